Background: an optimization exercise with open tools, aiming at small area, a short achievable clock period and few clock cycles per item. Do not read the settings as production practice. At most, simulation tests tie the RTL to the original design; equivalence was not proved. Runs are listed by start time; runs that overlapped did not see each other's results, and the first one shown may already differ from the original design. Some runs may be left out. An edit can pass the tests and still lose a function that they never use. Function not checked in runs 2 to 4, 6 to 14, 16, 17, 21 to 24, 28, 29 and 35: the RTL went through the layout flow alone. Power and IR drop assume default switching activity.

**config.mk**
```make
export PLATFORM = sky130hd
export DESIGN_NAME = pipelined
export DESIGN_NICKNAME = pipelined
export VERILOG_FILES = /design/flow/design.v
export SDC_FILE = /design/flow/constraint.sdc
export NUM_CORES = 4
export LEC_CHECK = 0
export CAP_MARGIN = 20
export CORE_MARGIN = 2
export CORE_UTILIZATION = 40
export SLEW_MARGIN = 20
```
**constraint.sdc**
```tcl
create_clock -name core_clock -period 8.0 [get_ports {clk}]
set_input_delay 1.6000 -clock core_clock [delete_from_list [all_inputs] [get_ports {clk}]]
set_output_delay 1.6000 -clock core_clock [all_outputs]
set_load 0.01 [all_outputs]
```
**design.v**
```verilog
`timescale 1ns / 1ps
module pipelined(
    input  wire              clk,
    input  wire              rst,
    input  wire              in_valid,
    output wire              in_ready,
    input  wire signed [15:0] a,
    input  wire signed [15:0] b,
    input  wire signed [15:0] c,
    input  wire signed [15:0] d,
    input  wire signed [15:0] e,
    output reg               out_valid,
    input  wire              out_ready,
    output reg signed [31:0]  y
);
    wire s3_ready_in;
    wire s2_ready_in;
    wire s1_ready_in;
    assign s3_ready_in = (~out_valid) || (out_valid && out_ready);
    assign s2_ready_in = (~s2_valid)  || (s2_valid  && s3_ready_in);
    assign s1_ready_in = (~s1_valid)  || (s1_valid  && s2_ready_in);
    assign in_ready = s1_ready_in;
    wire in_send = in_valid && in_ready;
    reg signed [31:0] s1_p1;
    reg signed [31:0] s1_p2;
    reg signed [15:0] s1_e;
    reg               s1_valid;
    always @(posedge clk) begin
        if (rst) begin
            s1_valid <= 1'b0;
            s1_p1    <= 32'sd0;
            s1_p2    <= 32'sd0;
            s1_e     <= 16'sd0;
        end else if (s1_ready_in) begin
            s1_valid <= in_send;
            if (in_send) begin
                s1_p1 <= $signed(a) * $signed(b);
                s1_p2 <= $signed(c) * $signed(d);
                s1_e  <= e;
            end
        end
    end
    reg signed [31:0] s2_s;
    reg signed [15:0] s2_e;
    reg               s2_valid;
    always @(posedge clk) begin
        if (rst) begin
            s2_valid <= 1'b0;
            s2_s     <= 32'sd0;
            s2_e     <= 16'sd0;
        end else if (s2_ready_in) begin
            s2_valid <= s1_valid;
            if (s1_valid) begin
                s2_s <= s1_p1 + s1_p2;
                s2_e <= s1_e;
            end
        end
    end
    always @(posedge clk) begin
        if (rst) begin
            out_valid <= 1'b0;
            y         <= 32'sd0;
        end else if (s3_ready_in) begin
            out_valid <= s2_valid;
            if (s2_valid) begin
                y <= s2_s + $signed(s2_e);
            end
        end
    end
endmodule
```
**run.sh**
```bash
#!/bin/bash
# synth_recipe.tcl (not shown) runs the flow's synth.tcl, then flattens the netlist and writes it again
# the make line also repeats each setting of config.mk as NAME=value (left out here)
make -C /OpenROAD-flow-scripts/flow DESIGN_CONFIG=/design/flow/config.mk WORK_HOME=/design/flow/orfs CLKGATE_MAP_FILE= SYNTH_SCRIPT=/design/flow/synth_recipe.tcl finish
```
==> results of run 1 <==
[per-stage QoR]
| stage | TNS, ns | utilization | cell area (µm²) |
|---|---|---|---|
| global placement | -0.152 | 0.448 | 31300 |
| CTS | 0 | 0.457 | 31900 |
| finish | 0 | 0.458 | 32000 |
| floorplan | 0 | - | 28200 |
| global route | 0 | 0.458 | 32000 |
| detailed placement | -0.393 | 0.448 | 31300 |
[placed cells by master, fill, tap and decap left out, types with 66 or more instances in the layout]
cell,count
nor2_1,94
clkdlybuf4s50_1,114
buf_4,158
fa_1,526
inv_1,596
dfxtp_1,163
ha_1,226
nand2_1,474
o21ai_0,77
xnor2_1,66
and2_1,254
a21oi_1,198
[flip-flops by register name (all words and copies together), names as in the netlist]
signal	flops
s2_valid	1
s2_e	16
s1_e	16
s1_valid	1
y	32
out_valid	1
s1_p1	32
s2_s	32
s1_p2	32
[how the worst min path moves through the flow]
| stage | slack [ns] | startpoint | end |
|---|---|---|---|
| floorplan | 0.43 | s1_p2[25]$_SDFFE_PP0P_ | s1_p2[25]$_SDFFE_PP0P_ |
| global placement | 0.44 | y[11]$_SDFFE_PP0P_ | y[11]$_SDFFE_PP0P_ |
| detailed placement | 0.44 | y[27]$_SDFFE_PP0P_ | y[27]$_SDFFE_PP0P_ |
| CTS | 0.45 | y[11]$_SDFFE_PP0P_ | y[11]$_SDFFE_PP0P_ |
| global route | 0.47 | s1_e[11]$_SDFFE_PP0P_ | s2_e[11]$_SDFFE_PP0P_ |
| finish | 0.45 | y[3]$_SDFFE_PP0P_ | y[3]$_SDFFE_PP0P_ |
[area by class of cell]
type                    count  area, µm²
fillers                  7022      37900
multi-input cells        2363      22200
flip-flops and latches    163       3260
repair buffers            277       2420
inverters                 597       2240
well taps                 940       1180
clock buffers              18        429
clock inverters            13        220
[per-layer routing]
metal  GRT usage  vias up
met2       0.337      310
met4      0.0358        0
met1       0.259    10800
met5           0        -
met3      0.0125       55
li1            -    10500
[cells by family after synthesis]
| logic type | share of synthesized area |
|---|---|
| AO/OA/AOI/OAI | 0.102 |
| XOR/XNOR | 0.0277 |
| adder cells (fa/ha/maj) | 0.474 |
| buffers and inverters | 0.0958 |
| flip-flops | 0.116 |
| multiplexers | 0.00249 |
| AND/OR/NAND/NOR | 0.182 |
[timing repair]
action,in CTS,in global routing
endpoints found under the setup margin,0,4
resized for setup,0,4
hold buffers,0,0
[critical path, delay by kind of cell]
kind / cells / cell delay, ns
mux: 1 / 0.16
fa+ha+maj: 7 / 3.24
simple gates: 4 / 0.83
compound gates: 5 / 1.01
buf+inv: 7 / 1.17
==> out/qor.csv, run 1 <==
metric;value;unit
TritonRoute pass-1 iters;7;
Remaining DRCs;0;
Final nets;4255;
routed vias/inst;4.97;
CP startpoint kind;input port;
CTS Buffer Depth;2;
Slew headroom;0.350;
Inst Count DP;4339;
maximum capacitance violations;0;
reg2reg start;s1_p1[0]$_SDFFE_PP0P_;
pin count of the biggest net entering global routing;94;
Mean Syn Cell Area;8.68;µm²
post-route setup slack;0.307;ns
Register-to-Register Setup Slack;4.27;ns
mapped cell area;0.0282;mm²
I/O Buffers;117;
clock insertion delay at the later pin of the skew report;0.44;ns
Yosys cell types;66;
vias in the first global route;22800;
Hold Path Depth;2;
critical-path cell with the highest stage delay;clkdlybuf4s50_1;
Data arrival, critical path;8.01;ns
Placer Congestion;0.849;
Crit path top cell by count;fa_1;
vias;21700;
Post-synth EDFFs;0;
Slew @ Worst Pin;0.974;ns
Synth Net Count;4081;
synthesized instance count;3245;
r2r endpoint;s2_s[18]$_SDFFE_PP0P_;
largest cells by area after synthesis;fa_1, dfxtp_1, ha_1;
Tot GR Track Use;0.191;
total die area;0.0726;mm²
H-tree depth;4;
Tmin final;7.69;ns
drt total wl;66300;µm
DR top layer;met4;
# Post-CTS Setup Buffers;0;
Setup crit end kind;flop;
status;no timing/DRC/antenna violations;
met1 wire length;30300;µm
Initial Util;0.403;
Place WS;-0.133;ns
register area share after synthesis;0.116;
CP Cell Sequence;clkdlybuf4s50_1, buf_4, and2_1, fa_1, inv_1, fa_1, fa_1, inv_1, fa_1, fa_1, inv_1, fa_1, inv_1, ha_1, o21ai_0, nand2b_1, or4b_1, a21oi_2, nor3_2, o31ai_1, o31a_1, buf_4, mux2i_1, o21ai_0;
Antenna Cells;0;
post-detailed-route wirelength per cell;15.2;µm
cts bufs inserted;17;
count leader, synth;inv_1;
top cell type by total area after synthesis;fa_1;
clock root cell;clkbuf_16;
Area Growth Syn to Fin;13.5;%
initial antenna violation count;0;
CP Max Fanout;11;
fraction of registers with async set/reset;0;
Synthesis Warnings;1;
prevailing post-synth register cell;dfxtp_1;
cell row count;97;
clock-pin transition on the worst setup and hold timing paths;0.07;ns
wire length on met3;1590;µm
DR WL met2;33400;µm
chip width;269;µm
worst reg2reg path depth;12;
share of the synthesized area in the top cell type;0.374;
non-filler cells, final;4371;
Worst Setup SP;a[11];
Slew Viols, Final;0;
Clock Skew;0.00984;ns
Antenna Nets Post-Route;0;
Post-synth top cells;inv_1, fa_1, nand2_1;
critical path's largest stage delay;0.57;ns
first-pass GRT wire length;114000;µm
core box area;0.0699;mm²
RSZ-0062 raised after global routing;no;
Synth Register Bits;163;
starting DRC count in detailed routing;863;
share of cells above drive strength 1;0.0609;
worst hold-check slack;0.450;ns
grt ovf;0;
# IOs;118;
final setup fails;0;
CTS tree;done;
max frequency;130;MHz
die height;269;µm
WS Path Type;in2reg;
detailed placer's ending HPWL;56100;µm
final hold violations;0;
CTS sink count;163;
crit share post-route;0.962;
Worst Path Required;8.32;ns
Hold Crit Class;reg2reg;
Setup crit end;s1_p1[31]$_SDFFE_PP0P_;
Testbench counts, summed over its fixed seeds: cycles 32,024, items 32,000.
Power of run 1 is not shown: default switching activity piles up to over one toggle a cycle in this logic, so the estimate is an artifact.
==> run 2: changes to the inputs <==
==> design.v (replaced) <==
module pipelined(
    input  wire              clk,
    input  wire              rst,
    input  wire              in_valid,
    output wire              in_ready,
    input  wire signed [15:0] a,
    input  wire signed [15:0] b,
    input  wire signed [15:0] c,
    input  wire signed [15:0] d,
    input  wire signed [15:0] e,
    output reg               out_valid,
    input  wire              out_ready,
    output wire signed [31:0] y
);
  wire stall = out_valid & ~out_ready;
  assign in_ready = ~stall;
  reg [15:0] A, B, C, D, E;
  reg va;
  always @(posedge clk) if (~stall) begin A <= a; B <= b; C <= c; D <= d; E <= e; end
  always @(posedge clk) if (rst) va <= 1'b0; else if (~stall) va <= in_valid;
  wire ppx1 = A[0] & B[0];
  wire ppx2 = A[1] & B[0];
  wire ppx3 = A[2] & B[0];
  wire ppx4 = A[3] & B[0];
  wire ppx5 = A[4] & B[0];
  wire ppx6 = A[5] & B[0];
  wire ppx7 = A[6] & B[0];
  wire ppx8 = A[7] & B[0];
  wire ppx9 = A[8] & B[0];
  wire ppx10 = A[9] & B[0];
  wire ppx11 = A[10] & B[0];
  wire ppx12 = A[11] & B[0];
  wire ppx13 = A[12] & B[0];
  wire ppx14 = A[13] & B[0];
  wire ppx15 = A[14] & B[0];
  wire ppx16 = A[15] & B[0];
  wire ns17 = ~ppx16;
  wire ppx18 = A[0] & B[1];
  wire ppx19 = A[1] & B[1];
  wire ppx20 = A[2] & B[1];
  wire ppx21 = A[3] & B[1];
  wire ppx22 = A[4] & B[1];
  wire ppx23 = A[5] & B[1];
  wire ppx24 = A[6] & B[1];
  wire ppx25 = A[7] & B[1];
  wire ppx26 = A[8] & B[1];
  wire ppx27 = A[9] & B[1];
  wire ppx28 = A[10] & B[1];
  wire ppx29 = A[11] & B[1];
  wire ppx30 = A[12] & B[1];
  wire ppx31 = A[13] & B[1];
  wire ppx32 = A[14] & B[1];
  wire ppx33 = A[15] & B[1];
  wire ns34 = ~ppx33;
  wire ppx35 = A[0] & B[2];
  wire ppx36 = A[1] & B[2];
  wire ppx37 = A[2] & B[2];
  wire ppx38 = A[3] & B[2];
  wire ppx39 = A[4] & B[2];
  wire ppx40 = A[5] & B[2];
  wire ppx41 = A[6] & B[2];
  wire ppx42 = A[7] & B[2];
  wire ppx43 = A[8] & B[2];
  wire ppx44 = A[9] & B[2];
  wire ppx45 = A[10] & B[2];
  wire ppx46 = A[11] & B[2];
  wire ppx47 = A[12] & B[2];
  wire ppx48 = A[13] & B[2];
  wire ppx49 = A[14] & B[2];
  wire ppx50 = A[15] & B[2];
  wire ns51 = ~ppx50;
  wire ppx52 = A[0] & B[3];
  wire ppx53 = A[1] & B[3];
  wire ppx54 = A[2] & B[3];
  wire ppx55 = A[3] & B[3];
  wire ppx56 = A[4] & B[3];
  wire ppx57 = A[5] & B[3];
  wire ppx58 = A[6] & B[3];
  wire ppx59 = A[7] & B[3];
  wire ppx60 = A[8] & B[3];
  wire ppx61 = A[9] & B[3];
  wire ppx62 = A[10] & B[3];
  wire ppx63 = A[11] & B[3];
  wire ppx64 = A[12] & B[3];
  wire ppx65 = A[13] & B[3];
  wire ppx66 = A[14] & B[3];
  wire ppx67 = A[15] & B[3];
  wire ns68 = ~ppx67;
  wire ppx69 = A[0] & B[4];
  wire ppx70 = A[1] & B[4];
  wire ppx71 = A[2] & B[4];
  wire ppx72 = A[3] & B[4];
  wire ppx73 = A[4] & B[4];
  wire ppx74 = A[5] & B[4];
  wire ppx75 = A[6] & B[4];
  wire ppx76 = A[7] & B[4];
  wire ppx77 = A[8] & B[4];
  wire ppx78 = A[9] & B[4];
  wire ppx79 = A[10] & B[4];
  wire ppx80 = A[11] & B[4];
  wire ppx81 = A[12] & B[4];
  wire ppx82 = A[13] & B[4];
  wire ppx83 = A[14] & B[4];
  wire ppx84 = A[15] & B[4];
  wire ns85 = ~ppx84;
  wire ppx86 = A[0] & B[5];
  wire ppx87 = A[1] & B[5];
  wire ppx88 = A[2] & B[5];
  wire ppx89 = A[3] & B[5];
  wire ppx90 = A[4] & B[5];
  wire ppx91 = A[5] & B[5];
  wire ppx92 = A[6] & B[5];
  wire ppx93 = A[7] & B[5];
  wire ppx94 = A[8] & B[5];
  wire ppx95 = A[9] & B[5];
  wire ppx96 = A[10] & B[5];
  wire ppx97 = A[11] & B[5];
  wire ppx98 = A[12] & B[5];
  wire ppx99 = A[13] & B[5];
  wire ppx100 = A[14] & B[5];
  wire ppx101 = A[15] & B[5];
  wire ns102 = ~ppx101;
  wire ppx103 = A[0] & B[6];
  wire ppx104 = A[1] & B[6];
  wire ppx105 = A[2] & B[6];
  wire ppx106 = A[3] & B[6];
  wire ppx107 = A[4] & B[6];
  wire ppx108 = A[5] & B[6];
  wire ppx109 = A[6] & B[6];
  wire ppx110 = A[7] & B[6];
  wire ppx111 = A[8] & B[6];
  wire ppx112 = A[9] & B[6];
  wire ppx113 = A[10] & B[6];
  wire ppx114 = A[11] & B[6];
  wire ppx115 = A[12] & B[6];
  wire ppx116 = A[13] & B[6];
  wire ppx117 = A[14] & B[6];
  wire ppx118 = A[15] & B[6];
  wire ns119 = ~ppx118;
  wire ppx120 = A[0] & B[7];
  wire ppx121 = A[1] & B[7];
  wire ppx122 = A[2] & B[7];
  wire ppx123 = A[3] & B[7];
  wire ppx124 = A[4] & B[7];
  wire ppx125 = A[5] & B[7];
  wire ppx126 = A[6] & B[7];
  wire ppx127 = A[7] & B[7];
  wire ppx128 = A[8] & B[7];
  wire ppx129 = A[9] & B[7];
  wire ppx130 = A[10] & B[7];
  wire ppx131 = A[11] & B[7];
  wire ppx132 = A[12] & B[7];
  wire ppx133 = A[13] & B[7];
  wire ppx134 = A[14] & B[7];
  wire ppx135 = A[15] & B[7];
  wire ns136 = ~ppx135;
  wire ppx137 = A[0] & B[8];
  wire ppx138 = A[1] & B[8];
  wire ppx139 = A[2] & B[8];
  wire ppx140 = A[3] & B[8];
  wire ppx141 = A[4] & B[8];
  wire ppx142 = A[5] & B[8];
  wire ppx143 = A[6] & B[8];
  wire ppx144 = A[7] & B[8];
  wire ppx145 = A[8] & B[8];
  wire ppx146 = A[9] & B[8];
  wire ppx147 = A[10] & B[8];
  wire ppx148 = A[11] & B[8];
  wire ppx149 = A[12] & B[8];
  wire ppx150 = A[13] & B[8];
  wire ppx151 = A[14] & B[8];
  wire ppx152 = A[15] & B[8];
  wire ns153 = ~ppx152;
  wire ppx154 = A[0] & B[9];
  wire ppx155 = A[1] & B[9];
  wire ppx156 = A[2] & B[9];
  wire ppx157 = A[3] & B[9];
  wire ppx158 = A[4] & B[9];
  wire ppx159 = A[5] & B[9];
  wire ppx160 = A[6] & B[9];
  wire ppx161 = A[7] & B[9];
  wire ppx162 = A[8] & B[9];
  wire ppx163 = A[9] & B[9];
  wire ppx164 = A[10] & B[9];
  wire ppx165 = A[11] & B[9];
  wire ppx166 = A[12] & B[9];
  wire ppx167 = A[13] & B[9];
  wire ppx168 = A[14] & B[9];
  wire ppx169 = A[15] & B[9];
  wire ns170 = ~ppx169;
  wire ppx171 = A[0] & B[10];
  wire ppx172 = A[1] & B[10];
  wire ppx173 = A[2] & B[10];
  wire ppx174 = A[3] & B[10];
  wire ppx175 = A[4] & B[10];
  wire ppx176 = A[5] & B[10];
  wire ppx177 = A[6] & B[10];
  wire ppx178 = A[7] & B[10];
  wire ppx179 = A[8] & B[10];
  wire ppx180 = A[9] & B[10];
  wire ppx181 = A[10] & B[10];
  wire ppx182 = A[11] & B[10];
  wire ppx183 = A[12] & B[10];
  wire ppx184 = A[13] & B[10];
  wire ppx185 = A[14] & B[10];
  wire ppx186 = A[15] & B[10];
  wire ns187 = ~ppx186;
  wire ppx188 = A[0] & B[11];
  wire ppx189 = A[1] & B[11];
  wire ppx190 = A[2] & B[11];
  wire ppx191 = A[3] & B[11];
  wire ppx192 = A[4] & B[11];
  wire ppx193 = A[5] & B[11];
  wire ppx194 = A[6] & B[11];
  wire ppx195 = A[7] & B[11];
  wire ppx196 = A[8] & B[11];
  wire ppx197 = A[9] & B[11];
  wire ppx198 = A[10] & B[11];
  wire ppx199 = A[11] & B[11];
  wire ppx200 = A[12] & B[11];
  wire ppx201 = A[13] & B[11];
  wire ppx202 = A[14] & B[11];
  wire ppx203 = A[15] & B[11];
  wire ns204 = ~ppx203;
  wire ppx205 = A[0] & B[12];
  wire ppx206 = A[1] & B[12];
  wire ppx207 = A[2] & B[12];
  wire ppx208 = A[3] & B[12];
  wire ppx209 = A[4] & B[12];
  wire ppx210 = A[5] & B[12];
  wire ppx211 = A[6] & B[12];
  wire ppx212 = A[7] & B[12];
  wire ppx213 = A[8] & B[12];
  wire ppx214 = A[9] & B[12];
  wire ppx215 = A[10] & B[12];
  wire ppx216 = A[11] & B[12];
  wire ppx217 = A[12] & B[12];
  wire ppx218 = A[13] & B[12];
  wire ppx219 = A[14] & B[12];
  wire ppx220 = A[15] & B[12];
  wire ns221 = ~ppx220;
  wire ppx222 = A[0] & B[13];
  wire ppx223 = A[1] & B[13];
  wire ppx224 = A[2] & B[13];
  wire ppx225 = A[3] & B[13];
  wire ppx226 = A[4] & B[13];
  wire ppx227 = A[5] & B[13];
  wire ppx228 = A[6] & B[13];
  wire ppx229 = A[7] & B[13];
  wire ppx230 = A[8] & B[13];
  wire ppx231 = A[9] & B[13];
  wire ppx232 = A[10] & B[13];
  wire ppx233 = A[11] & B[13];
  wire ppx234 = A[12] & B[13];
  wire ppx235 = A[13] & B[13];
  wire ppx236 = A[14] & B[13];
  wire ppx237 = A[15] & B[13];
  wire ns238 = ~ppx237;
  wire ppx239 = A[0] & B[14];
  wire ppx240 = A[1] & B[14];
  wire ppx241 = A[2] & B[14];
  wire ppx242 = A[3] & B[14];
  wire ppx243 = A[4] & B[14];
  wire ppx244 = A[5] & B[14];
  wire ppx245 = A[6] & B[14];
  wire ppx246 = A[7] & B[14];
  wire ppx247 = A[8] & B[14];
  wire ppx248 = A[9] & B[14];
  wire ppx249 = A[10] & B[14];
  wire ppx250 = A[11] & B[14];
  wire ppx251 = A[12] & B[14];
  wire ppx252 = A[13] & B[14];
  wire ppx253 = A[14] & B[14];
  wire ppx254 = A[15] & B[14];
  wire ns255 = ~ppx254;
  wire ppx256 = A[0] & B[15];
  wire ns257 = ~ppx256;
  wire ppx258 = A[1] & B[15];
  wire ns259 = ~ppx258;
  wire ppx260 = A[2] & B[15];
  wire ns261 = ~ppx260;
  wire ppx262 = A[3] & B[15];
  wire ns263 = ~ppx262;
  wire ppx264 = A[4] & B[15];
  wire ns265 = ~ppx264;
  wire ppx266 = A[5] & B[15];
  wire ns267 = ~ppx266;
  wire ppx268 = A[6] & B[15];
  wire ns269 = ~ppx268;
  wire ppx270 = A[7] & B[15];
  wire ns271 = ~ppx270;
  wire ppx272 = A[8] & B[15];
  wire ns273 = ~ppx272;
  wire ppx274 = A[9] & B[15];
  wire ns275 = ~ppx274;
  wire ppx276 = A[10] & B[15];
  wire ns277 = ~ppx276;
  wire ppx278 = A[11] & B[15];
  wire ns279 = ~ppx278;
  wire ppx280 = A[12] & B[15];
  wire ns281 = ~ppx280;
  wire ppx282 = A[13] & B[15];
  wire ns283 = ~ppx282;
  wire ppx284 = A[14] & B[15];
  wire ns285 = ~ppx284;
  wire ppx286 = A[15] & B[15];
  wire ppy287 = C[0] & D[0];
  wire ppy288 = C[1] & D[0];
  wire ppy289 = C[2] & D[0];
  wire ppy290 = C[3] & D[0];
  wire ppy291 = C[4] & D[0];
  wire ppy292 = C[5] & D[0];
  wire ppy293 = C[6] & D[0];
  wire ppy294 = C[7] & D[0];
  wire ppy295 = C[8] & D[0];
  wire ppy296 = C[9] & D[0];
  wire ppy297 = C[10] & D[0];
  wire ppy298 = C[11] & D[0];
  wire ppy299 = C[12] & D[0];
  wire ppy300 = C[13] & D[0];
  wire ppy301 = C[14] & D[0];
  wire ppy302 = C[15] & D[0];
  wire ns303 = ~ppy302;
  wire ppy304 = C[0] & D[1];
  wire ppy305 = C[1] & D[1];
  wire ppy306 = C[2] & D[1];
  wire ppy307 = C[3] & D[1];
  wire ppy308 = C[4] & D[1];
  wire ppy309 = C[5] & D[1];
  wire ppy310 = C[6] & D[1];
  wire ppy311 = C[7] & D[1];
  wire ppy312 = C[8] & D[1];
  wire ppy313 = C[9] & D[1];
  wire ppy314 = C[10] & D[1];
  wire ppy315 = C[11] & D[1];
  wire ppy316 = C[12] & D[1];
  wire ppy317 = C[13] & D[1];
  wire ppy318 = C[14] & D[1];
  wire ppy319 = C[15] & D[1];
  wire ns320 = ~ppy319;
  wire ppy321 = C[0] & D[2];
  wire ppy322 = C[1] & D[2];
  wire ppy323 = C[2] & D[2];
  wire ppy324 = C[3] & D[2];
  wire ppy325 = C[4] & D[2];
  wire ppy326 = C[5] & D[2];
  wire ppy327 = C[6] & D[2];
  wire ppy328 = C[7] & D[2];
  wire ppy329 = C[8] & D[2];
  wire ppy330 = C[9] & D[2];
  wire ppy331 = C[10] & D[2];
  wire ppy332 = C[11] & D[2];
  wire ppy333 = C[12] & D[2];
  wire ppy334 = C[13] & D[2];
  wire ppy335 = C[14] & D[2];
  wire ppy336 = C[15] & D[2];
  wire ns337 = ~ppy336;
  wire ppy338 = C[0] & D[3];
  wire ppy339 = C[1] & D[3];
  wire ppy340 = C[2] & D[3];
  wire ppy341 = C[3] & D[3];
  wire ppy342 = C[4] & D[3];
  wire ppy343 = C[5] & D[3];
  wire ppy344 = C[6] & D[3];
  wire ppy345 = C[7] & D[3];
  wire ppy346 = C[8] & D[3];
  wire ppy347 = C[9] & D[3];
  wire ppy348 = C[10] & D[3];
  wire ppy349 = C[11] & D[3];
  wire ppy350 = C[12] & D[3];
  wire ppy351 = C[13] & D[3];
  wire ppy352 = C[14] & D[3];
  wire ppy353 = C[15] & D[3];
  wire ns354 = ~ppy353;
  wire ppy355 = C[0] & D[4];
  wire ppy356 = C[1] & D[4];
  wire ppy357 = C[2] & D[4];
  wire ppy358 = C[3] & D[4];
  wire ppy359 = C[4] & D[4];
  wire ppy360 = C[5] & D[4];
  wire ppy361 = C[6] & D[4];
  wire ppy362 = C[7] & D[4];
  wire ppy363 = C[8] & D[4];
  wire ppy364 = C[9] & D[4];
  wire ppy365 = C[10] & D[4];
  wire ppy366 = C[11] & D[4];
  wire ppy367 = C[12] & D[4];
  wire ppy368 = C[13] & D[4];
  wire ppy369 = C[14] & D[4];
  wire ppy370 = C[15] & D[4];
  wire ns371 = ~ppy370;
  wire ppy372 = C[0] & D[5];
  wire ppy373 = C[1] & D[5];
  wire ppy374 = C[2] & D[5];
  wire ppy375 = C[3] & D[5];
  wire ppy376 = C[4] & D[5];
  wire ppy377 = C[5] & D[5];
  wire ppy378 = C[6] & D[5];
  wire ppy379 = C[7] & D[5];
  wire ppy380 = C[8] & D[5];
  wire ppy381 = C[9] & D[5];
  wire ppy382 = C[10] & D[5];
  wire ppy383 = C[11] & D[5];
  wire ppy384 = C[12] & D[5];
  wire ppy385 = C[13] & D[5];
  wire ppy386 = C[14] & D[5];
  wire ppy387 = C[15] & D[5];
  wire ns388 = ~ppy387;
  wire ppy389 = C[0] & D[6];
  wire ppy390 = C[1] & D[6];
  wire ppy391 = C[2] & D[6];
  wire ppy392 = C[3] & D[6];
  wire ppy393 = C[4] & D[6];
  wire ppy394 = C[5] & D[6];
  wire ppy395 = C[6] & D[6];
  wire ppy396 = C[7] & D[6];
  wire ppy397 = C[8] & D[6];
  wire ppy398 = C[9] & D[6];
  wire ppy399 = C[10] & D[6];
  wire ppy400 = C[11] & D[6];
  wire ppy401 = C[12] & D[6];
  wire ppy402 = C[13] & D[6];
  wire ppy403 = C[14] & D[6];
  wire ppy404 = C[15] & D[6];
  wire ns405 = ~ppy404;
  wire ppy406 = C[0] & D[7];
  wire ppy407 = C[1] & D[7];
  wire ppy408 = C[2] & D[7];
  wire ppy409 = C[3] & D[7];
  wire ppy410 = C[4] & D[7];
  wire ppy411 = C[5] & D[7];
  wire ppy412 = C[6] & D[7];
  wire ppy413 = C[7] & D[7];
  wire ppy414 = C[8] & D[7];
  wire ppy415 = C[9] & D[7];
  wire ppy416 = C[10] & D[7];
  wire ppy417 = C[11] & D[7];
  wire ppy418 = C[12] & D[7];
  wire ppy419 = C[13] & D[7];
  wire ppy420 = C[14] & D[7];
  wire ppy421 = C[15] & D[7];
  wire ns422 = ~ppy421;
  wire ppy423 = C[0] & D[8];
  wire ppy424 = C[1] & D[8];
  wire ppy425 = C[2] & D[8];
  wire ppy426 = C[3] & D[8];
  wire ppy427 = C[4] & D[8];
  wire ppy428 = C[5] & D[8];
  wire ppy429 = C[6] & D[8];
  wire ppy430 = C[7] & D[8];
  wire ppy431 = C[8] & D[8];
  wire ppy432 = C[9] & D[8];
  wire ppy433 = C[10] & D[8];
  wire ppy434 = C[11] & D[8];
  wire ppy435 = C[12] & D[8];
  wire ppy436 = C[13] & D[8];
  wire ppy437 = C[14] & D[8];
  wire ppy438 = C[15] & D[8];
  wire ns439 = ~ppy438;
  wire ppy440 = C[0] & D[9];
  wire ppy441 = C[1] & D[9];
  wire ppy442 = C[2] & D[9];
  wire ppy443 = C[3] & D[9];
  wire ppy444 = C[4] & D[9];
  wire ppy445 = C[5] & D[9];
  wire ppy446 = C[6] & D[9];
  wire ppy447 = C[7] & D[9];
  wire ppy448 = C[8] & D[9];
  wire ppy449 = C[9] & D[9];
  wire ppy450 = C[10] & D[9];
  wire ppy451 = C[11] & D[9];
  wire ppy452 = C[12] & D[9];
  wire ppy453 = C[13] & D[9];
  wire ppy454 = C[14] & D[9];
  wire ppy455 = C[15] & D[9];
  wire ns456 = ~ppy455;
  wire ppy457 = C[0] & D[10];
  wire ppy458 = C[1] & D[10];
  wire ppy459 = C[2] & D[10];
  wire ppy460 = C[3] & D[10];
  wire ppy461 = C[4] & D[10];
  wire ppy462 = C[5] & D[10];
  wire ppy463 = C[6] & D[10];
  wire ppy464 = C[7] & D[10];
  wire ppy465 = C[8] & D[10];
  wire ppy466 = C[9] & D[10];
  wire ppy467 = C[10] & D[10];
  wire ppy468 = C[11] & D[10];
  wire ppy469 = C[12] & D[10];
  wire ppy470 = C[13] & D[10];
  wire ppy471 = C[14] & D[10];
  wire ppy472 = C[15] & D[10];
  wire ns473 = ~ppy472;
  wire ppy474 = C[0] & D[11];
  wire ppy475 = C[1] & D[11];
  wire ppy476 = C[2] & D[11];
  wire ppy477 = C[3] & D[11];
  wire ppy478 = C[4] & D[11];
  wire ppy479 = C[5] & D[11];
  wire ppy480 = C[6] & D[11];
  wire ppy481 = C[7] & D[11];
  wire ppy482 = C[8] & D[11];
  wire ppy483 = C[9] & D[11];
  wire ppy484 = C[10] & D[11];
  wire ppy485 = C[11] & D[11];
  wire ppy486 = C[12] & D[11];
  wire ppy487 = C[13] & D[11];
  wire ppy488 = C[14] & D[11];
  wire ppy489 = C[15] & D[11];
  wire ns490 = ~ppy489;
  wire ppy491 = C[0] & D[12];
  wire ppy492 = C[1] & D[12];
  wire ppy493 = C[2] & D[12];
  wire ppy494 = C[3] & D[12];
  wire ppy495 = C[4] & D[12];
  wire ppy496 = C[5] & D[12];
  wire ppy497 = C[6] & D[12];
  wire ppy498 = C[7] & D[12];
  wire ppy499 = C[8] & D[12];
  wire ppy500 = C[9] & D[12];
  wire ppy501 = C[10] & D[12];
  wire ppy502 = C[11] & D[12];
  wire ppy503 = C[12] & D[12];
  wire ppy504 = C[13] & D[12];
  wire ppy505 = C[14] & D[12];
  wire ppy506 = C[15] & D[12];
  wire ns507 = ~ppy506;
  wire ppy508 = C[0] & D[13];
  wire ppy509 = C[1] & D[13];
  wire ppy510 = C[2] & D[13];
  wire ppy511 = C[3] & D[13];
  wire ppy512 = C[4] & D[13];
  wire ppy513 = C[5] & D[13];
  wire ppy514 = C[6] & D[13];
  wire ppy515 = C[7] & D[13];
  wire ppy516 = C[8] & D[13];
  wire ppy517 = C[9] & D[13];
  wire ppy518 = C[10] & D[13];
  wire ppy519 = C[11] & D[13];
  wire ppy520 = C[12] & D[13];
  wire ppy521 = C[13] & D[13];
  wire ppy522 = C[14] & D[13];
  wire ppy523 = C[15] & D[13];
  wire ns524 = ~ppy523;
  wire ppy525 = C[0] & D[14];
  wire ppy526 = C[1] & D[14];
  wire ppy527 = C[2] & D[14];
  wire ppy528 = C[3] & D[14];
  wire ppy529 = C[4] & D[14];
  wire ppy530 = C[5] & D[14];
  wire ppy531 = C[6] & D[14];
  wire ppy532 = C[7] & D[14];
  wire ppy533 = C[8] & D[14];
  wire ppy534 = C[9] & D[14];
  wire ppy535 = C[10] & D[14];
  wire ppy536 = C[11] & D[14];
  wire ppy537 = C[12] & D[14];
  wire ppy538 = C[13] & D[14];
  wire ppy539 = C[14] & D[14];
  wire ppy540 = C[15] & D[14];
  wire ns541 = ~ppy540;
  wire ppy542 = C[0] & D[15];
  wire ns543 = ~ppy542;
  wire ppy544 = C[1] & D[15];
  wire ns545 = ~ppy544;
  wire ppy546 = C[2] & D[15];
  wire ns547 = ~ppy546;
  wire ppy548 = C[3] & D[15];
  wire ns549 = ~ppy548;
  wire ppy550 = C[4] & D[15];
  wire ns551 = ~ppy550;
  wire ppy552 = C[5] & D[15];
  wire ns553 = ~ppy552;
  wire ppy554 = C[6] & D[15];
  wire ns555 = ~ppy554;
  wire ppy556 = C[7] & D[15];
  wire ns557 = ~ppy556;
  wire ppy558 = C[8] & D[15];
  wire ns559 = ~ppy558;
  wire ppy560 = C[9] & D[15];
  wire ns561 = ~ppy560;
  wire ppy562 = C[10] & D[15];
  wire ns563 = ~ppy562;
  wire ppy564 = C[11] & D[15];
  wire ns565 = ~ppy564;
  wire ppy566 = C[12] & D[15];
  wire ns567 = ~ppy566;
  wire ppy568 = C[13] & D[15];
  wire ns569 = ~ppy568;
  wire ppy570 = C[14] & D[15];
  wire ns571 = ~ppy570;
  wire ppy572 = C[15] & D[15];
  wire ns573 = ~E[15];
  wire s574 = ppx14 ^ ppx30;
  wire c575 = ppx14 & ppx30;
  wire s576 = ppx15 ^ ppx31 ^ ppx47;
  wire c577 = (ppx15 & ppx31) | (ppx15 & ppx47) | (ppx31 & ppx47);
  wire s578 = ppx63 ^ ppx79 ^ ppx95;
  wire c579 = (ppx63 & ppx79) | (ppx63 & ppx95) | (ppx79 & ppx95);
  wire s580 = ns17 ^ ppx32 ^ ppx48;
  wire c581 = (ns17 & ppx32) | (ns17 & ppx48) | (ppx32 & ppx48);
  wire s582 = ppx64 ^ ppx80 ^ ppx96;
  wire c583 = (ppx64 & ppx80) | (ppx64 & ppx96) | (ppx80 & ppx96);
  wire s584 = ppx112 ^ ppx128 ^ ppx144;
  wire c585 = (ppx112 & ppx128) | (ppx112 & ppx144) | (ppx128 & ppx144);
  wire s586 = ppx160 ^ ppx176 ^ ppx192;
  wire c587 = (ppx160 & ppx176) | (ppx160 & ppx192) | (ppx176 & ppx192);
  wire s588 = ns34 ^ ppx49 ^ ppx65;
  wire c589 = (ns34 & ppx49) | (ns34 & ppx65) | (ppx49 & ppx65);
  wire s590 = ppx81 ^ ppx97 ^ ppx113;
  wire c591 = (ppx81 & ppx97) | (ppx81 & ppx113) | (ppx97 & ppx113);
  wire s592 = ppx129 ^ ppx145 ^ ppx161;
  wire c593 = (ppx129 & ppx145) | (ppx129 & ppx161) | (ppx145 & ppx161);
  wire s594 = ppx177 ^ ppx193;
  wire c595 = ppx177 & ppx193;
  wire s596 = ns51 ^ ppx66 ^ ppx82;
  wire c597 = (ns51 & ppx66) | (ns51 & ppx82) | (ppx66 & ppx82);
  wire s598 = ppx98 ^ ppx114 ^ ppx130;
  wire c599 = (ppx98 & ppx114) | (ppx98 & ppx130) | (ppx114 & ppx130);
  wire s600 = ppx10 ^ ppx26 ^ ppx42;
  wire c601 = (ppx10 & ppx26) | (ppx10 & ppx42) | (ppx26 & ppx42);
  wire s602 = ppx11 ^ ppx27 ^ ppx43;
  wire c603 = (ppx11 & ppx27) | (ppx11 & ppx43) | (ppx27 & ppx43);
  wire s604 = ppx59 ^ ppx75 ^ ppx91;
  wire c605 = (ppx59 & ppx75) | (ppx59 & ppx91) | (ppx75 & ppx91);
  wire s606 = ppx107 ^ ppx123;
  wire c607 = ppx107 & ppx123;
  wire s608 = ppx12 ^ ppx28 ^ ppx44;
  wire c609 = (ppx12 & ppx28) | (ppx12 & ppx44) | (ppx28 & ppx44);
  wire s610 = ppx60 ^ ppx76 ^ ppx92;
  wire c611 = (ppx60 & ppx76) | (ppx60 & ppx92) | (ppx76 & ppx92);
  wire s612 = ppx108 ^ ppx124 ^ ppx140;
  wire c613 = (ppx108 & ppx124) | (ppx108 & ppx140) | (ppx124 & ppx140);
  wire s614 = ppx156 ^ ppx172 ^ ppx188;
  wire c615 = (ppx156 & ppx172) | (ppx156 & ppx188) | (ppx172 & ppx188);
  wire s616 = ppy298 ^ ppy314;
  wire c617 = ppy298 & ppy314;
  wire s618 = ppx13 ^ ppx29 ^ ppx45;
  wire c619 = (ppx13 & ppx29) | (ppx13 & ppx45) | (ppx29 & ppx45);
  wire s620 = ppx61 ^ ppx77 ^ ppx93;
  wire c621 = (ppx61 & ppx77) | (ppx61 & ppx93) | (ppx77 & ppx93);
  wire s622 = ppx109 ^ ppx125 ^ ppx141;
  wire c623 = (ppx109 & ppx125) | (ppx109 & ppx141) | (ppx125 & ppx141);
  wire s624 = ppx157 ^ ppx173 ^ ppx189;
  wire c625 = (ppx157 & ppx173) | (ppx157 & ppx189) | (ppx173 & ppx189);
  wire s626 = ppx205 ^ ppy299 ^ ppy315;
  wire c627 = (ppx205 & ppy299) | (ppx205 & ppy315) | (ppy299 & ppy315);
  wire s628 = ppy331 ^ ppy347 ^ ppy363;
  wire c629 = (ppy331 & ppy347) | (ppy331 & ppy363) | (ppy347 & ppy363);
  wire s630 = ppy379 ^ ppy395;
  wire c631 = ppy379 & ppy395;
  wire s632 = ppx46 ^ ppx62 ^ ppx78;
  wire c633 = (ppx46 & ppx62) | (ppx46 & ppx78) | (ppx62 & ppx78);
  wire s634 = ppx94 ^ ppx110 ^ ppx126;
  wire c635 = (ppx94 & ppx110) | (ppx94 & ppx126) | (ppx110 & ppx126);
  wire s636 = ppx142 ^ ppx158 ^ ppx174;
  wire c637 = (ppx142 & ppx158) | (ppx142 & ppx174) | (ppx158 & ppx174);
  wire s638 = ppx190 ^ ppx206 ^ ppx222;
  wire c639 = (ppx190 & ppx206) | (ppx190 & ppx222) | (ppx206 & ppx222);
  wire s640 = ppy300 ^ ppy316 ^ ppy332;
  wire c641 = (ppy300 & ppy316) | (ppy300 & ppy332) | (ppy316 & ppy332);
  wire s642 = ppy348 ^ ppy364 ^ ppy380;
  wire c643 = (ppy348 & ppy364) | (ppy348 & ppy380) | (ppy364 & ppy380);
  wire s644 = ppy396 ^ ppy412 ^ ppy428;
  wire c645 = (ppy396 & ppy412) | (ppy396 & ppy428) | (ppy412 & ppy428);
  wire s646 = ppy444 ^ ppy460 ^ ppy476;
  wire c647 = (ppy444 & ppy460) | (ppy444 & ppy476) | (ppy460 & ppy476);
  wire s648 = ppx111 ^ ppx127 ^ ppx143;
  wire c649 = (ppx111 & ppx127) | (ppx111 & ppx143) | (ppx127 & ppx143);
  wire s650 = ppx159 ^ ppx175 ^ ppx191;
  wire c651 = (ppx159 & ppx175) | (ppx159 & ppx191) | (ppx175 & ppx191);
  wire s652 = ppx207 ^ ppx223 ^ ppx239;
  wire c653 = (ppx207 & ppx223) | (ppx207 & ppx239) | (ppx223 & ppx239);
  wire s654 = ppy301 ^ ppy317 ^ ppy333;
  wire c655 = (ppy301 & ppy317) | (ppy301 & ppy333) | (ppy317 & ppy333);
  wire s656 = ppy349 ^ ppy365 ^ ppy381;
  wire c657 = (ppy349 & ppy365) | (ppy349 & ppy381) | (ppy365 & ppy381);
  wire s658 = ppy397 ^ ppy413 ^ ppy429;
  wire c659 = (ppy397 & ppy413) | (ppy397 & ppy429) | (ppy413 & ppy429);
  wire s660 = ppy445 ^ ppy461 ^ ppy477;
  wire c661 = (ppy445 & ppy461) | (ppy445 & ppy477) | (ppy461 & ppy477);
  wire s662 = ppy493 ^ ppy509 ^ ppy525;
  wire c663 = (ppy493 & ppy509) | (ppy493 & ppy525) | (ppy509 & ppy525);
  wire s664 = E[14] ^ s576;
  wire c665 = E[14] & s576;
  wire s666 = ppx208 ^ ppx224 ^ ppx240;
  wire c667 = (ppx208 & ppx224) | (ppx208 & ppx240) | (ppx224 & ppx240);
  wire s668 = ns257 ^ ns303 ^ ppy318;
  wire c669 = (ns257 & ns303) | (ns257 & ppy318) | (ns303 & ppy318);
  wire s670 = ppy334 ^ ppy350 ^ ppy366;
  wire c671 = (ppy334 & ppy350) | (ppy334 & ppy366) | (ppy350 & ppy366);
  wire s672 = ppy382 ^ ppy398 ^ ppy414;
  wire c673 = (ppy382 & ppy398) | (ppy382 & ppy414) | (ppy398 & ppy414);
  wire s674 = ppy430 ^ ppy446 ^ ppy462;
  wire c675 = (ppy430 & ppy446) | (ppy430 & ppy462) | (ppy446 & ppy462);
  wire s676 = ppy478 ^ ppy494 ^ ppy510;
  wire c677 = (ppy478 & ppy494) | (ppy478 & ppy510) | (ppy494 & ppy510);
  wire s678 = ppy526 ^ ns543 ^ ns573;
  wire c679 = (ppy526 & ns543) | (ppy526 & ns573) | (ns543 & ns573);
  wire s680 = 1'b1 ^ s580 ^ s582;
  wire c681 = (1'b1 & s580) | (1'b1 & s582) | (s580 & s582);
  wire s682 = s584 ^ s586 ^ c577;
  wire c683 = (s584 & s586) | (s584 & c577) | (s586 & c577);
  wire s684 = ppx209 ^ ppx225 ^ ppx241;
  wire c685 = (ppx209 & ppx225) | (ppx209 & ppx241) | (ppx225 & ppx241);
  wire s686 = ns259 ^ ns320 ^ ppy335;
  wire c687 = (ns259 & ns320) | (ns259 & ppy335) | (ns320 & ppy335);
  wire s688 = ppy351 ^ ppy367 ^ ppy383;
  wire c689 = (ppy351 & ppy367) | (ppy351 & ppy383) | (ppy367 & ppy383);
  wire s690 = ppy399 ^ ppy415 ^ ppy431;
  wire c691 = (ppy399 & ppy415) | (ppy399 & ppy431) | (ppy415 & ppy431);
  wire s692 = ppy447 ^ ppy463 ^ ppy479;
  wire c693 = (ppy447 & ppy463) | (ppy447 & ppy479) | (ppy463 & ppy479);
  wire s694 = ppy495 ^ ppy511 ^ ppy527;
  wire c695 = (ppy495 & ppy511) | (ppy495 & ppy527) | (ppy511 & ppy527);
  wire s696 = ns545 ^ 1'b1 ^ s588;
  wire c697 = (ns545 & 1'b1) | (ns545 & s588) | (1'b1 & s588);
  wire s698 = s590 ^ s592 ^ s594;
  wire c699 = (s590 & s592) | (s590 & s594) | (s592 & s594);
  wire s700 = c581 ^ c583 ^ c585;
  wire c701 = (c581 & c583) | (c581 & c585) | (c583 & c585);
  wire s702 = ppx146 ^ ppx162 ^ ppx178;
  wire c703 = (ppx146 & ppx162) | (ppx146 & ppx178) | (ppx162 & ppx178);
  wire s704 = ppx194 ^ ppx210 ^ ppx226;
  wire c705 = (ppx194 & ppx210) | (ppx194 & ppx226) | (ppx210 & ppx226);
  wire s706 = ppx242 ^ ns261 ^ ns337;
  wire c707 = (ppx242 & ns261) | (ppx242 & ns337) | (ns261 & ns337);
  wire s708 = ppy352 ^ ppy368 ^ ppy384;
  wire c709 = (ppy352 & ppy368) | (ppy352 & ppy384) | (ppy368 & ppy384);
  wire s710 = ppy400 ^ ppy416 ^ ppy432;
  wire c711 = (ppy400 & ppy416) | (ppy400 & ppy432) | (ppy416 & ppy432);
  wire s712 = ppy448 ^ ppy464 ^ ppy480;
  wire c713 = (ppy448 & ppy464) | (ppy448 & ppy480) | (ppy464 & ppy480);
  wire s714 = ppy496 ^ ppy512 ^ ppy528;
  wire c715 = (ppy496 & ppy512) | (ppy496 & ppy528) | (ppy512 & ppy528);
  wire s716 = ns547 ^ s596 ^ s598;
  wire c717 = (ns547 & s596) | (ns547 & s598) | (s596 & s598);
  wire s718 = c589 ^ c591 ^ c593;
  wire c719 = (c589 & c591) | (c589 & c593) | (c591 & c593);
  wire s720 = ns68 ^ ppx83 ^ ppx99;
  wire c721 = (ns68 & ppx83) | (ns68 & ppx99) | (ppx83 & ppx99);
  wire s722 = ppx115 ^ ppx131 ^ ppx147;
  wire c723 = (ppx115 & ppx131) | (ppx115 & ppx147) | (ppx131 & ppx147);
  wire s724 = ppx163 ^ ppx179 ^ ppx195;
  wire c725 = (ppx163 & ppx179) | (ppx163 & ppx195) | (ppx179 & ppx195);
  wire s726 = ppx211 ^ ppx227 ^ ppx243;
  wire c727 = (ppx211 & ppx227) | (ppx211 & ppx243) | (ppx227 & ppx243);
  wire s728 = ns263 ^ ns354 ^ ppy369;
  wire c729 = (ns263 & ns354) | (ns263 & ppy369) | (ns354 & ppy369);
  wire s730 = ppy385 ^ ppy401 ^ ppy417;
  wire c731 = (ppy385 & ppy401) | (ppy385 & ppy417) | (ppy401 & ppy417);
  wire s732 = ppy433 ^ ppy449 ^ ppy465;
  wire c733 = (ppy433 & ppy449) | (ppy433 & ppy465) | (ppy449 & ppy465);
  wire s734 = ppy481 ^ ppy497 ^ ppy513;
  wire c735 = (ppy481 & ppy497) | (ppy481 & ppy513) | (ppy497 & ppy513);
  wire s736 = ppy529 ^ ns549 ^ c597;
  wire c737 = (ppy529 & ns549) | (ppy529 & c597) | (ns549 & c597);
  wire s738 = ns85 ^ ppx100 ^ ppx116;
  wire c739 = (ns85 & ppx100) | (ns85 & ppx116) | (ppx100 & ppx116);
  wire s740 = ppx132 ^ ppx148 ^ ppx164;
  wire c741 = (ppx132 & ppx148) | (ppx132 & ppx164) | (ppx148 & ppx164);
  wire s742 = ppx180 ^ ppx196 ^ ppx212;
  wire c743 = (ppx180 & ppx196) | (ppx180 & ppx212) | (ppx196 & ppx212);
  wire s744 = ppx228 ^ ppx244 ^ ns265;
  wire c745 = (ppx228 & ppx244) | (ppx228 & ns265) | (ppx244 & ns265);
  wire s746 = ns371 ^ ppy386 ^ ppy402;
  wire c747 = (ns371 & ppy386) | (ns371 & ppy402) | (ppy386 & ppy402);
  wire s748 = ppy418 ^ ppy434 ^ ppy450;
  wire c749 = (ppy418 & ppy434) | (ppy418 & ppy450) | (ppy434 & ppy450);
  wire s750 = ppy466 ^ ppy482 ^ ppy498;
  wire c751 = (ppy466 & ppy482) | (ppy466 & ppy498) | (ppy482 & ppy498);
  wire s752 = ns102 ^ ppx117 ^ ppx133;
  wire c753 = (ns102 & ppx117) | (ns102 & ppx133) | (ppx117 & ppx133);
  wire s754 = ppx149 ^ ppx165 ^ ppx181;
  wire c755 = (ppx149 & ppx165) | (ppx149 & ppx181) | (ppx165 & ppx181);
  wire s756 = ppx197 ^ ppx213 ^ ppx229;
  wire c757 = (ppx197 & ppx213) | (ppx197 & ppx229) | (ppx213 & ppx229);
  wire s758 = ppx245 ^ ns267 ^ ns388;
  wire c759 = (ppx245 & ns267) | (ppx245 & ns388) | (ns267 & ns388);
  wire s760 = ppy403 ^ ppy419 ^ ppy435;
  wire c761 = (ppy403 & ppy419) | (ppy403 & ppy435) | (ppy419 & ppy435);
  wire s762 = ns119 ^ ppx134 ^ ppx150;
  wire c763 = (ns119 & ppx134) | (ns119 & ppx150) | (ppx134 & ppx150);
  wire s764 = ppx166 ^ ppx182 ^ ppx198;
  wire c765 = (ppx166 & ppx182) | (ppx166 & ppx198) | (ppx182 & ppx198);
  wire s766 = ppx214 ^ ppx230 ^ ppx246;
  wire c767 = (ppx214 & ppx230) | (ppx214 & ppx246) | (ppx230 & ppx246);
  wire s768 = ns136 ^ ppx151 ^ ppx167;
  wire c769 = (ns136 & ppx151) | (ns136 & ppx167) | (ppx151 & ppx167);
  wire s770 = ppx7 ^ ppx23 ^ ppx39;
  wire c771 = (ppx7 & ppx23) | (ppx7 & ppx39) | (ppx23 & ppx39);
  wire s772 = ppx8 ^ ppx24 ^ ppx40;
  wire c773 = (ppx8 & ppx24) | (ppx8 & ppx40) | (ppx24 & ppx40);
  wire s774 = ppx56 ^ ppx72 ^ ppx88;
  wire c775 = (ppx56 & ppx72) | (ppx56 & ppx88) | (ppx72 & ppx88);
  wire s776 = ppx104 ^ ppx120;
  wire c777 = ppx104 & ppx120;
  wire s778 = ppx9 ^ ppx25 ^ ppx41;
  wire c779 = (ppx9 & ppx25) | (ppx9 & ppx41) | (ppx25 & ppx41);
  wire s780 = ppx57 ^ ppx73 ^ ppx89;
  wire c781 = (ppx57 & ppx73) | (ppx57 & ppx89) | (ppx73 & ppx89);
  wire s782 = ppx105 ^ ppx121 ^ ppx137;
  wire c783 = (ppx105 & ppx121) | (ppx105 & ppx137) | (ppx121 & ppx137);
  wire s784 = ppy295 ^ ppy311 ^ ppy327;
  wire c785 = (ppy295 & ppy311) | (ppy295 & ppy327) | (ppy311 & ppy327);
  wire s786 = ppy343 ^ ppy359;
  wire c787 = ppy343 & ppy359;
  wire s788 = ppx58 ^ ppx74 ^ ppx90;
  wire c789 = (ppx58 & ppx74) | (ppx58 & ppx90) | (ppx74 & ppx90);
  wire s790 = ppx106 ^ ppx122 ^ ppx138;
  wire c791 = (ppx106 & ppx122) | (ppx106 & ppx138) | (ppx122 & ppx138);
  wire s792 = ppx154 ^ ppy296 ^ ppy312;
  wire c793 = (ppx154 & ppy296) | (ppx154 & ppy312) | (ppy296 & ppy312);
  wire s794 = ppy328 ^ ppy344 ^ ppy360;
  wire c795 = (ppy328 & ppy344) | (ppy328 & ppy360) | (ppy344 & ppy360);
  wire s796 = ppy376 ^ ppy392 ^ ppy408;
  wire c797 = (ppy376 & ppy392) | (ppy376 & ppy408) | (ppy392 & ppy408);
  wire s798 = ppy424 ^ ppy440;
  wire c799 = ppy424 & ppy440;
  wire s800 = ppx139 ^ ppx155 ^ ppx171;
  wire c801 = (ppx139 & ppx155) | (ppx139 & ppx171) | (ppx155 & ppx171);
  wire s802 = ppy297 ^ ppy313 ^ ppy329;
  wire c803 = (ppy297 & ppy313) | (ppy297 & ppy329) | (ppy313 & ppy329);
  wire s804 = ppy345 ^ ppy361 ^ ppy377;
  wire c805 = (ppy345 & ppy361) | (ppy345 & ppy377) | (ppy361 & ppy377);
  wire s806 = ppy393 ^ ppy409 ^ ppy425;
  wire c807 = (ppy393 & ppy409) | (ppy393 & ppy425) | (ppy409 & ppy425);
  wire s808 = ppy441 ^ ppy457 ^ E[10];
  wire c809 = (ppy441 & ppy457) | (ppy441 & E[10]) | (ppy457 & E[10]);
  wire s810 = s602 ^ s604 ^ s606;
  wire c811 = (s602 & s604) | (s602 & s606) | (s604 & s606);
  wire s812 = ppy330 ^ ppy346 ^ ppy362;
  wire c813 = (ppy330 & ppy346) | (ppy330 & ppy362) | (ppy346 & ppy362);
  wire s814 = ppy378 ^ ppy394 ^ ppy410;
  wire c815 = (ppy378 & ppy394) | (ppy378 & ppy410) | (ppy394 & ppy410);
  wire s816 = ppy426 ^ ppy442 ^ ppy458;
  wire c817 = (ppy426 & ppy442) | (ppy426 & ppy458) | (ppy442 & ppy458);
  wire s818 = ppy474 ^ E[11] ^ s608;
  wire c819 = (ppy474 & E[11]) | (ppy474 & s608) | (E[11] & s608);
  wire s820 = s610 ^ s612 ^ s614;
  wire c821 = (s610 & s612) | (s610 & s614) | (s612 & s614);
  wire s822 = s616 ^ c603 ^ c605;
  wire c823 = (s616 & c603) | (s616 & c605) | (c603 & c605);
  wire s824 = ppy411 ^ ppy427 ^ ppy443;
  wire c825 = (ppy411 & ppy427) | (ppy411 & ppy443) | (ppy427 & ppy443);
  wire s826 = ppy459 ^ ppy475 ^ ppy491;
  wire c827 = (ppy459 & ppy475) | (ppy459 & ppy491) | (ppy475 & ppy491);
  wire s828 = E[12] ^ s618 ^ s620;
  wire c829 = (E[12] & s618) | (E[12] & s620) | (s618 & s620);
  wire s830 = s622 ^ s624 ^ s626;
  wire c831 = (s622 & s624) | (s622 & s626) | (s624 & s626);
  wire s832 = s628 ^ s630 ^ c609;
  wire c833 = (s628 & s630) | (s628 & c609) | (s630 & c609);
  wire s834 = c611 ^ c613 ^ c615;
  wire c835 = (c611 & c613) | (c611 & c615) | (c613 & c615);
  wire s836 = ppy492 ^ ppy508 ^ E[13];
  wire c837 = (ppy492 & ppy508) | (ppy492 & E[13]) | (ppy508 & E[13]);
  wire s838 = s574 ^ s632 ^ s634;
  wire c839 = (s574 & s632) | (s574 & s634) | (s632 & s634);
  wire s840 = s636 ^ s638 ^ s640;
  wire c841 = (s636 & s638) | (s636 & s640) | (s638 & s640);
  wire s842 = s642 ^ s644 ^ s646;
  wire c843 = (s642 & s644) | (s642 & s646) | (s644 & s646);
  wire s844 = c619 ^ c621 ^ c623;
  wire c845 = (c619 & c621) | (c619 & c623) | (c621 & c623);
  wire s846 = c625 ^ c627 ^ c629;
  wire c847 = (c625 & c627) | (c625 & c629) | (c627 & c629);
  wire s848 = s578 ^ c575 ^ s648;
  wire c849 = (s578 & c575) | (s578 & s648) | (c575 & s648);
  wire s850 = s650 ^ s652 ^ s654;
  wire c851 = (s650 & s652) | (s650 & s654) | (s652 & s654);
  wire s852 = s656 ^ s658 ^ s660;
  wire c853 = (s656 & s658) | (s656 & s660) | (s658 & s660);
  wire s854 = s662 ^ s664 ^ c633;
  wire c855 = (s662 & s664) | (s662 & c633) | (s664 & c633);
  wire s856 = c635 ^ c637 ^ c639;
  wire c857 = (c635 & c637) | (c635 & c639) | (c637 & c639);
  wire s858 = c641 ^ c643 ^ c645;
  wire c859 = (c641 & c643) | (c641 & c645) | (c643 & c645);
  wire s860 = c579 ^ s666 ^ s668;
  wire c861 = (c579 & s666) | (c579 & s668) | (s666 & s668);
  wire s862 = s670 ^ s672 ^ s674;
  wire c863 = (s670 & s672) | (s670 & s674) | (s672 & s674);
  wire s864 = s676 ^ s678 ^ s680;
  wire c865 = (s676 & s678) | (s676 & s680) | (s678 & s680);
  wire s866 = s682 ^ c649 ^ c651;
  wire c867 = (s682 & c649) | (s682 & c651) | (c649 & c651);
  wire s868 = c653 ^ c655 ^ c657;
  wire c869 = (c653 & c655) | (c653 & c657) | (c655 & c657);
  wire s870 = c659 ^ c661 ^ c663;
  wire c871 = (c659 & c661) | (c659 & c663) | (c661 & c663);
  wire s872 = c587 ^ s684 ^ s686;
  wire c873 = (c587 & s684) | (c587 & s686) | (s684 & s686);
  wire s874 = s688 ^ s690 ^ s692;
  wire c875 = (s688 & s690) | (s688 & s692) | (s690 & s692);
  wire s876 = s694 ^ s696 ^ s698;
  wire c877 = (s694 & s696) | (s694 & s698) | (s696 & s698);
  wire s878 = s700 ^ c667 ^ c669;
  wire c879 = (s700 & c667) | (s700 & c669) | (c667 & c669);
  wire s880 = c671 ^ c673 ^ c675;
  wire c881 = (c671 & c673) | (c671 & c675) | (c673 & c675);
  wire s882 = c677 ^ c679 ^ c681;
  wire c883 = (c677 & c679) | (c677 & c681) | (c679 & c681);
  wire s884 = c595 ^ s702 ^ s704;
  wire c885 = (c595 & s702) | (c595 & s704) | (s702 & s704);
  wire s886 = s706 ^ s708 ^ s710;
  wire c887 = (s706 & s708) | (s706 & s710) | (s708 & s710);
  wire s888 = s712 ^ s714 ^ s716;
  wire c889 = (s712 & s714) | (s712 & s716) | (s714 & s716);
  wire s890 = s718 ^ c685 ^ c687;
  wire c891 = (s718 & c685) | (s718 & c687) | (c685 & c687);
  wire s892 = c689 ^ c691 ^ c693;
  wire c893 = (c689 & c691) | (c689 & c693) | (c691 & c693);
  wire s894 = c695 ^ c697 ^ c699;
  wire c895 = (c695 & c697) | (c695 & c699) | (c697 & c699);
  wire s896 = c599 ^ s720 ^ s722;
  wire c897 = (c599 & s720) | (c599 & s722) | (s720 & s722);
  wire s898 = s724 ^ s726 ^ s728;
  wire c899 = (s724 & s726) | (s724 & s728) | (s726 & s728);
  wire s900 = s730 ^ s732 ^ s734;
  wire c901 = (s730 & s732) | (s730 & s734) | (s732 & s734);
  wire s902 = s736 ^ c703 ^ c705;
  wire c903 = (s736 & c703) | (s736 & c705) | (c703 & c705);
  wire s904 = c707 ^ c709 ^ c711;
  wire c905 = (c707 & c709) | (c707 & c711) | (c709 & c711);
  wire s906 = c713 ^ c715 ^ c717;
  wire c907 = (c713 & c715) | (c713 & c717) | (c715 & c717);
  wire s908 = ppy514 ^ ppy530 ^ ns551;
  wire c909 = (ppy514 & ppy530) | (ppy514 & ns551) | (ppy530 & ns551);
  wire s910 = s738 ^ s740 ^ s742;
  wire c911 = (s738 & s740) | (s738 & s742) | (s740 & s742);
  wire s912 = s744 ^ s746 ^ s748;
  wire c913 = (s744 & s746) | (s744 & s748) | (s746 & s748);
  wire s914 = s750 ^ c721 ^ c723;
  wire c915 = (s750 & c721) | (s750 & c723) | (c721 & c723);
  wire s916 = c725 ^ c727 ^ c729;
  wire c917 = (c725 & c727) | (c725 & c729) | (c727 & c729);
  wire s918 = c731 ^ c733 ^ c735;
  wire c919 = (c731 & c733) | (c731 & c735) | (c733 & c735);
  wire s920 = ppy451 ^ ppy467 ^ ppy483;
  wire c921 = (ppy451 & ppy467) | (ppy451 & ppy483) | (ppy467 & ppy483);
  wire s922 = ppy499 ^ ppy515 ^ ppy531;
  wire c923 = (ppy499 & ppy515) | (ppy499 & ppy531) | (ppy515 & ppy531);
  wire s924 = ns553 ^ s752 ^ s754;
  wire c925 = (ns553 & s752) | (ns553 & s754) | (s752 & s754);
  wire s926 = s756 ^ s758 ^ s760;
  wire c927 = (s756 & s758) | (s756 & s760) | (s758 & s760);
  wire s928 = c739 ^ c741 ^ c743;
  wire c929 = (c739 & c741) | (c739 & c743) | (c741 & c743);
  wire s930 = c745 ^ c747 ^ c749;
  wire c931 = (c745 & c747) | (c745 & c749) | (c747 & c749);
  wire s932 = ns269 ^ ns405 ^ ppy420;
  wire c933 = (ns269 & ns405) | (ns269 & ppy420) | (ns405 & ppy420);
  wire s934 = ppy436 ^ ppy452 ^ ppy468;
  wire c935 = (ppy436 & ppy452) | (ppy436 & ppy468) | (ppy452 & ppy468);
  wire s936 = ppy484 ^ ppy500 ^ ppy516;
  wire c937 = (ppy484 & ppy500) | (ppy484 & ppy516) | (ppy500 & ppy516);
  wire s938 = ppy532 ^ ns555 ^ s762;
  wire c939 = (ppy532 & ns555) | (ppy532 & s762) | (ns555 & s762);
  wire s940 = s764 ^ s766 ^ c753;
  wire c941 = (s764 & s766) | (s764 & c753) | (s766 & c753);
  wire s942 = c755 ^ c757 ^ c759;
  wire c943 = (c755 & c757) | (c755 & c759) | (c757 & c759);
  wire s944 = ppx183 ^ ppx199 ^ ppx215;
  wire c945 = (ppx183 & ppx199) | (ppx183 & ppx215) | (ppx199 & ppx215);
  wire s946 = ppx231 ^ ppx247 ^ ns271;
  wire c947 = (ppx231 & ppx247) | (ppx231 & ns271) | (ppx247 & ns271);
  wire s948 = ns422 ^ ppy437 ^ ppy453;
  wire c949 = (ns422 & ppy437) | (ns422 & ppy453) | (ppy437 & ppy453);
  wire s950 = ppy469 ^ ppy485 ^ ppy501;
  wire c951 = (ppy469 & ppy485) | (ppy469 & ppy501) | (ppy485 & ppy501);
  wire s952 = ppy517 ^ ppy533 ^ ns557;
  wire c953 = (ppy517 & ppy533) | (ppy517 & ns557) | (ppy533 & ns557);
  wire s954 = s768 ^ c763 ^ c765;
  wire c955 = (s768 & c763) | (s768 & c765) | (c763 & c765);
  wire s956 = ns153 ^ ppx168 ^ ppx184;
  wire c957 = (ns153 & ppx168) | (ns153 & ppx184) | (ppx168 & ppx184);
  wire s958 = ppx200 ^ ppx216 ^ ppx232;
  wire c959 = (ppx200 & ppx216) | (ppx200 & ppx232) | (ppx216 & ppx232);
  wire s960 = ppx248 ^ ns273 ^ ns439;
  wire c961 = (ppx248 & ns273) | (ppx248 & ns439) | (ns273 & ns439);
  wire s962 = ppy454 ^ ppy470 ^ ppy486;
  wire c963 = (ppy454 & ppy470) | (ppy454 & ppy486) | (ppy470 & ppy486);
  wire s964 = ppy502 ^ ppy518 ^ ppy534;
  wire c965 = (ppy502 & ppy518) | (ppy502 & ppy534) | (ppy518 & ppy534);
  wire s966 = ns170 ^ ppx185 ^ ppx201;
  wire c967 = (ns170 & ppx185) | (ns170 & ppx201) | (ppx185 & ppx201);
  wire s968 = ppx217 ^ ppx233 ^ ppx249;
  wire c969 = (ppx217 & ppx233) | (ppx217 & ppx249) | (ppx233 & ppx249);
  wire s970 = ns275 ^ ns456 ^ ppy471;
  wire c971 = (ns275 & ns456) | (ns275 & ppy471) | (ns456 & ppy471);
  wire s972 = ns187 ^ ppx202 ^ ppx218;
  wire c973 = (ns187 & ppx202) | (ns187 & ppx218) | (ppx202 & ppx218);
  wire s974 = ppx5 ^ ppx21 ^ ppx37;
  wire c975 = (ppx5 & ppx21) | (ppx5 & ppx37) | (ppx21 & ppx37);
  wire s976 = ppx6 ^ ppx22 ^ ppx38;
  wire c977 = (ppx6 & ppx22) | (ppx6 & ppx38) | (ppx22 & ppx38);
  wire s978 = ppx54 ^ ppx70 ^ ppx86;
  wire c979 = (ppx54 & ppx70) | (ppx54 & ppx86) | (ppx70 & ppx86);
  wire s980 = ppy292 ^ ppy308;
  wire c981 = ppy292 & ppy308;
  wire s982 = ppx55 ^ ppx71 ^ ppx87;
  wire c983 = (ppx55 & ppx71) | (ppx55 & ppx87) | (ppx71 & ppx87);
  wire s984 = ppx103 ^ ppy293 ^ ppy309;
  wire c985 = (ppx103 & ppy293) | (ppx103 & ppy309) | (ppy293 & ppy309);
  wire s986 = ppy325 ^ ppy341 ^ ppy357;
  wire c987 = (ppy325 & ppy341) | (ppy325 & ppy357) | (ppy341 & ppy357);
  wire s988 = ppy373 ^ ppy389;
  wire c989 = ppy373 & ppy389;
  wire s990 = ppy294 ^ ppy310 ^ ppy326;
  wire c991 = (ppy294 & ppy310) | (ppy294 & ppy326) | (ppy310 & ppy326);
  wire s992 = ppy342 ^ ppy358 ^ ppy374;
  wire c993 = (ppy342 & ppy358) | (ppy342 & ppy374) | (ppy358 & ppy374);
  wire s994 = ppy390 ^ ppy406 ^ E[7];
  wire c995 = (ppy390 & ppy406) | (ppy390 & E[7]) | (ppy406 & E[7]);
  wire s996 = s772 ^ s774 ^ s776;
  wire c997 = (s772 & s774) | (s772 & s776) | (s774 & s776);
  wire s998 = ppy375 ^ ppy391 ^ ppy407;
  wire c999 = (ppy375 & ppy391) | (ppy375 & ppy407) | (ppy391 & ppy407);
  wire s1000 = ppy423 ^ E[8] ^ s778;
  wire c1001 = (ppy423 & E[8]) | (ppy423 & s778) | (E[8] & s778);
  wire s1002 = s780 ^ s782 ^ s784;
  wire c1003 = (s780 & s782) | (s780 & s784) | (s782 & s784);
  wire s1004 = s786 ^ c773 ^ c775;
  wire c1005 = (s786 & c773) | (s786 & c775) | (c773 & c775);
  wire s1006 = E[9] ^ s600 ^ s788;
  wire c1007 = (E[9] & s600) | (E[9] & s788) | (s600 & s788);
  wire s1008 = s790 ^ s792 ^ s794;
  wire c1009 = (s790 & s792) | (s790 & s794) | (s792 & s794);
  wire s1010 = s796 ^ s798 ^ c779;
  wire c1011 = (s796 & s798) | (s796 & c779) | (s798 & c779);
  wire s1012 = c781 ^ c783 ^ c785;
  wire c1013 = (c781 & c783) | (c781 & c785) | (c783 & c785);
  wire s1014 = c601 ^ s800 ^ s802;
  wire c1015 = (c601 & s800) | (c601 & s802) | (s800 & s802);
  wire s1016 = s804 ^ s806 ^ s808;
  wire c1017 = (s804 & s806) | (s804 & s808) | (s806 & s808);
  wire s1018 = s810 ^ c789 ^ c791;
  wire c1019 = (s810 & c789) | (s810 & c791) | (c789 & c791);
  wire s1020 = c793 ^ c795 ^ c797;
  wire c1021 = (c793 & c795) | (c793 & c797) | (c795 & c797);
  wire s1022 = c607 ^ s812 ^ s814;
  wire c1023 = (c607 & s812) | (c607 & s814) | (s812 & s814);
  wire s1024 = s816 ^ s818 ^ s820;
  wire c1025 = (s816 & s818) | (s816 & s820) | (s818 & s820);
  wire s1026 = s822 ^ c801 ^ c803;
  wire c1027 = (s822 & c801) | (s822 & c803) | (c801 & c803);
  wire s1028 = c805 ^ c807 ^ c809;
  wire c1029 = (c805 & c807) | (c805 & c809) | (c807 & c809);
  wire s1030 = c617 ^ s824 ^ s826;
  wire c1031 = (c617 & s824) | (c617 & s826) | (s824 & s826);
  wire s1032 = s828 ^ s830 ^ s832;
  wire c1033 = (s828 & s830) | (s828 & s832) | (s830 & s832);
  wire s1034 = s834 ^ c813 ^ c815;
  wire c1035 = (s834 & c813) | (s834 & c815) | (c813 & c815);
  wire s1036 = c817 ^ c819 ^ c821;
  wire c1037 = (c817 & c819) | (c817 & c821) | (c819 & c821);
  wire s1038 = c631 ^ s836 ^ s838;
  wire c1039 = (c631 & s836) | (c631 & s838) | (s836 & s838);
  wire s1040 = s840 ^ s842 ^ s844;
  wire c1041 = (s840 & s842) | (s840 & s844) | (s842 & s844);
  wire s1042 = s846 ^ c825 ^ c827;
  wire c1043 = (s846 & c825) | (s846 & c827) | (c825 & c827);
  wire s1044 = c829 ^ c831 ^ c833;
  wire c1045 = (c829 & c831) | (c829 & c833) | (c831 & c833);
  wire s1046 = c647 ^ s848 ^ s850;
  wire c1047 = (c647 & s848) | (c647 & s850) | (s848 & s850);
  wire s1048 = s852 ^ s854 ^ s856;
  wire c1049 = (s852 & s854) | (s852 & s856) | (s854 & s856);
  wire s1050 = s858 ^ c837 ^ c839;
  wire c1051 = (s858 & c837) | (s858 & c839) | (c837 & c839);
  wire s1052 = c841 ^ c843 ^ c845;
  wire c1053 = (c841 & c843) | (c841 & c845) | (c843 & c845);
  wire s1054 = c665 ^ s860 ^ s862;
  wire c1055 = (c665 & s860) | (c665 & s862) | (s860 & s862);
  wire s1056 = s864 ^ s866 ^ s868;
  wire c1057 = (s864 & s866) | (s864 & s868) | (s866 & s868);
  wire s1058 = s870 ^ c849 ^ c851;
  wire c1059 = (s870 & c849) | (s870 & c851) | (c849 & c851);
  wire s1060 = c853 ^ c855 ^ c857;
  wire c1061 = (c853 & c855) | (c853 & c857) | (c855 & c857);
  wire s1062 = c683 ^ s872 ^ s874;
  wire c1063 = (c683 & s872) | (c683 & s874) | (s872 & s874);
  wire s1064 = s876 ^ s878 ^ s880;
  wire c1065 = (s876 & s878) | (s876 & s880) | (s878 & s880);
  wire s1066 = s882 ^ c861 ^ c863;
  wire c1067 = (s882 & c861) | (s882 & c863) | (c861 & c863);
  wire s1068 = c865 ^ c867 ^ c869;
  wire c1069 = (c865 & c867) | (c865 & c869) | (c867 & c869);
  wire s1070 = c701 ^ s884 ^ s886;
  wire c1071 = (c701 & s884) | (c701 & s886) | (s884 & s886);
  wire s1072 = s888 ^ s890 ^ s892;
  wire c1073 = (s888 & s890) | (s888 & s892) | (s890 & s892);
  wire s1074 = s894 ^ c873 ^ c875;
  wire c1075 = (s894 & c873) | (s894 & c875) | (c873 & c875);
  wire s1076 = c877 ^ c879 ^ c881;
  wire c1077 = (c877 & c879) | (c877 & c881) | (c879 & c881);
  wire s1078 = c719 ^ s896 ^ s898;
  wire c1079 = (c719 & s896) | (c719 & s898) | (s896 & s898);
  wire s1080 = s900 ^ s902 ^ s904;
  wire c1081 = (s900 & s902) | (s900 & s904) | (s902 & s904);
  wire s1082 = s906 ^ c885 ^ c887;
  wire c1083 = (s906 & c885) | (s906 & c887) | (c885 & c887);
  wire s1084 = c889 ^ c891 ^ c893;
  wire c1085 = (c889 & c891) | (c889 & c893) | (c891 & c893);
  wire s1086 = c737 ^ s908 ^ s910;
  wire c1087 = (c737 & s908) | (c737 & s910) | (s908 & s910);
  wire s1088 = s912 ^ s914 ^ s916;
  wire c1089 = (s912 & s914) | (s912 & s916) | (s914 & s916);
  wire s1090 = s918 ^ c897 ^ c899;
  wire c1091 = (s918 & c897) | (s918 & c899) | (c897 & c899);
  wire s1092 = c901 ^ c903 ^ c905;
  wire c1093 = (c901 & c903) | (c901 & c905) | (c903 & c905);
  wire s1094 = c751 ^ s920 ^ s922;
  wire c1095 = (c751 & s920) | (c751 & s922) | (s920 & s922);
  wire s1096 = s924 ^ s926 ^ s928;
  wire c1097 = (s924 & s926) | (s924 & s928) | (s926 & s928);
  wire s1098 = s930 ^ c909 ^ c911;
  wire c1099 = (s930 & c909) | (s930 & c911) | (c909 & c911);
  wire s1100 = c913 ^ c915 ^ c917;
  wire c1101 = (c913 & c915) | (c913 & c917) | (c915 & c917);
  wire s1102 = c761 ^ s932 ^ s934;
  wire c1103 = (c761 & s932) | (c761 & s934) | (s932 & s934);
  wire s1104 = s936 ^ s938 ^ s940;
  wire c1105 = (s936 & s938) | (s936 & s940) | (s938 & s940);
  wire s1106 = s942 ^ c921 ^ c923;
  wire c1107 = (s942 & c921) | (s942 & c923) | (c921 & c923);
  wire s1108 = c925 ^ c927 ^ c929;
  wire c1109 = (c925 & c927) | (c925 & c929) | (c927 & c929);
  wire s1110 = c767 ^ s944 ^ s946;
  wire c1111 = (c767 & s944) | (c767 & s946) | (s944 & s946);
  wire s1112 = s948 ^ s950 ^ s952;
  wire c1113 = (s948 & s950) | (s948 & s952) | (s950 & s952);
  wire s1114 = s954 ^ c933 ^ c935;
  wire c1115 = (s954 & c933) | (s954 & c935) | (c933 & c935);
  wire s1116 = c937 ^ c939 ^ c941;
  wire c1117 = (c937 & c939) | (c937 & c941) | (c939 & c941);
  wire s1118 = ns559 ^ c769 ^ s956;
  wire c1119 = (ns559 & c769) | (ns559 & s956) | (c769 & s956);
  wire s1120 = s958 ^ s960 ^ s962;
  wire c1121 = (s958 & s960) | (s958 & s962) | (s960 & s962);
  wire s1122 = s964 ^ c945 ^ c947;
  wire c1123 = (s964 & c945) | (s964 & c947) | (c945 & c947);
  wire s1124 = c949 ^ c951 ^ c953;
  wire c1125 = (c949 & c951) | (c949 & c953) | (c951 & c953);
  wire s1126 = ppy487 ^ ppy503 ^ ppy519;
  wire c1127 = (ppy487 & ppy503) | (ppy487 & ppy519) | (ppy503 & ppy519);
  wire s1128 = ppy535 ^ ns561 ^ s966;
  wire c1129 = (ppy535 & ns561) | (ppy535 & s966) | (ns561 & s966);
  wire s1130 = s968 ^ s970 ^ c957;
  wire c1131 = (s968 & s970) | (s968 & c957) | (s970 & c957);
  wire s1132 = c959 ^ c961 ^ c963;
  wire c1133 = (c959 & c961) | (c959 & c963) | (c961 & c963);
  wire s1134 = ppx234 ^ ppx250 ^ ns277;
  wire c1135 = (ppx234 & ppx250) | (ppx234 & ns277) | (ppx250 & ns277);
  wire s1136 = ns473 ^ ppy488 ^ ppy504;
  wire c1137 = (ns473 & ppy488) | (ns473 & ppy504) | (ppy488 & ppy504);
  wire s1138 = ppy520 ^ ppy536 ^ ns563;
  wire c1139 = (ppy520 & ppy536) | (ppy520 & ns563) | (ppy536 & ns563);
  wire s1140 = s972 ^ c967 ^ c969;
  wire c1141 = (s972 & c967) | (s972 & c969) | (c967 & c969);
  wire s1142 = ns204 ^ ppx219 ^ ppx235;
  wire c1143 = (ns204 & ppx219) | (ns204 & ppx235) | (ppx219 & ppx235);
  wire s1144 = ppx251 ^ ns279 ^ ns490;
  wire c1145 = (ppx251 & ns279) | (ppx251 & ns490) | (ns279 & ns490);
  wire s1146 = ppy505 ^ ppy521 ^ ppy537;
  wire c1147 = (ppy505 & ppy521) | (ppy505 & ppy537) | (ppy521 & ppy537);
  wire s1148 = ns221 ^ ppx236 ^ ppx252;
  wire c1149 = (ns221 & ppx236) | (ns221 & ppx252) | (ppx236 & ppx252);
  wire s1150 = ppx3 ^ ppx19;
  wire c1151 = ppx3 & ppx19;
  wire s1152 = ppx4 ^ ppx20 ^ ppx36;
  wire c1153 = (ppx4 & ppx20) | (ppx4 & ppx36) | (ppx20 & ppx36);
  wire s1154 = ppx52 ^ ppy290 ^ ppy306;
  wire c1155 = (ppx52 & ppy290) | (ppx52 & ppy306) | (ppy290 & ppy306);
  wire s1156 = ppx53 ^ ppx69 ^ ppy291;
  wire c1157 = (ppx53 & ppx69) | (ppx53 & ppy291) | (ppx69 & ppy291);
  wire s1158 = ppy307 ^ ppy323 ^ ppy339;
  wire c1159 = (ppy307 & ppy323) | (ppy307 & ppy339) | (ppy323 & ppy339);
  wire s1160 = ppy355 ^ E[4];
  wire c1161 = ppy355 & E[4];
  wire s1162 = ppy324 ^ ppy340 ^ ppy356;
  wire c1163 = (ppy324 & ppy340) | (ppy324 & ppy356) | (ppy340 & ppy356);
  wire s1164 = ppy372 ^ E[5] ^ s976;
  wire c1165 = (ppy372 & E[5]) | (ppy372 & s976) | (E[5] & s976);
  wire s1166 = s978 ^ s980 ^ c975;
  wire c1167 = (s978 & s980) | (s978 & c975) | (s980 & c975);
  wire s1168 = E[6] ^ s770 ^ s982;
  wire c1169 = (E[6] & s770) | (E[6] & s982) | (s770 & s982);
  wire s1170 = s984 ^ s986 ^ s988;
  wire c1171 = (s984 & s986) | (s984 & s988) | (s986 & s988);
  wire s1172 = c977 ^ c979 ^ c981;
  wire c1173 = (c977 & c979) | (c977 & c981) | (c979 & c981);
  wire s1174 = c771 ^ s990 ^ s992;
  wire c1175 = (c771 & s990) | (c771 & s992) | (s990 & s992);
  wire s1176 = s994 ^ s996 ^ c983;
  wire c1177 = (s994 & s996) | (s994 & c983) | (s996 & c983);
  wire s1178 = c985 ^ c987 ^ c989;
  wire c1179 = (c985 & c987) | (c985 & c989) | (c987 & c989);
  wire s1180 = c777 ^ s998 ^ s1000;
  wire c1181 = (c777 & s998) | (c777 & s1000) | (s998 & s1000);
  wire s1182 = s1002 ^ s1004 ^ c991;
  wire c1183 = (s1002 & s1004) | (s1002 & c991) | (s1004 & c991);
  wire s1184 = c993 ^ c995 ^ c997;
  wire c1185 = (c993 & c995) | (c993 & c997) | (c995 & c997);
  wire s1186 = c787 ^ s1006 ^ s1008;
  wire c1187 = (c787 & s1006) | (c787 & s1008) | (s1006 & s1008);
  wire s1188 = s1010 ^ s1012 ^ c999;
  wire c1189 = (s1010 & s1012) | (s1010 & c999) | (s1012 & c999);
  wire s1190 = c1001 ^ c1003 ^ c1005;
  wire c1191 = (c1001 & c1003) | (c1001 & c1005) | (c1003 & c1005);
  wire s1192 = c799 ^ s1014 ^ s1016;
  wire c1193 = (c799 & s1014) | (c799 & s1016) | (s1014 & s1016);
  wire s1194 = s1018 ^ s1020 ^ c1007;
  wire c1195 = (s1018 & s1020) | (s1018 & c1007) | (s1020 & c1007);
  wire s1196 = c1009 ^ c1011 ^ c1013;
  wire c1197 = (c1009 & c1011) | (c1009 & c1013) | (c1011 & c1013);
  wire s1198 = c811 ^ s1022 ^ s1024;
  wire c1199 = (c811 & s1022) | (c811 & s1024) | (s1022 & s1024);
  wire s1200 = s1026 ^ s1028 ^ c1015;
  wire c1201 = (s1026 & s1028) | (s1026 & c1015) | (s1028 & c1015);
  wire s1202 = c1017 ^ c1019 ^ c1021;
  wire c1203 = (c1017 & c1019) | (c1017 & c1021) | (c1019 & c1021);
  wire s1204 = c823 ^ s1030 ^ s1032;
  wire c1205 = (c823 & s1030) | (c823 & s1032) | (s1030 & s1032);
  wire s1206 = s1034 ^ s1036 ^ c1023;
  wire c1207 = (s1034 & s1036) | (s1034 & c1023) | (s1036 & c1023);
  wire s1208 = c1025 ^ c1027 ^ c1029;
  wire c1209 = (c1025 & c1027) | (c1025 & c1029) | (c1027 & c1029);
  wire s1210 = c835 ^ s1038 ^ s1040;
  wire c1211 = (c835 & s1038) | (c835 & s1040) | (s1038 & s1040);
  wire s1212 = s1042 ^ s1044 ^ c1031;
  wire c1213 = (s1042 & s1044) | (s1042 & c1031) | (s1044 & c1031);
  wire s1214 = c1033 ^ c1035 ^ c1037;
  wire c1215 = (c1033 & c1035) | (c1033 & c1037) | (c1035 & c1037);
  wire s1216 = c847 ^ s1046 ^ s1048;
  wire c1217 = (c847 & s1046) | (c847 & s1048) | (s1046 & s1048);
  wire s1218 = s1050 ^ s1052 ^ c1039;
  wire c1219 = (s1050 & s1052) | (s1050 & c1039) | (s1052 & c1039);
  wire s1220 = c1041 ^ c1043 ^ c1045;
  wire c1221 = (c1041 & c1043) | (c1041 & c1045) | (c1043 & c1045);
  wire s1222 = c859 ^ s1054 ^ s1056;
  wire c1223 = (c859 & s1054) | (c859 & s1056) | (s1054 & s1056);
  wire s1224 = s1058 ^ s1060 ^ c1047;
  wire c1225 = (s1058 & s1060) | (s1058 & c1047) | (s1060 & c1047);
  wire s1226 = c1049 ^ c1051 ^ c1053;
  wire c1227 = (c1049 & c1051) | (c1049 & c1053) | (c1051 & c1053);
  wire s1228 = c871 ^ s1062 ^ s1064;
  wire c1229 = (c871 & s1062) | (c871 & s1064) | (s1062 & s1064);
  wire s1230 = s1066 ^ s1068 ^ c1055;
  wire c1231 = (s1066 & s1068) | (s1066 & c1055) | (s1068 & c1055);
  wire s1232 = c1057 ^ c1059 ^ c1061;
  wire c1233 = (c1057 & c1059) | (c1057 & c1061) | (c1059 & c1061);
  wire s1234 = c883 ^ s1070 ^ s1072;
  wire c1235 = (c883 & s1070) | (c883 & s1072) | (s1070 & s1072);
  wire s1236 = s1074 ^ s1076 ^ c1063;
  wire c1237 = (s1074 & s1076) | (s1074 & c1063) | (s1076 & c1063);
  wire s1238 = c1065 ^ c1067 ^ c1069;
  wire c1239 = (c1065 & c1067) | (c1065 & c1069) | (c1067 & c1069);
  wire s1240 = c895 ^ s1078 ^ s1080;
  wire c1241 = (c895 & s1078) | (c895 & s1080) | (s1078 & s1080);
  wire s1242 = s1082 ^ s1084 ^ c1071;
  wire c1243 = (s1082 & s1084) | (s1082 & c1071) | (s1084 & c1071);
  wire s1244 = c1073 ^ c1075 ^ c1077;
  wire c1245 = (c1073 & c1075) | (c1073 & c1077) | (c1075 & c1077);
  wire s1246 = c907 ^ s1086 ^ s1088;
  wire c1247 = (c907 & s1086) | (c907 & s1088) | (s1086 & s1088);
  wire s1248 = s1090 ^ s1092 ^ c1079;
  wire c1249 = (s1090 & s1092) | (s1090 & c1079) | (s1092 & c1079);
  wire s1250 = c1081 ^ c1083 ^ c1085;
  wire c1251 = (c1081 & c1083) | (c1081 & c1085) | (c1083 & c1085);
  wire s1252 = c919 ^ s1094 ^ s1096;
  wire c1253 = (c919 & s1094) | (c919 & s1096) | (s1094 & s1096);
  wire s1254 = s1098 ^ s1100 ^ c1087;
  wire c1255 = (s1098 & s1100) | (s1098 & c1087) | (s1100 & c1087);
  wire s1256 = c1089 ^ c1091 ^ c1093;
  wire c1257 = (c1089 & c1091) | (c1089 & c1093) | (c1091 & c1093);
  wire s1258 = c931 ^ s1102 ^ s1104;
  wire c1259 = (c931 & s1102) | (c931 & s1104) | (s1102 & s1104);
  wire s1260 = s1106 ^ s1108 ^ c1095;
  wire c1261 = (s1106 & s1108) | (s1106 & c1095) | (s1108 & c1095);
  wire s1262 = c1097 ^ c1099 ^ c1101;
  wire c1263 = (c1097 & c1099) | (c1097 & c1101) | (c1099 & c1101);
  wire s1264 = c943 ^ s1110 ^ s1112;
  wire c1265 = (c943 & s1110) | (c943 & s1112) | (s1110 & s1112);
  wire s1266 = s1114 ^ s1116 ^ c1103;
  wire c1267 = (s1114 & s1116) | (s1114 & c1103) | (s1116 & c1103);
  wire s1268 = c1105 ^ c1107 ^ c1109;
  wire c1269 = (c1105 & c1107) | (c1105 & c1109) | (c1107 & c1109);
  wire s1270 = c955 ^ s1118 ^ s1120;
  wire c1271 = (c955 & s1118) | (c955 & s1120) | (s1118 & s1120);
  wire s1272 = s1122 ^ s1124 ^ c1111;
  wire c1273 = (s1122 & s1124) | (s1122 & c1111) | (s1124 & c1111);
  wire s1274 = c1113 ^ c1115 ^ c1117;
  wire c1275 = (c1113 & c1115) | (c1113 & c1117) | (c1115 & c1117);
  wire s1276 = c965 ^ s1126 ^ s1128;
  wire c1277 = (c965 & s1126) | (c965 & s1128) | (s1126 & s1128);
  wire s1278 = s1130 ^ s1132 ^ c1119;
  wire c1279 = (s1130 & s1132) | (s1130 & c1119) | (s1132 & c1119);
  wire s1280 = c1121 ^ c1123 ^ c1125;
  wire c1281 = (c1121 & c1123) | (c1121 & c1125) | (c1123 & c1125);
  wire s1282 = c971 ^ s1134 ^ s1136;
  wire c1283 = (c971 & s1134) | (c971 & s1136) | (s1134 & s1136);
  wire s1284 = s1138 ^ s1140 ^ c1127;
  wire c1285 = (s1138 & s1140) | (s1138 & c1127) | (s1140 & c1127);
  wire s1286 = c1129 ^ c1131 ^ c1133;
  wire c1287 = (c1129 & c1131) | (c1129 & c1133) | (c1131 & c1133);
  wire s1288 = ns565 ^ c973 ^ s1142;
  wire c1289 = (ns565 & c973) | (ns565 & s1142) | (c973 & s1142);
  wire s1290 = s1144 ^ s1146 ^ c1135;
  wire c1291 = (s1144 & s1146) | (s1144 & c1135) | (s1146 & c1135);
  wire s1292 = c1137 ^ c1139 ^ c1141;
  wire c1293 = (c1137 & c1139) | (c1137 & c1141) | (c1139 & c1141);
  wire s1294 = ns281 ^ ns507 ^ ppy522;
  wire c1295 = (ns281 & ns507) | (ns281 & ppy522) | (ns507 & ppy522);
  wire s1296 = ppy538 ^ ns567 ^ s1148;
  wire c1297 = (ppy538 & ns567) | (ppy538 & s1148) | (ns567 & s1148);
  wire s1298 = c1143 ^ c1145 ^ c1147;
  wire c1299 = (c1143 & c1145) | (c1143 & c1147) | (c1145 & c1147);
  wire s1300 = ns238 ^ ppx253 ^ ns283;
  wire c1301 = (ns238 & ppx253) | (ns238 & ns283) | (ppx253 & ns283);
  wire s1302 = ns524 ^ ppy539 ^ ns569;
  wire c1303 = (ns524 & ppy539) | (ns524 & ns569) | (ppy539 & ns569);
  wire s1304 = ppx2 ^ ppx18;
  wire c1305 = ppx2 & ppx18;
  wire s1306 = ppx35 ^ ppy289 ^ ppy305;
  wire c1307 = (ppx35 & ppy289) | (ppx35 & ppy305) | (ppy289 & ppy305);
  wire s1308 = ppy321 ^ E[2];
  wire c1309 = ppy321 & E[2];
  wire s1310 = ppy322 ^ ppy338 ^ E[3];
  wire c1311 = (ppy322 & ppy338) | (ppy322 & E[3]) | (ppy338 & E[3]);
  wire s1312 = s1152 ^ s1154 ^ c1151;
  wire c1313 = (s1152 & s1154) | (s1152 & c1151) | (s1154 & c1151);
  wire s1314 = s974 ^ s1156 ^ s1158;
  wire c1315 = (s974 & s1156) | (s974 & s1158) | (s1156 & s1158);
  wire s1316 = s1160 ^ c1153 ^ c1155;
  wire c1317 = (s1160 & c1153) | (s1160 & c1155) | (c1153 & c1155);
  wire s1318 = s1162 ^ s1164 ^ s1166;
  wire c1319 = (s1162 & s1164) | (s1162 & s1166) | (s1164 & s1166);
  wire s1320 = c1157 ^ c1159 ^ c1161;
  wire c1321 = (c1157 & c1159) | (c1157 & c1161) | (c1159 & c1161);
  wire s1322 = s1168 ^ s1170 ^ s1172;
  wire c1323 = (s1168 & s1170) | (s1168 & s1172) | (s1170 & s1172);
  wire s1324 = c1163 ^ c1165 ^ c1167;
  wire c1325 = (c1163 & c1165) | (c1163 & c1167) | (c1165 & c1167);
  wire s1326 = s1174 ^ s1176 ^ s1178;
  wire c1327 = (s1174 & s1176) | (s1174 & s1178) | (s1176 & s1178);
  wire s1328 = c1169 ^ c1171 ^ c1173;
  wire c1329 = (c1169 & c1171) | (c1169 & c1173) | (c1171 & c1173);
  wire s1330 = s1180 ^ s1182 ^ s1184;
  wire c1331 = (s1180 & s1182) | (s1180 & s1184) | (s1182 & s1184);
  wire s1332 = c1175 ^ c1177 ^ c1179;
  wire c1333 = (c1175 & c1177) | (c1175 & c1179) | (c1177 & c1179);
  wire s1334 = s1186 ^ s1188 ^ s1190;
  wire c1335 = (s1186 & s1188) | (s1186 & s1190) | (s1188 & s1190);
  wire s1336 = c1181 ^ c1183 ^ c1185;
  wire c1337 = (c1181 & c1183) | (c1181 & c1185) | (c1183 & c1185);
  wire s1338 = s1192 ^ s1194 ^ s1196;
  wire c1339 = (s1192 & s1194) | (s1192 & s1196) | (s1194 & s1196);
  wire s1340 = c1187 ^ c1189 ^ c1191;
  wire c1341 = (c1187 & c1189) | (c1187 & c1191) | (c1189 & c1191);
  wire s1342 = s1198 ^ s1200 ^ s1202;
  wire c1343 = (s1198 & s1200) | (s1198 & s1202) | (s1200 & s1202);
  wire s1344 = c1193 ^ c1195 ^ c1197;
  wire c1345 = (c1193 & c1195) | (c1193 & c1197) | (c1195 & c1197);
  wire s1346 = s1204 ^ s1206 ^ s1208;
  wire c1347 = (s1204 & s1206) | (s1204 & s1208) | (s1206 & s1208);
  wire s1348 = c1199 ^ c1201 ^ c1203;
  wire c1349 = (c1199 & c1201) | (c1199 & c1203) | (c1201 & c1203);
  wire s1350 = s1210 ^ s1212 ^ s1214;
  wire c1351 = (s1210 & s1212) | (s1210 & s1214) | (s1212 & s1214);
  wire s1352 = c1205 ^ c1207 ^ c1209;
  wire c1353 = (c1205 & c1207) | (c1205 & c1209) | (c1207 & c1209);
  wire s1354 = s1216 ^ s1218 ^ s1220;
  wire c1355 = (s1216 & s1218) | (s1216 & s1220) | (s1218 & s1220);
  wire s1356 = c1211 ^ c1213 ^ c1215;
  wire c1357 = (c1211 & c1213) | (c1211 & c1215) | (c1213 & c1215);
  wire s1358 = s1222 ^ s1224 ^ s1226;
  wire c1359 = (s1222 & s1224) | (s1222 & s1226) | (s1224 & s1226);
  wire s1360 = c1217 ^ c1219 ^ c1221;
  wire c1361 = (c1217 & c1219) | (c1217 & c1221) | (c1219 & c1221);
  wire s1362 = s1228 ^ s1230 ^ s1232;
  wire c1363 = (s1228 & s1230) | (s1228 & s1232) | (s1230 & s1232);
  wire s1364 = c1223 ^ c1225 ^ c1227;
  wire c1365 = (c1223 & c1225) | (c1223 & c1227) | (c1225 & c1227);
  wire s1366 = s1234 ^ s1236 ^ s1238;
  wire c1367 = (s1234 & s1236) | (s1234 & s1238) | (s1236 & s1238);
  wire s1368 = c1229 ^ c1231 ^ c1233;
  wire c1369 = (c1229 & c1231) | (c1229 & c1233) | (c1231 & c1233);
  wire s1370 = s1240 ^ s1242 ^ s1244;
  wire c1371 = (s1240 & s1242) | (s1240 & s1244) | (s1242 & s1244);
  wire s1372 = c1235 ^ c1237 ^ c1239;
  wire c1373 = (c1235 & c1237) | (c1235 & c1239) | (c1237 & c1239);
  wire s1374 = s1246 ^ s1248 ^ s1250;
  wire c1375 = (s1246 & s1248) | (s1246 & s1250) | (s1248 & s1250);
  wire s1376 = c1241 ^ c1243 ^ c1245;
  wire c1377 = (c1241 & c1243) | (c1241 & c1245) | (c1243 & c1245);
  wire s1378 = s1252 ^ s1254 ^ s1256;
  wire c1379 = (s1252 & s1254) | (s1252 & s1256) | (s1254 & s1256);
  wire s1380 = c1247 ^ c1249 ^ c1251;
  wire c1381 = (c1247 & c1249) | (c1247 & c1251) | (c1249 & c1251);
  wire s1382 = s1258 ^ s1260 ^ s1262;
  wire c1383 = (s1258 & s1260) | (s1258 & s1262) | (s1260 & s1262);
  wire s1384 = c1253 ^ c1255 ^ c1257;
  wire c1385 = (c1253 & c1255) | (c1253 & c1257) | (c1255 & c1257);
  wire s1386 = s1264 ^ s1266 ^ s1268;
  wire c1387 = (s1264 & s1266) | (s1264 & s1268) | (s1266 & s1268);
  wire s1388 = c1259 ^ c1261 ^ c1263;
  wire c1389 = (c1259 & c1261) | (c1259 & c1263) | (c1261 & c1263);
  wire s1390 = s1270 ^ s1272 ^ s1274;
  wire c1391 = (s1270 & s1272) | (s1270 & s1274) | (s1272 & s1274);
  wire s1392 = c1265 ^ c1267 ^ c1269;
  wire c1393 = (c1265 & c1267) | (c1265 & c1269) | (c1267 & c1269);
  wire s1394 = s1276 ^ s1278 ^ s1280;
  wire c1395 = (s1276 & s1278) | (s1276 & s1280) | (s1278 & s1280);
  wire s1396 = c1271 ^ c1273 ^ c1275;
  wire c1397 = (c1271 & c1273) | (c1271 & c1275) | (c1273 & c1275);
  wire s1398 = s1282 ^ s1284 ^ s1286;
  wire c1399 = (s1282 & s1284) | (s1282 & s1286) | (s1284 & s1286);
  wire s1400 = c1277 ^ c1279 ^ c1281;
  wire c1401 = (c1277 & c1279) | (c1277 & c1281) | (c1279 & c1281);
  wire s1402 = s1288 ^ s1290 ^ s1292;
  wire c1403 = (s1288 & s1290) | (s1288 & s1292) | (s1290 & s1292);
  wire s1404 = c1283 ^ c1285 ^ c1287;
  wire c1405 = (c1283 & c1285) | (c1283 & c1287) | (c1285 & c1287);
  wire s1406 = s1294 ^ s1296 ^ s1298;
  wire c1407 = (s1294 & s1296) | (s1294 & s1298) | (s1296 & s1298);
  wire s1408 = c1289 ^ c1291 ^ c1293;
  wire c1409 = (c1289 & c1291) | (c1289 & c1293) | (c1291 & c1293);
  wire s1410 = c1149 ^ s1300 ^ s1302;
  wire c1411 = (c1149 & s1300) | (c1149 & s1302) | (s1300 & s1302);
  wire s1412 = c1295 ^ c1297 ^ c1299;
  wire c1413 = (c1295 & c1297) | (c1295 & c1299) | (c1297 & c1299);
  wire s1414 = ns255 ^ ns285 ^ ns541;
  wire c1415 = (ns255 & ns285) | (ns255 & ns541) | (ns285 & ns541);
  wire s1416 = ns571 ^ c1301 ^ c1303;
  wire c1417 = (ns571 & c1301) | (ns571 & c1303) | (c1301 & c1303);
  wire s1418 = ppy288 ^ ppy304;
  wire c1419 = ppy288 & ppy304;
  wire s1420 = s1150 ^ s1306 ^ s1308;
  wire c1421 = (s1150 & s1306) | (s1150 & s1308) | (s1306 & s1308);
  wire s1422 = s1310 ^ s1312 ^ c1307;
  wire c1423 = (s1310 & s1312) | (s1310 & c1307) | (s1312 & c1307);
  wire s1424 = s1314 ^ s1316 ^ c1311;
  wire c1425 = (s1314 & s1316) | (s1314 & c1311) | (s1316 & c1311);
  wire s1426 = s1318 ^ s1320 ^ c1315;
  wire c1427 = (s1318 & s1320) | (s1318 & c1315) | (s1320 & c1315);
  wire s1428 = s1322 ^ s1324 ^ c1319;
  wire c1429 = (s1322 & s1324) | (s1322 & c1319) | (s1324 & c1319);
  wire s1430 = s1326 ^ s1328 ^ c1323;
  wire c1431 = (s1326 & s1328) | (s1326 & c1323) | (s1328 & c1323);
  wire s1432 = s1330 ^ s1332 ^ c1327;
  wire c1433 = (s1330 & s1332) | (s1330 & c1327) | (s1332 & c1327);
  wire s1434 = s1334 ^ s1336 ^ c1331;
  wire c1435 = (s1334 & s1336) | (s1334 & c1331) | (s1336 & c1331);
  wire s1436 = s1338 ^ s1340 ^ c1335;
  wire c1437 = (s1338 & s1340) | (s1338 & c1335) | (s1340 & c1335);
  wire s1438 = s1342 ^ s1344 ^ c1339;
  wire c1439 = (s1342 & s1344) | (s1342 & c1339) | (s1344 & c1339);
  wire s1440 = s1346 ^ s1348 ^ c1343;
  wire c1441 = (s1346 & s1348) | (s1346 & c1343) | (s1348 & c1343);
  wire s1442 = s1350 ^ s1352 ^ c1347;
  wire c1443 = (s1350 & s1352) | (s1350 & c1347) | (s1352 & c1347);
  wire s1444 = s1354 ^ s1356 ^ c1351;
  wire c1445 = (s1354 & s1356) | (s1354 & c1351) | (s1356 & c1351);
  wire s1446 = s1358 ^ s1360 ^ c1355;
  wire c1447 = (s1358 & s1360) | (s1358 & c1355) | (s1360 & c1355);
  wire s1448 = s1362 ^ s1364 ^ c1359;
  wire c1449 = (s1362 & s1364) | (s1362 & c1359) | (s1364 & c1359);
  wire s1450 = s1366 ^ s1368 ^ c1363;
  wire c1451 = (s1366 & s1368) | (s1366 & c1363) | (s1368 & c1363);
  wire s1452 = s1370 ^ s1372 ^ c1367;
  wire c1453 = (s1370 & s1372) | (s1370 & c1367) | (s1372 & c1367);
  wire s1454 = s1374 ^ s1376 ^ c1371;
  wire c1455 = (s1374 & s1376) | (s1374 & c1371) | (s1376 & c1371);
  wire s1456 = s1378 ^ s1380 ^ c1375;
  wire c1457 = (s1378 & s1380) | (s1378 & c1375) | (s1380 & c1375);
  wire s1458 = s1382 ^ s1384 ^ c1379;
  wire c1459 = (s1382 & s1384) | (s1382 & c1379) | (s1384 & c1379);
  wire s1460 = s1386 ^ s1388 ^ c1383;
  wire c1461 = (s1386 & s1388) | (s1386 & c1383) | (s1388 & c1383);
  wire s1462 = s1390 ^ s1392 ^ c1387;
  wire c1463 = (s1390 & s1392) | (s1390 & c1387) | (s1392 & c1387);
  wire s1464 = s1394 ^ s1396 ^ c1391;
  wire c1465 = (s1394 & s1396) | (s1394 & c1391) | (s1396 & c1391);
  wire s1466 = s1398 ^ s1400 ^ c1395;
  wire c1467 = (s1398 & s1400) | (s1398 & c1395) | (s1400 & c1395);
  wire s1468 = s1402 ^ s1404 ^ c1399;
  wire c1469 = (s1402 & s1404) | (s1402 & c1399) | (s1404 & c1399);
  wire s1470 = s1406 ^ s1408 ^ c1403;
  wire c1471 = (s1406 & s1408) | (s1406 & c1403) | (s1408 & c1403);
  wire s1472 = s1410 ^ s1412 ^ c1407;
  wire c1473 = (s1410 & s1412) | (s1410 & c1407) | (s1412 & c1407);
  wire s1474 = s1414 ^ s1416 ^ c1411;
  wire c1475 = (s1414 & s1416) | (s1414 & c1411) | (s1416 & c1411);
  wire s1476 = ppx286 ^ ppy572 ^ c1415;
  wire c1477 = (ppx286 & ppy572) | (ppx286 & c1415) | (ppy572 & c1415);
  wire s1478 = ppx1 ^ ppy287;
  wire c1479 = ppx1 & ppy287;
  wire s1480 = E[1] ^ s1304 ^ s1418;
  wire c1481 = (E[1] & s1304) | (E[1] & s1418) | (s1304 & s1418);
  wire s1482 = c1305 ^ s1420 ^ c1419;
  wire c1483 = (c1305 & s1420) | (c1305 & c1419) | (s1420 & c1419);
  wire s1484 = c1309 ^ s1422 ^ c1421;
  wire c1485 = (c1309 & s1422) | (c1309 & c1421) | (s1422 & c1421);
  wire s1486 = c1313 ^ s1424 ^ c1423;
  wire c1487 = (c1313 & s1424) | (c1313 & c1423) | (s1424 & c1423);
  wire s1488 = c1317 ^ s1426 ^ c1425;
  wire c1489 = (c1317 & s1426) | (c1317 & c1425) | (s1426 & c1425);
  wire s1490 = c1321 ^ s1428 ^ c1427;
  wire c1491 = (c1321 & s1428) | (c1321 & c1427) | (s1428 & c1427);
  wire s1492 = c1325 ^ s1430 ^ c1429;
  wire c1493 = (c1325 & s1430) | (c1325 & c1429) | (s1430 & c1429);
  wire s1494 = c1329 ^ s1432 ^ c1431;
  wire c1495 = (c1329 & s1432) | (c1329 & c1431) | (s1432 & c1431);
  wire s1496 = c1333 ^ s1434 ^ c1433;
  wire c1497 = (c1333 & s1434) | (c1333 & c1433) | (s1434 & c1433);
  wire s1498 = c1337 ^ s1436 ^ c1435;
  wire c1499 = (c1337 & s1436) | (c1337 & c1435) | (s1436 & c1435);
  wire s1500 = c1341 ^ s1438 ^ c1437;
  wire c1501 = (c1341 & s1438) | (c1341 & c1437) | (s1438 & c1437);
  wire s1502 = c1345 ^ s1440 ^ c1439;
  wire c1503 = (c1345 & s1440) | (c1345 & c1439) | (s1440 & c1439);
  wire s1504 = c1349 ^ s1442 ^ c1441;
  wire c1505 = (c1349 & s1442) | (c1349 & c1441) | (s1442 & c1441);
  wire s1506 = c1353 ^ s1444 ^ c1443;
  wire c1507 = (c1353 & s1444) | (c1353 & c1443) | (s1444 & c1443);
  wire s1508 = c1357 ^ s1446 ^ c1445;
  wire c1509 = (c1357 & s1446) | (c1357 & c1445) | (s1446 & c1445);
  wire s1510 = c1361 ^ s1448 ^ c1447;
  wire c1511 = (c1361 & s1448) | (c1361 & c1447) | (s1448 & c1447);
  wire s1512 = c1365 ^ s1450 ^ c1449;
  wire c1513 = (c1365 & s1450) | (c1365 & c1449) | (s1450 & c1449);
  wire s1514 = c1369 ^ s1452 ^ c1451;
  wire c1515 = (c1369 & s1452) | (c1369 & c1451) | (s1452 & c1451);
  wire s1516 = c1373 ^ s1454 ^ c1453;
  wire c1517 = (c1373 & s1454) | (c1373 & c1453) | (s1454 & c1453);
  wire s1518 = c1377 ^ s1456 ^ c1455;
  wire c1519 = (c1377 & s1456) | (c1377 & c1455) | (s1456 & c1455);
  wire s1520 = c1381 ^ s1458 ^ c1457;
  wire c1521 = (c1381 & s1458) | (c1381 & c1457) | (s1458 & c1457);
  wire s1522 = c1385 ^ s1460 ^ c1459;
  wire c1523 = (c1385 & s1460) | (c1385 & c1459) | (s1460 & c1459);
  wire s1524 = c1389 ^ s1462 ^ c1461;
  wire c1525 = (c1389 & s1462) | (c1389 & c1461) | (s1462 & c1461);
  wire s1526 = c1393 ^ s1464 ^ c1463;
  wire c1527 = (c1393 & s1464) | (c1393 & c1463) | (s1464 & c1463);
  wire s1528 = c1397 ^ s1466 ^ c1465;
  wire c1529 = (c1397 & s1466) | (c1397 & c1465) | (s1466 & c1465);
  wire s1530 = c1401 ^ s1468 ^ c1467;
  wire c1531 = (c1401 & s1468) | (c1401 & c1467) | (s1468 & c1467);
  wire s1532 = c1405 ^ s1470 ^ c1469;
  wire c1533 = (c1405 & s1470) | (c1405 & c1469) | (s1470 & c1469);
  wire s1534 = c1409 ^ s1472 ^ c1471;
  wire c1535 = (c1409 & s1472) | (c1409 & c1471) | (s1472 & c1471);
  wire s1536 = c1413 ^ s1474 ^ c1473;
  wire c1537 = (c1413 & s1474) | (c1413 & c1473) | (s1474 & c1473);
  wire s1538 = c1417 ^ s1476 ^ c1475;
  wire c1539 = (c1417 & s1476) | (c1417 & c1475) | (s1476 & c1475);
  reg q0_0;
  always @(posedge clk) if (~stall) q0_0 <= E[0];
  reg q1_0;
  always @(posedge clk) if (~stall) q1_0 <= s1478;
  reg q0_1;
  always @(posedge clk) if (~stall) q0_1 <= s1480;
  reg q1_1;
  always @(posedge clk) if (~stall) q1_1 <= c1479;
  reg q0_2;
  always @(posedge clk) if (~stall) q0_2 <= s1482;
  reg q1_2;
  always @(posedge clk) if (~stall) q1_2 <= c1481;
  reg q0_3;
  always @(posedge clk) if (~stall) q0_3 <= s1484;
  reg q1_3;
  always @(posedge clk) if (~stall) q1_3 <= c1483;
  reg q0_4;
  always @(posedge clk) if (~stall) q0_4 <= s1486;
  reg q1_4;
  always @(posedge clk) if (~stall) q1_4 <= c1485;
  reg q0_5;
  always @(posedge clk) if (~stall) q0_5 <= s1488;
  reg q1_5;
  always @(posedge clk) if (~stall) q1_5 <= c1487;
  reg q0_6;
  always @(posedge clk) if (~stall) q0_6 <= s1490;
  reg q1_6;
  always @(posedge clk) if (~stall) q1_6 <= c1489;
  reg q0_7;
  always @(posedge clk) if (~stall) q0_7 <= s1492;
  reg q1_7;
  always @(posedge clk) if (~stall) q1_7 <= c1491;
  reg q0_8;
  always @(posedge clk) if (~stall) q0_8 <= s1494;
  reg q1_8;
  always @(posedge clk) if (~stall) q1_8 <= c1493;
  reg q0_9;
  always @(posedge clk) if (~stall) q0_9 <= s1496;
  reg q1_9;
  always @(posedge clk) if (~stall) q1_9 <= c1495;
  reg q0_10;
  always @(posedge clk) if (~stall) q0_10 <= s1498;
  reg q1_10;
  always @(posedge clk) if (~stall) q1_10 <= c1497;
  reg q0_11;
  always @(posedge clk) if (~stall) q0_11 <= s1500;
  reg q1_11;
  always @(posedge clk) if (~stall) q1_11 <= c1499;
  reg q0_12;
  always @(posedge clk) if (~stall) q0_12 <= s1502;
  reg q1_12;
  always @(posedge clk) if (~stall) q1_12 <= c1501;
  reg q0_13;
  always @(posedge clk) if (~stall) q0_13 <= s1504;
  reg q1_13;
  always @(posedge clk) if (~stall) q1_13 <= c1503;
  reg q0_14;
  always @(posedge clk) if (~stall) q0_14 <= s1506;
  reg q1_14;
  always @(posedge clk) if (~stall) q1_14 <= c1505;
  reg q0_15;
  always @(posedge clk) if (~stall) q0_15 <= s1508;
  reg q1_15;
  always @(posedge clk) if (~stall) q1_15 <= c1507;
  reg q0_16;
  always @(posedge clk) if (~stall) q0_16 <= s1510;
  reg q1_16;
  always @(posedge clk) if (~stall) q1_16 <= c1509;
  reg q0_17;
  always @(posedge clk) if (~stall) q0_17 <= s1512;
  reg q1_17;
  always @(posedge clk) if (~stall) q1_17 <= c1511;
  reg q0_18;
  always @(posedge clk) if (~stall) q0_18 <= s1514;
  reg q1_18;
  always @(posedge clk) if (~stall) q1_18 <= c1513;
  reg q0_19;
  always @(posedge clk) if (~stall) q0_19 <= s1516;
  reg q1_19;
  always @(posedge clk) if (~stall) q1_19 <= c1515;
  reg q0_20;
  always @(posedge clk) if (~stall) q0_20 <= s1518;
  reg q1_20;
  always @(posedge clk) if (~stall) q1_20 <= c1517;
  reg q0_21;
  always @(posedge clk) if (~stall) q0_21 <= s1520;
  reg q1_21;
  always @(posedge clk) if (~stall) q1_21 <= c1519;
  reg q0_22;
  always @(posedge clk) if (~stall) q0_22 <= s1522;
  reg q1_22;
  always @(posedge clk) if (~stall) q1_22 <= c1521;
  reg q0_23;
  always @(posedge clk) if (~stall) q0_23 <= s1524;
  reg q1_23;
  always @(posedge clk) if (~stall) q1_23 <= c1523;
  reg q0_24;
  always @(posedge clk) if (~stall) q0_24 <= s1526;
  reg q1_24;
  always @(posedge clk) if (~stall) q1_24 <= c1525;
  reg q0_25;
  always @(posedge clk) if (~stall) q0_25 <= s1528;
  reg q1_25;
  always @(posedge clk) if (~stall) q1_25 <= c1527;
  reg q0_26;
  always @(posedge clk) if (~stall) q0_26 <= s1530;
  reg q1_26;
  always @(posedge clk) if (~stall) q1_26 <= c1529;
  reg q0_27;
  always @(posedge clk) if (~stall) q0_27 <= s1532;
  reg q1_27;
  always @(posedge clk) if (~stall) q1_27 <= c1531;
  reg q0_28;
  always @(posedge clk) if (~stall) q0_28 <= s1534;
  reg q1_28;
  always @(posedge clk) if (~stall) q1_28 <= c1533;
  reg q0_29;
  always @(posedge clk) if (~stall) q0_29 <= s1536;
  reg q1_29;
  always @(posedge clk) if (~stall) q1_29 <= c1535;
  reg q0_30;
  always @(posedge clk) if (~stall) q0_30 <= s1538;
  reg q1_30;
  always @(posedge clk) if (~stall) q1_30 <= c1537;
  reg q0_31;
  always @(posedge clk) if (~stall) q0_31 <= c1477;
  reg q1_31;
  always @(posedge clk) if (~stall) q1_31 <= c1539;
  always @(posedge clk) if (rst) out_valid <= 1'b0; else if (~stall) out_valid <= va;
  wire [31:0] row0 = {q0_31, q0_30, q0_29, q0_28, q0_27, q0_26, q0_25, q0_24, q0_23, q0_22, q0_21, q0_20, q0_19, q0_18, q0_17, q0_16, q0_15, q0_14, q0_13, q0_12, q0_11, q0_10, q0_9, q0_8, q0_7, q0_6, q0_5, q0_4, q0_3, q0_2, q0_1, q0_0};
  wire [31:0] row1 = {q1_31, q1_30, q1_29, q1_28, q1_27, q1_26, q1_25, q1_24, q1_23, q1_22, q1_21, q1_20, q1_19, q1_18, q1_17, q1_16, q1_15, q1_14, q1_13, q1_12, q1_11, q1_10, q1_9, q1_8, q1_7, q1_6, q1_5, q1_4, q1_3, q1_2, q1_1, q1_0};
  assign y = row0 + row1;
endmodule
==> run 2 against run 1 <==
Effect of this change: die area shrank 29%; still clean; critical endpoint is now y[28]; highest routed layer unchanged; sequential cell count is 17 lower; utilization is 0.094 points lower; worst hold slack worse by 0.027 ns; critical path type is now reg2out.
==> out/qor.csv, run 2 <==
metric;value;unit;change
Mean Syn Cell Area;11.0;µm²;was 8.68 µm²
Worst Hold Launch;E[0]$_DFFE_PN_;;was y[3]$_SDFFE_PP0P_
TritonRoute pass-1 iters;7;;unchanged
Antenna Cells;0;;unchanged
Slew headroom;0.295;;was 0.350
maximum capacitance violations;0;;unchanged
Area Growth Syn to Fin;12.6;%;was 13.5%
pin count of the biggest net entering global routing;65;;was 94
prevailing post-synth register cell;edfxtp_1;;was dfxtp_1
Data arrival, critical path;4.20;ns;was 8.01 ns
starting DRC count in detailed routing;769;;was 863
CTS Buffer Depth;2;;unchanged
core box area;0.0490;mm²;was 0.0699 mm²
max frequency;172;MHz;was 130 MHz
drt total wl;55800;µm;was 66300 µm
share of the synthesized area in the top cell type;0.469;;was 0.374
final hold violations;0;;unchanged
Slew @ Worst Pin;1.06;ns;was 0.974 ns
count leader, synth;fa_1;;was inv_1
vias in the first global route;14600;;was 22800
grt ovf;0;;unchanged
clock root cell;clkbuf_16;;unchanged
setup_tns;0;ns;unchanged
r2r endpoint;q0_16$_DFFE_PN_;;was s2_s[18]$_SDFFE_PP0P_
worst reg2reg path depth;11;;was 12
Final nets;2488;;was 4255
Synth Register Bits;146;;was 163
Initial Util;0.405;;was 0.403
routed vias/inst;4.96;;was 4.97
WS Path Type;reg2out;;was in2reg
Synthesis Warnings;1;;unchanged
clock-pin transition on the worst setup and hold timing paths;0.07;ns;about the same
Hold Crit Class;reg2reg;;unchanged
Slew Viols, Final;0;;unchanged
reg2reg start;A[8]$_DFFE_PN_;;was s1_p1[0]$_SDFFE_PP0P_
top cell type by total area after synthesis;fa_1;;unchanged
I/O Buffers;117;;unchanged
storage element area;0.00436;mm²;was 0.00326 mm²
Antenna Nets Post-Route;0;;unchanged
detailed placer's ending HPWL;43300;µm;was 56100 µm
CTS sink count;146;;was 163
multi-input logic area;0.0138;mm²;was 0.0222 mm²
fraction of registers with async set/reset;0;;unchanged
Synth Net Count;2402;;was 4081
Worst Path Required;6.40;ns;was 8.32 ns
share of cells above drive strength 1;0.0352;;was 0.0609
total die area;0.0514;mm²;was 0.0726 mm²
synthesized instance count;1803;;was 3245
post-detailed-route wirelength per cell;21.8;µm;was 15.2 µm
Tmin final;5.80;ns;was 7.69 ns
H-tree depth;4;;unchanged
Hold Path Depth;0;;was 2
Clock Skew;0.0161;ns;was 0.00984 ns
clock insertion delay at the later pin of the skew report;0.50;ns;was 0.44 ns
Post-synth top cells;fa_1, inv_1, and2_1;;was inv_1, fa_1, nand2_1
Worst Setup SP;q0_0$_DFFE_PN_;;was a[11]
Register-to-Register Setup Slack;2.62;ns;was 4.27 ns
mapped cell area;0.0198;mm²;was 0.0282 mm²
register area share after synthesis;0.220;;was 0.116
WHS Endpoint;q0_0$_DFFE_PN_;;was y[3]$_SDFFE_PP0P_
Remaining DRCs;0;;unchanged
Post-synth EDFFs;144;;was 0
CP startpoint kind;flop;;was input port
# Post-CTS Setup Buffers;0;;unchanged
Post-CTS Hold Fix Bufs;0;;unchanged
crit share post-route;0.725;;was 0.962
cts bufs inserted;17;;unchanged
CTS resizes;0;;unchanged
# IOs;118;;unchanged
vias;12700;;was 21700
commonest non-fill, non-tap cells in the layout;fa_1, inv_1, and2_1;;was inv_1, fa_1, nand2_1
final setup fails;0;;unchanged
CP Max Fanout;4;;was 11
CTS tree;done;;unchanged
initial antenna violation count;0;;unchanged
status;no timing/DRC/antenna violations;;unchanged
chip width;227;µm;was 269 µm
commonest non-fill, non-tap cell in the layout;fa_1;;was inv_1
die height;227;µm;was 269 µm
Fillers;4511;;was 7022
RSZ-0062 raised after global routing;no;;unchanged
Yosys cell types;54;;was 66
Setup crit end kind;primary output;;was flop
cell row count;81;;was 97
Tot GR Track Use;0.236;;was 0.191
first-pass GRT wire length;86700;µm;was 114000 µm
largest cells by area after synthesis;fa_1, edfxtp_1, and2_1;;was fa_1, dfxtp_1, ha_1
Placer Congestion;0.887;;was 0.849
## run 2: kinds of logic (layout without fill, tap and decap cells)
group / Yosys count / after routing / synth area share
multiplexers: 1 / 1 / 0.000504
AND/OR/NAND/NOR: 570 / 570 / 0.148
XOR/XNOR: 30 / 30 / 0.0132
buffers and inverters: 459 / 558 / 0.0874
AO/OA/AOI/OAI: 82 / 82 / 0.0301
adder cells (fa/ha/maj): 515 / 515 / 0.501
flip-flops: 146 / 146 / 0.220
## run 2: cell type report
cell class | count | share of cell area
Multi-Input combinational cell | 1198 | 0.615
Sequential cell | 146 | 0.195
Inverter | 392 | 0.0658
Timing Repair Buffer | 134 | 0.0581
Tap cell | 664 | 0.0372
Clock buffer | 17 | 0.0190
Clock inverter | 15 | 0.00935
## run 2: how the worst max path moves through the flow
stage                                  to  slack (ns)  cells past startpoint
final                               y[28]        2.20                     12
after global routing                y[28]        1.96                     12
after detailed placement  q0_16$_DFFE_PN_        2.62                     11
after floorplan                  in_ready        1.21                      1
after global placement    q0_16$_DFFE_PN_        2.68                     11
after CTS                           y[28]        2.12                     12
## run 2: stage by stage
| stage | instances | utilization | worst slack [ns] | cell area, µm² | hold WS [ns] |
|---|---|---|---|---|---|
| after floorplan | 1803 | - | 1.21 | 19800 | 0.400 |
| after global placement | 2534 | 0.444 | 2.68 | 21700 | 0.402 |
| after detailed placement | 2534 | 0.444 | 2.62 | 21700 | 0.416 |
| after CTS | 2566 | 0.457 | 2.12 | 22400 | 0.427 |
| after global routing | 2566 | 0.457 | 1.96 | 22400 | 0.444 |
| final | 2566 | 0.457 | 2.20 | 22400 | 0.424 |
## run 2: worst max-delay path, cell delays in order (launching register included)
cell	delay (ns)
edfxtp_1	0.41
ha_1	0.25
inv_1	0.07
fa_1	0.21
and2b_1	0.20
o2111ai_1	0.31
a211oi_2	0.15
o211ai_2	0.54
nor3_1	0.21
o211a_1	0.34
a221oi_2	0.30
xnor2_1	0.16
clkdlybuf4s50_1	0.56
## run 2: layer usage
metal | part of all wire | GRT usage | routed length [µm] | up-vias
met2 | 0.49 | 0.391 | 27400 | 420
met4 | 0.041 | 0.105 | 2290 | 0
li1 | - | - | - | 5489
met3 | 0.068 | 0.0616 | 3810 | 106
met5 | 0 | 0 | 0 | -
met1 | 0.40 | 0.291 | 22400 | 6709
Power of run 2 is not shown: the default activity estimate is doubtful for this run.
## Run 3: large edit since run 2, in outline
design.v: 1692 -> 1140 lines; modules unchanged: 0
  pipelined: edited, 1692 -> 1140 lines, shown in part
==> module pipelined as of run 3, first 38 of 1140 lines <==
module pipelined(
    input  wire              clk,
    input  wire              rst,
    input  wire              in_valid,
    output wire              in_ready,
    input  wire signed [15:0] a,
    input  wire signed [15:0] b,
    input  wire signed [15:0] c,
    input  wire signed [15:0] d,
    input  wire signed [15:0] e,
    output reg               out_valid,
    input  wire              out_ready,
    output wire signed [31:0] y
);
  wire stall = out_valid & ~out_ready;
  assign in_ready = ~stall;
  reg [15:0] A, B, C, D, E;
  reg va;
  always @(posedge clk) if (~stall) begin A <= a; B <= b; C <= c; D <= d; E <= e; end
  always @(posedge clk) if (rst) va <= 1'b0; else if (~stall) va <= in_valid;
  wire onex0_1 = B[0] ^ 1'b0;
  wire twox0_2 = (B[1] & ~B[0] & ~1'b0) | (~B[1] & B[0] & 1'b0);
  wire ppx0_3 = (onex0_1 & A[0]) ^ B[1];
  wire ppx0_4 = ((onex0_1 & A[1]) | (twox0_2 & A[0])) ^ B[1];
  wire ppx0_5 = ((onex0_1 & A[2]) | (twox0_2 & A[1])) ^ B[1];
  wire ppx0_6 = ((onex0_1 & A[3]) | (twox0_2 & A[2])) ^ B[1];
  wire ppx0_7 = ((onex0_1 & A[4]) | (twox0_2 & A[3])) ^ B[1];
  wire ppx0_8 = ((onex0_1 & A[5]) | (twox0_2 & A[4])) ^ B[1];
  wire ppx0_9 = ((onex0_1 & A[6]) | (twox0_2 & A[5])) ^ B[1];
  wire ppx0_10 = ((onex0_1 & A[7]) | (twox0_2 & A[6])) ^ B[1];
  wire ppx0_11 = ((onex0_1 & A[8]) | (twox0_2 & A[7])) ^ B[1];
  wire ppx0_12 = ((onex0_1 & A[9]) | (twox0_2 & A[8])) ^ B[1];
  wire ppx0_13 = ((onex0_1 & A[10]) | (twox0_2 & A[9])) ^ B[1];
  wire ppx0_14 = ((onex0_1 & A[11]) | (twox0_2 & A[10])) ^ B[1];
  wire ppx0_15 = ((onex0_1 & A[12]) | (twox0_2 & A[11])) ^ B[1];
  wire ppx0_16 = ((onex0_1 & A[13]) | (twox0_2 & A[12])) ^ B[1];
  wire ppx0_17 = ((onex0_1 & A[14]) | (twox0_2 & A[13])) ^ B[1];
  wire ppx0_18 = ((onex0_1 & A[15]) | (twox0_2 & A[14])) ^ B[1];
==> run 3 against run 2 <==
Effect of this change: count of clock-buffer cells in the layout grew 17; clock skew grew 0.0059 ns; wire length grew 35%; setup slack gained 0.46 ns; first-iteration DRC count grew to 3.2 times the previous value; worst hold slack lost 0.0019 ns; cell count grew 42%; via count grew 65%; die area grew 27%; critical path depth shrank 1; global-route usage shrank 0.65 points; sequential share of layout area grew 6.1 points; critical path type is now reg2reg.
==> out/qor.csv, run 3 <==
metric;value;unit;change
status;no timing/DRC/antenna violations;;unchanged
Final nets;3172;;was 2488
Compound-Gate Fraction of Synth Area;0.220;;was 0.0301
commonest non-fill, non-tap cell in the layout;inv_1;;was fa_1
Hold Crit Class;reg2reg;;unchanged
Synthesis Warnings;1;;unchanged
final setup fails;0;;unchanged
commonest non-fill, non-tap cells in the layout;inv_1, nand2_1, a21oi_1;;was fa_1, inv_1, and2_1
initial antenna violation count;0;;unchanged
CP startpoint kind;flop;;unchanged
grt ovf;0;;unchanged
clock-pin transition on the worst setup and hold timing paths;0.06;ns;was 0.07 ns
drt total wl;75500;µm;was 55800 µm
Post-synth top cells;inv_1, nand2_1, a21oi_1;;was fa_1, inv_1, and2_1
first-pass GRT wire length;115000;µm;was 86700 µm
maximum capacitance violations;0;;unchanged
Data arrival, critical path;5.67;ns;was 4.20 ns
Hold Path Depth;0;;unchanged
Worst Setup SP;D[2]$_DFFE_PN_;;was q0_0$_DFFE_PN_
max FFs per register;32;;
Setup crit end kind;flop;;was primary output
Slew @ Worst Pin;1.03;ns;was 1.06 ns
starting DRC count in detailed routing;2425;;was 769
Remaining DRCs;0;;unchanged
pin count of the biggest net entering global routing;96;;was 65
Tot GR Track Use;0.230;;was 0.236
Fillers;6033;;was 4511
mapped cell area;0.0253;mm²;was 0.0198 mm²
Design Area, Final;0.0277;mm²;was 0.0224 mm²
worst reg2reg path depth;11;;unchanged
r2r endpoint;m0_17$_DFFE_PN_;;was q0_16$_DFFE_PN_
setup_tns;0;ns;unchanged
Antenna Cells;0;;unchanged
largest cells by area after synthesis;edfxtp_1, fa_1, a21oi_1;;was fa_1, edfxtp_1, and2_1
detailed placer's ending HPWL;55300;µm;was 43300 µm
routed vias/inst;5.74;;was 4.96
proportion of synthesized area in mux cells;0.00342;;was 0.000504
Yosys cell types;70;;was 54
Placer Congestion;0.889;;was 0.887
core box area;0.0627;mm²;was 0.0490 mm²
Synth Net Count;3262;;was 2402
Worst Hold Launch;E[2]$_DFFE_PN_;;was E[0]$_DFFE_PN_
post-synthesis simple-gate area fraction;0.116;;was 0.148
post-detailed-route wirelength per cell;20.6;µm;was 21.8 µm
Area Growth Syn to Fin;9.54;%;was 12.6%
Place WS;2.75;ns;was 2.62 ns
XOR/XNOR Fraction of Synth Area;0.0305;;was 0.0132
TritonRoute pass-1 iters;5;;was 7
Largest Register;yq;;
Slew headroom;0.311;;was 0.295
share of the synthesized area in the top cell type;0.278;;was 0.469
prevailing post-synth register cell;edfxtp_1;;unchanged
Register-to-Register Setup Slack;2.66;ns;was 2.62 ns
final hold violations;0;;unchanged
clock root cell;clkbuf_16;;unchanged
Mean Syn Cell Area;8.77;µm²;was 11.0 µm²
register area share after synthesis;0.281;;was 0.220
placed cell areas;0.0267;mm²;was 0.0217 mm²
largest family of logic cells by synthesized area;adder cells;;unchanged
total die area;0.0652;mm²;was 0.0514 mm²
Initial Util;0.402;;was 0.405
fraction of registers with async set/reset;0;;unchanged
Tmin final;5.34;ns;was 5.80 ns
synthesized instance count;2879;;was 1803
RSZ-0062 raised after global routing;no;;unchanged
count leader, synth;inv_1;;was fa_1
vias;21000;;was 12700
cell row count;92;;was 81
reg2reg start;D[2]$_DFFE_PN_;;was A[8]$_DFFE_PN_
Synth Register Bits;237;;was 146
CTS sink count;237;;was 146
Clock Skew;0.0221;ns;was 0.0161 ns
Worst Path Required;8.33;ns;was 6.40 ns
top cell type by total area after synthesis;edfxtp_1;;was fa_1
Post-CTS Hold Fix Bufs;0;;unchanged
WS Path Type;reg2reg;;was reg2out
CTS resizes;0;;unchanged
max frequency;187;MHz;was 172 MHz
Post-synth EDFFs;234;;was 144
Synth Area in Adders;0.255;;was 0.501
post-route setup slack;2.66;ns;was 2.20 ns
Setup crit end;m0_17$_DFFE_PN_;;was y[28]
share of cells above drive strength 1;0.0473;;was 0.0352
CTS Buffer Depth;3;;was 2
I/O Buffers;117;;unchanged
CTS tree;done;;unchanged
CP Max Fanout;29;;was 4
worst hold-check slack;0.422;ns;was 0.424 ns
# Post-CTS Setup Buffers;0;;unchanged
Antenna Nets Post-Route;0;;unchanged
Slew Viols, Final;0;;unchanged
H-tree depth;1;;was 4
cts bufs inserted;30;;was 17
clock insertion delay at the later pin of the skew report;0.60;ns;was 0.50 ns
vias in the first global route;19000;;was 14600
die height;255;µm;was 227 µm
crit share post-route;0.668;;was 0.725
chip width;255;µm;was 227 µm
# IOs;118;;unchanged
==> run 3: stage by stage <==
step | instances | utilization
6_report | 3656 | 0.441
5_1_grt | 3656 | 0.441
4_1_cts | 3655 | 0.441
3_5_place_dp | 3602 | 0.426
3_3_place_gp | 3602 | 0.426
2_1_floorplan | 2879 | -
==> run 3: worst max-delay path, cell delays in order, from the launching register on <==
cell      delay, ns
edfxtp_1       1.00
clkinv_1       0.73
nor2_1         0.80
a21oi_1        0.16
o22ai_1        0.15
a21oi_1        0.10
fa_1           0.55
inv_1          0.05
fa_1           0.49
fa_1           0.55
inv_1          0.05
fa_1           0.42
==> run 3: kinds of logic (layout without fill, tap and decap cells) <==
logic type,Yosys count,after routing
AO/OA/AOI/OAI,868,868
AND/OR/NAND/NOR,667,667
buffers and inverters,621,552
adder cells (fa/ha/maj),390,390
flip-flops,237,237
XOR/XNOR,88,88
multiplexers,8,8
==> run 3: per-layer routing <==
metal	vias to the layer above	part of all wire	GRT usage
met5	-	0	0
met4	0	0.025	0.0505
met3	105	0.079	0.0333
met2	917	0.45	0.359
met1	10200	0.45	0.337
li1	9790	-	-
==> run 3: how the worst min path moves through the flow <==
stage,endpoint,slack [ns]
3_5_place_dp,m2_1$_DFFE_PN_,0.41
6_report,m1_2$_DFFE_PN_,0.42
2_1_floorplan,m1_2$_DFFE_PN_,0.40
3_3_place_gp,m2_1$_DFFE_PN_,0.41
4_1_cts,m1_2$_DFFE_PN_,0.42
5_1_grt,m2_1$_DFFE_PN_,0.44
==> run 3: cell type report <==
class,instances,area (µm²),share of cell area
clock buffers,34,766,0.0277
clock inverters,19,133,0.00479
inverters,324,1220,0.0442
multi-input cells,2021,15800,0.570
flip-flops and latches,237,7090,0.256
well taps,846,1060,0.0383
repair buffers,175,1610,0.0584
Power of run 3 is not shown: the default activity estimate is doubtful for this run.
==> run 4: changes to the inputs <==
--- a/config.mk
+++ b/config.mk
@@ -8,4 +8,5 @@
 export CAP_MARGIN = 20
 export CORE_MARGIN = 2
 export CORE_UTILIZATION = 40
+export SETUP_SLACK_MARGIN = 4.0
 export SLEW_MARGIN = 20
==> run 4 against run 3 <==
Effect of this change: still clean; clock skew increased by 0.0072 ns; first-iteration DRC count increased by 0.91%; count of clock-buffer cells in the layout decreased by 4; utilization increased by 1.4 points; fmax increased by 35%; synthesized area unchanged; sequential share of layout area decreased by 0.80 points; largest cell class unchanged.
==> out/qor.csv, run 4 <==
metric;value;unit;change
Antenna Cells;0;;unchanged
Synth Net Count;3262;;unchanged
register area share after synthesis;0.281;;unchanged
Area Growth Syn to Fin;13.1;%;was 9.54%
Slew headroom;0.336;;was 0.311
maximum capacitance violations;0;;unchanged
synthesized instance count;2879;;unchanged
I/O Buffers;117;;unchanged
CTS Buffer Depth;3;;unchanged
CP startpoint kind;flop;;unchanged
Mean Syn Cell Area;8.77;µm²;unchanged
top cell type by total area after synthesis;edfxtp_1;;unchanged
clock-pin transition on the worst setup and hold timing paths;0.06;ns;about the same
max FFs per register;32;;unchanged
Slew @ Worst Pin;0.996;ns;was 1.03 ns
RSZ-0062 raised after global routing;yes;;was no
reg2reg start;D[3]$_DFFE_PN_;;was D[2]$_DFFE_PN_
share of cells above drive strength 1;0.0866;;was 0.0473
WS Path Type;reg2reg;;unchanged
Worst Setup SP;D[3]$_DFFE_PN_;;was D[2]$_DFFE_PN_
Setup crit end kind;flop;;unchanged
CTS sink count;237;;unchanged
vias in the first global route;19300;;was 19000
Worst Path Required;8.33;ns;about the same
Yosys cell types;70;;unchanged
crit share post-route;0.494;;was 0.668
chip width;255;µm;unchanged
final hold violations;0;;unchanged
starting DRC count in detailed routing;2447;;was 2425
TritonRoute pass-1 iters;8;;was 5
Synth Register Bits;237;;unchanged
Fillers;5941;;was 6033
mapped cell area;0.0253;mm²;unchanged
grt ovf;0;;unchanged
fraction of registers with async set/reset;0;;unchanged
Placer Congestion;0.899;;was 0.889
Hold Crit Class;reg2reg;;unchanged
Synthesis Warnings;1;;unchanged
routed vias/inst;5.75;;was 5.74
Final nets;3236;;was 3172
count leader, synth;inv_1;;unchanged
cts bufs inserted;28;;was 30
max frequency;253;MHz;was 187 MHz
setup_tns;0;ns;unchanged
Remaining DRCs;0;;unchanged
# IOs;118;;unchanged
Clock Skew;0.0293;ns;was 0.0221 ns
largest cells by area after synthesis;edfxtp_1, fa_1, a21oi_1;;unchanged
CTS tree;done;;unchanged
Design Area, Final;0.0286;mm²;was 0.0277 mm²
vias;21400;;was 21000
post-detailed-route wirelength per cell;21.1;µm;was 20.6 µm
detailed placer's ending HPWL;55700;µm;was 55300 µm
initial antenna violation count;0;;unchanged
Antenna Nets Post-Route;0;;unchanged
Largest Register;yq;;unchanged
total die area;0.0652;mm²;unchanged
Tmin final;3.95;ns;was 5.34 ns
drt total wl;78600;µm;was 75500 µm
CP Max Fanout;77;;was 29
first-pass GRT wire length;118000;µm;was 115000 µm
cell row count;92;;unchanged
Post-CTS Hold Fix Bufs;0;;unchanged
final setup fails;0;;unchanged
Tot GR Track Use;0.236;;was 0.230
Worst Hold Launch;E[2]$_DFFE_PN_;;unchanged
core box area;0.0627;mm²;unchanged
clock root cell;clkbuf_16;;unchanged
clock insertion delay at the later pin of the skew report;0.59;ns;was 0.60 ns
pin count of the biggest net entering global routing;96;;unchanged
Initial Util;0.402;;unchanged
Post-synth top cells;inv_1, nand2_1, a21oi_1;;unchanged
Post-synth EDFFs;234;;unchanged
share of the synthesized area in the top cell type;0.278;;unchanged
placed cell areas;0.0268;mm²;was 0.0267 mm²
H-tree depth;1;;unchanged
status;no timing/DRC/antenna violations;;unchanged
prevailing post-synth register cell;edfxtp_1;;unchanged
Data arrival, critical path;4.29;ns;was 5.67 ns
Slew Viols, Final;0;;unchanged
commonest non-fill, non-tap cell in the layout;nand2_1;;was inv_1
die height;255;µm;unchanged
commonest non-fill, non-tap cells in the layout;nand2_1, inv_1, a21oi_1;;was inv_1, nand2_1, a21oi_1
worst hold-check slack;0.399;ns;was 0.422 ns
[run 4: cell counts after synthesis]
No cell type changed its count.
[run 4: kinds of logic after synthesis]
group,count (synthesis),share of synthesized area
compound gates,868,0.220
simple gates,667,0.116
buf+inv,621,0.0944
fa+ha+maj,390,0.255
flops,237,0.281
xor+xnor,88,0.0305
mux,8,0.00342
[run 4: per-layer routing]
layer	wire length, µm	part of all wire	vias up	GRT usage
li1	-	-	9942	-
met1	34800	0.44	10400	0.350
met2	35000	0.45	969	0.366
met3	6380	0.081	118	0.0307
met4	2350	0.030	0	0.0546
met5	0	0	-	0
[run 4: cell type report]
class,instances,area [µm²],area share
clock buffers,30,708,0.0248
clock inverters,21,200,0.00701
inverters,324,1260,0.0441
multi-input cells,2021,15900,0.558
flip-flops and latches,237,7090,0.248
well taps,846,1060,0.0371
repair buffers,240,2300,0.0804
repair inverters,1,5.00,0.000175
[run 4: final timing paths]
path / end / slack (ns) / cells past startpoint
hold reg to reg: m1_2$_DFFE_PN_ / 0.40 / 0
hold / removal: m1_2$_DFFE_PN_ / 0.40 / 0
setup reg to reg: m0_17$_DFFE_PN_ / 4.05 / 12
setup / recovery: m0_17$_DFFE_PN_ / 4.05 / 12
[run 4: worst max-delay path, cell delays in order (launching register included)]
cell       delay [ns]
edfxtp_1         0.36
clkbuf_16        0.30
inv_1            0.21
nor2_1           0.28
nand2_1          0.14
o21ai_0          0.14
a21oi_1          0.13
fa_1             0.53
inv_1            0.06
fa_1             0.48
fa_1             0.54
inv_1            0.05
fa_1             0.45
[run 4: timing repair]
item,4_1_cts,5_1_grt
buffers inserted,26,32
pin swaps,0,3
resized for setup,61,50
cloned,1,4
setup endpoints to repair,207,28
endpoints found under the hold margin,0,0
[run 4: stage by stage]
step	cells	util	setup slack (ns)
after floorplan	2879	-	2.01
after global placement	3606	0.427	2.86
after detailed placement	3606	0.427	2.68
after CTS	3684	0.448	3.91
after global routing	3720	0.455	3.94
final	3720	0.455	4.05
Power of run 4 is not shown: the default activity estimate is doubtful for this run.
==> run 5: changes to the inputs <==
--- a/design.v
+++ b/design.v
@@ -761,377 +761,319 @@
   wire c741 = (ns140 & ppx7_157) | (ns140 & ns300) | (ppx7_157 & ns300);
   wire s742 = ppy7_317 ^ 1'b1;
   wire c743 = ppy7_317 & 1'b1;
+  wire s744 = ppy0_163 ^ D[1];
+  wire c745 = ppy0_163 & D[1];
+  wire s746 = ppx0_4 ^ ppy0_164 ^ E[1];
+  wire c747 = (ppx0_4 & ppy0_164) | (ppx0_4 & E[1]) | (ppy0_164 & E[1]);
+  wire s748 = D[3] ^ E[2] ^ s504;
+  wire c749 = (D[3] & E[2]) | (D[3] & s504) | (E[2] & s504);
+  wire s750 = c505 ^ s640 ^ s642;
+  wire c751 = (c505 & s640) | (c505 & s642) | (s640 & s642);
+  wire s752 = s644 ^ s646 ^ c641;
+  wire c753 = (s644 & s646) | (s644 & c641) | (s646 & c641);
+  wire s754 = s648 ^ s650 ^ c645;
+  wire c755 = (s648 & s650) | (s648 & c645) | (s650 & c645);
+  wire s756 = s652 ^ s654 ^ c649;
+  wire c757 = (s652 & s654) | (s652 & c649) | (s654 & c649);
+  wire s758 = s656 ^ s658 ^ c653;
+  wire c759 = (s656 & s658) | (s656 & c653) | (s658 & c653);
+  wire s760 = s660 ^ s662 ^ c657;
+  wire c761 = (s660 & s662) | (s660 & c657) | (s662 & c657);
+  wire s762 = s664 ^ s666 ^ c661;
+  wire c763 = (s664 & s666) | (s664 & c661) | (s666 & c661);
+  wire s764 = s668 ^ s670 ^ c665;
+  wire c765 = (s668 & s670) | (s668 & c665) | (s670 & c665);
+  wire s766 = s672 ^ s674 ^ c669;
+  wire c767 = (s672 & s674) | (s672 & c669) | (s674 & c669);
+  wire s768 = s676 ^ s678 ^ c673;
+  wire c769 = (s676 & s678) | (s676 & c673) | (s678 & c673);
+  wire s770 = s680 ^ s682 ^ c677;
+  wire c771 = (s680 & s682) | (s680 & c677) | (s682 & c677);
+  wire s772 = s684 ^ s686 ^ c681;
+  wire c773 = (s684 & s686) | (s684 & c681) | (s686 & c681);
+  wire s774 = s688 ^ s690 ^ c685;
+  wire c775 = (s688 & s690) | (s688 & c685) | (s690 & c685);
+  wire s776 = s692 ^ s694 ^ c689;
+  wire c777 = (s692 & s694) | (s692 & c689) | (s694 & c689);
+  wire s778 = s696 ^ s698 ^ c693;
+  wire c779 = (s696 & s698) | (s696 & c693) | (s698 & c693);
+  wire s780 = s700 ^ s702 ^ c697;
+  wire c781 = (s700 & s702) | (s700 & c697) | (s702 & c697);
+  wire s782 = s704 ^ s706 ^ c701;
+  wire c783 = (s704 & s706) | (s704 & c701) | (s706 & c701);
+  wire s784 = s708 ^ s710 ^ c705;
+  wire c785 = (s708 & s710) | (s708 & c705) | (s710 & c705);
+  wire s786 = s712 ^ s714 ^ c709;
+  wire c787 = (s712 & s714) | (s712 & c709) | (s714 & c709);
+  wire s788 = s716 ^ s718 ^ c713;
+  wire c789 = (s716 & s718) | (s716 & c713) | (s718 & c713);
+  wire s790 = s720 ^ s722 ^ c717;
+  wire c791 = (s720 & s722) | (s720 & c717) | (s722 & c717);
+  wire s792 = s724 ^ s726 ^ c721;
+  wire c793 = (s724 & s726) | (s724 & c721) | (s726 & c721);
+  wire s794 = s728 ^ s730 ^ c725;
+  wire c795 = (s728 & s730) | (s728 & c725) | (s730 & c725);
+  wire s796 = s732 ^ s734 ^ c729;
+  wire c797 = (s732 & s734) | (s732 & c729) | (s734 & c729);
+  wire s798 = s736 ^ s738 ^ c733;
+  wire c799 = (s736 & s738) | (s736 & c733) | (s738 & c733);
+  wire s800 = s740 ^ s742 ^ c737;
+  wire c801 = (s740 & s742) | (s740 & c737) | (s742 & c737);
+  wire s802 = ppx7_158 ^ ppy7_318 ^ c741;
+  wire c803 = (ppx7_158 & ppy7_318) | (ppx7_158 & c741) | (ppy7_318 & c741);
+  wire s804 = ns160 ^ ns320;
+  wire c805 = ns160 & ns320;
   reg m0_0;
-  always @(posedge clk) if (~stall) m0_0 <= ppy0_163;
+  always @(posedge clk) if (~stall) m0_0 <= E[0];
   reg m1_0;
-  always @(posedge clk) if (~stall) m1_0 <= D[1];
+  always @(posedge clk) if (~stall) m1_0 <= s636;
   reg m2_0;
-  always @(posedge clk) if (~stall) m2_0 <= E[0];
-  reg m3_0;
-  always @(posedge clk) if (~stall) m3_0 <= s636;
+  always @(posedge clk) if (~stall) m2_0 <= s744;
   reg m0_1;
-  always @(posedge clk) if (~stall) m0_1 <= ppx0_4;
+  always @(posedge clk) if (~stall) m0_1 <= c637;
   reg m1_1;
-  always @(posedge clk) if (~stall) m1_1 <= ppy0_164;
+  always @(posedge clk) if (~stall) m1_1 <= s746;
   reg m2_1;
-  always @(posedge clk) if (~stall) m2_1 <= E[1];
-  reg m3_1;
-  always @(posedge clk) if (~stall) m3_1 <= c637;
+  always @(posedge clk) if (~stall) m2_1 <= c745;
   reg m0_2;
-  always @(posedge clk) if (~stall) m0_2 <= D[3];
+  always @(posedge clk) if (~stall) m0_2 <= s638;
   reg m1_2;
-  always @(posedge clk) if (~stall) m1_2 <= E[2];
+  always @(posedge clk) if (~stall) m1_2 <= s748;
   reg m2_2;
-  always @(posedge clk) if (~stall) m2_2 <= s504;
-  reg m3_2;
-  always @(posedge clk) if (~stall) m3_2 <= s638;
+  always @(posedge clk) if (~stall) m2_2 <= c747;
   reg m0_3;
-  always @(posedge clk) if (~stall) m0_3 <= c505;
+  always @(posedge clk) if (~stall) m0_3 <= c639;
   reg m1_3;
-  always @(posedge clk) if (~stall) m1_3 <= s640;
+  always @(posedge clk) if (~stall) m1_3 <= s750;
   reg m2_3;
-  always @(posedge clk) if (~stall) m2_3 <= s642;
-  reg m3_3;
-  always @(posedge clk) if (~stall) m3_3 <= c639;
+  always @(posedge clk) if (~stall) m2_3 <= c749;
   reg m0_4;
-  always @(posedge clk) if (~stall) m0_4 <= s644;
+  always @(posedge clk) if (~stall) m0_4 <= c643;
   reg m1_4;
-  always @(posedge clk) if (~stall) m1_4 <= s646;
+  always @(posedge clk) if (~stall) m1_4 <= s752;
   reg m2_4;
-  always @(posedge clk) if (~stall) m2_4 <= c641;
-  reg m3_4;
-  always @(posedge clk) if (~stall) m3_4 <= c643;
+  always @(posedge clk) if (~stall) m2_4 <= c751;
   reg m0_5;
-  always @(posedge clk) if (~stall) m0_5 <= s648;
+  always @(posedge clk) if (~stall) m0_5 <= c647;
   reg m1_5;
-  always @(posedge clk) if (~stall) m1_5 <= s650;
+  always @(posedge clk) if (~stall) m1_5 <= s754;
   reg m2_5;
-  always @(posedge clk) if (~stall) m2_5 <= c645;
-  reg m3_5;
-  always @(posedge clk) if (~stall) m3_5 <= c647;
+  always @(posedge clk) if (~stall) m2_5 <= c753;
   reg m0_6;
-  always @(posedge clk) if (~stall) m0_6 <= s652;
+  always @(posedge clk) if (~stall) m0_6 <= c651;
   reg m1_6;
-  always @(posedge clk) if (~stall) m1_6 <= s654;
+  always @(posedge clk) if (~stall) m1_6 <= s756;
   reg m2_6;
-  always @(posedge clk) if (~stall) m2_6 <= c649;
-  reg m3_6;
-  always @(posedge clk) if (~stall) m3_6 <= c651;
+  always @(posedge clk) if (~stall) m2_6 <= c755;
   reg m0_7;
-  always @(posedge clk) if (~stall) m0_7 <= s656;
+  always @(posedge clk) if (~stall) m0_7 <= c655;
   reg m1_7;
-  always @(posedge clk) if (~stall) m1_7 <= s658;
+  always @(posedge clk) if (~stall) m1_7 <= s758;
   reg m2_7;
-  always @(posedge clk) if (~stall) m2_7 <= c653;
-  reg m3_7;
-  always @(posedge clk) if (~stall) m3_7 <= c655;
+  always @(posedge clk) if (~stall) m2_7 <= c757;
   reg m0_8;
-  always @(posedge clk) if (~stall) m0_8 <= s660;
+  always @(posedge clk) if (~stall) m0_8 <= c659;
   reg m1_8;
-  always @(posedge clk) if (~stall) m1_8 <= s662;
+  always @(posedge clk) if (~stall) m1_8 <= s760;
   reg m2_8;
-  always @(posedge clk) if (~stall) m2_8 <= c657;
-  reg m3_8;
-  always @(posedge clk) if (~stall) m3_8 <= c659;
+  always @(posedge clk) if (~stall) m2_8 <= c759;
   reg m0_9;
-  always @(posedge clk) if (~stall) m0_9 <= s664;
+  always @(posedge clk) if (~stall) m0_9 <= c663;
   reg m1_9;
-  always @(posedge clk) if (~stall) m1_9 <= s666;
+  always @(posedge clk) if (~stall) m1_9 <= s762;
   reg m2_9;
-  always @(posedge clk) if (~stall) m2_9 <= c661;
-  reg m3_9;
-  always @(posedge clk) if (~stall) m3_9 <= c663;
+  always @(posedge clk) if (~stall) m2_9 <= c761;
   reg m0_10;
-  always @(posedge clk) if (~stall) m0_10 <= s668;
+  always @(posedge clk) if (~stall) m0_10 <= c667;
   reg m1_10;
-  always @(posedge clk) if (~stall) m1_10 <= s670;
+  always @(posedge clk) if (~stall) m1_10 <= s764;
   reg m2_10;
-  always @(posedge clk) if (~stall) m2_10 <= c665;
-  reg m3_10;
-  always @(posedge clk) if (~stall) m3_10 <= c667;
+  always @(posedge clk) if (~stall) m2_10 <= c763;
   reg m0_11;
-  always @(posedge clk) if (~stall) m0_11 <= s672;
+  always @(posedge clk) if (~stall) m0_11 <= c671;
   reg m1_11;
-  always @(posedge clk) if (~stall) m1_11 <= s674;
+  always @(posedge clk) if (~stall) m1_11 <= s766;
   reg m2_11;
-  always @(posedge clk) if (~stall) m2_11 <= c669;
-  reg m3_11;
-  always @(posedge clk) if (~stall) m3_11 <= c671;
+  always @(posedge clk) if (~stall) m2_11 <= c765;
   reg m0_12;
-  always @(posedge clk) if (~stall) m0_12 <= s676;
+  always @(posedge clk) if (~stall) m0_12 <= c675;
   reg m1_12;
-  always @(posedge clk) if (~stall) m1_12 <= s678;
+  always @(posedge clk) if (~stall) m1_12 <= s768;
   reg m2_12;
-  always @(posedge clk) if (~stall) m2_12 <= c673;
-  reg m3_12;
-  always @(posedge clk) if (~stall) m3_12 <= c675;
+  always @(posedge clk) if (~stall) m2_12 <= c767;
   reg m0_13;
-  always @(posedge clk) if (~stall) m0_13 <= s680;
+  always @(posedge clk) if (~stall) m0_13 <= c679;
   reg m1_13;
-  always @(posedge clk) if (~stall) m1_13 <= s682;
+  always @(posedge clk) if (~stall) m1_13 <= s770;
   reg m2_13;
-  always @(posedge clk) if (~stall) m2_13 <= c677;
-  reg m3_13;
-  always @(posedge clk) if (~stall) m3_13 <= c679;
+  always @(posedge clk) if (~stall) m2_13 <= c769;
   reg m0_14;
-  always @(posedge clk) if (~stall) m0_14 <= s684;
+  always @(posedge clk) if (~stall) m0_14 <= c683;
   reg m1_14;
-  always @(posedge clk) if (~stall) m1_14 <= s686;
+  always @(posedge clk) if (~stall) m1_14 <= s772;
   reg m2_14;
-  always @(posedge clk) if (~stall) m2_14 <= c681;
-  reg m3_14;
-  always @(posedge clk) if (~stall) m3_14 <= c683;
+  always @(posedge clk) if (~stall) m2_14 <= c771;
   reg m0_15;
-  always @(posedge clk) if (~stall) m0_15 <= s688;
+  always @(posedge clk) if (~stall) m0_15 <= c687;
   reg m1_15;
-  always @(posedge clk) if (~stall) m1_15 <= s690;
+  always @(posedge clk) if (~stall) m1_15 <= s774;
   reg m2_15;
-  always @(posedge clk) if (~stall) m2_15 <= c685;
-  reg m3_15;
-  always @(posedge clk) if (~stall) m3_15 <= c687;
+  always @(posedge clk) if (~stall) m2_15 <= c773;
   reg m0_16;
-  always @(posedge clk) if (~stall) m0_16 <= s692;
+  always @(posedge clk) if (~stall) m0_16 <= c691;
   reg m1_16;
-  always @(posedge clk) if (~stall) m1_16 <= s694;
+  always @(posedge clk) if (~stall) m1_16 <= s776;
   reg m2_16;
-  always @(posedge clk) if (~stall) m2_16 <= c689;
-  reg m3_16;
-  always @(posedge clk) if (~stall) m3_16 <= c691;
+  always @(posedge clk) if (~stall) m2_16 <= c775;
   reg m0_17;
-  always @(posedge clk) if (~stall) m0_17 <= s696;
+  always @(posedge clk) if (~stall) m0_17 <= c695;
   reg m1_17;
-  always @(posedge clk) if (~stall) m1_17 <= s698;
+  always @(posedge clk) if (~stall) m1_17 <= s778;
   reg m2_17;
-  always @(posedge clk) if (~stall) m2_17 <= c693;
-  reg m3_17;
-  always @(posedge clk) if (~stall) m3_17 <= c695;
+  always @(posedge clk) if (~stall) m2_17 <= c777;
   reg m0_18;
-  always @(posedge clk) if (~stall) m0_18 <= s700;
+  always @(posedge clk) if (~stall) m0_18 <= c699;
   reg m1_18;
-  always @(posedge clk) if (~stall) m1_18 <= s702;
+  always @(posedge clk) if (~stall) m1_18 <= s780;
   reg m2_18;
-  always @(posedge clk) if (~stall) m2_18 <= c697;
-  reg m3_18;
-  always @(posedge clk) if (~stall) m3_18 <= c699;
+  always @(posedge clk) if (~stall) m2_18 <= c779;
   reg m0_19;
-  always @(posedge clk) if (~stall) m0_19 <= s704;
+  always @(posedge clk) if (~stall) m0_19 <= c703;
   reg m1_19;
-  always @(posedge clk) if (~stall) m1_19 <= s706;
+  always @(posedge clk) if (~stall) m1_19 <= s782;
   reg m2_19;
-  always @(posedge clk) if (~stall) m2_19 <= c701;
-  reg m3_19;
-  always @(posedge clk) if (~stall) m3_19 <= c703;
+  always @(posedge clk) if (~stall) m2_19 <= c781;
   reg m0_20;
-  always @(posedge clk) if (~stall) m0_20 <= s708;
+  always @(posedge clk) if (~stall) m0_20 <= c707;
   reg m1_20;
-  always @(posedge clk) if (~stall) m1_20 <= s710;
+  always @(posedge clk) if (~stall) m1_20 <= s784;
   reg m2_20;
-  always @(posedge clk) if (~stall) m2_20 <= c705;
-  reg m3_20;
-  always @(posedge clk) if (~stall) m3_20 <= c707;
+  always @(posedge clk) if (~stall) m2_20 <= c783;
   reg m0_21;
-  always @(posedge clk) if (~stall) m0_21 <= s712;
+  always @(posedge clk) if (~stall) m0_21 <= c711;
   reg m1_21;
-  always @(posedge clk) if (~stall) m1_21 <= s714;
+  always @(posedge clk) if (~stall) m1_21 <= s786;
   reg m2_21;
-  always @(posedge clk) if (~stall) m2_21 <= c709;
-  reg m3_21;
-  always @(posedge clk) if (~stall) m3_21 <= c711;
+  always @(posedge clk) if (~stall) m2_21 <= c785;
   reg m0_22;
-  always @(posedge clk) if (~stall) m0_22 <= s716;
+  always @(posedge clk) if (~stall) m0_22 <= c715;
   reg m1_22;
-  always @(posedge clk) if (~stall) m1_22 <= s718;
+  always @(posedge clk) if (~stall) m1_22 <= s788;
   reg m2_22;
-  always @(posedge clk) if (~stall) m2_22 <= c713;
-  reg m3_22;
-  always @(posedge clk) if (~stall) m3_22 <= c715;
+  always @(posedge clk) if (~stall) m2_22 <= c787;
   reg m0_23;
-  always @(posedge clk) if (~stall) m0_23 <= s720;
+  always @(posedge clk) if (~stall) m0_23 <= c719;
   reg m1_23;
-  always @(posedge clk) if (~stall) m1_23 <= s722;
+  always @(posedge clk) if (~stall) m1_23 <= s790;
   reg m2_23;
-  always @(posedge clk) if (~stall) m2_23 <= c717;
-  reg m3_23;
-  always @(posedge clk) if (~stall) m3_23 <= c719;
+  always @(posedge clk) if (~stall) m2_23 <= c789;
   reg m0_24;
-  always @(posedge clk) if (~stall) m0_24 <= s724;
+  always @(posedge clk) if (~stall) m0_24 <= c723;
   reg m1_24;
-  always @(posedge clk) if (~stall) m1_24 <= s726;
+  always @(posedge clk) if (~stall) m1_24 <= s792;
   reg m2_24;
-  always @(posedge clk) if (~stall) m2_24 <= c721;
-  reg m3_24;
-  always @(posedge clk) if (~stall) m3_24 <= c723;
+  always @(posedge clk) if (~stall) m2_24 <= c791;
   reg m0_25;
-  always @(posedge clk) if (~stall) m0_25 <= s728;
+  always @(posedge clk) if (~stall) m0_25 <= c727;
   reg m1_25;
-  always @(posedge clk) if (~stall) m1_25 <= s730;
+  always @(posedge clk) if (~stall) m1_25 <= s794;
   reg m2_25;
-  always @(posedge clk) if (~stall) m2_25 <= c725;
-  reg m3_25;
-  always @(posedge clk) if (~stall) m3_25 <= c727;
+  always @(posedge clk) if (~stall) m2_25 <= c793;
   reg m0_26;
-  always @(posedge clk) if (~stall) m0_26 <= s732;
+  always @(posedge clk) if (~stall) m0_26 <= c731;
   reg m1_26;
-  always @(posedge clk) if (~stall) m1_26 <= s734;
+  always @(posedge clk) if (~stall) m1_26 <= s796;
   reg m2_26;
-  always @(posedge clk) if (~stall) m2_26 <= c729;
-  reg m3_26;
-  always @(posedge clk) if (~stall) m3_26 <= c731;
+  always @(posedge clk) if (~stall) m2_26 <= c795;
   reg m0_27;
-  always @(posedge clk) if (~stall) m0_27 <= s736;
+  always @(posedge clk) if (~stall) m0_27 <= c735;
   reg m1_27;
-  always @(posedge clk) if (~stall) m1_27 <= s738;
+  always @(posedge clk) if (~stall) m1_27 <= s798;
   reg m2_27;
-  always @(posedge clk) if (~stall) m2_27 <= c733;
-  reg m3_27;
-  always @(posedge clk) if (~stall) m3_27 <= c735;
+  always @(posedge clk) if (~stall) m2_27 <= c797;
   reg m0_28;
-  always @(posedge clk) if (~stall) m0_28 <= s740;
+  always @(posedge clk) if (~stall) m0_28 <= c739;
   reg m1_28;
-  always @(posedge clk) if (~stall) m1_28 <= s742;
+  always @(posedge clk) if (~stall) m1_28 <= s800;
   reg m2_28;
-  always @(posedge clk) if (~stall) m2_28 <= c737;
-  reg m3_28;
-  always @(posedge clk) if (~stall) m3_28 <= c739;
+  always @(posedge clk) if (~stall) m2_28 <= c799;
   reg m0_29;
-  always @(posedge clk) if (~stall) m0_29 <= ppx7_158;
+  always @(posedge clk) if (~stall) m0_29 <= c743;
   reg m1_29;
-  always @(posedge clk) if (~stall) m1_29 <= ppy7_318;
+  always @(posedge clk) if (~stall) m1_29 <= s802;
   reg m2_29;
-  always @(posedge clk) if (~stall) m2_29 <= c741;
-  reg m3_29;
-  always @(posedge clk) if (~stall) m3_29 <= c743;
-  reg m0_30;
-  always @(posedge clk) if (~stall) m0_30 <= ns160;
+  always @(posedge clk) if (~stall) m2_29 <= c801;
   reg m1_30;
-  always @(posedge clk) if (~stall) m1_30 <= ns320;
+  always @(posedge clk) if (~stall) m1_30 <= s804;
+  reg m2_30;
+  always @(posedge clk) if (~stall) m2_30 <= c803;
+  reg m0_31;
+  always @(posedge clk) if (~stall) m0_31 <= c805;
   reg vm;
   always @(posedge clk) if (rst) vm <= 1'b0; else if (~stall) vm <= va;
-  wire s744 = m0_0 ^ m1_0;
-  wire c745 = m0_0 & m1_0;
-  wire s746 = m0_1 ^ m1_1 ^ m2_1;
-  wire c747 = (m0_1 & m1_1) | (m0_1 & m2_1) | (m1_1 & m2_1);
-  wire s748 = m0_2 ^ m1_2 ^ m2_2;
-  wire c749 = (m0_2 & m1_2) | (m0_2 & m2_2) | (m1_2 & m2_2);
-  wire s750 = m0_3 ^ m1_3 ^ m2_3;
-  wire c751 = (m0_3 & m1_3) | (m0_3 & m2_3) | (m1_3 & m2_3);
-  wire s752 = m0_4 ^ m1_4 ^ m2_4;
-  wire c753 = (m0_4 & m1_4) | (m0_4 & m2_4) | (m1_4 & m2_4);
-  wire s754 = m0_5 ^ m1_5 ^ m2_5;
-  wire c755 = (m0_5 & m1_5) | (m0_5 & m2_5) | (m1_5 & m2_5);
-  wire s756 = m0_6 ^ m1_6 ^ m2_6;
-  wire c757 = (m0_6 & m1_6) | (m0_6 & m2_6) | (m1_6 & m2_6);
-  wire s758 = m0_7 ^ m1_7 ^ m2_7;
-  wire c759 = (m0_7 & m1_7) | (m0_7 & m2_7) | (m1_7 & m2_7);
-  wire s760 = m0_8 ^ m1_8 ^ m2_8;
-  wire c761 = (m0_8 & m1_8) | (m0_8 & m2_8) | (m1_8 & m2_8);
-  wire s762 = m0_9 ^ m1_9 ^ m2_9;
-  wire c763 = (m0_9 & m1_9) | (m0_9 & m2_9) | (m1_9 & m2_9);
-  wire s764 = m0_10 ^ m1_10 ^ m2_10;
-  wire c765 = (m0_10 & m1_10) | (m0_10 & m2_10) | (m1_10 & m2_10);
-  wire s766 = m0_11 ^ m1_11 ^ m2_11;
-  wire c767 = (m0_11 & m1_11) | (m0_11 & m2_11) | (m1_11 & m2_11);
-  wire s768 = m0_12 ^ m1_12 ^ m2_12;
-  wire c769 = (m0_12 & m1_12) | (m0_12 & m2_12) | (m1_12 & m2_12);
-  wire s770 = m0_13 ^ m1_13 ^ m2_13;
-  wire c771 = (m0_13 & m1_13) | (m0_13 & m2_13) | (m1_13 & m2_13);
-  wire s772 = m0_14 ^ m1_14 ^ m2_14;
-  wire c773 = (m0_14 & m1_14) | (m0_14 & m2_14) | (m1_14 & m2_14);
-  wire s774 = m0_15 ^ m1_15 ^ m2_15;
-  wire c775 = (m0_15 & m1_15) | (m0_15 & m2_15) | (m1_15 & m2_15);
-  wire s776 = m0_16 ^ m1_16 ^ m2_16;
-  wire c777 = (m0_16 & m1_16) | (m0_16 & m2_16) | (m1_16 & m2_16);
-  wire s778 = m0_17 ^ m1_17 ^ m2_17;
-  wire c779 = (m0_17 & m1_17) | (m0_17 & m2_17) | (m1_17 & m2_17);
-  wire s780 = m0_18 ^ m1_18 ^ m2_18;
-  wire c781 = (m0_18 & m1_18) | (m0_18 & m2_18) | (m1_18 & m2_18);
-  wire s782 = m0_19 ^ m1_19 ^ m2_19;
-  wire c783 = (m0_19 & m1_19) | (m0_19 & m2_19) | (m1_19 & m2_19);
-  wire s784 = m0_20 ^ m1_20 ^ m2_20;
-  wire c785 = (m0_20 & m1_20) | (m0_20 & m2_20) | (m1_20 & m2_20);
-  wire s786 = m0_21 ^ m1_21 ^ m2_21;
-  wire c787 = (m0_21 & m1_21) | (m0_21 & m2_21) | (m1_21 & m2_21);
-  wire s788 = m0_22 ^ m1_22 ^ m2_22;
-  wire c789 = (m0_22 & m1_22) | (m0_22 & m2_22) | (m1_22 & m2_22);
-  wire s790 = m0_23 ^ m1_23 ^ m2_23;
-  wire c791 = (m0_23 & m1_23) | (m0_23 & m2_23) | (m1_23 & m2_23);
-  wire s792 = m0_24 ^ m1_24 ^ m2_24;
-  wire c793 = (m0_24 & m1_24) | (m0_24 & m2_24) | (m1_24 & m2_24);
-  wire s794 = m0_25 ^ m1_25 ^ m2_25;
-  wire c795 = (m0_25 & m1_25) | (m0_25 & m2_25) | (m1_25 & m2_25);
-  wire s796 = m0_26 ^ m1_26 ^ m2_26;
-  wire c797 = (m0_26 & m1_26) | (m0_26 & m2_26) | (m1_26 & m2_26);
-  wire s798 = m0_27 ^ m1_27 ^ m2_27;
-  wire c799 = (m0_27 & m1_27) | (m0_27 & m2_27) | (m1_27 & m2_27);
-  wire s800 = m0_28 ^ m1_28 ^ m2_28;
-  wire c801 = (m0_28 & m1_28) | (m0_28 & m2_28) | (m1_28 & m2_28);
-  wire s802 = m0_29 ^ m1_29 ^ m2_29;
-  wire c803 = (m0_29 & m1_29) | (m0_29 & m2_29) | (m1_29 & m2_29);
-  wire s804 = m0_30 ^ m1_30;
-  wire c805 = m0_30 & m1_30;
-  wire s806 = m2_0 ^ m3_0;
-  wire c807 = m2_0 & m3_0;
-  wire s808 = m3_1 ^ s746 ^ c745;
-  wire c809 = (m3_1 & s746) | (m3_1 & c745) | (s746 & c745);
-  wire s810 = m3_2 ^ s748 ^ c747;
-  wire c811 = (m3_2 & s748) | (m3_2 & c747) | (s748 & c747);
-  wire s812 = m3_3 ^ s750 ^ c749;
-  wire c813 = (m3_3 & s750) | (m3_3 & c749) | (s750 & c749);
-  wire s814 = m3_4 ^ s752 ^ c751;
-  wire c815 = (m3_4 & s752) | (m3_4 & c751) | (s752 & c751);
-  wire s816 = m3_5 ^ s754 ^ c753;
-  wire c817 = (m3_5 & s754) | (m3_5 & c753) | (s754 & c753);
-  wire s818 = m3_6 ^ s756 ^ c755;
-  wire c819 = (m3_6 & s756) | (m3_6 & c755) | (s756 & c755);
-  wire s820 = m3_7 ^ s758 ^ c757;
-  wire c821 = (m3_7 & s758) | (m3_7 & c757) | (s758 & c757);
-  wire s822 = m3_8 ^ s760 ^ c759;
-  wire c823 = (m3_8 & s760) | (m3_8 & c759) | (s760 & c759);
-  wire s824 = m3_9 ^ s762 ^ c761;
-  wire c825 = (m3_9 & s762) | (m3_9 & c761) | (s762 & c761);
-  wire s826 = m3_10 ^ s764 ^ c763;
-  wire c827 = (m3_10 & s764) | (m3_10 & c763) | (s764 & c763);
-  wire s828 = m3_11 ^ s766 ^ c765;
-  wire c829 = (m3_11 & s766) | (m3_11 & c765) | (s766 & c765);
-  wire s830 = m3_12 ^ s768 ^ c767;
-  wire c831 = (m3_12 & s768) | (m3_12 & c767) | (s768 & c767);
-  wire s832 = m3_13 ^ s770 ^ c769;
-  wire c833 = (m3_13 & s770) | (m3_13 & c769) | (s770 & c769);
-  wire s834 = m3_14 ^ s772 ^ c771;
-  wire c835 = (m3_14 & s772) | (m3_14 & c771) | (s772 & c771);
-  wire s836 = m3_15 ^ s774 ^ c773;
-  wire c837 = (m3_15 & s774) | (m3_15 & c773) | (s774 & c773);
-  wire s838 = m3_16 ^ s776 ^ c775;
-  wire c839 = (m3_16 & s776) | (m3_16 & c775) | (s776 & c775);
-  wire s840 = m3_17 ^ s778 ^ c777;
-  wire c841 = (m3_17 & s778) | (m3_17 & c777) | (s778 & c777);
-  wire s842 = m3_18 ^ s780 ^ c779;
-  wire c843 = (m3_18 & s780) | (m3_18 & c779) | (s780 & c779);
-  wire s844 = m3_19 ^ s782 ^ c781;
-  wire c845 = (m3_19 & s782) | (m3_19 & c781) | (s782 & c781);
-  wire s846 = m3_20 ^ s784 ^ c783;
-  wire c847 = (m3_20 & s784) | (m3_20 & c783) | (s784 & c783);
-  wire s848 = m3_21 ^ s786 ^ c785;
-  wire c849 = (m3_21 & s786) | (m3_21 & c785) | (s786 & c785);
-  wire s850 = m3_22 ^ s788 ^ c787;
-  wire c851 = (m3_22 & s788) | (m3_22 & c787) | (s788 & c787);
-  wire s852 = m3_23 ^ s790 ^ c789;
-  wire c853 = (m3_23 & s790) | (m3_23 & c789) | (s790 & c789);
-  wire s854 = m3_24 ^ s792 ^ c791;
-  wire c855 = (m3_24 & s792) | (m3_24 & c791) | (s792 & c791);
-  wire s856 = m3_25 ^ s794 ^ c793;
-  wire c857 = (m3_25 & s794) | (m3_25 & c793) | (s794 & c793);
-  wire s858 = m3_26 ^ s796 ^ c795;
-  wire c859 = (m3_26 & s796) | (m3_26 & c795) | (s796 & c795);
-  wire s860 = m3_27 ^ s798 ^ c797;
-  wire c861 = (m3_27 & s798) | (m3_27 & c797) | (s798 & c797);
-  wire s862 = m3_28 ^ s800 ^ c799;
-  wire c863 = (m3_28 & s800) | (m3_28 & c799) | (s800 & c799);
-  wire s864 = m3_29 ^ s802 ^ c801;
-  wire c865 = (m3_29 & s802) | (m3_29 & c801) | (s802 & c801);
-  wire s866 = 1'b1 ^ s804 ^ c803;
-  wire c867 = (1'b1 & s804) | (1'b1 & c803) | (s804 & c803);
-  wire [31:0] row0 = {c805, s866, s864, s862, s860, s858, s856, s854, s852, s850, s848, s846, s844, s842, s840, s838, s836, s834, s832, s830, s828, s826, s824, s822, s820, s818, s816, s814, s812, s810, s808, s744};
+  wire s806 = m0_0 ^ m1_0;
+  wire c807 = m0_0 & m1_0;
+  wire s808 = m0_1 ^ m1_1 ^ m2_1;
+  wire c809 = (m0_1 & m1_1) | (m0_1 & m2_1) | (m1_1 & m2_1);
+  wire s810 = m0_2 ^ m1_2 ^ m2_2;
+  wire c811 = (m0_2 & m1_2) | (m0_2 & m2_2) | (m1_2 & m2_2);
+  wire s812 = m0_3 ^ m1_3 ^ m2_3;
+  wire c813 = (m0_3 & m1_3) | (m0_3 & m2_3) | (m1_3 & m2_3);
+  wire s814 = m0_4 ^ m1_4 ^ m2_4;
+  wire c815 = (m0_4 & m1_4) | (m0_4 & m2_4) | (m1_4 & m2_4);
+  wire s816 = m0_5 ^ m1_5 ^ m2_5;
+  wire c817 = (m0_5 & m1_5) | (m0_5 & m2_5) | (m1_5 & m2_5);
+  wire s818 = m0_6 ^ m1_6 ^ m2_6;
+  wire c819 = (m0_6 & m1_6) | (m0_6 & m2_6) | (m1_6 & m2_6);
+  wire s820 = m0_7 ^ m1_7 ^ m2_7;
+  wire c821 = (m0_7 & m1_7) | (m0_7 & m2_7) | (m1_7 & m2_7);
+  wire s822 = m0_8 ^ m1_8 ^ m2_8;
+  wire c823 = (m0_8 & m1_8) | (m0_8 & m2_8) | (m1_8 & m2_8);
+  wire s824 = m0_9 ^ m1_9 ^ m2_9;
+  wire c825 = (m0_9 & m1_9) | (m0_9 & m2_9) | (m1_9 & m2_9);
+  wire s826 = m0_10 ^ m1_10 ^ m2_10;
+  wire c827 = (m0_10 & m1_10) | (m0_10 & m2_10) | (m1_10 & m2_10);
+  wire s828 = m0_11 ^ m1_11 ^ m2_11;
+  wire c829 = (m0_11 & m1_11) | (m0_11 & m2_11) | (m1_11 & m2_11);
+  wire s830 = m0_12 ^ m1_12 ^ m2_12;
+  wire c831 = (m0_12 & m1_12) | (m0_12 & m2_12) | (m1_12 & m2_12);
+  wire s832 = m0_13 ^ m1_13 ^ m2_13;
+  wire c833 = (m0_13 & m1_13) | (m0_13 & m2_13) | (m1_13 & m2_13);
+  wire s834 = m0_14 ^ m1_14 ^ m2_14;
+  wire c835 = (m0_14 & m1_14) | (m0_14 & m2_14) | (m1_14 & m2_14);
+  wire s836 = m0_15 ^ m1_15 ^ m2_15;
+  wire c837 = (m0_15 & m1_15) | (m0_15 & m2_15) | (m1_15 & m2_15);
+  wire s838 = m0_16 ^ m1_16 ^ m2_16;
+  wire c839 = (m0_16 & m1_16) | (m0_16 & m2_16) | (m1_16 & m2_16);
+  wire s840 = m0_17 ^ m1_17 ^ m2_17;
+  wire c841 = (m0_17 & m1_17) | (m0_17 & m2_17) | (m1_17 & m2_17);
+  wire s842 = m0_18 ^ m1_18 ^ m2_18;
+  wire c843 = (m0_18 & m1_18) | (m0_18 & m2_18) | (m1_18 & m2_18);
+  wire s844 = m0_19 ^ m1_19 ^ m2_19;
+  wire c845 = (m0_19 & m1_19) | (m0_19 & m2_19) | (m1_19 & m2_19);
+  wire s846 = m0_20 ^ m1_20 ^ m2_20;
+  wire c847 = (m0_20 & m1_20) | (m0_20 & m2_20) | (m1_20 & m2_20);
+  wire s848 = m0_21 ^ m1_21 ^ m2_21;
+  wire c849 = (m0_21 & m1_21) | (m0_21 & m2_21) | (m1_21 & m2_21);
+  wire s850 = m0_22 ^ m1_22 ^ m2_22;
+  wire c851 = (m0_22 & m1_22) | (m0_22 & m2_22) | (m1_22 & m2_22);
+  wire s852 = m0_23 ^ m1_23 ^ m2_23;
+  wire c853 = (m0_23 & m1_23) | (m0_23 & m2_23) | (m1_23 & m2_23);
+  wire s854 = m0_24 ^ m1_24 ^ m2_24;
+  wire c855 = (m0_24 & m1_24) | (m0_24 & m2_24) | (m1_24 & m2_24);
+  wire s856 = m0_25 ^ m1_25 ^ m2_25;
+  wire c857 = (m0_25 & m1_25) | (m0_25 & m2_25) | (m1_25 & m2_25);
+  wire s858 = m0_26 ^ m1_26 ^ m2_26;
+  wire c859 = (m0_26 & m1_26) | (m0_26 & m2_26) | (m1_26 & m2_26);
+  wire s860 = m0_27 ^ m1_27 ^ m2_27;
+  wire c861 = (m0_27 & m1_27) | (m0_27 & m2_27) | (m1_27 & m2_27);
+  wire s862 = m0_28 ^ m1_28 ^ m2_28;
+  wire c863 = (m0_28 & m1_28) | (m0_28 & m2_28) | (m1_28 & m2_28);
+  wire s864 = m0_29 ^ m1_29 ^ m2_29;
+  wire c865 = (m0_29 & m1_29) | (m0_29 & m2_29) | (m1_29 & m2_29);
+  wire s866 = 1'b1 ^ m1_30 ^ m2_30;
+  wire c867 = (1'b1 & m1_30) | (1'b1 & m2_30) | (m1_30 & m2_30);
+  wire [31:0] row0 = {m0_31, s866, s864, s862, s860, s858, s856, s854, s852, s850, s848, s846, s844, s842, s840, s838, s836, s834, s832, s830, s828, s826, s824, s822, s820, s818, s816, s814, s812, s810, s808, m2_0};
   wire [31:0] row1 = {c867, c865, c863, c861, c859, c857, c855, c853, c851, c849, c847, c845, c843, c841, c839, c837, c835, c833, c831, c829, c827, c825, c823, c821, c819, c817, c815, c813, c811, c809, c807, s806};
   reg [31:0] yq;
   always @(posedge clk) if (~stall) yq <= row0 + row1;
==> flow/run.sh (new file) <==
#!/bin/bash
# Standard ORFS layout, except that Yosys's "synth" runs with -noabc, so the quick
# ABC pass before full-adder extraction does not scramble the adder tree's polarity.
set -euo pipefail
sed 's/yosys synth -nofsm -noshare {\*}\$args/yosys synth -nofsm -noshare -noabc {*}$args/' synth_recipe.tcl > flow/noabc_synth.tcl
grep -q -- '-noabc' flow/noabc_synth.tcl
sed "s#SYNTH_SCRIPT=[^ ]*#SYNTH_SCRIPT=$PWD/flow/noabc_synth.tcl#" standard.sh > flow/standard_noabc.sh
grep -q noabc_synth flow/standard_noabc.sh
bash flow/standard_noabc.sh > standard.log 2>&1
==> standard.sh (new file) <==
#!/bin/bash
# synth_recipe.tcl (not shown) runs the flow's synth.tcl, then flattens the netlist and writes it again
# the make line also repeats each setting of config.mk as NAME=value (left out here)
make -C /OpenROAD-flow-scripts/flow DESIGN_CONFIG=/design/flow/config.mk WORK_HOME=/design/flow/orfs CLKGATE_MAP_FILE= SYNTH_SCRIPT=/design/flow/synth_recipe.tcl "${@:-finish}"
--- a/config.mk
+++ b/config.mk
@@ -5,6 +5,7 @@
 export SDC_FILE = /design/flow/constraint.sdc
 export NUM_CORES = 4
 export LEC_CHECK = 0
+export ABC_AREA = 1
 export CAP_MARGIN = 20
 export CORE_MARGIN = 2
 export CORE_UTILIZATION = 40
removed: run.sh
==> run 5 against run 4 <==
Effect of this change: worst hold slack better by 0.018 ns; first-iteration DRC count down 55%; count of clock-buffer cells in the layout unchanged; register-to-register slack worse by 0.35 ns; utilization up 5.4 points; critical path depth unchanged; synthesized area down 21%; non-clock buffer count up 30; largest cell class unchanged; die area down 21%; sequential cell count down 29; highest routed layer unchanged.
==> out/qor.csv, run 5 <==
metric;value;unit;change
Post-synth top cells;nand2_1, xor2_1, fa_1;;was inv_1, nand2_1, a21oi_1
vias in the first global route;14700;;was 19300
reg2reg start;B[7]$_DFFE_PN_;;was D[3]$_DFFE_PN_
placed cell areas;0.0217;mm²;was 0.0268 mm²
critical-path cell with the highest stage delay;fa_2;;was fa_1
post-detailed-route wirelength per cell;22.2;µm;was 21.1 µm
critical path's top delay family;adder cells;;unchanged
Largest Register;yq;;unchanged
H-tree depth;1;;unchanged
top cell type by total area after synthesis;edfxtp_1;;unchanged
Hold Crit Class;reg2reg;;unchanged
Buffers & Inverters on Critical Path;2;;was 4
clock-pin transition on the worst setup and hold timing paths;0.06;ns;about the same
initial antenna violation count;0;;unchanged
share of the synthesized area in the top cell type;0.308;;was 0.278
Yosys cell types;40;;was 70
I/O Buffers;117;;unchanged
Slew @ Worst Pin;0.987;ns;was 0.996 ns
Crit path top cell by count;fa_1;;unchanged
clock insertion delay at the later pin of the skew report;0.56;ns;was 0.59 ns
TritonRoute pass-1 iters;8;;unchanged
Slew Viols, Final;0;;unchanged
Placer Congestion;0.919;;was 0.899
CTS sink count;208;;was 237
Slew headroom;0.342;;was 0.336
Setup crit end kind;flop;;unchanged
total die area;0.0518;mm²;was 0.0652 mm²
Worst Path Required;8.29;ns;was 8.33 ns
count leader, synth;nand2_1;;was inv_1
Area Growth Syn to Fin;25.2;%;was 13.1%
synthesized instance count;1822;;was 2879
Synth Net Count;2220;;was 3262
Clock Skew;0.0162;ns;was 0.0293 ns
Worst Hold Launch;E[0]$_DFFE_PN_;;was E[2]$_DFFE_PN_
RSZ-0062 raised after global routing;yes;;unchanged
setup_tns;0;ns;unchanged
Remaining DRCs;0;;unchanged
Synth Register Bits;208;;was 237
fin util;0.509;;was 0.455
cts bufs inserted;26;;was 28
non-filler cells, final;2706;;was 3720
max FFs per register;32;;unchanged
maximum capacitance violations;0;;unchanged
cell row count;81;;was 92
Tot GR Track Use;0.235;;was 0.236
commonest non-fill, non-tap cells in the layout;nand2_1, xor2_1, fa_1;;was nand2_1, inv_1, a21oi_1
CP startpoint kind;flop;;unchanged
largest cells by area after synthesis;edfxtp_1, fa_1, xor2_1;;was edfxtp_1, fa_1, a21oi_1
# IOs;118;;unchanged
status;no timing/DRC/antenna violations;;unchanged
final setup fails;0;;unchanged
prevailing post-synth register cell;edfxtp_1;;unchanged
pin count of the biggest net entering global routing;81;;was 96
Fillers;4321;;was 5941
Data arrival, critical path;4.60;ns;was 4.29 ns
Antenna Cells;0;;unchanged
critical path's largest stage delay;0.61;ns;was 0.54 ns
Design Area, Final;0.0250;mm²;was 0.0286 mm²
CP Cell Sequence;buf_12, or2_4, nand2_8, nand2_8, buf_6, o22ai_2, xor2_2, fa_1, fa_2, fa_1, fa_2, fa_1;;was clkbuf_16, inv_1, nor2_1, nand2_1, o21ai_0, a21oi_1, fa_1, inv_1, fa_1, fa_1, inv_1, fa_1
detailed placer's ending HPWL;42700;µm;was 55700 µm
drt total wl;60000;µm;was 78600 µm
commonest non-fill, non-tap cell in the layout;nand2_1;;unchanged
grt ovf;0;;unchanged
CTS tree;done;;unchanged
Initial Util;0.407;;was 0.402
share of cells above drive strength 1;0.243;;was 0.0866
mapped cell area;0.0200;mm²;was 0.0253 mm²
vias;14400;;was 21400
first-pass GRT wire length;90100;µm;was 118000 µm
routed vias/inst;5.31;;was 5.75
clock root cell;clkbuf_16;;unchanged
crit share post-route;0.538;;was 0.494
Mean Syn Cell Area;11.0;µm²;was 8.77 µm²
CTS Buffer Depth;3;;unchanged
Post-CTS Hold Fix Bufs;0;;unchanged
Worst Setup SP;B[7]$_DFFE_PN_;;was D[3]$_DFFE_PN_
die height;228;µm;was 255 µm
Post-synth EDFFs;205;;was 234
CP Max Fanout;6;;was 77
Tmin final;4.30;ns;was 3.95 ns
core box area;0.0492;mm²;was 0.0627 mm²
WS Path Type;reg2reg;;unchanged
fraction of registers with async set/reset;0;;unchanged
final hold violations;0;;unchanged
register area share after synthesis;0.311;;was 0.281
Antenna Nets Post-Route;0;;unchanged
max frequency;232;MHz;was 253 MHz
Synthesis Warnings;1;;unchanged
chip width;228;µm;was 255 µm
Inst Count DP;2530;;was 3606
Final nets;2423;;was 3236
starting DRC count in detailed routing;1104;;was 2447
run 5: path summary, 6_finish.rpt:
path	to	cells past startpoint	slack (ns)
worst max register to register	m1_12$_DFFE_PN_	12	3.70
worst min-delay path	m0_0$_DFFE_PN_	0	0.42
worst max-delay path	m1_12$_DFFE_PN_	12	3.70
worst min register to register	m0_0$_DFFE_PN_	0	0.42
run 5: layout make-up:
class / instances / area, µm² / share of cell area
multi-input combinational: 1301 / 13400 / 0.535
sequential: 208 / 6220 / 0.248
timing repair buffer: 270 / 2900 / 0.116
inverter: 218 / 917 / 0.0367
tap: 664 / 831 / 0.0332
clock buffer: 30 / 666 / 0.0266
clock inverter: 15 / 106 / 0.00425
run 5: routing by layer:
layer | wire length [µm] | up-vias | part of all wire | global-route usage
met5 | 0 | - | 0 | 0
met4 | 1650 | 0 | 0.027 | 0.0635
li1 | - | 6468 | - | -
met2 | 28700 | 580 | 0.48 | 0.391
met3 | 4130 | 79 | 0.069 | 0.0356
met1 | 25600 | 7248 | 0.43 | 0.320
run 5: timing repair:
action | 4_1_cts | 5_1_grt
endpoints found under the setup margin | 46 | 114
pin swaps | 88 | 81
cloned | 12 | 0
buffers inserted | 91 | 28
resized for setup | 201 | 77
run 5: cell families (layout without fill, tap and decap cells):
kind of cell,after synthesis,count (layout),synth area share
compound gates,292,292,0.124
simple gates,427,430,0.0891
flops,208,208,0.311
fa+ha+maj,314,314,0.287
xor+xnor,265,265,0.118
buf+inv,316,533,0.0700
run 5: through the flow:
| step | hold slack (ns) | worst slack (ns) |
|---|---|---|
| after detailed placement | 0.406 | 3.07 |
| after global placement | 0.402 | 3.07 |
| after global routing | 0.429 | 3.63 |
| after CTS | 0.420 | 3.75 |
| final | 0.417 | 3.70 |
| after floorplan | 0.400 | 2.36 |
Testbench counts for the RTL of run 5, summed over its fixed seeds: cycles 32,024, items 32,000.
Power of run 5 is not shown: the default activity estimate is doubtful for this run.
==> run 6: too many edits to list; what changed since run 5 <==
design.v: 1082 -> 1127 lines; modules unchanged: 0
  pipelined: edited, 1082 -> 1127 lines, shown in part
==> module pipelined as of run 6, first 30 of 1127 lines <==
module pipelined(
    input  wire              clk,
    input  wire              rst,
    input  wire              in_valid,
    output wire              in_ready,
    input  wire signed [15:0] a,
    input  wire signed [15:0] b,
    input  wire signed [15:0] c,
    input  wire signed [15:0] d,
    input  wire signed [15:0] e,
    output reg               out_valid,
    input  wire              out_ready,
    output wire signed [31:0] y
);
  wire stall = out_valid & ~out_ready;
  assign in_ready = ~stall;
  reg vA, vM;
  always @(posedge clk) begin
    if (rst) begin
      vA <= 1'b0; vM <= 1'b0; out_valid <= 1'b0;
    end else if (~stall) begin
      vA <= in_valid; vM <= vA; out_valid <= vM;
    end
  end
  reg [15:0] A, C, E;
  always @(posedge clk) if (~stall) begin A <= a; C <= c; E <= e; end
  reg [7:0] xneg, xone, xtwo;
  always @(posedge clk) if (~stall) begin xneg[0] <= b[1]; xone[0] <= b[0] ^ 1'b0; xtwo[0] <= (b[1] & ~b[0] & ~1'b0) | (~b[1] & b[0] & 1'b0); end
  always @(posedge clk) if (~stall) begin xneg[1] <= b[3]; xone[1] <= b[2] ^ b[1]; xtwo[1] <= (b[3] & ~b[2] & ~b[1]) | (~b[3] & b[2] & b[1]); end
  always @(posedge clk) if (~stall) begin xneg[2] <= b[5]; xone[2] <= b[4] ^ b[3]; xtwo[2] <= (b[5] & ~b[4] & ~b[3]) | (~b[5] & b[4] & b[3]); end
==> flow/noabc_synth.tcl (new file) <==
proc synth {args} { yosys synth -nofsm -noshare -noabc {*}$args }
source $::env(SCRIPTS_DIR)/synth.tcl
# left out here: clear keep_hierarchy, flatten, clean up, hide names made inside functions, write 1_2_yosys.v
==> flow/standard_noabc.sh (new file) <==
#!/bin/bash
# The standard flow's own layout of this design, on the ORFS make targets given (by default finish). After
# finish it leaves the final layout's DEF at /design/flow/out/final.def.
set -euo pipefail
make -C /OpenROAD-flow-scripts/flow DESIGN_CONFIG=/design/flow/config.mk WORK_HOME=/design/flow/orfs CLKGATE_MAP_FILE= SYNTH_SCRIPT=/design/flow/flow/noabc_synth.tcl ABC_AREA=1 CAP_MARGIN=20 CORE_MARGIN=2 CORE_UTILIZATION=40 SETUP_SLACK_MARGIN=4.5 SLEW_MARGIN=20 "${@:-finish}"
if [[ -f /design/flow/orfs/results/sky130hd/pipelined/base/6_final.odb ]]; then
  : # left out here: write the final layout as DEF
fi
--- a/config.mk
+++ b/config.mk
@@ -9,5 +9,5 @@
 export CAP_MARGIN = 20
 export CORE_MARGIN = 2
 export CORE_UTILIZATION = 40
-export SETUP_SLACK_MARGIN = 4.0
+export SETUP_SLACK_MARGIN = 4.5
 export SLEW_MARGIN = 20
==> run 6 against run 5 <==
Effect of this change: die area is 2.9% higher; still clean; register-to-register slack better by 0.75 ns; synthesized area is 2.9% higher; highest routed layer is now met5; largest cell class unchanged; utilization is 1.4 points lower; critical path depth is 7 lower; via count is 4.0% higher; final area is 1.2% higher; synthesized cell count is 1.6% higher; sequential share of layout area is 5.1 points higher.
==> out/qor.csv, run 6 <==
metric;value;unit;change
post-detailed-route wirelength per cell;22.3;µm;was 22.2 µm
initial antenna violation count;1;;was 0
Clock Skew;0.0194;ns;was 0.0162 ns
routed vias/inst;5.31;;about the same
Post-synth top cells;xor2_1, edfxtp_1, fa_1;;was nand2_1, xor2_1, fa_1
Buffers & Inverters on Critical Path;4;;was 2
largest family of logic cells by synthesized area;adder cells;;unchanged
Slew Viols, Final;0;;unchanged
count leader, synth;xor2_1;;was nand2_1
starting DRC count in detailed routing;1654;;was 1104
Initial Util;0.403;;was 0.407
status;no timing/DRC/antenna violations;;unchanged
CTS tree;done;;unchanged
reg2reg start;xone[2]$_DFFE_PN_;;was B[7]$_DFFE_PN_
synthesized instance count;1851;;was 1822
WHS Endpoint;m1_0$_DFFE_PN_;;was m0_0$_DFFE_PN_
Tot GR Track Use;0.229;;was 0.235
WS Path Type;in2out;;was reg2reg
Placer Congestion;0.951;;was 0.919
storage element area;0.00757;mm²;was 0.00622 mm²
CP startpoint kind;input port;;was flop
Post-synth EDFFs;250;;was 205
commonest non-fill, non-tap cell in the layout;xor2_1;;was nand2_1
XOR/XNOR Fraction of Synth Area;0.123;;was 0.118
largest cells by area after synthesis;edfxtp_1, fa_1, xor2_1;;unchanged
critical path's top delay family;buffers and inverters;;was adder cells
Data arrival, critical path;2.18;ns;was 4.60 ns
Synth Register Bits;253;;was 208
cts bufs inserted;29;;was 26
Compound-Gate Fraction of Synth Area;0.0837;;was 0.124
Setup crit end kind;primary output;;was flop
final setup fails;0;;unchanged
Register-to-Register Setup Slack;4.45;ns;was 3.70 ns
Slew @ Worst Pin;1.06;ns;was 0.987 ns
pin count of the biggest net entering global routing;182;;was 81
Remaining DRCs;0;;unchanged
CP Cell Sequence;buf_6, nor2_4, clkinvlp_4, buf_12, buf_6;;was buf_12, or2_4, nand2_8, nand2_8, buf_6, o22ai_2, xor2_2, fa_1, fa_2, fa_1, fa_2, fa_1
proportion of synthesized area in mux cells;0.00766;;was 0
setup_tns;0;ns;unchanged
share of cells above drive strength 1;0.190;;was 0.243
WP depth;5;;was 12
grt ovf;0;;unchanged
Hold Path Depth;0;;unchanged
core box area;0.0511;mm²;was 0.0492 mm²
Fillers;4634;;was 4321
register area share after synthesis;0.368;;was 0.311
Area Growth Syn to Fin;23.0;%;was 25.2%
# IOs;118;;unchanged
critical path's largest stage delay;0.15;ns;was 0.61 ns
clock root cell;clkbuf_16;;unchanged
detailed placer's ending HPWL;45100;µm;was 42700 µm
clock-pin transition on the worst setup and hold timing paths;0.06;ns;about the same
chip width;231;µm;was 228 µm
prevailing post-synth register cell;edfxtp_1;;unchanged
Final nets;2503;;was 2423
commonest non-fill, non-tap cells in the layout;xor2_1, edfxtp_1, fa_1;;was nand2_1, xor2_1, fa_1
non-filler cells, final;2815;;was 2706
Post-CTS Hold Fix Bufs;0;;unchanged
share of the synthesized area in the top cell type;0.365;;was 0.308
Antenna Nets Post-Route;0;;unchanged
max FFs per register;32;;unchanged
maximum capacitance violations;0;;unchanged
drt total wl;62800;µm;was 60000 µm
I/O Buffers;117;;unchanged
cell row count;83;;was 81
Tmin final;3.78;ns;was 4.30 ns
H-tree depth;1;;unchanged
Design Area, Final;0.0253;mm²;was 0.0250 mm²
Inst Count DP;2566;;was 2530
Worst Path Required;6.40;ns;was 8.29 ns
r2r endpoint;m12_3$_DFFE_PN_;;was m1_12$_DFFE_PN_
CTS Buffer Depth;3;;unchanged
worst hold-check slack;0.422;ns;was 0.417 ns
Synth Area in Adders;0.273;;was 0.287
first-pass GRT wire length;91500;µm;was 90100 µm
Synthesis Warnings;1;;unchanged
vias;14900;;was 14400
post-synthesis simple-gate area fraction;0.0786;;was 0.0891
Hold Crit Class;reg2reg;;unchanged
TritonRoute pass-1 iters;5;;was 8
RSZ-0062 raised after global routing;yes;;unchanged
crit share post-route;0.473;;was 0.538
fraction of registers with async set/reset;0;;unchanged
clock insertion delay at the later pin of the skew report;0.58;ns;was 0.56 ns
Synth Net Count;2240;;was 2220
Worst Hold Launch;E[1]$_DFFE_PN_;;was E[0]$_DFFE_PN_
worst reg2reg path depth;8;;was 12
Crit path top cell by count;buf_6;;was fa_1
die height;231;µm;was 228 µm
vias in the first global route;14700;;about the same
Largest Register;Y;;was yq
multi-input logic area;0.0117;mm²;was 0.0134 mm²
Slew headroom;0.295;;was 0.342
mapped cell area;0.0206;mm²;was 0.0200 mm²
Mean Syn Cell Area;11.1;µm²;was 11.0 µm²
critical-path cell with the highest stage delay;buf_12;;was fa_2
total die area;0.0533;mm²;was 0.0518 mm²
Antenna Cells;0;;unchanged
placed cell areas;0.0223;mm²;was 0.0217 mm²
CTS sink count;253;;was 208
Yosys cell types;30;;was 40
CP Max Fanout;2;;was 6
top cell type by total area after synthesis;edfxtp_1;;unchanged
max frequency;264;MHz;was 232 MHz
final hold violations;0;;unchanged
==> run 6: what timing repair did <==
action | 4_1_cts | 5_1_grt
resized for setup | 51 | 34
cloned | 0 | 8
pin swaps | 1 | 4
endpoints found under the hold margin | 0 | 0
setup buffers | 79 | 110
endpoints found under the setup margin | 25 | 23
==> run 6: how the worst max path moves through the flow <==
| stage | startpoint | to | slack [ns] |
|---|---|---|---|
| final | out_ready | in_ready | 4.22 |
| after global routing | out_ready | in_ready | 4.17 |
| after CTS | out_ready | in_ready | 4.18 |
| after detailed placement | out_ready | in_ready | 3.23 |
| after global placement | out_ready | in_ready | 3.23 |
| after floorplan | out_ready | in_ready | 1.88 |
==> run 6: layout make-up <==
cell class | count | area share
Inverter | 244 | 0.0451
Timing Repair inverter | 8 | 0.00178
Clock inverter | 17 | 0.00618
Timing Repair Buffer | 318 | 0.122
Clock buffer | 35 | 0.0300
Multi-Input combinational cell | 1260 | 0.463
Tap cell | 680 | 0.0336
Sequential cell | 253 | 0.299
==> run 6: logic make-up after synthesis <==
kind of cell               Yosys count
DFF                                253
and+or+nand+nor                    372
AOI/OAI and AO/OA                  281
adders and majority gates          305
buffers and inverters              338
muxes                               14
xor gates and xnor gates           288
==> run 6: worst reg2reg max path, stage by stage, from the launching register on <==
cell and delay [ns]:
edfxtp_1 0.49, clkinvlp_2 0.46, buf_4 0.29, o22ai_1 0.15, xor2_1 0.12, fa_1 0.43
fa_1 0.53, fa_1 0.48, ha_1 0.33
==> run 6: metrics by stage <==
step	utilization	setup WS, ns
finish	0.495	4.22
global route	0.495	4.17
CTS	0.471	4.18
floorplan	-	1.88
global placement	0.436	3.23
detailed placement	0.436	3.23
==> run 6: metal layers <==
layer	GRT usage	wire [µm]	vias to the layer above
met4	0.0815	2710	2
li1	-	-	6713
met5	0	14	-
met1	0.308	25700	7290
met3	0.0447	5450	174
met2	0.369	28900	764
Power of run 6 is not shown: the default activity estimate is doubtful for this run.
## Run 7: large edit since run 6, in outline
design.v: 1127 -> 1126 lines; modules unchanged: 0
  pipelined: edited, 1127 -> 1126 lines, shown in part
==> module pipelined, changes in run 7, first 43 of 1513 lines <==
@@ -12,14 +12,23 @@
     input  wire              out_ready,
     output wire signed [31:0] y
 );
-  wire stall = out_valid & ~out_ready;
-  assign in_ready = ~stall;
-  reg vA, vM;
+  reg vA, vM, y2v, rdy;
+  wire stall = y2v;             
+  wire pop = out_valid & out_ready;
+  assign in_ready = rdy;
   always @(posedge clk) begin
     if (rst) begin
-      vA <= 1'b0; vM <= 1'b0; out_valid <= 1'b0;
-    end else if (~stall) begin
-      vA <= in_valid; vM <= vA; out_valid <= vM;
+      vA <= 1'b0; vM <= 1'b0; out_valid <= 1'b0; y2v <= 1'b0; rdy <= 1'b1;
+    end else begin
+      if (~y2v) begin
+        vA <= in_valid; vM <= vA;
+      end
+      if (~out_valid | out_ready) out_valid <= y2v | vM;
+      if (y2v) begin
+        y2v <= ~pop; rdy <= pop;
+      end else begin
+        y2v <= out_valid & ~out_ready & vM; rdy <= ~(out_valid & ~out_ready & vM);
+      end
     end
   end
   reg [15:0] A, C, E;
@@ -331,797 +340,787 @@
   wire ppy7_287 = ((yone[7] & C[15]) | (ytwo[7] & C[15])) ^ yneg[7];
   wire ns288 = ~ppy7_287;
   wire ns289 = ~E[15];
-  wire s290 = E[0] ^ xneg[0];
-  wire c291 = E[0] & xneg[0];
-  wire s292 = E[2] ^ xneg[1] ^ yneg[1];
-  wire c293 = (E[2] & xneg[1]) | (E[2] & yneg[1]) | (xneg[1] & yneg[1]);
-  wire s294 = ppx0_3 ^ ppx1_19;
-  wire c295 = ppx0_3 & ppx1_19;
-  wire s296 = E[3] ^ c293 ^ ppx0_4;
-  wire c297 = (E[3] & c293) | (E[3] & ppx0_4) | (c293 & ppx0_4);
-  wire s298 = ppx1_20 ^ ppy0_148;
==> flow/standard_noabc.sh (replaced) <==
#!/bin/bash
# The standard flow's own layout of this design, on the ORFS make targets given (by default finish). After
# finish it leaves the final layout's DEF at /design/flow/out/final.def.
set -euo pipefail
make -C /OpenROAD-flow-scripts/flow DESIGN_CONFIG=/design/flow/config.mk WORK_HOME=/design/flow/orfs CLKGATE_MAP_FILE= SYNTH_SCRIPT=/design/flow/flow/noabc_synth.tcl ABC_AREA=1 CAP_MARGIN=20 CORE_MARGIN=2 CORE_UTILIZATION=40 SETUP_SLACK_MARGIN=5.0 SLEW_MARGIN=20 "${@:-finish}"
if [[ -f /design/flow/orfs/results/sky130hd/pipelined/base/6_final.odb ]]; then
  : # left out here: write the final layout as DEF
fi
--- a/config.mk
+++ b/config.mk
@@ -9,5 +9,5 @@
 export CAP_MARGIN = 20
 export CORE_MARGIN = 2
 export CORE_UTILIZATION = 40
-export SETUP_SLACK_MARGIN = 4.5
+export SETUP_SLACK_MARGIN = 5.0
 export SLEW_MARGIN = 20
==> run 7 against run 6 <==
Effect of this change: cell count increased by 2.7%; sequential share of layout area decreased by 0.55 points; die area rose by 2.5%; via count increased by 3.3%; clock skew up 0.0089 ns; highest routed layer is now met4.
==> out/qor.csv, run 7 <==
metric;value;unit;change
status;no timing/DRC/antenna violations;;unchanged
final hold violations;0;;unchanged
total die area;0.0546;mm²;was 0.0533 mm²
Register-to-Register Setup Slack;4.46;ns;was 4.45 ns
Final nets;2570;;was 2503
Fillers;4563;;was 4634
Slew @ Worst Pin;0.933;ns;was 1.06 ns
vias;15400;;was 14900
CTS Buffer Depth;3;;unchanged
prevailing post-synth register cell;edfxtp_1;;unchanged
Worst Hold Launch;Y2[31]$_DFF_P_;;was E[1]$_DFFE_PN_
RSZ-0062 raised after global routing;yes;;unchanged
top cell type by total area after synthesis;edfxtp_1;;unchanged
Post-CTS Hold Fix Bufs;0;;unchanged
Post-synth EDFFs;240;;was 250
share of the synthesized area in the top cell type;0.342;;was 0.365
crit share post-route;0.442;;was 0.473
clock-pin transition on the worst setup and hold timing paths;0.06;ns;about the same
fraction of registers with async set/reset;0;;unchanged
post-detailed-route wirelength per cell;21.8;µm;was 22.3 µm
mapped cell area;0.0211;mm²;was 0.0206 mm²
register area share after synthesis;0.377;;was 0.368
CP Max Fanout;4;;was 2
chip width;234;µm;was 231 µm
Synth Register Bits;277;;was 253
commonest non-fill, non-tap cells in the layout;xor2_1, edfxtp_1, nand2_1;;was xor2_1, edfxtp_1, fa_1
Slew Viols, Final;0;;unchanged
count leader, synth;nand2_1;;was xor2_1
TritonRoute pass-1 iters;5;;unchanged
Hold Path Depth;2;;was 0
Data arrival, critical path;3.87;ns;was 2.18 ns
commonest non-fill, non-tap cell in the layout;xor2_1;;unchanged
pin count of the biggest net entering global routing;112;;was 182
Initial Util;0.403;;about the same
Setup crit end kind;flop;;was primary output
core box area;0.0523;mm²;was 0.0511 mm²
detailed placer's ending HPWL;45500;µm;was 45100 µm
cell row count;84;;was 83
r2r endpoint;Y[28]$_DFFE_PP_;;was m12_3$_DFFE_PN_
final setup fails;0;;unchanged
Antenna Nets Post-Route;0;;unchanged
max frequency;283;MHz;was 264 MHz
Mean Syn Cell Area;11.0;µm²;was 11.1 µm²
setup_tns;0;ns;unchanged
CP startpoint kind;flop;;was input port
routed vias/inst;5.34;;was 5.31
# IOs;118;;unchanged
largest cells by area after synthesis;edfxtp_1, fa_1, xor2_1;;unchanged
Post-synth top cells;nand2_1, xor2_1, fa_1;;was xor2_1, edfxtp_1, fa_1
Tot GR Track Use;0.228;;was 0.229
clock insertion delay at the later pin of the skew report;0.61;ns;was 0.58 ns
Top Registers;Y2: 32 flops, Y: 32 flops;;
Remaining DRCs;0;;unchanged
Slew headroom;0.378;;was 0.295
Synth Net Count;2314;;was 2240
worst hold-check slack;0.442;ns;was 0.422 ns
Clock Skew;0.0283;ns;was 0.0194 ns
drt total wl;63000;µm;was 62800 µm
CTS sink count;277;;was 253
worst reg2reg path depth;15;;was 8
die height;234;µm;was 231 µm
grt ovf;0;;unchanged
reg2reg start;m17_5$_DFFE_PN_;;was xone[2]$_DFFE_PN_
clock root cell;clkbuf_16;;unchanged
share of cells above drive strength 1;0.241;;was 0.190
cts bufs inserted;31;;was 29
Hold Crit Class;reg2reg;;unchanged
Area Growth Syn to Fin;28.4;%;was 23.0%
CTS tree;done;;unchanged
WS Path Type;reg2reg;;was in2out
initial antenna violation count;0;;was 1
I/O Buffers;117;;unchanged
Worst Path Required;8.34;ns;was 6.40 ns
maximum capacitance violations;0;;unchanged
vias in the first global route;15500;;was 14700
Synthesis Warnings;1;;unchanged
Tmin final;3.54;ns;was 3.78 ns
starting DRC count in detailed routing;1370;;was 1654
Yosys cell types;35;;was 30
synthesized instance count;1924;;was 1851
Placer Congestion;0.943;;was 0.951
first-pass GRT wire length;93400;µm;was 91500 µm
H-tree depth;1;;unchanged
Antenna Cells;0;;unchanged
WHS Endpoint;Y2[31]$_DFF_P_;;was m1_0$_DFFE_PN_
[run 7: cell types whose count changed after synthesis, moves of 15 or more]
cell      previous run  this run
dfxtp_1              3        37
clkbuf_1             5        57
nand2_2             28        11
nand3_1             21        40
nand2_1            237       288
xor2_1             274       259
buf_2               77        31
[run 7: worst max-delay path by stage]
| stage | slack [ns] | depth (start not counted) | endpoint | startpoint |
|---|---|---|---|---|
| CTS | 4.43 | 15 | Y[30]$_DFFE_PP_ | m15_1$_DFFE_PN_ |
| global placement | 4.38 | 14 | Y[31]$_DFFE_PP_ | m15_5$_DFFE_PN_ |
| floorplan | 4.68 | 15 | Y[28]$_DFFE_PP_ | m17_5$_DFFE_PN_ |
| detailed placement | 4.35 | 14 | Y[27]$_DFFE_PP_ | m15_5$_DFFE_PN_ |
| finish | 4.46 | 15 | Y[28]$_DFFE_PP_ | m17_5$_DFFE_PN_ |
| global route | 4.30 | 14 | Y[27]$_DFFE_PP_ | m13_5$_DFFE_PN_ |
[run 7: per-stage QoR]
step / instances / util / worst slack, ns / instance area, µm²
after floorplan: 1924 / - / 4.68 / 21300
after global placement: 2640 / 0.439 / 4.38 / 23000
after detailed placement: 2640 / 0.439 / 4.35 / 23000
after CTS: 2813 / 0.495 / 4.43 / 25900
after global routing: 2892 / 0.518 / 4.30 / 27100
final: 2892 / 0.518 / 4.46 / 27100
[run 7: cell type report]
class                      count  area (µm²)  area share
timing repair inverter         8        55.1     0.00203
sequential                   277        7950       0.293
timing repair buffer         316        3330       0.123
tap                          688         861      0.0318
clock inverter                22         201     0.00744
multi-input combinational   1318       12800       0.473
inverter                     228        1100      0.0405
clock buffer                  35         791      0.0292
[run 7: kinds of logic (layout without fill, tap and decap cells)]
family,Yosys count,in the layout,synth area share
AO/OA/AOI/OAI,288,288,0.0831
XOR/XNOR,280,280,0.116
adder cells (fa/ha/maj),306,306,0.268
AND/OR/NAND/NOR,430,430,0.0879
multiplexers,14,14,0.00748
buffers and inverters,329,609,0.0604
flip-flops,277,277,0.377
[run 7: per-layer routing]
layer | up-vias | wire, µm | track usage
met5 | - | 0 | 0
met4 | 0 | 2990 | 0.0843
met3 | 172 | 4680 | 0.0364
met2 | 685 | 29200 | 0.371
met1 | 7652 | 26100 | 0.307
li1 | 6934 | - | -
[run 7: worst max-delay path, cell delays in order, from the launching register on]
cell and delay [ns]:
edfxtp_1 0.40, fa_1 0.52, fa_2 0.38, fa_2 0.35, fa_2 0.56, ha_4 0.23
nand2_4 0.10, inv_1 0.04, nand2_1 0.05, nand2_1 0.06, inv_1 0.06, nand2_2 0.08
a21oi_4 0.18, nand3_1 0.09, nand3_1 0.09, nand2_1 0.08
[run 7: repair_timing]
action / in CTS / in global routing
buffers inserted: 116 / 71
resized for setup: 189 / 102
pin swaps: 50 / 63
gates cloned: 0 / 8
setup endpoints to repair: 156 / 92
Power of run 7 is not shown: default switching activity piles up to over one toggle a cycle in this logic, so the estimate is an artifact.
--- run 8: outline of the changes from run 7 ---
design.v: 1126 -> 1082 lines; modules unchanged: 0
  pipelined: edited, 1126 -> 1082 lines, shown in part
==> module pipelined, changes in run 8, first 31 of 1356 lines <==
@@ -362,8 +362,8 @@
   wire c309 = (ppx1_20 & ppy0_148) | (ppx1_20 & ppy1_164) | (ppy0_148 & ppy1_164);
   wire s310 = c301 ^ s306 ^ s308;
   wire c311 = (c301 & s306) | (c301 & s308) | (s306 & s308);
-  wire s312 = c303 ^ s310;
-  wire c313 = c303 & s310;
+  wire s312 = c303 ^ s310 ^ c305;
+  wire c313 = (c303 & s310) | (c303 & c305) | (s310 & c305);
   wire s314 = E[4] ^ xneg[2] ^ yneg[2];
   wire c315 = (E[4] & xneg[2]) | (E[4] & yneg[2]) | (xneg[2] & yneg[2]);
   wire s316 = ppx0_5 ^ ppx1_21 ^ ppx2_37;
@@ -374,8 +374,8 @@
   wire c321 = (s314 & c307) | (s314 & c309) | (c307 & c309);
   wire s322 = s316 ^ s318 ^ c311;
   wire c323 = (s316 & s318) | (s316 & c311) | (s318 & c311);
-  wire s324 = s320 ^ c313;
-  wire c325 = s320 & c313;
+  wire s324 = s320 ^ s322;
+  wire c325 = s320 & s322;
   wire s326 = E[5] ^ c315 ^ ppx0_6;
   wire c327 = (E[5] & c315) | (E[5] & ppx0_6) | (c315 & ppx0_6);
   wire s328 = ppx1_22 ^ ppx2_38 ^ ppy0_150;
@@ -386,374 +386,422 @@
   wire c333 = (c319 & s326) | (c319 & s328) | (s326 & s328);
   wire s334 = c321 ^ s330 ^ s332;
   wire c335 = (c321 & s330) | (c321 & s332) | (s330 & s332);
-  wire s336 = E[6] ^ xneg[3] ^ yneg[3];
-  wire c337 = (E[6] & xneg[3]) | (E[6] & yneg[3]) | (xneg[3] & yneg[3]);
-  wire s338 = ppx0_7 ^ ppx1_23 ^ ppx2_39;
-  wire c339 = (ppx0_7 & ppx1_23) | (ppx0_7 & ppx2_39) | (ppx1_23 & ppx2_39);
-  wire s340 = ppx3_55 ^ ppy0_151 ^ ppy1_167;
==> flow/standard_noabc.sh (replaced) <==
#!/bin/bash
# The standard flow's own layout of this design, on the ORFS make targets given (by default finish). After
# finish it leaves the final layout's DEF at /design/flow/out/final.def.
set -euo pipefail
make -C /OpenROAD-flow-scripts/flow DESIGN_CONFIG=/design/flow/config.mk WORK_HOME=/design/flow/orfs CLKGATE_MAP_FILE= SYNTH_SCRIPT=/design/flow/flow/noabc_synth.tcl ABC_AREA=1 CAP_MARGIN=20 CORE_MARGIN=2 CORE_UTILIZATION=40 SETUP_SLACK_MARGIN=4.9 SLEW_MARGIN=20 "${@:-finish}"
if [[ -f /design/flow/orfs/results/sky130hd/pipelined/base/6_final.odb ]]; then
  : # left out here: write the final layout as DEF
fi
--- a/config.mk
+++ b/config.mk
@@ -9,5 +9,5 @@
 export CAP_MARGIN = 20
 export CORE_MARGIN = 2
 export CORE_UTILIZATION = 40
-export SETUP_SLACK_MARGIN = 5.0
+export SETUP_SLACK_MARGIN = 4.9
 export SLEW_MARGIN = 20
==> run 8 against run 7 <==
Effect of this change: still clean; synthesized area fell by 3.7%; utilization rose by 4.0 points; clock skew fell by 0.015 ns; register-to-register slack improved by 0.23 ns; non-clock buffer count rose by 66.
==> out/qor.csv, run 8 <==
metric;value;unit;change
Initial Util;0.405;;was 0.403
Antenna Cells;0;;unchanged
CP Max Fanout;5;;was 4
Tot GR Track Use;0.248;;was 0.228
prevailing post-synth register cell;edfxtp_1;;unchanged
CP startpoint kind;flop;;unchanged
maximum capacitance violations;0;;unchanged
WS Path Type;reg2reg;;unchanged
CTS Buffer Depth;3;;unchanged
die height;229;µm;was 234 µm
initial antenna violation count;0;;unchanged
Setup crit end kind;flop;;unchanged
pin count of the biggest net entering global routing;77;;was 112
share of the synthesized area in the top cell type;0.321;;was 0.342
# IOs;118;;unchanged
setup_tns;0;ns;unchanged
max frequency;302;MHz;was 283 MHz
met2 GRT Util;0.398;;was 0.371
Final nets;2595;;was 2570
CTS sink count;254;;was 277
critical-path cell with the highest stage delay;fa_2;;unchanged
vias in the first global route;16000;;was 15500
Placer Congestion;0.945;;was 0.943
Clock Skew;0.0131;ns;was 0.0283 ns
CTS tree;done;;unchanged
starting DRC count in detailed routing;1564;;was 1370
count leader, synth;nand2_1;;unchanged
Slew headroom;0.355;;was 0.378
vias;15500;;was 15400
Area Growth Syn to Fin;37.7;%;was 28.4%
Post-synth EDFFs;217;;was 240
cts bufs inserted;30;;was 31
synthesized instance count;1887;;was 1924
met3 Usage GRT;0.0433;;was 0.0364
Buffers & Inverters on Critical Path;3;;was 2
mapped cell area;0.0203;mm²;was 0.0211 mm²
status;no timing/DRC/antenna violations;;unchanged
total die area;0.0526;mm²;was 0.0546 mm²
Top Registers;Y2: 32 flops, Y: 32 flops;;unchanged
H-tree depth;1;;unchanged
Crit path top cell by count;fa_2;;
multi-input logic area;0.0137;mm²;was 0.0128 mm²
routed vias/inst;5.35;;was 5.34
Worst Path Required;8.33;ns;was 8.34 ns
commonest non-fill, non-tap cell in the layout;nand2_1;;was xor2_1
Yosys cell types;38;;was 35
TritonRoute pass-1 iters;6;;was 5
storage element area;0.00726;mm²;was 0.00795 mm²
Remaining DRCs;0;;unchanged
commonest non-fill, non-tap cells in the layout;nand2_1, xor2_1, edfxtp_1;;was xor2_1, edfxtp_1, nand2_1
post-detailed-route wirelength per cell;22.6;µm;was 21.8 µm
fin util;0.557;;was 0.518
most used routing layer;met2;;unchanged
cell row count;82;;was 84
clock root cell;clkbuf_16;;unchanged
Tmin final;3.31;ns;was 3.54 ns
CP Cell Sequence;buf_4, clkinvlp_4, buf_4, o22ai_2, xor2_1, fa_2, fa_2, fa_2, fa_1;;was fa_1, fa_2, fa_2, fa_2, ha_4, nand2_4, inv_1, nand2_1, nand2_1, inv_1, nand2_2, a21oi_4, nand3_1, nand3_1, nand2_1
fraction of registers with async set/reset;0;;unchanged
grt ovf;0;;unchanged
clock-pin transition on the worst setup and hold timing paths;0.06;ns;about the same
crit share post-route;0.414;;was 0.442
Slew Viols, Final;0;;unchanged
I/O Buffers;117;;unchanged
critical path's largest stage delay;0.53;ns;was 0.56 ns
Synth Register Bits;254;;was 277
register area share after synthesis;0.357;;was 0.377
Hold Crit Class;reg2reg;;unchanged
share of cells above drive strength 1;0.353;;was 0.241
drt total wl;65700;µm;was 63000 µm
met1 Usage GRT;0.333;;was 0.307
top cell type by total area after synthesis;edfxtp_1;;unchanged
Synthesis Warnings;1;;unchanged
largest cells by area after synthesis;edfxtp_1, fa_1, xor2_1;;unchanged
chip width;229;µm;was 234 µm
Synth Net Count;2277;;was 2314
Fillers;4140;;was 4563
first-pass GRT wire length;98600;µm;was 93400 µm
Data arrival, critical path;3.64;ns;was 3.87 ns
Mean Syn Cell Area;10.8;µm²;was 11.0 µm²
final setup fails;0;;unchanged
RSZ-0062 raised after global routing;yes;;unchanged
critical path's top delay family;adder cells;;unchanged
Slew @ Worst Pin;0.967;ns;was 0.933 ns
clock insertion delay at the later pin of the skew report;0.59;ns;was 0.61 ns
detailed placer's ending HPWL;45700;µm;was 45500 µm
core box area;0.0502;mm²;was 0.0523 mm²
Antenna Nets Post-Route;0;;unchanged
Post-synth top cells;nand2_1, xor2_1, fa_1;;unchanged
final hold violations;0;;unchanged
[run 8: cell type report]
type	instances	share of cell area
multi-input cells	1307	0.489
flip-flops and latches	254	0.260
clock inverters	10	0.00336
clock buffers	45	0.0319
repair inverters	6	0.00161
inverters	224	0.0385
repair buffers	382	0.146
well taps	672	0.0301
[run 8: cell families after synthesis]
group | count (synthesis) | share of synthesized area
AOI/OAI and AO/OA | 290 | 0.0870
and+or+nand+nor | 419 | 0.0866
xor gates and xnor gates | 278 | 0.120
buffers and inverters | 326 | 0.0624
DFF | 254 | 0.357
adders and majority gates | 306 | 0.279
muxes | 14 | 0.00777
[run 8: through the flow]
| step | instance area (µm²) | std cells | hold WS [ns] | setup WS, ns |
|---|---|---|---|---|
| floorplan | 20400 | 1887 | 0.418 | 4.83 |
| finish | 28000 | 2900 | 0.448 | 4.69 |
| detailed placement | 22000 | 2586 | 0.436 | 4.10 |
| global placement | 22000 | 2582 | 0.431 | 4.18 |
| CTS | 26800 | 2870 | 0.452 | 4.74 |
| global route | 28000 | 2900 | 0.470 | 4.64 |
[run 8: worst min-delay path: stages (launching register included)]
cell     delay (ns)
dfxtp_1        0.30
nand2_1        0.05
nand2_1        0.07
[run 8: repair_timing]
| action | 4_1_cts | 5_1_grt |
|---|---|---|
| endpoints found under the setup margin | 118 | 90 |
| pin swaps | 149 | 157 |
| gates resized for setup | 333 | 207 |
| gates cloned | 7 | 0 |
| hold buffers | 0 | 0 |
| buffers inserted | 222 | 30 |
[run 8: worst paths after layout]
check	start	depth (start not counted)	slack, ns	to
worst max-delay path	yone[5]$_DFFE_PN_	9	4.69	m18_3$_DFFE_PN_
worst min-delay path	Y2[28]$_DFF_P_	2	0.45	Y2[28]$_DFF_P_
worst max register to register	yone[5]$_DFFE_PN_	9	4.69	m18_3$_DFFE_PN_
worst min register to register	Y2[28]$_DFF_P_	2	0.45	Y2[28]$_DFF_P_
[run 8: per-layer routing]
metal | wire (µm) | vias up | part of all wire
li1 | - | 6919 | -
met1 | 27500 | 7714 | 0.42
met2 | 30300 | 711 | 0.46
met3 | 4620 | 183 | 0.070
met4 | 3300 | 0 | 0.050
met5 | 0 | - | 0
Power of run 8 is not shown: the default activity estimate is doubtful for this run.
==> run 9: changes to the inputs <==
--- a/flow/run.sh
+++ b/flow/run.sh
@@ -6,4 +6,4 @@
 grep -q -- '-noabc' flow/noabc_synth.tcl
 sed "s#SYNTH_SCRIPT=[^ ]*#SYNTH_SCRIPT=$PWD/flow/noabc_synth.tcl#" standard.sh > flow/standard_noabc.sh
 grep -q noabc_synth flow/standard_noabc.sh
-bash flow/standard_noabc.sh > standard.log 2>&1
+bash flow/standard_noabc.sh "BUFFER_PORTS_ARGS=-buffer_cell sky130_fd_sc_hd__buf_1" finish > standard.log 2>&1
==> flow/standard_noabc.sh (replaced) <==
#!/bin/bash
# The standard flow's own layout of this design, on the ORFS make targets given (by default finish). After
# finish it leaves the final layout's DEF at /design/flow/out/final.def.
set -euo pipefail
make -C /OpenROAD-flow-scripts/flow DESIGN_CONFIG=/design/flow/config.mk WORK_HOME=/design/flow/orfs CLKGATE_MAP_FILE= SYNTH_SCRIPT=/design/flow/flow/noabc_synth.tcl ABC_AREA=1 CAP_MARGIN=20 CORE_MARGIN=2 CORE_UTILIZATION=40 SETUP_SLACK_MARGIN=4.5 SLEW_MARGIN=20 "${@:-finish}"
if [[ -f /design/flow/orfs/results/sky130hd/pipelined/base/6_final.odb ]]; then
  : # left out here: write the final layout as DEF
fi
--- a/config.mk
+++ b/config.mk
@@ -9,5 +9,5 @@
 export CAP_MARGIN = 20
 export CORE_MARGIN = 2
 export CORE_UTILIZATION = 40
-export SETUP_SLACK_MARGIN = 4.9
+export SETUP_SLACK_MARGIN = 4.5
 export SLEW_MARGIN = 20
==> run 9 against run 8 <==
Effect of this change: global-route usage is 0.45 points lower; highest routed layer unchanged; critical path type unchanged; still clean on timing, DRC and antenna; sequential share of layout area is 3.4 points higher; die area stayed put; clock skew is 0.012 ns higher.
==> out/qor.csv, run 9 <==
metric;value;unit;change
TritonRoute pass-1 iters;6;;unchanged
setup_tns;0;ns;unchanged
clock-pin transition on the worst setup and hold timing paths;0.06;ns;about the same
Slew Viols, Final;0;;unchanged
drt total wl;63900;µm;was 65700 µm
Post-CTS Hold Fix Bufs;0;;unchanged
cts bufs inserted;30;;unchanged
worst hold-check slack;0.449;ns;was 0.448 ns
initial antenna violation count;0;;unchanged
Post-synth top cells;nand2_1, xor2_1, fa_1;;unchanged
mapped cell area;0.0203;mm²;unchanged
top cell type by total area after synthesis;edfxtp_1;;unchanged
Setup crit end kind;flop;;unchanged
Post-synth EDFFs;217;;unchanged
I/O Buffers;117;;unchanged
Antenna Nets Post-Route;0;;unchanged
CP Cell Sequence;clkinvlp_4, o22ai_1, xor2_1, fa_1, fa_1, fa_1, fa_1;;was buf_4, clkinvlp_4, buf_4, o22ai_2, xor2_1, fa_2, fa_2, fa_2, fa_1
CTS tree;done;;unchanged
commonest non-fill, non-tap cell in the layout;nand2_1;;unchanged
count leader, synth;nand2_1;;unchanged
fraction of registers with async set/reset;0;;unchanged
detailed placer's ending HPWL;45900;µm;was 45700 µm
Register-to-Register Setup Slack;4.53;ns;was 4.69 ns
H-tree depth;1;;unchanged
post-detailed-route wirelength per cell;22.3;µm;was 22.6 µm
Synthesis Warnings;1;;unchanged
final hold violations;0;;unchanged
Initial Util;0.405;;unchanged
clock root cell;clkbuf_16;;unchanged
starting DRC count in detailed routing;1721;;was 1564
Slew headroom;0.394;;was 0.355
Remaining DRCs;0;;unchanged
Data arrival, critical path;3.79;ns;was 3.64 ns
clock insertion delay at the later pin of the skew report;0.60;ns;was 0.59 ns
proportion of synthesized area in mux cells;0.00777;;unchanged
synthesized instance count;1887;;unchanged
pin count of the biggest net entering global routing;75;;was 77
critical path's largest stage delay;0.49;ns;was 0.53 ns
Clock Skew;0.0256;ns;was 0.0131 ns
Crit path top cell by count;fa_1;;was fa_2
first-pass GRT wire length;96600;µm;was 98600 µm
Worst Path Required;8.33;ns;about the same
cell row count;82;;unchanged
post-synthesis simple-gate area fraction;0.0866;;unchanged
largest family of logic cells by synthesized area;adder cells;;unchanged
CP startpoint kind;flop;;unchanged
Compound-Gate Fraction of Synth Area;0.0870;;unchanged
Placer Congestion;0.970;;was 0.945
non-filler cells, final;2861;;was 2900
Final nets;2555;;was 2595
XOR/XNOR Fraction of Synth Area;0.120;;unchanged
core box area;0.0502;mm²;unchanged
routed vias/inst;5.36;;was 5.35
largest cells by area after synthesis;edfxtp_1, fa_1, xor2_1;;unchanged
total die area;0.0526;mm²;unchanged
fin util;0.493;;was 0.557
Tot GR Track Use;0.243;;was 0.248
WS Path Type;reg2reg;;unchanged
max frequency;288;MHz;was 302 MHz
Synth Register Bits;254;;unchanged
share of cells above drive strength 1;0.188;;was 0.353
Area Growth Syn to Fin;22.0;%;was 37.7%
CP Max Fanout;16;;was 5
Yosys cell types;38;;unchanged
Slew @ Worst Pin;0.909;ns;was 0.967 ns
RSZ-0062 raised after global routing;yes;;unchanged
Mean Syn Cell Area;10.8;µm²;unchanged
status;no timing/DRC/antenna violations;;unchanged
grt ovf;0;;unchanged
share of the synthesized area in the top cell type;0.321;;unchanged
Antenna Cells;0;;unchanged
Inst Count DP;2586;;unchanged
final setup fails;0;;unchanged
Synth Area in Adders;0.279;;unchanged
Tmin final;3.47;ns;was 3.31 ns
register area share after synthesis;0.357;;unchanged
vias in the first global route;15700;;was 16000
maximum capacitance violations;0;;unchanged
Top Registers;Y2: 32 flops, Y: 32 flops;;unchanged
CTS sink count;254;;unchanged
prevailing post-synth register cell;edfxtp_1;;unchanged
chip width;229;µm;unchanged
vias;15300;;was 15500
commonest non-fill, non-tap cells in the layout;nand2_1, xor2_1, o22ai_1;;was nand2_1, xor2_1, edfxtp_1
die height;229;µm;unchanged
Hold Crit Class;reg2reg;;unchanged
critical-path cell with the highest stage delay;fa_1;;was fa_2
Synth Net Count;2277;;unchanged
crit share post-route;0.434;;was 0.414
CTS Buffer Depth;3;;unchanged
# IOs;118;;unchanged
## run 9: cell counts after synthesis
No cell type changed its count.
## run 9: timing repair
action                     in CTS  in global routing
pin swaps                       0                 15
cloned                          0                  2
gates resized for setup        53                 40
buffers inserted              153                 64
setup endpoints to repair      49                 48
## run 9: through the flow
step                area, µm²  setup slack (ns)
detailed placement      21300              4.14
global placement        21200              4.15
floorplan               20300              4.70
CTS                     24000              4.48
global route            24800              4.46
finish                  24800              4.53
## run 9: worst paths after layout
kind | cells past startpoint | from | end
hold / removal | 2 | Y2[21]$_DFF_P_ | Y2[21]$_DFF_P_
hold reg to reg | 2 | Y2[21]$_DFF_P_ | Y2[21]$_DFF_P_
setup reg to reg | 7 | yone[7]$_DFFE_PN_ | m20_1$_DFFE_PN_
setup / recovery | 7 | yone[7]$_DFFE_PN_ | m20_1$_DFFE_PN_
## run 9: area by class of cell
cell class,count,area (µm²)
multi-input cells,1307,11900
clock inverters,12,111
repair inverters,2,12.5
fillers,4583,25400
repair buffers,346,2680
inverters,224,1070
clock buffers,44,895
well taps,672,841
flip-flops and latches,254,7260
## run 9: critical path: cells and delay by family (launching register included)
kind	cells	cell delay, ns
adder cells (fa/ha/maj)	4	1.86
flip-flops	1	0.42
buffers and inverters	1	0.38
AO/OA/AOI/OAI	1	0.32
XOR/XNOR	1	0.21
## run 9: kinds of logic (layout without fill, tap and decap cells)
logic type	after synthesis	after routing
compound gates	290	290
xor+xnor	278	278
fa+ha+maj	306	306
buf+inv	326	628
flops	254	254
mux	14	14
simple gates	419	419
## run 9: layer usage
layer	routed length [µm]	track usage	part of all wire
met5	0	0	0
met4	2580	0.0944	0.040
met3	5570	0.0446	0.087
met2	29400	0.390	0.46
met1	26400	0.329	0.41
Power of run 9 is not shown: the default activity estimate is doubtful for this run.
==> run 10: changes to the inputs <==
--- a/flow/run.sh
+++ b/flow/run.sh
@@ -6,4 +6,4 @@
 grep -q -- '-noabc' flow/noabc_synth.tcl
 sed "s#SYNTH_SCRIPT=[^ ]*#SYNTH_SCRIPT=$PWD/flow/noabc_synth.tcl#" standard.sh > flow/standard_noabc.sh
 grep -q noabc_synth flow/standard_noabc.sh
-bash flow/standard_noabc.sh "BUFFER_PORTS_ARGS=-buffer_cell sky130_fd_sc_hd__buf_1" finish > standard.log 2>&1
+bash flow/standard_noabc.sh > standard.log 2>&1
==> run 10 against run 9 <==
Effect of this change: cell count shrank 1.8%; highest routed layer unchanged; still clean; non-clock buffer count shrank 50; die area is the same; sequential cell count is the same; clock skew grew 0.0048 ns; final area grew 1.9%; register-to-register slack is essentially flat; sequential share of layout area shrank 0.56 points; global-route usage shrank 1.2 points.
==> out/qor.csv, run 10 <==
metric;value;unit;change
detailed placer's ending HPWL;45300;µm;was 45900 µm
worst reg2reg path depth;7;;unchanged
chip width;229;µm;unchanged
Final nets;2503;;was 2555
Worst Hold Launch;Y2[23]$_DFF_P_;;was Y2[21]$_DFF_P_
mapped cell area;0.0203;mm²;unchanged
Area Growth Syn to Fin;24.3;%;was 22.0%
critical path's largest stage delay;0.53;ns;was 0.49 ns
largest cells by area after synthesis;edfxtp_1, fa_1, xor2_1;;unchanged
initial antenna violation count;0;;unchanged
CP Cell Sequence;clkinvlp_4, o22ai_1, xor2_1, fa_1, fa_1, fa_1, fa_1;;unchanged
share of cells above drive strength 1;0.165;;was 0.188
CTS Buffer Depth;3;;unchanged
count leader, synth;nand2_1;;unchanged
first-pass GRT wire length;92300;µm;was 96600 µm
final hold violations;0;;unchanged
Synth Net Count;2277;;unchanged
max frequency;287;MHz;was 288 MHz
commonest non-fill, non-tap cell in the layout;nand2_1;;unchanged
CTS tree;done;;unchanged
crit share post-route;0.435;;was 0.434
H-tree depth;1;;unchanged
Synth Register Bits;254;;unchanged
I/O Buffers;117;;unchanged
Remaining DRCs;0;;unchanged
Worst Setup SP;ytwo[0]$_DFFE_PN_;;was yone[7]$_DFFE_PN_
Post-synth EDFFs;217;;unchanged
CP Max Fanout;13;;was 16
WP depth;7;;unchanged
vias in the first global route;14900;;was 15700
CP startpoint kind;flop;;unchanged
Slew headroom;0.491;;was 0.394
cell row count;82;;unchanged
Post-synth top cells;nand2_1, xor2_1, fa_1;;unchanged
vias;15000;;was 15300
total die area;0.0526;mm²;unchanged
Hold Path Depth;2;;unchanged
Yosys cell types;38;;unchanged
routed vias/inst;5.34;;was 5.36
clock insertion delay at the later pin of the skew report;0.60;ns;about the same
WS Path Type;reg2reg;;unchanged
Buffers & Inverters on Critical Path;1;;unchanged
commonest non-fill, non-tap cells in the layout;nand2_1, xor2_1, o22ai_1;;unchanged
final setup fails;0;;unchanged
post-route setup slack;4.52;ns;was 4.53 ns
Antenna Nets Post-Route;0;;unchanged
Slew @ Worst Pin;0.763;ns;was 0.909 ns
post-detailed-route wirelength per cell;22.0;µm;was 22.3 µm
critical path's top delay family;adder cells;;unchanged
critical-path cell with the highest stage delay;fa_1;;unchanged
share of the synthesized area in the top cell type;0.321;;unchanged
Mean Syn Cell Area;10.8;µm²;unchanged
Tmin final;3.48;ns;was 3.47 ns
clock-pin transition on the worst setup and hold timing paths;0.06;ns;about the same
grt ovf;0;;unchanged
setup_tns;0;ns;unchanged
maximum capacitance violations;0;;unchanged
clock root cell;clkbuf_16;;unchanged
register area share after synthesis;0.357;;unchanged
prevailing post-synth register cell;edfxtp_1;;unchanged
non-filler cells, final;2809;;was 2861
Data arrival, critical path;3.78;ns;was 3.79 ns
die height;229;µm;unchanged
Clock Skew;0.0303;ns;was 0.0256 ns
Tot GR Track Use;0.232;;was 0.243
status;no timing/DRC/antenna violations;;unchanged
Worst Path Required;8.30;ns;was 8.33 ns
Setup crit end kind;flop;;unchanged
Top Registers;Y2: 32 flops, Y: 32 flops;;unchanged
synthesized instance count;1887;;unchanged
pin count of the biggest net entering global routing;105;;was 75
Slew Viols, Final;0;;unchanged
CTS sink count;254;;unchanged
Placer Congestion;0.946;;was 0.970
Place WS;4.26;ns;was 4.14 ns
Antenna Cells;0;;unchanged
Synthesis Warnings;1;;unchanged
Initial Util;0.405;;unchanged
core box area;0.0502;mm²;unchanged
# IOs;118;;unchanged
top cell type by total area after synthesis;edfxtp_1;;unchanged
Hold Crit Class;reg2reg;;unchanged
reg2reg start;ytwo[0]$_DFFE_PN_;;was yone[7]$_DFFE_PN_
Inst Count DP;2586;;unchanged
Crit path top cell by count;fa_1;;unchanged
starting DRC count in detailed routing;1560;;was 1721
Post-CTS Hold Fix Bufs;0;;unchanged
fraction of registers with async set/reset;0;;unchanged
RSZ-0062 raised after global routing;yes;;unchanged
drt total wl;61700;µm;was 63900 µm
TritonRoute pass-1 iters;5;;was 6
cts bufs inserted;30;;unchanged
==> run 10: cell counts after synthesis <==
Identical to the previous run, type by type.
==> run 10: logic make-up (layout without fill, tap and decap cells) <==
family | count (synthesis) | count (layout) | share of synthesized area
AND/OR/NAND/NOR | 419 | 419 | 0.0866
buffers and inverters | 326 | 576 | 0.0624
multiplexers | 14 | 14 | 0.00777
adder cells (fa/ha/maj) | 306 | 306 | 0.279
AO/OA/AOI/OAI | 290 | 290 | 0.0870
flip-flops | 254 | 254 | 0.357
XOR/XNOR | 278 | 278 | 0.120
==> run 10: cell type report <==
class                   count  area, µm²
multi-input cells        1307      11900
inverters                 224       1070
repair buffers            296       3130
well taps                 672        841
clock inverters            16        208
flip-flops and latches    254       7260
clock buffers              40        828
fillers                  4486      24900
==> run 10: what timing repair did <==
item,CTS,global route
hold endpoints to repair,0,0
pin swaps,0,3
buffers inserted,80,87
gates cloned,0,0
setup endpoints to repair,43,52
gates resized for setup,40,47
==> run 10: worst register-to-register path, stage by stage, from the launching register on <==
cell	delay [ns]
edfxtp_1	0.40
clkinvlp_4	0.29
o22ai_1	0.30
xor2_1	0.31
fa_1	0.49
fa_1	0.43
fa_1	0.44
fa_1	0.53
==> run 10: stage by stage <==
| step | instance area [µm²] | util | hold WS, ns |
|---|---|---|---|
| after CTS | 24000 | 0.479 | 0.449 |
| final | 25200 | 0.503 | 0.449 |
| after global routing | 25200 | 0.503 | 0.481 |
| after global placement | 22000 | 0.438 | 0.434 |
| after floorplan | 20300 | - | 0.418 |
| after detailed placement | 22000 | 0.438 | 0.435 |
==> run 10: path summary, 6_finish.rpt <==
path / endpoint / slack, ns
hold / removal: Y2[23]$_DFF_P_ / 0.45
setup reg to reg: m14_2$_DFFE_PN_ / 4.52
setup / recovery: m14_2$_DFFE_PN_ / 4.52
hold reg to reg: Y2[23]$_DFF_P_ / 0.45
==> run 10: per-layer routing <==
metal / vias to the layer above / global-route usage / share of wire
met5: - / 0 / 0
met4: 0 / 0.0858 / 0.041
met3: 156 / 0.0426 / 0.084
met2: 785 / 0.366 / 0.45
met1: 7313 / 0.319 / 0.42
li1: 6750 / - / -
Power of run 10 is not shown: the default activity estimate is doubtful for this run.
==> run 11: changes to the inputs <==
--- a/flow/run.sh
+++ b/flow/run.sh
@@ -6,4 +6,4 @@
 grep -q -- '-noabc' flow/noabc_synth.tcl
 sed "s#SYNTH_SCRIPT=[^ ]*#SYNTH_SCRIPT=$PWD/flow/noabc_synth.tcl#" standard.sh > flow/standard_noabc.sh
 grep -q noabc_synth flow/standard_noabc.sh
-bash flow/standard_noabc.sh > standard.log 2>&1
+bash flow/standard_noabc.sh "BUFFER_PORTS_ARGS=-buffer_cell sky130_fd_sc_hd__buf_1" finish > standard.log 2>&1
==> flow/standard_noabc.sh (replaced) <==
#!/bin/bash
# The standard flow's own layout of this design, on the ORFS make targets given (by default finish). After
# finish it leaves the final layout's DEF at /design/flow/out/final.def.
set -euo pipefail
make -C /OpenROAD-flow-scripts/flow DESIGN_CONFIG=/design/flow/config.mk WORK_HOME=/design/flow/orfs CLKGATE_MAP_FILE= SYNTH_SCRIPT=/design/flow/flow/noabc_synth.tcl ABC_AREA=1 CAP_MARGIN=20 CORE_MARGIN=2 CORE_UTILIZATION=40 SETUP_SLACK_MARGIN=4.2 SLEW_MARGIN=20 "${@:-finish}"
if [[ -f /design/flow/orfs/results/sky130hd/pipelined/base/6_final.odb ]]; then
  : # left out here: write the final layout as DEF
fi
--- a/config.mk
+++ b/config.mk
@@ -9,5 +9,5 @@
 export CAP_MARGIN = 20
 export CORE_MARGIN = 2
 export CORE_UTILIZATION = 40
-export SETUP_SLACK_MARGIN = 4.5
+export SETUP_SLACK_MARGIN = 4.2
 export SLEW_MARGIN = 20
==> run 11 against run 10 <==
Effect of this change: final area decreased by 11%; worst hold slack is essentially flat; die area unchanged; first-iteration DRC count shrank 14%; cell count decreased by 5.1%; fmax is 7.2% lower; synthesized area did not move; register-to-register slack got worse by 0.27 ns; setup slack got worse by 0.27 ns; critical path type unchanged; largest cell class unchanged; highest routed layer unchanged.
==> out/qor.csv, run 11 <==
metric;value;unit;change
status;no timing/DRC/antenna violations;;unchanged
commonest non-fill, non-tap cells in the layout;nand2_1, xor2_1, fa_1;;was nand2_1, xor2_1, o22ai_1
CP Max Fanout;15;;was 13
clock root cell;clkbuf_16;;unchanged
synthesized instance count;1887;;unchanged
starting DRC count in detailed routing;1345;;was 1560
Data arrival, critical path;4.08;ns;was 3.78 ns
initial antenna violation count;0;;unchanged
Yosys cell types;38;;unchanged
Post-synth top cells;nand2_1, xor2_1, fa_1;;unchanged
Setup crit end kind;flop;;unchanged
total die area;0.0526;mm²;unchanged
drt total wl;60500;µm;was 61700 µm
H-tree depth;1;;unchanged
prevailing post-synth register cell;edfxtp_1;;unchanged
RSZ-0062 raised after global routing;yes;;unchanged
Mean Syn Cell Area;10.8;µm²;unchanged
maximum capacitance violations;0;;unchanged
Slew @ Worst Pin;1.10;ns;was 0.763 ns
grt ovf;0;;unchanged
mapped cell area;0.0203;mm²;unchanged
share of the synthesized area in the top cell type;0.321;;unchanged
routed vias/inst;5.37;;was 5.34
cts bufs inserted;30;;unchanged
register area share after synthesis;0.357;;unchanged
max frequency;266;MHz;was 287 MHz
clock-pin transition on the worst setup and hold timing paths;0.06;ns;about the same
Placer Congestion;0.970;;was 0.946
detailed placer's ending HPWL;45900;µm;was 45300 µm
Hold Crit Class;reg2reg;;unchanged
first-pass GRT wire length;92600;µm;was 92300 µm
Post-CTS Hold Fix Bufs;0;;unchanged
Clock Skew;0.0299;ns;was 0.0303 ns
Buffers & Inverters on Critical Path;1;;unchanged
post-route setup slack;4.25;ns;was 4.52 ns
Initial Util;0.405;;unchanged
commonest non-fill, non-tap cell in the layout;nand2_1;;unchanged
count leader, synth;nand2_1;;unchanged
Area Growth Syn to Fin;10.9;%;was 24.3%
setup_tns;0;ns;unchanged
clock insertion delay at the later pin of the skew report;0.61;ns;was 0.60 ns
CTS sink count;254;;unchanged
core box area;0.0502;mm²;unchanged
critical path's largest stage delay;0.59;ns;was 0.53 ns
Fillers;4733;;was 4486
CP startpoint kind;flop;;unchanged
crit share post-route;0.469;;was 0.435
Design Area, Final;0.0225;mm²;was 0.0252 mm²
pin count of the biggest net entering global routing;75;;was 105
share of cells above drive strength 1;0.0657;;was 0.165
final setup fails;0;;unchanged
Synth Register Bits;254;;unchanged
TritonRoute pass-1 iters;6;;was 5
largest cells by area after synthesis;edfxtp_1, fa_1, xor2_1;;unchanged
I/O Buffers;117;;unchanged
fraction of registers with async set/reset;0;;unchanged
Synth Net Count;2277;;unchanged
WS Path Type;reg2reg;;unchanged
Tot GR Track Use;0.233;;was 0.232
critical-path cell with the highest stage delay;fa_1;;unchanged
post-detailed-route wirelength per cell;22.7;µm;was 22.0 µm
CP Cell Sequence;inv_1, o22ai_1, xor2_1, fa_1, fa_1, fa_1, fa_1;;was clkinvlp_4, o22ai_1, xor2_1, fa_1, fa_1, fa_1, fa_1
critical path's top delay family;adder cells;;unchanged
Top Registers;Y2: 32 flops, Y: 32 flops;;unchanged
Synthesis Warnings;1;;unchanged
# IOs;118;;unchanged
Tmin final;3.75;ns;was 3.48 ns
Crit path top cell by count;fa_1;;unchanged
CTS tree;done;;unchanged
Worst Path Required;8.33;ns;was 8.30 ns
multi-input logic area;0.0118;mm²;was 0.0119 mm²
Slew Viols, Final;0;;unchanged
Place WS;4.14;ns;was 4.26 ns
storage element area;0.00726;mm²;unchanged
Remaining DRCs;0;;unchanged
CTS Buffer Depth;3;;unchanged
Antenna Nets Post-Route;0;;unchanged
Slew headroom;0.269;;was 0.491
Final nets;2360;;was 2503
fin util;0.449;;was 0.503
cell row count;82;;unchanged
Post-synth EDFFs;217;;unchanged
top cell type by total area after synthesis;edfxtp_1;;unchanged
final hold violations;0;;unchanged
placed cell areas;0.0213;mm²;was 0.0220 mm²
vias;14300;;was 15000
chip width;229;µm;unchanged
vias in the first global route;14800;;was 14900
Antenna Cells;0;;unchanged
die height;229;µm;unchanged
run 11: worst reg2reg max path, cell delays in order (launching register included):
cell      delay, ns
edfxtp_1       0.45
inv_1          0.57
o22ai_1        0.22
xor2_1         0.21
fa_1           0.56
fa_1           0.45
fa_1           0.59
fa_1           0.43
run 11: timing repair:
action                     CTS  global route
setup endpoints to repair    5            10
gates resized for setup      0             4
buffers inserted            10            14
run 11: cells by family (layout without fill, tap and decap cells):
kind of cell / after synthesis / in the layout / synth area share
AO/OA/AOI/OAI: 290 / 290 / 0.0870
XOR/XNOR: 278 / 278 / 0.120
adder cells (fa/ha/maj): 306 / 306 / 0.279
buffers and inverters: 326 / 433 / 0.0624
flip-flops: 254 / 254 / 0.357
multiplexers: 14 / 14 / 0.00777
AND/OR/NAND/NOR: 419 / 419 / 0.0866
run 11: path summary, 6_finish.rpt:
kind | start | to | slack (ns) | depth (start not counted)
setup / recovery | ytwo[4]$_DFFE_PN_ | m15_2$_DFFE_PN_ | 4.25 | 7
hold reg to reg | Y2[21]$_DFF_P_ | Y2[21]$_DFF_P_ | 0.45 | 2
setup reg to reg | ytwo[4]$_DFFE_PN_ | m15_2$_DFFE_PN_ | 4.25 | 7
hold / removal | Y2[21]$_DFF_P_ | Y2[21]$_DFF_P_ | 0.45 | 2
run 11: per-layer routing:
| metal | global-route usage | vias up | share of wire |
|---|---|---|---|
| met1 | 0.325 | 7076 | 0.43 |
| met4 | 0.0842 | 0 | 0.032 |
| li1 | - | 6459 | - |
| met3 | 0.0423 | 111 | 0.084 |
| met2 | 0.366 | 671 | 0.45 |
| met5 | 0 | - | 0 |
run 11: final cells by class:
cell class | count | share of cell area
tap | 672 | 0.0373
clock buffer | 44 | 0.0397
inverter | 224 | 0.0383
sequential | 254 | 0.322
multi-input combinational | 1307 | 0.523
clock inverter | 12 | 0.00495
timing repair buffer | 153 | 0.0343
run 11: stage by stage:
step	hold WS, ns	cells
2_1_floorplan	0.418	1887
3_3_place_gp	0.435	2581
3_5_place_dp	0.437	2586
4_1_cts	0.450	2652
5_1_grt	0.471	2666
6_report	0.449	2666
Power of run 11 is not shown: the default activity estimate is doubtful for this run.
==> run 12: changes to the inputs <==
==> flow/standard_noabc.sh (replaced) <==
#!/bin/bash
# The standard flow's own layout of this design, on the ORFS make targets given (by default finish). After
# finish it leaves the final layout's DEF at /design/flow/out/final.def.
set -euo pipefail
make -C /OpenROAD-flow-scripts/flow DESIGN_CONFIG=/design/flow/config.mk WORK_HOME=/design/flow/orfs CLKGATE_MAP_FILE= SYNTH_SCRIPT=/design/flow/flow/noabc_synth.tcl ABC_AREA=1 CAP_MARGIN=20 CORE_MARGIN=2 CORE_UTILIZATION=40 SETUP_SLACK_MARGIN=3.8 SLEW_MARGIN=20 "${@:-finish}"
if [[ -f /design/flow/orfs/results/sky130hd/pipelined/base/6_final.odb ]]; then
  : # left out here: write the final layout as DEF
fi
--- a/config.mk
+++ b/config.mk
@@ -9,5 +9,5 @@
 export CAP_MARGIN = 20
 export CORE_MARGIN = 2
 export CORE_UTILIZATION = 40
-export SETUP_SLACK_MARGIN = 4.2
+export SETUP_SLACK_MARGIN = 3.8
 export SLEW_MARGIN = 20
==> run 12 against run 11 <==
Effect of this change: clock skew fell by 0.0021 ns; utilization fell by 0.41 points; register-to-register slack got worse by 0.18 ns; fmax fell by 4.6%; critical endpoint is now m20_1$_DFFE_PN_; global-route usage barely moved; sequential share of layout area rose by 0.30 points; via count fell by 0.94%; synthesized cell count did not move.
==> out/qor.csv, run 12 <==
metric;value;unit;change
initial antenna violation count;0;;unchanged
Slew headroom;0.175;;was 0.269
WHS Endpoint;Y2[21]$_DFF_P_;;unchanged
max frequency;254;MHz;was 266 MHz
final hold violations;0;;unchanged
synthesized instance count;1887;;unchanged
Register-to-Register Setup Slack;4.06;ns;was 4.25 ns
pin count of the biggest net entering global routing;75;;unchanged
chip width;229;µm;unchanged
Synthesis Warnings;1;;unchanged
Synth Register Bits;254;;unchanged
Slew @ Worst Pin;1.24;ns;was 1.10 ns
Crit path top cell by count;fa_1;;unchanged
CTS sink count;254;;unchanged
WS Path Type;reg2reg;;unchanged
Setup crit end kind;flop;;unchanged
commonest non-fill, non-tap cell in the layout;nand2_1;;unchanged
Data arrival, critical path;4.26;ns;was 4.08 ns
commonest non-fill, non-tap cells in the layout;nand2_1, xor2_1, fa_1;;unchanged
I/O Buffers;117;;unchanged
Yosys cell types;38;;unchanged
RSZ-0062 raised after global routing;no;;was yes
maximum capacitance violations;0;;unchanged
post-detailed-route wirelength per cell;22.8;µm;was 22.7 µm
Fillers;4742;;was 4733
storage element area;0.00726;mm²;unchanged
vias;14200;;was 14300
detailed placer's ending HPWL;45900;µm;unchanged
Tmin final;3.94;ns;was 3.75 ns
H-tree depth;1;;unchanged
drt total wl;60300;µm;was 60500 µm
Initial Util;0.405;;unchanged
Post-synth EDFFs;217;;unchanged
Clock Skew;0.0279;ns;was 0.0299 ns
crit share post-route;0.492;;was 0.469
share of the synthesized area in the top cell type;0.321;;unchanged
Top Registers;Y2: 32 flops, Y: 32 flops;;unchanged
r2r endpoint;m20_1$_DFFE_PN_;;was m15_2$_DFFE_PN_
prevailing post-synth register cell;edfxtp_1;;unchanged
Area Growth Syn to Fin;9.89;%;was 10.9%
fraction of registers with async set/reset;0;;unchanged
largest cells by area after synthesis;edfxtp_1, fa_1, xor2_1;;unchanged
share of cells above drive strength 1;0.0523;;was 0.0657
clock insertion delay at the later pin of the skew report;0.61;ns;about the same
starting DRC count in detailed routing;1656;;was 1345
Synth Net Count;2277;;unchanged
final setup fails;0;;unchanged
Antenna Nets Post-Route;0;;unchanged
critical path's largest stage delay;1.17;ns;was 0.59 ns
Antenna Cells;0;;unchanged
Hold Path Depth;2;;unchanged
worst reg2reg path depth;7;;unchanged
cts bufs inserted;30;;unchanged
grt ovf;0;;unchanged
mapped cell area;0.0203;mm²;unchanged
CTS Buffer Depth;3;;unchanged
core box area;0.0502;mm²;unchanged
Worst Path Required;8.33;ns;about the same
CP Max Fanout;16;;was 15
# IOs;118;;unchanged
Remaining DRCs;0;;unchanged
CTS resizes;0;;unchanged
vias in the first global route;14700;;was 14800
count leader, synth;nand2_1;;unchanged
clock-pin transition on the worst setup and hold timing paths;0.06;ns;about the same
Post-synth top cells;nand2_1, xor2_1, fa_1;;unchanged
Post-CTS Hold Fix Bufs;0;;unchanged
routed vias/inst;5.37;;about the same
Final nets;2336;;was 2360
CTS tree;done;;unchanged
# Post-CTS Setup Buffers;0;;was 10
critical-path cell with the highest stage delay;edfxtp_1;;was fa_1
die height;229;µm;unchanged
reg2reg start;xneg[1]$_DFFE_PN_;;was ytwo[4]$_DFFE_PN_
Tot GR Track Use;0.233;;about the same
CP Cell Sequence;inv_1, xor2_1, fa_1, inv_1, fa_1, fa_1, fa_1;;was inv_1, o22ai_1, xor2_1, fa_1, fa_1, fa_1, fa_1
setup_tns;0;ns;unchanged
Hold Crit Class;reg2reg;;unchanged
first-pass GRT wire length;92500;µm;was 92600 µm
TritonRoute pass-1 iters;5;;was 6
clock root cell;clkbuf_16;;unchanged
Placer Congestion;0.970;;unchanged
Slew Viols, Final;0;;unchanged
status;no timing/DRC/antenna violations;;unchanged
top cell type by total area after synthesis;edfxtp_1;;unchanged
Mean Syn Cell Area;10.8;µm²;unchanged
Worst Hold Launch;Y2[21]$_DFF_P_;;unchanged
register area share after synthesis;0.357;;unchanged
CP startpoint kind;flop;;unchanged
cell row count;82;;unchanged
total die area;0.0526;mm²;unchanged
multi-input logic area;0.0118;mm²;unchanged
run 12: changes by cell type in the layout (fill, tap and decap cells not counted):
cell / before / now
clkinvlp_4: 4 / 0
buf_12: 1 / 0
buf_4: 30 / 7
inv_1: 215 / 219
run 12: cells by family (layout without fill, tap and decap cells):
| group | after synthesis | count (layout) | synth area share |
|---|---|---|---|
| muxes | 14 | 14 | 0.00777 |
| adders and majority gates | 306 | 306 | 0.279 |
| and+or+nand+nor | 419 | 419 | 0.0866 |
| buffers and inverters | 326 | 409 | 0.0624 |
| DFF | 254 | 254 | 0.357 |
| xor gates and xnor gates | 278 | 278 | 0.120 |
| AOI/OAI and AO/OA | 290 | 290 | 0.0870 |
run 12: worst max-delay path: cells and delay by family, from the launching register on:
family                     cells  cell delay (ns)
xor gates and xnor gates       1             0.28
adders and majority gates      4             1.89
buffers and inverters          2             0.33
DFF                            1             1.17
run 12: routing by layer:
layer  global-route usage  wire length [µm]  vias to the layer above
li1                     -                 -                     6409
met1                0.328             26300                     7014
met2                0.367             27500                      640
met3               0.0376              4610                      120
met4               0.0806              1920                        0
met5                    0                 0                        -
run 12: per-stage QoR:
stage          hold WS [ns]  cells  worst slack, ns  area [µm²]  utilization
2_1_floorplan         0.418   1887             4.70       20300            -
3_3_place_gp          0.435   2581             4.15       21200        0.423
3_5_place_dp          0.437   2586             4.14       21300        0.425
4_1_cts               0.450   2642             4.11       22300        0.445
5_1_grt               0.471   2642             4.03       22300        0.445
6_report              0.449   2642             4.06       22300        0.445
run 12: how the worst max path moves through the flow:
| stage | to | slack [ns] | cells past startpoint | startpoint |
|---|---|---|---|---|
| after floorplan | m24_1$_DFFE_PN_ | 4.70 | 9 | A[9]$_DFFE_PN_ |
| after global placement | m20_1$_DFFE_PN_ | 4.15 | 7 | xneg[1]$_DFFE_PN_ |
| after detailed placement | m20_1$_DFFE_PN_ | 4.14 | 7 | xneg[1]$_DFFE_PN_ |
| after CTS | m20_1$_DFFE_PN_ | 4.11 | 7 | xneg[1]$_DFFE_PN_ |
| after global routing | m12_2$_DFFE_PN_ | 4.03 | 6 | xneg[5]$_DFFE_PN_ |
| final | m20_1$_DFFE_PN_ | 4.06 | 7 | xneg[1]$_DFFE_PN_ |
run 12: area by class of cell:
| class | count | area share |
|---|---|---|
| well taps | 672 | 0.0377 |
| inverters | 224 | 0.0380 |
| multi-input cells | 1307 | 0.528 |
| flip-flops and latches | 254 | 0.325 |
| repair buffers | 129 | 0.0260 |
| clock buffers | 44 | 0.0401 |
| clock inverters | 12 | 0.00499 |
Power of run 12 is not shown: the default activity estimate is doubtful for this run.
## Run 13: large edit since run 12, in outline
design.v: 1082 -> 1082 lines; modules unchanged: 0
  pipelined: edited, 1082 -> 1082 lines, shown in part
==> module pipelined as of run 13, first 38 of 1082 lines <==
module pipelined(
    input  wire              clk,
    input  wire              rst,
    input  wire              in_valid,
    output wire              in_ready,
    input  wire signed [15:0] a,
    input  wire signed [15:0] b,
    input  wire signed [15:0] c,
    input  wire signed [15:0] d,
    input  wire signed [15:0] e,
    output reg               out_valid,
    input  wire              out_ready,
    output wire signed [31:0] y
);
  reg vA, vM, y2v, rdy;
  wire stall = y2v;             
  wire pop = out_valid & out_ready;
  assign in_ready = rdy;
  always @(posedge clk) begin
    if (rst) begin
      vA <= 1'b0; vM <= 1'b0; out_valid <= 1'b0; y2v <= 1'b0; rdy <= 1'b1;
    end else begin
      if (~y2v) begin
        vA <= in_valid; vM <= vA;
      end
      if (~out_valid | out_ready) out_valid <= y2v | vM;
      if (y2v) begin
        y2v <= ~pop; rdy <= pop;
      end else begin
        y2v <= out_valid & ~out_ready & vM; rdy <= ~(out_valid & ~out_ready & vM);
      end
    end
  end
  reg [15:0] An, Cn, E;
  always @(posedge clk) if (~stall) begin An <= ~a; Cn <= ~c; E <= e; end
  reg [7:0] xneg, xonen, xtwon;
  always @(posedge clk) if (~stall) begin xneg[0] <= b[1]; xonen[0] <= ~(b[0] ^ 1'b0); xtwon[0] <= ~((b[1] & ~b[0] & ~1'b0) | (~b[1] & b[0] & 1'b0)); end
  always @(posedge clk) if (~stall) begin xneg[1] <= b[3]; xonen[1] <= ~(b[2] ^ b[1]); xtwon[1] <= ~((b[3] & ~b[2] & ~b[1]) | (~b[3] & b[2] & b[1])); end
==> flow/standard_noabc.sh (replaced) <==
#!/bin/bash
# The standard flow's own layout of this design, on the ORFS make targets given (by default finish). After
# finish it leaves the final layout's DEF at /design/flow/out/final.def.
set -euo pipefail
make -C /OpenROAD-flow-scripts/flow DESIGN_CONFIG=/design/flow/config.mk WORK_HOME=/design/flow/orfs CLKGATE_MAP_FILE= SYNTH_SCRIPT=/design/flow/flow/noabc_synth.tcl ABC_AREA=1 CAP_MARGIN=20 CORE_MARGIN=2 CORE_UTILIZATION=40 SETUP_SLACK_MARGIN=4.2 SLEW_MARGIN=20 "${@:-finish}"
if [[ -f /design/flow/orfs/results/sky130hd/pipelined/base/6_final.odb ]]; then
  : # left out here: write the final layout as DEF
fi
--- a/config.mk
+++ b/config.mk
@@ -9,5 +9,5 @@
 export CAP_MARGIN = 20
 export CORE_MARGIN = 2
 export CORE_UTILIZATION = 40
-export SETUP_SLACK_MARGIN = 3.8
+export SETUP_SLACK_MARGIN = 4.2
 export SLEW_MARGIN = 20
==> run 13 against run 12 <==
Effect of this change: via count fell by 1.6%; global-route usage fell by 2.4 points; count of clock-buffer cells in the layout fell by 9; sequential share of layout area rose by 0.27 points; final area fell by 0.82%; wire length fell by 8.6%.
==> out/qor.csv, run 13 <==
metric;value;unit;change
status;no timing/DRC/antenna violations;;unchanged
CP Cell Sequence;fa_1, fa_1, fa_1, fa_1, fa_1;;was inv_1, xor2_1, fa_1, inv_1, fa_1, fa_1, fa_1
Tot GR Track Use;0.209;;was 0.233
H-tree depth;1;;unchanged
Placer Congestion;0.958;;was 0.970
WS Path Type;reg2reg;;unchanged
post-synthesis simple-gate area fraction;0.0828;;was 0.0866
Antenna Nets Post-Route;0;;unchanged
DR WL met2;24500;µm;was 27500 µm
Area Growth Syn to Fin;7.68;%;was 9.89%
largest cells by area after synthesis;edfxtp_1, fa_1, xor2_1;;unchanged
Initial Util;0.402;;was 0.405
CP startpoint kind;flop;;unchanged
vias;14000;;was 14200
Post-synth top cells;xor2_1, nand2_1, fa_1;;was nand2_1, xor2_1, fa_1
total die area;0.0532;mm²;was 0.0526 mm²
wire length on met3;4900;µm;was 4610 µm
top cell type by total area after synthesis;edfxtp_1;;unchanged
cts bufs inserted;29;;was 30
fraction of registers with async set/reset;0;;unchanged
synthesized instance count;1920;;was 1887
prevailing post-synth register cell;edfxtp_1;;unchanged
final hold violations;0;;unchanged
clock root cell;clkbuf_16;;unchanged
critical-path cell with the highest stage delay;edfxtp_1;;unchanged
Slew Viols, Final;0;;unchanged
CTS Buffer Depth;3;;unchanged
die height;231;µm;was 229 µm
Final nets;2300;;was 2336
Antenna Cells;0;;unchanged
maximum capacitance violations;0;;unchanged
Synth Register Bits;254;;unchanged
Synth Net Count;2310;;was 2277
commonest non-fill, non-tap cell in the layout;xor2_1;;was nand2_1
grt ovf;0;;unchanged
TritonRoute pass-1 iters;5;;unchanged
Clock Skew;0.0291;ns;was 0.0279 ns
Compound-Gate Fraction of Synth Area;0.0917;;was 0.0870
XOR/XNOR Fraction of Synth Area;0.125;;was 0.120
first-pass GRT wire length;85300;µm;was 92500 µm
setup_tns;0;ns;unchanged
final setup fails;0;;unchanged
CTS tree;done;;unchanged
critical path's largest stage delay;1.09;ns;was 1.17 ns
mapped cell area;0.0205;mm²;was 0.0203 mm²
Data arrival, critical path;4.05;ns;was 4.26 ns
vias in the first global route;14100;;was 14700
proportion of synthesized area in mux cells;0;;was 0.00777
Setup crit end kind;flop;;unchanged
CTS resizes;0;;unchanged
drt total wl;55100;µm;was 60300 µm
# IOs;118;;unchanged
pin count of the biggest net entering global routing;74;;was 75
initial antenna violation count;0;;unchanged
CTS sink count;254;;unchanged
Remaining DRCs;0;;unchanged
Hold Crit Class;reg2reg;;unchanged
share of the synthesized area in the top cell type;0.317;;was 0.321
routed vias/inst;5.34;;was 5.37
Synthesis Warnings;1;;unchanged
chip width;231;µm;was 229 µm
Slew @ Worst Pin;1.18;ns;was 1.24 ns
core box area;0.0511;mm²;was 0.0502 mm²
Slew headroom;0.212;;was 0.175
DR top layer;met4;;unchanged
Place WS;4.31;ns;was 4.14 ns
Yosys cell types;37;;was 38
max frequency;269;MHz;was 254 MHz
Mean Syn Cell Area;10.7;µm²;was 10.8 µm²
clock-pin transition on the worst setup and hold timing paths;0.06;ns;about the same
Top Registers;Y2: 32 flops, Y: 32 flops;;unchanged
CP Max Fanout;18;;was 16
starting DRC count in detailed routing;1654;;was 1656
post-route setup slack;4.28;ns;was 4.06 ns
critical path's top delay family;adder cells;;unchanged
Synth Area in Adders;0.275;;was 0.279
Tmin final;3.72;ns;was 3.94 ns
count leader, synth;xor2_1;;was nand2_1
Worst Path Required;8.33;ns;about the same
Fillers;4886;;was 4742
share of cells above drive strength 1;0.0445;;was 0.0523
largest family of logic cells by synthesized area;adder cells;;unchanged
I/O Buffers;117;;unchanged
RSZ-0062 raised after global routing;no;;unchanged
post-detailed-route wirelength per cell;21.1;µm;was 22.8 µm
Post-CTS Hold Fix Bufs;0;;unchanged
register area share after synthesis;0.353;;was 0.357
crit share post-route;0.465;;was 0.492
# Post-CTS Setup Buffers;0;;unchanged
Crit path top cell by count;fa_1;;unchanged
cell row count;83;;was 82
detailed placer's ending HPWL;41000;µm;was 45900 µm
Buffers & Inverters on Critical Path;0;;was 2
clock insertion delay at the later pin of the skew report;0.60;ns;was 0.61 ns
Post-synth EDFFs;217;;unchanged
met1 wire length;24300;µm;was 26300 µm
commonest non-fill, non-tap cells in the layout;xor2_1, nand2_1, fa_1;;was nand2_1, xor2_1, fa_1
run 13: cell types whose count changed after synthesis, moves of 3 or more:
| cell | change |
|---|---|
| buf_2 | +64 |
| inv_1 | -33 |
| buf_1 | -17 |
| clkbuf_1 | +16 |
| mux2_2 | -14 |
| nor2_1 | -14 |
| xor2_1 | +14 |
| o21ai_0 | +11 |
| a21oi_1 | +10 |
| nand2_1 | -8 |
| a21o_1 | +3 |
| nand3b_1 | -3 |
| nand3b_4 | +3 |
run 13: logic make-up after synthesis:
family	count (synthesis)
DFF	254
xor gates and xnor gates	294
buffers and inverters	358
AOI/OAI and AO/OA	313
adders and majority gates	306
and+or+nand+nor	395
run 13: final cells by class:
class	count	area [µm²]	area share
Inverter	191	724	0.0327
Tap cell	680	851	0.0385
Multi-Input combinational cell	1308	11800	0.534
Timing Repair Buffer	126	514	0.0232
Clock inverter	19	178	0.00803
Clock buffer	35	778	0.0352
Sequential cell	254	7260	0.328
run 13: worst min-delay path, delay by kind of cell, from the launching register on:
family | cells | cell delay [ns]
DFF | 1 | 0.30
and+or+nand+nor | 2 | 0.12
run 13: metrics by stage:
| step | area, µm² | std cells | util | hold WS, ns |
|---|---|---|---|---|
| floorplan | 20500 | 1920 | - | 0.418 |
| global placement | 21200 | 2558 | 0.414 | 0.433 |
| detailed placement | 21200 | 2558 | 0.414 | 0.436 |
| CTS | 22100 | 2612 | 0.433 | 0.450 |
| global route | 22100 | 2613 | 0.433 | 0.476 |
| finish | 22100 | 2613 | 0.433 | 0.449 |
run 13: layer usage:
layer,track usage,vias to the layer above
li1,-,6333
met3,0.0450,103
met2,0.325,665
met5,0,-
met4,0.0565,0
met1,0.295,6850
run 13: path summary, 6_finish.rpt:
check                                        from             end  slack (ns)  cells past startpoint
worst max register to register  yneg[0]$_DFFE_PN_  m3_0$_DFFE_PN_        4.28                      5
worst min register to register      Y2[0]$_DFF_P_   Y2[0]$_DFF_P_        0.45                      2
worst min-delay path                Y2[0]$_DFF_P_   Y2[0]$_DFF_P_        0.45                      2
worst max-delay path            yneg[0]$_DFFE_PN_  m3_0$_DFFE_PN_        4.28                      5
Power of run 13 is not shown: the default activity estimate is doubtful for this run.
==> run 14: changes to the inputs <==
==> design.v: back to that of run 8 <==
==> flow/standard_noabc.sh (replaced) <==
#!/bin/bash
# The standard flow's own layout of this design, on the ORFS make targets given (by default finish). After
# finish it leaves the final layout's DEF at /design/flow/out/final.def.
set -euo pipefail
make -C /OpenROAD-flow-scripts/flow DESIGN_CONFIG=/design/flow/config.mk WORK_HOME=/design/flow/orfs CLKGATE_MAP_FILE= SYNTH_SCRIPT=/design/flow/flow/noabc_synth.tcl ABC_AREA=0 CAP_MARGIN=20 CORE_MARGIN=2 CORE_UTILIZATION=40 SETUP_SLACK_MARGIN=4.2 SLEW_MARGIN=20 "${@:-finish}"
if [[ -f /design/flow/orfs/results/sky130hd/pipelined/base/6_final.odb ]]; then
  : # left out here: write the final layout as DEF
fi
--- a/config.mk
+++ b/config.mk
@@ -5,7 +5,7 @@
 export SDC_FILE = /design/flow/constraint.sdc
 export NUM_CORES = 4
 export LEC_CHECK = 0
-export ABC_AREA = 1
+export ABC_AREA = 0
 export CAP_MARGIN = 20
 export CORE_MARGIN = 2
 export CORE_UTILIZATION = 40
==> run 14 against run 13 <==
Effect of this change: still clean; sequential share of layout area barely moved; global-route usage is 0.61 points lower; critical path depth increased by 5; worst hold slack gained 0.0043 ns; clock skew is 0.018 ns lower; final area decreased by 0.14%; sequential cell count did not move; setup slack got worse by 0.064 ns; utilization grew 1.0 points; register-to-register slack got worse by 0.06 ns; non-clock buffer count is 23 higher; largest cell class unchanged.
==> out/qor.csv, run 14 <==
metric;value;unit;change
status;no timing/DRC/antenna violations;;unchanged
Tot GR Track Use;0.203;;was 0.209
WS Path Type;reg2reg;;unchanged
clock root cell;clkbuf_16;;unchanged
max frequency;264;MHz;was 269 MHz
multi-input logic area;0.0121;mm²;was 0.0118 mm²
Post-synth EDFFs;217;;unchanged
top cell type by total area after synthesis;edfxtp_1;;unchanged
largest cells by area after synthesis;edfxtp_1, fa_1, xnor2_1;;was edfxtp_1, fa_1, xor2_1
CP Cell Sequence;fa_2, fa_2, fa_1, ha_4, a21o_1, a221o_1, a31oi_1, o211ai_2, o21ai_1, mux2_1;;was fa_1, fa_1, fa_1, fa_1, fa_1
Antenna Cells;0;;unchanged
Remaining DRCs;0;;unchanged
total die area;0.0520;mm²;was 0.0532 mm²
placed cell areas;0.0208;mm²;was 0.0212 mm²
Design Area, Final;0.0221;mm²;about the same
share of cells above drive strength 1;0.0697;;was 0.0445
storage element area;0.00726;mm²;unchanged
post-detailed-route wirelength per cell;22.4;µm;was 21.1 µm
Area Growth Syn to Fin;10.0;%;was 7.68%
Slew @ Worst Pin;1.16;ns;was 1.18 ns
clock insertion delay at the later pin of the skew report;0.57;ns;was 0.60 ns
fraction of registers with async set/reset;0;;unchanged
prevailing post-synth register cell;edfxtp_1;;unchanged
Hold Crit Class;reg2reg;;unchanged
Worst Hold Launch;Y2[27]$_DFF_P_;;was Y2[0]$_DFF_P_
setup_tns;0;ns;unchanged
reg2reg start;m18_0$_DFFE_PN_;;was yneg[0]$_DFFE_PN_
Slew Viols, Final;0;;unchanged
RSZ-0062 raised after global routing;yes;;was no
Worst Setup SP;m18_0$_DFFE_PN_;;was yneg[0]$_DFFE_PN_
Buffers & Inverters on Critical Path;0;;unchanged
share of the synthesized area in the top cell type;0.325;;was 0.317
pin count of the biggest net entering global routing;124;;was 74
H-tree depth;1;;unchanged
Top Registers;Y2: 32 flops, Y: 32 flops;;unchanged
detailed placer's ending HPWL;37900;µm;was 41000 µm
Post-CTS Hold Fix Bufs;0;;unchanged
Yosys cell types;71;;was 37
CTS sink count;254;;unchanged
Clock Skew;0.0116;ns;was 0.0291 ns
register area share after synthesis;0.361;;was 0.353
CTS Buffer Depth;3;;unchanged
I/O Buffers;117;;unchanged
# IOs;118;;unchanged
vias in the first global route;13500;;was 14100
Worst Path Required;8.31;ns;was 8.33 ns
TritonRoute pass-1 iters;6;;was 5
Setup crit end kind;flop;;unchanged
first-pass GRT wire length;82800;µm;was 85300 µm
synthesized instance count;1641;;was 1920
Synthesis Warnings;1;;unchanged
commonest non-fill, non-tap cells in the layout;xnor2_1, fa_1, a22oi_1;;was xor2_1, nand2_1, fa_1
drt total wl;52700;µm;was 55100 µm
Antenna Nets Post-Route;0;;unchanged
Final nets;2047;;was 2300
CTS tree;done;;unchanged
Post-synth top cells;xnor2_1, fa_1, a22oi_1;;was xor2_1, nand2_1, fa_1
starting DRC count in detailed routing;1435;;was 1654
final hold violations;0;;unchanged
critical path's top delay family;adder cells;;unchanged
Crit path top cell by count;fa_2;;was fa_1
Mean Syn Cell Area;12.2;µm²;was 10.7 µm²
Initial Util;0.403;;was 0.402
cell row count;82;;was 83
chip width;228;µm;was 231 µm
non-filler cells, final;2350;;was 2613
critical path's largest stage delay;0.59;ns;was 1.09 ns
Inst Count DP;2278;;was 2558
Placer Congestion;0.921;;was 0.958
maximum capacitance violations;0;;unchanged
commonest non-fill, non-tap cell in the layout;xnor2_1;;was xor2_1
grt ovf;0;;unchanged
mapped cell area;0.0201;mm²;was 0.0205 mm²
die height;228;µm;was 231 µm
crit share post-route;0.473;;was 0.465
clock-pin transition on the worst setup and hold timing paths;0.06;ns;about the same
core box area;0.0499;mm²;was 0.0511 mm²
Tmin final;3.78;ns;was 3.72 ns
Data arrival, critical path;4.09;ns;was 4.05 ns
initial antenna violation count;0;;unchanged
Slew headroom;0.225;;was 0.212
CP startpoint kind;flop;;unchanged
final setup fails;0;;unchanged
cts bufs inserted;28;;was 29
Synth Register Bits;254;;unchanged
worst hold-check slack;0.453;ns;was 0.449 ns
Synth Net Count;2031;;was 2310
critical-path cell with the highest stage delay;fa_1;;was edfxtp_1
vias;13100;;was 14000
Fillers;4606;;was 4886
CP Max Fanout;5;;was 18
count leader, synth;xnor2_1;;was xor2_1
routed vias/inst;5.57;;was 5.34
## run 14: cell count changes after synthesis, sizes merged, moves of 23 or more
| cell | before | now |
|---|---|---|
| buf | 96 | 12 |
| nor2 | 60 | 30 |
| o22ai | 240 | 0 |
| nand3 | 39 | 6 |
| a22oi | 0 | 240 |
| clkbuf | 71 | 151 |
| xor2 | 273 | 41 |
| o21ai | 35 | 58 |
| xnor2 | 21 | 259 |
| nand2 | 276 | 85 |
| inv | 189 | 46 |
## run 14: final timing paths
kind / slack [ns] / to / depth (start not counted)
setup / recovery: 4.22 / Y[30]$_DFFE_PP_ / 10
setup reg to reg: 4.22 / Y[30]$_DFFE_PP_ / 10
hold / removal: 0.45 / Y2[27]$_DFF_P_ / 2
hold reg to reg: 0.45 / Y2[27]$_DFF_P_ / 2
## run 14: through the flow
step           setup slack [ns]  utilization
2_1_floorplan              4.24            -
6_report                   4.22        0.443
4_1_cts                    4.20        0.438
5_1_grt                    4.11        0.443
3_5_place_dp               3.96        0.418
3_3_place_gp               4.00        0.417
## run 14: worst register-to-register path, stage by stage, from the launching register on
cell and delay [ns]:
edfxtp_1 0.40, fa_2 0.49, fa_2 0.38, fa_1 0.59, ha_4 0.23, a21o_1 0.17
a221o_1 0.35, a31oi_1 0.17, o211ai_2 0.21, o21ai_1 0.19, mux2_1 0.35
## run 14: logic make-up (layout without fill, tap and decap cells)
| logic type | Yosys count | in the layout | share of synthesized area |
|---|---|---|---|
| buffers and inverters | 209 | 246 | 0.0402 |
| muxes | 12 | 12 | 0.00648 |
| and+or+nand+nor | 175 | 175 | 0.0412 |
| adders and majority gates | 306 | 306 | 0.282 |
| AOI/OAI and AO/OA | 385 | 385 | 0.138 |
| DFF | 254 | 254 | 0.361 |
| xor gates and xnor gates | 300 | 300 | 0.131 |
## run 14: layout make-up
cell class	count	area share
Multi-Input combinational cell	1178	0.549
Sequential cell	254	0.329
Clock buffer	33	0.0335
Tap cell	672	0.0381
Clock inverter	18	0.0102
Timing Repair Buffer	149	0.0326
Inverter	46	0.00815
## run 14: timing repair
| item | CTS | global route |
|---|---|---|
| pin swaps | 4 | 5 |
| setup buffers | 3 | 17 |
| gates resized for setup | 9 | 13 |
| endpoints found under the setup margin | 9 | 12 |
| gates cloned | 0 | 0 |
## run 14: layer usage
layer,track usage,up-vias,routed length (µm)
met1,0.290,6654,23500
met5,0,-,0
li1,-,5819,-
met4,0.0517,0,983
met3,0.0320,66,4010
met2,0.323,558,24200
Power of run 14 is not shown: the default activity estimate is doubtful for this run.
==> run 15: too many edits to list; what changed since run 14 <==
design.v: 1082 -> 1212 lines; modules unchanged: 0
  pipelined: edited, 1082 -> 1212 lines, shown in part
==> module pipelined as of run 15, first 38 of 1212 lines <==
module pipelined(
    input  wire              clk,
    input  wire              rst,
    input  wire              in_valid,
    output wire              in_ready,
    input  wire signed [15:0] a,
    input  wire signed [15:0] b,
    input  wire signed [15:0] c,
    input  wire signed [15:0] d,
    input  wire signed [15:0] e,
    output reg               out_valid,
    input  wire              out_ready,
    output wire signed [31:0] y
);
  reg vA, vM, y2v, rdy;
  wire stall = y2v;             
  wire pop = out_valid & out_ready;
  assign in_ready = rdy;
  always @(posedge clk) begin
    if (rst) begin
      vA <= 1'b0; vM <= 1'b0; out_valid <= 1'b0; y2v <= 1'b0; rdy <= 1'b1;
    end else begin
      if (~y2v) begin
        vA <= in_valid; vM <= vA;
      end
      if (~out_valid | out_ready) out_valid <= y2v | vM;
      if (y2v) begin
        y2v <= ~pop; rdy <= pop;
      end else begin
        y2v <= out_valid & ~out_ready & vM; rdy <= ~(out_valid & ~out_ready & vM);
      end
    end
  end
  reg [15:0] An, Cn, E;
  always @(posedge clk) if (~stall) begin An <= ~a; Cn <= ~c; E <= e; end
  reg [7:0] xneg, xonen, xtwon;
  always @(posedge clk) if (~stall) begin xneg[0] <= b[1]; xonen[0] <= ~(b[0] ^ 1'b0); xtwon[0] <= ~((b[1] & ~b[0] & ~1'b0) | (~b[1] & b[0] & 1'b0)); end
  always @(posedge clk) if (~stall) begin xneg[1] <= b[3]; xonen[1] <= ~(b[2] ^ b[1]); xtwon[1] <= ~((b[3] & ~b[2] & ~b[1]) | (~b[3] & b[2] & b[1])); end
==> flow/standard_noabc.sh (replaced) <==
#!/bin/bash
# The standard flow's own layout of this design, on the ORFS make targets given (by default finish). After
# finish it leaves the final layout's DEF at /design/flow/out/final.def.
set -euo pipefail
make -C /OpenROAD-flow-scripts/flow DESIGN_CONFIG=/design/flow/config.mk WORK_HOME=/design/flow/orfs CLKGATE_MAP_FILE= SYNTH_SCRIPT=/design/flow/flow/noabc_synth.tcl ABC_AREA=1 CAP_MARGIN=20 CORE_MARGIN=2 CORE_UTILIZATION=40 SETUP_SLACK_MARGIN=4.2 SLEW_MARGIN=20 "${@:-finish}"
if [[ -f /design/flow/orfs/results/sky130hd/pipelined/base/6_final.odb ]]; then
  : # left out here: write the final layout as DEF
fi
--- a/config.mk
+++ b/config.mk
@@ -5,7 +5,7 @@
 export SDC_FILE = /design/flow/constraint.sdc
 export NUM_CORES = 4
 export LEC_CHECK = 0
-export ABC_AREA = 0
+export ABC_AREA = 1
 export CAP_MARGIN = 20
 export CORE_MARGIN = 2
 export CORE_UTILIZATION = 40
==> run 15 against run 14 <==
Effect of this change: sequential share of layout area rose by 1.1 points; non-clock buffer count shrank 21; global-route usage decreased by 0.39 points; synthesized cell count grew 6.6%; cell count up 3.2%; first-iteration DRC count shrank 5.4%; setup slack improved by 0.087 ns.
==> out/qor.csv, run 15 <==
metric;value;unit;change
status;no timing/DRC/antenna violations;;unchanged
Top Registers;Y2: 32 flops, Y: 32 flops;;unchanged
commonest non-fill, non-tap cells in the layout;xor2_1, fa_1, o22ai_1;;was xnor2_1, fa_1, a22oi_1
Synth Net Count;2141;;was 2031
vias in the first global route;13200;;was 13500
RSZ-0062 raised after global routing;no;;was yes
multi-input logic area;0.0113;mm²;was 0.0121 mm²
CTS Buffer Depth;3;;unchanged
CP Max Fanout;18;;was 5
TritonRoute pass-1 iters;6;;unchanged
top cell type by total area after synthesis;edfxtp_1;;unchanged
routed vias/inst;5.33;;was 5.57
commonest non-fill, non-tap cell in the layout;xor2_1;;was xnor2_1
critical-path cell with the highest stage delay;edfxtp_1;;was fa_1
crit share post-route;0.462;;was 0.473
starting DRC count in detailed routing;1358;;was 1435
count leader, synth;xor2_1;;was xnor2_1
detailed placer's ending HPWL;36600;µm;was 37900 µm
first-pass GRT wire length;78100;µm;was 82800 µm
Synthesis Warnings;1;;unchanged
Mean Syn Cell Area;11.3;µm²;was 12.2 µm²
Remaining DRCs;0;;unchanged
Antenna Nets Post-Route;0;;unchanged
vias;12900;;was 13100
CTS tree;done;;unchanged
Hold Crit Class;reg2reg;;unchanged
# IOs;118;;unchanged
final setup fails;0;;unchanged
Tmin final;3.70;ns;was 3.78 ns
clock-pin transition on the worst setup and hold timing paths;0.07;ns;was 0.06 ns
largest cells by area after synthesis;edfxtp_1, fa_1, xor2_1;;was edfxtp_1, fa_1, xnor2_1
critical path's largest stage delay;1.04;ns;was 0.59 ns
Post-synth EDFFs;217;;unchanged
H-tree depth;1;;unchanged
Tot GR Track Use;0.199;;was 0.203
Post-CTS Hold Fix Bufs;0;;unchanged
prevailing post-synth register cell;edfxtp_1;;unchanged
share of cells above drive strength 1;0.0437;;was 0.0697
Area Growth Syn to Fin;8.27;%;was 10.0%
CP Cell Sequence;fa_1, fa_1, fa_1, fa_1, fa_1;;was fa_2, fa_2, fa_1, ha_4, a21o_1, a221o_1, a31oi_1, o211ai_2, o21ai_1, mux2_1
storage element area;0.00726;mm²;unchanged
share of the synthesized area in the top cell type;0.330;;was 0.325
max frequency;271;MHz;was 264 MHz
CP startpoint kind;flop;;unchanged
chip width;226;µm;was 228 µm
Placer Congestion;0.916;;was 0.921
WS Path Type;reg2reg;;unchanged
cts bufs inserted;29;;was 28
Fillers;4585;;was 4606
mapped cell area;0.0197;mm²;was 0.0201 mm²
post-detailed-route wirelength per cell;20.7;µm;was 22.4 µm
clock insertion delay at the later pin of the skew report;0.57;ns;about the same
maximum capacitance violations;0;;unchanged
initial antenna violation count;0;;unchanged
fraction of registers with async set/reset;0;;unchanged
total die area;0.0512;mm²;was 0.0520 mm²
register area share after synthesis;0.368;;was 0.361
Yosys cell types;30;;was 71
Antenna Cells;0;;unchanged
Worst Path Required;8.31;ns;about the same
Data arrival, critical path;4.01;ns;was 4.09 ns
Post-synth top cells;xor2_1, fa_1, o22ai_1;;was xnor2_1, fa_1, a22oi_1
pin count of the biggest net entering global routing;142;;was 124
fin util;0.438;;was 0.443
drt total wl;50100;µm;was 52700 µm
core box area;0.0488;mm²;was 0.0499 mm²
die height;226;µm;was 228 µm
final hold violations;0;;unchanged
Synth Register Bits;254;;unchanged
Setup crit end kind;flop;;unchanged
grt ovf;0;;unchanged
clock root cell;clkbuf_16;;unchanged
I/O Buffers;117;;unchanged
Slew headroom;0.226;;was 0.225
setup_tns;0;ns;unchanged
Crit path top cell by count;fa_1;;was fa_2
Slew @ Worst Pin;1.16;ns;about the same
synthesized instance count;1749;;was 1641
CTS sink count;254;;unchanged
Slew Viols, Final;0;;unchanged
Initial Util;0.404;;was 0.403
Clock Skew;0.0149;ns;was 0.0116 ns
Final nets;2131;;was 2047
cell row count;81;;was 82
## run 15: cell types whose count changed after synthesis, sizes merged, moves of 9 or more
cell | before | now
a22oi | 240 | 0
o22ai | 0 | 240
xnor2 | 259 | 20
xor2 | 41 | 271
inv | 46 | 143
nand2 | 85 | 167
nor2 | 30 | 56
nand3 | 6 | 30
o21ai | 58 | 36
a21oi | 23 | 41
buf | 12 | 30
clkbuf | 151 | 139
a211oi | 10 | 1
o31ai | 9 | 0
## run 15: critical path: cells and delay by family (launching register included)
family                   cells  cell delay [ns]
adder cells (fa/ha/maj)      5             2.38
flip-flops                   1             1.04
## run 15: path summary, 6_finish.rpt
check / slack, ns / cells past startpoint / from / endpoint
setup / recovery: 4.30 / 5 / xneg[0]$_DFFE_PN_ / m3_0$_DFFE_PN_
hold / removal: 0.45 / 2 / Y2[29]$_DFF_P_ / Y2[29]$_DFF_P_
setup reg to reg: 4.30 / 5 / xneg[0]$_DFFE_PN_ / m3_0$_DFFE_PN_
hold reg to reg: 0.45 / 2 / Y2[29]$_DFF_P_ / Y2[29]$_DFF_P_
## run 15: cell type report
class	count	area share
Clock buffer	33	0.0371
Inverter	143	0.0255
Clock inverter	20	0.00702
Timing Repair Buffer	128	0.0244
Tap cell	664	0.0389
Multi-Input combinational cell	1183	0.528
Sequential cell	254	0.340
## run 15: metrics by stage
stage                     worst slack (ns)  hold WS (ns)  cell area, µm²  cells
after floorplan                       4.60         0.418           19700   1749
after global placement                4.37         0.433           20400   2371
after detailed placement              4.28         0.438           20400   2371
after CTS                             4.28         0.454           21400   2424
after global routing                  4.21         0.474           21400   2425
final                                 4.30         0.449           21400   2425
## run 15: what timing repair did
item                                    4_1_cts  5_1_grt
gates resized for setup                       0        1
endpoints found under the setup margin        0        3
buffers inserted                              0        1
## run 15: cells by family (layout without fill, tap and decap cells)
family	after synthesis	in the layout	share of synthesized area
adder cells (fa/ha/maj)	308	308	0.289
AO/OA/AOI/OAI	324	324	0.0983
AND/OR/NAND/NOR	260	260	0.0544
XOR/XNOR	291	291	0.129
flip-flops	254	254	0.368
buffers and inverters	312	324	0.0616
## run 15: layer usage
metal | GRT usage | wire length [µm] | vias up
met2 | 0.310 | 22500 | 583
met4 | 0.0452 | 843 | 0
met5 | 0 | 0 | -
met1 | 0.288 | 22600 | 6405
li1 | - | - | 5857
met3 | 0.0381 | 4180 | 80
Testbench counts for the RTL of run 15, summed over its fixed seeds: cycles 32,024, items 32,000.
Power of run 15 is not shown: the default activity estimate is doubtful for this run.
==> run 16: changes to the inputs <==
--- a/design.v
+++ b/design.v
@@ -12,23 +12,14 @@
     input  wire              out_ready,
     output wire signed [31:0] y
 );
-  reg vA, vM, y2v, rdy;
-  wire stall = y2v;             
-  wire pop = out_valid & out_ready;
-  assign in_ready = rdy;
+  wire stall = out_valid & ~out_ready;
+  assign in_ready = ~stall;
+  reg vA, vM;
   always @(posedge clk) begin
     if (rst) begin
-      vA <= 1'b0; vM <= 1'b0; out_valid <= 1'b0; y2v <= 1'b0; rdy <= 1'b1;
-    end else begin
-      if (~y2v) begin
-        vA <= in_valid; vM <= vA;
-      end
-      if (~out_valid | out_ready) out_valid <= y2v | vM;
-      if (y2v) begin
-        y2v <= ~pop; rdy <= pop;
-      end else begin
-        y2v <= out_valid & ~out_ready & vM; rdy <= ~(out_valid & ~out_ready & vM);
-      end
+      vA <= 1'b0; vM <= 1'b0; out_valid <= 1'b0;
+    end else if (~stall) begin
+      vA <= in_valid; vM <= vA; out_valid <= vM;
     end
   end
   reg [15:0] An, Cn, E;
@@ -1074,139 +1065,7 @@
   wire c843 = m31_0 & m31_1;
   wire [31:0] row0 = {c841, c839, c837, c835, c833, s832, s830, c827, c823, s822, c815, s814, c805, c799, c793, c787, c783, s780, c773, c769, c765, s764, c759, s756, c753, m6_2, m5_0, m4_0, m3_0, m2_0, m1_0, m0_0};
   wire [31:0] row1 = {s842, s840, s838, s836, s834, c831, c829, s828, s826, c819, s818, c811, s810, s804, s798, s792, s786, s782, s776, s772, s768, c761, s760, s758, s754, s752, m5_1, m4_1, 1'b0, 1'b0, 1'b0, 1'b0};
-  wire [31:0] cg = row0 & row1, cp = row0 ^ row1;
-  wire pg844g = cg[1] | (cp[1] & cg[0]);
-  wire pg845g = cg[3] | (cp[3] & cg[2]);
-  wire pg845p = cp[3] & cp[2];
-  wire pg846g = cg[5] | (cp[5] & cg[4]);
-  wire pg846p = cp[5] & cp[4];
-  wire pg847g = cg[7] | (cp[7] & cg[6]);
-  wire pg847p = cp[7] & cp[6];
-  wire pg848g = cg[9] | (cp[9] & cg[8]);
-  wire pg848p = cp[9] & cp[8];
-  wire pg849g = cg[11] | (cp[11] & cg[10]);
-  wire pg849p = cp[11] & cp[10];
-  wire pg850g = cg[13] | (cp[13] & cg[12]);
-  wire pg850p = cp[13] & cp[12];
-  wire pg851g = cg[15] | (cp[15] & cg[14]);
-  wire pg851p = cp[15] & cp[14];
-  wire pg852g = cg[17] | (cp[17] & cg[16]);
-  wire pg852p = cp[17] & cp[16];
-  wire pg853g = cg[19] | (cp[19] & cg[18]);
-  wire pg853p = cp[19] & cp[18];
-  wire pg854g = cg[21] | (cp[21] & cg[20]);
-  wire pg854p = cp[21] & cp[20];
-  wire pg855g = cg[23] | (cp[23] & cg[22]);
-  wire pg855p = cp[23] & cp[22];
-  wire pg856g = cg[25] | (cp[25] & cg[24]);
-  wire pg856p = cp[25] & cp[24];
-  wire pg857g = cg[27] | (cp[27] & cg[26]);
-  wire pg857p = cp[27] & cp[26];
-  wire pg858g = cg[29] | (cp[29] & cg[28]);
-  wire pg858p = cp[29] & cp[28];
-  wire pg859g = cg[31] | (cp[31] & cg[30]);
-  wire pg859p = cp[31] & cp[30];
-  wire pg860g = cg[2] | (cp[2] & pg844g);
-  wire pg861g = pg845g | (pg845p & pg844g);
-  wire pg862g = cg[6] | (cp[6] & pg846g);
-  wire pg862p = cp[6] & pg846p;
-  wire pg863g = pg847g | (pg847p & pg846g);
-  wire pg863p = pg847p & pg846p;
-  wire pg864g = cg[10] | (cp[10] & pg848g);
-  wire pg864p = cp[10] & pg848p;
-  wire pg865g = pg849g | (pg849p & pg848g);
-  wire pg865p = pg849p & pg848p;
-  wire pg866g = cg[14] | (cp[14] & pg850g);
-  wire pg866p = cp[14] & pg850p;
-  wire pg867g = pg851g | (pg851p & pg850g);
-  wire pg867p = pg851p & pg850p;
-  wire pg868g = cg[18] | (cp[18] & pg852g);
-  wire pg868p = cp[18] & pg852p;
-  wire pg869g = pg853g | (pg853p & pg852g);
-  wire pg869p = pg853p & pg852p;
-  wire pg870g = cg[22] | (cp[22] & pg854g);
-  wire pg870p = cp[22] & pg854p;
-  wire pg871g = pg855g | (pg855p & pg854g);
-  wire pg871p = pg855p & pg854p;
-  wire pg872g = cg[26] | (cp[26] & pg856g);
-  wire pg872p = cp[26] & pg856p;
-  wire pg873g = pg857g | (pg857p & pg856g);
-  wire pg873p = pg857p & pg856p;
-  wire pg874g = cg[30] | (cp[30] & pg858g);
-  wire pg874p = cp[30] & pg858p;
-  wire pg875g = pg859g | (pg859p & pg858g);
-  wire pg875p = pg859p & pg858p;
-  wire pg876g = cg[4] | (cp[4] & pg861g);
-  wire pg877g = pg846g | (pg846p & pg861g);
-  wire pg878g = pg862g | (pg862p & pg861g);
-  wire pg879g = pg863g | (pg863p & pg861g);
-  wire pg880g = cg[12] | (cp[12] & pg865g);
-  wire pg880p = cp[12] & pg865p;
-  wire pg881g = pg850g | (pg850p & pg865g);
-  wire pg881p = pg850p & pg865p;
-  wire pg882g = pg866g | (pg866p & pg865g);
-  wire pg882p = pg866p & pg865p;
-  wire pg883g = pg867g | (pg867p & pg865g);
-  wire pg883p = pg867p & pg865p;
-  wire pg884g = cg[20] | (cp[20] & pg869g);
-  wire pg884p = cp[20] & pg869p;
-  wire pg885g = pg854g | (pg854p & pg869g);
-  wire pg885p = pg854p & pg869p;
-  wire pg886g = pg870g | (pg870p & pg869g);
-  wire pg886p = pg870p & pg869p;
-  wire pg887g = pg871g | (pg871p & pg869g);
-  wire pg887p = pg871p & pg869p;
-  wire pg888g = cg[28] | (cp[28] & pg873g);
-  wire pg888p = cp[28] & pg873p;
-  wire pg889g = pg858g | (pg858p & pg873g);
-  wire pg889p = pg858p & pg873p;
-  wire pg890g = pg874g | (pg874p & pg873g);
-  wire pg890p = pg874p & pg873p;
-  wire pg891g = pg875g | (pg875p & pg873g);
-  wire pg891p = pg875p & pg873p;
-  wire pg892g = cg[8] | (cp[8] & pg879g);
-  wire pg893g = pg848g | (pg848p & pg879g);
-  wire pg894g = pg864g | (pg864p & pg879g);
-  wire pg895g = pg865g | (pg865p & pg879g);
-  wire pg896g = pg880g | (pg880p & pg879g);
-  wire pg897g = pg881g | (pg881p & pg879g);
-  wire pg898g = pg882g | (pg882p & pg879g);
-  wire pg899g = pg883g | (pg883p & pg879g);
-  wire pg900g = cg[24] | (cp[24] & pg887g);
-  wire pg900p = cp[24] & pg887p;
-  wire pg901g = pg856g | (pg856p & pg887g);
-  wire pg901p = pg856p & pg887p;
-  wire pg902g = pg872g | (pg872p & pg887g);
-  wire pg902p = pg872p & pg887p;
-  wire pg903g = pg873g | (pg873p & pg887g);
-  wire pg903p = pg873p & pg887p;
-  wire pg904g = pg888g | (pg888p & pg887g);
-  wire pg904p = pg888p & pg887p;
-  wire pg905g = pg889g | (pg889p & pg887g);
-  wire pg905p = pg889p & pg887p;
-  wire pg906g = pg890g | (pg890p & pg887g);
-  wire pg906p = pg890p & pg887p;
-  wire pg907g = pg891g | (pg891p & pg887g);
-  wire pg907p = pg891p & pg887p;
-  wire pg908g = cg[16] | (cp[16] & pg899g);
-  wire pg909g = pg852g | (pg852p & pg899g);
-  wire pg910g = pg868g | (pg868p & pg899g);
-  wire pg911g = pg869g | (pg869p & pg899g);
-  wire pg912g = pg884g | (pg884p & pg899g);
-  wire pg913g = pg885g | (pg885p & pg899g);
-  wire pg914g = pg886g | (pg886p & pg899g);
-  wire pg915g = pg887g | (pg887p & pg899g);
-  wire pg916g = pg900g | (pg900p & pg899g);
-  wire pg917g = pg901g | (pg901p & pg899g);
-  wire pg918g = pg902g | (pg902p & pg899g);
-  wire pg919g = pg903g | (pg903p & pg899g);
-  wire pg920g = pg904g | (pg904p & pg899g);
-  wire pg921g = pg905g | (pg905p & pg899g);
-  wire pg922g = pg906g | (pg906p & pg899g);
-  wire pg923g = pg907g | (pg907p & pg899g);
-  wire [31:0] sum = {cp[31] ^ pg922g, cp[30] ^ pg921g, cp[29] ^ pg920g, cp[28] ^ pg919g, cp[27] ^ pg918g, cp[26] ^ pg917g, cp[25] ^ pg916g, cp[24] ^ pg915g, cp[23] ^ pg914g, cp[22] ^ pg913g, cp[21] ^ pg912g, cp[20] ^ pg911g, cp[19] ^ pg910g, cp[18] ^ pg909g, cp[17] ^ pg908g, cp[16] ^ pg899g, cp[15] ^ pg898g, cp[14] ^ pg897g, cp[13] ^ pg896g, cp[12] ^ pg895g, cp[11] ^ pg894g, cp[10] ^ pg893g, cp[9] ^ pg892g, cp[8] ^ pg879g, cp[7] ^ pg878g, cp[6] ^ pg877g, cp[5] ^ pg876g, cp[4] ^ pg861g, cp[3] ^ pg860g, cp[2] ^ pg844g, cp[1] ^ cg[0], cp[0]};
-  reg [31:0] Y, Y2;
-  always @(posedge clk) if (~out_valid | out_ready) Y <= y2v ? Y2 : sum;
-  always @(posedge clk) if (~y2v) Y2 <= sum;
+  reg [31:0] Y;
+  always @(posedge clk) if (~stall) Y <= row0 + row1;
   assign y = Y;
 endmodule
==> run 16 against run 15 <==
Effect of this change: highest routed layer is now met5; count of clock-buffer cells in the layout down 5; critical path depth unchanged; first-iteration DRC count down 6.3%; final area down 2.3%; critical path type is now in2out; via count up 2.1%.
==> out/qor.csv, run 16 <==
metric;value;unit;change
status;no timing/DRC/antenna violations;;unchanged
largest cells by area after synthesis;edfxtp_1, fa_1, xor2_1;;unchanged
vias;13200;;was 12900
Slew @ Worst Pin;1.14;ns;was 1.16 ns
top cell type by total area after synthesis;edfxtp_1;;unchanged
register area share after synthesis;0.339;;was 0.368
Antenna Cells;0;;unchanged
total die area;0.0503;mm²;was 0.0512 mm²
critical-path cell with the highest stage delay;buf_12;;was edfxtp_1
post-detailed-route wirelength per cell;21.5;µm;was 20.7 µm
critical path's largest stage delay;0.15;ns;was 1.04 ns
setup_tns;0;ns;unchanged
detailed placer's ending HPWL;38600;µm;was 36600 µm
Inst Count DP;2358;;was 2371
Synth Register Bits;220;;was 254
max frequency;262;MHz;was 271 MHz
first-pass GRT wire length;80500;µm;was 78100 µm
CP Max Fanout;2;;was 18
share of the synthesized area in the top cell type;0.336;;was 0.330
post-route setup slack;4.19;ns;was 4.30 ns
Largest Register;Y;;
H-tree depth;1;;unchanged
Placer Congestion;0.926;;was 0.916
most used routing layer;met2;;unchanged
vias in the first global route;13500;;was 13200
CP startpoint kind;input port;;was flop
Hold Path Depth;0;;was 2
non-filler cells, final;2409;;was 2425
synthesized instance count;1776;;was 1749
Synthesis Warnings;1;;unchanged
max FFs per register;32;;
Tot GR Track Use;0.209;;was 0.199
commonest non-fill, non-tap cells in the layout;xor2_1, fa_1, o22ai_1;;unchanged
clock insertion delay at the later pin of the skew report;0.55;ns;was 0.57 ns
pin count of the biggest net entering global routing;71;;was 142
maximum capacitance violations;0;;unchanged
Buffers & Inverters on Critical Path;4;;was 0
Area Growth Syn to Fin;7.59;%;was 8.27%
fraction of registers with async set/reset;0;;unchanged
chip width;224;µm;was 226 µm
TritonRoute pass-1 iters;5;;was 6
grt ovf;0;;unchanged
routed vias/inst;5.48;;was 5.33
Hold Crit Class;reg2reg;;unchanged
CP Cell Sequence;buf_6, nor2_4, clkinvlp_4, buf_12, buf_8;;was fa_1, fa_1, fa_1, fa_1, fa_1
reg2reg start;yneg[0]$_DFFE_PN_;;was xneg[0]$_DFFE_PN_
critical path's top delay family;buffers and inverters;;was adder cells
I/O Buffers;117;;unchanged
met1 Usage GRT;0.295;;was 0.288
RSZ-0062 raised after global routing;yes;;was no
Post-synth top cells;xor2_1, fa_1, o22ai_1;;unchanged
CTS Buffer Depth;3;;unchanged
fin util;0.436;;was 0.438
WHS Endpoint;Y[1]$_DFFE_PN_;;was Y2[29]$_DFF_P_
final hold violations;0;;unchanged
CTS sink count;220;;was 254
Post-CTS Hold Fix Bufs;0;;unchanged
initial antenna violation count;2;;was 0
starting DRC count in detailed routing;1273;;was 1358
Data arrival, critical path;2.21;ns;was 4.01 ns
commonest non-fill, non-tap cell in the layout;xor2_1;;unchanged
core box area;0.0478;mm²;was 0.0488 mm²
Worst Path Required;6.40;ns;was 8.31 ns
prevailing post-synth register cell;edfxtp_1;;unchanged
Worst Hold Launch;m1_0$_DFFE_PN_;;was Y2[29]$_DFF_P_
Clock Skew;0.0200;ns;was 0.0149 ns
Setup crit end kind;primary output;;was flop
Synth Net Count;2166;;was 2141
die height;224;µm;was 226 µm
final setup fails;0;;unchanged
cell row count;80;;was 81
# IOs;118;;unchanged
drt total wl;51800;µm;was 50100 µm
count leader, synth;xor2_1;;unchanged
cts bufs inserted;25;;was 29
Mean Syn Cell Area;10.9;µm²;was 11.3 µm²
WS Path Type;in2out;;was reg2reg
share of cells above drive strength 1;0.0446;;was 0.0437
clock-pin transition on the worst setup and hold timing paths;0.06;ns;was 0.07 ns
crit share post-route;0.477;;was 0.462
Antenna Nets Post-Route;0;;unchanged
Yosys cell types;28;;was 30
worst reg2reg path depth;5;;unchanged
r2r endpoint;m3_0$_DFFE_PN_;;unchanged
Initial Util;0.406;;was 0.404
Post-synth EDFFs;217;;unchanged
clock root cell;clkbuf_16;;unchanged
Remaining DRCs;0;;unchanged
mapped cell area;0.0194;mm²;was 0.0197 mm²
Slew headroom;0.243;;was 0.226
Register-to-Register Setup Slack;4.34;ns;was 4.30 ns
Place WS;3.78;ns;was 4.28 ns
Final nets;2167;;was 2131
Slew Viols, Final;0;;unchanged
met3 Usage GRT;0.0474;;was 0.0381
met2 GRT Util;0.326;;was 0.310
Tmin final;3.81;ns;was 3.70 ns
CTS tree;done;;unchanged
[run 16: cell count changes after synthesis, moves of 4 or more]
cell and change:
clkbuf_1 -74, buf_2 +64, inv_1 +44, dfxtp_1 -34, nand2_1 +29, xor2_1 +12
a21oi_1 -7, o21ai_0 -7, nand4_1 +6, nor2_2 +6, nor2_1 -4
[run 16: how the worst max path moves through the flow]
stage,start,endpoint,depth (start not counted)
2_1_floorplan,out_ready,in_ready,2
3_3_place_gp,out_ready,in_ready,5
3_5_place_dp,out_ready,in_ready,5
4_1_cts,out_ready,in_ready,5
5_1_grt,out_ready,in_ready,5
6_report,out_ready,in_ready,5
[run 16: repair_timing]
action | CTS | global route
setup buffers | 3 | 0
gates cloned | 1 | 0
setup endpoints to repair | 1 | 1
pin swaps | 1 | 1
resized for setup | 9 | 0
[run 16: stage by stage]
| step | instance area, µm² | hold WS, ns |
|---|---|---|
| floorplan | 19400 | 0.400 |
| global placement | 20000 | 0.404 |
| detailed placement | 20000 | 0.410 |
| CTS | 20800 | 0.423 |
| global route | 20900 | 0.426 |
| finish | 20900 | 0.422 |
[run 16: final cells by class]
type,instances,area [µm²]
tap,615,769
multi-input combinational,1212,11400
inverter,184,694
clock inverter,16,119
fill,4545,27000
sequential,220,6580
clock buffer,28,637
timing repair buffer,134,658
[run 16: worst register-to-register path: stages (launching register included)]
cell and delay (ns):
edfxtp_1 1.08, fa_1 0.59, fa_1 0.40, fa_1 0.43
fa_1 0.45, fa_1 0.46
[run 16: kinds of logic after synthesis]
family | count (synthesis) | synth area share
compound gates | 305 | 0.0947
xor+xnor | 303 | 0.137
fa+ha+maj | 306 | 0.292
buf+inv | 344 | 0.0727
flops | 220 | 0.339
simple gates | 298 | 0.0654
[run 16: per-layer routing]
metal	up-vias	part of all wire
li1	5920	-
met1	6566	0.44
met2	604	0.45
met3	105	0.089
met4	4	0.024
met5	-	0.00044
Power of run 16 is not shown: the default activity estimate is doubtful for this run.
==> run 17: too many edits to list; what changed since run 16 <==
design.v: 1071 -> 1166 lines; modules unchanged: 0
  pipelined: edited, 1071 -> 1166 lines, shown in part
==> module pipelined, changes in run 17, first 46 of 1375 lines <==
@@ -12,14 +12,23 @@
     input  wire              out_ready,
     output wire signed [31:0] y
 );
-  wire stall = out_valid & ~out_ready;
-  assign in_ready = ~stall;
-  reg vA, vM;
+  reg vA, vM, y2v, rdy;
+  wire stall = y2v;             
+  wire pop = out_valid & out_ready;
+  assign in_ready = rdy;
   always @(posedge clk) begin
     if (rst) begin
-      vA <= 1'b0; vM <= 1'b0; out_valid <= 1'b0;
-    end else if (~stall) begin
-      vA <= in_valid; vM <= vA; out_valid <= vM;
+      vA <= 1'b0; vM <= 1'b0; out_valid <= 1'b0; y2v <= 1'b0; rdy <= 1'b1;
+    end else begin
+      if (~y2v) begin
+        vA <= in_valid; vM <= vA;
+      end
+      if (~out_valid | out_ready) out_valid <= y2v | vM;
+      if (y2v) begin
+        y2v <= ~pop; rdy <= pop;
+      end else begin
+        y2v <= out_valid & ~out_ready & vM; rdy <= ~(out_valid & ~out_ready & vM);
+      end
     end
   end
   reg [15:0] An, Cn, E;
@@ -393,406 +402,424 @@
   wire c349 = (s342 & s344) | (s342 & c331) | (s344 & c331);
   wire s350 = c333 ^ s346 ^ s348;
   wire c351 = (c333 & s346) | (c333 & s348) | (s346 & s348);
-  wire s352 = E[7] ^ c339 ^ ppx0_8;
-  wire c353 = (E[7] & c339) | (E[7] & ppx0_8) | (c339 & ppx0_8);
-  wire s354 = ppx1_24 ^ ppx2_40 ^ ppx3_56;
-  wire c355 = (ppx1_24 & ppx2_40) | (ppx1_24 & ppx3_56) | (ppx2_40 & ppx3_56);
-  wire s356 = ppy0_152 ^ ppy1_168 ^ ppy2_184;
-  wire c357 = (ppy0_152 & ppy1_168) | (ppy0_152 & ppy2_184) | (ppy1_168 & ppy2_184);
-  wire s358 = ppy3_200 ^ c341 ^ c343;
-  wire c359 = (ppy3_200 & c341) | (ppy3_200 & c343) | (c341 & c343);
-  wire s360 = c345 ^ s352 ^ s354;
-  wire c361 = (c345 & s352) | (c345 & s354) | (s352 & s354);
-  wire s362 = s356 ^ c347 ^ s358;
-  wire c363 = (s356 & c347) | (s356 & s358) | (c347 & s358);
==> run 17 against run 16 <==
Effect of this change: worst hold slack better by 0.026 ns; sequential share of layout area up 0.61 points; global-route usage down 0.69 points; fmax up 1.4%; synthesized area up 0.41%; still clean; register-to-register slack worse by 0.10 ns; highest routed layer is now met4.
==> out/qor.csv, run 17 <==
metric;value;unit;change
status;no timing/DRC/antenna violations;;unchanged
Tmin final;3.76;ns;was 3.81 ns
final hold violations;0;;unchanged
Final nets;2115;;was 2167
share of cells above drive strength 1;0.110;;was 0.0446
Data arrival, critical path;4.08;ns;was 2.21 ns
Post-synth top cells;xor2_1, fa_1, o22ai_1;;unchanged
Setup crit end kind;flop;;was primary output
max frequency;266;MHz;was 262 MHz
XOR/XNOR Fraction of Synth Area;0.135;;was 0.137
detailed placer's ending HPWL;35500;µm;was 38600 µm
Initial Util;0.406;;about the same
die height;225;µm;was 224 µm
# IOs;118;;unchanged
Synth Area in Adders;0.304;;was 0.292
Hold Crit Class;reg2reg;;unchanged
Fillers;4273;;was 4545
Top Registers;Y2: 32 flops, Y: 32 flops;;
Register-to-Register Setup Slack;4.24;ns;was 4.34 ns
Antenna Cells;0;;unchanged
critical-path cell with the highest stage delay;edfxtp_1;;was buf_12
register area share after synthesis;0.368;;was 0.339
critical path's top delay family;adder cells;;was buffers and inverters
prevailing post-synth register cell;edfxtp_1;;unchanged
Crit path top cell by count;fa_1;;
CTS tree;done;;unchanged
CTS sink count;251;;was 220
Post-synth EDFFs;214;;was 217
WS Path Type;reg2reg;;was in2out
post-detailed-route wirelength per cell;21.6;µm;was 21.5 µm
chip width;225;µm;was 224 µm
clock root cell;clkbuf_16;;unchanged
Mean Syn Cell Area;12.0;µm²;was 10.9 µm²
maximum capacitance violations;0;;unchanged
commonest non-fill, non-tap cells in the layout;xor2_1, fa_1, o22ai_1;;unchanged
grt ovf;0;;unchanged
routed vias/inst;5.51;;was 5.48
TritonRoute pass-1 iters;5;;unchanged
synthesized instance count;1624;;was 1776
RSZ-0062 raised after global routing;yes;;unchanged
initial antenna violation count;0;;was 2
clock-pin transition on the worst setup and hold timing paths;0.06;ns;about the same
Slew headroom;0.358;;was 0.243
Post-CTS Hold Fix Bufs;0;;unchanged
share of the synthesized area in the top cell type;0.330;;was 0.336
Yosys cell types;27;;was 28
Synth Net Count;2028;;was 2166
pin count of the biggest net entering global routing;128;;was 71
worst hold-check slack;0.448;ns;was 0.422 ns
vias in the first global route;13400;;was 13500
setup_tns;0;ns;unchanged
CP Cell Sequence;o22ai_1, xor2_1, fa_1, fa_1, fa_1, fa_1, ha_1;;was buf_6, nor2_4, clkinvlp_4, buf_12, buf_8
Compound-Gate Fraction of Synth Area;0.0978;;was 0.0947
top cell type by total area after synthesis;edfxtp_1;;unchanged
cell row count;80;;unchanged
crit share post-route;0.470;;was 0.477
CP Max Fanout;16;;was 2
Buffers & Inverters on Critical Path;0;;was 4
starting DRC count in detailed routing;1395;;was 1273
largest cells by area after synthesis;edfxtp_1, fa_1, xor2_1;;unchanged
Antenna Nets Post-Route;0;;unchanged
drt total wl;50600;µm;was 51800 µm
count leader, synth;xor2_1;;unchanged
Slew Viols, Final;0;;unchanged
core box area;0.0479;mm²;was 0.0478 mm²
H-tree depth;1;;unchanged
Placer Congestion;0.933;;was 0.926
largest family of logic cells by synthesized area;adder cells;;unchanged
Area Growth Syn to Fin;14.6;%;was 7.59%
I/O Buffers;117;;unchanged
clock insertion delay at the later pin of the skew report;0.58;ns;was 0.55 ns
Slew @ Worst Pin;0.962;ns;was 1.14 ns
Worst Path Required;8.32;ns;was 6.40 ns
final setup fails;0;;unchanged
Tot GR Track Use;0.202;;was 0.209
proportion of synthesized area in mux cells;0;;unchanged
fraction of registers with async set/reset;0;;unchanged
CP startpoint kind;flop;;was input port
first-pass GRT wire length;78500;µm;was 80500 µm
total die area;0.0505;mm²;was 0.0503 mm²
mapped cell area;0.0195;mm²;was 0.0194 mm²
cts bufs inserted;29;;was 25
CTS Buffer Depth;3;;unchanged
post-synthesis simple-gate area fraction;0.0349;;was 0.0654
commonest non-fill, non-tap cell in the layout;xor2_1;;unchanged
Remaining DRCs;0;;unchanged
Synth Register Bits;251;;was 220
vias;12900;;was 13200
Clock Skew;0.0219;ns;was 0.0200 ns
Synthesis Warnings;1;;unchanged
critical path's largest stage delay;0.82;ns;was 0.15 ns
-- run 17: path summary, 6_finish.rpt --
| check | endpoint | depth (start not counted) | from |
|---|---|---|---|
| worst min-delay path | Y2[14]$_DFF_P_ | 2 | Y2[14]$_DFF_P_ |
| worst min register to register | Y2[14]$_DFF_P_ | 2 | Y2[14]$_DFF_P_ |
| worst max-delay path | m19_1$_DFFE_PN_ | 7 | xtwon[3]$_DFFE_PN_ |
| worst max register to register | m19_1$_DFFE_PN_ | 7 | xtwon[3]$_DFFE_PN_ |
-- run 17: worst min-delay path, delay by kind of cell, from the launching register on --
kind | cells | cell delay, ns
DFF | 1 | 0.30
and+or+nand+nor | 2 | 0.11
-- run 17: through the flow --
stage / cell area [µm²] / instances / setup WS (ns) / utilization
after detailed placement: 20100 / 2203 / 4.02 / 0.418
after CTS: 21400 / 2277 / 4.20 / 0.446
after floorplan: 19500 / 1624 / 4.26 / -
final: 22300 / 2348 / 4.24 / 0.466
after global placement: 20100 / 2203 / 4.08 / 0.418
after global routing: 22300 / 2348 / 4.12 / 0.466
-- run 17: area by class of cell --
cell class	count	area [µm²]	share of cell area
sequential	251	7170	0.321
clock inverter	20	292	0.0131
tap	615	769	0.0345
inverter	111	424	0.0190
clock buffer	33	761	0.0341
multi-input combinational	1095	11300	0.504
timing repair buffer	223	1660	0.0744
-- run 17: logic make-up (layout without fill, tap and decap cells) --
group / Yosys count / in the layout
AO/OA/AOI/OAI: 313 / 313
XOR/XNOR: 301 / 301
adder cells (fa/ha/maj): 320 / 320
buffers and inverters: 278 / 387
flip-flops: 251 / 251
AND/OR/NAND/NOR: 161 / 161
-- run 17: repair_timing --
action | in CTS | in global routing
setup endpoints to repair | 6 | 15
gates resized for setup | 10 | 7
buffers inserted | 21 | 71
pin swaps | 5 | 1
-- run 17: routing by layer --
layer / part of all wire / up-vias / GRT usage
met4: 0.028 / 0 / 0.0632
met5: 0 / - / 0
met3: 0.095 / 122 / 0.0444
met2: 0.44 / 706 / 0.311
li1: - / 5673 / -
met1: 0.43 / 6426 / 0.285
Power of run 17 is not shown: the default activity estimate is doubtful for this run.
==> run 18: changes to the inputs <==
==> design.v: back to that of run 15 <==
removed: flow/noabc_synth.tcl
removed: flow/standard_noabc.sh
==> run 18 against run 17 <==
Effect of this change: synthesized area is 1.3% higher; via count is essentially flat; still clean on timing, DRC and antenna; sequential cell count rose by 3; count of clock-buffer cells in the layout is the same.
==> out/qor.csv, run 18 <==
metric;value;unit;change
CP startpoint kind;flop;;unchanged
cell row count;81;;was 80
Mean Syn Cell Area;11.3;µm²;was 12.0 µm²
crit share post-route;0.462;;was 0.470
total die area;0.0512;mm²;was 0.0505 mm²
H-tree depth;1;;unchanged
CTS sink count;254;;was 251
Clock Skew;0.0149;ns;was 0.0219 ns
WS Path Type;reg2reg;;unchanged
maximum capacitance violations;0;;unchanged
# IOs;118;;unchanged
Crit path top cell by count;fa_1;;unchanged
worst hold-check slack;0.449;ns;was 0.448 ns
CTS tree;done;;unchanged
synthesized instance count;1749;;was 1624
Setup crit end kind;flop;;unchanged
Synth Register Bits;254;;was 251
final setup fails;0;;unchanged
CP Cell Sequence;fa_1, fa_1, fa_1, fa_1, fa_1;;was o22ai_1, xor2_1, fa_1, fa_1, fa_1, fa_1, ha_1
Post-synth top cells;xor2_1, fa_1, o22ai_1;;unchanged
chip width;226;µm;was 225 µm
status;no timing/DRC/antenna violations;;unchanged
prevailing post-synth register cell;edfxtp_1;;unchanged
share of cells above drive strength 1;0.0437;;was 0.110
Remaining DRCs;0;;unchanged
detailed placer's ending HPWL;36600;µm;was 35500 µm
largest cells by area after synthesis;edfxtp_1, fa_1, xor2_1;;unchanged
critical-path cell with the highest stage delay;edfxtp_1;;unchanged
RSZ-0062 raised after global routing;no;;was yes
CP Max Fanout;18;;was 16
Top Registers;Y2: 32 flops, Y: 32 flops;;unchanged
commonest non-fill, non-tap cells in the layout;xor2_1, fa_1, o22ai_1;;unchanged
reg2reg start;xneg[0]$_DFFE_PN_;;was xtwon[3]$_DFFE_PN_
first-pass GRT wire length;78100;µm;was 78500 µm
Synth Net Count;2141;;was 2028
final hold violations;0;;unchanged
fraction of registers with async set/reset;0;;unchanged
I/O Buffers;117;;unchanged
grt ovf;0;;unchanged
Worst Setup SP;xneg[0]$_DFFE_PN_;;was xtwon[3]$_DFFE_PN_
Synthesis Warnings;1;;unchanged
clock-pin transition on the worst setup and hold timing paths;0.07;ns;was 0.06 ns
routed vias/inst;5.33;;was 5.51
clock root cell;clkbuf_16;;unchanged
Slew Viols, Final;0;;unchanged
Setup crit end;m3_0$_DFFE_PN_;;was m19_1$_DFFE_PN_
max frequency;271;MHz;was 266 MHz
top cell type by total area after synthesis;edfxtp_1;;unchanged
Antenna Nets Post-Route;0;;unchanged
Initial Util;0.404;;was 0.406
vias in the first global route;13200;;was 13400
Tmin final;3.70;ns;was 3.76 ns
Data arrival, critical path;4.01;ns;was 4.08 ns
Area Growth Syn to Fin;8.27;%;was 14.6%
Post-CTS Hold Fix Bufs;0;;unchanged
die height;226;µm;was 225 µm
r2r endpoint;m3_0$_DFFE_PN_;;was m19_1$_DFFE_PN_
core box area;0.0488;mm²;was 0.0479 mm²
clock insertion delay at the later pin of the skew report;0.57;ns;was 0.58 ns
Antenna Cells;0;;unchanged
Hold Crit Class;reg2reg;;unchanged
mapped cell area;0.0197;mm²;was 0.0195 mm²
Tot GR Track Use;0.199;;was 0.202
TritonRoute pass-1 iters;6;;was 5
Slew @ Worst Pin;1.16;ns;was 0.962 ns
share of the synthesized area in the top cell type;0.330;;about the same
Final nets;2131;;was 2115
CTS Buffer Depth;3;;unchanged
initial antenna violation count;0;;unchanged
drt total wl;50100;µm;was 50600 µm
Worst Hold Launch;Y2[29]$_DFF_P_;;was Y2[14]$_DFF_P_
starting DRC count in detailed routing;1358;;was 1395
Register-to-Register Setup Slack;4.30;ns;was 4.24 ns
setup_tns;0;ns;unchanged
Slew headroom;0.226;;was 0.358
Yosys cell types;30;;was 27
Post-synth EDFFs;217;;was 214
Worst Path Required;8.31;ns;was 8.32 ns
register area share after synthesis;0.368;;about the same
pin count of the biggest net entering global routing;142;;was 128
vias;12900;;about the same
critical path's largest stage delay;1.04;ns;was 0.82 ns
commonest non-fill, non-tap cell in the layout;xor2_1;;unchanged
post-detailed-route wirelength per cell;20.7;µm;was 21.6 µm
cts bufs inserted;29;;unchanged
worst reg2reg path depth;5;;was 7
Placer Congestion;0.916;;was 0.933
count leader, synth;xor2_1;;unchanged
==> run 18: cell types whose count changed after synthesis, sizes merged, moves of 5 or more <==
cell,previous run,this run
inv,111,143
xnor2,31,20
a21oi,23,41
buf,97,30
nand2,118,167
nand3,10,30
nor2,32,56
fa,257,247
o21ai,41,36
clkbuf,70,139
==> run 18: worst min-delay path by stage <==
stage / end / slack (ns) / depth (start not counted)
5_1_grt: Y2[0]$_DFF_P_ / 0.47 / 2
3_3_place_gp: Y2[16]$_DFF_P_ / 0.43 / 2
3_5_place_dp: Y2[31]$_DFF_P_ / 0.44 / 2
4_1_cts: Y2[25]$_DFF_P_ / 0.45 / 2
6_report: Y2[29]$_DFF_P_ / 0.45 / 2
2_1_floorplan: Y2[4]$_DFF_P_ / 0.42 / 2
==> run 18: area by class of cell <==
| cell class | count | area (µm²) |
|---|---|---|
| sequential | 254 | 7260 |
| inverter | 143 | 544 |
| fill | 4585 | 27500 |
| multi-input combinational | 1183 | 11300 |
| timing repair buffer | 128 | 522 |
| clock buffer | 33 | 793 |
| clock inverter | 20 | 150 |
| tap | 664 | 831 |
==> run 18: what timing repair did <==
action                     4_1_cts  5_1_grt
resized for setup                0        1
hold endpoints to repair         0        0
setup endpoints to repair        0        3
buffers inserted                 0        1
==> run 18: worst max-delay path: cells and delay by family, from the launching register on <==
kind	cells	cell delay, ns
flip-flops	1	1.04
adder cells (fa/ha/maj)	5	2.38
==> run 18: cells by family (layout without fill, tap and decap cells) <==
kind of cell / after synthesis / after routing / share of synthesized area
AOI/OAI and AO/OA: 324 / 324 / 0.0983
buffers and inverters: 312 / 324 / 0.0616
adders and majority gates: 308 / 308 / 0.289
xor gates and xnor gates: 291 / 291 / 0.129
and+or+nand+nor: 260 / 260 / 0.0544
DFF: 254 / 254 / 0.368
==> run 18: stage by stage <==
step,instances,setup WS [ns],utilization,area (µm²)
6_report,2425,4.30,0.438,21400
5_1_grt,2425,4.21,0.438,21400
4_1_cts,2424,4.28,0.437,21400
3_5_place_dp,2371,4.28,0.418,20400
3_3_place_gp,2371,4.37,0.418,20400
2_1_floorplan,1749,4.60,-,19700
==> run 18: per-layer routing <==
metal  vias up  GRT usage  share of wire
met5         -          0              0
met4         0     0.0452          0.017
met3        80     0.0381          0.083
met2       583      0.310           0.45
met1      6405      0.288           0.45
li1       5857          -              -
Testbench counts for the RTL of run 18, summed over its fixed seeds: cycles 32,024, items 32,000.
Power of run 18 is not shown: the default activity estimate is doubtful for this run.
==> run 19: changes to the inputs <==
==> flow/noabc_synth.tcl (new file) <==
proc synth {args} { yosys synth -nofsm -noshare -noabc {*}$args }
source $::env(SCRIPTS_DIR)/synth.tcl
# left out here: clear keep_hierarchy, flatten, clean up, hide names made inside functions, write 1_2_yosys.v
==> flow/standard_noabc.sh (new file) <==
#!/bin/bash
# The standard flow's own layout of this design, on the ORFS make targets given (by default finish). After
# finish it leaves the final layout's DEF at /design/flow/out/final.def.
set -euo pipefail
make -C /OpenROAD-flow-scripts/flow DESIGN_CONFIG=/design/flow/config.mk WORK_HOME=/design/flow/orfs CLKGATE_MAP_FILE= SYNTH_SCRIPT=/design/flow/flow/noabc_synth.tcl ABC_AREA=1 CAP_MARGIN=20 CORE_MARGIN=2 CORE_UTILIZATION=40 'CTS_BUF_LIST=sky130_fd_sc_hd__clkbuf_4 sky130_fd_sc_hd__clkbuf_8' SETUP_SLACK_MARGIN=4.2 SLEW_MARGIN=20 "${@:-finish}"
if [[ -f /design/flow/orfs/results/sky130hd/pipelined/base/6_final.odb ]]; then
  : # left out here: write the final layout as DEF
fi
--- a/config.mk
+++ b/config.mk
@@ -9,5 +9,6 @@
 export CAP_MARGIN = 20
 export CORE_MARGIN = 2
 export CORE_UTILIZATION = 40
+export CTS_BUF_LIST = sky130_fd_sc_hd__clkbuf_4 sky130_fd_sc_hd__clkbuf_8
 export SETUP_SLACK_MARGIN = 4.2
 export SLEW_MARGIN = 20
==> run 19 against run 18 <==
Effect of this change: synthesized cell count did not move; synthesized area stayed put; first-iteration DRC count shrank 2.7%; clock skew grew 0.012 ns; count of clock-buffer cells in the layout is 29 higher; register-to-register slack about the same; cell count grew 1.2%; critical endpoint unchanged.
==> out/qor.csv, run 19 <==
metric;value;unit;change
status;no timing/DRC/antenna violations;;unchanged
synthesized instance count;1749;;unchanged
initial antenna violation count;0;;unchanged
Post-synth top cells;xor2_1, fa_1, o22ai_1;;unchanged
total die area;0.0512;mm²;unchanged
max frequency;271;MHz;about the same
share of cells above drive strength 1;0.0609;;was 0.0437
met1 wire length;22500;µm;was 22600 µm
maximum capacitance violations;0;;unchanged
Worst Path Required;8.37;ns;was 8.31 ns
reg2reg start;xneg[0]$_DFFE_PN_;;unchanged
Crit path top cell by count;fa_1;;unchanged
critical path's largest stage delay;1.05;ns;was 1.04 ns
# IOs;118;;unchanged
post-detailed-route wirelength per cell;20.6;µm;was 20.7 µm
critical-path cell with the highest stage delay;edfxtp_1;;unchanged
DR top layer;met4;;unchanged
clock-pin transition on the worst setup and hold timing paths;0.06;ns;was 0.07 ns
Synth Net Count;2141;;unchanged
cts bufs inserted;46;;was 29
share of the synthesized area in the top cell type;0.330;;unchanged
Mean Syn Cell Area;11.3;µm²;unchanged
Final nets;2148;;was 2131
Register-to-Register Setup Slack;4.30;ns;about the same
starting DRC count in detailed routing;1321;;was 1358
vias in the first global route;13400;;was 13200
Initial Util;0.404;;unchanged
grt ovf;0;;unchanged
routed vias/inst;5.31;;was 5.33
storage element area;0.00726;mm²;unchanged
cell row count;81;;unchanged
pin count of the biggest net entering global routing;142;;unchanged
fraction of registers with async set/reset;0;;unchanged
Antenna Nets Post-Route;0;;unchanged
prevailing post-synth register cell;edfxtp_1;;unchanged
Hold Crit Class;reg2reg;;unchanged
commonest non-fill, non-tap cell in the layout;xor2_1;;unchanged
detailed placer's ending HPWL;36600;µm;unchanged
WS Path Type;reg2reg;;unchanged
Area Growth Syn to Fin;8.52;%;was 8.27%
TritonRoute pass-1 iters;5;;was 6
die height;226;µm;unchanged
clock insertion delay at the later pin of the skew report;0.64;ns;was 0.57 ns
WP depth;5;;unchanged
CP startpoint kind;flop;;unchanged
first-pass GRT wire length;78700;µm;was 78100 µm
Slew Viols, Final;0;;unchanged
Slew @ Worst Pin;1.15;ns;was 1.16 ns
Tot GR Track Use;0.202;;was 0.199
worst reg2reg path depth;5;;unchanged
register area share after synthesis;0.368;;unchanged
DR WL met2;22300;µm;was 22500 µm
Tmin final;3.70;ns;about the same
CP Max Fanout;18;;unchanged
Fillers;4592;;was 4585
final setup fails;0;;unchanged
setup_tns;0;ns;unchanged
H-tree depth;2;;was 1
drt total wl;50600;µm;was 50100 µm
count leader, synth;xor2_1;;unchanged
commonest non-fill, non-tap cells in the layout;xor2_1, fa_1, o22ai_1;;unchanged
chip width;226;µm;unchanged
Placer Congestion;0.916;;unchanged
Top Registers;Y2: 32 flops, Y: 32 flops;;unchanged
Yosys cell types;30;;unchanged
multi-input logic area;0.0113;mm²;unchanged
CTS tree;done;;unchanged
largest cells by area after synthesis;edfxtp_1, fa_1, xor2_1;;unchanged
Clock Skew;0.0269;ns;was 0.0149 ns
Synth Register Bits;254;;unchanged
Slew headroom;0.232;;was 0.226
mapped cell area;0.0197;mm²;unchanged
critical path's top delay family;adder cells;;unchanged
CTS sink count;254;;unchanged
I/O Buffers;117;;unchanged
CTS Buffer Depth;3;;unchanged
Setup crit end;m3_0$_DFFE_PN_;;unchanged
Post-synth EDFFs;217;;unchanged
RSZ-0062 raised after global routing;no;;unchanged
Remaining DRCs;0;;unchanged
r2r endpoint;m3_0$_DFFE_PN_;;unchanged
Antenna Cells;0;;unchanged
core box area;0.0488;mm²;unchanged
crit share post-route;0.462;;about the same
CP Cell Sequence;fa_1, fa_1, fa_1, fa_1, fa_1;;unchanged
Setup crit end kind;flop;;unchanged
wire length on met3;4680;µm;was 4180 µm
Data arrival, critical path;4.07;ns;was 4.01 ns
top cell type by total area after synthesis;edfxtp_1;;unchanged
clock root cell;clkbuf_8;;was clkbuf_16
Synthesis Warnings;1;;unchanged
final hold violations;0;;unchanged
Post-CTS Hold Fix Bufs;0;;unchanged
vias;13000;;was 12900
Worst Setup SP;xneg[0]$_DFFE_PN_;;unchanged
Buffers & Inverters on Critical Path;0;;unchanged
-- run 19: cell families after synthesis --
logic type	count (synthesis)	synth area share
AND/OR/NAND/NOR	260	0.0544
AO/OA/AOI/OAI	324	0.0983
adder cells (fa/ha/maj)	308	0.289
XOR/XNOR	291	0.129
buffers and inverters	312	0.0616
flip-flops	254	0.368
-- run 19: timing repair --
item,4_1_cts,5_1_grt
gates resized for setup,0,1
setup buffers,0,1
setup endpoints to repair,0,3
-- run 19: how the worst min path moves through the flow --
stage	start	endpoint	slack, ns	depth (start not counted)
floorplan	Y2[4]$_DFF_P_	Y2[4]$_DFF_P_	0.42	2
global placement	Y2[16]$_DFF_P_	Y2[16]$_DFF_P_	0.43	2
detailed placement	Y2[31]$_DFF_P_	Y2[31]$_DFF_P_	0.44	2
CTS	Y2[31]$_DFF_P_	Y2[31]$_DFF_P_	0.45	2
global route	Y2[0]$_DFF_P_	Y2[0]$_DFF_P_	0.47	2
finish	Y2[31]$_DFF_P_	Y2[31]$_DFF_P_	0.45	2
-- run 19: per-layer routing --
metal	vias up	track usage
li1	5888	-
met1	6390	0.289
met2	662	0.308
met3	106	0.0479
met4	0	0.0533
met5	-	0
-- run 19: area by class of cell --
type,instances,share of cell area
multi-input combinational,1183,0.526
sequential,254,0.339
tap,664,0.0388
clock buffer,62,0.0381
inverter,143,0.0254
timing repair buffer,128,0.0244
clock inverter,21,0.00829
-- run 19: metrics by stage --
step / area, µm² / hold WS, ns / instances / setup WS (ns) / util
after floorplan: 19700 / 0.418 / 1749 / 4.60 / -
after global placement: 20400 / 0.433 / 2371 / 4.37 / 0.418
after detailed placement: 20400 / 0.438 / 2371 / 4.28 / 0.418
after CTS: 21400 / 0.455 / 2454 / 4.29 / 0.438
after global routing: 21400 / 0.473 / 2455 / 4.20 / 0.439
final: 21400 / 0.450 / 2455 / 4.30 / 0.439
-- run 19: worst min-delay path, delay by kind of cell (launching register included) --
kind             cells  cell delay, ns
DFF                  1            0.31
and+or+nand+nor      2            0.11
Power of run 19 is not shown: the default activity estimate is doubtful for this run.
==> run 20: changes to the inputs <==
==> flow/standard_noabc.sh (replaced) <==
#!/bin/bash
# The standard flow's own layout of this design, on the ORFS make targets given (by default finish). After
# finish it leaves the final layout's DEF at /design/flow/out/final.def.
set -euo pipefail
make -C /OpenROAD-flow-scripts/flow DESIGN_CONFIG=/design/flow/config.mk WORK_HOME=/design/flow/orfs CLKGATE_MAP_FILE= SYNTH_SCRIPT=/design/flow/flow/noabc_synth.tcl ABC_AREA=1 CAP_MARGIN=20 CORE_MARGIN=2 CORE_UTILIZATION=60 PLACE_DENSITY=0.75 SETUP_SLACK_MARGIN=4.2 SLEW_MARGIN=20 "${@:-finish}"
if [[ -f /design/flow/orfs/results/sky130hd/pipelined/base/6_final.odb ]]; then
  : # left out here: write the final layout as DEF
fi
--- a/config.mk
+++ b/config.mk
@@ -8,7 +8,7 @@
 export ABC_AREA = 1
 export CAP_MARGIN = 20
 export CORE_MARGIN = 2
-export CORE_UTILIZATION = 40
-export CTS_BUF_LIST = sky130_fd_sc_hd__clkbuf_4 sky130_fd_sc_hd__clkbuf_8
+export CORE_UTILIZATION = 60
+export PLACE_DENSITY = 0.75
 export SETUP_SLACK_MARGIN = 4.2
 export SLEW_MARGIN = 20
==> run 20 against run 19 <==
Effect of this change: register-to-register slack worse by 0.03 ns; via count up 0.94%; sequential share of layout area up 0.31 points; sequential cell count unchanged; largest cell class unchanged; highest routed layer unchanged.
==> out/qor.csv, run 20 <==
metric;value;unit;change
maximum capacitance violations;0;;unchanged
core box area;0.0325;mm²;was 0.0488 mm²
initial antenna violation count;0;;unchanged
pin count of the biggest net entering global routing;136;;was 142
final hold violations;0;;unchanged
Antenna Nets Post-Route;0;;unchanged
H-tree depth;1;;was 2
worst hold-check slack;0.450;ns;about the same
setup_tns;0;ns;unchanged
largest cells by area after synthesis;edfxtp_1, fa_1, xor2_1;;unchanged
first-pass GRT wire length;74500;µm;was 78700 µm
Slew Viols, Final;0;;unchanged
top cell type by total area after synthesis;edfxtp_1;;unchanged
CTS Buffer Depth;3;;unchanged
die height;185;µm;was 226 µm
critical path's largest stage delay;0.97;ns;was 1.05 ns
clock root cell;clkbuf_16;;was clkbuf_8
critical-path cell with the highest stage delay;edfxtp_1;;unchanged
Mean Syn Cell Area;11.3;µm²;unchanged
Setup crit end kind;flop;;unchanged
share of the synthesized area in the top cell type;0.330;;unchanged
Buffers & Inverters on Critical Path;0;;unchanged
max frequency;269;MHz;was 271 MHz
Top Registers;Y2: 32 flops, Y: 32 flops;;unchanged
prevailing post-synth register cell;edfxtp_1;;unchanged
Synthesis Warnings;1;;unchanged
commonest non-fill, non-tap cell in the layout;xor2_1;;unchanged
total die area;0.0344;mm²;was 0.0512 mm²
Synth Register Bits;254;;unchanged
Tmin final;3.72;ns;was 3.70 ns
Slew headroom;0.200;;was 0.232
count leader, synth;xor2_1;;unchanged
RSZ-0062 raised after global routing;no;;unchanged
status;no timing/DRC/antenna violations;;unchanged
Area Growth Syn to Fin;7.53;%;was 8.52%
Data arrival, critical path;4.04;ns;was 4.07 ns
commonest non-fill, non-tap cells in the layout;xor2_1, fa_1, o22ai_1;;unchanged
critical path's top delay family;adder cells;;unchanged
starting DRC count in detailed routing;1654;;was 1321
Slew @ Worst Pin;1.20;ns;was 1.15 ns
CP Max Fanout;17;;was 18
register area share after synthesis;0.368;;unchanged
detailed placer's ending HPWL;34500;µm;was 36600 µm
drt total wl;47800;µm;was 50600 µm
cts bufs inserted;29;;was 46
CP Cell Sequence;fa_1, fa_1, fa_1, fa_1, fa_1;;unchanged
I/O Buffers;117;;unchanged
Post-synth EDFFs;217;;unchanged
vias;13200;;was 13000
crit share post-route;0.466;;was 0.462
post-detailed-route wirelength per cell;21.6;µm;was 20.6 µm
Yosys cell types;30;;unchanged
WS Path Type;reg2reg;;unchanged
routed vias/inst;5.96;;was 5.31
Initial Util;0.608;;was 0.404
Post-CTS Hold Fix Bufs;0;;unchanged
CTS sink count;254;;unchanged
CTS tree;done;;unchanged
final setup fails;0;;unchanged
fraction of registers with async set/reset;0;;unchanged
Crit path top cell by count;fa_1;;unchanged
Clock Skew;0.0122;ns;was 0.0269 ns
Tot GR Track Use;0.286;;was 0.202
Hold Crit Class;reg2reg;;unchanged
chip width;185;µm;was 226 µm
TritonRoute pass-1 iters;7;;was 5
Placer Congestion;0.946;;was 0.916
share of cells above drive strength 1;0.0453;;was 0.0609
Synth Net Count;2141;;unchanged
Antenna Cells;0;;unchanged
clock insertion delay at the later pin of the skew report;0.58;ns;was 0.64 ns
Remaining DRCs;0;;unchanged
vias in the first global route;13100;;was 13400
# IOs;118;;unchanged
CP startpoint kind;flop;;unchanged
Final nets;2136;;was 2148
mapped cell area;0.0197;mm²;unchanged
synthesized instance count;1749;;unchanged
Post-synth top cells;xor2_1, fa_1, o22ai_1;;unchanged
cell row count;66;;was 81
Worst Path Required;8.32;ns;was 8.37 ns
clock-pin transition on the worst setup and hold timing paths;0.06;ns;about the same
grt ovf;0;;unchanged
run 20: changes by cell type in the layout (fill, tap and decap cells not counted), moves of 4 or more:
cell and change:
clkinvlp_4 -4, clkinv_2 -4, clkbuf_16 +29, clkbuf_4 -6
buf_4 +4, clkbuf_8 -55
run 20: logic make-up (layout without fill, tap and decap cells):
logic type,count (synthesis),in the layout,synth area share
XOR/XNOR,291,291,0.129
AO/OA/AOI/OAI,324,324,0.0983
buffers and inverters,312,330,0.0616
flip-flops,254,254,0.368
AND/OR/NAND/NOR,260,260,0.0544
adder cells (fa/ha/maj),308,308,0.289
run 20: area by class of cell:
class,count,area [µm²]
multi-input cells,1183,11300
repair buffers,133,572
inverters,143,544
flip-flops and latches,254,7260
clock inverters,21,275
well taps,442,553
fillers,2437,11200
clock buffers,33,751
run 20: path summary, 6_finish.rpt:
kind | from | end | slack, ns | depth (start not counted)
worst max-delay path | xneg[6]$_DFFE_PN_ | m13_2$_DFFE_PN_ | 4.28 | 5
worst min-delay path | Y2[30]$_DFF_P_ | Y2[30]$_DFF_P_ | 0.45 | 2
worst max register to register | xneg[6]$_DFFE_PN_ | m13_2$_DFFE_PN_ | 4.28 | 5
worst min register to register | Y2[30]$_DFF_P_ | Y2[30]$_DFF_P_ | 0.45 | 2
run 20: worst reg2reg max path: cells and delay by family, from the launching register on:
kind | cells | cell delay [ns]
fa+ha+maj | 5 | 2.50
flops | 1 | 0.97
run 20: metal layers:
layer | share of wire | wire length, µm | up-vias | global-route usage
met5 | 0 | 0 | - | 0
met4 | 0.022 | 1050 | 0 | 0.0648
met3 | 0.12 | 5770 | 113 | 0.0745
met2 | 0.43 | 20700 | 843 | 0.424
met1 | 0.42 | 20300 | 6345 | 0.425
li1 | - | - | 5867 | -
run 20: through the flow:
stage / worst slack (ns) / std cells / utilization / instance area (µm²)
2_1_floorplan: 4.60 / 1749 / - / 19700
3_3_place_gp: 4.34 / 2145 / 0.620 / 20100
3_5_place_dp: 4.31 / 2145 / 0.620 / 20100
4_1_cts: 4.29 / 2199 / 0.651 / 21100
5_1_grt: 4.21 / 2209 / 0.654 / 21200
6_report: 4.28 / 2209 / 0.654 / 21200
run 20: repair_timing:
item | in CTS | in global routing
setup buffers | 0 | 10
gates resized for setup | 0 | 1
endpoints found under the setup margin | 0 | 2
Power of run 20 is not shown: the default activity estimate is doubtful for this run.
--- run 21: outline of the changes from run 20 ---
design.v: 1212 -> 1416 lines; modules unchanged: 0
  pipelined: edited, 1212 -> 1416 lines, shown in part
==> module pipelined, changes in run 21, first 37 of 1821 lines <==
@@ -12,22 +12,22 @@
     input  wire              out_ready,
     output wire signed [31:0] y
 );
-  reg vA, vM, y2v, rdy;
+  reg vA, vM, vN, y2v, rdy;
   wire stall = y2v;             
   wire pop = out_valid & out_ready;
   assign in_ready = rdy;
   always @(posedge clk) begin
     if (rst) begin
-      vA <= 1'b0; vM <= 1'b0; out_valid <= 1'b0; y2v <= 1'b0; rdy <= 1'b1;
+      vA <= 1'b0; vM <= 1'b0; vN <= 1'b0; out_valid <= 1'b0; y2v <= 1'b0; rdy <= 1'b1;
     end else begin
       if (~y2v) begin
-        vA <= in_valid; vM <= vA;
+        vA <= in_valid; vM <= vA; vN <= vM;
       end
-      if (~out_valid | out_ready) out_valid <= y2v | vM;
+      if (~out_valid | out_ready) out_valid <= y2v | vN;
       if (y2v) begin
         y2v <= ~pop; rdy <= pop;
       end else begin
-        y2v <= out_valid & ~out_ready & vM; rdy <= ~(out_valid & ~out_ready & vM);
+        y2v <= out_valid & ~out_ready & vN; rdy <= ~(out_valid & ~out_ready & vN);
       end
     end
   end
@@ -362,8 +362,8 @@
   wire c309 = (ppx1_20 & ppy0_148) | (ppx1_20 & ppy1_164) | (ppy0_148 & ppy1_164);
   wire s310 = c301 ^ s306 ^ s308;
   wire c311 = (c301 & s306) | (c301 & s308) | (s306 & s308);
-  wire s312 = c303 ^ s310 ^ c305;
-  wire c313 = (c303 & s310) | (c303 & c305) | (s310 & c305);
+  wire s312 = c303 ^ s310;
+  wire c313 = c303 & s310;
   wire s314 = E[4] ^ xneg[2] ^ yneg[2];
==> flow/standard_noabc.sh (replaced) <==
#!/bin/bash
# The standard flow's own layout of this design, on the ORFS make targets given (by default finish). After
# finish it leaves the final layout's DEF at /design/flow/out/final.def.
set -euo pipefail
make -C /OpenROAD-flow-scripts/flow DESIGN_CONFIG=/design/flow/config.mk WORK_HOME=/design/flow/orfs CLKGATE_MAP_FILE= SYNTH_SCRIPT=/design/flow/flow/noabc_synth.tcl ABC_AREA=1 CAP_MARGIN=20 CORE_MARGIN=2 CORE_UTILIZATION=40 SETUP_SLACK_MARGIN=5.0 SLEW_MARGIN=20 "${@:-finish}"
if [[ -f /design/flow/orfs/results/sky130hd/pipelined/base/6_final.odb ]]; then
  : # left out here: write the final layout as DEF
fi
--- a/config.mk
+++ b/config.mk
@@ -8,7 +8,6 @@
 export ABC_AREA = 1
 export CAP_MARGIN = 20
 export CORE_MARGIN = 2
-export CORE_UTILIZATION = 60
-export PLACE_DENSITY = 0.75
-export SETUP_SLACK_MARGIN = 4.2
+export CORE_UTILIZATION = 40
+export SETUP_SLACK_MARGIN = 5.0
 export SLEW_MARGIN = 20
==> run 21 against run 20 <==
Effect of this change: sequential share of layout area is 3.8 points higher; wire length is 18% higher; highest routed layer unchanged; sequential cell count is 95 higher; synthesized area is 15% higher; via count is 9.5% higher.
==> out/qor.csv, run 21 <==
metric;value;unit;change
reg2reg start;ytwon[5]$_DFFE_PN_;;was xneg[6]$_DFFE_PN_
Final nets;2366;;was 2136
detailed placer's ending HPWL;40000;µm;was 34500 µm
critical path's largest stage delay;0.92;ns;was 0.97 ns
cts bufs inserted;40;;was 29
total die area;0.0588;mm²;was 0.0344 mm²
mapped cell area;0.0227;mm²;was 0.0197 mm²
Top Registers;Y2: 32 flops, Y: 32 flops;;unchanged
critical path's top delay family;adder cells;;unchanged
Place WS;4.82;ns;was 4.31 ns
routed vias/inst;5.24;;was 5.96
Worst Setup SP;ytwon[5]$_DFFE_PN_;;was xneg[6]$_DFFE_PN_
Clock Skew;0.0123;ns;was 0.0122 ns
synthesized instance count;1852;;was 1749
Post-CTS Hold Fix Bufs;0;;unchanged
first-pass GRT wire length;86900;µm;was 74500 µm
Register-to-Register Setup Slack;5.01;ns;was 4.28 ns
setup_tns;0;ns;unchanged
clock share of power;0.195;;
Mean Syn Cell Area;12.3;µm²;was 11.3 µm²
switching power total;0.00384;W;
multi-input logic area;0.0115;mm²;was 0.0113 mm²
CP Max Fanout;16;;was 17
Synthesis Warnings;1;;unchanged
initial antenna violation count;0;;unchanged
drt total wl;56200;µm;was 47800 µm
Post-synth EDFFs;311;;was 217
chip width;242;µm;was 185 µm
prevailing post-synth register cell;edfxtp_1;;unchanged
Seq pwr share;0.350;;
WHS Endpoint;n3_1$_DFFE_PN_;;was Y2[30]$_DFF_P_
Hold Crit Class;reg2reg;;unchanged
H-tree depth;2;;was 1
Internal Power;0.00647;W;
Antenna Cells;0;;unchanged
final hold violations;0;;unchanged
Antenna Nets Post-Route;0;;unchanged
Max VDD drop;0.188;mV;
# IOs;118;;unchanged
vias in the first global route;14600;;was 13100
Worst Path Required;8.29;ns;was 8.32 ns
Tmin final;2.99;ns;was 3.72 ns
WS Path Type;reg2reg;;unchanged
vias;14400;;was 13200
cell row count;87;;was 66
Crit path top cell by count;fa_1;;unchanged
Slew @ Worst Pin;0.895;ns;was 1.20 ns
share of cells above drive strength 1;0.113;;was 0.0453
Gate power share;0.455;;
clock-pin transition on the worst setup and hold timing paths;0.07;ns;was 0.06 ns
RSZ-0062 raised after global routing;no;;unchanged
status;no timing/DRC/antenna violations;;unchanged
CP Cell Sequence;o22ai_1, xor2_1, fa_1, fa_1, fa_1;;was fa_1, fa_1, fa_1, fa_1, fa_1
starting DRC count in detailed routing;1240;;was 1654
commonest non-fill, non-tap cell in the layout;edfxtp_1;;was xor2_1
Yosys cell types;39;;was 30
r2r endpoint;m14_5$_DFFE_PN_;;was m13_2$_DFFE_PN_
Post-synth top cells;edfxtp_1, xor2_1, fa_1;;was xor2_1, fa_1, o22ai_1
maximum capacitance violations;0;;unchanged
Pleak;10.8;nW;
Placer Congestion;0.955;;was 0.946
Setup crit end kind;flop;;unchanged
register area share after synthesis;0.444;;was 0.368
Buffers & Inverters on Critical Path;0;;unchanged
crit share post-route;0.374;;was 0.466
Area Growth Syn to Fin;17.1;%;was 7.53%
die height;242;µm;was 185 µm
largest cells by area after synthesis;edfxtp_1, fa_1, xor2_1;;unchanged
Slew Viols, Final;0;;unchanged
non-filler cells, final;2755;;was 2209
Cell Pwr Density;387;mW/mm²;
Synth Net Count;2248;;was 2141
Data arrival, critical path;3.28;ns;was 4.04 ns
grt ovf;0;;unchanged
I/O Buffers;117;;unchanged
CTS Buffer Depth;3;;unchanged
Tot GR Track Use;0.190;;was 0.286
Slew headroom;0.403;;was 0.200
Synth Register Bits;349;;was 254
Initial Util;0.404;;was 0.608
CP startpoint kind;flop;;unchanged
TritonRoute pass-1 iters;5;;was 7
switching share of power;0.373;;
core box area;0.0563;mm²;was 0.0325 mm²
fin util;0.473;;was 0.654
post-detailed-route wirelength per cell;20.4;µm;was 21.6 µm
clock insertion delay at the later pin of the skew report;0.57;ns;was 0.58 ns
share of the synthesized area in the top cell type;0.411;;was 0.330
Remaining DRCs;0;;unchanged
CTS sink count;349;;was 254
final setup fails;0;;unchanged
critical-path cell with the highest stage delay;edfxtp_1;;unchanged
top cell type by total area after synthesis;edfxtp_1;;unchanged
max frequency;335;MHz;was 269 MHz
Inst Count DP;2566;;was 2145
storage element area;0.0101;mm²;was 0.00726 mm²
CTS tree;done;;unchanged
worst reg2reg path depth;5;;unchanged
commonest non-fill, non-tap cells in the layout;edfxtp_1, xor2_1, fa_1;;was xor2_1, fa_1, o22ai_1
fraction of registers with async set/reset;0;;unchanged
pin count of the biggest net entering global routing;156;;was 136
post-route setup slack;5.01;ns;was 4.28 ns
Fillers;4985;;was 2437
clock root cell;clkbuf_16;;unchanged
Hold Path Depth;0;;was 2
count leader, synth;edfxtp_1;;was xor2_1
Worst Hold Launch;m3_1$_DFFE_PN_;;was Y2[30]$_DFF_P_
-- run 21: changes by cell type in the layout (fill, tap and decap cells not counted), moves of 7 or more --
cell	delta
a21oi_1	-8
a21oi_2	+7
buf_12	+57
buf_4	+51
clkbuf_16	+12
edfxtp_1	+94
-- run 21: how the worst max path moves through the flow --
stage / endpoint / slack [ns] / depth (start not counted)
after global placement: m2_0$_DFFE_PN_ / 4.87 / 4
final: m14_5$_DFFE_PN_ / 5.01 / 5
after floorplan: An[0]$_DFFE_PN_ / 5.05 / 2
after global routing: m15_4$_DFFE_PN_ / 4.99 / 5
after detailed placement: m2_0$_DFFE_PN_ / 4.82 / 4
after CTS: m16_6$_DFFE_PN_ / 5.00 / 5
-- run 21: what timing repair did --
item,in CTS,in global routing
hold endpoints to repair,0,0
pin swaps,0,3
setup buffers,34,82
gates cloned,0,1
gates resized for setup,1,13
endpoints found under the setup margin,48,49
-- run 21: cell families (layout without fill, tap and decap cells) --
logic type	count (synthesis)	after routing	synth area share
buffers and inverters	305	451	0.0531
xor gates and xnor gates	293	293	0.113
DFF	349	349	0.444
and+or+nand+nor	264	265	0.0490
AOI/OAI and AO/OA	329	329	0.0871
adders and majority gates	312	312	0.254
-- run 21: through the flow --
stage | hold WS (ns) | instance area (µm²) | total power (W)
global route | 0.430 | 26600 | 0.0112
CTS | 0.421 | 25300 | 0.0102
detailed placement | 0.405 | 23500 | 0.00816
floorplan | 0.400 | 22700 | 0.00664
finish | 0.419 | 26600 | 0.0103
global placement | 0.407 | 23500 | 0.00797
-- run 21: power by group through the flow --
stage	logic, W	clock network (W)	registers [W]
4_1_cts	0.00446	0.00207	0.00371
3_3_place_gp	0.00423	0	0.00375
2_1_floorplan	0.00309	0	0.00355
6_report	0.00469	0.00201	0.00361
5_1_grt	0.00540	0.00214	0.00369
3_5_place_dp	0.00438	0	0.00377
-- run 21: cell type report --
class | count | area share
timing repair buffer | 243 | 0.0802
inverter | 137 | 0.0196
tap | 756 | 0.0355
clock buffer | 43 | 0.0388
clock inverter | 28 | 0.0149
sequential | 349 | 0.379
multi-input combinational | 1199 | 0.432
-- run 21: layer usage --
layer | global-route usage | vias to the layer above | wire, µm
li1 | - | 6551 | -
met1 | 0.274 | 7124 | 25100
met2 | 0.294 | 633 | 25400
met3 | 0.0353 | 116 | 4330
met4 | 0.0556 | 0 | 1330
met5 | 0 | - | 0
==> run 22: too many edits to list; what changed since run 21 <==
design.v: 1416 -> 1347 lines; modules unchanged: 0
  pipelined: edited, 1416 -> 1347 lines, shown in part
==> module pipelined, changes in run 22, first 33 of 2007 lines <==
@@ -12,36 +12,51 @@
     input  wire              out_ready,
     output wire signed [31:0] y
 );
-  reg vA, vM, vN, y2v, rdy;
+  reg vM, y2v, rdy;
   wire stall = y2v;             
   wire pop = out_valid & out_ready;
   assign in_ready = rdy;
   always @(posedge clk) begin
     if (rst) begin
-      vA <= 1'b0; vM <= 1'b0; vN <= 1'b0; out_valid <= 1'b0; y2v <= 1'b0; rdy <= 1'b1;
+      vM <= 1'b0; out_valid <= 1'b0; y2v <= 1'b0; rdy <= 1'b1;
     end else begin
       if (~y2v) begin
-        vA <= in_valid; vM <= vA; vN <= vM;
+        vM <= in_valid;
       end
-      if (~out_valid | out_ready) out_valid <= y2v | vN;
+      if (~out_valid | out_ready) out_valid <= y2v | vM;
       if (y2v) begin
         y2v <= ~pop; rdy <= pop;
       end else begin
-        y2v <= out_valid & ~out_ready & vN; rdy <= ~(out_valid & ~out_ready & vN);
+        y2v <= out_valid & ~out_ready & vM; rdy <= ~(out_valid & ~out_ready & vM);
       end
     end
   end
-  reg [15:0] An, Cn, E;
-  always @(posedge clk) if (~stall) begin An <= ~a; Cn <= ~c; E <= e; end
-  reg [7:0] xneg, xonen, xtwon;
-  always @(posedge clk) if (~stall) begin xneg[0] <= b[1]; xonen[0] <= ~(b[0] ^ 1'b0); xtwon[0] <= ~((b[1] & ~b[0] & ~1'b0) | (~b[1] & b[0] & 1'b0)); end
-  always @(posedge clk) if (~stall) begin xneg[1] <= b[3]; xonen[1] <= ~(b[2] ^ b[1]); xtwon[1] <= ~((b[3] & ~b[2] & ~b[1]) | (~b[3] & b[2] & b[1])); end
==> flow/standard_noabc.sh (replaced) <==
#!/bin/bash
# The standard flow's own layout of this design, on the ORFS make targets given (by default finish). After
# finish it leaves the final layout's DEF at /design/flow/out/final.def.
set -euo pipefail
make -C /OpenROAD-flow-scripts/flow DESIGN_CONFIG=/design/flow/config.mk WORK_HOME=/design/flow/orfs CLKGATE_MAP_FILE= SYNTH_SCRIPT=/design/flow/flow/noabc_synth.tcl ABC_AREA=1 CAP_MARGIN=20 CORE_MARGIN=2 CORE_UTILIZATION=40 SETUP_SLACK_MARGIN=4.0 SLEW_MARGIN=20 "${@:-finish}"
if [[ -f /design/flow/orfs/results/sky130hd/pipelined/base/6_final.odb ]]; then
  : # left out here: write the final layout as DEF
fi
--- a/config.mk
+++ b/config.mk
@@ -9,5 +9,5 @@
 export CAP_MARGIN = 20
 export CORE_MARGIN = 2
 export CORE_UTILIZATION = 40
-export SETUP_SLACK_MARGIN = 5.0
+export SETUP_SLACK_MARGIN = 4.0
 export SLEW_MARGIN = 20
==> run 22 against run 21 <==
Effect of this change: still clean on timing, DRC and antenna; cell count down 12%; die area decreased by 18%; synthesized cell count down 8.9%; count of clock-buffer cells in the layout shrank 9; fmax decreased by 26%; first-iteration DRC count is 3.7% lower; critical path depth is 9 higher; wire length is 4.5% lower; global-route usage rose by 3.1 points; setup slack lost 1.1 ns; sequential share of layout area down 9.6 points; critical endpoint is now Y[17]$_DFFE_PP_.
==> out/qor.csv, run 22 <==
metric;value;unit;change
status;no timing/DRC/antenna violations;;unchanged
H-tree depth;1;;was 2
clock root cell;clkbuf_16;;unchanged
Tmin final;4.06;ns;was 2.99 ns
Buffers & Inverters on Critical Path;1;;was 0
Synth Register Bits;213;;was 349
CTS tree;done;;unchanged
Slew headroom;0.277;;was 0.403
Placer Congestion;0.926;;was 0.955
drt total wl;53700;µm;was 56200 µm
CP Max Fanout;3;;was 16
Hold Crit Class;reg2reg;;unchanged
Synthesis Warnings;1;;unchanged
core box area;0.0463;mm²;was 0.0563 mm²
placed cell areas;0.0195;mm²;was 0.0235 mm²
pin count of the biggest net entering global routing;108;;was 156
Data arrival, critical path;4.32;ns;was 3.28 ns
total die area;0.0484;mm²;was 0.0588 mm²
final hold violations;0;;unchanged
Design Area, Final;0.0213;mm²;was 0.0266 mm²
first-pass GRT wire length;81400;µm;was 86900 µm
vias in the first global route;13400;;was 14600
max frequency;246;MHz;was 335 MHz
Clock Skew;0.0141;ns;was 0.0123 ns
Post-synth EDFFs;177;;was 311
met1 Usage GRT;0.323;;was 0.274
clock-pin transition on the worst setup and hold timing paths;0.06;ns;was 0.07 ns
cts bufs inserted;26;;was 40
Register-to-Register Setup Slack;3.94;ns;was 5.01 ns
vias;13300;;was 14400
CTS Buffer Depth;3;;unchanged
Initial Util;0.403;;was 0.404
critical-path cell with the highest stage delay;fa_2;;was edfxtp_1
Synth Net Count;2079;;was 2248
initial antenna violation count;0;;unchanged
synthesized instance count;1688;;was 1852
Crit path top cell by count;fa_2;;was fa_1
prevailing post-synth register cell;edfxtp_1;;unchanged
Post-CTS Hold Fix Bufs;0;;unchanged
critical path's top delay family;adder cells;;unchanged
Final nets;2175;;was 2366
share of cells above drive strength 1;0.145;;was 0.113
commonest non-fill, non-tap cell in the layout;xor2_1;;was edfxtp_1
Slew @ Worst Pin;1.08;ns;was 0.895 ns
die height;220;µm;was 242 µm
Tot GR Track Use;0.222;;was 0.190
mapped cell area;0.0187;mm²;was 0.0227 mm²
register area share after synthesis;0.323;;was 0.444
maximum capacitance violations;0;;unchanged
TritonRoute pass-1 iters;5;;unchanged
cell row count;79;;was 87
top cell type by total area after synthesis;edfxtp_1;;unchanged
Slew Viols, Final;0;;unchanged
crit share post-route;0.507;;was 0.374
clock insertion delay at the later pin of the skew report;0.55;ns;was 0.57 ns
detailed placer's ending HPWL;38900;µm;was 40000 µm
largest cells by area after synthesis;edfxtp_1, fa_1, xor2_1;;unchanged
Antenna Nets Post-Route;0;;unchanged
post-detailed-route wirelength per cell;22.3;µm;was 20.4 µm
# IOs;118;;unchanged
chip width;220;µm;was 242 µm
CP startpoint kind;flop;;unchanged
Area Growth Syn to Fin;14.1;%;was 17.1%
critical path's largest stage delay;0.60;ns;was 0.92 ns
Antenna Cells;0;;unchanged
grt ovf;0;;unchanged
setup_tns;0;ns;unchanged
Worst Path Required;8.27;ns;was 8.29 ns
final setup fails;0;;unchanged
CP Cell Sequence;fa_2, fa_1, fa_2, fa_2, ha_4, nand2_4, inv_2, nand2_2, nand2_2, a21oi_4, nand2_8, fa_2, xnor2_1, o21ai_1;;was o22ai_1, xor2_1, fa_1, fa_1, fa_1
Post-synth top cells;xor2_1, fa_1, o22ai_1;;was edfxtp_1, xor2_1, fa_1
routed vias/inst;5.53;;was 5.24
count leader, synth;xor2_1;;was edfxtp_1
fin util;0.460;;was 0.473
most used routing layer;met2;;unchanged
share of the synthesized area in the top cell type;0.285;;was 0.411
Remaining DRCs;0;;unchanged
Top Registers;Y2: 32 flops, Y: 32 flops;;unchanged
RSZ-0062 raised after global routing;yes;;was no
commonest non-fill, non-tap cells in the layout;xor2_1, fa_1, o22ai_1;;was edfxtp_1, xor2_1, fa_1
worst hold-check slack;0.442;ns;was 0.419 ns
starting DRC count in detailed routing;1194;;was 1240
Setup crit end kind;flop;;unchanged
fraction of registers with async set/reset;0;;unchanged
Yosys cell types;40;;was 39
met2 GRT Util;0.340;;was 0.294
I/O Buffers;117;;unchanged
CTS sink count;213;;was 349
met3 Usage GRT;0.0429;;was 0.0353
Mean Syn Cell Area;11.1;µm²;was 12.3 µm²
WS Path Type;reg2reg;;unchanged
[run 22: area by class of cell]
cell class,instances,area (µm²)
clock buffer,34,702
sequential,213,6040
timing repair buffer,173,958
inverter,155,589
fill,4297,25000
tap,607,759
multi-input combinational,1215,12100
clock inverter,14,123
[run 22: logic make-up (layout without fill, tap and decap cells)]
logic type / after synthesis / in the layout / synth area share
and+or+nand+nor: 327 / 327 / 0.0734
xor gates and xnor gates: 263 / 263 / 0.123
AOI/OAI and AO/OA: 316 / 316 / 0.111
buffers and inverters: 260 / 376 / 0.0619
adders and majority gates: 307 / 307 / 0.305
DFF: 213 / 213 / 0.323
muxes: 2 / 2 / 0.00161
[run 22: through the flow]
stage | worst slack (ns) | std cells
after global placement | 3.31 | 2328
final | 3.94 | 2411
after CTS | 3.92 | 2382
after detailed placement | 3.25 | 2328
after floorplan | 3.95 | 1688
after global routing | 3.82 | 2411
[run 22: timing repair]
action	in CTS	in global routing
pin swaps	20	27
resized for setup	66	70
buffers inserted	6	29
setup endpoints to repair	57	48
[run 22: worst register-to-register path: stages (launching register included)]
cell and delay (ns):
edfxtp_1 0.40, fa_2 0.42, fa_1 0.53, fa_2 0.46
fa_2 0.60, ha_4 0.22, nand2_4 0.08, inv_2 0.04
nand2_2 0.05, nand2_2 0.06, a21oi_4 0.23, nand2_8 0.09
fa_2 0.35, xnor2_1 0.16, o21ai_1 0.10
[run 22: final timing paths]
path / to / depth (start not counted) / startpoint
setup / recovery: Y[17]$_DFFE_PP_ / 14 / m14_0$_DFFE_PN_
hold / removal: Y2[19]$_DFF_P_ / 2 / Y2[19]$_DFF_P_
setup reg to reg: Y[17]$_DFFE_PP_ / 14 / m14_0$_DFFE_PN_
hold reg to reg: Y2[19]$_DFF_P_ / 2 / Y2[19]$_DFF_P_
[run 22: metal layers]
metal / wire (µm) / part of all wire
met5: 0 / 0
met4: 1300 / 0.024
met3: 5100 / 0.095
met2: 23900 / 0.45
met1: 23400 / 0.44
Power of run 22 is left out: the tool's default activity adds up to more than one toggle a clock period on the data nets, which glitch-free logic cannot reach.
## Run 23: large edit since run 22, in outline
design.v: 1347 -> 1365 lines; modules unchanged: 0
  pipelined: edited, 1347 -> 1365 lines, shown in part
==> module pipelined as of run 23, first 45 of 1365 lines <==
module pipelined(
    input  wire              clk,
    input  wire              rst,
    input  wire              in_valid,
    output wire              in_ready,
    input  wire signed [15:0] a,
    input  wire signed [15:0] b,
    input  wire signed [15:0] c,
    input  wire signed [15:0] d,
    input  wire signed [15:0] e,
    output reg               out_valid,
    input  wire              out_ready,
    output wire signed [31:0] y
);
  reg vM, y2v, rdy;
  wire stall = y2v;             
  wire pop = out_valid & out_ready;
  assign in_ready = rdy;
  always @(posedge clk) begin
    if (rst) begin
      vM <= 1'b0; out_valid <= 1'b0; y2v <= 1'b0; rdy <= 1'b1;
    end else begin
      if (~y2v) begin
        vM <= in_valid;
      end
      if (~out_valid | out_ready) out_valid <= y2v | vM;
      if (y2v) begin
        y2v <= ~pop; rdy <= pop;
      end else begin
        y2v <= out_valid & ~out_ready & vM; rdy <= ~(out_valid & ~out_ready & vM);
      end
    end
  end
  wire [15:0] An = ~a, Cn = ~c, E = e;
  wire [7:0] xneg, xonen, xtwon;
  assign xneg[0] = b[1];
  assign xonen[0] = ~(b[0] ^ 1'b0);
  assign xtwon[0] = ~((b[1] & ~b[0] & ~1'b0) | (~b[1] & b[0] & 1'b0));
  assign xneg[1] = b[3];
  assign xonen[1] = ~(b[2] ^ b[1]);
  assign xtwon[1] = ~((b[3] & ~b[2] & ~b[1]) | (~b[3] & b[2] & b[1]));
  assign xneg[2] = b[5];
  assign xonen[2] = ~(b[4] ^ b[3]);
  assign xtwon[2] = ~((b[5] & ~b[4] & ~b[3]) | (~b[5] & b[4] & b[3]));
  assign xneg[3] = b[7];
==> flow/standard_noabc.sh (replaced) <==
#!/bin/bash
# The standard flow's own layout of this design, on the ORFS make targets given (by default finish). After
# finish it leaves the final layout's DEF at /design/flow/out/final.def.
set -euo pipefail
make -C /OpenROAD-flow-scripts/flow DESIGN_CONFIG=/design/flow/config.mk WORK_HOME=/design/flow/orfs CLKGATE_MAP_FILE= SYNTH_SCRIPT=/design/flow/flow/noabc_synth.tcl ABC_AREA=1 CAP_MARGIN=20 CORE_MARGIN=2 CORE_UTILIZATION=40 SETUP_SLACK_MARGIN=4.2 SLEW_MARGIN=20 "${@:-finish}"
if [[ -f /design/flow/orfs/results/sky130hd/pipelined/base/6_final.odb ]]; then
  : # left out here: write the final layout as DEF
fi
--- a/config.mk
+++ b/config.mk
@@ -9,5 +9,5 @@
 export CAP_MARGIN = 20
 export CORE_MARGIN = 2
 export CORE_UTILIZATION = 40
-export SETUP_SLACK_MARGIN = 4.0
+export SETUP_SLACK_MARGIN = 4.2
 export SLEW_MARGIN = 20
==> run 23 against run 22 <==
Effect of this change: cell count is 0.12% lower; sequential cell count up 9; register-to-register slack lost 0.15 ns; setup slack worse by 0.15 ns; wire length up 2.0%; synthesized cell count increased by 0.30%; non-clock buffer count down 10; sequential share of layout area up 1.2 points; critical path type unchanged; critical endpoint is now Y2[16]$_DFF_P_; largest cell class unchanged.
==> out/qor.csv, run 23 <==
metric;value;unit;change
Clock Skew;0.0212;ns;was 0.0141 ns
Synth Register Bits;222;;was 213
post-route setup slack;3.79;ns;was 3.94 ns
critical-path cell with the highest stage delay;fa_1;;was fa_2
mapped cell area;0.0188;mm²;was 0.0187 mm²
crit share post-route;0.526;;was 0.507
largest cells by area after synthesis;edfxtp_1, fa_1, xor2_1;;unchanged
Synthesis Warnings;1;;unchanged
CP Cell Sequence;fa_2, fa_2, fa_1, fa_2, fa_1, ha_4, nand2_4, inv_2, nand2_2, nand2_2, a21oi_4, nand2_8, fa_2, nand2_2, nand2_2, buf_4;;was fa_2, fa_1, fa_2, fa_2, ha_4, nand2_4, inv_2, nand2_2, nand2_2, a21oi_4, nand2_8, fa_2, xnor2_1, o21ai_1
starting DRC count in detailed routing;1066;;was 1194
max frequency;238;MHz;was 246 MHz
maximum capacitance violations;0;;unchanged
final hold violations;0;;unchanged
Final nets;2171;;was 2175
grt ovf;0;;unchanged
detailed placer's ending HPWL;39400;µm;was 38900 µm
setup_tns;0;ns;unchanged
cell row count;79;;unchanged
first-pass GRT wire length;83200;µm;was 81400 µm
Placer Congestion;0.903;;was 0.926
chip width;221;µm;was 220 µm
routed vias/inst;5.58;;was 5.53
pin count of the biggest net entering global routing;104;;was 108
Slew headroom;0.332;;was 0.277
initial antenna violation count;2;;was 0
cts bufs inserted;26;;unchanged
# IOs;118;;unchanged
fraction of registers with async set/reset;0;;unchanged
Remaining DRCs;0;;unchanged
CTS sink count;222;;was 213
prevailing post-synth register cell;edfxtp_1;;unchanged
Slew Viols, Final;0;;unchanged
I/O Buffers;117;;unchanged
Worst Path Required;8.49;ns;was 8.27 ns
RSZ-0062 raised after global routing;yes;;unchanged
final setup fails;0;;unchanged
Place WS;3.30;ns;was 3.25 ns
Area Growth Syn to Fin;13.6;%;was 14.1%
Post-synth EDFFs;186;;was 177
H-tree depth;1;;unchanged
clock-pin transition on the worst setup and hold timing paths;0.06;ns;about the same
share of the synthesized area in the top cell type;0.297;;was 0.285
post-detailed-route wirelength per cell;22.7;µm;was 22.3 µm
Setup crit end kind;flop;;unchanged
Tmin final;4.21;ns;was 4.06 ns
clock insertion delay at the later pin of the skew report;0.56;ns;was 0.55 ns
WS Path Type;reg2reg;;unchanged
Slew @ Worst Pin;1.00;ns;was 1.08 ns
register area share after synthesis;0.335;;was 0.323
CTS tree;done;;unchanged
vias;13400;;was 13300
total die area;0.0488;mm²;was 0.0484 mm²
Tot GR Track Use;0.226;;was 0.222
share of cells above drive strength 1;0.122;;was 0.145
vias in the first global route;13500;;was 13400
Data arrival, critical path;4.69;ns;was 4.32 ns
CTS Buffer Depth;3;;unchanged
die height;221;µm;was 220 µm
clock root cell;clkbuf_16;;unchanged
critical path's largest stage delay;0.55;ns;was 0.60 ns
top cell type by total area after synthesis;edfxtp_1;;unchanged
Yosys cell types;41;;was 40
Antenna Nets Post-Route;0;;unchanged
commonest non-fill, non-tap cell in the layout;xor2_1;;unchanged
commonest non-fill, non-tap cells in the layout;xor2_1, fa_1, o22ai_1;;unchanged
Top Registers;Y2: 32 flops, Y: 32 flops;;unchanged
Post-synth top cells;xor2_1, fa_1, o22ai_1;;unchanged
status;no timing/DRC/antenna violations;;unchanged
CP Max Fanout;4;;was 3
CP startpoint kind;flop;;unchanged
Mean Syn Cell Area;11.1;µm²;about the same
Hold Crit Class;reg2reg;;unchanged
drt total wl;54800;µm;was 53700 µm
synthesized instance count;1693;;was 1688
count leader, synth;xor2_1;;unchanged
Initial Util;0.405;;was 0.403
core box area;0.0465;mm²;was 0.0463 mm²
TritonRoute pass-1 iters;6;;was 5
Synth Net Count;2084;;was 2079
[run 23: changes by cell type after synthesis, sizes merged, moves of 2 or more]
| cell | before | now |
|---|---|---|
| inv | 155 | 151 |
| nor2 | 53 | 60 |
| nand2 | 222 | 216 |
| clkbuf | 32 | 41 |
| nand3 | 45 | 42 |
| edfxtp | 177 | 186 |
| and2 | 1 | 3 |
| buf | 73 | 63 |
[run 23: metrics by stage]
step	instances	util	hold WS [ns]	cell area [µm²]
3_3_place_gp	2333	0.426	0.427	19800
6_report	2408	0.460	0.445	21300
3_5_place_dp	2333	0.426	0.431	19800
4_1_cts	2391	0.451	0.453	21000
2_1_floorplan	1693	-	0.412	19000
5_1_grt	2407	0.459	0.474	21300
[run 23: cell families (layout without fill, tap and decap cells)]
group	after synthesis	in the layout	share of synthesized area
xor+xnor	264	264	0.123
mux	2	2	0.00140
fa+ha+maj	307	307	0.303
simple gates	326	326	0.0720
compound gates	316	316	0.106
buf+inv	256	363	0.0593
flops	222	222	0.335
other cells	0	1	0
[run 23: layout make-up]
cell class | count | area, µm²
multi-input combinational | 1215 | 11900
timing repair buffer | 163 | 965
clock buffer | 30 | 708
fill | 4312 | 25100
inverter | 152 | 587
sequential | 222 | 6310
antenna | 1 | 2.50
tap | 607 | 759
clock inverter | 18 | 165
[run 23: final timing paths]
path | to | slack (ns) | depth (start not counted) | start
setup / recovery | Y2[16]$_DFF_P_ | 3.79 | 16 | m12_1$_DFFE_PN_
setup reg to reg | Y2[16]$_DFF_P_ | 3.79 | 16 | m12_1$_DFFE_PN_
hold / removal | Y2[2]$_DFF_P_ | 0.45 | 2 | Y2[2]$_DFF_P_
hold reg to reg | Y2[2]$_DFF_P_ | 0.45 | 2 | Y2[2]$_DFF_P_
[run 23: critical path, delay by kind of cell, from the launching register on]
| family | cells | cell delay (ns) |
|---|---|---|
| adder cells (fa/ha/maj) | 7 | 2.90 |
| AND/OR/NAND/NOR | 6 | 0.45 |
| flip-flops | 1 | 0.43 |
| AO/OA/AOI/OAI | 1 | 0.23 |
| buffers and inverters | 2 | 0.14 |
[run 23: timing repair]
item | 4_1_cts | 5_1_grt
gates resized for setup | 41 | 51
pin swaps | 8 | 14
setup endpoints to repair | 131 | 108
buffers inserted | 10 | 16
hold buffers | 0 | 0
[run 23: routing by layer]
| metal | vias up | wire length (µm) | global-route usage |
|---|---|---|---|
| met5 | - | 0 | 0 |
| met4 | 0 | 1670 | 0.0704 |
| met3 | 126 | 5660 | 0.0517 |
| met1 | 6680 | 23600 | 0.327 |
| met2 | 708 | 23900 | 0.339 |
| li1 | 5930 | - | - |
Power of run 23 is left out for the same reason.
## Run 24: large edit since run 23, in outline
design.v: 1365 -> 1236 lines; modules unchanged: 0
  pipelined: edited, 1365 -> 1236 lines, shown in part
==> module pipelined as of run 24, first 38 of 1236 lines <==
module pipelined(
    input  wire              clk,
    input  wire              rst,
    input  wire              in_valid,
    output wire              in_ready,
    input  wire signed [15:0] a,
    input  wire signed [15:0] b,
    input  wire signed [15:0] c,
    input  wire signed [15:0] d,
    input  wire signed [15:0] e,
    output reg               out_valid,
    input  wire              out_ready,
    output wire signed [31:0] y
);
  reg vA, vM, y2v, rdy;
  wire stall = y2v;             
  wire pop = out_valid & out_ready;
  assign in_ready = rdy;
  always @(posedge clk) begin
    if (rst) begin
      vA <= 1'b0; vM <= 1'b0; out_valid <= 1'b0; y2v <= 1'b0; rdy <= 1'b1;
    end else begin
      if (~y2v) begin
        vA <= in_valid; vM <= vA;
      end
      if (~out_valid | out_ready) out_valid <= y2v | vM;
      if (y2v) begin
        y2v <= ~pop; rdy <= pop;
      end else begin
        y2v <= out_valid & ~out_ready & vM; rdy <= ~(out_valid & ~out_ready & vM);
      end
    end
  end
  reg [15:0] An, Cn, E;
  always @(posedge clk) if (~stall) begin An <= ~a; Cn <= ~c; E <= e; end
  reg [7:0] xneg, xonen, xtwon;
  always @(posedge clk) if (~stall) begin xneg[0] <= b[1]; xonen[0] <= ~(b[0] ^ 1'b0); xtwon[0] <= ~((b[1] & ~b[0] & ~1'b0) | (~b[1] & b[0] & 1'b0)); end
  always @(posedge clk) if (~stall) begin xneg[1] <= b[3]; xonen[1] <= ~(b[2] ^ b[1]); xtwon[1] <= ~((b[3] & ~b[2] & ~b[1]) | (~b[3] & b[2] & b[1])); end
==> flow/standard_noabc.sh (replaced) <==
#!/bin/bash
# The standard flow's own layout of this design, on the ORFS make targets given (by default finish). After
# finish it leaves the final layout's DEF at /design/flow/out/final.def.
set -euo pipefail
make -C /OpenROAD-flow-scripts/flow DESIGN_CONFIG=/design/flow/config.mk WORK_HOME=/design/flow/orfs CLKGATE_MAP_FILE= SYNTH_SCRIPT=/design/flow/flow/noabc_synth.tcl ABC_AREA=1 CAP_MARGIN=20 CORE_MARGIN=2 CORE_UTILIZATION=40 SETUP_SLACK_MARGIN=4.3 SLEW_MARGIN=20 "${@:-finish}"
if [[ -f /design/flow/orfs/results/sky130hd/pipelined/base/6_final.odb ]]; then
  : # left out here: write the final layout as DEF
fi
--- a/config.mk
+++ b/config.mk
@@ -9,5 +9,5 @@
 export CAP_MARGIN = 20
 export CORE_MARGIN = 2
 export CORE_UTILIZATION = 40
-export SETUP_SLACK_MARGIN = 4.2
+export SETUP_SLACK_MARGIN = 4.3
 export SLEW_MARGIN = 20
==> run 24 against run 23 <==
Effect of this change: critical endpoint is now m13_3$_DFFE_PN_; synthesized cell count rose by 3.9%; sequential share of layout area grew 5.0 points; cell count up 2.0%; first-iteration DRC count increased by 32%; sequential cell count increased by 42; largest cell class unchanged.
==> out/qor.csv, run 24 <==
metric;value;unit;change
status;no timing/DRC/antenna violations;;unchanged
Buffers & Inverters on Critical Path;0;;was 2
clock insertion delay at the later pin of the skew report;0.58;ns;was 0.56 ns
Final nets;2154;;was 2171
critical path's largest stage delay;0.88;ns;was 0.55 ns
chip width;228;µm;was 221 µm
worst reg2reg path depth;6;;was 16
Setup crit end kind;flop;;unchanged
vias;13300;;was 13400
Place WS;4.29;ns;was 3.30 ns
cell row count;82;;was 79
CTS tree;done;;unchanged
Antenna Nets Post-Route;0;;unchanged
worst hold-check slack;0.450;ns;was 0.445 ns
CP Max Fanout;16;;was 4
Post-synth top cells;xor2_1, fa_1, o22ai_1;;unchanged
Crit path top cell by count;fa_1;;
Compound-Gate Fraction of Synth Area;0.0959;;was 0.106
total die area;0.0522;mm²;was 0.0488 mm²
setup_tns;0;ns;unchanged
Data arrival, critical path;3.93;ns;was 4.69 ns
WHS Endpoint;Y2[25]$_DFF_P_;;was Y2[2]$_DFF_P_
maximum capacitance violations;0;;unchanged
share of cells above drive strength 1;0.0555;;was 0.122
max frequency;276;MHz;was 238 MHz
vias in the first global route;13800;;was 13500
starting DRC count in detailed routing;1410;;was 1066
final hold violations;0;;unchanged
Area Growth Syn to Fin;8.52;%;was 13.6%
# IOs;118;;unchanged
r2r endpoint;m13_3$_DFFE_PN_;;was Y2[16]$_DFF_P_
WS Path Type;reg2reg;;unchanged
Slew headroom;0.288;;was 0.332
commonest non-fill, non-tap cells in the layout;xor2_1, fa_1, o22ai_1;;unchanged
critical path's top delay family;adder cells;;unchanged
Initial Util;0.403;;was 0.405
first-pass GRT wire length;81500;µm;was 83200 µm
share of the synthesized area in the top cell type;0.338;;was 0.297
cts bufs inserted;29;;was 26
post-route setup slack;4.37;ns;was 3.79 ns
pin count of the biggest net entering global routing;151;;was 104
Synth Net Count;2153;;was 2084
Antenna Cells;0;;was 1
CP Cell Sequence;o22ai_1, xor2_1, fa_1, fa_1, fa_1, fa_1;;was fa_2, fa_2, fa_1, fa_2, fa_1, ha_4, nand2_4, inv_2, nand2_2, nand2_2, a21oi_4, nand2_8, fa_2, nand2_2, nand2_2, buf_4
Remaining DRCs;0;;unchanged
Clock Skew;0.0189;ns;was 0.0212 ns
drt total wl;52200;µm;was 54800 µm
CTS sink count;264;;was 222
CP startpoint kind;flop;;unchanged
Synthesis Warnings;1;;unchanged
die height;228;µm;was 221 µm
largest cells by area after synthesis;edfxtp_1, fa_1, xor2_1;;unchanged
Synth Area in Adders;0.285;;was 0.303
top cell type by total area after synthesis;edfxtp_1;;unchanged
crit share post-route;0.453;;was 0.526
Placer Congestion;0.912;;was 0.903
register area share after synthesis;0.375;;was 0.335
Slew @ Worst Pin;1.07;ns;was 1.00 ns
RSZ-0062 raised after global routing;yes;;unchanged
post-detailed-route wirelength per cell;21.3;µm;was 22.7 µm
Worst Path Required;8.31;ns;was 8.49 ns
Tot GR Track Use;0.200;;was 0.226
critical-path cell with the highest stage delay;edfxtp_1;;was fa_1
Slew Viols, Final;0;;unchanged
core box area;0.0500;mm²;was 0.0465 mm²
mapped cell area;0.0201;mm²;was 0.0188 mm²
Post-synth EDFFs;227;;was 186
Register-to-Register Setup Slack;4.37;ns;was 3.79 ns
Fillers;4647;;was 4312
count leader, synth;xor2_1;;unchanged
Top Registers;Y2: 32 flops, Y: 32 flops;;unchanged
clock root cell;clkbuf_16;;unchanged
Synth Register Bits;264;;was 222
initial antenna violation count;0;;was 2
Tmin final;3.63;ns;was 4.21 ns
routed vias/inst;5.41;;was 5.58
Worst Hold Launch;Y2[25]$_DFF_P_;;was Y2[2]$_DFF_P_
prevailing post-synth register cell;edfxtp_1;;unchanged
CTS Buffer Depth;3;;unchanged
grt ovf;0;;unchanged
detailed placer's ending HPWL;37200;µm;was 39400 µm
Yosys cell types;35;;was 41
clock-pin transition on the worst setup and hold timing paths;0.06;ns;about the same
largest family of logic cells by synthesized area;adder cells;;unchanged
TritonRoute pass-1 iters;5;;was 6
H-tree depth;1;;unchanged
Hold Path Depth;2;;unchanged
fraction of registers with async set/reset;0;;unchanged
commonest non-fill, non-tap cell in the layout;xor2_1;;unchanged
XOR/XNOR Fraction of Synth Area;0.127;;was 0.123
synthesized instance count;1759;;was 1693
final setup fails;0;;unchanged
post-synthesis simple-gate area fraction;0.0579;;was 0.0720
reg2reg start;ytwon[0]$_DFFE_PN_;;was m12_1$_DFFE_PN_
I/O Buffers;117;;unchanged
proportion of synthesized area in mux cells;0;;was 0.00140
Mean Syn Cell Area;11.5;µm²;was 11.1 µm²
Hold Crit Class;reg2reg;;unchanged
## run 24: cell types whose count changed after synthesis, moves of 8 or more
cell / delta
edfxtp_1: +41
o22ai_1: +12
o21ai_0: +14
o22ai_2: -10
nand2_1: -45
xnor2_1: +17
inv_1: -14
buf_4: -18
clkbuf_1: +95
nand3_1: -14
xor2_1: +10
o21ai_2: -8
## run 24: tightest hold or removal path, cell delays in order, from the launching register on
cell,delay [ns]
dfxtp_1,0.31
nand2_1,0.05
nand2_1,0.06
## run 24: stage by stage
stage | instances | cell area, µm² | util
detailed placement | 2394 | 20900 | 0.417
finish | 2455 | 21900 | 0.438
floorplan | 1759 | 20200 | -
CTS | 2451 | 21800 | 0.437
global placement | 2394 | 20900 | 0.417
global route | 2455 | 21900 | 0.438
## run 24: cells by family after synthesis
| family | count (synthesis) |
|---|---|
| compound gates | 321 |
| fa+ha+maj | 310 |
| buf+inv | 307 |
| xor+xnor | 291 |
| simple gates | 266 |
| flops | 264 |
## run 24: worst max path at each step
stage | cells after the start | slack, ns | endpoint | from
global placement | 5 | 4.32 | m3_0$_DFFE_PN_ | xneg[0]$_DFFE_PN_
global route | 14 | 4.28 | Y[29]$_DFFE_PP_ | m18_0$_DFFE_PN_
floorplan | 3 | 4.36 | An[0]$_DFFE_PN_ | y2v$_SDFF_PP0_
CTS | 6 | 4.46 | m13_3$_DFFE_PN_ | yonen[0]$_DFFE_PN_
finish | 6 | 4.37 | m13_3$_DFFE_PN_ | ytwon[0]$_DFFE_PN_
detailed placement | 11 | 4.29 | Y[17]$_DFFE_PP_ | m14_0$_DFFE_PN_
## run 24: cell type report
type                    count  area, µm²  share of cell area
inverters                 139        529              0.0242
repair buffers            138        622              0.0284
flip-flops and latches    264       7560               0.346
clock buffers              42        857              0.0392
multi-input cells        1188      11400               0.521
clock inverters            12       70.1             0.00321
well taps                 672        841              0.0385
## run 24: routing by layer
| layer | up-vias | GRT usage | share of wire |
|---|---|---|---|
| met4 | 0 | 0.0611 | 0.028 |
| li1 | 5920 | - | - |
| met3 | 129 | 0.0399 | 0.083 |
| met2 | 631 | 0.307 | 0.44 |
| met1 | 6606 | 0.286 | 0.45 |
| met5 | - | 0 | 0 |
## run 24: repair_timing
item | 4_1_cts | 5_1_grt
setup endpoints to repair | 2 | 5
gates resized for setup | 0 | 1
setup buffers | 3 | 4
pin swaps | 1 | 0
hold buffers | 0 | 0
endpoints found under the hold margin | 0 | 0
Power of run 24 is not shown: the default activity estimate is doubtful for this run.
==> run 25: changes to the inputs <==
==> design.v: back to that of run 15 <==
==> flow/standard_noabc.sh (replaced) <==
#!/bin/bash
# The standard flow's own layout of this design, on the ORFS make targets given (by default finish). After
# finish it leaves the final layout's DEF at /design/flow/out/final.def.
set -euo pipefail
make -C /OpenROAD-flow-scripts/flow DESIGN_CONFIG=/design/flow/config.mk WORK_HOME=/design/flow/orfs CLKGATE_MAP_FILE= SYNTH_SCRIPT=/design/flow/flow/noabc_synth.tcl ABC_AREA=1 CAP_MARGIN=20 CORE_MARGIN=2 CORE_UTILIZATION=40 GPL_TIMING_DRIVEN=0 SETUP_SLACK_MARGIN=4.2 SLEW_MARGIN=20 "${@:-finish}"
if [[ -f /design/flow/orfs/results/sky130hd/pipelined/base/6_final.odb ]]; then
  : # left out here: write the final layout as DEF
fi
--- a/config.mk
+++ b/config.mk
@@ -9,5 +9,6 @@
 export CAP_MARGIN = 20
 export CORE_MARGIN = 2
 export CORE_UTILIZATION = 40
-export SETUP_SLACK_MARGIN = 4.3
+export GPL_TIMING_DRIVEN = 0
+export SETUP_SLACK_MARGIN = 4.2
 export SLEW_MARGIN = 20
==> run 25 against run 24 <==
Effect of this change: still clean; critical path type unchanged; cell count increased by 5.5%; worst hold slack improved by 0.0014 ns; final area increased by 1.5%; synthesized cell count decreased by 0.57%; sequential cell count decreased by 10; register-to-register slack got worse by 0.13 ns; non-clock buffer count increased by 154.
==> out/qor.csv, run 25 <==
metric;value;unit;change
status;no timing/DRC/antenna violations;;unchanged
setup_tns;0;ns;unchanged
routed vias/inst;5.18;;was 5.41
CP Cell Sequence;clkbuf_1, clkbuf_1, o22ai_1, xor2_1, fa_1, fa_1, fa_1, fa_1;;was o22ai_1, xor2_1, fa_1, fa_1, fa_1, fa_1
I/O Buffers;117;;unchanged
Hold Crit Class;reg2reg;;unchanged
# IOs;118;;unchanged
vias;13400;;was 13300
share of cells above drive strength 1;0.0893;;was 0.0555
cts bufs inserted;29;;unchanged
Initial Util;0.404;;was 0.403
Final nets;2295;;was 2154
worst hold-check slack;0.451;ns;was 0.450 ns
clock insertion delay at the later pin of the skew report;0.58;ns;about the same
Crit path top cell by count;fa_1;;unchanged
Top Registers;Y2: 32 flops, Y: 32 flops;;unchanged
Inst Count DP;2533;;was 2394
total die area;0.0512;mm²;was 0.0522 mm²
post-detailed-route wirelength per cell;21.7;µm;was 21.3 µm
max frequency;266;MHz;was 276 MHz
commonest non-fill, non-tap cells in the layout;xor2_1, fa_1, o22ai_1;;unchanged
Area Growth Syn to Fin;12.3;%;was 8.52%
core box area;0.0488;mm²;was 0.0500 mm²
Post-synth EDFFs;217;;was 227
multi-input logic area;0.0113;mm²;was 0.0114 mm²
share of the synthesized area in the top cell type;0.330;;was 0.338
storage element area;0.00726;mm²;was 0.00756 mm²
critical-path cell with the highest stage delay;fa_1;;was edfxtp_1
Tot GR Track Use;0.225;;was 0.200
grt ovf;0;;unchanged
TritonRoute pass-1 iters;7;;was 5
Slew headroom;0.510;;was 0.288
CTS sink count;254;;was 264
CP Max Fanout;10;;was 16
Antenna Cells;0;;unchanged
first-pass GRT wire length;85800;µm;was 81500 µm
maximum capacitance violations;0;;unchanged
Tmin final;3.75;ns;was 3.63 ns
Post-CTS Hold Fix Bufs;0;;unchanged
detailed placer's ending HPWL;45600;µm;was 37200 µm
clock root cell;clkbuf_16;;unchanged
top cell type by total area after synthesis;edfxtp_1;;unchanged
pin count of the biggest net entering global routing;100;;was 151
register area share after synthesis;0.368;;was 0.375
critical path's largest stage delay;0.57;ns;was 0.88 ns
Antenna Nets Post-Route;0;;unchanged
H-tree depth;1;;unchanged
CTS tree;done;;unchanged
Clock Skew;0.0273;ns;was 0.0189 ns
CP startpoint kind;flop;;unchanged
RSZ-0062 raised after global routing;yes;;unchanged
vias in the first global route;14000;;was 13800
chip width;226;µm;was 228 µm
crit share post-route;0.469;;was 0.453
die height;226;µm;was 228 µm
non-filler cells, final;2590;;was 2455
final setup fails;0;;unchanged
final hold violations;0;;unchanged
count leader, synth;xor2_1;;unchanged
Synthesis Warnings;1;;unchanged
prevailing post-synth register cell;edfxtp_1;;unchanged
Yosys cell types;30;;was 35
fraction of registers with async set/reset;0;;unchanged
initial antenna violation count;0;;unchanged
CTS Buffer Depth;3;;unchanged
Synth Net Count;2141;;was 2153
Slew @ Worst Pin;0.736;ns;was 1.07 ns
Synth Register Bits;254;;was 264
drt total wl;56200;µm;was 52200 µm
mapped cell area;0.0197;mm²;was 0.0201 mm²
synthesized instance count;1749;;was 1759
Mean Syn Cell Area;11.3;µm²;was 11.5 µm²
Data arrival, critical path;4.07;ns;was 3.93 ns
Post-synth top cells;xor2_1, fa_1, o22ai_1;;unchanged
WS Path Type;reg2reg;;unchanged
Remaining DRCs;0;;unchanged
cell row count;81;;was 82
Fillers;4649;;was 4647
largest cells by area after synthesis;edfxtp_1, fa_1, xor2_1;;unchanged
Slew Viols, Final;0;;unchanged
starting DRC count in detailed routing;1050;;was 1410
Setup crit end kind;flop;;unchanged
Placer Congestion;0.948;;was 0.912
clock-pin transition on the worst setup and hold timing paths;0.06;ns;about the same
Worst Path Required;8.32;ns;was 8.31 ns
commonest non-fill, non-tap cell in the layout;xor2_1;;unchanged
-- run 25: cell types whose count changed after synthesis, moves of 2 or more --
cell / before / now
a21oi_1: 38 / 40
a21oi_2: 3 / 1
clkbuf_1: 136 / 138
edfxtp_1: 227 / 217
ha_1: 63 / 61
inv_1: 136 / 139
nand2_1: 157 / 159
nand2_2: 12 / 8
nor2_1: 51 / 53
nor3_2: 2 / 0
o21ai_1: 0 / 2
-- run 25: kinds of logic after synthesis --
| group | synth area share |
|---|---|
| AOI/OAI and AO/OA | 0.0983 |
| buffers and inverters | 0.0616 |
| adders and majority gates | 0.289 |
| xor gates and xnor gates | 0.129 |
| and+or+nand+nor | 0.0544 |
| DFF | 0.368 |
-- run 25: through the flow --
stage,util,area [µm²],worst slack (ns)
after CTS,0.453,22100,4.14
after global placement,0.430,21000,3.65
after global routing,0.454,22200,4.18
final,0.454,22200,4.25
after detailed placement,0.432,21100,3.93
after floorplan,-,19700,4.60
-- run 25: path summary, 6_finish.rpt --
check	from	endpoint	slack, ns	cells past startpoint
setup reg to reg	yonen[6]$_DFFE_PN_	m15_2$_DFFE_PN_	4.25	8
hold / removal	Y2[8]$_DFF_P_	Y2[8]$_DFF_P_	0.45	2
setup / recovery	yonen[6]$_DFFE_PN_	m15_2$_DFFE_PN_	4.25	8
hold reg to reg	Y2[8]$_DFF_P_	Y2[8]$_DFF_P_	0.45	2
-- run 25: layout make-up --
class                      count  area share
multi-input combinational   1183       0.508
tap                          664      0.0375
inverter                     143      0.0242
sequential                   254       0.327
timing repair buffer         123      0.0245
clock inverter                 9     0.00463
buffer                       169      0.0354
clock buffer                  45      0.0382
-- run 25: repair_timing --
item,CTS,global route
pin swaps,1,2
setup endpoints to repair,41,35
setup buffers,1,2
gates resized for setup,36,81
-- run 25: worst max-delay path, delay by kind of cell, from the launching register on --
family / cells / cell delay (ns)
xor gates and xnor gates: 1 / 0.24
DFF: 1 / 0.33
buffers and inverters: 2 / 0.88
adders and majority gates: 4 / 1.88
AOI/OAI and AO/OA: 1 / 0.17
-- run 25: per-layer routing --
metal | global-route usage | vias up | routed length [µm]
li1 | - | 6193 | -
met1 | 0.309 | 6650 | 24600
met2 | 0.366 | 477 | 26000
met3 | 0.0336 | 91 | 3890
met4 | 0.0719 | 0 | 1680
met5 | 0 | - | 0
Testbench counts for the RTL of run 25, summed over its fixed seeds: cycles 32,024, items 32,000.
Power of run 25 is not shown: the default activity estimate is doubtful for this run.
==> run 26: changes to the inputs <==
==> flow/standard_noabc.sh (replaced) <==
#!/bin/bash
# The standard flow's own layout of this design, on the ORFS make targets given (by default finish). After
# finish it leaves the final layout's DEF at /design/flow/out/final.def.
set -euo pipefail
make -C /OpenROAD-flow-scripts/flow DESIGN_CONFIG=/design/flow/config.mk WORK_HOME=/design/flow/orfs CLKGATE_MAP_FILE= SYNTH_SCRIPT=/design/flow/flow/noabc_synth.tcl ABC_AREA=0 CAP_MARGIN=20 CORE_MARGIN=2 CORE_UTILIZATION=40 SETUP_SLACK_MARGIN=4.2 SLEW_MARGIN=20 "${@:-finish}"
if [[ -f /design/flow/orfs/results/sky130hd/pipelined/base/6_final.odb ]]; then
  : # left out here: write the final layout as DEF
fi
--- a/config.mk
+++ b/config.mk
@@ -5,10 +5,9 @@
 export SDC_FILE = /design/flow/constraint.sdc
 export NUM_CORES = 4
 export LEC_CHECK = 0
-export ABC_AREA = 1
+export ABC_AREA = 0
 export CAP_MARGIN = 20
 export CORE_MARGIN = 2
 export CORE_UTILIZATION = 40
-export GPL_TIMING_DRIVEN = 0
 export SETUP_SLACK_MARGIN = 4.2
 export SLEW_MARGIN = 20
==> run 26 against run 25 <==
Effect of this change: synthesized cell count decreased by 9.5%; critical path type unchanged; non-clock buffer count fell by 153; final area decreased by 3.7%; cell count is 14% lower; fmax rose by 1.5%; via count decreased by 8.1%; setup slack improved by 0.055 ns; global-route usage down 2.4 points; still clean on timing, DRC and antenna; synthesized area shrank 2.0%.
==> out/qor.csv, run 26 <==
metric;value;unit;change
commonest non-fill, non-tap cell in the layout;xor2_1;;unchanged
cell row count;80;;was 81
I/O Buffers;117;;unchanged
RSZ-0062 raised after global routing;yes;;unchanged
DR top layer;met4;;unchanged
cts bufs inserted;29;;unchanged
final setup fails;0;;unchanged
pin count of the biggest net entering global routing;191;;was 100
Antenna Cells;0;;unchanged
Initial Util;0.405;;was 0.404
Fillers;4326;;was 4649
Post-CTS Hold Fix Bufs;0;;unchanged
Post-synth EDFFs;217;;unchanged
Worst Path Required;8.28;ns;was 8.32 ns
Synthesis Warnings;1;;unchanged
Placer Congestion;0.923;;was 0.948
Hold Path Depth;2;;unchanged
Yosys cell types;51;;was 30
final hold violations;0;;unchanged
TritonRoute pass-1 iters;5;;was 7
Final nets;1978;;was 2295
fraction of registers with async set/reset;0;;unchanged
total die area;0.0501;mm²;was 0.0512 mm²
Slew Viols, Final;0;;unchanged
register area share after synthesis;0.375;;was 0.368
max frequency;270;MHz;was 266 MHz
synthesized instance count;1582;;was 1749
clock-pin transition on the worst setup and hold timing paths;0.06;ns;about the same
CP startpoint kind;flop;;unchanged
starting DRC count in detailed routing;1188;;was 1050
DR WL met2;22700;µm;was 26000 µm
crit share post-route;0.462;;was 0.469
die height;224;µm;was 226 µm
CTS sink count;254;;unchanged
WS Path Type;reg2reg;;unchanged
clock insertion delay at the later pin of the skew report;0.56;ns;was 0.58 ns
count leader, synth;xor2_1;;unchanged
share of the synthesized area in the top cell type;0.337;;was 0.330
prevailing post-synth register cell;edfxtp_1;;unchanged
Tmin final;3.70;ns;was 3.75 ns
met1 wire length;22400;µm;was 24600 µm
CP Max Fanout;6;;was 10
Setup crit end kind;flop;;unchanged
commonest non-fill, non-tap cells in the layout;xor2_1, fa_1, o22ai_1;;unchanged
grt ovf;0;;unchanged
initial antenna violation count;0;;unchanged
Mean Syn Cell Area;12.2;µm²;was 11.3 µm²
largest cells by area after synthesis;edfxtp_1, fa_1, xor2_1;;unchanged
Synth Net Count;1974;;was 2141
Hold Crit Class;reg2reg;;unchanged
core box area;0.0477;mm²;was 0.0488 mm²
vias;12300;;was 13400
Area Growth Syn to Fin;10.4;%;was 12.3%
status;no timing/DRC/antenna violations;;unchanged
H-tree depth;1;;unchanged
Remaining DRCs;0;;unchanged
worst reg2reg path depth;12;;was 8
Top Registers;Y2: 32 flops, Y: 32 flops;;unchanged
share of cells above drive strength 1;0.0721;;was 0.0893
detailed placer's ending HPWL;35400;µm;was 45600 µm
Slew headroom;0.233;;was 0.510
Design Area, Final;0.0214;mm²;was 0.0222 mm²
routed vias/inst;5.54;;was 5.18
vias in the first global route;12800;;was 14000
clock root cell;clkbuf_16;;unchanged
chip width;224;µm;was 226 µm
CTS Buffer Depth;3;;unchanged
top cell type by total area after synthesis;edfxtp_1;;unchanged
wire length on met3;4270;µm;was 3890 µm
Post-synth top cells;xor2_1, fa_1, o22ai_1;;unchanged
setup_tns;0;ns;unchanged
post-detailed-route wirelength per cell;22.6;µm;was 21.7 µm
CTS tree;done;;unchanged
Data arrival, critical path;3.98;ns;was 4.07 ns
placed cell areas;0.0200;mm²;was 0.0211 mm²
mapped cell area;0.0193;mm²;was 0.0197 mm²
Clock Skew;0.00935;ns;was 0.0273 ns
maximum capacitance violations;0;;unchanged
first-pass GRT wire length;77400;µm;was 85800 µm
Antenna Nets Post-Route;0;;unchanged
# IOs;118;;unchanged
Synth Register Bits;254;;unchanged
Tot GR Track Use;0.200;;was 0.225
Slew @ Worst Pin;1.15;ns;was 0.736 ns
drt total wl;50200;µm;was 56200 µm
## run 26: cell count changes after synthesis, sizes merged, moves of 5 or more
cell    delta
mux2      +11
nand3     -27
o31ai     +11
o21ai     -22
buf       -24
clkbuf    +21
xor2      -16
o21a       +7
nand2    -121
inv       -62
nor3       +5
xnor2     +22
## run 26: metrics by stage
stage / cells / utilization / hold slack [ns] / worst slack [ns]
detailed placement: 2158 / 0.419 / 0.442 / 4.00
global placement: 2158 / 0.419 / 0.440 / 4.06
global route: 2223 / 0.447 / 0.481 / 4.12
floorplan: 1582 / - / 0.423 / 4.18
finish: 2223 / 0.447 / 0.459 / 4.30
CTS: 2216 / 0.444 / 0.460 / 4.08
## run 26: timing repair
action | CTS | global route
setup endpoints to repair | 13 | 16
gates resized for setup | 13 | 14
buffers inserted | 5 | 4
pin swaps | 8 | 6
## run 26: worst paths after layout
| path | from | endpoint | slack [ns] |
|---|---|---|---|
| setup reg to reg | m18_0$_DFFE_PN_ | Y[29]$_DFFE_PP_ | 4.30 |
| hold / removal | Y2[25]$_DFF_P_ | Y2[25]$_DFF_P_ | 0.46 |
| hold reg to reg | Y2[25]$_DFF_P_ | Y2[25]$_DFF_P_ | 0.46 |
| setup / recovery | m18_0$_DFFE_PN_ | Y[29]$_DFFE_PP_ | 4.30 |
## run 26: area by class of cell
class | count | area [µm²] | share of cell area
timing repair buffer | 139 | 652 | 0.0305
tap | 615 | 769 | 0.0360
inverter | 81 | 308 | 0.0144
sequential | 254 | 7260 | 0.340
clock buffer | 38 | 779 | 0.0365
clock inverter | 15 | 284 | 0.0133
multi-input combinational | 1081 | 11300 | 0.530
## run 26: layer usage
metal / vias up / track usage
met5: - / 0
met4: 0 / 0.0482
met3: 69 / 0.0401
met2: 561 / 0.310
met1: 6210 / 0.290
li1: 5486 / -
## run 26: critical path: stages, from the launching register on
cell and delay [ns]:
edfxtp_1 0.42, fa_2 0.40, fa_1 0.47, fa_1 0.61
ha_4 0.24, a21oi_4 0.17, nand2_4 0.08, a221oi_4 0.28
o21ai_2 0.12, buf_4 0.15, o31a_4 0.28, o21ai_1 0.12
o21ai_1 0.08
## run 26: logic make-up (layout without fill, tap and decap cells)
logic type               after synthesis  count (layout)  synth area share
adder cells (fa/ha/maj)              308             308             0.295
AND/OR/NAND/NOR                      125             125            0.0272
XOR/XNOR                             297             297             0.134
AO/OA/AOI/OAI                        337             337             0.112
flip-flops                           254             254             0.375
multiplexers                          14              14           0.00795
buffers and inverters                247             273            0.0479
Power of run 26 is not shown: the default activity estimate is doubtful for this run.
==> run 27: changes to the inputs <==
==> flow/standard_noabc.sh (replaced) <==
#!/bin/bash
# The standard flow's own layout of this design, on the ORFS make targets given (by default finish). After
# finish it leaves the final layout's DEF at /design/flow/out/final.def.
set -euo pipefail
make -C /OpenROAD-flow-scripts/flow DESIGN_CONFIG=/design/flow/config.mk WORK_HOME=/design/flow/orfs CLKGATE_MAP_FILE= SYNTH_SCRIPT=/design/flow/flow/noabc_synth.tcl ABC_AREA=1 CAP_MARGIN=20 CORE_MARGIN=2 CORE_UTILIZATION=40 SETUP_SLACK_MARGIN=4.35 SLEW_MARGIN=20 "${@:-finish}"
if [[ -f /design/flow/orfs/results/sky130hd/pipelined/base/6_final.odb ]]; then
  : # left out here: write the final layout as DEF
fi
--- a/config.mk
+++ b/config.mk
@@ -5,9 +5,9 @@
 export SDC_FILE = /design/flow/constraint.sdc
 export NUM_CORES = 4
 export LEC_CHECK = 0
-export ABC_AREA = 0
+export ABC_AREA = 1
 export CAP_MARGIN = 20
 export CORE_MARGIN = 2
 export CORE_UTILIZATION = 40
-export SETUP_SLACK_MARGIN = 4.2
+export SETUP_SLACK_MARGIN = 4.35
 export SLEW_MARGIN = 20
==> run 27 against run 26 <==
Effect of this change: count of clock-buffer cells in the layout decreased by 5; cell count increased by 11%; non-clock buffer count increased by 30; via count increased by 6.6%; wire length increased by 0.49%; utilization about the same; worst hold slack got worse by 0.0097 ns; global-route usage decreased by 0.16 points; die area increased by 2.0%; clock skew increased by 0.0072 ns; synthesized cell count increased by 11%; still clean.
==> out/qor.csv, run 27 <==
metric;value;unit;change
status;no timing/DRC/antenna violations;;unchanged
CTS Buffer Depth;3;;unchanged
Synthesis Warnings;1;;unchanged
share of the synthesized area in the top cell type;0.330;;was 0.337
proportion of synthesized area in mux cells;0;;was 0.00795
first-pass GRT wire length;78100;µm;was 77400 µm
core box area;0.0488;mm²;was 0.0477 mm²
pin count of the biggest net entering global routing;142;;was 191
starting DRC count in detailed routing;1267;;was 1188
Slew headroom;0.209;;was 0.233
Fillers;4534;;was 4326
Tmin final;3.60;ns;was 3.70 ns
worst reg2reg path depth;5;;was 12
setup_tns;0;ns;unchanged
Tot GR Track Use;0.199;;was 0.200
grt ovf;0;;unchanged
cell row count;81;;was 80
I/O Buffers;117;;unchanged
Hold Crit Class;reg2reg;;unchanged
TritonRoute pass-1 iters;6;;was 5
top cell type by total area after synthesis;edfxtp_1;;unchanged
Area Growth Syn to Fin;10.8;%;was 10.4%
chip width;226;µm;was 224 µm
# IOs;118;;unchanged
mapped cell area;0.0197;mm²;was 0.0193 mm²
Synth Net Count;2141;;was 1974
Setup crit end kind;flop;;unchanged
r2r endpoint;m13_2$_DFFE_PN_;;was Y[29]$_DFFE_PP_
fin util;0.448;;was 0.447
clock root cell;clkbuf_16;;unchanged
die height;226;µm;was 224 µm
detailed placer's ending HPWL;36600;µm;was 35400 µm
non-filler cells, final;2466;;was 2223
Antenna Nets Post-Route;0;;unchanged
met2 GRT Util;0.310;;about the same
clock insertion delay at the later pin of the skew report;0.57;ns;was 0.56 ns
routed vias/inst;5.33;;was 5.54
met3 Usage GRT;0.0411;;was 0.0401
multi-input logic area;0.0113;mm²;about the same
largest cells by area after synthesis;edfxtp_1, fa_1, xor2_1;;unchanged
Final nets;2172;;was 1978
maximum capacitance violations;0;;unchanged
CP startpoint kind;flop;;unchanged
cts bufs inserted;29;;unchanged
H-tree depth;1;;unchanged
Top Registers;Y2: 32 flops, Y: 32 flops;;unchanged
Register-to-Register Setup Slack;4.40;ns;was 4.30 ns
Slew Viols, Final;0;;unchanged
vias in the first global route;13200;;was 12800
total die area;0.0512;mm²;was 0.0501 mm²
CTS tree;done;;unchanged
Worst Setup SP;yneg[1]$_DFFE_PN_;;was m18_0$_DFFE_PN_
Inst Count DP;2371;;was 2158
CP Max Fanout;18;;was 6
Slew @ Worst Pin;1.19;ns;was 1.15 ns
Synth Register Bits;254;;unchanged
prevailing post-synth register cell;edfxtp_1;;unchanged
crit share post-route;0.450;;was 0.462
reg2reg start;yneg[1]$_DFFE_PN_;;was m18_0$_DFFE_PN_
Post-synth top cells;xor2_1, fa_1, o22ai_1;;unchanged
vias;13100;;was 12300
WS Path Type;reg2reg;;unchanged
Data arrival, critical path;3.90;ns;was 3.98 ns
Mean Syn Cell Area;11.3;µm²;was 12.2 µm²
post-synthesis simple-gate area fraction;0.0544;;was 0.0272
post-detailed-route wirelength per cell;20.5;µm;was 22.6 µm
synthesized instance count;1749;;was 1582
Setup crit end;m13_2$_DFFE_PN_;;was Y[29]$_DFFE_PP_
RSZ-0062 raised after global routing;yes;;unchanged
most used routing layer;met2;;unchanged
count leader, synth;xor2_1;;unchanged
register area share after synthesis;0.368;;was 0.375
Remaining DRCs;0;;unchanged
met1 Usage GRT;0.285;;was 0.290
XOR/XNOR Fraction of Synth Area;0.129;;was 0.134
Placer Congestion;0.916;;was 0.923
final setup fails;0;;unchanged
largest family of logic cells by synthesized area;adder cells;;unchanged
commonest non-fill, non-tap cell in the layout;xor2_1;;unchanged
worst hold-check slack;0.449;ns;was 0.459 ns
clock-pin transition on the worst setup and hold timing paths;0.06;ns;about the same
fraction of registers with async set/reset;0;;unchanged
Post-synth EDFFs;217;;unchanged
storage element area;0.00726;mm²;unchanged
share of cells above drive strength 1;0.0716;;was 0.0721
Yosys cell types;30;;was 51
max frequency;278;MHz;was 270 MHz
Compound-Gate Fraction of Synth Area;0.0983;;was 0.112
final hold violations;0;;unchanged
Antenna Cells;0;;unchanged
Clock Skew;0.0165;ns;was 0.00935 ns
commonest non-fill, non-tap cells in the layout;xor2_1, fa_1, o22ai_1;;unchanged
CTS sink count;254;;unchanged
initial antenna violation count;0;;unchanged
drt total wl;50500;µm;was 50200 µm
Initial Util;0.404;;was 0.405
Worst Path Required;8.30;ns;was 8.28 ns
Post-CTS Hold Fix Bufs;0;;unchanged
Synth Area in Adders;0.289;;was 0.295
[run 27: repair_timing]
item                                    in CTS  in global routing
gates resized for setup                      1                 12
endpoints found under the setup margin       3                 23
buffers inserted                             3                 39
pin swaps                                    0                  1
endpoints found under the hold margin        0                  0
[run 27: cell type report]
type / count / share of cell area
Tap cell: 664 / 0.0380
Sequential cell: 254 / 0.332
Clock inverter: 20 / 0.00686
Timing Repair Buffer: 169 / 0.0442
Clock buffer: 33 / 0.0363
Inverter: 143 / 0.0249
Multi-Input combinational cell: 1183 / 0.518
[run 27: kinds of logic after synthesis]
family                   Yosys count
AO/OA/AOI/OAI                    324
XOR/XNOR                         291
adder cells (fa/ha/maj)          308
buffers and inverters            312
flip-flops                       254
AND/OR/NAND/NOR                  260
[run 27: worst max-delay path, stage by stage (launching register included)]
cell,delay [ns]
edfxtp_1,1.13
xor2_1,0.21
fa_1,0.50
fa_1,0.47
fa_1,0.57
fa_1,0.44
[run 27: per-stage QoR]
stage	instance area, µm²	setup slack (ns)
3_5_place_dp	20400	4.28
2_1_floorplan	19700	4.60
3_3_place_gp	20400	4.37
5_1_grt	21900	4.35
6_report	21900	4.40
4_1_cts	21400	4.36
[run 27: how the worst min path moves through the flow]
stage | to | depth (start not counted) | from
finish | Y2[29]$_DFF_P_ | 2 | Y2[29]$_DFF_P_
global route | Y2[0]$_DFF_P_ | 2 | Y2[0]$_DFF_P_
CTS | Y2[25]$_DFF_P_ | 2 | Y2[25]$_DFF_P_
detailed placement | Y2[31]$_DFF_P_ | 2 | Y2[31]$_DFF_P_
global placement | Y2[16]$_DFF_P_ | 2 | Y2[16]$_DFF_P_
floorplan | Y2[4]$_DFF_P_ | 2 | Y2[4]$_DFF_P_
[run 27: metal layers]
layer  vias up  share of wire
li1       5939              -
met3        87          0.091
met1      6476           0.44
met4         0          0.019
met5         -              0
met2       636           0.45
Power of run 27 is not shown: the default activity estimate is doubtful for this run.
==> run 28: too many edits to list; what changed since run 27 <==
design.v: 1212 -> 1218 lines; modules unchanged: 0
  pipelined: edited, 1212 -> 1218 lines, shown in part
==> module pipelined as of run 28, first 38 of 1218 lines <==
module pipelined(
    input  wire              clk,
    input  wire              rst,
    input  wire              in_valid,
    output wire              in_ready,
    input  wire signed [15:0] a,
    input  wire signed [15:0] b,
    input  wire signed [15:0] c,
    input  wire signed [15:0] d,
    input  wire signed [15:0] e,
    output reg               out_valid,
    input  wire              out_ready,
    output wire signed [31:0] y
);
  reg vA, vM, y2v, rdy;
  wire stall = y2v;             
  wire pop = out_valid & out_ready;
  assign in_ready = rdy;
  always @(posedge clk) begin
    if (rst) begin
      vA <= 1'b0; vM <= 1'b0; out_valid <= 1'b0; y2v <= 1'b0; rdy <= 1'b1;
    end else begin
      if (~y2v) begin
        vA <= in_valid; vM <= vA;
      end
      if (~out_valid | out_ready) out_valid <= y2v | vM;
      if (y2v) begin
        y2v <= ~pop; rdy <= pop;
      end else begin
        y2v <= out_valid & ~out_ready & vM; rdy <= ~(out_valid & ~out_ready & vM);
      end
    end
  end
  reg [15:0] An, Cn, E;
  always @(posedge clk) if (~stall) begin An <= ~a; Cn <= ~c; E <= e; end
  reg [7:0] xneg, xonen, xtwon;
  always @(posedge clk) if (~stall) begin xneg[0] <= b[1]; xonen[0] <= ~(b[0] ^ 1'b0); xtwon[0] <= ~((b[1] & ~b[0] & ~1'b0) | (~b[1] & b[0] & 1'b0)); end
  always @(posedge clk) if (~stall) begin xneg[1] <= b[3]; xonen[1] <= ~(b[2] ^ b[1]); xtwon[1] <= ~((b[3] & ~b[2] & ~b[1]) | (~b[3] & b[2] & b[1])); end
==> flow/standard_noabc.sh (replaced) <==
#!/bin/bash
# The standard flow's own layout of this design, on the ORFS make targets given (by default finish). After
# finish it leaves the final layout's DEF at /design/flow/out/final.def.
set -euo pipefail
make -C /OpenROAD-flow-scripts/flow DESIGN_CONFIG=/design/flow/config.mk WORK_HOME=/design/flow/orfs CLKGATE_MAP_FILE= SYNTH_SCRIPT=/design/flow/flow/noabc_synth.tcl ABC_AREA=1 CAP_MARGIN=20 CORE_MARGIN=2 CORE_UTILIZATION=40 SETUP_SLACK_MARGIN=4.3 SLEW_MARGIN=20 "${@:-finish}"
if [[ -f /design/flow/orfs/results/sky130hd/pipelined/base/6_final.odb ]]; then
  : # left out here: write the final layout as DEF
fi
--- a/config.mk
+++ b/config.mk
@@ -9,5 +9,5 @@
 export CAP_MARGIN = 20
 export CORE_MARGIN = 2
 export CORE_UTILIZATION = 40
-export SETUP_SLACK_MARGIN = 4.35
+export SETUP_SLACK_MARGIN = 4.3
 export SLEW_MARGIN = 20
==> run 28 against run 27 <==
Effect of this change: wire length grew 5.2%; utilization grew 0.50 points; count of clock-buffer cells in the layout grew 3; global-route usage grew 0.63 points; final area grew 1.5%; first-iteration DRC count shrank 2.8%; largest cell class unchanged; worst hold slack lost 0.0026 ns; synthesized area grew 1.0%; non-clock buffer count grew 14; cell count grew 1.4%; sequential share of layout area shrank 0.097 points.
==> out/qor.csv, run 28 <==
metric;value;unit;change
CP Cell Sequence;o22ai_1, xor2_1, fa_1, fa_1, fa_1, fa_1, ha_1;;was xor2_1, fa_1, fa_1, fa_1, fa_1
TritonRoute pass-1 iters;5;;was 6
commonest non-fill, non-tap cells in the layout;xor2_1, fa_1, o22ai_1;;unchanged
Yosys cell types;34;;was 30
Fillers;4593;;was 4534
Final nets;2210;;was 2172
CP startpoint kind;flop;;unchanged
mapped cell area;0.0199;mm²;was 0.0197 mm²
Hold Crit Class;reg2reg;;unchanged
cell row count;81;;unchanged
CTS sink count;257;;was 254
Slew Viols, Final;0;;unchanged
status;no timing/DRC/antenna violations;;unchanged
Worst Hold Launch;Y2[25]$_DFF_P_;;was Y2[29]$_DFF_P_
Post-CTS Hold Fix Bufs;0;;unchanged
Top Registers;Y2: 32 flops, Y: 32 flops;;unchanged
clock insertion delay at the later pin of the skew report;0.58;ns;was 0.57 ns
Slew headroom;0.233;;was 0.209
top cell type by total area after synthesis;edfxtp_1;;unchanged
synthesized instance count;1770;;was 1749
crit share post-route;0.455;;was 0.450
I/O Buffers;117;;unchanged
Placer Congestion;0.932;;was 0.916
clock root cell;clkbuf_16;;unchanged
storage element area;0.00735;mm²;was 0.00726 mm²
Synth Register Bits;257;;was 254
starting DRC count in detailed routing;1231;;was 1267
Worst Setup SP;xonen[5]$_DFFE_PN_;;was yneg[1]$_DFFE_PN_
Synth Area in Adders;0.287;;was 0.289
Post-synth EDFFs;220;;was 217
XOR/XNOR Fraction of Synth Area;0.128;;was 0.129
multi-input logic area;0.0114;mm²;was 0.0113 mm²
count leader, synth;xor2_1;;unchanged
final hold violations;0;;unchanged
share of the synthesized area in the top cell type;0.331;;was 0.330
fraction of registers with async set/reset;0;;unchanged
RSZ-0062 raised after global routing;yes;;unchanged
Area Growth Syn to Fin;11.3;%;was 10.8%
Data arrival, critical path;3.98;ns;was 3.90 ns
critical-path cell with the highest stage delay;edfxtp_1;;unchanged
first-pass GRT wire length;80300;µm;was 78100 µm
vias in the first global route;13300;;was 13200
maximum capacitance violations;0;;unchanged
largest cells by area after synthesis;edfxtp_1, fa_1, xor2_1;;unchanged
commonest non-fill, non-tap cell in the layout;xor2_1;;unchanged
chip width;227;µm;was 226 µm
Crit path top cell by count;fa_1;;unchanged
initial antenna violation count;1;;was 0
drt total wl;53100;µm;was 50500 µm
Remaining DRCs;0;;unchanged
Compound-Gate Fraction of Synth Area;0.0994;;was 0.0983
vias;13500;;was 13100
Setup crit end kind;flop;;unchanged
Initial Util;0.407;;was 0.404
final setup fails;0;;unchanged
Clock Skew;0.0282;ns;was 0.0165 ns
Antenna Cells;0;;unchanged
total die area;0.0517;mm²;was 0.0512 mm²
Post-synth top cells;xor2_1, fa_1, o22ai_1;;unchanged
reg2reg start;xonen[5]$_DFFE_PN_;;was yneg[1]$_DFFE_PN_
cts bufs inserted;29;;unchanged
routed vias/inst;5.39;;was 5.33
CTS Buffer Depth;3;;unchanged
grt ovf;0;;unchanged
proportion of synthesized area in mux cells;0;;unchanged
register area share after synthesis;0.368;;about the same
post-synthesis simple-gate area fraction;0.0556;;was 0.0544
critical path's largest stage delay;0.87;ns;was 1.13 ns
max frequency;274;MHz;was 278 MHz
CP Max Fanout;17;;was 18
WS Path Type;reg2reg;;unchanged
Slew @ Worst Pin;1.15;ns;was 1.19 ns
Tmin final;3.64;ns;was 3.60 ns
pin count of the biggest net entering global routing;78;;was 142
CTS tree;done;;unchanged
core box area;0.0491;mm²;was 0.0488 mm²
setup_tns;0;ns;unchanged
Synth Net Count;2165;;was 2141
die height;227;µm;was 226 µm
# IOs;118;;unchanged
share of cells above drive strength 1;0.0800;;was 0.0716
Tot GR Track Use;0.205;;was 0.199
Worst Path Required;8.33;ns;was 8.30 ns
clock-pin transition on the worst setup and hold timing paths;0.06;ns;about the same
Mean Syn Cell Area;11.3;µm²;about the same
Synthesis Warnings;1;;unchanged
largest family of logic cells by synthesized area;adder cells;;unchanged
H-tree depth;1;;unchanged
post-detailed-route wirelength per cell;21.2;µm;was 20.5 µm
Antenna Nets Post-Route;0;;unchanged
detailed placer's ending HPWL;37600;µm;was 36600 µm
prevailing post-synth register cell;edfxtp_1;;unchanged
run 28: cell count changes in the layout (fill, tap and decap cells not counted), sizes merged, moves of 3 or more:
| cell | delta |
|---|---|
| buf | +14 |
| clkinv | -5 |
| ha | +5 |
| nand2 | +5 |
| a21oi | +3 |
| and2 | +3 |
| clkbuf | +3 |
| clkinvlp | +3 |
| edfxtp | +3 |
| nand3 | +3 |
| nand3b | -3 |
run 28: cells by family after synthesis:
kind of cell,after synthesis
xor+xnor,291
flops,257
fa+ha+maj,311
compound gates,331
buf+inv,313
simple gates,267
run 28: stage by stage:
step,cell area (µm²),hold slack [ns],worst slack [ns],utilization,instances
final,22200,0.447,4.36,0.453,2501
after global routing,22200,0.486,4.26,0.453,2501
after CTS,21600,0.456,4.32,0.440,2445
after detailed placement,20600,0.438,4.28,0.420,2391
after global placement,20600,0.432,4.35,0.420,2389
after floorplan,20000,0.418,4.34,-,1770
run 28: final timing paths:
path                      to  slack, ns  cells past startpoint
min           Y2[25]$_DFF_P_       0.45                      2
max reg2reg  m24_1$_DFFE_PN_       4.36                      7
max          m24_1$_DFFE_PN_       4.36                      7
min reg2reg   Y2[25]$_DFF_P_       0.45                      2
run 28: metal layers:
| metal | wire, µm | GRT usage | share of wire |
|---|---|---|---|
| met1 | 23400 | 0.294 | 0.44 |
| met2 | 23800 | 0.316 | 0.45 |
| met3 | 4350 | 0.0403 | 0.082 |
| met4 | 1530 | 0.0601 | 0.029 |
| met5 | 12 | 0 | 0.00023 |
run 28: layout make-up:
class | count | area share
clock buffers | 36 | 0.0366
clock inverters | 17 | 0.00620
inverters | 144 | 0.0247
multi-input cells | 1200 | 0.514
flip-flops and latches | 257 | 0.331
well taps | 664 | 0.0374
repair buffers | 183 | 0.0504
run 28: critical path, delay by kind of cell (launching register included):
family,cells,cell delay [ns]
AOI/OAI and AO/OA,1,0.17
xor gates and xnor gates,1,0.20
adders and majority gates,5,2.16
DFF,1,0.87
run 28: repair_timing:
item	CTS	global route
setup buffers	1	54
pin swaps	1	0
resized for setup	0	12
setup endpoints to repair	1	17
Power of run 28 is not shown: the default activity estimate is doubtful for this run.
--- run 29: outline of the changes from run 28 ---
design.v: 1218 -> 1210 lines; modules unchanged: 0
  pipelined: edited, 1218 -> 1210 lines, shown in part
==> module pipelined, changes in run 29, first 38 of 1181 lines <==
@@ -360,8 +360,8 @@
   wire c307 = (E[3] & ppx0_4) | (E[3] & ppx1_20) | (ppx0_4 & ppx1_20);
   wire s308 = ppy0_148 ^ ppy1_164 ^ c299;
   wire c309 = (ppy0_148 & ppy1_164) | (ppy0_148 & c299) | (ppy1_164 & c299);
-  wire s310 = s306 ^ c301 ^ c303;
-  wire c311 = (s306 & c301) | (s306 & c303) | (c301 & c303);
+  wire s310 = c301 ^ s306 ^ c303;
+  wire c311 = (c301 & s306) | (c301 & c303) | (s306 & c303);
   wire s312 = s308 ^ s310;
   wire c313 = s308 & s310;
   wire s314 = E[4] ^ ppx0_5 ^ ppx1_21;
@@ -382,8 +382,8 @@
   wire c329 = (ppx2_38 & ppy0_150) | (ppx2_38 & ppy1_166) | (ppy0_150 & ppy1_166);
   wire s330 = ppy2_182 ^ c315 ^ c317;
   wire c331 = (ppy2_182 & c315) | (ppy2_182 & c317) | (c315 & c317);
-  wire s332 = s326 ^ s328 ^ c319;
-  wire c333 = (s326 & s328) | (s326 & c319) | (s328 & c319);
+  wire s332 = c319 ^ s326 ^ s328;
+  wire c333 = (c319 & s326) | (c319 & s328) | (s326 & s328);
   wire s334 = c321 ^ s330 ^ s332;
   wire c335 = (c321 & s330) | (c321 & s332) | (s330 & s332);
   wire s336 = c323 ^ s334;
@@ -398,10 +398,10 @@
   wire c345 = (xneg[3] & yneg[3]) | (xneg[3] & c327) | (yneg[3] & c327);
   wire s346 = c329 ^ s338 ^ s340;
   wire c347 = (c329 & s338) | (c329 & s340) | (s338 & s340);
-  wire s348 = s342 ^ c331 ^ s344;
-  wire c349 = (s342 & c331) | (s342 & s344) | (c331 & s344);
-  wire s350 = c333 ^ s346 ^ s348;
-  wire c351 = (c333 & s346) | (c333 & s348) | (s346 & s348);
+  wire s348 = s342 ^ c331 ^ c333;
+  wire c349 = (s342 & c331) | (s342 & c333) | (c331 & c333);
+  wire s350 = s344 ^ s346 ^ c335;
+  wire c351 = (s344 & s346) | (s344 & c335) | (s346 & c335);
   wire s352 = E[7] ^ ppx0_8 ^ ppx1_24;
   wire c353 = (E[7] & ppx0_8) | (E[7] & ppx1_24) | (ppx0_8 & ppx1_24);
   wire s354 = ppx2_40 ^ ppx3_56 ^ ppy0_152;
@@ -432,24 +432,24 @@
==> run 29 against run 28 <==
Effect of this change: still clean; sequential cell count down 4; critical path depth is the same; wire length shrank 2.0%; fmax fell by 0.88%; critical path type unchanged.
==> out/qor.csv, run 29 <==
metric;value;unit;change
Initial Util;0.405;;was 0.407
Place WS;4.23;ns;was 4.28 ns
CTS sink count;253;;was 257
I/O Buffers;117;;unchanged
CP Cell Sequence;o22ai_1, xor2_1, fa_1, fa_1, fa_1, fa_1, ha_1;;unchanged
setup_tns;0;ns;unchanged
Data arrival, critical path;3.99;ns;was 3.98 ns
clock insertion delay at the later pin of the skew report;0.56;ns;was 0.58 ns
post-route setup slack;4.32;ns;was 4.36 ns
clock root cell;clkbuf_16;;unchanged
max frequency;272;MHz;was 274 MHz
cell row count;81;;unchanged
critical-path cell with the highest stage delay;edfxtp_1;;unchanged
critical path's largest stage delay;0.83;ns;was 0.87 ns
worst reg2reg path depth;7;;unchanged
top cell type by total area after synthesis;edfxtp_1;;unchanged
Post-synth top cells;xor2_1, fa_1, o22ai_1;;unchanged
Placer Congestion;0.978;;was 0.932
share of cells above drive strength 1;0.0982;;was 0.0800
Tot GR Track Use;0.202;;was 0.205
starting DRC count in detailed routing;1550;;was 1231
Remaining DRCs;0;;unchanged
final hold violations;0;;unchanged
largest cells by area after synthesis;edfxtp_1, fa_1, xor2_1;;unchanged
Buffers & Inverters on Critical Path;0;;unchanged
core box area;0.0490;mm²;was 0.0491 mm²
drt total wl;52000;µm;was 53100 µm
Antenna Nets Post-Route;0;;unchanged
maximum capacitance violations;0;;unchanged
synthesized instance count;1766;;was 1770
Post-synth EDFFs;216;;was 220
storage element area;0.00723;mm²;was 0.00735 mm²
CTS Buffer Depth;3;;unchanged
# IOs;118;;unchanged
fraction of registers with async set/reset;0;;unchanged
CP startpoint kind;flop;;unchanged
pin count of the biggest net entering global routing;77;;was 78
Area Growth Syn to Fin;14.1;%;was 11.3%
vias in the first global route;13600;;was 13300
critical path's top delay family;adder cells;;unchanged
crit share post-route;0.459;;was 0.455
Yosys cell types;34;;unchanged
H-tree depth;1;;unchanged
chip width;227;µm;about the same
mapped cell area;0.0198;mm²;was 0.0199 mm²
Final nets;2256;;was 2210
Tmin final;3.68;ns;was 3.64 ns
Hold Path Depth;2;;unchanged
routed vias/inst;5.34;;was 5.39
Slew Viols, Final;0;;unchanged
Synth Net Count;2161;;was 2165
r2r endpoint;m22_1$_DFFE_PN_;;was m24_1$_DFFE_PN_
WS Path Type;reg2reg;;unchanged
status;no timing/DRC/antenna violations;;unchanged
Clock Skew;0.0128;ns;was 0.0282 ns
count leader, synth;xor2_1;;unchanged
Register-to-Register Setup Slack;4.32;ns;was 4.36 ns
Antenna Cells;0;;unchanged
Worst Path Required;8.31;ns;was 8.33 ns
reg2reg start;Cn[5]$_DFFE_PN_;;was xonen[5]$_DFFE_PN_
first-pass GRT wire length;79500;µm;was 80300 µm
Worst Hold Launch;Y2[7]$_DFF_P_;;was Y2[25]$_DFF_P_
CP Max Fanout;16;;was 17
Setup crit end kind;flop;;unchanged
Crit path top cell by count;fa_1;;unchanged
detailed placer's ending HPWL;37100;µm;was 37600 µm
total die area;0.0514;mm²;was 0.0517 mm²
final setup fails;0;;unchanged
commonest non-fill, non-tap cell in the layout;xor2_1;;unchanged
register area share after synthesis;0.364;;was 0.368
WHS Endpoint;Y2[7]$_DFF_P_;;was Y2[25]$_DFF_P_
Top Registers;Y2: 32 flops, Y: 32 flops;;unchanged
die height;227;µm;about the same
Slew headroom;0.390;;was 0.233
commonest non-fill, non-tap cells in the layout;xor2_1, fa_1, o22ai_1;;unchanged
TritonRoute pass-1 iters;6;;was 5
Mean Syn Cell Area;11.2;µm²;was 11.3 µm²
clock-pin transition on the worst setup and hold timing paths;0.06;ns;about the same
Fillers;4453;;was 4593
grt ovf;0;;unchanged
initial antenna violation count;0;;was 1
cts bufs inserted;28;;was 29
multi-input logic area;0.0114;mm²;about the same
share of the synthesized area in the top cell type;0.327;;was 0.331
post-detailed-route wirelength per cell;20.4;µm;was 21.2 µm
Synthesis Warnings;1;;unchanged
vias;13600;;was 13500
Synth Register Bits;253;;was 257
RSZ-0062 raised after global routing;yes;;unchanged
Hold Crit Class;reg2reg;;unchanged
prevailing post-synth register cell;edfxtp_1;;unchanged
Slew @ Worst Pin;0.915;ns;was 1.15 ns
CTS tree;done;;unchanged
-- run 29: cell families (layout without fill, tap and decap cells) --
| group | count (synthesis) | after routing | synth area share |
|---|---|---|---|
| adder cells (fa/ha/maj) | 311 | 311 | 0.289 |
| XOR/XNOR | 291 | 291 | 0.129 |
| buffers and inverters | 313 | 430 | 0.0620 |
| AND/OR/NAND/NOR | 267 | 267 | 0.0560 |
| flip-flops | 253 | 253 | 0.364 |
| AO/OA/AOI/OAI | 331 | 331 | 0.100 |
-- run 29: routing by layer --
metal | vias to the layer above | part of all wire | global-route usage
li1 | 6116 | - | -
met1 | 6658 | 0.43 | 0.288
met2 | 720 | 0.45 | 0.309
met3 | 112 | 0.093 | 0.0412
met4 | 0 | 0.026 | 0.0666
met5 | - | 0 | 0
-- run 29: worst max-delay path by stage --
stage / start / to / slack, ns / cells after the start
floorplan: y2v$_SDFF_PP0_ / An[0]$_DFFE_PN_ / 4.39 / 4
global placement: yonen[4]$_DFFE_PN_ / m22_1$_DFFE_PN_ / 4.32 / 7
detailed placement: m14_0$_DFFE_PN_ / Y[17]$_DFFE_PP_ / 4.23 / 13
CTS: yneg[0]$_DFFE_PN_ / m10_1$_DFFE_PN_ / 4.31 / 6
global route: ytwon[5]$_DFFE_PN_ / m22_1$_DFFE_PN_ / 4.26 / 7
finish: Cn[5]$_DFFE_PN_ / m22_1$_DFFE_PN_ / 4.32 / 7
-- run 29: per-stage QoR --
step                hold WS (ns)  cell area (µm²)  instances   util
detailed placement         0.436            20500       2391  0.419
CTS                        0.450            21400       2444  0.438
floorplan                  0.418            19800       1766      -
global route               0.475            22600       2547  0.462
finish                     0.447            22600       2547  0.462
global placement           0.432            20500       2391  0.419
-- run 29: cell type report --
| type | count | area share |
|---|---|---|
| Timing Repair Buffer | 234 | 0.0746 |
| Sequential cell | 253 | 0.320 |
| Clock buffer | 39 | 0.0355 |
| Tap cell | 664 | 0.0367 |
| Multi-Input combinational cell | 1200 | 0.504 |
| Inverter | 144 | 0.0242 |
| Clock inverter | 13 | 0.00542 |
-- run 29: tightest hold or removal path: stages (launching register included) --
cell and delay [ns]:
dfxtp_1 0.30, nand2_1 0.04, nand2_1 0.07
-- run 29: timing repair --
action                     4_1_cts  5_1_grt
hold buffers                     0        0
setup buffers                    1      102
gates resized for setup          0        4
pin swaps                        1        2
setup endpoints to repair        1       24
Power of run 29 is not shown: the default activity estimate is doubtful for this run.
==> run 30: changes to the inputs <==
==> design.v: back to that of run 15 <==
==> flow/standard_noabc.sh (replaced) <==
#!/bin/bash
# The standard flow's own layout of this design, on the ORFS make targets given (by default finish). After
# finish it leaves the final layout's DEF at /design/flow/out/final.def.
set -euo pipefail
make -C /OpenROAD-flow-scripts/flow DESIGN_CONFIG=/design/flow/config.mk WORK_HOME=/design/flow/orfs CLKGATE_MAP_FILE= SYNTH_SCRIPT=/design/flow/flow/noabc_synth.tcl ABC_AREA=1 CAP_MARGIN=20 CORE_MARGIN=2 CORE_UTILIZATION=40 CTS_CLUSTER_DIAMETER=80 CTS_CLUSTER_SIZE=40 SETUP_SLACK_MARGIN=4.2 SLEW_MARGIN=20 "${@:-finish}"
if [[ -f /design/flow/orfs/results/sky130hd/pipelined/base/6_final.odb ]]; then
  : # left out here: write the final layout as DEF
fi
--- a/config.mk
+++ b/config.mk
@@ -9,5 +9,7 @@
 export CAP_MARGIN = 20
 export CORE_MARGIN = 2
 export CORE_UTILIZATION = 40
-export SETUP_SLACK_MARGIN = 4.3
+export CTS_CLUSTER_DIAMETER = 80
+export CTS_CLUSTER_SIZE = 40
+export SETUP_SLACK_MARGIN = 4.2
 export SLEW_MARGIN = 20
==> run 30 against run 29 <==
Effect of this change: largest cell class unchanged; clock skew up 0.026 ns; cell count down 5.5%; first-iteration DRC count down 15%.
==> out/qor.csv, run 30 <==
metric;value;unit;change
status;no timing/DRC/antenna violations;;unchanged
Post-synth EDFFs;217;;was 216
initial antenna violation count;0;;unchanged
Yosys cell types;30;;was 34
mapped cell area;0.0197;mm²;was 0.0198 mm²
final hold violations;0;;unchanged
H-tree depth;1;;unchanged
CTS tree;done;;unchanged
post-route setup slack;4.30;ns;was 4.32 ns
TritonRoute pass-1 iters;5;;was 6
Synth Net Count;2141;;was 2161
final setup fails;0;;unchanged
max frequency;270;MHz;was 272 MHz
WS Path Type;reg2reg;;unchanged
storage element area;0.00726;mm²;was 0.00723 mm²
Tot GR Track Use;0.198;;was 0.202
commonest non-fill, non-tap cells in the layout;xor2_1, fa_1, o22ai_1;;unchanged
vias in the first global route;13100;;was 13600
Setup crit end kind;flop;;unchanged
fraction of registers with async set/reset;0;;unchanged
register area share after synthesis;0.368;;was 0.364
worst reg2reg path depth;5;;was 7
Remaining DRCs;0;;unchanged
clock-pin transition on the worst setup and hold timing paths;0.10;ns;was 0.06 ns
clock insertion delay at the later pin of the skew report;0.57;ns;was 0.56 ns
clock root cell;clkbuf_16;;unchanged
Area Growth Syn to Fin;7.67;%;was 14.1%
Synthesis Warnings;1;;unchanged
largest cells by area after synthesis;edfxtp_1, fa_1, xor2_1;;unchanged
Post-synth top cells;xor2_1, fa_1, o22ai_1;;unchanged
commonest non-fill, non-tap cell in the layout;xor2_1;;unchanged
Initial Util;0.404;;was 0.405
wire length on met3;4060;µm;was 4840 µm
cts bufs inserted;20;;was 28
multi-input logic area;0.0113;mm²;was 0.0114 mm²
DR WL met2;22300;µm;was 23300 µm
Top Registers;Y2: 32 flops, Y: 32 flops;;unchanged
Slew headroom;0.230;;was 0.390
WHS Endpoint;Y2[31]$_DFF_P_;;was Y2[7]$_DFF_P_
RSZ-0062 raised after global routing;no;;was yes
pin count of the biggest net entering global routing;142;;was 77
DR top layer;met4;;unchanged
prevailing post-synth register cell;edfxtp_1;;unchanged
routed vias/inst;5.33;;was 5.34
CP Max Fanout;18;;was 16
Antenna Cells;0;;unchanged
Register-to-Register Setup Slack;4.30;ns;was 4.32 ns
maximum capacitance violations;0;;unchanged
# IOs;118;;unchanged
reg2reg start;xneg[0]$_DFFE_PN_;;was Cn[5]$_DFFE_PN_
setup_tns;0;ns;unchanged
detailed placer's ending HPWL;36600;µm;was 37100 µm
Placer Congestion;0.916;;was 0.978
Mean Syn Cell Area;11.3;µm²;was 11.2 µm²
met1 wire length;22600;µm;was 22500 µm
Worst Hold Launch;Y2[31]$_DFF_P_;;was Y2[7]$_DFF_P_
drt total wl;49800;µm;was 52000 µm
Antenna Nets Post-Route;0;;unchanged
share of cells above drive strength 1;0.0378;;was 0.0982
r2r endpoint;m3_0$_DFFE_PN_;;was m22_1$_DFFE_PN_
first-pass GRT wire length;77800;µm;was 79500 µm
Place WS;4.28;ns;was 4.23 ns
Clock Skew;0.0386;ns;was 0.0128 ns
Slew @ Worst Pin;1.15;ns;was 0.915 ns
Post-CTS Hold Fix Bufs;0;;unchanged
starting DRC count in detailed routing;1312;;was 1550
core box area;0.0488;mm²;was 0.0490 mm²
CTS Buffer Depth;3;;unchanged
Hold Path Depth;2;;unchanged
synthesized instance count;1749;;was 1766
Slew Viols, Final;0;;unchanged
crit share post-route;0.462;;was 0.459
count leader, synth;xor2_1;;unchanged
die height;226;µm;was 227 µm
CP startpoint kind;flop;;unchanged
I/O Buffers;117;;unchanged
Worst Path Required;8.31;ns;about the same
post-detailed-route wirelength per cell;20.7;µm;was 20.4 µm
Hold Crit Class;reg2reg;;unchanged
total die area;0.0512;mm²;was 0.0514 mm²
vias;12800;;was 13600
Final nets;2122;;was 2256
chip width;226;µm;was 227 µm
Synth Register Bits;254;;was 253
Fillers;4588;;was 4453
share of the synthesized area in the top cell type;0.330;;was 0.327
Tmin final;3.70;ns;was 3.68 ns
Data arrival, critical path;4.00;ns;was 3.99 ns
CTS sink count;254;;was 253
grt ovf;0;;unchanged
cell row count;81;;unchanged
top cell type by total area after synthesis;edfxtp_1;;unchanged
[run 30: cell count changes after synthesis, sizes merged, moves of 3 or more]
cell,before,now
nand3b,0,3
ha,66,61
and2,3,0
nand2,171,167
nand3,33,30
a21oi,44,41
[run 30: critical path, stage by stage (launching register included)]
cell	delay, ns
edfxtp_1	1.06
fa_1	0.61
fa_1	0.41
fa_1	0.45
fa_1	0.45
fa_1	0.46
[run 30: metal layers]
metal	vias to the layer above	global-route usage
li1	5831	-
met1	6347	0.288
met2	573	0.309
met3	77	0.0362
met4	0	0.0429
met5	-	0
[run 30: what timing repair did]
action / CTS / global route
setup buffers: 0 / 1
setup endpoints to repair: 0 / 3
resized for setup: 0 / 1
[run 30: cells by family after synthesis]
group / count (synthesis) / share of synthesized area
and+or+nand+nor: 260 / 0.0544
xor gates and xnor gates: 291 / 0.129
buffers and inverters: 312 / 0.0616
adders and majority gates: 308 / 0.289
DFF: 254 / 0.368
AOI/OAI and AO/OA: 324 / 0.0983
[run 30: worst max path at each step]
stage	startpoint	end	slack [ns]	depth (start not counted)
finish	xneg[0]$_DFFE_PN_	m3_0$_DFFE_PN_	4.30	5
floorplan	y2v$_SDFF_PP0_	An[0]$_DFFE_PN_	4.60	3
global route	xneg[0]$_DFFE_PN_	m3_0$_DFFE_PN_	4.20	5
global placement	m13_0$_DFFE_PN_	Y[17]$_DFFE_PP_	4.37	11
CTS	m13_0$_DFFE_PN_	Y[17]$_DFFE_PP_	4.29	11
detailed placement	m13_0$_DFFE_PN_	Y[17]$_DFFE_PP_	4.28	11
[run 30: final cells by class]
| type | count | share of cell area |
|---|---|---|
| tap | 664 | 0.0391 |
| sequential | 254 | 0.341 |
| clock buffer | 21 | 0.0247 |
| clock inverter | 15 | 0.0141 |
| multi-input combinational | 1183 | 0.531 |
| timing repair buffer | 128 | 0.0245 |
| inverter | 143 | 0.0256 |
[run 30: metrics by stage]
step | instance area (µm²) | cells | util | hold slack (ns)
2_1_floorplan | 19700 | 1749 | - | 0.418
3_3_place_gp | 20400 | 2371 | 0.418 | 0.433
3_5_place_dp | 20400 | 2371 | 0.418 | 0.438
4_1_cts | 21200 | 2407 | 0.435 | 0.459
5_1_grt | 21300 | 2408 | 0.435 | 0.482
6_report | 21300 | 2408 | 0.435 | 0.454
Testbench counts for the RTL of run 30, summed over its fixed seeds: cycles 32,024, items 32,000.
Power of run 30 is not shown: the default activity estimate is doubtful for this run.
==> run 31: changes to the inputs <==
==> flow/standard_noabc.sh (replaced) <==
#!/bin/bash
# The standard flow's own layout of this design, on the ORFS make targets given (by default finish). After
# finish it leaves the final layout's DEF at /design/flow/out/final.def.
set -euo pipefail
make -C /OpenROAD-flow-scripts/flow DESIGN_CONFIG=/design/flow/config.mk WORK_HOME=/design/flow/orfs CLKGATE_MAP_FILE= SYNTH_SCRIPT=/design/flow/flow/noabc_synth.tcl ABC_AREA=1 CAP_MARGIN=20 CORE_MARGIN=2 CORE_UTILIZATION=40 CTS_CLUSTER_SIZE=30 SETUP_SLACK_MARGIN=4.2 SLEW_MARGIN=20 "${@:-finish}"
if [[ -f /design/flow/orfs/results/sky130hd/pipelined/base/6_final.odb ]]; then
  : # left out here: write the final layout as DEF
fi
--- a/config.mk
+++ b/config.mk
@@ -9,7 +9,6 @@
 export CAP_MARGIN = 20
 export CORE_MARGIN = 2
 export CORE_UTILIZATION = 40
-export CTS_CLUSTER_DIAMETER = 80
-export CTS_CLUSTER_SIZE = 40
+export CTS_CLUSTER_SIZE = 30
 export SETUP_SLACK_MARGIN = 4.2
 export SLEW_MARGIN = 20
==> run 31 against run 30 <==
Effect of this change: still clean; sequential cell count stayed put; setup slack gained 0.0022 ns; synthesized area stayed put; synthesized cell count unchanged; via count up 0.76%; wire length grew 0.51%; die area stayed put; critical path depth did not move; first-iteration DRC count increased by 3.5%; fmax barely moved; register-to-register slack barely moved; worst hold slack got worse by 0.0047 ns; highest routed layer unchanged.
==> out/qor.csv, run 31 <==
metric;value;unit;change
Setup crit end;m3_0$_DFFE_PN_;;unchanged
clock-pin transition on the worst setup and hold timing paths;0.07;ns;was 0.10 ns
routed vias/inst;5.33;;about the same
Area Growth Syn to Fin;8.27;%;was 7.67%
largest cells by area after synthesis;edfxtp_1, fa_1, xor2_1;;unchanged
reg2reg start;xneg[0]$_DFFE_PN_;;unchanged
CP Max Fanout;18;;unchanged
H-tree depth;1;;unchanged
Data arrival, critical path;4.01;ns;was 4.00 ns
register area share after synthesis;0.368;;unchanged
fraction of registers with async set/reset;0;;unchanged
Fillers;4585;;was 4588
Clock Skew;0.0149;ns;was 0.0386 ns
share of cells above drive strength 1;0.0437;;was 0.0378
Antenna Cells;0;;unchanged
mapped cell area;0.0197;mm²;unchanged
Initial Util;0.404;;unchanged
total die area;0.0512;mm²;unchanged
synthesized instance count;1749;;unchanged
count leader, synth;xor2_1;;unchanged
Hold Path Depth;2;;unchanged
drt total wl;50100;µm;was 49800 µm
first-pass GRT wire length;78100;µm;was 77800 µm
Post-synth top cells;xor2_1, fa_1, o22ai_1;;unchanged
final hold violations;0;;unchanged
Slew Viols, Final;0;;unchanged
Synth Net Count;2141;;unchanged
maximum capacitance violations;0;;unchanged
Placer Congestion;0.916;;unchanged
r2r endpoint;m3_0$_DFFE_PN_;;unchanged
Tot GR Track Use;0.199;;was 0.198
Synthesis Warnings;1;;unchanged
Yosys cell types;30;;unchanged
CTS sink count;254;;unchanged
# IOs;118;;unchanged
commonest non-fill, non-tap cell in the layout;xor2_1;;unchanged
Setup crit end kind;flop;;unchanged
Worst Path Required;8.31;ns;about the same
crit share post-route;0.462;;about the same
Worst Setup SP;xneg[0]$_DFFE_PN_;;unchanged
top cell type by total area after synthesis;edfxtp_1;;unchanged
Final nets;2131;;was 2122
commonest non-fill, non-tap cells in the layout;xor2_1, fa_1, o22ai_1;;unchanged
RSZ-0062 raised after global routing;no;;unchanged
clock insertion delay at the later pin of the skew report;0.57;ns;about the same
Slew headroom;0.226;;was 0.230
Top Registers;Y2: 32 flops, Y: 32 flops;;unchanged
final setup fails;0;;unchanged
core box area;0.0488;mm²;unchanged
Register-to-Register Setup Slack;4.30;ns;about the same
max frequency;271;MHz;was 270 MHz
Post-CTS Hold Fix Bufs;0;;unchanged
pin count of the biggest net entering global routing;142;;unchanged
CTS Buffer Depth;3;;unchanged
detailed placer's ending HPWL;36600;µm;unchanged
Hold Crit Class;reg2reg;;unchanged
initial antenna violation count;0;;unchanged
worst reg2reg path depth;5;;unchanged
share of the synthesized area in the top cell type;0.330;;unchanged
cts bufs inserted;29;;was 20
cell row count;81;;unchanged
TritonRoute pass-1 iters;6;;was 5
I/O Buffers;117;;unchanged
clock root cell;clkbuf_16;;unchanged
CTS tree;done;;unchanged
Tmin final;3.70;ns;about the same
Slew @ Worst Pin;1.16;ns;was 1.15 ns
vias in the first global route;13200;;was 13100
vias;12900;;was 12800
die height;226;µm;unchanged
post-detailed-route wirelength per cell;20.7;µm;about the same
setup_tns;0;ns;unchanged
Remaining DRCs;0;;unchanged
grt ovf;0;;unchanged
status;no timing/DRC/antenna violations;;unchanged
Antenna Nets Post-Route;0;;unchanged
CP startpoint kind;flop;;unchanged
Post-synth EDFFs;217;;unchanged
Mean Syn Cell Area;11.3;µm²;unchanged
prevailing post-synth register cell;edfxtp_1;;unchanged
Synth Register Bits;254;;unchanged
chip width;226;µm;unchanged
WS Path Type;reg2reg;;unchanged
starting DRC count in detailed routing;1358;;was 1312
[run 31: cell counts after synthesis]
Identical to the previous run, type by type.
[run 31: cell families (layout without fill, tap and decap cells)]
group                    Yosys count  count (layout)  share of synthesized area
AO/OA/AOI/OAI                    324             324                     0.0983
XOR/XNOR                         291             291                      0.129
adder cells (fa/ha/maj)          308             308                      0.289
buffers and inverters            312             324                     0.0616
flip-flops                       254             254                      0.368
AND/OR/NAND/NOR                  260             260                     0.0544
[run 31: what timing repair did]
action | in CTS | in global routing
resized for setup | 0 | 1
endpoints found under the setup margin | 0 | 3
setup buffers | 0 | 1
[run 31: worst max-delay path, stage by stage, from the launching register on]
cell and delay [ns]:
edfxtp_1 1.04, fa_1 0.61, fa_1 0.41, fa_1 0.45, fa_1 0.45, fa_1 0.46
[run 31: area by class of cell]
class | instances | area (µm²) | share of cell area
Clock inverter | 20 | 150 | 0.00702
Sequential cell | 254 | 7260 | 0.340
Inverter | 143 | 544 | 0.0255
Multi-Input combinational cell | 1183 | 11300 | 0.528
Timing Repair Buffer | 128 | 522 | 0.0244
Clock buffer | 33 | 793 | 0.0371
Tap cell | 664 | 831 | 0.0389
[run 31: per-layer routing]
layer  GRT usage  vias up  routed length (µm)
met5           0        -                   0
met4      0.0452        0                 843
met3      0.0381       80                4180
met2       0.310      583               22500
met1       0.288     6405               22600
li1            -     5857                   -
[run 31: through the flow]
step | cells | worst slack (ns) | hold WS, ns | cell area (µm²) | utilization
2_1_floorplan | 1749 | 4.60 | 0.418 | 19700 | -
3_3_place_gp | 2371 | 4.37 | 0.433 | 20400 | 0.418
3_5_place_dp | 2371 | 4.28 | 0.438 | 20400 | 0.418
4_1_cts | 2424 | 4.28 | 0.454 | 21400 | 0.437
5_1_grt | 2425 | 4.21 | 0.474 | 21400 | 0.438
6_report | 2425 | 4.30 | 0.449 | 21400 | 0.438
[run 31: worst min path at each step]
stage	startpoint	slack, ns	endpoint
2_1_floorplan	Y2[4]$_DFF_P_	0.42	Y2[4]$_DFF_P_
3_3_place_gp	Y2[16]$_DFF_P_	0.43	Y2[16]$_DFF_P_
3_5_place_dp	Y2[31]$_DFF_P_	0.44	Y2[31]$_DFF_P_
4_1_cts	Y2[25]$_DFF_P_	0.45	Y2[25]$_DFF_P_
5_1_grt	Y2[0]$_DFF_P_	0.47	Y2[0]$_DFF_P_
6_report	Y2[29]$_DFF_P_	0.45	Y2[29]$_DFF_P_
Power of run 31 is not shown: the default activity estimate is doubtful for this run.
==> run 32: changes to the inputs <==
--- a/flow/run.sh
+++ b/flow/run.sh
@@ -1,6 +1,11 @@
 #!/bin/bash
-# Standard ORFS layout, except that Yosys's "synth" runs with -noabc, so the quick
-# ABC pass before full-adder extraction does not scramble the adder tree's polarity.
+# The standard ORFS layout with two changes:
+#  - Yosys's "synth" runs with -noabc. Otherwise the quick ABC pass before full-adder extraction
+#    changes the adder tree's polarity, and extract_fa then puts inverters between the fa cells.
+#    Registers, their names and their cell types stay as the standard synthesis makes them.
+#  - Port buffers are buf_1 rather than the default buffer cell. Every port still gets a buffer.
+# The tools' full output goes to standard.log in the work folder; ORFS also keeps per-step logs
+# under orfs/logs/.
 set -euo pipefail
 sed 's/yosys synth -nofsm -noshare {\*}\$args/yosys synth -nofsm -noshare -noabc {*}$args/' synth_recipe.tcl > flow/noabc_synth.tcl
 grep -q -- '-noabc' flow/noabc_synth.tcl
--- a/config.mk
+++ b/config.mk
@@ -9,6 +9,5 @@
 export CAP_MARGIN = 20
 export CORE_MARGIN = 2
 export CORE_UTILIZATION = 40
-export CTS_CLUSTER_SIZE = 30
 export SETUP_SLACK_MARGIN = 4.2
 export SLEW_MARGIN = 20
removed: flow/noabc_synth.tcl
removed: flow/standard_noabc.sh
==> run 32 against run 31 <==
Effect of this change: still clean; synthesized area unchanged; synthesized cell count unchanged; wire length unchanged; non-clock buffer count unchanged; clock skew unchanged; via count unchanged; cell count unchanged; sequential share of layout area unchanged; global-route usage unchanged; utilization unchanged; count of clock-buffer cells in the layout unchanged; sequential cell count unchanged.
==> out/qor.csv, run 32 <==
metric;value;unit;change
Register-to-Register Setup Slack;4.30;ns;about the same
chip width;226;µm;unchanged
clock insertion delay at the later pin of the skew report;0.57;ns;about the same
Compound-Gate Fraction of Synth Area;0.0983;;unchanged
commonest non-fill, non-tap cell in the layout;xor2_1;;unchanged
WS Path Type;reg2reg;;unchanged
top cell type by total area after synthesis;edfxtp_1;;unchanged
Hold Path Depth;2;;unchanged
routed vias/inst;5.33;;unchanged
TritonRoute pass-1 iters;6;;unchanged
placed cell areas;0.0204;mm²;unchanged
maximum capacitance violations;0;;unchanged
Synth Register Bits;254;;unchanged
post-synthesis simple-gate area fraction;0.0544;;unchanged
Tmin final;3.70;ns;unchanged
Data arrival, critical path;4.01;ns;about the same
first-pass GRT wire length;78100;µm;unchanged
Worst Hold Launch;Y2[29]$_DFF_P_;;unchanged
critical-path cell with the highest stage delay;edfxtp_1;;unchanged
share of cells above drive strength 1;0.0437;;unchanged
register area share after synthesis;0.368;;unchanged
starting DRC count in detailed routing;1358;;unchanged
H-tree depth;1;;unchanged
vias;12900;;unchanged
Hold Crit Class;reg2reg;;unchanged
Post-synth EDFFs;217;;unchanged
mapped cell area;0.0197;mm²;unchanged
largest family of logic cells by synthesized area;adder cells;;unchanged
share of the synthesized area in the top cell type;0.330;;unchanged
r2r endpoint;m3_0$_DFFE_PN_;;unchanged
grt ovf;0;;unchanged
Slew Viols, Final;0;;unchanged
fraction of registers with async set/reset;0;;unchanged
crit share post-route;0.462;;unchanged
status;no timing/DRC/antenna violations;;unchanged
Synth Area in Adders;0.289;;unchanged
Top Registers;Y2: 32 flops, Y: 32 flops;;unchanged
clock root cell;clkbuf_16;;unchanged
CP Cell Sequence;fa_1, fa_1, fa_1, fa_1, fa_1;;unchanged
Area Growth Syn to Fin;8.27;%;unchanged
final setup fails;0;;unchanged
Tot GR Track Use;0.199;;unchanged
max frequency;271;MHz;unchanged
Final nets;2131;;unchanged
XOR/XNOR Fraction of Synth Area;0.129;;unchanged
critical path's largest stage delay;1.04;ns;about the same
detailed placer's ending HPWL;36600;µm;unchanged
drt total wl;50100;µm;unchanged
initial antenna violation count;0;;unchanged
largest cells by area after synthesis;edfxtp_1, fa_1, xor2_1;;unchanged
prevailing post-synth register cell;edfxtp_1;;unchanged
Worst Setup SP;xneg[0]$_DFFE_PN_;;unchanged
synthesized instance count;1749;;unchanged
Slew headroom;0.226;;unchanged
Initial Util;0.404;;unchanged
CP startpoint kind;flop;;unchanged
Clock Skew;0.0149;ns;unchanged
worst reg2reg path depth;5;;unchanged
Design Area, Final;0.0214;mm²;unchanged
storage element area;0.00726;mm²;unchanged
Antenna Nets Post-Route;0;;unchanged
Synth Net Count;2141;;unchanged
reg2reg start;xneg[0]$_DFFE_PN_;;unchanged
CTS tree;done;;unchanged
CTS sink count;254;;unchanged
post-detailed-route wirelength per cell;20.7;µm;unchanged
RSZ-0062 raised after global routing;no;;unchanged
Antenna Cells;0;;unchanged
cts bufs inserted;29;;unchanged
Remaining DRCs;0;;unchanged
cell row count;81;;unchanged
Slew @ Worst Pin;1.16;ns;unchanged
Yosys cell types;30;;unchanged
CP Max Fanout;18;;unchanged
core box area;0.0488;mm²;unchanged
Synthesis Warnings;1;;unchanged
die height;226;µm;unchanged
commonest non-fill, non-tap cells in the layout;xor2_1, fa_1, o22ai_1;;unchanged
Worst Path Required;8.31;ns;about the same
setup_tns;0;ns;unchanged
Fillers;4585;;unchanged
clock-pin transition on the worst setup and hold timing paths;0.07;ns;about the same
Post-synth top cells;xor2_1, fa_1, o22ai_1;;unchanged
Post-CTS Hold Fix Bufs;0;;unchanged
Setup crit end;m3_0$_DFFE_PN_;;unchanged
Setup crit end kind;flop;;unchanged
proportion of synthesized area in mux cells;0;;unchanged
Crit path top cell by count;fa_1;;unchanged
CTS Buffer Depth;3;;unchanged
# IOs;118;;unchanged
final hold violations;0;;unchanged
total die area;0.0512;mm²;unchanged
Mean Syn Cell Area;11.3;µm²;unchanged
count leader, synth;xor2_1;;unchanged
Placer Congestion;0.916;;unchanged
fin util;0.438;;unchanged
vias in the first global route;13200;;unchanged
I/O Buffers;117;;unchanged
multi-input logic area;0.0113;mm²;unchanged
pin count of the biggest net entering global routing;142;;unchanged
## run 32: per-layer routing
| layer | share of wire | track usage | vias up |
|---|---|---|---|
| met2 | 0.45 | 0.310 | 583 |
| met5 | 0 | 0 | - |
| li1 | - | - | 5857 |
| met1 | 0.45 | 0.288 | 6405 |
| met3 | 0.083 | 0.0381 | 80 |
| met4 | 0.017 | 0.0452 | 0 |
## run 32: timing repair
| action | 4_1_cts | 5_1_grt |
|---|---|---|
| hold endpoints to repair | 0 | 0 |
| endpoints found under the setup margin | 0 | 3 |
| resized for setup | 0 | 1 |
| buffers inserted | 0 | 1 |
## run 32: layout make-up
class,instances,share of cell area
multi-input cells,1183,0.528
flip-flops and latches,254,0.340
well taps,664,0.0389
clock buffers,33,0.0371
inverters,143,0.0255
repair buffers,128,0.0244
clock inverters,20,0.00702
## run 32: worst max-delay path: cells and delay by family (launching register included)
kind	cells	cell delay (ns)
flip-flops	1	1.04
adder cells (fa/ha/maj)	5	2.38
## run 32: stage by stage
step | std cells | worst slack (ns) | hold WS (ns)
3_5_place_dp | 2371 | 4.28 | 0.438
4_1_cts | 2424 | 4.28 | 0.454
6_report | 2425 | 4.30 | 0.449
3_3_place_gp | 2371 | 4.37 | 0.433
5_1_grt | 2425 | 4.21 | 0.474
2_1_floorplan | 1749 | 4.60 | 0.418
## run 32: cells by family (layout without fill, tap and decap cells)
group                      after synthesis  after routing
xor gates and xnor gates               291            291
buffers and inverters                  312            324
and+or+nand+nor                        260            260
DFF                                    254            254
AOI/OAI and AO/OA                      324            324
adders and majority gates              308            308
## run 32: worst min-delay path by stage
| stage | to |
|---|---|
| 2_1_floorplan | Y2[4]$_DFF_P_ |
| 3_3_place_gp | Y2[16]$_DFF_P_ |
| 3_5_place_dp | Y2[31]$_DFF_P_ |
| 4_1_cts | Y2[25]$_DFF_P_ |
| 5_1_grt | Y2[0]$_DFF_P_ |
| 6_report | Y2[29]$_DFF_P_ |
Power of run 32 is not shown: the default activity estimate is doubtful for this run.
==> run 33: changes to the inputs <==
==> flow/run.sh (replaced) <==
#!/bin/bash
# Standard ORFS layout, except that Yosys's "synth" runs with -noabc, so the quick
# ABC pass before full-adder extraction does not scramble the adder tree's polarity.
set -euo pipefail
sed 's/yosys synth -nofsm -noshare {\*}\$args/yosys synth -nofsm -noshare -noabc {*}$args/' synth_recipe.tcl > flow/noabc_synth.tcl
grep -q -- '-noabc' flow/noabc_synth.tcl
sed "s#SYNTH_SCRIPT=[^ ]*#SYNTH_SCRIPT=$PWD/flow/noabc_synth.tcl#" standard.sh > flow/standard_noabc.sh
grep -q noabc_synth flow/standard_noabc.sh
bash flow/standard_noabc.sh "BUFFER_PORTS_ARGS=-buffer_cell sky130_fd_sc_hd__buf_1" finish > standard.log 2>&1
==> flow/noabc_synth.tcl (new file) <==
proc synth {args} { yosys synth -nofsm -noshare -noabc {*}$args }
source $::env(SCRIPTS_DIR)/synth.tcl
# left out here: clear keep_hierarchy, flatten, clean up, hide names made inside functions, write 1_2_yosys.v
==> flow/standard_noabc.sh (new file) <==
#!/bin/bash
# The standard flow's own layout of this design, on the ORFS make targets given (by default finish). After
# finish it leaves the final layout's DEF at /design/flow/out/final.def.
set -euo pipefail
make -C /OpenROAD-flow-scripts/flow DESIGN_CONFIG=/design/flow/config.mk WORK_HOME=/design/flow/orfs CLKGATE_MAP_FILE= SYNTH_SCRIPT=/design/flow/flow/noabc_synth.tcl ABC_AREA=1 CAP_MARGIN=20 CORE_MARGIN=2 CORE_UTILIZATION=40 SETUP_SLACK_MARGIN=4.2 SLEW_MARGIN=20 TNS_END_PERCENT=30 "${@:-finish}"
if [[ -f /design/flow/orfs/results/sky130hd/pipelined/base/6_final.odb ]]; then
  : # left out here: write the final layout as DEF
fi
--- a/config.mk
+++ b/config.mk
@@ -11,3 +11,4 @@
 export CORE_UTILIZATION = 40
 export SETUP_SLACK_MARGIN = 4.2
 export SLEW_MARGIN = 20
+export TNS_END_PERCENT = 30
==> run 33 against run 32 <==
Effect of this change: non-clock buffer count unchanged; first-iteration DRC count stayed put; critical endpoint unchanged; still clean; synthesized area unchanged; critical path depth unchanged; wire length did not move; cell count unchanged; setup slack stayed put; critical path type unchanged.
==> out/qor.csv, run 33 <==
metric;value;unit;change
cell row count;81;;unchanged
drt total wl;50100;µm;unchanged
CTS sink count;254;;unchanged
Top Registers;Y2: 32 flops, Y: 32 flops;;unchanged
final setup fails;0;;unchanged
I/O Buffers;117;;unchanged
Post-synth top cells;xor2_1, fa_1, o22ai_1;;unchanged
Synth Area in Adders;0.289;;unchanged
Synth Register Bits;254;;unchanged
core box area;0.0488;mm²;unchanged
total die area;0.0512;mm²;unchanged
CP startpoint kind;flop;;unchanged
H-tree depth;1;;unchanged
commonest non-fill, non-tap cell in the layout;xor2_1;;unchanged
RSZ-0062 raised after global routing;no;;unchanged
max frequency;271;MHz;unchanged
Antenna Nets Post-Route;0;;unchanged
Hold Crit Class;reg2reg;;unchanged
fraction of registers with async set/reset;0;;unchanged
placed cell areas;0.0204;mm²;unchanged
largest family of logic cells by synthesized area;adder cells;;unchanged
critical-path cell with the highest stage delay;edfxtp_1;;unchanged
Antenna Cells;0;;unchanged
CTS Buffer Depth;3;;unchanged
first-pass GRT wire length;78100;µm;unchanged
Slew @ Worst Pin;1.16;ns;unchanged
chip width;226;µm;unchanged
register area share after synthesis;0.368;;unchanged
detailed placer's ending HPWL;36600;µm;unchanged
critical path's largest stage delay;1.04;ns;about the same
share of the synthesized area in the top cell type;0.330;;unchanged
WS Path Type;reg2reg;;unchanged
routed vias/inst;5.33;;unchanged
Synthesis Warnings;1;;unchanged
Initial Util;0.404;;unchanged
Synth Net Count;2141;;unchanged
grt ovf;0;;unchanged
Fillers;4585;;unchanged
Buffers & Inverters on Critical Path;0;;unchanged
Remaining DRCs;0;;unchanged
proportion of synthesized area in mux cells;0;;unchanged
crit share post-route;0.462;;unchanged
Slew headroom;0.226;;unchanged
setup_tns;0;ns;unchanged
count leader, synth;xor2_1;;unchanged
Compound-Gate Fraction of Synth Area;0.0983;;unchanged
die height;226;µm;unchanged
clock root cell;clkbuf_16;;unchanged
critical path's top delay family;adder cells;;unchanged
Placer Congestion;0.916;;unchanged
synthesized instance count;1749;;unchanged
Slew Viols, Final;0;;unchanged
Final nets;2131;;unchanged
Clock Skew;0.0149;ns;unchanged
clock insertion delay at the later pin of the skew report;0.57;ns;about the same
post-synthesis simple-gate area fraction;0.0544;;unchanged
Area Growth Syn to Fin;8.27;%;unchanged
cts bufs inserted;29;;unchanged
final hold violations;0;;unchanged
pin count of the biggest net entering global routing;142;;unchanged
Worst Path Required;8.31;ns;about the same
status;no timing/DRC/antenna violations;;unchanged
XOR/XNOR Fraction of Synth Area;0.129;;unchanged
vias in the first global route;13200;;unchanged
clock-pin transition on the worst setup and hold timing paths;0.07;ns;about the same
maximum capacitance violations;0;;unchanged
Tot GR Track Use;0.199;;unchanged
TritonRoute pass-1 iters;6;;unchanged
prevailing post-synth register cell;edfxtp_1;;unchanged
CP Max Fanout;18;;unchanged
mapped cell area;0.0197;mm²;unchanged
Data arrival, critical path;4.01;ns;about the same
Setup crit end kind;flop;;unchanged
# IOs;118;;unchanged
Yosys cell types;30;;unchanged
CP Cell Sequence;fa_1, fa_1, fa_1, fa_1, fa_1;;unchanged
top cell type by total area after synthesis;edfxtp_1;;unchanged
Crit path top cell by count;fa_1;;unchanged
CTS tree;done;;unchanged
commonest non-fill, non-tap cells in the layout;xor2_1, fa_1, o22ai_1;;unchanged
Mean Syn Cell Area;11.3;µm²;unchanged
starting DRC count in detailed routing;1358;;unchanged
Design Area, Final;0.0214;mm²;unchanged
largest cells by area after synthesis;edfxtp_1, fa_1, xor2_1;;unchanged
Post-synth EDFFs;217;;unchanged
initial antenna violation count;0;;unchanged
Tmin final;3.70;ns;unchanged
share of cells above drive strength 1;0.0437;;unchanged
post-detailed-route wirelength per cell;20.7;µm;unchanged
vias;12900;;unchanged
-- run 33: cell counts after synthesis --
Identical to the previous run, type by type.
-- run 33: metrics by stage --
step | hold slack [ns] | instances | setup slack, ns | utilization
after floorplan | 0.418 | 1749 | 4.60 | -
after global placement | 0.433 | 2371 | 4.37 | 0.418
after detailed placement | 0.438 | 2371 | 4.28 | 0.418
after CTS | 0.454 | 2424 | 4.28 | 0.437
after global routing | 0.474 | 2425 | 4.21 | 0.438
final | 0.449 | 2425 | 4.30 | 0.438
-- run 33: worst paths after layout --
kind / from / end / slack (ns) / cells after the start
setup / recovery: xneg[0]$_DFFE_PN_ / m3_0$_DFFE_PN_ / 4.30 / 5
setup reg to reg: xneg[0]$_DFFE_PN_ / m3_0$_DFFE_PN_ / 4.30 / 5
hold reg to reg: Y2[29]$_DFF_P_ / Y2[29]$_DFF_P_ / 0.45 / 2
hold / removal: Y2[29]$_DFF_P_ / Y2[29]$_DFF_P_ / 0.45 / 2
-- run 33: kinds of logic after synthesis --
| logic type | after synthesis |
|---|---|
| buffers and inverters | 312 |
| xor gates and xnor gates | 291 |
| and+or+nand+nor | 260 |
| adders and majority gates | 308 |
| AOI/OAI and AO/OA | 324 |
| DFF | 254 |
-- run 33: layout make-up --
cell class	count	area, µm²	area share
clock inverters	20	150	0.00702
inverters	143	544	0.0255
repair buffers	128	522	0.0244
well taps	664	831	0.0389
multi-input cells	1183	11300	0.528
flip-flops and latches	254	7260	0.340
clock buffers	33	793	0.0371
-- run 33: worst min-delay path: cells and delay by family (launching register included) --
kind	cells	cell delay, ns
and+or+nand+nor	2	0.12
DFF	1	0.30
-- run 33: what timing repair did --
| action | in CTS | in global routing |
|---|---|---|
| setup endpoints to repair | 0 | 3 |
| resized for setup | 0 | 1 |
| buffers inserted | 0 | 1 |
| hold buffers | 0 | 0 |
-- run 33: metal layers --
layer,vias up,share of wire,GRT usage
li1,5857,-,-
met1,6405,0.45,0.288
met2,583,0.45,0.310
met3,80,0.083,0.0381
met4,0,0.017,0.0452
met5,-,0,0
Power of run 33 is not shown: the default activity estimate is doubtful for this run.
==> run 34: changes to the inputs <==
==> flow/standard_noabc.sh (replaced) <==
#!/bin/bash
# The standard flow's own layout of this design, on the ORFS make targets given (by default finish). After
# finish it leaves the final layout's DEF at /design/flow/out/final.def.
set -euo pipefail
make -C /OpenROAD-flow-scripts/flow DESIGN_CONFIG=/design/flow/config.mk WORK_HOME=/design/flow/orfs CLKGATE_MAP_FILE= SYNTH_SCRIPT=/design/flow/flow/noabc_synth.tcl ABC_AREA=1 CAP_MARGIN=5 CORE_MARGIN=2 CORE_UTILIZATION=40 SETUP_SLACK_MARGIN=4.2 SLEW_MARGIN=5 "${@:-finish}"
if [[ -f /design/flow/orfs/results/sky130hd/pipelined/base/6_final.odb ]]; then
  : # left out here: write the final layout as DEF
fi
--- a/config.mk
+++ b/config.mk
@@ -6,9 +6,8 @@
 export NUM_CORES = 4
 export LEC_CHECK = 0
 export ABC_AREA = 1
-export CAP_MARGIN = 20
+export CAP_MARGIN = 5
 export CORE_MARGIN = 2
 export CORE_UTILIZATION = 40
 export SETUP_SLACK_MARGIN = 4.2
-export SLEW_MARGIN = 20
-export TNS_END_PERCENT = 30
+export SLEW_MARGIN = 5
==> run 34 against run 33 <==
Effect of this change: global-route usage did not move; critical path type unchanged; count of clock-buffer cells in the layout did not move; clock skew did not move; non-clock buffer count did not move; worst hold slack did not move.
==> out/qor.csv, run 34 <==
metric;value;unit;change
status;no timing/DRC/antenna violations;;unchanged
share of the synthesized area in the top cell type;0.330;;unchanged
register area share after synthesis;0.368;;unchanged
Setup crit end kind;flop;;unchanged
clock-pin transition on the worst setup and hold timing paths;0.07;ns;about the same
CP startpoint kind;flop;;unchanged
TritonRoute pass-1 iters;6;;unchanged
clock insertion delay at the later pin of the skew report;0.57;ns;about the same
Synth Area in Adders;0.289;;unchanged
met2 GRT Util;0.310;;unchanged
most used routing layer;met2;;unchanged
Hold Crit Class;reg2reg;;unchanged
reg2reg start;xneg[0]$_DFFE_PN_;;unchanged
Yosys cell types;30;;unchanged
first-pass GRT wire length;78100;µm;unchanged
Slew headroom;0.226;;unchanged
Slew @ Worst Pin;1.16;ns;unchanged
CTS Buffer Depth;3;;unchanged
RSZ-0062 raised after global routing;no;;unchanged
Synthesis Warnings;1;;unchanged
Hold Path Depth;2;;unchanged
Clock Skew;0.0149;ns;unchanged
Remaining DRCs;0;;unchanged
WHS Endpoint;Y2[29]$_DFF_P_;;unchanged
Tmin final;3.70;ns;unchanged
post-detailed-route wirelength per cell;20.7;µm;unchanged
fraction of registers with async set/reset;0;;unchanged
r2r endpoint;m3_0$_DFFE_PN_;;unchanged
Area Growth Syn to Fin;8.27;%;unchanged
setup_tns;0;ns;unchanged
max frequency;271;MHz;unchanged
largest family of logic cells by synthesized area;adder cells;;unchanged
cell row count;81;;unchanged
Placer Congestion;0.916;;unchanged
met1 Usage GRT;0.288;;unchanged
mapped cell area;0.0197;mm²;unchanged
maximum capacitance violations;0;;unchanged
routed vias/inst;5.33;;unchanged
Worst Path Required;8.31;ns;about the same
Register-to-Register Setup Slack;4.30;ns;about the same
Tot GR Track Use;0.199;;unchanged
vias in the first global route;13200;;unchanged
initial antenna violation count;0;;unchanged
proportion of synthesized area in mux cells;0;;unchanged
synthesized instance count;1749;;unchanged
Post-CTS Hold Fix Bufs;0;;unchanged
grt ovf;0;;unchanged
clock root cell;clkbuf_16;;unchanged
fin util;0.438;;unchanged
prevailing post-synth register cell;edfxtp_1;;unchanged
Top Registers;Y2: 32 flops, Y: 32 flops;;unchanged
commonest non-fill, non-tap cell in the layout;xor2_1;;unchanged
Post-synth top cells;xor2_1, fa_1, o22ai_1;;unchanged
starting DRC count in detailed routing;1358;;unchanged
H-tree depth;1;;unchanged
WS Path Type;reg2reg;;unchanged
drt total wl;50100;µm;unchanged
Slew Viols, Final;0;;unchanged
I/O Buffers;117;;unchanged
# IOs;118;;unchanged
core box area;0.0488;mm²;unchanged
Initial Util;0.404;;unchanged
XOR/XNOR Fraction of Synth Area;0.129;;unchanged
post-synthesis simple-gate area fraction;0.0544;;unchanged
CP Max Fanout;18;;unchanged
crit share post-route;0.462;;unchanged
vias;12900;;unchanged
Antenna Nets Post-Route;0;;unchanged
total die area;0.0512;mm²;unchanged
worst reg2reg path depth;5;;unchanged
count leader, synth;xor2_1;;unchanged
CTS sink count;254;;unchanged
Worst Hold Launch;Y2[29]$_DFF_P_;;unchanged
detailed placer's ending HPWL;36600;µm;unchanged
die height;226;µm;unchanged
final setup fails;0;;unchanged
Synth Register Bits;254;;unchanged
Fillers;4585;;unchanged
Post-synth EDFFs;217;;unchanged
Antenna Cells;0;;unchanged
Final nets;2131;;unchanged
Compound-Gate Fraction of Synth Area;0.0983;;unchanged
pin count of the biggest net entering global routing;142;;unchanged
final hold violations;0;;unchanged
cts bufs inserted;29;;unchanged
Synth Net Count;2141;;unchanged
CTS tree;done;;unchanged
share of cells above drive strength 1;0.0437;;unchanged
Mean Syn Cell Area;11.3;µm²;unchanged
top cell type by total area after synthesis;edfxtp_1;;unchanged
met3 Usage GRT;0.0381;;unchanged
chip width;226;µm;unchanged
commonest non-fill, non-tap cells in the layout;xor2_1, fa_1, o22ai_1;;unchanged
Data arrival, critical path;4.01;ns;about the same
largest cells by area after synthesis;edfxtp_1, fa_1, xor2_1;;unchanged
[run 34: stage by stage]
step	setup slack, ns	std cells	hold WS [ns]	instance area (µm²)
after floorplan	4.60	1749	0.418	19700
after global placement	4.37	2371	0.433	20400
after detailed placement	4.28	2371	0.438	20400
after CTS	4.28	2424	0.454	21400
after global routing	4.21	2425	0.474	21400
final	4.30	2425	0.449	21400
[run 34: area by class of cell]
class | instances | area [µm²] | share of cell area
inverters | 143 | 544 | 0.0255
clock buffers | 33 | 793 | 0.0371
well taps | 664 | 831 | 0.0389
flip-flops and latches | 254 | 7260 | 0.340
clock inverters | 20 | 150 | 0.00702
repair buffers | 128 | 522 | 0.0244
multi-input cells | 1183 | 11300 | 0.528
[run 34: metal layers]
metal  up-vias  share of wire  wire length (µm)
li1       5857              -                 -
met1      6405           0.45             22600
met5         -              0                 0
met3        80          0.083              4180
met4         0          0.017               843
met2       583           0.45             22500
[run 34: kinds of logic (layout without fill, tap and decap cells)]
group / Yosys count / after routing
AOI/OAI and AO/OA: 324 / 324
buffers and inverters: 312 / 324
adders and majority gates: 308 / 308
xor gates and xnor gates: 291 / 291
and+or+nand+nor: 260 / 260
DFF: 254 / 254
[run 34: how the worst max path moves through the flow]
stage | startpoint | to | slack [ns]
after floorplan | y2v$_SDFF_PP0_ | An[0]$_DFFE_PN_ | 4.60
after global placement | m13_0$_DFFE_PN_ | Y[17]$_DFFE_PP_ | 4.37
after detailed placement | m13_0$_DFFE_PN_ | Y[17]$_DFFE_PP_ | 4.28
after CTS | m13_0$_DFFE_PN_ | Y[17]$_DFFE_PP_ | 4.28
after global routing | xneg[0]$_DFFE_PN_ | m3_0$_DFFE_PN_ | 4.21
final | xneg[0]$_DFFE_PN_ | m3_0$_DFFE_PN_ | 4.30
[run 34: worst max-delay path, stage by stage, from the launching register on]
cell and delay, ns:
edfxtp_1 1.04, fa_1 0.61, fa_1 0.41, fa_1 0.45, fa_1 0.45, fa_1 0.46
[run 34: repair_timing]
item / CTS / global route
buffers inserted: 0 / 1
gates resized for setup: 0 / 1
endpoints found under the setup margin: 0 / 3
Power of run 34 is not shown: the default activity estimate is doubtful for this run.
==> run 35: changes to the inputs <==
==> design.v: back to that of run 16 <==
==> run 35 against run 34 <==
Effect of this change: fmax fell by 3.1%; wire length is 3.5% higher; via count grew 2.8%; critical path depth unchanged.
==> out/qor.csv, run 35 <==
metric;value;unit;change
status;no timing/DRC/antenna violations;;unchanged
synthesized instance count;1776;;was 1749
first-pass GRT wire length;80500;µm;was 78100 µm
WHS Endpoint;Y[1]$_DFFE_PN_;;was Y2[29]$_DFF_P_
TritonRoute pass-1 iters;5;;was 6
Synth Register Bits;220;;was 254
Post-synth top cells;xor2_1, fa_1, o22ai_1;;unchanged
Register-to-Register Setup Slack;4.30;ns;about the same
max frequency;262;MHz;was 271 MHz
Post-synth EDFFs;217;;unchanged
Worst Hold Launch;m1_0$_DFFE_PN_;;was Y2[29]$_DFF_P_
top cell type by total area after synthesis;edfxtp_1;;unchanged
detailed placer's ending HPWL;38600;µm;was 36600 µm
register area share after synthesis;0.339;;was 0.368
critical path's largest stage delay;0.15;ns;was 1.04 ns
commonest non-fill, non-tap cells in the layout;xor2_1, fa_1, o22ai_1;;unchanged
RSZ-0062 raised after global routing;yes;;was no
fin util;0.436;;was 0.438
clock-pin transition on the worst setup and hold timing paths;0.06;ns;was 0.07 ns
Buffers & Inverters on Critical Path;4;;was 0
cell row count;80;;was 81
setup_tns;0;ns;unchanged
starting DRC count in detailed routing;1175;;was 1358
pin count of the biggest net entering global routing;71;;was 142
Yosys cell types;28;;was 30
total die area;0.0503;mm²;was 0.0512 mm²
clock root cell;clkbuf_16;;unchanged
H-tree depth;1;;unchanged
storage element area;0.00658;mm²;was 0.00726 mm²
vias in the first global route;13500;;was 13200
share of the synthesized area in the top cell type;0.336;;was 0.330
Hold Path Depth;0;;was 2
Hold Crit Class;reg2reg;;unchanged
maximum capacitance violations;0;;unchanged
die height;224;µm;was 226 µm
final hold violations;0;;unchanged
initial antenna violation count;2;;was 0
prevailing post-synth register cell;edfxtp_1;;unchanged
vias;13300;;was 12900
Fillers;4546;;was 4585
WS Path Type;in2out;;was reg2reg
max FFs per register;32;;
Worst Path Required;6.40;ns;was 8.31 ns
CTS Buffer Depth;3;;unchanged
CTS sink count;220;;was 254
commonest non-fill, non-tap cell in the layout;xor2_1;;unchanged
Final nets;2169;;was 2131
Tot GR Track Use;0.209;;was 0.199
routed vias/inst;5.51;;was 5.33
reg2reg start;yneg[1]$_DFFE_PN_;;was xneg[0]$_DFFE_PN_
drt total wl;51800;µm;was 50100 µm
Data arrival, critical path;2.21;ns;was 4.01 ns
Setup crit end kind;primary output;;was flop
final setup fails;0;;unchanged
Slew Viols, Final;0;;unchanged
mapped cell area;0.0194;mm²;was 0.0197 mm²
Antenna Cells;0;;unchanged
core box area;0.0478;mm²;was 0.0488 mm²
critical path's top delay family;buffers and inverters;;was adder cells
worst reg2reg path depth;5;;unchanged
r2r endpoint;m13_2$_DFFE_PN_;;was m3_0$_DFFE_PN_
critical-path cell with the highest stage delay;buf_12;;was edfxtp_1
Synth Net Count;2166;;was 2141
CP Max Fanout;2;;was 18
Placer Congestion;0.926;;was 0.916
CP startpoint kind;input port;;was flop
CP Cell Sequence;buf_6, nor2_4, clkinvlp_4, buf_12, buf_8;;was fa_1, fa_1, fa_1, fa_1, fa_1
Post-CTS Hold Fix Bufs;0;;unchanged
multi-input logic area;0.0114;mm²;was 0.0113 mm²
I/O Buffers;117;;unchanged
fraction of registers with async set/reset;0;;unchanged
crit share post-route;0.477;;was 0.462
Mean Syn Cell Area;10.9;µm²;was 11.3 µm²
Slew @ Worst Pin;1.28;ns;was 1.16 ns
Remaining DRCs;0;;unchanged
count leader, synth;xor2_1;;unchanged
Area Growth Syn to Fin;7.49;%;was 8.27%
Synthesis Warnings;1;;unchanged
clock insertion delay at the later pin of the skew report;0.55;ns;was 0.57 ns
Slew headroom;0.149;;was 0.226
post-detailed-route wirelength per cell;21.5;µm;was 20.7 µm
share of cells above drive strength 1;0.0457;;was 0.0437
CTS tree;done;;unchanged
# IOs;118;;unchanged
Clock Skew;0.0217;ns;was 0.0149 ns
grt ovf;0;;unchanged
chip width;224;µm;was 226 µm
Initial Util;0.406;;was 0.404
Largest Register;Y;;
largest cells by area after synthesis;edfxtp_1, fa_1, xor2_1;;unchanged
cts bufs inserted;25;;was 29
Antenna Nets Post-Route;0;;unchanged
Tmin final;3.81;ns;was 3.70 ns
-- run 35: worst max path at each step --
| stage | from | end | slack (ns) | depth (start not counted) |
|---|---|---|---|---|
| after global routing | out_ready | in_ready | 4.16 | 5 |
| final | out_ready | in_ready | 4.19 | 5 |
| after floorplan | out_ready | in_ready | 2.23 | 2 |
| after CTS | out_ready | in_ready | 4.16 | 5 |
| after detailed placement | out_ready | in_ready | 3.78 | 5 |
| after global placement | out_ready | in_ready | 3.78 | 5 |
-- run 35: layout make-up --
| class | instances | share of cell area |
|---|---|---|
| clock inverters | 16 | 0.00570 |
| clock buffers | 28 | 0.0305 |
| multi-input cells | 1212 | 0.548 |
| repair buffers | 136 | 0.0306 |
| well taps | 615 | 0.0369 |
| flip-flops and latches | 220 | 0.315 |
| inverters | 184 | 0.0333 |
-- run 35: logic make-up (layout without fill, tap and decap cells) --
| group | Yosys count | after routing | share of synthesized area |
|---|---|---|---|
| xor gates and xnor gates | 303 | 303 | 0.137 |
| AOI/OAI and AO/OA | 305 | 305 | 0.0947 |
| adders and majority gates | 306 | 306 | 0.292 |
| buffers and inverters | 344 | 364 | 0.0727 |
| DFF | 220 | 220 | 0.339 |
| and+or+nand+nor | 298 | 298 | 0.0654 |
-- run 35: through the flow --
step | std cells | hold slack [ns] | area [µm²] | worst slack, ns
floorplan | 1776 | 0.400 | 19400 | 2.23
finish | 2411 | 0.422 | 20900 | 4.19
global route | 2411 | 0.426 | 20900 | 4.16
detailed placement | 2358 | 0.410 | 20000 | 3.78
CTS | 2406 | 0.423 | 20800 | 4.16
global placement | 2358 | 0.404 | 20000 | 3.78
-- run 35: what timing repair did --
action,in CTS,in global routing
endpoints found under the setup margin,1,2
buffers inserted,3,5
gates resized for setup,9,0
pin swaps,1,1
cloned,1,0
endpoints found under the hold margin,0,0
-- run 35: per-layer routing --
layer	global-route usage	part of all wire	wire, µm
met4	0.0532	0.023	1180
met2	0.326	0.45	23400
met5	0	0.00044	23
met3	0.0474	0.091	4720
met1	0.295	0.44	22600
-- run 35: worst reg2reg max path, cell delays in order, from the launching register on --
cell	delay, ns
edfxtp_1	1.19
xor2_1	0.24
fa_1	0.52
fa_1	0.53
fa_1	0.44
fa_1	0.51
Power of run 35 is not shown: the default activity estimate is doubtful for this run.

[port drivers added, routing unchanged]
How much do the figures lean on ideal ports? The routed layouts below were timed once more, with nothing changed but the port constraints.
Step 1: set_driving_cell puts a clkbuf_16 on clk and a buf_2 on each other input, an assumption about the parent block.
Step 2 times the ports against the registers' clock, not the clock port: input delays grow and output delays shrink by t, the midpoint of the rising clock arrivals with the driver on.
Three values: no drivers, after step 1, after step 2; two values: the first two.
run	shift t [ns]	setup slack, ns	worst hold slack (ns)
run 1	0.483	0.307 / 0.331 / -0.152	0.450 / 0.450 / 0.450
run 2	0.547	2.198 / 2.142 / 2.617	0.424 / 0.424 / 0.424
run 3	0.645	2.656 / 2.656 / 2.656	0.422 / 0.422 / 0.422
run 4	0.641	4.046 / 4.046 / 3.576	0.399 / 0.399 / 0.399
run 5	0.613	3.697 / 3.697 / 3.697	0.417 / 0.417 / 0.417
run 6	0.632	4.217 / 4.186 / 4.186	0.422 / 0.422 / 0.422
run 7	0.661	4.464 / 4.464 / 4.464	0.442 / 0.442 / 0.442
run 8	0.643	4.691 / 4.691 / 4.691	0.448 / 0.448 / 0.448
run 9	0.649	4.531 / 4.531 / 4.531	0.449 / 0.449 / 0.449
run 10	0.642	4.517 / 4.517 / 4.517	0.449 / 0.449 / 0.449
run 11	0.647	4.247 / 4.247 / 4.247	0.449 / 0.449 / 0.449
run 12	0.651	4.065 / 4.065 / 4.065	0.449 / 0.449 / 0.449
run 13	0.639	4.281 / 4.281 / 4.281	0.449 / 0.449 / 0.449
run 14	0.615	4.217 / 4.217 / 4.217	0.453 / 0.453 / 0.453
run 15	0.618	4.304 / 4.304 / 4.304	0.449 / 0.449 / 0.449
run 16	0.599	4.185 / 4.153 / 3.917	0.422 / 0.422 / 0.422
run 17	0.621	4.240 / 4.240 / 4.240	0.448 / 0.448 / 0.448
run 18	0.618	4.304 / 4.304 / 4.304	0.449 / 0.449 / 0.449
run 19	0.672	4.304 / 4.304 / 4.304	0.450 / 0.450 / 0.450
run 20	0.625	4.276 / 4.276 / 4.276	0.450 / 0.450 / 0.450
run 21	0.623	5.011 / 5.011 / 5.011	0.419 / 0.419 / 0.419
run 22	0.591	3.943 / 3.943 / 3.501	0.442 / 0.442 / 0.442
run 23	0.591	3.794 / 3.794 / 3.672	0.445 / 0.445 / 0.445
run 24	0.623	4.374 / 4.374 / 4.374	0.450 / 0.450 / 0.450
run 25	0.623	4.246 / 4.246 / 4.246	0.451 / 0.451 / 0.451
run 26	0.611	4.302 / 4.302 / 4.302	0.459 / 0.459 / 0.459
run 27	0.623	4.398 / 4.398 / 4.398	0.449 / 0.449 / 0.449
run 28	0.621	4.357 / 4.357 / 4.357	0.447 / 0.447 / 0.447
run 29	0.614	4.325 / 4.325 / 4.325	0.447 / 0.447 / 0.447
run 30	0.601	4.302 / 4.302 / 4.302	0.454 / 0.454 / 0.454
run 31	0.618	4.304 / 4.304 / 4.304	0.449 / 0.449 / 0.449
run 32	0.618	4.304 / 4.304 / 4.304	0.449 / 0.449 / 0.449
run 33	0.618	4.304 / 4.304 / 4.304	0.449 / 0.449 / 0.449
run 34	0.618	4.304 / 4.304 / 4.304	0.449 / 0.449 / 0.449
run 35	0.598	4.186 / 4.153 / 3.912	0.422 / 0.422 / 0.422
Met with ideal ports but missed after step 2: setup timing in run 1. The setup slack of run 4, which loses most, moves by 0.000 ns with the drivers and by -0.470 ns with both steps.
